This is an optimization exercise on Yosys and OpenROAD, whose aim is small area, a short achievable clock period and few clock cycles, not a production implementation.
Where RTL was checked, it was by simulation tests only, not by an equivalence proof against the original.
The runs stand in the order in which they began. Some may have run side by side, so a run need not build on the results above it, and the first need not be the original design.
The series may have gaps, and a smaller design here may also do less where the tests do not look.
The RTL of runs 5 to 12, 14 to 17, 21, 29, 30, 32 and 46 to 48 was laid out without a check of its function.
Power is estimated from default activity; no workload was simulated.

**flow/config.mk**
```make
export PLATFORM = sky130hd
export DESIGN_NAME = my_cpu
export DESIGN_NICKNAME = my_cpu
export VERILOG_FILES = /design/flow/design.v
export SDC_FILE = /design/flow/constraint.sdc
export NUM_CORES = 4
export LEC_CHECK = 0
export CAP_MARGIN = 20
export CORE_MARGIN = 2
export CORE_UTILIZATION = 40
export SLEW_MARGIN = 20
```
**flow/constraint.sdc**
```tcl
create_clock -name core_clock -period 5.0 [get_ports {clk}]
set_input_delay 1.0000 -clock core_clock [delete_from_list [all_inputs] [get_ports {clk}]]
set_output_delay 1.0000 -clock core_clock [all_outputs]
set_load 0.01 [all_outputs]
```
**flow/design.v**
```verilog
module flopr # (parameter WIDTH = 8)
(input clk, reset,load,
input [WIDTH-1:0] d,
output [WIDTH-1:0] q);
reg [WIDTH-1:0] data;
assign q = data;
always @ (posedge clk)
begin
if(reset)
	data <= 0;
else if(load)
	data <= d;
end
endmodule 
module mux2 # (parameter WIDTH = 8)
(input [WIDTH-1:0] d0, d1, input s,
output [WIDTH-1:0] y);
assign y = s ? d1 : d0;
endmodule
module acc_mux #(parameter N = 8)
(input [N-1:0]d0,d1,d2,d3,
input [1:0] sel,
output reg [N-1:0] out);
always@(*)
	begin 
		case(sel)
		2'b00: out <= d0;
		2'b01: out <= d1;
		2'b10: out <= d2;
		2'b11: out <= d3;
		default: out <= d0;
		endcase
	end
endmodule
module jump_mux #(parameter N = 6)
(input[N-1:0] d0,d1,d2,d3,
input [1:0] sel,
output reg [N-1:0] out);
always@(*)
 begin
	case(sel)
	2'b00: out <= d0;
	2'b01: out <= d1;
	2'b10: out <= d2;
	2'b11: out <= d3;
	default: out <= d1;
	endcase
 end
endmodule 
module alu (a,b,sel, out);
    input [7:0] a,b;
    input [2:0] sel; 
    output reg [7:0] out;
    always @ (*) 
    begin 
        case(sel) 
            3'b000: out = a; 
		    3'b001: out = a & b; 	
            3'b010: out = a | b;  
			3'b011: out = ~a;    
            3'b100: out = a + b;
			3'b101: out = a - b;
			3'b110: out = a + 8'd1;
			3'b111: out = a - 8'd1;
			default: out = a;  
        endcase
    end
endmodule
module shifter(a,sel,out);
	input [7:0] a;
	input [1:0] sel;
	output reg [7:0] out;
	always@(*)
	begin
		case(sel)
		2'b00:out = a;
		2'b01:out = a << 1;
		2'b10:out = a >> 1;
		2'b11:out = {a[0],a[7:1]};
		default: out = a;
	endcase
	end
endmodule 
module regfile(input[7:0] D,input[2:0] address ,input we,clock,
output [7:0] out);
reg [7:0] register [7:0];
always@(posedge clock)
begin
	if(we)
	begin
		register[address] <= D; 
	end
end
assign out = register[address];
endmodule 
module relplus(input[5:0] a,b,
output[5:0] OUT);
assign OUT =  a + {3'b000,b[2:0]};
endmodule 
module relminus(input[5:0]a,b,
output[5:0] OUT);
assign OUT =  a - {3'b000,b[2:0]};
endmodule 
module pcplus(input[5:0] d,
output [5:0] q);
assign q = d + 6'd1; 
endmodule
module controller(input clk,reset,
			      input [7:0] instr,
			      input [7:0] readdata,
				  output halt,
				  output memWr,
				  output [1:0] Jmpmuxsel,Shiftsel,Asel,
				  output IRload,PCload,MRload,Aload,RFwr,
				  output outen,MemInst,
				  output [2:0] ALUsel,
				  input [7:0] wd
				  );
reg [5:0] present;
reg [5:0] next;
reg [16:0] bits;
localparam FETCH = 6'd0,
		   DECODE = 6'd1,
		   LDA = 6'd2,
		   STA = 6'd3,
		   LDM = 6'd4,
		   STM = 6'd5,
		   LDI = 6'd6,
		   AND = 6'd7,
		   OR = 6'd8,
		   ADD = 6'd9,
		   SUB = 6'd10,
		   NOT = 6'd11,
		   INC = 6'd12,
		   DEC = 6'd13,
		   SHFL = 6'd14,
		   SHFR = 6'd15,
		   ROTR = 6'd16,
		   IN = 6'd17,
		   OUT = 6'd18,
		   HALT = 6'd19,
		   NOP = 6'd20,
		   JMP = 6'd21,
		   JMPR = 6'd22,
		   JZ = 6'd23,
		   JZR = 6'd24,
		   JNZ = 6'd25,
		   JNZR = 6'd26,
		   JP = 6'd27,
		   JPR = 6'd28,
		   LDMC2 = 6'd29,
		   STMC2 = 6'd30;
always@(*)
	present = next;
always@(posedge clk)
begin
		if(reset)
			begin
			next <= FETCH;
			bits <= 17'd0;
		end 
		else 
			begin
			case(present)
				FETCH:
					begin					
						bits <= 17'b10010000000000000;
						next <= DECODE;
					end
				DECODE:
				begin
						bits <= 17'd0;
					if(readdata[7:4] == 4'b0001)
						next <= LDA;
					else if(readdata[7:4] == 4'b0010)
						next <= STA;
					else if(readdata == 8'b0011_0000)
						next <= LDM;
					else if(readdata == 8'b0100_0000)
						next <= STM;
					else if(readdata == 8'b0101_0000)
						next <= LDI;
					else if(readdata[7:4] == 4'b1010)
						next <= AND;
					else if(readdata[7:4] == 4'b1011)
						next <= OR;
					else if(readdata[7:4] == 4'b1100)
						next <= ADD;
					else if(readdata[7:4] == 4'b1101)
						next <= SUB;
					else if(readdata == 8'b1110_0000)
						next <= NOT;
					else if(readdata == 8'b1110_0001)
						next <= INC;
					else if(readdata == 8'b1110_0010)
						next <= DEC;
					else if(readdata == 8'b1110_0011)
						next <= SHFL;
					else if(readdata == 8'b1110_0100)
						next <= SHFR;
					else if(readdata == 8'b1110_0101)
						next <= ROTR;
					else if(readdata == 8'b1111_0000)
						next <= IN;
					else if(readdata == 8'b1111_0001)
						next <= OUT;
					else if(readdata == 8'b1111_0010)
						next <= HALT;
					else if(readdata == 8'b0000_0000)
						next <= NOP;
					else if(readdata == 8'b0110_0000)
						next <= JMP;
					else if(readdata[7:4] == 4'b0110)
						next <= JMPR;
					else if(readdata == 8'b0111_0000)
						next <= JZ;
					else if(readdata[7:4] == 4'b0111)
						next <= JZR;
					else if(readdata[7:4] == 4'b1000)
					begin
						if(readdata[3:0] == 4'd0)
							next <= JNZ;
						else 
							next <= JNZR;
					end
					else if(readdata == 8'b1001_0000)
						next <= JP;
					else if(readdata[7:4] == 4'b1001)
						next <= JPR;
					else 
						next <= FETCH;
				end
				LDA:
					begin
						bits <= 17'b00000000110000000;
						next <= FETCH;
					end
				STA:
					begin
						bits <= 17'b00000000001000000;
						next <= FETCH;
					end
				LDM:
					begin
						bits <= 17'b00010100000000000;
						next <= LDMC2;
					end
				STM:
					begin 
						bits <= 17'b00010100000000000;
						next <= STMC2;
					end
				LDI:
					begin
						bits <= 17'b00010001110000000;
						next <= FETCH;
					end
				AND:
					begin
						bits <= 17'b00000000010001000;
						next <= FETCH;
					end
				OR:
					begin
						bits <= 17'b00000000010010000;
						next <= FETCH;
					end
				ADD:
					begin
						bits <= 17'b00000000010100000;
						next <= FETCH;
					end
				SUB:
					begin
						bits <= 17'b00000000010101000;
						next <= FETCH;
					end
				NOT:
					begin
						bits <= 17'b00000000010011000;
						next <= FETCH;
					end
				INC:
					begin
						bits <= 17'b00000000010110000;
						next <= FETCH;
					end
				DEC:
					begin
						bits <= 17'b00000000010111000;
						next <= FETCH;
					end
				SHFL:
					begin
						bits <= 17'b00000000010000010;
						next <= FETCH;
					end
				SHFR:
					begin
						bits <= 17'b00000000010000100;
						next <= FETCH;
					end
				ROTR:
					begin
						bits <= 17'b00000000010000110;
						next <= FETCH;
					end
				IN:
					begin
						bits <= 17'b00000001010000000;
						next <= FETCH;
					end
				OUT:
					begin
						bits <= 17'b00000000000000001;
						next <= FETCH;
					end
				HALT:
					begin
						bits <= 17'd0;
						next <= HALT;
					end
				NOP:
					begin
						bits <= 17'b00000000000000000;
						next <= FETCH;
					end
				LDMC2:
					begin
						bits <= 17'b00001001110000000;
						next <= FETCH;
					end
				STMC2:
					begin
						bits <= 17'b00001010000000000;
						next <= FETCH;
					end
				JMP:
					begin
						bits <= 17'b00110000000000000;
						next <= FETCH;
					end
				JMPR:
					begin
						if(instr[3:0] == 4'd0)
							bits <= 17'd0;
						else
						begin
							if(instr[3] == 1'd0) 
								bits <= 17'b01110000000000000;
							else 
								bits <= 17'b01010000000000000;
						end
					next <= FETCH;
					end
				JZ:
					begin
						if(wd == 8'b0)
							bits <= 17'b00110000000000000;
						else  
							bits <= 17'b00010000000000000;
						next <= FETCH;
					end
				JZR:
					begin
						if(wd == 8'b0 && instr[3:0]!= 4'd0)
							begin
								if(instr[3] == 1'd0) 
									bits <= 17'b01110000000000000;
								else 
									bits <= 17'b01010000000000000;
							end
						else 
							bits <=17'd0;
						next <= FETCH;
					end
				JNZ:
					begin
						if(wd != 8'b0)
							bits <= 17'b00110000000000000;
						else
							bits <= 17'b00010000000000000;
						next <= FETCH;
					end
				JNZR:
					begin
						if(wd!=8'b0 && instr[3:0] != 4'd0)
							begin
								if(instr[3] == 1'd0) 
									bits <= 17'b01110000000000000;
								else 
									bits <= 17'b01010000000000000;
							end
						else  
							bits <= 17'd0;
						next <= FETCH;
					end
				JP:
					begin
						if(wd[7] == 1'd0 && wd !=8'd0 ) 
							bits <= 17'b00110000000000000;
						else  
							bits <= 17'b00010000000000000;
						next <= FETCH;
					end
				JPR:
					begin
						if(wd[7] == 1'd0 && instr[3:0] != 4'd0)
							begin
								if(instr[3] == 1'd0) 
									bits <= 17'b01110000000000000;
								else 
									bits <= 17'b01010000000000000;
							end
						else  
							bits <= 17'd0;
					next <= FETCH;
					end
			endcase
		end
end
assign IRload = bits[16];
assign Jmpmuxsel = bits[15:14];
assign PCload = bits[13];
assign MemInst = bits[12];
assign MRload = bits[11];
assign memWr = bits[10];
assign Asel = bits[9:8];
assign Aload = bits [7];
assign RFwr = bits [6];
assign ALUsel = bits [5:3];
assign Shiftsel = bits [2:1];
assign outen = bits[0];
assign halt = (present == HALT);	
endmodule 
module datapath(input clk,reset,
				input [7:0] readdata,
				input IRload,
				input [1:0] Jmpmuxsel,
				input PCload,
				input MemInst,
				input MRload,
				input [1:0] Asel,
				input Aload,
				input RFwr,
				input [2:0] ALUsel,
				input [1:0] Shiftsel,
				input outen,
				input [7:0] IN,
				output [7:0] accout,
				output [7:0]OUT,
				output [7:0] INSTR,
				output [5:0] address 
				);				
wire [7:0] result,rfout;
wire [7:0] aluout;
wire [7:0] amux_out; 
wire [5:0] MAout;
wire [5:0] PCout,pos_sign,neg_sign,PCplusone;
wire [5:0] JMPmuxOut; 
wire [7:0] reg_out;
assign OUT = reg_out;
acc_mux #(8) accmux4(result,rfout,IN,readdata,Asel,amux_out);
flopr #(8) accumlator(clk,reset,Aload,amux_out,accout);
regfile RF(accout,INSTR[2:0],RFwr,clk,rfout);
alu ALU(accout,rfout,ALUsel,aluout);
shifter shiftReg(aluout,Shiftsel,result);
flopr #(8) OUTREG(clk,reset,outen,accout,reg_out);
flopr #(8) IR (clk,reset,IRload,readdata,INSTR);
flopr #(6) MA (clk,reset,MRload,readdata[5:0],MAout);
flopr #(6) PC(clk,reset,PCload,JMPmuxOut,PCout);
relplus pos(PCout,INSTR[5:0],pos_sign);
relminus min(PCout,INSTR[5:0],neg_sign);
pcplus pcplusone(PCout,PCplusone);
jump_mux #(6) JMPmux(PCplusone,readdata[5:0],neg_sign,pos_sign,Jmpmuxsel,JMPmuxOut);
mux2 #(6) MemMux(PCout,MAout,MemInst,address);
endmodule
module my_cpu(input clk,reset,
output[5:0] address,
output memWr,
output[7:0] writedata,
input [7:0] readdata,IN,
output [7:0] OUT,
output halt
);
wire IRload,PCload,MRload,RFwr,outen;
wire Aload;
wire MemInst;
wire [1:0] Jmpmuxsel,Shiftsel;
wire [1:0] Asel;
wire [2:0] ALUsel;
wire [7:0] instr;
controller fsm(clk,reset,instr,readdata,halt,memWr,Jmpmuxsel,Shiftsel,Asel,IRload,PCload,MRload,
Aload,RFwr,outen,MemInst,ALUsel,writedata);
datapath DP(clk,reset,readdata,IRload,Jmpmuxsel,PCload,MemInst,MRload,
Asel,Aload,RFwr,ALUsel,Shiftsel,outen,IN,writedata,OUT,instr,address);
endmodule
```
**flow/run.sh**
```bash
#!/bin/bash
# synth_recipe.tcl (not shown) runs the flow's synth.tcl, then flattens the netlist and writes it again
# the make line also repeats each setting of config.mk as NAME=value (left out here)
make -C /OpenROAD-flow-scripts/flow DESIGN_CONFIG=/design/flow/config.mk WORK_HOME=/design/flow/orfs CLKGATE_MAP_FILE= SYNTH_SCRIPT=/design/flow/synth_recipe.tcl finish
```
==> results_dict.tcl, run 1 <==
set metrics [dict create \
    outcome "finished clean" \
    drv_cap 0 \
    setup_violations 0 \
    fin_skew_ps 6.054 \
    clk_latency_ps 420 \
    drt-vias-per-instance 5.883 \
    tritoncts "built" \
    tightest_slew_ps 958.4 \
    yosysSeqAreaShare 0.4415 \
    path_cells "mux4_2, mux2i_2, ha_1, nand3_1, xnor2_1, a22oi_1, ha_1, o2111ai_1, and4_1, or2_2, a2111oi_0, a31oi_1, nor4_1, a221o_1" \
    synth.distinct_cells 69 \
    initial_core_util 0.4053 \
    num_vias 5695 \
    synth_area_um2 6938 \
    setup-tns-final_ps 0 \
    grt_max_degree 40 \
    top_usage_layer "met2" \
    pre_cts_slack_ps 530.9 \
    cts_sinks 121 \
    die_y_um 135.7 \
    num_rows 48 \
    cp_max_fo 8 \
    cp_slowest_cell "mux4_2" \
    crit_arrival_ps 4850 \
    die_area_um2 18410 \
    drc 0 \
    maxSlewViolCount 0 \
    synth-seq-cells 121 \
    peakVddDrop_v 0.0002755 \
    portBuffers 41 \
    antenna_found_initial 0 \
    grt_overflow 0 \
    post_cts_buffers 0 \
    met3_usage 0.03966 \
    numCtsBuffers 17 \
    area_growth_syn_to_layout_pct 17.39 \
    nFillCells 1608 \
    drive_gt1_frac 0.1211 \
    max_slew_margin 0.3587 \
    fmax_mhz 222.7 \
    crit_required_ps 5360 \
    grt_pass1_wl_mm 29.64 \
    grt_util_met1 0.2809 \
    synth-main-ff-cell "edfxtp_1" \
    finalCritPeriodShare 0.8980 \
    r2r_setup_slack_ps 510 \
    diodes 0 \
    cp-end-kind "register" \
    clkSlewWorstSetupHoldPaths_ps 60 \
    track_usage 0.2119 \
    use_met2 0.3437 \
    drtAntennaViolNets 0 \
    power_leakage_nw 2.723 \
    synth.net_count 744 \
    grt_pass1_vias 5484 \
    routed_wl_mm 19.13 \
    synthArstFlopShare 0 \
    cts_buffer_depth 2 \
    place_hpwl_mm 13.01 \
    syn_avg_cell_area_um2 9.785 \
    crit_top_cell "ha_1" \
    synth_edf_count 64 \
    hold_viol_final 0 \
    crit_path_max_incr_delay_ps 580 \
    layout_setup_ws_ps 509.8 \
    rsz0062_at_grt "no" \
    ios 42 \
    die_width_um 135.7 \
    hp-class "register to register" \
    period_needed_ps 4490 \
    cp-start-kind "register" \
    drtPass1Iterations 5 \
    place.gp.congestion 0.8795 \
    core-area_um2 17120 \
    netlist_instances 709 \
    cts-root-buf "clkbuf_16" \
    p_per_area_nw_per_um2 424.6 \
    cts_max_level 4 \
    wl_per_cell_um 19.76 \
    ctsResizeCount 0 \
    yosys_warnings 8 \
    holdBufCountCts 0 \
    worstSetupPathType "register to register" \
    nets 765 \
    initialDrtViolationCount 499 \
]
==> per-stage QoR <==
stage                     hold slack [ps]  std cells  power [mW]  instance area, µm²  utilization
after CTS                           490.7        968       3.468                8144       0.4758
final                               488.6        968       3.458                8144       0.4758
after floorplan                     454.4        709       1.895                6938            -
after global placement              468.3        936       2.103                7496       0.4379
after detailed placement            477.6        936       2.125                7496       0.4379
after global routing                518.1        968       3.622                8144       0.4758
==> power breakdown <==
part | total [mW] | switching (mW) | internal (mW)
logic | 0.864 | 0.469 | 0.395
registers | 1.26 | 0.153 | 1.10
clock network | 1.34 | 0.477 | 0.860
total | 3.46 | 1.10 | 2.36
==> critical path, delay by kind of cell, from the launching register on <==
kind / cells / cell delay, ps
AND/OR/NAND/NOR: 4 / 1080
multiplexers: 2 / 940
XOR/XNOR: 1 / 180
adder cells (fa/ha/maj): 2 / 710
AO/OA/AOI/OAI: 5 / 950
flip-flops: 1 / 550
==> layer usage <==
metal  up-vias  share of wire  wire length (µm)
li1       2682              -                 -
met1      2788           0.44              8421
met2       184           0.48              9102
met3        41          0.058              1107
met4         0          0.026               495
met5         -              0                 0
==> cells by family (layout without fill, tap and decap cells) <==
logic type | after synthesis | count (layout) | share of synthesized area
muxes | 60 | 60 | 0.1246
buffers and inverters | 74 | 108 | 0.04400
xor gates and xnor gates | 17 | 17 | 0.02146
AOI/OAI and AO/OA | 182 | 182 | 0.1730
and+or+nand+nor | 238 | 238 | 0.1627
adders and majority gates | 17 | 17 | 0.03282
DFF | 121 | 121 | 0.4415
==> cell type report <==
type                       count  area [µm²]  share of cell area
tap                          225       281.5             0.03457
sequential                   121        3063              0.3761
multi-input combinational    514        3570              0.4383
inverter                      23       86.33             0.01060
clock buffer                  18       439.2             0.05393
clock inverter                14       209.0             0.02566
timing repair buffer          53       495.5             0.06084
==> worst paths after layout <==
| check | start | to | depth (start not counted) |
|---|---|---|---|
| hold / removal | DP.MA.data[0]$_SDFFE_PP0P_ | DP.MA.data[0]$_SDFFE_PP0P_ | 2 |
| setup reg to reg | register | DP.accumlator.data[7]$_SDFFE_PP0P_ | 14 |
| hold reg to reg | DP.MA.data[0]$_SDFFE_PP0P_ | DP.MA.data[0]$_SDFFE_PP0P_ | 2 |
| setup / recovery | register | DP.accumlator.data[7]$_SDFFE_PP0P_ | 14 |
==> flip-flops by register name, indices dropped and copies added, names as in the netlist, named ones only <==
name,cells
DP.PC.data,6
fsm.bits,17
DP.MA.data,6
fsm.next,5
DP.accumlator.data,8
DP.OUTREG.data,8
DP.IR.data,4
DP.RF.register,64
==> synth_stat cells, drive strengths merged (20+ instances only) <==
cell type | count | area (µm²)
a21oi | 41 | 205.2
clkbuf | 40 | 150.1
dfxtp | 57 | 1141
edfxtp | 64 | 1922
inv | 21 | 78.83
mux2i | 35 | 402.9
nand2 | 61 | 229.0
nor2 | 83 | 311.6
nor3 | 25 | 136.4
o211ai | 20 | 150.1
o21ai | 40 | 200.2
==> layout by cell type, fill, tap and decap left out, types with 6 or more instances in the layout <==
cell type	count
nor2_1	83
edfxtp_1	64
nand2_1	61
dfxtp_1	57
a21oi_1	41
clkdlybuf4s50_1	40
o21ai_0	38
mux2i_1	28
nor3_1	24
inv_1	21
o211ai_1	20
clkbuf_16	17
mux4_2	16
ha_1	15
nand3_1	14
nand2b_1	13
buf_4	12
a31oi_1	11
a211oi_1	11
mux2_2	9
xor2_1	9
xnor2_1	8
nor2b_1	7
or2_2	7
nor4_1	7
a22oi_1	6
a32oi_1	6
a21o_1	6
Testbench counts, summed over its fixed seeds: cycles 59,924.
==> inputs of run 2 (changes only) <==
==> flow/design.v (replaced) <==
module my_cpu(input clk, reset,
output [5:0] address,
output memWr,
output [7:0] writedata,
input [7:0] readdata, IN,
output [7:0] OUT,
output halt
);
reg [5:0] pc;
reg [7:0] a;
reg [7:0] outr;
reg [7:0] ir;       
reg       ev;       
reg [7:0] rf [0:7];
reg       haltr;
reg       s_ldi, s_jmp, s_ldm, s_stm, s_dld, s_dst;
wire fetch = ~(s_ldi | s_jmp | s_ldm | s_stm | s_dld | s_dst | haltr);
assign address   = (s_dld | s_dst) ? ir[5:0] : pc;
assign memWr     = s_dst;
assign writedata = a;
assign OUT       = outr;
assign halt      = haltr;
wire [3:0] eh = ir[7:4];
wire [2:0] er = ir[2:0];
wire [7:0] rv = rf[er];
wire e_lda = ev & (eh == 4'h1);
wire e_sta = ev & (eh == 4'h2);
wire e_and = ev & (eh == 4'hA);
wire e_or  = ev & (eh == 4'hB);
wire e_add = ev & (eh == 4'hC);
wire e_sub = ev & (eh == 4'hD);
wire e_e   = ev & (eh == 4'hE) & (ir[3:0] <= 4'd5);
wire e_not = e_e & (ir[2:0] == 3'd0);
wire e_inc = e_e & (ir[2:0] == 3'd1);
wire e_dec = e_e & (ir[2:0] == 3'd2);
wire e_shl = e_e & (ir[2:0] == 3'd3);
wire e_shr = e_e & (ir[2:0] == 3'd4);
wire e_ror = e_e & (ir[2:0] == 3'd5);
wire e_in  = ev & (ir == 8'hF0);
wire e_out = ev & (ir == 8'hF1);
wire e_aw = e_lda | e_and | e_or | e_add | e_sub | e_e | e_in;
reg [7:0] ares;
always @(*) begin
	ares = a;
	if (e_lda) ares = rv;
	if (e_and) ares = a & rv;
	if (e_or)  ares = a | rv;
	if (e_add) ares = a + rv;
	if (e_sub) ares = a - rv;
	if (e_not) ares = ~a;
	if (e_inc) ares = a + 8'd1;
	if (e_dec) ares = a - 8'd1;
	if (e_shl) ares = {a[6:0], 1'b0};
	if (e_shr) ares = {1'b0, a[7:1]};
	if (e_ror) ares = {a[0], a[7:1]};
	if (e_in)  ares = IN;
end
always @(posedge clk)
	if (e_sta)
		rf[er] <= a;
wire [3:0] fh = readdata[7:4];
wire       flo0 = (readdata[3:0] == 4'd0);
wire       f_br = (fh == 4'h6) | (fh == 4'h7) | (fh == 4'h8) | (fh == 4'h9);
wire       f_cond = (fh != 4'h6);
wire       az = (a == 8'd0);
reg        f_take;
always @(*)
	case (fh)
		4'h7:    f_take = az;
		4'h8:    f_take = ~az;
		4'h9:    f_take = ~a[7] & (~flo0 | ~az);
		default: f_take = 1'b1;
	endcase
wire f_stall = f_br & f_cond & e_aw;
wire f_ldm  = (readdata == 8'h30);
wire f_stm  = (readdata == 8'h40);
wire f_ldi  = (readdata == 8'h50);
wire f_halt = (readdata == 8'hF2);
wire f_e    = ~f_br & ~f_ldm & ~f_stm & ~f_ldi & ~f_halt;
wire [5:0] pc1 = pc + 6'd1;
wire [5:0] pc2 = pc + 6'd2;
wire [5:0] pcrel = readdata[3] ? pc1 - {3'd0, readdata[2:0]} : pc1 + {3'd0, readdata[2:0]};
always @(posedge clk) begin
	if (reset) begin
		pc <= 6'd0;
		a <= 8'd0;
		outr <= 8'd0;
		ev <= 1'b0;
		haltr <= 1'b0;
		s_ldi <= 1'b0; s_jmp <= 1'b0; s_ldm <= 1'b0; s_stm <= 1'b0;
		s_dld <= 1'b0; s_dst <= 1'b0;
	end else begin
		a <= ares;
		if (e_out) outr <= a;
		ev <= 1'b0;
		s_ldi <= 1'b0; s_jmp <= 1'b0; s_ldm <= 1'b0; s_stm <= 1'b0;
		s_dld <= 1'b0; s_dst <= 1'b0;
		if (fetch) begin
			ir <= readdata;
			if (f_stall) begin
				pc <= pc;
			end else if (f_halt) begin
				haltr <= 1'b1;
			end else if (f_br) begin
				if (flo0) begin
					if (f_take) begin
						pc <= pc1;
						s_jmp <= 1'b1;
					end else
						pc <= pc2;
				end else
					pc <= f_take ? pcrel : pc1;
			end else begin
				pc <= pc1;
				ev <= f_e;
				s_ldi <= f_ldi;
				s_ldm <= f_ldm;
				s_stm <= f_stm;
			end
		end
		if (s_ldi) begin
			a <= readdata;
			pc <= pc1;
		end
		if (s_jmp)
			pc <= readdata[5:0];
		if (s_ldm | s_stm) begin
			ir <= readdata;
			pc <= pc1;
			s_dld <= s_ldm;
			s_dst <= s_stm;
		end
		if (s_dld)
			a <= readdata;
	end
end
endmodule
==> results_dict.tcl, run 2 <==
set metrics [dict create \
    rr_worst_depth 12 \
    top_usage_layer "met2" \
    cp_max_fo 6 \
    yosys.area_share.adder 0.07561 \
    yosys.area_share.xor_xnor 0.03212 \
    cts_max_level 3 \
    crit_path_max_incr_delay_ps 620 \
    wl_met3_mm 1.221 \
    synth.distinct_cells 75 \
    die_y_um 134.6 \
    grt_max_degree 31 \
    period_needed_ps 3927 \
    cts_sinks 105 \
    cp-end-kind "register" \
    met3_usage 0.03829 \
    die_width_um 134.6 \
    cts_buffer_depth 2 \
    holdBufCountCts 0 \
    drive_gt1_frac 0.1100 \
    synth-main-ff-cell "edfxtp_1" \
    fin_skew_ps 8.703 \
    yosysSeqAreaShare 0.4140 \
    outcome "finished clean" \
    syn_avg_cell_area_um2 9.838 \
    clkSlewWorstSetupHoldPaths_ps 70 \
    seqCellArea_um2 2823 \
    num_rows 47 \
    p_per_area_nw_per_um2 289.9 \
    synthArstFlopShare 0 \
    antenna_found_initial 0 \
    tightest_slew_ps 919.0 \
    initial_core_util 0.4097 \
    synth_area_um2 6818 \
    synth_edf_count 72 \
    max_slew_margin 0.3851 \
    critPathTopFamily "compound AO/OA/AOI/OAI gates" \
    top_layer "met4" \
    place.gp.congestion 0.9408 \
    final_cell_mix "nor2_1, edfxtp_1, a21oi_1" \
    crit_buf_inv 3 \
    fin_area_um2 7705 \
    use_met2 0.3662 \
    portBuffers 41 \
    synth_top_family_by_area "compound AO/OA/AOI/OAI gates" \
    synth.area.top_cells "edfxtp_1, dfxtp_1, ha_1" \
    dpl_cell_area_um2 7437 \
    numCtsBuffers 9 \
    m1WireLength_mm 8.687 \
    clk_latency_ps 360 \
    multi_input_area_um2 3674 \
    wl_met2_mm 9.542 \
    core-area_um2 16640 \
    largest-register "rf" \
    power_leakage_nw 2.740 \
    peakVddDrop_v 0.0001953 \
    worstSetupPathType "input port to register" \
    largest_reg_flops 64 \
    rsz0062_at_grt "no" \
    yosys_warnings 1 \
    area_growth_syn_to_layout_pct 13.01 \
    grt_pass1_wl_mm 30.87 \
    tritoncts "built" \
    setup_violations 0 \
    layout_commonest_cell "nor2_1" \
    yosysMostFrequentCell "nor2_1" \
    crit_required_ps 5280 \
    hp-class "register to register" \
    post_cts_buffers 0 \
    grt_overflow 0 \
    cts-root-buf "clkbuf_16" \
    track_usage 0.2228 \
    worstHoldPathCells 2 \
    synth_compound_area_frac 0.1760 \
    initialDrtViolationCount 601 \
    grt_util_met1 0.3050 \
    r2r_setup_slack_ps 1240 \
    wl_per_cell_um 20.82 \
    drt-vias-per-instance 5.927 \
    crit_arrival_ps 4210 \
    netlist_instances 693 \
    drv_cap 0 \
    hold_end "outr[1]$_SDFFE_PP0P_" \
    nFillCells 1575 \
    die_area_um2 18110 \
    place_hpwl_mm 14.56 \
    diodes 0 \
    drtPass1Iterations 5 \
    fmax_mhz 254.7 \
    cp-start-kind "input port" \
    synth-simple-area-share 0.1703 \
    finalCritPeriodShare 0.7853 \
    grt_pass1_vias 5330 \
    timing.rr.end "a[7]$_SDFFE_PP0P_" \
    synth.mux.area_fraction 0.08479 \
    num_vias 5613 \
    cp_slowest_cell "clkdlybuf4s50_1" \
    synth-seq-cells 105 \
    synthDominantCellAreaShare 0.3171 \
    setup-tns-final_ps 0 \
    path_cells "clkdlybuf4s50_1, inv_1, ha_1, mux2_2, inv_1, ha_1, nor2b_1, o21a_1, o21ai_0, a21oi_1, o31ai_2, mux2i_1, a211o_1, a211oi_2" \
    routed_wl_mm 19.72 \
    hold_viol_final 0 \
    worstHoldStart "outr[1]$_SDFFE_PP0P_" \
    ios 42 \
    maxSlewViolCount 0 \
    ctsResizeCount 0 \
    drtAntennaViolNets 0 \
    drc 0 \
    nets 780 \
    yosys-top-cells-count "nor2_1, edfxtp_1, a21oi_1" \
    synth.net_count 751 \
    yosysTopAreaCell "edfxtp_1" \
]
run 2: cell types whose count changed in the layout (fill, tap and decap cells not counted), sizes merged, moves of 11 or more:
cell / previous run / this run
inv: 26 / 41
dfxtp: 57 / 33
ha: 15 / 38
mux2i: 35 / 6
o211ai: 20 / 9
nand2: 61 / 44
run 2: logic make-up after synthesis:
logic type	after synthesis
AND/OR/NAND/NOR	227
buffers and inverters	77
adder cells (fa/ha/maj)	40
multiplexers	35
AO/OA/AOI/OAI	184
XOR/XNOR	25
flip-flops	105
run 2: cell type report:
type,count,area share
repair buffers,55,0.06690
inverters,40,0.01949
clock inverters,4,0.004060
flip-flops and latches,105,0.3664
multi-input cells,511,0.4768
well taps,220,0.03573
clock buffers,12,0.03069
run 2: worst max-delay path by stage:
| stage | startpoint | cells after the start | to | slack, ps |
|---|---|---|---|---|
| floorplan | readdata[0] | 13 | pc[5]$_SDFFE_PP0P_ | 1640 |
| detailed placement | readdata[0] | 14 | pc[5]$_SDFFE_PP0P_ | 740 |
| finish | readdata[0] | 14 | pc[5]$_SDFFE_PP0P_ | 1070 |
| global placement | readdata[0] | 14 | pc[5]$_SDFFE_PP0P_ | 850 |
| global route | register | 12 | a[6]$_SDFFE_PP0P_ | 870 |
| CTS | readdata[0] | 14 | pc[5]$_SDFFE_PP0P_ | 1100 |
run 2: stage by stage:
stage | cells | worst slack [ps] | hold WS [ps] | total power, mW | utilization
final | 947 | 1073 | 493.0 | 2.234 | 0.4630
after CTS | 947 | 1103 | 495.5 | 2.243 | 0.4630
after global routing | 947 | 867.7 | 529.5 | 2.341 | 0.4630
after detailed placement | 931 | 743.3 | 479.1 | 1.582 | 0.4469
after global placement | 931 | 854.6 | 464.2 | 1.575 | 0.4469
after floorplan | 693 | 1639 | 467.8 | 1.408 | -
run 2: report_power, final:
group / switching [mW] / internal [mW] / leakage, nW
Sequential: 0.0619 / 0.955 / 0.938
Clock: 0.318 / 0.341 / 0.127
Combinational: 0.312 / 0.246 / 1.68
Total: 0.692 / 1.54 / 2.74
run 2: worst reg2reg max path: stages (launching register included):
cell,delay (ps)
dfxtp_1,700
mux4_2,580
mux2_2,340
inv_1,100
ha_1,290
a211oi_1,250
nor2_1,100
o21a_1,190
o21a_1,180
o41ai_1,400
xor2_1,120
o211ai_1,300
o2bb2ai_1,150
Testbench counts for the RTL of run 2, summed over its fixed seeds: cycles 27,619.
==> inputs of run 3 (changes only) <==
--- a/flow/config.mk
+++ b/flow/config.mk
@@ -7,2 +7,3 @@
 export LEC_CHECK = 0
+export ABC_AREA = 1
 export CAP_MARGIN = 20
==> results_dict.tcl, run 3 <==
set metrics [dict create \
    outcome "finished clean" \
    yosys.area_share.adder 0.07274 \
    largest_reg_flops 64 \
    drtPass1Iterations 5 \
    placedCellCount 1195 \
    wl_per_cell_um 16.29 \
    peakVddDrop_v 0.0001855 \
    drive_gt1_frac 0.08114 \
    worstHoldPathCells 2 \
    drt-vias-per-instance 5.267 \
    maxSlewViolCount 0 \
    yosysMostFrequentCell "nand2_1" \
    nets 1039 \
    worstSetupPathType "input port to register" \
    cp-end-kind "register" \
    portBuffers 41 \
    clkSlewWorstSetupHoldPaths_ps 70 \
    track_usage 0.2197 \
    synth-main-ff-cell "edfxtp_1" \
    synth_compound_area_frac 0.1617 \
    largest-register "rf" \
    synth.mux.area_fraction 0 \
    yosys_warnings 1 \
    holdWs_ps 466.0 \
    yosys.area_share.xor_xnor 0.01854 \
    finish.utilization 0.4670 \
    synth.net_count 994 \
    cts_sinks 105 \
    syn_avg_cell_area_um2 7.571 \
    timing.rr.end "a[6]$_SDFFE_PP0P_" \
    crit_arrival_ps 3870 \
    synth_edf_count 72 \
    yosysSeqAreaShare 0.3983 \
    synth-seq-cells 105 \
    tritoncts "built" \
    area_growth_syn_to_layout_pct 13.98 \
    setup_violations 0 \
    yosysTopAreaCell "edfxtp_1" \
    synth_top_family_by_area "simple AND/OR/NAND/NOR gates" \
    crit_path_max_incr_delay_ps 620 \
    hp-class "register to register" \
    cp_max_fo 6 \
    layout_commonest_cell "nand2_1" \
    synth_area_um2 7087 \
    crit_required_ps 5280 \
    num_vias 6378 \
    layout_setup_ws_ps 1410 \
    drc 0 \
    clk_latency_ps 360 \
    die_y_um 137.1 \
    netlist_instances 936 \
    cts_max_level 3 \
    finalCritPeriodShare 0.7180 \
    crit_top_cell "nand2_1" \
    cts-root-buf "clkbuf_16" \
    core-area_um2 17300 \
    p_per_area_nw_per_um2 292.2 \
    cp_slowest_cell "clkdlybuf4s50_1" \
    yosys-top-cells-count "nand2_1, inv_1, o21ai_0" \
    fmax_mhz 278.6 \
    die_area_um2 18800 \
    place_hpwl_mm 14.44 \
    power_leakage_nw 3.443 \
    grt_max_degree 33 \
    fin_area_um2 8078 \
    drv_cap 0 \
    holdBufCountCts 0 \
    rsz0062_at_grt "no" \
    grt_overflow 0 \
    pre_cts_slack_ps 1037 \
    ctsResizeCount 0 \
    seqCellArea_um2 2823 \
    tightest_slew_ps 978.0 \
    synthArstFlopShare 0 \
    synth-simple-area-share 0.2617 \
    diodes 0 \
    nFillCells 1769 \
    worstHoldStart "s_stm$_SDFF_PP0_" \
    crit-reg2reg-launch "a[0]$_SDFFE_PP0P_" \
    antenna_found_initial 0 \
    routed_wl_mm 19.73 \
    cts_buffer_depth 2 \
    max_slew_margin 0.3430 \
    place.gp.congestion 0.8931 \
    grt_pass1_vias 5924 \
    total_power_mw 2.360 \
    fin_skew_ps 10.60 \
    final_cell_mix "nand2_1, inv_1, o21ai_0" \
    cp-start-kind "input port" \
    hold_end "s_dst$_SDFF_PP0_" \
    multi_input_area_um2 3647 \
    period_needed_ps 3590 \
    dpl_cell_area_um2 7786 \
    setup-tns-final_ps 0 \
    synth.distinct_cells 46 \
    path_cells "clkdlybuf4s50_1, inv_1, ha_1, ha_1, o21ai_0, ha_1, a21oi_1, nand2_1, nand2_1, nand2_1, nand2_1, nand2_1, nand2_1, nand2_1, inv_1, nand2_1, nand2_1, nand3_1, nand3_1, nand2_1, o21ai_1, nand2_1, a21oi_1" \
    initial_core_util 0.4097 \
    rr_worst_depth 19 \
    post_cts_buffers 0 \
    grt_pass1_wl_mm 31.80 \
    synth.area.top_cells "edfxtp_1, nand2_1, dfxtp_1" \
    die_width_um 137.1 \
    num_rows 48 \
    drtAntennaViolNets 0 \
    instances_no_fill 1211 \
    ios 42 \
    numCtsBuffers 9 \
    synthDominantCellAreaShare 0.3051 \
    r2r_setup_slack_ps 1670 \
    hold_viol_final 0 \
    initialDrtViolationCount 592 \
]
run 3: worst max path at each step:
| stage | cells past startpoint | endpoint | start |
|---|---|---|---|
| detailed placement | 23 | pc[5]$_SDFFE_PP0P_ | readdata[1] |
| global placement | 23 | pc[5]$_SDFFE_PP0P_ | readdata[0] |
| CTS | 23 | pc[5]$_SDFFE_PP0P_ | readdata[1] |
| global route | 23 | pc[5]$_SDFFE_PP0P_ | readdata[1] |
| floorplan | 22 | pc[5]$_SDFFE_PP0P_ | readdata[0] |
| finish | 23 | pc[5]$_SDFFE_PP0P_ | readdata[1] |
run 3: area by class of cell:
cell class / instances / share of cell area
tap: 225 / 0.03485
clock inverter: 7 / 0.008209
timing repair buffer: 56 / 0.06475
inverter: 136 / 0.06335
sequential: 105 / 0.3494
multi-input combinational: 673 / 0.4515
clock buffer: 9 / 0.02788
run 3: cell families after synthesis:
logic type	count (synthesis)
AND/OR/NAND/NOR	404
buffers and inverters	158
AO/OA/AOI/OAI	214
XOR/XNOR	15
flip-flops	105
adder cells (fa/ha/maj)	40
run 3: routing by layer:
metal	track usage	wire (µm)	vias to the layer above
met4	0.05155	244	0
met5	0	0	-
met3	0.02704	785	17
li1	-	-	3221
met2	0.3695	9514	155
met1	0.3014	9183	2985
run 3: report_power, final:
part | internal [mW] | total, mW | switching [mW]
registers | 0.955 | 0.995 | 0.0392
clock network | 0.352 | 0.708 | 0.356
logic | 0.241 | 0.657 | 0.416
total | 1.55 | 2.36 | 0.812
run 3: worst max-delay path, delay by kind of cell:
family / cells / cell delay (ps)
AO/OA/AOI/OAI: 4 / 480
adder cells (fa/ha/maj): 3 / 810
buffers and inverters: 3 / 800
AND/OR/NAND/NOR: 13 / 770
==> inputs of run 4 (changes only) <==
--- a/flow/config.mk
+++ b/flow/config.mk
@@ -7,3 +7,2 @@
 export LEC_CHECK = 0
-export ABC_AREA = 1
 export CAP_MARGIN = 20
@@ -11,2 +10,3 @@
 export CORE_UTILIZATION = 40
+export SETUP_SLACK_MARGIN = 2.0
 export SLEW_MARGIN = 20
==> results_dict.tcl, run 4 <==
set metrics [dict create \
    die_area_um2 18110 \
    grt_pass1_vias 5769 \
    clkSlewWorstSetupHoldPaths_ps 70 \
    synthArstFlopShare 0 \
    synth-main-ff-cell "edfxtp_1" \
    period_needed_ps 3119 \
    worstSetupPathType "register to register" \
    largest-register "rf" \
    met3_usage 0.04017 \
    nFillCells 1526 \
    grt_overflow 0 \
    wl_per_cell_um 21.46 \
    finalCritPeriodShare 0.6238 \
    largest_reg_flops 64 \
    worstHoldStart "outr[2]$_SDFFE_PP0P_" \
    yosys_warnings 1 \
    rsz0062_at_grt "yes" \
    pre_cts_slack_ps 879.7 \
    drc 0 \
    grt_util_met1 0.3051 \
    initial_core_util 0.4097 \
    top_layer "met4" \
    drt-vias-per-instance 5.997 \
    drtAntennaViolNets 0 \
    fin_skew_ps 5.722 \
    m1WireLength_mm 8.912 \
    num_rows 47 \
    cp_max_fo 8 \
    drtPass1Iterations 5 \
    outcome "finished clean" \
    cp-start-kind "register" \
    grt_pass1_wl_mm 32.71 \
    fmax_mhz 320.6 \
    top_usage_layer "met2" \
    cts_sinks 105 \
    die_width_um 134.6 \
    synth.area.top_cells "edfxtp_1, dfxtp_1, ha_1" \
    yosys-top-cells-count "nor2_1, edfxtp_1, a21oi_1" \
    area_growth_syn_to_layout_pct 22.28 \
    layout_setup_ws_ps 1881 \
    syn_avg_cell_area_um2 9.838 \
    synthDominantCellAreaShare 0.3171 \
    portBuffers 41 \
    cts_buffer_depth 2 \
    cts_max_level 3 \
    setup-tns-final_ps 0 \
    wl_met2_mm 10.25 \
    hold_viol_final 0 \
    wl_met3_mm 1.203 \
    synth_compound_area_frac 0.1760 \
    finish.utilization 0.5009 \
    tritoncts "built" \
    num_vias 5847 \
    place.gp.congestion 0.9747 \
    synth_top_family_by_area "compound AO/OA/AOI/OAI gates" \
    diodes 0 \
    routed_wl_mm 20.92 \
    holdBufCountCts 0 \
    numCtsBuffers 9 \
    yosys.area_share.xor_xnor 0.03212 \
    yosysMostFrequentCell "nor2_1" \
    power_leakage_nw 2.993 \
    grt_max_degree 31 \
    die_y_um 134.6 \
    cts-root-buf "clkbuf_16" \
    p_per_area_nw_per_um2 286.9 \
    nets 808 \
    clk_latency_ps 360 \
    max_slew_margin 0.2966 \
    synth.mux.area_fraction 0.08479 \
    crit_arrival_ps 3420 \
    initialDrtViolationCount 440 \
    synth.distinct_cells 75 \
    ios 42 \
    hp-class "register to register" \
    cp-end-kind "register" \
    core-area_um2 16640 \
    synth-simple-area-share 0.1703 \
    drive_gt1_frac 0.2185 \
    tightest_slew_ps 1051 \
    netlist_instances 693 \
    layout_commonest_cell "nor2_1" \
    maxSlewViolCount 0 \
    use_met2 0.3988 \
    setup_violations 0 \
    antenna_found_initial 0 \
    peakVddDrop_v 0.0001781 \
    drv_cap 0 \
    yosysTopAreaCell "edfxtp_1" \
    yosysSeqAreaShare 0.4140 \
    worstHoldPathCells 2 \
    crit_required_ps 5300 \
    final_cell_mix "nor2_1, edfxtp_1, nand2_1, a21oi_1" \
    synth-seq-cells 105 \
    track_usage 0.2355 \
    yosys.area_share.adder 0.07561 \
    synth_area_um2 6818 \
    synth.net_count 751 \
    synth_edf_count 72 \
    place_hpwl_mm 14.52 \
    rr_worst_depth 12 \
]
## run 4: cell types whose count changed after synthesis, sizes merged, moves of 9 or more
cell     delta
a21oi      -34
clkbuf     +11
inv        -91
mux2       +12
mux4       +17
nand2     -151
nand3      -43
nor2       -23
nor2b       +9
o2111ai    +10
o21ai      -60
## run 4: stage by stage
stage | std cells | cell area (µm²) | hold slack [ps] | power (mW)
6_report | 975 | 8337 | 487.6 | 2.392
5_1_grt | 975 | 8337 | 522.5 | 2.492
4_1_cts | 967 | 8132 | 492.2 | 2.350
3_5_place_dp | 928 | 7481 | 477.0 | 1.595
3_3_place_gp | 928 | 7481 | 467.9 | 1.584
2_1_floorplan | 693 | 6888 | 467.8 | 1.420
## run 4: logic make-up (layout without fill, tap and decap cells)
kind of cell | Yosys count | count (layout)
flip-flops | 105 | 105
adder cells (fa/ha/maj) | 40 | 40
AND/OR/NAND/NOR | 227 | 227
AO/OA/AOI/OAI | 184 | 184
XOR/XNOR | 25 | 25
buffers and inverters | 77 | 139
multiplexers | 35 | 35
## run 4: worst paths after layout
| kind | end | slack [ps] |
|---|---|---|
| max reg2reg | a[7]$_SDFFE_PP0P_ | 1880 |
| max | a[7]$_SDFFE_PP0P_ | 1880 |
| min | outr[2]$_SDFFE_PP0P_ | 490 |
| min reg2reg | outr[2]$_SDFFE_PP0P_ | 490 |
## run 4: critical path, stage by stage (launching register included)
cell and delay [ps]:
dfxtp_4 420, mux4_2 510, mux2_4 290, inv_2 80, ha_4 220, a211oi_2 230, nor2_1 90, o21a_1 190
o21a_1 200, o41ai_2 270, xor2_1 110, o211ai_1 290, o2bb2ai_1 150
## run 4: timing repair
action / CTS / global route
buffers inserted: 23 / 7
pin swaps: 24 / 23
cloned: 0 / 0
gates resized for setup: 75 / 35
setup endpoints to repair: 20 / 16
## run 4: area by class of cell
cell class | count | area (µm²) | share of cell area
Inverter | 40 | 177.7 | 0.02131
Sequential cell | 105 | 2840 | 0.3407
Clock inverter | 7 | 67.56 | 0.008104
Timing Repair Buffer | 83 | 762.0 | 0.09140
Clock buffer | 9 | 225.2 | 0.02701
Multi-Input combinational cell | 511 | 3989 | 0.4785
Tap cell | 220 | 275.3 | 0.03302
## run 4: power by group
group | internal, mW | total (mW) | switching, mW
combinational | 0.313 | 0.667 | 0.354
sequential | 0.955 | 1.02 | 0.0693
clock | 0.351 | 0.701 | 0.350
total | 1.62 | 2.39 | 0.773
==> inputs of run 5 (changes only) <==
==> flow/design.v (replaced) <==
module my_cpu(input clk, reset,
output [5:0] address,
output memWr,
output [7:0] writedata,
input [7:0] readdata, IN,
output [7:0] OUT,
output halt
);
reg [5:0] pc;
reg [7:0] a;
reg [7:0] outr;
reg [7:0] ir;       
reg       ev;       
reg [7:0] rf [0:7];
reg       haltr;
reg       s_ldi, s_jmp, s_ldm, s_stm, s_dld, s_dst;
wire s_d   = s_dld | s_dst;
wire fetch = ~(s_ldi | s_jmp | s_ldm | s_stm | s_d | haltr);
assign address   = s_d ? ir[5:0] : pc;
assign memWr     = s_dst;
assign writedata = a;
assign OUT       = outr;
assign halt      = haltr;
wire [3:0] eh = ir[7:4];
wire [2:0] er = ir[2:0];
wire [7:0] rv = rf[er];
wire e_lda = ev & (eh == 4'h1);
wire e_sta = ev & (eh == 4'h2);
wire e_and = ev & (eh == 4'hA);
wire e_or  = ev & (eh == 4'hB);
wire e_add = ev & (eh == 4'hC);
wire e_sub = ev & (eh == 4'hD);
wire e_e   = ev & (eh == 4'hE) & ~ir[3] & ~(ir[2] & ir[1]);
wire e_not = e_e & (ir[2:0] == 3'd0);
wire e_inc = e_e & (ir[2:0] == 3'd1);
wire e_dec = e_e & (ir[2:0] == 3'd2);
wire e_shl = e_e & (ir[2:0] == 3'd3);
wire e_shr = e_e & (ir[2:0] == 3'd4);
wire e_ror = e_e & (ir[2:0] == 3'd5);
wire e_in  = ev & (ir == 8'hF0);
wire e_out = ev & (ir == 8'hF1);
wire e_aw = e_lda | e_and | e_or | e_add | e_sub | e_e | e_in;
wire       e_arith = e_add | e_sub | e_inc | e_dec;
wire [7:0] y = ({8{e_add | e_sub}} & rv) ^ {8{e_sub | e_dec}};
wire [7:0] sum = a + y + {7'd0, e_sub | e_inc};
wire       a_mem = s_ldi | s_dld;
wire       a_hold = ~(e_aw | a_mem);
wire [7:0] ares = ({8{e_lda}} & rv)
                | ({8{e_and}} & (a & rv))
                | ({8{e_or}} & (a | rv))
                | ({8{e_arith}} & sum)
                | ({8{e_not}} & ~a)
                | ({8{e_shl}} & {a[6:0], 1'b0})
                | ({8{e_shr}} & {1'b0, a[7:1]})
                | ({8{e_ror}} & {a[0], a[7:1]})
                | ({8{e_in}} & IN)
                | ({8{a_mem}} & readdata)
                | ({8{a_hold}} & a);
always @(posedge clk)
	if (e_sta)
		rf[er] <= a;
wire [3:0] fh = readdata[7:4];
wire       flo0 = (readdata[3:0] == 4'd0);
wire       f_br = (fh[3:2] == 2'b01 & fh[1:0] != 2'b00 & fh[1:0] != 2'b01) | (fh[3:2] == 2'b10 & fh[1] == 1'b0);
wire       az = (a == 8'd0);
reg        f_take;
always @(*)
	case (fh)
		4'h7:    f_take = az;
		4'h8:    f_take = ~az;
		4'h9:    f_take = ~a[7] & (~flo0 | ~az);
		default: f_take = 1'b1;
	endcase
wire f_stall = f_br & (fh != 4'h6) & e_aw;
wire f_ldm  = (readdata == 8'h30);
wire f_stm  = (readdata == 8'h40);
wire f_ldi  = (readdata == 8'h50);
wire f_halt = (readdata == 8'hF2);
wire f_e    = ~f_br & ~f_ldm & ~f_stm & ~f_ldi & ~f_halt;
wire f_go   = fetch & ~f_stall;
wire f_jabs = f_go & f_br & flo0 & f_take;      
wire f_skip = f_go & f_br & flo0 & ~f_take;     
wire f_jrel = f_go & f_br & ~flo0 & f_take;
wire f_next = f_go & ~f_halt & ~f_skip & ~f_jrel;
wire [5:0] pc1 = pc + 6'd1;
wire [5:0] pc2 = pc + 6'd2;
wire [5:0] pcrel = readdata[3] ? pc1 - {3'd0, readdata[2:0]} : pc1 + {3'd0, readdata[2:0]};
wire p_inc  = f_next | s_ldi | s_ldm | s_stm;
wire p_hold = ~(p_inc | f_skip | f_jrel | s_jmp);
wire [5:0] pcn = ({6{p_inc}} & pc1)
               | ({6{f_skip}} & pc2)
               | ({6{f_jrel}} & pcrel)
               | ({6{s_jmp}} & readdata[5:0])
               | ({6{p_hold}} & pc);
always @(posedge clk) begin
	if (~s_d)
		ir <= readdata;
	if (reset) begin
		pc <= 6'd0;
		a <= 8'd0;
		outr <= 8'd0;
		ev <= 1'b0;
		haltr <= 1'b0;
		s_ldi <= 1'b0; s_jmp <= 1'b0; s_ldm <= 1'b0; s_stm <= 1'b0;
		s_dld <= 1'b0; s_dst <= 1'b0;
	end else begin
		a <= ares;
		pc <= pcn;
		if (e_out) outr <= a;
		ev    <= f_go & f_e;
		haltr <= haltr | (f_go & f_halt);
		s_ldi <= f_go & f_ldi;
		s_ldm <= f_go & f_ldm;
		s_stm <= f_go & f_stm;
		s_jmp <= f_jabs;
		s_dld <= s_ldm;
		s_dst <= s_stm;
	end
end
endmodule
--- a/flow/config.mk
+++ b/flow/config.mk
@@ -10,3 +10,3 @@
 export CORE_UTILIZATION = 40
-export SETUP_SLACK_MARGIN = 2.0
+export SETUP_SLACK_MARGIN = 2.5
 export SLEW_MARGIN = 20
==> results_dict.tcl, run 5 <==
set metrics [dict create \
    synth-main-ff-cell "edfxtp_1" \
    power_leakage_nw 2.758 \
    fin_skew_ps 10.79 \
    setup_violations 0 \
    layout_commonest_cell "edfxtp_1" \
    cts-root-buf "clkbuf_16" \
    die_width_um 122.3 \
    area_growth_syn_to_layout_pct 31.09 \
    largest_reg_flops 64 \
    final_cell_mix "edfxtp_1, buf_4, nand2_1" \
    initial_core_util 0.4062 \
    p_sw_mw 0.5536 \
    crit_arrival_ps 3380 \
    largest-register "rf" \
    grt_pass1_wl_mm 23.45 \
    drc 0 \
    hold_viol_final 0 \
    portBuffers 41 \
    rsz0062_at_grt "yes" \
    die_area_um2 14950 \
    finish.utilization 0.5324 \
    track_usage 0.2111 \
    use_met2 0.3191 \
    routed_wl_mm 15.26 \
    setup-tns-final_ps 0 \
    worstSetupPathType "register to register" \
    num_vias 4320 \
    top_usage_layer "met2" \
    drv_cap 0 \
    fmax_mhz 323.7 \
    cts_sinks 105 \
    pwr-share-seq 0.476 \
    drt-vias-per-instance 5.760 \
    grt_overflow 0 \
    drive_gt1_frac 0.3298 \
    synth_edf_count 72 \
    tritoncts "built" \
    place.gp.congestion 0.8275 \
    wl_per_cell_um 20.35 \
    synth.area.top_cells "edfxtp_1, dfxtp_1, mux4_2" \
    grt_pass1_vias 4090 \
    synth.distinct_cells 63 \
    clk_latency_ps 360 \
    yosysMostFrequentCell "edfxtp_1" \
    place_hpwl_mm 10.00 \
    cp-end-kind "register" \
    tightest_slew_ps 773.9 \
    crit_buf_inv 0 \
    yosysSeqAreaShare 0.5046 \
    yosys_warnings 1 \
    critPathTopFamily "multiplexers" \
    period_needed_ps 3089 \
    syn_avg_cell_area_um2 11.53 \
    p_sw_frac 0.2700 \
    max_slew_margin 0.4810 \
    crit_path_max_incr_delay_ps 560 \
    synth.net_count 522 \
    instances_no_fill 750 \
    ios 42 \
    maxSlewViolCount 0 \
    dpl_cell_area_um2 6287 \
    drtPass1Iterations 5 \
    die_y_um 122.3 \
    hp-class "register to register" \
    p_per_area_nw_per_um2 279.6 \
    peakVddDrop_v 0.0001917 \
    core-area_um2 13770 \
    nets 602 \
    cp_slowest_cell "mux4_2" \
    netlist_instances 485 \
    path_cells "mux4_2, mux2i_4, nor2_2, xnor2_2, fa_2, fa_2, a21o_1, a21oi_2, o21bai_1, a21oi_2, xnor2_1, nand2_1, a41oi_2" \
    cts_max_level 3 \
    grt_util_met1 0.3024 \
    synth-seq-cells 105 \
    synthArstFlopShare 0 \
    crit_required_ps 5290 \
    diodes 0 \
    grt_max_degree 20 \
    yosys-top-cells-count "edfxtp_1, nand2_1, nor2_1" \
    p_int_mw 1.497 \
    num_rows 43 \
    outcome "finished clean" \
    fin_area_um2 7333 \
    cp-start-kind "register" \
    cts_buffer_depth 2 \
    antenna_found_initial 0 \
    initialDrtViolationCount 352 \
    power.share.clock 0.364 \
    met3_usage 0.03485 \
    drtAntennaViolNets 0 \
    numCtsBuffers 9 \
    yosysTopAreaCell "edfxtp_1" \
    synthDominantCellAreaShare 0.3865 \
    clkSlewWorstSetupHoldPaths_ps 80 \
    combPwrFrac 0.160 \
    cp_max_fo 7 \
    placedCellCount 687 \
    synth_area_um2 5594 \
    finalCritPeriodShare 0.6179 \
]
[run 5: what timing repair did]
action	CTS	global route
setup endpoints to repair	34	75
pin swaps	19	19
gates resized for setup	110	41
endpoints found under the hold margin	0	0
setup buffers	27	20
hold buffers	0	0
[run 5: per-layer routing]
layer,wire [µm],up-vias,share of wire
li1,-,2016,-
met3,883,31,0.058
met5,0,-,0
met2,7002,154,0.46
met1,6901,2119,0.45
met4,474,0,0.031
[run 5: cell type report]
type                       instances  area [µm²]
clock buffer                      10       229.0
clock inverter                     6       78.83
fill                            1240        6440
inverter                          10       57.56
multi-input combinational        343        2990
sequential                       105        2851
tap                              180       225.2
timing repair buffer              96       900.9
[run 5: worst register-to-register path, delay by kind of cell (launching register included)]
family | cells | cell delay, ps
and+or+nand+nor | 2 | 160
muxes | 2 | 760
adders and majority gates | 2 | 700
xor gates and xnor gates | 2 | 260
DFF | 1 | 420
AOI/OAI and AO/OA | 5 | 730
[run 5: kinds of logic (layout without fill, tap and decap cells)]
group | after synthesis | count (layout) | synth area share
simple gates | 156 | 156 | 0.1443
compound gates | 105 | 105 | 0.1344
flops | 105 | 105 | 0.5046
mux | 39 | 39 | 0.1067
buf+inv | 37 | 122 | 0.02594
xor+xnor | 24 | 24 | 0.03758
fa+ha+maj | 19 | 19 | 0.04652
[run 5: path summary, 6_finish.rpt]
check	start	slack [ps]	depth (start not counted)	end
setup reg to reg	register	1910	13	a[6]$_SDFF_PP0_
hold reg to reg	s_ldm$_SDFF_PP0_	460	1	s_dld$_SDFF_PP0_
hold / removal	s_ldm$_SDFF_PP0_	460	1	s_dld$_SDFF_PP0_
setup / recovery	register	1910	13	a[6]$_SDFF_PP0_
[run 5: through the flow]
stage | power [mW] | hold slack, ps | worst slack (ps)
after global placement | 1.276 | 445.6 | 1224
final | 2.050 | 455.5 | 1911
after CTS | 2.036 | 452.4 | 1859
after detailed placement | 1.279 | 446.9 | 1163
after floorplan | 1.185 | 429.1 | 1890
after global routing | 2.128 | 462.5 | 1730
[run 5: power groups by stage]
| stage | Combinational, mW | Sequential [mW] | Clock [mW] |
|---|---|---|---|
| 6_report | 0.329 | 0.975 | 0.746 |
| 5_1_grt | 0.356 | 0.979 | 0.793 |
| 4_1_cts | 0.307 | 0.975 | 0.754 |
| 3_5_place_dp | 0.278 | 1.00 | 0 |
| 3_3_place_gp | 0.276 | 1.00 | 0 |
| 2_1_floorplan | 0.208 | 0.978 | 0 |
==> inputs of run 6 (changes only) <==
--- a/flow/config.mk
+++ b/flow/config.mk
@@ -10,3 +10,3 @@
 export CORE_UTILIZATION = 40
-export SETUP_SLACK_MARGIN = 2.5
+export SETUP_SLACK_MARGIN = 2.0
 export SLEW_MARGIN = 20
==> results_dict.tcl, run 6 <==
set metrics [dict create \
    outcome "finished clean" \
    num_vias 4219 \
    peakVddDrop_v 0.0001904 \
    synth-main-ff-cell "edfxtp_1" \
    largest-register "rf" \
    initialDrtViolationCount 490 \
    layout_setup_ws_ps 1837 \
    power_leakage_nw 2.575 \
    hold_viol_final 0 \
    rsz0062_at_grt "yes" \
    yosysTopAreaCell "edfxtp_1" \
    wl_per_cell_um 20.66 \
    largest_reg_flops 64 \
    holdBufCountCts 0 \
    crit_arrival_ps 3450 \
    synth-seq-cells 105 \
    max_slew_margin 0.3833 \
    finalCritPeriodShare 0.6325 \
    nFillCells 1283 \
    final_cell_mix "edfxtp_1, nand2_1, nor2_1" \
    grt_pass1_vias 4043 \
    synthDominantCellAreaShare 0.3865 \
    fin_skew_ps 14.13 \
    cts_buffer_depth 2 \
    yosys_warnings 1 \
    synth_edf_count 72 \
    core-area_um2 13770 \
    nets 582 \
    grt_pass1_wl_mm 22.88 \
    worstSetupPathType "register to register" \
    initial_core_util 0.4062 \
    cts_max_level 3 \
    synth.net_count 522 \
    crit_required_ps 5280 \
    synth.distinct_cells 63 \
    drc 0 \
    numCtsBuffers 9 \
    synthArstFlopShare 0 \
    p_per_area_nw_per_um2 293.7 \
    yosysMostFrequentCell "edfxtp_1" \
    diodes 0 \
    cts-root-buf "clkbuf_16" \
    syn_avg_cell_area_um2 11.53 \
    num_rows 43 \
    synth.area.top_cells "edfxtp_1, dfxtp_1, mux4_2" \
    pre_cts_slack_ps 1140 \
    cts_sinks 105 \
    tritoncts "built" \
    layout_commonest_cell "edfxtp_1" \
    tightest_slew_ps 921.6 \
    drv_cap 0 \
    drtPass1Iterations 5 \
    cp_max_fo 4 \
    routed_wl_mm 15.08 \
    cp-end-kind "register" \
    die_area_um2 14950 \
    portBuffers 41 \
    die_width_um 122.3 \
    drt-vias-per-instance 5.779 \
    place_hpwl_mm 10.21 \
    drive_gt1_frac 0.2455 \
    area_growth_syn_to_layout_pct 24.00 \
    yosys-top-cells-count "edfxtp_1, nand2_1, nor2_1" \
    track_usage 0.2063 \
    hp-class "register to register" \
    setup-tns-final_ps 0 \
    antenna_found_initial 0 \
    yosysSeqAreaShare 0.5046 \
    clk_latency_ps 360 \
    dpl_cell_area_um2 6202 \
    place.gp.congestion 0.8460 \
    setup_violations 0 \
    drtAntennaViolNets 0 \
    cp-start-kind "register" \
    ios 42 \
    netlist_instances 485 \
    period_needed_ps 3163 \
    grt_max_degree 23 \
    clkSlewWorstSetupHoldPaths_ps 70 \
    grt_overflow 0 \
    fmax_mhz 316.2 \
    maxSlewViolCount 0 \
    synth_area_um2 5594 \
    fin_area_um2 6937 \
    die_y_um 122.3 \
]
-- run 6: path summary, 6_finish.rpt --
kind               startpoint          endpoint  slack [ps]  cells after the start
max           ir[6]$_DFFE_PP_   a[6]$_SDFF_PP0_        1840                     14
min          s_ldm$_SDFF_PP0_  s_dld$_SDFF_PP0_         460                      1
max reg2reg   ir[6]$_DFFE_PP_   a[6]$_SDFF_PP0_        1840                     14
min reg2reg  s_ldm$_SDFF_PP0_  s_dld$_SDFF_PP0_         460                      1
-- run 6: per-stage QoR --
| stage | power [mW] | cells | util | hold WS, ps |
|---|---|---|---|---|
| floorplan | 1.174 | 485 | - | 429.1 |
| global placement | 1.267 | 686 | 0.4503 | 448.7 |
| detailed placement | 1.269 | 686 | 0.4503 | 451.8 |
| CTS | 2.026 | 715 | 0.4850 | 464.1 |
| global route | 2.110 | 730 | 0.5036 | 476.5 |
| finish | 2.037 | 730 | 0.5036 | 463.9 |
-- run 6: final cells by class --
type,count,area [µm²],area share
clock inverters,6,78.83,0.01136
repair buffers,76,694.4,0.1001
inverters,10,40.04,0.005772
well taps,180,225.2,0.03247
multi-input cells,343,2835,0.4087
flip-flops and latches,105,2834,0.4086
clock buffers,10,229.0,0.03301
-- run 6: per-layer routing --
| layer | GRT usage | part of all wire |
|---|---|---|
| met3 | 0.03857 | 0.059 |
| met4 | 0.04957 | 0.014 |
| met5 | 0 | 0 |
| met2 | 0.3333 | 0.48 |
| met1 | 0.2887 | 0.45 |
-- run 6: power breakdown --
part	internal (mW)	switching (mW)	total [mW]
clock	0.402	0.351	0.753
sequential	0.939	0.0426	0.981
combinational	0.150	0.153	0.303
-- run 6: timing repair --
| action | 4_1_cts | 5_1_grt |
|---|---|---|
| endpoints found under the setup margin | 19 | 11 |
| resized for setup | 38 | 39 |
| endpoints found under the hold margin | 0 | 0 |
| pin swaps | 6 | 17 |
| buffers inserted | 13 | 15 |
| gates cloned | 0 | 0 |
-- run 6: cell families after synthesis --
logic type,share of synthesized area
xor+xnor,0.03758
buf+inv,0.02594
fa+ha+maj,0.04652
mux,0.1067
compound gates,0.1344
simple gates,0.1443
flops,0.5046
-- run 6: critical path, stage by stage (launching register included) --
cell and delay (ps):
edfxtp_1 420, nand4_1 180, nor4_2 350, nand2_1 110
and2_4 170, xnor2_2 150, fa_2 370, fa_2 350
a21o_1 170, a21oi_2 140, o21bai_1 90, a21oi_1 170
xnor2_1 150, nand2_1 90, a41oi_2 170
==> inputs of run 7 (changes only) <==
--- a/flow/design.v
+++ b/flow/design.v
@@ -1 +1,22 @@
+module fastadd #(parameter N = 8)
+(input [N-1:0] x, y,
+input ci,
+output [N-1:0] s);
+reg [N:0] G, P;
+integer i, d;
+always @(*) begin
+	G[0] = ci;
+	P[0] = 1'b0;
+	for (i = 0; i < N; i = i + 1) begin
+		G[i+1] = x[i] & y[i];
+		P[i+1] = x[i] ^ y[i];
+	end
+	for (d = 1; d <= N; d = d * 2)
+		for (i = N; i >= d; i = i - 1) begin
+			G[i] = G[i] | (P[i] & G[i-d]);
+			P[i] = P[i] & P[i-d];
+		end
+end
+assign s = x ^ y ^ G[N-1:0];
+endmodule
 module my_cpu(input clk, reset,
@@ -44,3 +65,4 @@
 wire [7:0] y = ({8{e_add | e_sub}} & rv) ^ {8{e_sub | e_dec}};
-wire [7:0] sum = a + y + {7'd0, e_sub | e_inc};
+wire [7:0] sum;
+fastadd #(8) adder(a, y, e_sub | e_inc, sum);
 wire       a_mem = s_ldi | s_dld;
@@ -86,3 +108,4 @@
 wire [5:0] pc2 = pc + 6'd2;
-wire [5:0] pcrel = readdata[3] ? pc1 - {3'd0, readdata[2:0]} : pc1 + {3'd0, readdata[2:0]};
+wire [5:0] pcrel;
+fastadd #(6) reladd(pc1, {{3{readdata[3]}}, readdata[2:0] ^ {3{readdata[3]}}}, readdata[3], pcrel);
 wire p_inc  = f_next | s_ldi | s_ldm | s_stm;
@@ -95,4 +118,3 @@
 always @(posedge clk) begin
-	if (~s_d)
-		ir <= readdata;
+	ir <= readdata;
 	if (reset) begin
==> results_dict.tcl, run 7 <==
set metrics [dict create \
    wl_met2_mm 6.581 \
    crit_arrival_ps 3250 \
    tightest_slew_ps 1052 \
    clkSlewWorstSetupHoldPaths_ps 70 \
    core-area_um2 13240 \
    crit_path_max_incr_delay_ps 570 \
    placedCellCount 686 \
    drtPass1Iterations 5 \
    die_width_um 120.4 \
    antenna_found_initial 0 \
    outcome "finished clean" \
    drc 0 \
    largest_reg_flops 64 \
    wl_met3_um 772 \
    nets 573 \
    cts_buffer_depth 2 \
    finalCritPeriodShare 0.6042 \
    yosysMostFrequentCell "edfxtp_1" \
    total_power_mw 1.935 \
    setup_violations 0 \
    initialDrtViolationCount 394 \
    routed_wl_mm 14.13 \
    layout_commonest_cell "edfxtp_1" \
    syn_avg_cell_area_um2 11.16 \
    holdWs_ps 486.5 \
    rsz0062_at_grt "yes" \
    grt_overflow 0 \
    peakVddDrop_v 0.0001937 \
    layout_setup_ws_ps 1979 \
    synth.distinct_cells 65 \
    p_per_area_nw_per_um2 294.3 \
    initial_core_util 0.4096 \
    nFillCells 1208 \
    drtAntennaViolNets 0 \
    place.gp.congestion 0.9151 \
    hp-class "register to register" \
    critPathTopFamily "compound AO/OA/AOI/OAI gates" \
    clk_latency_ps 350 \
    cp-start-kind "register" \
    yosys-top-cells-count "edfxtp_1, nor2_1, dfxtp_1" \
    wl_per_cell_um 19.63 \
    drv_cap 0 \
    fin_area_um2 6575 \
    cts_max_level 3 \
    yosysTopAreaCell "edfxtp_1" \
    path_cells "mux4_2, mux2i_4, nor2_2, xnor2_2, fa_2, a21o_1, a21oi_2, o21bai_1, a21oi_2, buf_4, xnor2_1, a211oi_2, nor2_1" \
    worstSetupPathType "register to register" \
    cp_max_fo 5 \
    synth_area_um2 5424 \
    drt-vias-per-instance 5.786 \
    synth-seq-cells 102 \
    power_leakage_nw 2.307 \
    instances_no_fill 720 \
    numCtsBuffers 9 \
    top_layer "met4" \
    drive_gt1_frac 0.1912 \
    fmax_mhz 331.0 \
    synthDominantCellAreaShare 0.3543 \
    synthArstFlopShare 0 \
    diodes 0 \
    yosysSeqAreaShare 0.4946 \
    synth.area.top_cells "edfxtp_1, dfxtp_1, mux4_2" \
    portBuffers 41 \
    yosys_warnings 3 \
    dpl_cell_area_um2 6012 \
    grt_max_degree 31 \
    final_cell_mix "edfxtp_1, nor2_1, nand2_1" \
    track_usage 0.2000 \
    pre_cts_slack_ps 1077 \
    synth.net_count 520 \
    m1WireLength_mm 6.414 \
    setup-tns-final_ps 0 \
    hold_viol_final 0 \
    netlist_instances 486 \
    largest-register "rf" \
    crit_required_ps 5230 \
    cp_slowest_cell "mux4_2" \
    die_y_um 120.4 \
    place_hpwl_mm 9.646 \
    cts_sinks 102 \
    area_growth_syn_to_layout_pct 21.22 \
    max_slew_margin 0.2932 \
    maxSlewViolCount 0 \
    grt_pass1_vias 3989 \
    synth-main-ff-cell "edfxtp_1" \
    cp-end-kind "register" \
    cts-root-buf "clkbuf_16" \
    synth_edf_count 64 \
    num_vias 4166 \
    period_needed_ps 3021 \
    crit_top_cell "a21oi_2" \
    ios 42 \
    die_area_um2 14510 \
    fin_skew_ps 8.961 \
    finish.utilization 0.4965 \
    crit_buf_inv 1 \
    num_rows 42 \
    grt_pass1_wl_mm 22.00 \
    tritoncts "built" \
]
[run 7: cell count changes in the layout (fill, tap and decap cells not counted), moves of 5 or more]
cell	delta
dfxtp_1	+6
edfxtp_1	-8
a21o_1	-5
nor2_1	+15
nand2_1	-9
o21ai_0	+13
xnor2_1	+6
[run 7: cell type report]
cell class                      instances  area, µm²  area share
Clock buffer                           11      242.7     0.03692
Clock inverter                          5      65.06    0.009895
Inverter                               11      41.29    0.006280
Multi-Input combinational cell        346       2690      0.4091
Sequential cell                       102       2698      0.4103
Tap cell                              176      220.2     0.03349
Timing Repair Buffer                   69      618.1     0.09401
[run 7: metal layers]
metal | GRT usage | vias up
li1 | - | 1951
met1 | 0.2749 | 2026
met2 | 0.3097 | 161
met3 | 0.04151 | 28
met4 | 0.08067 | 0
met5 | 0 | -
[run 7: power by group]
| group | total (mW) | switching (mW) | leakage (nW) | internal, mW |
|---|---|---|---|---|
| logic | 0.269 | 0.139 | 1.25 | 0.130 |
| clock network | 0.731 | 0.324 | 0.151 | 0.408 |
| registers | 0.935 | 0.0331 | 0.904 | 0.902 |
| total | 1.94 | 0.496 | 2.31 | 1.44 |
[run 7: logic make-up after synthesis]
| family | after synthesis | share of synthesized area |
|---|---|---|
| simple gates | 152 | 0.1409 |
| compound gates | 111 | 0.1396 |
| flops | 102 | 0.4946 |
| buf+inv | 38 | 0.03137 |
| mux | 38 | 0.1084 |
| xor+xnor | 29 | 0.04683 |
| fa+ha+maj | 16 | 0.03829 |
[run 7: repair_timing]
item	in CTS	in global routing
pin swaps	3	11
buffers inserted	8	10
hold buffers	0	0
resized for setup	32	19
setup endpoints to repair	20	14
[run 7: path summary, 6_finish.rpt]
check,startpoint,end,slack [ps],cells after the start
max,ir[0]$_DFF_P_,a[5]$_SDFF_PP0_,1980,13
max reg2reg,ir[0]$_DFF_P_,a[5]$_SDFF_PP0_,1980,13
min reg2reg,s_stm$_SDFF_PP0_,s_dst$_SDFF_PP0_,490,1
min,s_stm$_SDFF_PP0_,s_dst$_SDFF_PP0_,490,1
[run 7: worst reg2reg max path, stage by stage (launching register included)]
cell	delay, ps
dfxtp_4	410
mux4_2	570
mux2i_4	220
nor2_2	80
xnor2_2	160
fa_2	370
a21o_1	210
a21oi_2	150
o21bai_1	100
a21oi_2	180
buf_4	130
xnor2_1	60
a211oi_2	220
nor2_1	50
==> inputs of run 8 (changes only) <==
--- a/flow/design.v
+++ b/flow/design.v
@@ -46,3 +46,5 @@
 wire [2:0] er = ir[2:0];
-wire [7:0] rv = rf[er];
+reg  [7:0] b;
+reg        fwd;
+wire [7:0] rv = fwd ? a : b;
 wire e_lda = ev & (eh == 4'h1);
@@ -119,2 +121,4 @@
 	ir <= readdata;
+	b <= rf[readdata[2:0]];
+	fwd <= e_sta & (er == readdata[2:0]);
 	if (reset) begin
==> results_dict.tcl, run 8 <==
set metrics [dict create \
    outcome "finished clean" \
    numCtsBuffers 9 \
    combPwrFrac 0.155 \
    synth-main-ff-cell "edfxtp_1" \
    grt_pass1_vias 4544 \
    ios 42 \
    num_rows 44 \
    holdBufCountCts 0 \
    worstSetupPathType "register to primary output" \
    fmax_mhz 343.6 \
    cp-start-kind "register" \
    clkSlewWorstSetupHoldPaths_ps 80 \
    crit-reg2reg-launch "ir[3]$_DFF_P_" \
    yosysMostFrequentCell "edfxtp_1" \
    initial_core_util 0.4090 \
    worstHoldStart "s_ldm$_SDFF_PP0_" \
    nets 630 \
    largest_reg_flops 64 \
    maxSlewViolCount 0 \
    p_per_area_nw_per_um2 298.2 \
    die_y_um 125.9 \
    p_sw_frac 0.2739 \
    rr_worst_depth 12 \
    yosys-top-cells-count "edfxtp_1, nand2_1, dfxtp_1" \
    setup_violations 0 \
    fin_skew_ps 12.28 \
    layout_setup_ws_ps 2090 \
    pwr-share-seq 0.476 \
    layout_commonest_cell "edfxtp_1" \
    max_slew_margin 0.3478 \
    drv_cap 0 \
    hold_viol_final 0 \
    drt-vias-per-instance 6.041 \
    crit_required_ps 4000 \
    timing.rr.end "a[7]$_SDFF_PP0_" \
    portBuffers 41 \
    drc 0 \
    place_hpwl_mm 10.79 \
    largest-register "rf" \
    diodes 0 \
    synth.net_count 584 \
    worstHoldPathCells 1 \
    tightest_slew_ps 970.8 \
    p_int_mw 1.555 \
    yosys_warnings 3 \
    cp-end-kind "primary output" \
    antenna_found_initial 0 \
    drtPass1Iterations 5 \
    finalCritPeriodShare 0.5821 \
    cts_buffer_depth 2 \
    grt_max_degree 26 \
    hold_end "s_dld$_SDFF_PP0_" \
    syn_avg_cell_area_um2 10.81 \
    netlist_instances 550 \
    rsz0062_at_grt "no" \
    area_growth_syn_to_layout_pct 20.80 \
    drtAntennaViolNets 0 \
    power.share.clock 0.369 \
    holdWs_ps 484.3 \
    finish.utilization 0.4941 \
    tritoncts "built" \
    grt_overflow 0 \
    synthArstFlopShare 0 \
    yosysTopAreaCell "edfxtp_1" \
    wl_per_cell_um 20.90 \
    die_area_um2 15850 \
    cts_max_level 3 \
    drive_gt1_frac 0.1963 \
    grt_pass1_wl_mm 25.15 \
    routed_wl_mm 16.40 \
    clk_latency_ps 360 \
    setup-tns-final_ps 0 \
    core-area_um2 14530 \
    cts_sinks 111 \
    num_vias 4742 \
    pre_cts_slack_ps 1121 \
    synth_edf_count 64 \
    cp_max_fo 7 \
    synth.distinct_cells 77 \
    synth.area.top_cells "edfxtp_1, dfxtp_1, mux4_2" \
    startpoint "s_dld$_SDFF_PP0_" \
    track_usage 0.2051 \
    place.gp.congestion 0.8707 \
    initialDrtViolationCount 546 \
    final_cell_mix "edfxtp_1, nand2_1, nor2_1" \
    crit_arrival_ps 1910 \
    cts-root-buf "clkbuf_16" \
    synth-seq-cells 111 \
    p_sw_mw 0.5866 \
    r2r_setup_slack_ps 2120 \
    power_leakage_nw 2.606 \
    period_needed_ps 2910 \
    hp-class "register to register" \
    yosysSeqAreaShare 0.4816 \
    synthDominantCellAreaShare 0.3233 \
    peakVddDrop_v 0.0001508 \
    die_width_um 125.9 \
    synth_area_um2 5944 \
]
==> run 8: changes by cell type after synthesis, sizes merged, moves of 6 or more <==
cell / change
nand2: +21
o21ai: -11
nor2: -10
xor2: +10
dfxtp: +9
nand3: +9
mux2i: -8
nor2b: +8
xnor2: -8
o221ai: +7
buf: +6
clkbuf: +6
==> run 8: what timing repair did <==
action	in CTS	in global routing
buffers inserted	13	6
setup endpoints to repair	17	10
resized for setup	31	30
pin swaps	14	14
gates cloned	0	1
==> run 8: power groups by stage <==
stage	Clock, mW	Combinational (mW)	Sequential (mW)
final	0.791	0.332	1.02
after global routing	0.840	0.358	1.02
after CTS	0.801	0.319	1.02
after detailed placement	0	0.308	1.04
after global placement	0	0.302	1.04
after floorplan	0	0.227	1.02
==> run 8: worst max path at each step <==
stage	to	slack, ps	depth (start not counted)
after CTS	a[7]$_SDFF_PP0_	1890	12
after global routing	pc[0]$_SDFF_PP0_	2000	11
after detailed placement	pc[3]$_SDFF_PP0_	1120	10
final	address[0]	2090	3
after floorplan	pc[2]$_SDFF_PP0_	2020	10
after global placement	pc[4]$_SDFF_PP0_	1240	10
==> run 8: per-layer routing <==
metal  global-route usage  vias up  wire length [µm]  share of wire
li1                     -     2166                 -              -
met1               0.2809     2316              7151           0.44
met2               0.3308      216              7732           0.47
met3              0.03356       44              1126          0.069
met4              0.07369        0               394          0.024
met5                    0        -                 0              0
==> run 8: logic make-up after synthesis <==
logic type / count (synthesis) / share of synthesized area
DFF: 111 / 0.4816
buffers and inverters: 50 / 0.03494
and+or+nand+nor: 197 / 0.1772
xor gates and xnor gates: 31 / 0.04567
adders and majority gates: 16 / 0.03494
muxes: 31 / 0.08735
AOI/OAI and AO/OA: 114 / 0.1383
==> run 8: final cells by class <==
cell class | instances | area (µm²)
multi-input cells | 389 | 2987
clock buffers | 10 | 239.0
well taps | 184 | 230.2
fillers | 1332 | 7353
repair buffers | 74 | 686.9
clock inverters | 6 | 98.84
inverters | 11 | 53.80
flip-flops and latches | 111 | 2885
==> run 8: stage by stage <==
stage	instance area, µm²	total power [mW]	instances
floorplan	5979	1.243	550
global placement	6531	1.342	749
detailed placement	6531	1.347	749
CTS	7051	2.138	778
global route	7181	2.221	785
finish	7181	2.141	785
==> run 8: worst max-delay path: stages (launching register included) <==
cell	delay, ps
dfxtp_1	330
nor2_2	350
mux2_2	390
clkdlybuf4s50_1	480
==> inputs of run 9 (changes only) <==
--- a/flow/design.v
+++ b/flow/design.v
@@ -34,2 +34,3 @@
 reg       ev;       
+reg       ym, yi, yc;   
 reg [7:0] rf [0:7];
@@ -39,3 +40,3 @@
 wire fetch = ~(s_ldi | s_jmp | s_ldm | s_stm | s_d | haltr);
-assign address   = s_d ? ir[5:0] : pc;
+assign address   = pc;
 assign memWr     = s_dst;
@@ -46,5 +47,3 @@
 wire [2:0] er = ir[2:0];
-reg  [7:0] b;
-reg        fwd;
-wire [7:0] rv = fwd ? a : b;
+wire [7:0] rv = rf[er];
 wire e_lda = ev & (eh == 4'h1);
@@ -66,5 +65,5 @@
 wire       e_arith = e_add | e_sub | e_inc | e_dec;
-wire [7:0] y = ({8{e_add | e_sub}} & rv) ^ {8{e_sub | e_dec}};
+wire [7:0] y = ({8{ym}} & rv) ^ {8{yi}};
 wire [7:0] sum;
-fastadd #(8) adder(a, y, e_sub | e_inc, sum);
+fastadd #(8) adder(a, y, yc, sum);
 wire       a_mem = s_ldi | s_dld;
@@ -87,3 +86,3 @@
 wire       flo0 = (readdata[3:0] == 4'd0);
-wire       f_br = (fh[3:2] == 2'b01 & fh[1:0] != 2'b00 & fh[1:0] != 2'b01) | (fh[3:2] == 2'b10 & fh[1] == 1'b0);
+wire       f_br = (fh[3:2] == 2'b01 & fh[1]) | (fh[3:2] == 2'b10 & ~fh[1]);
 wire       az = (a == 8'd0);
@@ -103,2 +102,6 @@
 wire f_e    = ~f_br & ~f_ldm & ~f_stm & ~f_ldi & ~f_halt;
+wire f_add  = (fh == 4'hC);
+wire f_sub  = (fh == 4'hD);
+wire f_inc  = (readdata == 8'hE1);
+wire f_dec  = (readdata == 8'hE2);
 wire f_go   = fetch & ~f_stall;
@@ -112,4 +115,5 @@
 fastadd #(6) reladd(pc1, {{3{readdata[3]}}, readdata[2:0] ^ {3{readdata[3]}}}, readdata[3], pcrel);
-wire p_inc  = f_next | s_ldi | s_ldm | s_stm;
-wire p_hold = ~(p_inc | f_skip | f_jrel | s_jmp);
+wire p_inc  = f_next | s_ldi;
+wire p_rd   = s_jmp | s_ldm | s_stm;
+wire p_hold = ~(p_inc | f_skip | f_jrel | p_rd | s_d);
 wire [5:0] pcn = ({6{p_inc}} & pc1)
@@ -117,8 +121,13 @@
                | ({6{f_jrel}} & pcrel)
-               | ({6{s_jmp}} & readdata[5:0])
+               | ({6{p_rd}} & readdata[5:0])
+               | ({6{s_d}} & ir[5:0])
                | ({6{p_hold}} & pc);
 always @(posedge clk) begin
-	ir <= readdata;
-	b <= rf[readdata[2:0]];
-	fwd <= e_sta & (er == readdata[2:0]);
+	if (s_ldm | s_stm)
+		ir <= {2'b00, pc1};
+	else
+		ir <= readdata;
+	ym <= f_add | f_sub;
+	yi <= f_sub | f_dec;
+	yc <= f_sub | f_inc;
 	if (reset) begin
==> results_dict.tcl, run 9 <==
set metrics [dict create \
    crit-reg2reg-launch "ir[0]$_DFF_P_" \
    clk_latency_ps 350 \
    power.share.clock 0.350 \
    drive_gt1_frac 0.1897 \
    cts_max_level 3 \
    yosys_warnings 3 \
    synth_edf_count 64 \
    finalCritPeriodShare 0.6264 \
    layout_setup_ws_ps 1868 \
    worstSetupPathType "register to register" \
    yosysMostFrequentCell "edfxtp_1" \
    holdBufCountCts 0 \
    path_cells "buf_12, mux4_2, mux2_4, nand2_2, xnor2_2, ha_1, a21o_1, a21oi_2, buf_4, buf_4, buf_4, buf_4, xnor2_2, a22oi_1, a41oi_1" \
    grt_overflow 0 \
    netlist_instances 504 \
    initialDrtViolationCount 589 \
    drt-vias-per-instance 5.820 \
    die_area_um2 14820 \
    num_vias 4330 \
    synth.net_count 538 \
    drv_cap 0 \
    power_leakage_nw 2.464 \
    antenna_found_initial 0 \
    p_sw_mw 0.5517 \
    outcome "finished clean" \
    largest_reg_flops 64 \
    clkSlewWorstSetupHoldPaths_ps 70 \
    wl_per_cell_um 20.42 \
    routed_wl_mm 15.19 \
    final_cell_mix "edfxtp_1, nand2_1, nor2_1" \
    cts-root-buf "clkbuf_16" \
    tightest_slew_ps 912.0 \
    cp_slowest_cell "mux4_2" \
    initial_core_util 0.4041 \
    place.gp.congestion 0.9144 \
    synth_area_um2 5544 \
    fmax_mhz 319.3 \
    drtAntennaViolNets 0 \
    portBuffers 41 \
    die_y_um 121.7 \
    startpoint "ir[0]$_DFF_P_" \
    cp_max_fo 5 \
    synth.area.top_cells "edfxtp_1, dfxtp_1, mux4_2" \
    cp-end-kind "register" \
    yosysTopAreaCell "edfxtp_1" \
    fin_skew_ps 10.77 \
    pwr-share-seq 0.488 \
    p_sw_frac 0.2766 \
    place_hpwl_mm 10.10 \
    p_int_mw 1.443 \
    setup-tns-final_ps 0 \
    num_rows 43 \
    worstHoldStart "s_stm$_SDFF_PP0_" \
    grt_pass1_wl_mm 23.69 \
    drtPass1Iterations 8 \
    synth.distinct_cells 64 \
    crit_path_max_incr_delay_ps 500 \
    yosys-top-cells-count "edfxtp_1, nand2_1, nor2_1" \
    synth-main-ff-cell "edfxtp_1" \
    setup_violations 0 \
    cts_sinks 105 \
    drc 0 \
    crit_arrival_ps 3400 \
    cts_buffer_depth 2 \
    synthDominantCellAreaShare 0.3466 \
    maxSlewViolCount 0 \
    hold_viol_final 0 \
    crit_top_cell "buf_4" \
    core-area_um2 13720 \
    rsz0062_at_grt "yes" \
    layout_commonest_cell "edfxtp_1" \
    ios 42 \
    numCtsBuffers 9 \
    grt_max_degree 28 \
    yosysSeqAreaShare 0.4947 \
    synthArstFlopShare 0 \
    nets 593 \
    period_needed_ps 3132 \
    pre_cts_slack_ps 1265 \
    syn_avg_cell_area_um2 11.00 \
    p_per_area_nw_per_um2 295.1 \
    largest-register "rf" \
    fin_area_um2 6758 \
    combPwrFrac 0.163 \
    max_slew_margin 0.3898 \
    area_growth_syn_to_layout_pct 21.89 \
    crit_required_ps 5260 \
    diodes 0 \
    tritoncts "built" \
    track_usage 0.2128 \
    cp-start-kind "register" \
    peakVddDrop_v 0.0001522 \
    hp-class "register to register" \
    total_power_mw 1.994 \
    grt_pass1_vias 4165 \
    die_width_um 121.7 \
    synth-seq-cells 105 \
    dpl_cell_area_um2 6152 \
]
run 9: worst max-delay path, delay by kind of cell, from the launching register on:
| kind | cells | cell delay (ps) |
|---|---|---|
| mux | 2 | 790 |
| compound gates | 4 | 730 |
| buf+inv | 5 | 550 |
| flops | 1 | 370 |
| fa+ha+maj | 1 | 270 |
| xor+xnor | 2 | 250 |
| simple gates | 1 | 90 |
run 9: kinds of logic (layout without fill, tap and decap cells):
| kind of cell | Yosys count | after routing | share of synthesized area |
|---|---|---|---|
| simple gates | 164 | 164 | 0.1456 |
| flops | 105 | 105 | 0.4947 |
| compound gates | 103 | 103 | 0.1361 |
| buf+inv | 52 | 112 | 0.03927 |
| mux | 35 | 35 | 0.1011 |
| xor+xnor | 29 | 29 | 0.04581 |
| fa+ha+maj | 16 | 16 | 0.03746 |
run 9: final cells by class:
class | count | area [µm²]
Inverter | 22 | 82.58
Sequential cell | 105 | 2751
Timing Repair Buffer | 74 | 700.7
Fill cell | 1209 | 6962
Tap cell | 180 | 225.2
Multi-Input combinational cell | 347 | 2708
Clock inverter | 7 | 65.06
Clock buffer | 9 | 225.2
run 9: repair_timing:
action / in CTS / in global routing
pin swaps: 16 / 15
endpoints found under the hold margin: 0 / 0
gates resized for setup: 27 / 15
setup endpoints to repair: 14 / 12
buffers inserted: 16 / 5
cloned: 0 / 0
run 9: metrics by stage:
step                hold WS (ps)    util  cells
finish                     490.3  0.4926    744
global route               518.2  0.4926    744
CTS                        491.1  0.4857    739
detailed placement         476.4  0.4484    707
global placement           469.6  0.4484    707
floorplan                  454.2       -    504
run 9: final timing paths:
check / slack, ps / to / cells past startpoint
max: 1870 / a[2]$_SDFF_PP0_ / 15
min: 490 / s_dst$_SDFF_PP0_ / 1
max reg2reg: 1870 / a[2]$_SDFF_PP0_ / 15
min reg2reg: 490 / s_dst$_SDFF_PP0_ / 1
run 9: per-layer routing:
metal  GRT usage  wire [µm]  vias up
li1            -          -     1991
met2      0.3399       7217      200
met1      0.3005       6587     2112
met5           0          0        -
met4     0.06897        378        0
met3     0.02996       1010       27
run 9: power groups by stage:
| stage | clock, mW | sequential [mW] | combinational, mW |
|---|---|---|---|
| finish | 0.698 | 0.972 | 0.324 |
| CTS | 0.715 | 0.970 | 0.314 |
| global route | 0.752 | 0.976 | 0.350 |
| floorplan | 0 | 0.976 | 0.209 |
| detailed placement | 0 | 0.993 | 0.291 |
| global placement | 0 | 0.992 | 0.288 |
==> inputs of run 10 (changes only) <==
--- a/flow/config.mk
+++ b/flow/config.mk
@@ -10,3 +10,3 @@
 export CORE_UTILIZATION = 40
-export SETUP_SLACK_MARGIN = 2.0
+export SETUP_SLACK_MARGIN = 2.5
 export SLEW_MARGIN = 20
==> results_dict.tcl, run 10 <==
set metrics [dict create \
    netlist_instances 504 \
    grt_pass1_vias 4394 \
    cp-start-kind "register" \
    final_cell_mix "edfxtp_1, nand2_1, nor2_1" \
    place.gp.congestion 0.8744 \
    hp-class "register to register" \
    num_vias 4336 \
    synthArstFlopShare 0 \
    seqCellArea_um2 2780 \
    num_rows 43 \
    worstSetupPathType "register to register" \
    crit_required_ps 5230 \
    setup_violations 0 \
    place_hpwl_mm 10.03 \
    dpl_cell_area_um2 6201 \
    crit_arrival_ps 3260 \
    yosysSeqAreaShare 0.4947 \
    cts_sinks 105 \
    drc 0 \
    period_needed_ps 3037 \
    synthDominantCellAreaShare 0.3466 \
    largest_reg_flops 64 \
    synth_edf_count 64 \
    yosysMostFrequentCell "edfxtp_1" \
    cts_buffer_depth 2 \
    synth.net_count 538 \
    total_power_mw 2.007 \
    drtPass1Iterations 5 \
    drtAntennaViolNets 0 \
    synth-main-ff-cell "edfxtp_1" \
    finalCritPeriodShare 0.6075 \
    path_cells "mux4_2, mux2_4, nand2_2, xnor2_1, ha_1, nor2b_4, o21ai_2, a21boi_2, o21a_1, or3_1, a32oi_1, a41oi_1" \
    layout_setup_ws_ps 1963 \
    max_slew_margin 0.4215 \
    yosys-top-cells-count "edfxtp_1, nand2_1, nor2_1" \
    largest-register "rf" \
    power_leakage_nw 2.430 \
    grt_pass1_wl_mm 23.90 \
    clkSlewWorstSetupHoldPaths_ps 70 \
    core-area_um2 13720 \
    initial_core_util 0.4041 \
    synth-seq-cells 105 \
    synth.distinct_cells 64 \
    nFillCells 1239 \
    die_width_um 121.7 \
    synth.area.top_cells "edfxtp_1, dfxtp_1, mux4_2" \
    cp-end-kind "register" \
    initialDrtViolationCount 399 \
    synth_area_um2 5544 \
    holdBufCountCts 0 \
    die_area_um2 14820 \
    fmax_mhz 329.2 \
    drt-vias-per-instance 5.836 \
    clk_latency_ps 360 \
    drv_cap 0 \
    fin_skew_ps 10.48 \
    diodes 0 \
    drive_gt1_frac 0.2504 \
    multi_input_area_um2 2825 \
    cp_slowest_cell "mux4_2" \
    die_y_um 121.7 \
    tritoncts "built" \
    p_per_area_nw_per_um2 292.0 \
    area_growth_syn_to_layout_pct 23.94 \
    hold_viol_final 0 \
    portBuffers 41 \
    critPathTopFamily "multiplexers" \
    antenna_found_initial 0 \
    pre_cts_slack_ps 1268 \
    cts-root-buf "clkbuf_16" \
    crit_buf_inv 0 \
    wl_per_cell_um 20.56 \
    peakVddDrop_v 0.0001885 \
    track_usage 0.2154 \
    fin_area_um2 6872 \
    syn_avg_cell_area_um2 11.00 \
    yosys_warnings 3 \
    cp_max_fo 5 \
    tightest_slew_ps 860.6 \
    numCtsBuffers 9 \
    maxSlewViolCount 0 \
    rsz0062_at_grt "yes" \
    grt_max_degree 28 \
    layout_commonest_cell "edfxtp_1" \
    outcome "finished clean" \
    crit_path_max_incr_delay_ps 520 \
    setup-tns-final_ps 0 \
    yosysTopAreaCell "edfxtp_1" \
    routed_wl_mm 15.28 \
    grt_overflow 0 \
    cts_max_level 3 \
    nets 592 \
    ios 42 \
]
[run 10: cell types whose count changed in the layout (fill, tap and decap cells not counted), sizes merged]
| cell | previous run | this run |
|---|---|---|
| buf | 33 | 36 |
| clkbuf | 9 | 10 |
| clkdlybuf4s15 | 1 | 4 |
| clkdlybuf4s50 | 35 | 33 |
| clkinvlp | 0 | 1 |
| dlygate4sd2 | 1 | 0 |
| dlymetal6s2s | 4 | 0 |
| inv | 27 | 25 |
[run 10: final timing paths]
check / from / endpoint / slack, ps / depth (start not counted)
max reg2reg: ir[0]$_DFF_P_ / a[5]$_SDFF_PP0_ / 1960 / 12
min reg2reg: s_ldm$_SDFF_PP0_ / s_dld$_SDFF_PP0_ / 490 / 1
min: s_ldm$_SDFF_PP0_ / s_dld$_SDFF_PP0_ / 490 / 1
max: ir[0]$_DFF_P_ / a[5]$_SDFF_PP0_ / 1960 / 12
[run 10: what timing repair did]
action / CTS / global route
pin swaps: 16 / 13
setup buffers: 19 / 3
hold endpoints to repair: 0 / 0
setup endpoints to repair: 29 / 41
gates resized for setup: 69 / 29
[run 10: kinds of logic after synthesis]
| group | synth area share |
|---|---|
| buffers and inverters | 0.03927 |
| AOI/OAI and AO/OA | 0.1361 |
| and+or+nand+nor | 0.1456 |
| muxes | 0.1011 |
| xor gates and xnor gates | 0.04581 |
| DFF | 0.4947 |
| adders and majority gates | 0.03746 |
[run 10: through the flow]
| step | hold slack [ps] | utilization | instances |
|---|---|---|---|
| finish | 489.5 | 0.5009 | 743 |
| CTS | 493.0 | 0.4928 | 740 |
| floorplan | 454.2 | - | 504 |
| global route | 507.0 | 0.5009 | 743 |
| detailed placement | 477.5 | 0.4520 | 705 |
| global placement | 475.8 | 0.4515 | 705 |
[run 10: layer usage]
layer	vias to the layer above	global-route usage	wire, µm
met4	0	0.08046	395
met3	34	0.04167	831
met5	-	0	0
li1	1992	-	-
met2	149	0.3423	7213
met1	2161	0.2938	6835
[run 10: report_power, final]
part           switching, mW  internal (mW)  total (mW)
sequential            0.0427          0.929       0.972
clock                  0.343          0.345       0.688
combinational          0.175          0.172       0.346
[run 10: layout make-up]
class	instances	share of cell area
multi-input cells	347	0.4111
flip-flops and latches	105	0.4046
inverters	22	0.01275
clock buffers	10	0.03332
repair buffers	73	0.09832
well taps	180	0.03277
clock inverters	6	0.007101
==> inputs of run 11 (changes only) <==
--- a/flow/design.v
+++ b/flow/design.v
@@ -47,3 +47,5 @@
 wire [2:0] er = ir[2:0];
-wire [7:0] rv = rf[er];
+reg  [7:0] b;
+reg        fwd;
+wire [7:0] rv = fwd ? a : b;
 wire e_lda = ev & (eh == 4'h1);
@@ -129,2 +131,4 @@
 		ir <= readdata;
+	b <= rf[readdata[2:0]];
+	fwd <= e_sta & (er == readdata[2:0]);
 	ym <= f_add | f_sub;
--- a/flow/config.mk
+++ b/flow/config.mk
@@ -10,3 +10,3 @@
 export CORE_UTILIZATION = 40
-export SETUP_SLACK_MARGIN = 2.5
+export SETUP_SLACK_MARGIN = 2.0
 export SLEW_MARGIN = 20
==> results_dict.tcl, run 11 <==
set metrics [dict create \
    tightest_slew_ps 1132 \
    place.gp.congestion 0.8304 \
    instances_no_fill 800 \
    holdBufCountCts 0 \
    place_hpwl_mm 10.65 \
    yosys_warnings 3 \
    grt_pass1_wl_mm 25.72 \
    outcome "finished clean" \
    drc 0 \
    max_slew_margin 0.2432 \
    track_usage 0.2090 \
    largest-register "rf" \
    p_sw_mw 0.6689 \
    initial_core_util 0.4123 \
    p_sw_frac 0.2499 \
    yosysMostFrequentCell "edfxtp_1" \
    antenna_found_initial 0 \
    final_cell_mix "edfxtp_1, nand2_1, dfxtp_1" \
    use_met2 0.3242 \
    portBuffers 41 \
    synth-main-ff-cell "edfxtp_1" \
    num_vias 4690 \
    pwr-share-seq 0.390 \
    cts_sinks 114 \
    die_width_um 126.9 \
    grt_pass1_vias 4592 \
    fin_skew_ps 10.40 \
    holdWs_ps 477.2 \
    nets 637 \
    hp-class "register to register" \
    numCtsBuffers 17 \
    cp-start-kind "input port" \
    netlist_instances 566 \
    power.share.clock 0.494 \
    synth_area_um2 6038 \
    drt-vias-per-instance 5.863 \
    num_rows 44 \
    synthDominantCellAreaShare 0.3183 \
    synth_edf_count 64 \
    cp-end-kind "register" \
    pg_comb_mw 0.311 \
    initialDrtViolationCount 483 \
    clkSlewWorstSetupHoldPaths_ps 60 \
    placedCellCount 763 \
    setup-tns-final_ps 0 \
    drtPass1Iterations 6 \
    top_usage_layer "met2" \
    critPathTopFamily "simple AND/OR/NAND/NOR gates" \
    combPwrFrac 0.116 \
    layout_commonest_cell "edfxtp_1" \
    p_seq_mw 1.04 \
    synth.net_count 600 \
    synth.area.top_cells "edfxtp_1, dfxtp_1, mux4_2" \
    crit_required_ps 5300 \
    grt_max_degree 28 \
    cts_max_level 4 \
    p_int_mw 2.008 \
    total_power_mw 2.677 \
    setup_violations 0 \
    die_y_um 126.9 \
    path_cells "clkdlybuf4s50_1, nand2b_1, nor2_1, or4_4, nand3_1, nor2_1, a222oi_1, a21oi_1" \
    met3_usage 0.05441 \
    rsz0062_at_grt "no" \
    drv_cap 0 \
    die_area_um2 16090 \
    fmax_mhz 343.2 \
    synth.distinct_cells 76 \
    cp_max_fo 8 \
    cts_buffer_depth 2 \
    routed_wl_mm 16.30 \
    synth-seq-cells 114 \
    finalCritPeriodShare 0.5827 \
    period_needed_ps 2914 \
    layout_setup_ws_ps 2086 \
    crit_path_max_incr_delay_ps 590 \
    maxSlewViolCount 0 \
    clk_latency_ps 420 \
    grt_util_met1 0.2909 \
    p_per_area_nw_per_um2 362.1 \
    pg_clk_mw 1.32 \
    drive_gt1_frac 0.1753 \
    peakVddDrop_v 0.0002517 \
    yosysTopAreaCell "edfxtp_1" \
    largestPowerGroup "the clock network" \
    ios 42 \
    synthArstFlopShare 0 \
    syn_avg_cell_area_um2 10.67 \
    drtAntennaViolNets 0 \
    yosys-top-cells-count "edfxtp_1, nand2_1, dfxtp_1" \
    wl_per_cell_um 20.38 \
    yosysSeqAreaShare 0.4840 \
    grt_overflow 0 \
    worstSetupPathType "input port to register" \
    diodes 0 \
    hold_viol_final 0 \
    crit_buf_inv 1 \
    crit_top_cell "nor2_1" \
    area_growth_syn_to_layout_pct 22.44 \
    tritoncts "built" \
    pre_cts_slack_ps 1073 \
    power_leakage_nw 2.692 \
    core-area_um2 14640 \
    cp_slowest_cell "clkdlybuf4s50_1" \
    crit_arrival_ps 3210 \
    cts-root-buf "clkbuf_16" \
    largest_reg_flops 64 \
]
[run 11: changes by cell type in the layout (fill, tap and decap cells not counted), moves of 5 or more]
cell and delta:
dlymetal6s2s_1 +5, buf_4 -18, a21oi_1 +12, nand2_1 +8, o221ai_1 +7, a22oi_1 -11
dfxtp_1 +17, o21ai_0 +19, clkbuf_16 +9, nor2b_1 +8, dfxtp_4 -6
[run 11: layer usage]
layer / up-vias / wire length (µm)
met2: 149 / 7614
met4: 0 / 290
met1: 2305 / 7494
li1: 2215 / -
met5: - / 0
met3: 21 / 902
[run 11: per-stage QoR]
stage	utilization	instance area [µm²]
floorplan	-	6057
global placement	0.4499	6589
detailed placement	0.4499	6589
CTS	0.4960	7263
global route	0.5049	7393
finish	0.5049	7393
[run 11: logic make-up (layout without fill, tap and decap cells)]
logic type | count (synthesis) | in the layout | share of synthesized area
adder cells (fa/ha/maj) | 16 | 16 | 0.03440
AND/OR/NAND/NOR | 195 | 195 | 0.1722
buffers and inverters | 54 | 104 | 0.03688
XOR/XNOR | 27 | 27 | 0.03916
AO/OA/AOI/OAI | 129 | 129 | 0.1480
multiplexers | 31 | 31 | 0.08537
flip-flops | 114 | 114 | 0.4840
[run 11: cell type report]
| class | instances | area (µm²) |
|---|---|---|
| well taps | 184 | 230.2 |
| repair buffers | 54 | 545.5 |
| clock buffers | 18 | 439.2 |
| inverters | 18 | 75.07 |
| clock inverters | 14 | 198.9 |
| fillers | 1316 | 7251 |
| flip-flops and latches | 114 | 2935 |
| multi-input cells | 398 | 2969 |
[run 11: what timing repair did]
| action | 4_1_cts | 5_1_grt |
|---|---|---|
| setup endpoints to repair | 14 | 12 |
| pin swaps | 0 | 4 |
| gates resized for setup | 9 | 26 |
| setup buffers | 1 | 2 |
| endpoints found under the hold margin | 0 | 0 |
| cloned | 0 | 1 |
[run 11: final timing paths]
check | start | end | slack [ps] | cells after the start
setup / recovery | readdata[6] | pc[0]$_SDFF_PP0_ | 2090 | 8
hold / removal | s_ldm$_SDFF_PP0_ | s_dld$_SDFF_PP0_ | 480 | 1
setup reg to reg | pc[0]$_SDFF_PP0_ | pc[5]$_SDFF_PP0_ | 2130 | 10
hold reg to reg | s_ldm$_SDFF_PP0_ | s_dld$_SDFF_PP0_ | 480 | 1
==> inputs of run 12 (changes only) <==
--- a/flow/config.mk
+++ b/flow/config.mk
@@ -10,3 +10,3 @@
 export CORE_UTILIZATION = 40
-export SETUP_SLACK_MARGIN = 2.0
+export SETUP_SLACK_MARGIN = 2.5
 export SLEW_MARGIN = 20
==> results_dict.tcl, run 12 <==
set metrics [dict create \
    clk_latency_ps 420 \
    num_vias 5019 \
    wl_met2_mm 8.678 \
    setup_violations 0 \
    die_area_um2 16090 \
    num_rows 44 \
    pre_cts_slack_ps 1147 \
    nets 668 \
    total_power_mw 2.608 \
    netlist_instances 566 \
    cp_max_fo 13 \
    crit_path_max_incr_delay_ps 290 \
    setup-tns-final_ps 0 \
    peakVddDrop_v 0.0002636 \
    synth.net_count 600 \
    fin_skew_ps 8.370 \
    tritoncts "built" \
    clkSlewWorstSetupHoldPaths_ps 60 \
    timing.rr.end "pc[5]$_SDFF_PP0_" \
    worstHoldStart "s_stm$_SDFF_PP0_" \
    cts_buffer_depth 2 \
    drc 0 \
    die_y_um 126.9 \
    synthArstFlopShare 0 \
    cp_slowest_cell "ha_4" \
    wl_per_cell_um 21.85 \
    cts-root-buf "clkbuf_16" \
    core-area_um2 14640 \
    cp-end-kind "register" \
    yosysMostFrequentCell "edfxtp_1" \
    max_slew_margin 0.4292 \
    synth.area.top_cells "edfxtp_1, dfxtp_1, mux4_2" \
    hp-class "register to register" \
    period_needed_ps 2530 \
    p_per_area_nw_per_um2 332.3 \
    r2r_setup_slack_ps 2480 \
    placedCellCount 764 \
    place_hpwl_mm 10.83 \
    yosys_warnings 3 \
    instances_no_fill 831 \
    portBuffers 41 \
    fmax_mhz 395.2 \
    grt_pass1_vias 4983 \
    layout_commonest_cell "edfxtp_1" \
    antenna_found_initial 0 \
    final_cell_mix "edfxtp_1, nand2_1, buf_4" \
    nFillCells 1270 \
    initialDrtViolationCount 533 \
    synthDominantCellAreaShare 0.3183 \
    diodes 0 \
    initial_core_util 0.4123 \
    maxSlewViolCount 0 \
    power_leakage_nw 2.875 \
    crit_end "pc[5]$_SDFF_PP0_" \
    routed_wl_mm 18.16 \
    finalCritPeriodShare 0.5061 \
    syn_avg_cell_area_um2 10.67 \
    dpl_cell_area_um2 6660 \
    largest_reg_flops 64 \
    yosysSeqAreaShare 0.4840 \
    synth-seq-cells 114 \
    synth.distinct_cells 76 \
    path_cells "buf_6, inv_2, ha_4, ha_4, and3_1, nand3_1, a311o_1, o2111ai_2, nor3b_2, mux2i_1, a41oi_2" \
    grt_max_degree 28 \
    top_layer "met4" \
    synth_area_um2 6038 \
    cts_sinks 114 \
    track_usage 0.2267 \
    drv_cap 0 \
    wl_met3_mm 1.159 \
    crit_arrival_ps 2870 \
    hold_viol_final 0 \
    drtPass1Iterations 7 \
    rsz0062_at_grt "yes" \
    cts_max_level 4 \
    crit_required_ps 5340 \
    synth_edf_count 64 \
    yosysTopAreaCell "edfxtp_1" \
    drtAntennaViolNets 0 \
    m1WireLength_mm 7.904 \
    finish.utilization 0.5360 \
    die_width_um 126.9 \
    area_growth_syn_to_layout_pct 29.98 \
    crit_top_cell "ha_4" \
    cp-start-kind "input port" \
    synth-main-ff-cell "edfxtp_1" \
    worstSetupPathType "input port to register" \
    outcome "finished clean" \
    drive_gt1_frac 0.2906 \
    grt_pass1_wl_mm 27.67 \
    startpoint "readdata[3]" \
    tightest_slew_ps 849.6 \
    numCtsBuffers 17 \
    holdWs_ps 473.2 \
    crit-reg2reg-launch "pc[0]$_SDFF_PP0_" \
    fin_area_um2 7849 \
    layout_setup_ws_ps 2470 \
    yosys-top-cells-count "edfxtp_1, nand2_1, dfxtp_1" \
    largest-register "rf" \
    rr_worst_depth 10 \
    ios 42 \
    grt_overflow 0 \
    place.gp.congestion 0.8709 \
    drt-vias-per-instance 6.040 \
]
run 12: cell count changes in the layout (fill, tap and decap cells not counted), moves of 4 or more:
cell            delta
dfxtp_1           -11
dlymetal6s2s_1     -5
dfxtp_2            +6
o21ai_0            -5
nor2_1             -7
dfxtp_4            +5
nor2b_1            -5
buf_8              +4
buf_12             +4
buf_2              +5
nor2b_2            +4
buf_4             +26
nor2_2             +7
run 12: repair_timing:
action                                  4_1_cts  5_1_grt
cloned                                        2        0
gates resized for setup                      75       52
pin swaps                                    10       26
hold buffers                                  0        0
buffers inserted                             24        9
endpoints found under the setup margin       27       64
run 12: cell type report:
type                    count  area, µm²  area share
inverters                  18      80.08     0.01020
clock inverters            15      158.9     0.02025
well taps                 184      230.2     0.02933
clock buffers              17      425.4     0.05420
repair buffers             85      852.1      0.1086
flip-flops and latches    114       2962      0.3773
multi-input cells         398       3141      0.4001
run 12: worst min path at each step:
stage / endpoint / slack [ps] / cells after the start
after CTS: s_dst$_SDFF_PP0_ / 470 / 1
after floorplan: s_dld$_SDFF_PP0_ / 450 / 1
after global placement: s_dst$_SDFF_PP0_ / 460 / 1
after global routing: s_dst$_SDFF_PP0_ / 500 / 1
final: s_dst$_SDFF_PP0_ / 470 / 1
after detailed placement: s_dst$_SDFF_PP0_ / 470 / 1
run 12: critical path: cells and delay by family:
| family | cells | cell delay, ps |
|---|---|---|
| AND/OR/NAND/NOR | 3 | 430 |
| buffers and inverters | 2 | 240 |
| adder cells (fa/ha/maj) | 2 | 520 |
| AO/OA/AOI/OAI | 3 | 570 |
| multiplexers | 1 | 110 |
run 12: cells by family (layout without fill, tap and decap cells):
group	after synthesis	count (layout)	share of synthesized area
buffers and inverters	54	135	0.03688
AO/OA/AOI/OAI	129	129	0.1480
adder cells (fa/ha/maj)	16	16	0.03440
AND/OR/NAND/NOR	195	195	0.1722
flip-flops	114	114	0.4840
XOR/XNOR	27	27	0.03916
multiplexers	31	31	0.08537
run 12: per-layer routing:
metal	track usage	up-vias
met5	0	-
met4	0.07886	0
met3	0.05652	37
met2	0.3703	225
met1	0.2951	2490
li1	-	2267
run 12: report_power, final:
group	internal (mW)	leakage, nW	switching (mW)
sequential	1.00	1.01	0.0358
combinational	0.179	1.58	0.186
clock	0.737	0.282	0.466
total	1.92	2.87	0.687
==> inputs of run 13 (changes only) <==
--- a/flow/design.v
+++ b/flow/design.v
@@ -34,3 +34,3 @@
 reg       ev;       
-reg       ym, yi, yc;   
+reg       yi, yc;   
 reg [7:0] rf [0:7];
@@ -47,5 +47,10 @@
 wire [2:0] er = ir[2:0];
-reg  [7:0] b;
-reg        fwd;
-wire [7:0] rv = fwd ? a : b;
+reg  [7:0] rsel;
+reg  [7:0] rv;
+integer k;
+always @(*) begin
+	rv = 8'd0;
+	for (k = 0; k < 8; k = k + 1)
+		rv = rv | ({8{rsel[k]}} & rf[k]);
+end
 wire e_lda = ev & (eh == 4'h1);
@@ -67,3 +72,3 @@
 wire       e_arith = e_add | e_sub | e_inc | e_dec;
-wire [7:0] y = ({8{ym}} & rv) ^ {8{yi}};
+wire [7:0] y = rv ^ {8{yi}};
 wire [7:0] sum;
@@ -84,4 +89,5 @@
 always @(posedge clk)
-	if (e_sta)
-		rf[er] <= a;
+	for (k = 0; k < 8; k = k + 1)
+		if (e_sta & rsel[k])
+			rf[k] <= a;
 wire [3:0] fh = readdata[7:4];
@@ -131,5 +137,3 @@
 		ir <= readdata;
-	b <= rf[readdata[2:0]];
-	fwd <= e_sta & (er == readdata[2:0]);
-	ym <= f_add | f_sub;
+	rsel <= (f_inc | f_dec) ? 8'd0 : (8'd1 << readdata[2:0]);
 	yi <= f_sub | f_dec;
--- a/flow/config.mk
+++ b/flow/config.mk
@@ -10,3 +10,3 @@
 export CORE_UTILIZATION = 40
-export SETUP_SLACK_MARGIN = 2.5
+export SETUP_SLACK_MARGIN = 2.0
 export SLEW_MARGIN = 20
==> results_dict.tcl, run 13 <==
set metrics [dict create \
    final_cell_mix "edfxtp_1, dfxtp_1, nor2_1" \
    grt_overflow 0 \
    portBuffers 41 \
    drtAntennaViolNets 0 \
    layout_commonest_cell "edfxtp_1" \
    cts_buffer_depth 2 \
    holdWs_ps 473.9 \
    track_usage 0.2032 \
    core-area_um2 13720 \
    period_needed_ps 2917 \
    worstHoldPathCells 1 \
    setup_violations 0 \
    rsz0062_at_grt "yes" \
    crit_path_max_incr_delay_ps 560 \
    synth_edf_count 64 \
    peakVddDrop_v 0.0001677 \
    yosys-top-cells-count "edfxtp_1, dfxtp_1, nor2_1" \
    power_leakage_nw 2.374 \
    total_power_mw 2.031 \
    crit-reg2reg-launch "rsel[5]$_SDFF_PP0_" \
    grt_pass1_wl_mm 22.92 \
    cts_max_level 3 \
    fin_skew_ps 15.41 \
    grt_max_degree 28 \
    combPwrFrac 0.152 \
    tritoncts "built" \
    die_y_um 121.8 \
    rr_worst_depth 11 \
    yosysSeqAreaShare 0.5196 \
    dpl_cell_area_um2 6102 \
    nFillCells 1319 \
    finish.utilization 0.4655 \
    die_width_um 121.8 \
    synth-seq-cells 112 \
    synth.area.top_cells "edfxtp_1, dfxtp_1, a22oi_1" \
    layout_setup_ws_ps 2083 \
    place_hpwl_mm 10.04 \
    cp-end-kind "register" \
    hp-class "register to register" \
    num_vias 4208 \
    cts-root-buf "clkbuf_16" \
    synth-main-ff-cell "edfxtp_1" \
    worstSetupPathType "register to register" \
    drtPass1Iterations 8 \
    synthArstFlopShare 0 \
    synth.distinct_cells 65 \
    worstHoldStart "s_stm$_SDFF_PP0_" \
    power.share.clock 0.337 \
    pwr-share-seq 0.511 \
    p_sw_frac 0.2756 \
    seqCellArea_um2 2887 \
    p_per_area_nw_per_um2 318.0 \
    crit_required_ps 5210 \
    setup-tns-final_ps 0 \
    cts_sinks 112 \
    multi_input_area_um2 2500 \
    nets 585 \
    outcome "finished clean" \
    synth_area_um2 5548 \
    antenna_found_initial 0 \
    initial_core_util 0.4044 \
    yosys_warnings 4 \
    placedCellCount 718 \
    largest_reg_flops 64 \
    wl_met2_mm 7.031 \
    fmax_mhz 342.8 \
    routed_wl_mm 14.41 \
    area_growth_syn_to_layout_pct 15.11 \
    instances_no_fill 734 \
    drt-vias-per-instance 5.733 \
    largest-register "rf" \
    yosysTopAreaCell "edfxtp_1" \
    yosysMostFrequentCell "edfxtp_1" \
    holdBufCountCts 0 \
    num_rows 43 \
    initialDrtViolationCount 362 \
    p_sw_mw 0.5598 \
    die_area_um2 14830 \
    synthDominantCellAreaShare 0.3464 \
    cp-start-kind "register" \
    wl_per_cell_um 19.63 \
    hold_end "s_dst$_SDFF_PP0_" \
    netlist_instances 523 \
    grt_pass1_vias 4225 \
    synth.net_count 558 \
    pre_cts_slack_ps 1267 \
    hold_viol_final 0 \
    r2r_setup_slack_ps 2080 \
    numCtsBuffers 9 \
    syn_avg_cell_area_um2 10.61 \
    diodes 0 \
    cp_max_fo 9 \
    path_cells "a22oi_1, nand4_1, xor2_1, ha_1, nor2b_1, o21ai_0, a21boi_1, o21a_1, or3_1, nand3_1, a41oi_1" \
    cp_slowest_cell "dfxtp_1" \
    finalCritPeriodShare 0.5834 \
    wl_met3_um 744 \
    timing.rr.end "a[5]$_SDFF_PP0_" \
    m1WireLength_mm 6.401 \
    place.gp.congestion 0.8405 \
    fin_area_um2 6386 \
    p_int_mw 1.471 \
    clk_latency_ps 360 \
    maxSlewViolCount 0 \
    drv_cap 0 \
    clkSlewWorstSetupHoldPaths_ps 80 \
    top_layer "met4" \
    drc 0 \
    ios 42 \
    drive_gt1_frac 0.08484 \
    max_slew_margin 0.4571 \
    tightest_slew_ps 807.0 \
    crit_arrival_ps 3130 \
]
## run 13: cell types whose count changed after synthesis, sizes merged, moves of 5 or more
cell	previous run	this run
a22oi	5	39
nor2b	14	6
a41oi	7	1
nand4	2	9
a221oi	0	5
xnor2	21	13
buf	13	4
xor2	6	15
o21ai	29	17
and3	8	0
o221ai	7	0
nand2	58	32
mux4	16	0
## run 13: power groups by stage
stage | sequential [mW] | combinational (mW) | clock, mW
final | 1.04 | 0.309 | 0.685
after CTS | 1.04 | 0.306 | 0.687
after global placement | 1.06 | 0.300 | 0
after global routing | 1.04 | 0.341 | 0.719
after floorplan | 1.04 | 0.211 | 0
after detailed placement | 1.06 | 0.304 | 0
## run 13: critical path, delay by kind of cell, from the launching register on
family,cells,cell delay (ps)
compound gates,5,880
simple gates,4,810
flops,1,560
fa+ha+maj,1,290
xor+xnor,1,240
## run 13: how the worst max path moves through the flow
stage | from | end | cells past startpoint
after global placement | readdata[3] | pc[5]$_SDFF_PP0_ | 11
after global routing | rsel[5]$_SDFF_PP0_ | a[5]$_SDFF_PP0_ | 11
after CTS | readdata[6] | pc[2]$_SDFF_PP0_ | 8
final | rsel[5]$_SDFF_PP0_ | a[5]$_SDFF_PP0_ | 11
after floorplan | readdata[2] | pc[5]$_SDFF_PP0_ | 11
after detailed placement | readdata[3] | pc[5]$_SDFF_PP0_ | 11
## run 13: timing repair
action / 4_1_cts / 5_1_grt
resized for setup: 13 / 10
setup endpoints to repair: 6 / 8
hold endpoints to repair: 0 / 0
buffers inserted: 0 / 1
pin swaps: 0 / 2
## run 13: per-layer routing
metal / GRT usage / up-vias
li1: - / 2028
met1: 0.2690 / 2034
met2: 0.3446 / 127
met3: 0.03043 / 19
met4: 0.06106 / 0
met5: 0 / -
## run 13: kinds of logic after synthesis
kind of cell | count (synthesis) | share of synthesized area
adder cells (fa/ha/maj) | 17 | 0.03969
AO/OA/AOI/OAI | 146 | 0.1861
AND/OR/NAND/NOR | 161 | 0.1567
buffers and inverters | 48 | 0.03293
XOR/XNOR | 28 | 0.04420
flip-flops | 112 | 0.5196
multiplexers | 11 | 0.02075
## run 13: area by class of cell
type	count	share of cell area
Clock buffer	9	0.03527
Clock inverter	6	0.007641
Inverter	17	0.009992
Multi-Input combinational cell	363	0.3915
Sequential cell	112	0.4520
Tap cell	180	0.03527
Timing Repair Buffer	47	0.06838
Testbench counts for the RTL of run 13, summed over its fixed seeds: cycles 27,619.
==> inputs of run 14 (changes only) <==
--- a/flow/design.v
+++ b/flow/design.v
@@ -35,7 +35,8 @@
 reg       yi, yc;   
+reg [7:0] rsel;     
 reg [7:0] rf [0:7];
 reg       haltr;
-reg       s_ldi, s_jmp, s_ldm, s_stm, s_dld, s_dst;
+reg       s_ldi, s_jmp, s_rel, s_ldm, s_stm, s_dld, s_dst;
 wire s_d   = s_dld | s_dst;
-wire fetch = ~(s_ldi | s_jmp | s_ldm | s_stm | s_d | haltr);
+wire fetch = ~(s_ldi | s_jmp | s_rel | s_ldm | s_stm | s_d | haltr);
 assign address   = pc;
@@ -46,4 +47,2 @@
 wire [3:0] eh = ir[7:4];
-wire [2:0] er = ir[2:0];
-reg  [7:0] rsel;
 reg  [7:0] rv;
@@ -92,2 +91,13 @@
 			rf[k] <= a;
+wire az = (a == 8'd0);
+function take;
+	input [7:0] op;
+	input z, n;
+	case (op[7:4])
+		4'h7:    take = z;
+		4'h8:    take = ~z;
+		4'h9:    take = ~n & ((op[3:0] != 4'd0) | ~z);
+		default: take = 1'b1;
+	endcase
+endfunction
 wire [3:0] fh = readdata[7:4];
@@ -95,12 +105,3 @@
 wire       f_br = (fh[3:2] == 2'b01 & fh[1]) | (fh[3:2] == 2'b10 & ~fh[1]);
-wire       az = (a == 8'd0);
-reg        f_take;
-always @(*)
-	case (fh)
-		4'h7:    f_take = az;
-		4'h8:    f_take = ~az;
-		4'h9:    f_take = ~a[7] & (~flo0 | ~az);
-		default: f_take = 1'b1;
-	endcase
-wire f_stall = f_br & (fh != 4'h6) & e_aw;
+wire       f_later = (fh != 4'h6) & e_aw | take(readdata, az, a[7]);
 wire f_ldm  = (readdata == 8'h30);
@@ -114,7 +115,4 @@
 wire f_dec  = (readdata == 8'hE2);
-wire f_go   = fetch & ~f_stall;
-wire f_jabs = f_go & f_br & flo0 & f_take;      
-wire f_skip = f_go & f_br & flo0 & ~f_take;     
-wire f_jrel = f_go & f_br & ~flo0 & f_take;
-wire f_next = f_go & ~f_halt & ~f_skip & ~f_jrel;
+wire f_skip = fetch & f_br & flo0 & ~f_later;     
+wire       j_take = take(ir, az, a[7]);
 wire [5:0] pc1 = pc + 6'd1;
@@ -122,9 +120,10 @@
 wire [5:0] pcrel;
-fastadd #(6) reladd(pc1, {{3{readdata[3]}}, readdata[2:0] ^ {3{readdata[3]}}}, readdata[3], pcrel);
-wire p_inc  = f_next | s_ldi;
-wire p_rd   = s_jmp | s_ldm | s_stm;
-wire p_hold = ~(p_inc | f_skip | f_jrel | p_rd | s_d);
+fastadd #(6) reladd(pc, {{3{ir[3]}}, ir[2:0] ^ {3{ir[3]}}}, ir[3], pcrel);
+wire p_inc  = (fetch & ~f_skip) | s_ldi | (s_jmp & ~j_take);
+wire p_rd   = (s_jmp & j_take) | s_ldm | s_stm;
+wire p_rel  = s_rel & j_take;
+wire p_hold = haltr | (s_rel & ~j_take);
 wire [5:0] pcn = ({6{p_inc}} & pc1)
                | ({6{f_skip}} & pc2)
-               | ({6{f_jrel}} & pcrel)
+               | ({6{p_rel}} & pcrel)
                | ({6{p_rd}} & readdata[5:0])
@@ -146,3 +145,3 @@
 		haltr <= 1'b0;
-		s_ldi <= 1'b0; s_jmp <= 1'b0; s_ldm <= 1'b0; s_stm <= 1'b0;
+		s_ldi <= 1'b0; s_jmp <= 1'b0; s_rel <= 1'b0; s_ldm <= 1'b0; s_stm <= 1'b0;
 		s_dld <= 1'b0; s_dst <= 1'b0;
@@ -152,8 +151,9 @@
 		if (e_out) outr <= a;
-		ev    <= f_go & f_e;
-		haltr <= haltr | (f_go & f_halt);
-		s_ldi <= f_go & f_ldi;
-		s_ldm <= f_go & f_ldm;
-		s_stm <= f_go & f_stm;
-		s_jmp <= f_jabs;
+		ev    <= fetch & f_e;
+		haltr <= haltr | (fetch & f_halt);
+		s_ldi <= fetch & f_ldi;
+		s_ldm <= fetch & f_ldm;
+		s_stm <= fetch & f_stm;
+		s_jmp <= fetch & f_br & flo0 & f_later;
+		s_rel <= fetch & f_br & ~flo0 & f_later;
 		s_dld <= s_ldm;
--- a/flow/config.mk
+++ b/flow/config.mk
@@ -10,3 +10,3 @@
 export CORE_UTILIZATION = 40
-export SETUP_SLACK_MARGIN = 2.0
+export SETUP_SLACK_MARGIN = 3.0
 export SLEW_MARGIN = 20
==> results_dict.tcl, run 14 <==
set metrics [dict create \
    top_usage_layer "met2" \
    cts_sinks 113 \
    drtAntennaViolNets 0 \
    total_power_mw 2.659 \
    synth.net_count 603 \
    yosysMostFrequentCell "edfxtp_1" \
    max_slew_margin 0.5117 \
    worstHoldStart "s_stm$_SDFF_PP0_" \
    die_width_um 125.7 \
    crit_path_max_incr_delay_ps 370 \
    wl_met2_mm 9.709 \
    grt_util_met1 0.2958 \
    setup_violations 0 \
    m1WireLength_mm 7.727 \
    drtPass1Iterations 6 \
    place_hpwl_mm 12.07 \
    p_per_area_nw_per_um2 324.2 \
    period_needed_ps 2564 \
    hold_end "s_dst$_SDFF_PP0_" \
    wl_per_cell_um 22.48 \
    initialDrtViolationCount 442 \
    grt_overflow 0 \
    largest-register "rf" \
    clkSlewWorstSetupHoldPaths_ps 50 \
    clk_latency_ps 420 \
    grt_pass1_vias 5264 \
    grt_pass1_wl_mm 29.93 \
    place.gp.congestion 0.9185 \
    synth_edf_count 64 \
    layout_commonest_cell "buf_4" \
    cts_max_level 4 \
    outcome "finished clean" \
    finalCritPeriodShare 0.5128 \
    nets 717 \
    crit-reg2reg-launch "rf[3][0]$_DFFE_PP_" \
    cp_max_fo 3 \
    synth_area_um2 5919 \
    cp-end-kind "register" \
    syn_avg_cell_area_um2 10.42 \
    crit_buf_inv 1 \
    critPathTopFamily "compound AO/OA/AOI/OAI gates" \
    synthArstFlopShare 0 \
    path_cells "a22oi_2, nand4_1, xor2_1, inv_1, fa_2, nor2b_4, o21ai_2, a21boi_2, o211ai_1, a21o_1, a31oi_1" \
    yosysTopAreaCell "edfxtp_1" \
    hold_viol_final 0 \
    instances_no_fill 879 \
    initial_core_util 0.4088 \
    top_layer "met4" \
    diodes 0 \
    rsz0062_at_grt "yes" \
    setup-tns-final_ps 0 \
    die_y_um 125.7 \
    final_cell_mix "buf_4, edfxtp_1, nor2_1" \
    yosysSeqAreaShare 0.4904 \
    drive_gt1_frac 0.3612 \
    track_usage 0.2511 \
    synth-main-ff-cell "edfxtp_1" \
    maxSlewViolCount 0 \
    wl_met3_mm 1.257 \
    die_area_um2 15790 \
    portBuffers 41 \
    timing.rr.end "a[7]$_SDFF_PP0_" \
    drv_cap 0 \
    synthDominantCellAreaShare 0.3247 \
    largest_reg_flops 64 \
    crit_required_ps 5330 \
    synth.distinct_cells 76 \
    cts-root-buf "clkbuf_16" \
    yosys-top-cells-count "edfxtp_1, dfxtp_1, nor2_1" \
    tritoncts "built" \
    synth-seq-cells 113 \
    cp_slowest_cell "edfxtp_1" \
    hp-class "register to register" \
    drt-vias-per-instance 5.967 \
    cp-start-kind "register" \
    fin_skew_ps 6.354 \
    r2r_setup_slack_ps 2440 \
    num_vias 5245 \
    grt_max_degree 28 \
    routed_wl_mm 19.76 \
    netlist_instances 568 \
    drc 0 \
    core-area_um2 14480 \
    ios 42 \
    area_growth_syn_to_layout_pct 38.55 \
    holdBufCountCts 0 \
    worstHoldPathCells 1 \
    placedCellCount 766 \
    antenna_found_initial 0 \
    worstSetupPathType "register to register" \
    power_leakage_nw 3.040 \
    numCtsBuffers 17 \
    yosys_warnings 4 \
    cts_buffer_depth 2 \
    tightest_slew_ps 732.4 \
    synth.area.top_cells "edfxtp_1, dfxtp_1, a22oi_1" \
    crit_arrival_ps 2890 \
    num_rows 44 \
    met3_usage 0.05650 \
    peakVddDrop_v 0.0002450 \
    use_met2 0.4188 \
    fmax_mhz 390.0 \
    rr_worst_depth 11 \
]
## run 14: cell types whose count changed after synthesis, moves of 6 or more
cell and delta:
o21ai_0 +15, a21oi_1 -6, a221oi_1 +6, a31oi_1 -6, nand3_1 +6
## run 14: area by class of cell
class,instances,area [µm²]
fillers,1211,6277
multi-input cells,402,3181
inverters,19,71.32
well taps,184,230.2
clock buffers,20,436.7
clock inverters,12,141.4
repair buffers,129,1139
flip-flops and latches,113,3003
## run 14: power breakdown
part           switching [mW]  leakage [nW]  internal, mW  total, mW
clock                   0.418         0.272         0.774       1.19
sequential             0.0349          1.01         0.994       1.03
combinational           0.229          1.76         0.208      0.437
## run 14: metrics by stage
step | hold slack [ps] | instance area, µm² | utilization | setup slack [ps]
2_1_floorplan | 468.6 | 6055 | - | 2451
3_3_place_gp | 475.6 | 6530 | 0.4510 | 1772
3_5_place_dp | 483.7 | 6530 | 0.4510 | 1705
4_1_cts | 488.8 | 7971 | 0.5506 | 2458
5_1_grt | 521.5 | 8202 | 0.5665 | 2354
6_report | 493.4 | 8202 | 0.5665 | 2436
## run 14: how the worst max path moves through the flow
stage	startpoint	to	cells after the start
2_1_floorplan	readdata[0]	pc[5]$_SDFF_PP0_	7
3_3_place_gp	readdata[0]	pc[3]$_SDFF_PP0_	7
3_5_place_dp	readdata[0]	pc[3]$_SDFF_PP0_	7
4_1_cts	rf[3][0]$_DFFE_PP_	a[7]$_SDFF_PP0_	11
5_1_grt	rf[3][0]$_DFFE_PP_	a[7]$_SDFF_PP0_	11
6_report	rf[3][0]$_DFFE_PP_	a[7]$_SDFF_PP0_	11
## run 14: logic make-up (layout without fill, tap and decap cells)
kind of cell / Yosys count / count (layout) / synth area share
AO/OA/AOI/OAI: 152 / 152 / 0.1873
buffers and inverters: 54 / 180 / 0.03762
adder cells (fa/ha/maj): 17 / 17 / 0.03720
XOR/XNOR: 26 / 26 / 0.03847
multiplexers: 14 / 15 / 0.02621
flip-flops: 113 / 113 / 0.4904
AND/OR/NAND/NOR: 192 / 192 / 0.1828
## run 14: repair_timing
| action | 4_1_cts | 5_1_grt |
|---|---|---|
| cloned | 1 | 0 |
| setup endpoints to repair | 120 | 69 |
| pin swaps | 18 | 26 |
| gates resized for setup | 247 | 37 |
| buffers inserted | 61 | 19 |
==> inputs of run 15 (changes only) <==
--- a/flow/config.mk
+++ b/flow/config.mk
@@ -10,3 +10,3 @@
 export CORE_UTILIZATION = 40
-export SETUP_SLACK_MARGIN = 3.0
+export SETUP_SLACK_MARGIN = 2.5
 export SLEW_MARGIN = 20
==> results_dict.tcl, run 15 <==
set metrics [dict create \
    hold_viol_final 0 \
    synth.mux.area_fraction 0.02621 \
    yosysMostFrequentCell "edfxtp_1" \
    finalCritPeriodShare 0.5237 \
    crit_arrival_ps 2940 \
    drv_cap 0 \
    critPathTopFamily "compound AO/OA/AOI/OAI gates" \
    synth-simple-area-share 0.1828 \
    routed_wl_mm 18.03 \
    grt_pass1_vias 4767 \
    synth-main-ff-cell "edfxtp_1" \
    fin_skew_ps 9.951 \
    area_growth_syn_to_layout_pct 27.14 \
    worstSetupPathType "register to register" \
    antenna_found_initial 0 \
    yosysSeqAreaShare 0.4904 \
    drive_gt1_frac 0.2333 \
    yosys.area_share.adder 0.03720 \
    cts_sinks 113 \
    die_width_um 125.7 \
    track_usage 0.2257 \
    hold_end "outr[4]$_SDFFE_PP0P_" \
    power_leakage_nw 2.685 \
    timing.rr.end "a[5]$_SDFF_PP0_" \
    drtPass1Iterations 5 \
    num_rows 44 \
    nets 665 \
    synth_compound_area_frac 0.1873 \
    holdWs_ps 495.0 \
    final_cell_mix "edfxtp_1, nor2_1, nand2_1" \
    synth_edf_count 64 \
    met3_usage 0.04503 \
    grt_util_met1 0.2931 \
    yosys-top-cells-count "edfxtp_1, dfxtp_1, nor2_1" \
    netlist_instances 568 \
    peakVddDrop_v 0.0002412 \
    maxSlewViolCount 0 \
    yosysTopAreaCell "edfxtp_1" \
    core-area_um2 14480 \
    grt_max_degree 28 \
    crit_required_ps 5320 \
    synth_top_family_by_area "compound AO/OA/AOI/OAI gates" \
    wl_per_cell_um 21.80 \
    cts_buffer_depth 2 \
    num_vias 4940 \
    synthArstFlopShare 0 \
    use_met2 0.3749 \
    rsz0062_at_grt "yes" \
    seqCellArea_um2 2954 \
    cp-end-kind "register" \
    multi_input_area_um2 3004 \
    cp-start-kind "register" \
    initialDrtViolationCount 406 \
    tightest_slew_ps 840.1 \
    period_needed_ps 2619 \
    holdBufCountCts 0 \
    die_area_um2 15790 \
    tritoncts "built" \
    yosys.area_share.xor_xnor 0.03847 \
    crit_path_max_incr_delay_ps 390 \
    portBuffers 41 \
    synth.net_count 603 \
    synth-seq-cells 113 \
    syn_avg_cell_area_um2 10.42 \
    setup-tns-final_ps 0 \
    clk_latency_ps 410 \
    outcome "finished clean" \
    diodes 0 \
    cp_slowest_cell "dfxtp_4" \
    fmax_mhz 381.9 \
    crit_buf_inv 0 \
    nFillCells 1269 \
    numCtsBuffers 17 \
    rr_worst_depth 10 \
    initial_core_util 0.4088 \
    synthDominantCellAreaShare 0.3247 \
    drtAntennaViolNets 0 \
    cp_max_fo 9 \
    setup_violations 0 \
    grt_pass1_wl_mm 27.34 \
    worstHoldPathCells 2 \
    cts-root-buf "clkbuf_16" \
    clkSlewWorstSetupHoldPaths_ps 50 \
    path_cells "a22oi_1, nand4_1, xor2_2, ha_1, nor2b_4, o21ai_2, a21boi_2, o21a_1, or3_1, a31oi_1" \
    largest_reg_flops 64 \
    crit-reg2reg-launch "rsel[6]$_SDFF_PP0_" \
    synth.distinct_cells 76 \
    grt_overflow 0 \
    layout_commonest_cell "edfxtp_1" \
    synth_area_um2 5919 \
    cts_max_level 4 \
    r2r_setup_slack_ps 2380 \
    total_power_mw 2.550 \
    drt-vias-per-instance 5.973 \
    drc 0 \
    synth.area.top_cells "edfxtp_1, dfxtp_1, a22oi_1" \
    hp-class "register to register" \
    place_hpwl_mm 12.11 \
    yosys_warnings 4 \
    top_usage_layer "met2" \
    place.gp.congestion 0.9061 \
    worstHoldStart "outr[4]$_SDFFE_PP0P_" \
    ios 42 \
    p_per_area_nw_per_um2 338.8 \
    max_slew_margin 0.4399 \
    largest-register "rf" \
    die_y_um 125.7 \
]
-- run 15: worst register-to-register path: stages (launching register included) --
cell      delay, ps
dfxtp_4         390
a22oi_1         210
nand4_1         250
xor2_2          250
ha_1            350
nor2b_4         140
o21ai_2         160
a21boi_2        110
o21a_1          200
or3_1           320
a31oi_1         150
-- run 15: layout make-up --
type / instances / share of cell area
multi-input combinational: 401 / 0.3992
sequential: 113 / 0.3925
timing repair buffer: 78 / 0.09260
clock buffer: 18 / 0.05702
tap: 184 / 0.03059
clock inverter: 14 / 0.01862
inverter: 19 / 0.009476
-- run 15: where the power goes --
part	switching (mW)	internal (mW)
Combinational	0.187	0.159
Clock	0.430	0.731
Sequential	0.0451	0.998
-- run 15: per-layer routing --
metal  wire (µm)  up-vias  part of all wire
met5           0        -                 0
met4         517        0             0.029
met3         976       39             0.054
met2        8645      174              0.48
met1        7891     2445              0.44
li1            -     2282                 -
-- run 15: worst max-delay path by stage --
stage,from,endpoint,slack (ps),cells after the start
final,rsel[6]$_SDFF_PP0_,a[5]$_SDFF_PP0_,2380,10
after global placement,readdata[2],pc[3]$_SDFF_PP0_,1760,7
after detailed placement,readdata[0],pc[2]$_SDFF_PP0_,1670,7
after global routing,rsel[0]$_SDFF_PP0_,a[7]$_SDFF_PP0_,2310,13
after CTS,rf[0][1]$_DFFE_PP_,a[5]$_SDFF_PP0_,2430,10
after floorplan,readdata[0],pc[5]$_SDFF_PP0_,2450,7
-- run 15: logic make-up (layout without fill, tap and decap cells) --
group | Yosys count | after routing
DFF | 113 | 113
buffers and inverters | 54 | 129
xor gates and xnor gates | 26 | 26
and+or+nand+nor | 192 | 192
muxes | 14 | 14
adders and majority gates | 17 | 17
AOI/OAI and AO/OA | 152 | 152
-- run 15: timing repair --
action | in CTS | in global routing
pin swaps | 8 | 20
endpoints found under the setup margin | 27 | 17
setup buffers | 16 | 15
gates resized for setup | 70 | 26
-- run 15: per-stage QoR --
step | util | instance area (µm²) | std cells | worst slack, ps
after global placement | 0.4473 | 6476 | 764 | 1758
after floorplan | - | 5969 | 568 | 2451
final | 0.5198 | 7526 | 827 | 2381
after detailed placement | 0.4473 | 6476 | 764 | 1671
after CTS | 0.5060 | 7327 | 812 | 2431
after global routing | 0.5198 | 7526 | 827 | 2312
==> inputs of run 16 (changes only) <==
--- a/flow/config.mk
+++ b/flow/config.mk
@@ -10,2 +10,5 @@
 export CORE_UTILIZATION = 40
+export CTS_BUF_LIST = sky130_fd_sc_hd__clkbuf_8
+export CTS_CLUSTER_DIAMETER = 150
+export CTS_CLUSTER_SIZE = 40
 export SETUP_SLACK_MARGIN = 2.5
==> results_dict.tcl, run 16 <==
set metrics [dict create \
    rr_worst_depth 10 \
    crit-reg2reg-launch "rsel[6]$_SDFF_PP0_" \
    area_growth_syn_to_layout_pct 23.04 \
    cp-end-kind "register" \
    setup-tns-final_ps 0 \
    timing.rr.end "a[5]$_SDFF_PP0_" \
    critPathTopFamily "compound AO/OA/AOI/OAI gates" \
    synth-seq-cells 113 \
    rsz0062_at_grt "yes" \
    grt_overflow 0 \
    nets 662 \
    num_rows 44 \
    fmax_mhz 389.6 \
    antenna_found_initial 0 \
    place_hpwl_mm 12.11 \
    hp-class "register to register" \
    drt-vias-per-instance 5.961 \
    syn_avg_cell_area_um2 10.42 \
    p_per_area_nw_per_um2 302.9 \
    grt_pass1_wl_mm 27.28 \
    initial_core_util 0.4088 \
    largest_reg_flops 64 \
    initialDrtViolationCount 421 \
    synth.distinct_cells 76 \
    cp_max_fo 9 \
    crit_arrival_ps 2930 \
    finish.utilization 0.5030 \
    outcome "finished clean" \
    r2r_setup_slack_ps 2430 \
    synth.net_count 603 \
    synth_edf_count 64 \
    fin_area_um2 7283 \
    total_power_mw 2.206 \
    synth-main-ff-cell "edfxtp_1" \
    hold_end "outr[4]$_SDFFE_PP0P_" \
    holdBufCountCts 0 \
    routed_wl_mm 17.93 \
    synthDominantCellAreaShare 0.3247 \
    cts_buffer_depth 2 \
    path_cells "a22oi_1, nand4_1, xor2_2, ha_1, nor2b_4, o21ai_2, a21boi_2, o21a_1, or3_1, a31oi_1" \
    layout_commonest_cell "edfxtp_1" \
    numCtsBuffers 17 \
    instances_no_fill 824 \
    cts-root-buf "clkbuf_8" \
    clk_latency_ps 450 \
    cp-start-kind "register" \
    power_leakage_nw 2.573 \
    grt_pass1_vias 4752 \
    netlist_instances 568 \
    die_area_um2 15790 \
    tightest_slew_ps 854.7 \
    yosysMostFrequentCell "edfxtp_1" \
    drtPass1Iterations 5 \
    die_y_um 125.7 \
    cts_max_level 4 \
    synth_area_um2 5919 \
    yosysTopAreaCell "edfxtp_1" \
    largest-register "rf" \
    cts_sinks 113 \
    track_usage 0.2257 \
    max_slew_margin 0.4287 \
    setup_violations 0 \
    synthArstFlopShare 0 \
    place.gp.congestion 0.9061 \
    period_needed_ps 2567 \
    fin_skew_ps 14.99 \
    cp_slowest_cell "dfxtp_4" \
    hold_viol_final 0 \
    yosysSeqAreaShare 0.4904 \
    maxSlewViolCount 0 \
    yosys_warnings 4 \
    yosys-top-cells-count "edfxtp_1, dfxtp_1, nor2_1" \
    portBuffers 41 \
    worstHoldStart "outr[4]$_SDFFE_PP0P_" \
    ios 42 \
    synth.area.top_cells "edfxtp_1, dfxtp_1, a22oi_1" \
    grt_max_degree 28 \
    finalCritPeriodShare 0.5133 \
    worstHoldPathCells 2 \
    core-area_um2 14480 \
    crit_buf_inv 0 \
    worstSetupPathType "register to register" \
    diodes 0 \
    clkSlewWorstSetupHoldPaths_ps 70 \
    drtAntennaViolNets 0 \
    placedCellCount 764 \
    peakVddDrop_v 0.0001722 \
    drc 0 \
    tritoncts "built" \
    dpl_cell_area_um2 6476 \
    final_cell_mix "edfxtp_1, nor2_1, nand2_1" \
    wl_per_cell_um 21.75 \
    crit_required_ps 5360 \
    crit_path_max_incr_delay_ps 390 \
    die_width_um 125.7 \
    drive_gt1_frac 0.2250 \
    drv_cap 0 \
    num_vias 4912 \
]
run 16: timing repair:
action | CTS | global route
buffers inserted | 14 | 14
pin swaps | 9 | 17
resized for setup | 69 | 22
endpoints found under the setup margin | 28 | 18
run 16: stage by stage:
stage | hold slack [ps] | worst slack [ps]
floorplan | 468.6 | 2451
global placement | 490.0 | 1758
detailed placement | 483.4 | 1671
CTS | 493.9 | 2418
global route | 517.5 | 2328
finish | 498.5 | 2433
run 16: how the worst max path moves through the flow:
stage / slack (ps) / to / from / cells after the start
global route: 2330 / a[5]$_SDFF_PP0_ / rsel[0]$_SDFF_PP0_ / 10
global placement: 1760 / pc[3]$_SDFF_PP0_ / readdata[2] / 7
detailed placement: 1670 / pc[2]$_SDFF_PP0_ / readdata[0] / 7
finish: 2430 / a[5]$_SDFF_PP0_ / rsel[6]$_SDFF_PP0_ / 10
CTS: 2420 / writedata[4] / a[4]$_SDFF_PP0_ / 1
floorplan: 2450 / pc[5]$_SDFF_PP0_ / readdata[0] / 7
run 16: layer usage:
metal,global-route usage,routed length (µm)
met4,0.09281,529
met3,0.04291,1000
met5,0,0
met2,0.3727,8592
met1,0.2926,7803
run 16: worst reg2reg max path, cell delays in order, from the launching register on:
cell and delay [ps]:
dfxtp_4 390, a22oi_1 200, nand4_1 230, xor2_2 250, ha_1 350, nor2b_4 140
o21ai_2 150, a21boi_2 100, o21a_1 200, or3_1 310, a31oi_1 160
run 16: power breakdown:
part	internal, mW	switching [mW]
Clock	0.438	0.394
Combinational	0.152	0.181
Sequential	0.995	0.0447
Total	1.59	0.620
run 16: kinds of logic after synthesis:
logic type                 after synthesis  share of synthesized area
and+or+nand+nor                        192                     0.1828
AOI/OAI and AO/OA                      152                     0.1873
DFF                                    113                     0.4904
buffers and inverters                   54                    0.03762
xor gates and xnor gates                26                    0.03847
adders and majority gates               17                    0.03720
muxes                                   14                    0.02621
run 16: layout make-up:
type                            instances  area [µm²]
Clock buffer                           17       234.0
Clock inverter                         15       143.9
Fill cell                            1310        7196
Inverter                               19       71.32
Multi-Input combinational cell        401        2970
Sequential cell                       113        2964
Tap cell                              184       230.2
Timing Repair Buffer                   75       669.4
==> inputs of run 17 (changes only) <==
--- a/flow/config.mk
+++ b/flow/config.mk
@@ -10,5 +10,3 @@
 export CORE_UTILIZATION = 40
-export CTS_BUF_LIST = sky130_fd_sc_hd__clkbuf_8
-export CTS_CLUSTER_DIAMETER = 150
-export CTS_CLUSTER_SIZE = 40
+export CTS_BUF_LIST = sky130_fd_sc_hd__clkbuf_4
 export SETUP_SLACK_MARGIN = 2.5
==> results_dict.tcl, run 17 <==
set metrics [dict create \
    drc 0 \
    fmax_mhz 381.5 \
    hold_viol_final 0 \
    area_growth_syn_to_layout_pct 22.60 \
    pre_cts_slack_ps 1671 \
    place.gp.congestion 0.9061 \
    place_hpwl_mm 12.11 \
    crit_required_ps 5370 \
    clk_latency_ps 510 \
    finalCritPeriodShare 0.5243 \
    nets 666 \
    cts-root-buf "clkbuf_4" \
    drtPass1Iterations 5 \
    dpl_cell_area_um2 6476 \
    hp-class "register to register" \
    antenna_found_initial 1 \
    combPwrFrac 0.168 \
    synth.area.top_cells "edfxtp_1, dfxtp_1, a22oi_1" \
    total_power_mw 2.049 \
    grt_max_degree 28 \
    multi_input_area_um2 2993 \
    fin_area_um2 7257 \
    synth-main-ff-cell "edfxtp_1" \
    pwr-share-seq 0.505 \
    portBuffers 41 \
    cts_buffer_depth 2 \
    synthArstFlopShare 0 \
    wl_per_cell_um 21.96 \
    power.share.clock 0.327 \
    synth_edf_count 64 \
    synth-seq-cells 113 \
    cts_sinks 113 \
    drive_gt1_frac 0.2329 \
    synth.net_count 603 \
    synth.distinct_cells 76 \
    cts_max_level 4 \
    power_leakage_nw 2.627 \
    grt_overflow 0 \
    grt_pass1_wl_mm 27.48 \
    setup-tns-final_ps 0 \
    outcome "finished clean" \
    cp-start-kind "register" \
    diodes 0 \
    rsz0062_at_grt "yes" \
    tightest_slew_ps 847.8 \
    numCtsBuffers 17 \
    drt-vias-per-instance 5.982 \
    yosys_warnings 4 \
    drv_cap 0 \
    yosysMostFrequentCell "edfxtp_1" \
    crit_arrival_ps 2990 \
    worstSetupPathType "register to register" \
    max_slew_margin 0.4348 \
    peakVddDrop_v 0.0001254 \
    die_y_um 125.7 \
    grt_pass1_vias 4771 \
    initialDrtViolationCount 449 \
    maxSlewViolCount 0 \
    layout_commonest_cell "edfxtp_1" \
    routed_wl_mm 18.19 \
    fin_skew_ps 19.16 \
    cp-end-kind "register" \
    track_usage 0.2280 \
    p_int_mw 1.451 \
    instances_no_fill 828 \
    synthDominantCellAreaShare 0.3247 \
    p_per_area_nw_per_um2 282.4 \
    drtAntennaViolNets 0 \
    yosysSeqAreaShare 0.4904 \
    core-area_um2 14480 \
    final_cell_mix "edfxtp_1, nor2_1, nand2_1" \
    num_rows 44 \
    setup_violations 0 \
    syn_avg_cell_area_um2 10.42 \
    seqCellArea_um2 2982 \
    tritoncts "built" \
    layout_setup_ws_ps 2379 \
    synth_area_um2 5919 \
    die_width_um 125.7 \
    yosys-top-cells-count "edfxtp_1, dfxtp_1, nor2_1" \
    netlist_instances 568 \
    cp_max_fo 4 \
    ios 42 \
    clkSlewWorstSetupHoldPaths_ps 100 \
    holdBufCountCts 0 \
    nFillCells 1315 \
    p_sw_mw 0.5982 \
    placedCellCount 764 \
    num_vias 4953 \
    p_sw_frac 0.2919 \
    largest_reg_flops 64 \
    yosysTopAreaCell "edfxtp_1" \
    die_area_um2 15790 \
    period_needed_ps 2621 \
    largest-register "rf" \
    initial_core_util 0.4088 \
]
run 17: cell counts after synthesis:
No cell type changed its count.
run 17: routing by layer:
layer	GRT usage	up-vias	share of wire
met4	0.09346	2	0.027
li1	-	2298	-
met3	0.04673	42	0.062
met5	0	-	0.00071
met2	0.3742	192	0.49
met1	0.2954	2419	0.42
run 17: timing repair:
action / 4_1_cts / 5_1_grt
buffers inserted: 20 / 12
setup endpoints to repair: 29 / 15
gates resized for setup: 88 / 23
pin swaps: 10 / 22
run 17: through the flow:
stage	hold WS [ps]	utilization
final	504.4	0.5012
after global routing	520.4	0.5012
after detailed placement	483.4	0.4473
after global placement	490.0	0.4473
after CTS	499.2	0.4892
after floorplan	468.6	-
run 17: kinds of logic after synthesis:
logic type | Yosys count | synth area share
AND/OR/NAND/NOR | 192 | 0.1828
AO/OA/AOI/OAI | 152 | 0.1873
flip-flops | 113 | 0.4904
buffers and inverters | 54 | 0.03762
XOR/XNOR | 26 | 0.03847
adder cells (fa/ha/maj) | 17 | 0.03720
multiplexers | 14 | 0.02621
run 17: path summary, 6_finish.rpt:
check | slack (ps) | cells after the start | startpoint | endpoint
worst min register to register | 500 | 2 | outr[4]$_SDFFE_PP0P_ | outr[4]$_SDFFE_PP0P_
worst max register to register | 2380 | 11 | rsel[0]$_SDFF_PP0_ | a[4]$_SDFF_PP0_
worst max-delay path | 2380 | 11 | rsel[0]$_SDFF_PP0_ | a[4]$_SDFF_PP0_
worst min-delay path | 500 | 2 | outr[4]$_SDFFE_PP0P_ | outr[4]$_SDFFE_PP0P_
run 17: power groups by stage:
stage          sequential, mW  combinational [mW]  clock (mW)
6_report                 1.03               0.344       0.670
5_1_grt                  1.04               0.373       0.725
4_1_cts                  1.03               0.319       0.680
3_5_place_dp             1.07               0.286           0
3_3_place_gp             1.07               0.280           0
2_1_floorplan            1.04               0.211           0
run 17: layout make-up:
class,count,area share
multi-input combinational,401,0.4124
sequential,113,0.4109
timing repair buffer,79,0.09724
tap,184,0.03172
clock inverter,14,0.01931
clock buffer,18,0.01862
inverter,19,0.009828
run 17: worst max-delay path, stage by stage, from the launching register on:
cell and delay (ps):
dfxtp_4 380, a22oi_2 230, nand4_1 240, xor2_2 250, buf_4 190, ha_4 220
a211oi_2 200, a21oi_2 120, buf_4 150, or3_1 330, nand3_1 110, a21oi_1 70
==> inputs of run 18 (changes only) <==
==> flow/design.v: back to that of run 13 <==
--- a/flow/config.mk
+++ b/flow/config.mk
@@ -10,3 +10,2 @@
 export CORE_UTILIZATION = 40
-export CTS_BUF_LIST = sky130_fd_sc_hd__clkbuf_4
 export SETUP_SLACK_MARGIN = 2.5
==> results_dict.tcl, run 18 <==
set metrics [dict create \
    grt_pass1_vias 4252 \
    cts_sinks 112 \
    final_cell_mix "edfxtp_1, nor2_1, nand2_1" \
    cp_slowest_cell "dfxtp_4" \
    crit-reg2reg-launch "rsel[0]$_SDFF_PP0_" \
    yosys_warnings 4 \
    tritoncts "built" \
    synth_area_um2 5548 \
    cts_max_level 3 \
    yosys-top-cells-count "edfxtp_1, dfxtp_1, nor2_1" \
    initialDrtViolationCount 456 \
    power_leakage_nw 2.531 \
    power.share.clock 0.348 \
    pg_comb_mw 0.371 \
    drive_gt1_frac 0.2112 \
    path_cells "a22oi_2, nand4_1, xor2_2, ha_1, nor2b_4, o21ai_2, a21boi_2, o21a_1, or3_1, nand3_2, a41oi_1" \
    fin_skew_ps 13.19 \
    rsz0062_at_grt "yes" \
    cp_max_fo 6 \
    layout_commonest_cell "edfxtp_1" \
    crit_arrival_ps 2910 \
    finalCritPeriodShare 0.5365 \
    outcome "finished clean" \
    grt_max_degree 21 \
    fin_area_um2 6817 \
    seqCellArea_um2 2932 \
    clk_latency_ps 360 \
    synth.net_count 558 \
    synth.area.top_cells "edfxtp_1, dfxtp_1, a22oi_1" \
    synth-seq-cells 112 \
    netlist_instances 523 \
    wl_per_cell_um 20.20 \
    pre_cts_slack_ps 1503 \
    ctsResizeCount 73 \
    portBuffers 41 \
    dpl_cell_area_um2 6171 \
    die_y_um 121.8 \
    largest-register "rf" \
    crit_end "a[5]$_SDFF_PP0_" \
    rr_worst_depth 11 \
    maxSlewViolCount 0 \
    clkSlewWorstSetupHoldPaths_ps 80 \
    yosysTopAreaCell "edfxtp_1" \
    fmax_mhz 372.8 \
    holdBufCountCts 0 \
    max_slew_margin 0.5359 \
    place.gp.congestion 0.8559 \
    cts_buffer_depth 2 \
    die_width_um 121.8 \
    synth-main-ff-cell "edfxtp_1" \
    total_power_mw 2.166 \
    timing.rr.end "a[5]$_SDFF_PP0_" \
    drtPass1Iterations 6 \
    pwr-share-seq 0.481 \
    synth.distinct_cells 65 \
    place_hpwl_mm 10.14 \
    crit_buf_inv 0 \
    largestPowerGroup "sequential cells" \
    nFillCells 1262 \
    setup_violations 0 \
    yosysSeqAreaShare 0.5196 \
    setup-tns-final_ps 0 \
    p_sw_frac 0.2784 \
    pg_clk_mw 0.754 \
    core-area_um2 13720 \
    yosysMostFrequentCell "edfxtp_1" \
    crit_path_max_incr_delay_ps 390 \
    drtAntennaViolNets 0 \
    cts-root-buf "clkbuf_16" \
    hp-class "register to register" \
    synthArstFlopShare 0 \
    num_vias 4453 \
    numCtsBuffers 9 \
    combPwrFrac 0.171 \
    cp-start-kind "register" \
    cp-end-kind "register" \
    multi_input_area_um2 2698 \
    startpoint "rsel[0]$_SDFF_PP0_" \
    nets 604 \
    drv_cap 0 \
    syn_avg_cell_area_um2 10.61 \
    ios 42 \
    drc 0 \
    p_int_mw 1.563 \
    area_growth_syn_to_layout_pct 22.87 \
    layout_setup_ws_ps 2318 \
    diodes 0 \
    cp.depth 11 \
    routed_wl_mm 15.21 \
    peakVddDrop_v 0.0001501 \
    worstSetupPathType "register to register" \
    crit_required_ps 5230 \
    grt_pass1_wl_mm 23.65 \
    period_needed_ps 2682 \
    largest_reg_flops 64 \
    die_area_um2 14830 \
    grt_overflow 0 \
    post_cts_buffers 10 \
    p_per_area_nw_per_um2 317.8 \
    antenna_found_initial 0 \
    tightest_slew_ps 689.8 \
    num_rows 43 \
    drt-vias-per-instance 5.914 \
    r2r_setup_slack_ps 2320 \
    p_sw_mw 0.6032 \
    track_usage 0.2110 \
    p_seq_mw 1.04 \
    hold_viol_final 0 \
    critPathTopFamily "simple AND/OR/NAND/NOR gates" \
    synth_edf_count 64 \
    initial_core_util 0.4044 \
    synthDominantCellAreaShare 0.3464 \
]
[run 18: cell types whose count changed in the layout (fill, tap and decap cells not counted), moves of 6 or more]
cell,previous run,this run
a221oi_1,10,4
buf_4,34,23
nand3_1,14,8
nor2_1,45,39
clkbuf_4,18,0
dlygate4sd2_1,16,1
dfxtp_4,18,10
o21ai_0,21,7
dfxtp_1,22,29
clkdlybuf4s50_1,19,31
clkbuf_16,0,9
[run 18: final cells by class]
cell class                 instances  share of cell area
clock inverter                     6             0.01230
sequential                       112              0.4301
inverter                          17             0.01083
multi-input combinational        363              0.3957
timing repair buffer              66             0.08499
tap                              180             0.03304
clock buffer                       9             0.03304
[run 18: layer usage]
metal | global-route usage | up-vias | wire length (µm)
li1 | - | 2066 | -
met1 | 0.2888 | 2197 | 6536
met2 | 0.3380 | 163 | 7475
met3 | 0.04026 | 27 | 955
met4 | 0.06897 | 0 | 246
met5 | 0 | - | 0
[run 18: metrics by stage]
step	hold slack [ps]	util	instances
after CTS	481.1	0.4835	742
after detailed placement	467.0	0.4498	717
final	475.6	0.4969	753
after global routing	494.6	0.4969	753
after global placement	464.3	0.4498	717
after floorplan	443.7	-	523
[run 18: how the worst min path moves through the flow]
stage / start / end / slack, ps / cells after the start
2_1_floorplan: s_stm$_SDFF_PP0_ / s_dst$_SDFF_PP0_ / 440 / 1
3_3_place_gp: s_stm$_SDFF_PP0_ / s_dst$_SDFF_PP0_ / 460 / 1
3_5_place_dp: s_stm$_SDFF_PP0_ / s_dst$_SDFF_PP0_ / 470 / 1
4_1_cts: s_stm$_SDFF_PP0_ / s_dst$_SDFF_PP0_ / 480 / 1
5_1_grt: s_stm$_SDFF_PP0_ / s_dst$_SDFF_PP0_ / 490 / 1
6_report: s_stm$_SDFF_PP0_ / s_dst$_SDFF_PP0_ / 480 / 1
[run 18: cell families (layout without fill, tap and decap cells)]
logic type | count (synthesis) | in the layout | synth area share
muxes | 11 | 11 | 0.02075
AOI/OAI and AO/OA | 146 | 146 | 0.1861
buffers and inverters | 48 | 98 | 0.03293
adders and majority gates | 17 | 17 | 0.03969
xor gates and xnor gates | 28 | 28 | 0.04420
DFF | 112 | 112 | 0.5196
and+or+nand+nor | 161 | 161 | 0.1567
[run 18: worst register-to-register path: cells and delay by family, from the launching register on]
kind | cells | cell delay, ps
AND/OR/NAND/NOR | 4 | 810
AO/OA/AOI/OAI | 5 | 750
flip-flops | 1 | 390
adder cells (fa/ha/maj) | 1 | 350
XOR/XNOR | 1 | 240
Testbench counts for the RTL of run 18, summed over its fixed seeds: cycles 27,619.
==> inputs of run 19 (changes only) <==
==> flow/flow/run.sh (new file) <==
#!/bin/bash
# Standard layout, but with plain buffers on the ports instead of the
# delay-cell buffers buffer_ports picks by default.
set -euo pipefail
export BUFFER_PORTS_ARGS="-buffer_cell sky130_fd_sc_hd__buf_1"
bash standard.sh > standard.log 2>&1
==> flow/standard.sh (new file) <==
#!/bin/bash
# synth_recipe.tcl (not shown) runs the flow's synth.tcl, then flattens the netlist and writes it again
# the make line also repeats each setting of config.mk as NAME=value (left out here)
make -C /OpenROAD-flow-scripts/flow DESIGN_CONFIG=/design/flow/config.mk WORK_HOME=/design/flow/orfs CLKGATE_MAP_FILE= SYNTH_SCRIPT=/design/flow/synth_recipe.tcl "${@:-finish}"
removed: flow/run.sh
==> results_dict.tcl, run 19 <==
set metrics [dict create \
    synth-seq-cells 112 \
    yosysSeqAreaShare 0.5196 \
    synth-main-ff-cell "edfxtp_1" \
    drtPass1Iterations 5 \
    clk_latency_ps 360 \
    initial_core_util 0.4044 \
    total_power_mw 2.079 \
    crit-reg2reg-launch "rsel[5]$_SDFF_PP0_" \
    maxSlewViolCount 0 \
    cp_slowest_cell "dfxtp_4" \
    p_sw_mw 0.5900 \
    holdWs_ps 468.7 \
    cp.depth 11 \
    p_sw_frac 0.2838 \
    placedCellCount 719 \
    fin_skew_ps 8.207 \
    die_area_um2 14830 \
    final_cell_mix "edfxtp_1, nor2_1, dfxtp_1" \
    crit_arrival_ps 2850 \
    core-area_um2 13720 \
    drive_gt1_frac 0.1920 \
    cts_sinks 112 \
    peakVddDrop_v 0.0001902 \
    synth.distinct_cells 65 \
    pre_cts_slack_ps 1789 \
    num_vias 4400 \
    netlist_instances 523 \
    rsz0062_at_grt "yes" \
    max_slew_margin 0.5018 \
    cp_max_fo 9 \
    synth.area.top_cells "edfxtp_1, dfxtp_1, a22oi_1" \
    yosysTopAreaCell "edfxtp_1" \
    setup-tns-final_ps 0 \
    largest_reg_flops 64 \
    synth_edf_count 64 \
    startpoint "rsel[5]$_SDFF_PP0_" \
    synthArstFlopShare 0 \
    grt_overflow 0 \
    drv_cap 0 \
    layout_commonest_cell "edfxtp_1" \
    hp-class "register to register" \
    initialDrtViolationCount 424 \
    combPwrFrac 0.162 \
    synthDominantCellAreaShare 0.3464 \
    syn_avg_cell_area_um2 10.61 \
    clkSlewWorstSetupHoldPaths_ps 70 \
    outcome "finished clean" \
    largest-register "rf" \
    drt-vias-per-instance 5.843 \
    finish.utilization 0.4765 \
    layout_setup_ws_ps 2366 \
    synth.net_count 558 \
    antenna_found_initial 0 \
    numCtsBuffers 9 \
    area_growth_syn_to_layout_pct 17.84 \
    cts_max_level 3 \
    power_leakage_nw 2.397 \
    wl_per_cell_um 19.30 \
    yosys_warnings 4 \
    path_cells "a22oi_2, nand4_1, xor2_1, ha_1, nor2b_4, o21ai_2, a21boi_2, o21a_1, or3_1, nand3_2, a41oi_1" \
    finalCritPeriodShare 0.5269 \
    worstHoldStart "s_stm$_SDFF_PP0_" \
    tightest_slew_ps 740.4 \
    worstHoldPathCells 1 \
    place_hpwl_mm 10.03 \
    drtAntennaViolNets 0 \
    cp-start-kind "register" \
    rr_worst_depth 11 \
    p_int_mw 1.489 \
    crit_required_ps 5220 \
    power.share.clock 0.340 \
    cp-end-kind "register" \
    diodes 0 \
    fin_area_um2 6538 \
    tritoncts "built" \
    grt_max_degree 28 \
    nets 603 \
    place.gp.congestion 0.8997 \
    cts_buffer_depth 2 \
    crit_path_max_incr_delay_ps 390 \
    portBuffers 41 \
    fmax_mhz 379.6 \
    period_needed_ps 2634 \
    pwr-share-seq 0.499 \
    drc 0 \
    instances_no_fill 753 \
    grt_pass1_wl_mm 23.27 \
    p_per_area_nw_per_um2 318.0 \
    die_y_um 121.8 \
    grt_pass1_vias 4190 \
    critPathTopFamily "simple AND/OR/NAND/NOR gates" \
    hold_viol_final 0 \
    track_usage 0.2063 \
    die_width_um 121.8 \
    dpl_cell_area_um2 5929 \
    yosysMostFrequentCell "edfxtp_1" \
    crit_buf_inv 0 \
    synth_area_um2 5548 \
    ios 42 \
    cts-root-buf "clkbuf_16" \
    num_rows 43 \
    routed_wl_mm 14.53 \
    yosys-top-cells-count "edfxtp_1, dfxtp_1, nor2_1" \
    setup_violations 0 \
    worstSetupPathType "register to register" \
]
## run 19: cell count changes in the layout (fill, tap and decap cells not counted), moves of 3 or more
cell             delta
dfxtp_1            +10
dfxtp_2             -7
dfxtp_4             -3
buf_1              +34
clkdlybuf4s50_1    -31
## run 19: area by class of cell
| cell class | instances | area, µm² |
|---|---|---|
| repair buffers | 65 | 367.9 |
| multi-input cells | 363 | 2665 |
| well taps | 180 | 225.2 |
| clock buffers | 9 | 225.2 |
| inverters | 17 | 73.82 |
| fillers | 1258 | 7182 |
| clock inverters | 7 | 68.82 |
| flip-flops and latches | 112 | 2912 |
## run 19: repair_timing
item | CTS | global route
hold buffers | 0 | 0
setup buffers | 17 | 1
pin swaps | 27 | 16
gates resized for setup | 41 | 14
endpoints found under the setup margin | 12 | 14
## run 19: routing by layer
| metal | track usage | vias up | share of wire |
|---|---|---|---|
| met5 | 0 | - | 0 |
| met4 | 0.06322 | 0 | 0.016 |
| met3 | 0.03371 | 23 | 0.063 |
| met2 | 0.3230 | 178 | 0.48 |
| met1 | 0.2938 | 2134 | 0.44 |
| li1 | - | 2065 | - |
## run 19: cells by family after synthesis
logic type | share of synthesized area
xor gates and xnor gates | 0.04420
DFF | 0.5196
and+or+nand+nor | 0.1567
adders and majority gates | 0.03969
AOI/OAI and AO/OA | 0.1861
buffers and inverters | 0.03293
muxes | 0.02075
## run 19: worst paths after layout
| check | to | slack (ps) |
|---|---|---|
| worst max-delay path | a[5]$_SDFF_PP0_ | 2370 |
| worst min-delay path | s_dst$_SDFF_PP0_ | 470 |
| worst max register to register | a[5]$_SDFF_PP0_ | 2370 |
| worst min register to register | s_dst$_SDFF_PP0_ | 470 |
## run 19: power by group through the flow
stage               clock network (mW)  logic, mW  registers, mW
global route                     0.761      0.368           1.04
floorplan                            0      0.232           1.04
detailed placement                   0      0.299           1.06
CTS                              0.722      0.325           1.04
global placement                     0      0.295           1.06
finish                           0.706      0.336           1.04
## run 19: worst reg2reg max path, stage by stage, from the launching register on
cell	delay, ps
dfxtp_4	390
a22oi_2	200
nand4_1	210
xor2_1	220
ha_1	350
nor2b_4	140
o21ai_2	170
a21boi_2	80
o21a_1	190
or3_1	330
nand3_2	100
a41oi_1	110
==> inputs of run 20 (changes only) <==
--- a/flow/flow/run.sh
+++ b/flow/flow/run.sh
@@ -4,3 +4,3 @@
 set -euo pipefail
-export BUFFER_PORTS_ARGS="-buffer_cell sky130_fd_sc_hd__buf_1"
+export BUFFER_PORTS_ARGS="-buffer_cell sky130_fd_sc_hd__buf_2"
 bash standard.sh > standard.log 2>&1
==> results_dict.tcl, run 20 <==
set metrics [dict create \
    numCtsBuffers 9 \
    finalCritPeriodShare 0.5374 \
    synth-main-ff-cell "edfxtp_1" \
    total_power_mw 2.119 \
    worstSetupPathType "register to register" \
    wl_per_cell_um 19.76 \
    tritoncts "built" \
    dpl_cell_area_um2 5973 \
    maxSlewViolCount 0 \
    outcome "finished clean" \
    cts_buffer_depth 2 \
    period_needed_ps 2687 \
    synthArstFlopShare 0 \
    p_int_mw 1.511 \
    yosys-top-cells-count "edfxtp_1, dfxtp_1, nor2_1" \
    grt_max_degree 28 \
    power.share.clock 0.338 \
    initialDrtViolationCount 343 \
    hp-class "register to register" \
    finish.utilization 0.4932 \
    nFillCells 1241 \
    nets 610 \
    largest-register "rf" \
    synth_edf_count 64 \
    place.gp.congestion 0.8662 \
    initial_core_util 0.4044 \
    portBuffers 41 \
    grt_pass1_wl_mm 22.66 \
    cts_sinks 112 \
    layout_setup_ws_ps 2313 \
    yosys_warnings 4 \
    cp_max_fo 9 \
    hold_viol_final 0 \
    synth.net_count 558 \
    ios 42 \
    drc 0 \
    instances_no_fill 760 \
    synth_area_um2 5548 \
    netlist_instances 523 \
    holdWs_ps 472.9 \
    rsz0062_at_grt "yes" \
    diodes 0 \
    peakVddDrop_v 0.0001461 \
    synthDominantCellAreaShare 0.3464 \
    antenna_found_initial 0 \
    yosysSeqAreaShare 0.5196 \
    drtAntennaViolNets 0 \
    power_leakage_nw 2.594 \
    setup_violations 0 \
    setup-tns-final_ps 0 \
    startpoint "rsel[6]$_SDFF_PP0_" \
    syn_avg_cell_area_um2 10.61 \
    p_sw_mw 0.6081 \
    final_cell_mix "edfxtp_1, nor2_1, dfxtp_1" \
    grt_overflow 0 \
    clkSlewWorstSetupHoldPaths_ps 80 \
    yosysTopAreaCell "edfxtp_1" \
    yosysMostFrequentCell "edfxtp_1" \
    placedCellCount 718 \
    fin_area_um2 6766 \
    cp-end-kind "register" \
    combPwrFrac 0.173 \
    cts_max_level 3 \
    routed_wl_mm 15.02 \
    layout_commonest_cell "edfxtp_1" \
    p_per_area_nw_per_um2 313.2 \
    p_sw_frac 0.2870 \
    drv_cap 0 \
    die_y_um 121.8 \
    crit_arrival_ps 2910 \
    cp-start-kind "register" \
    die_area_um2 14830 \
    clk_latency_ps 360 \
    drtPass1Iterations 5 \
    worstHoldStart "s_stm$_SDFF_PP0_" \
    core-area_um2 13720 \
    place_hpwl_mm 10.06 \
    synth-seq-cells 112 \
    synth.area.top_cells "edfxtp_1, dfxtp_1, a22oi_1" \
    num_rows 43 \
    tightest_slew_ps 789.3 \
    num_vias 4485 \
    crit-reg2reg-launch "rsel[6]$_SDFF_PP0_" \
    pwr-share-seq 0.489 \
    fmax_mhz 372.2 \
    area_growth_syn_to_layout_pct 21.97 \
    largest_reg_flops 64 \
    max_slew_margin 0.4727 \
    fin_skew_ps 7.484 \
    die_width_um 121.8 \
    drive_gt1_frac 0.2724 \
    cts-root-buf "clkbuf_16" \
    track_usage 0.2028 \
    grt_pass1_vias 4092 \
    pre_cts_slack_ps 2055 \
    synth.distinct_cells 65 \
    crit_required_ps 5220 \
    drt-vias-per-instance 5.901 \
]
[run 20: cell counts after synthesis]
No cell type changed its count.
[run 20: final cells by class]
cell class | instances | area [µm²] | area share
sequential | 112 | 2913 | 0.4305
clock buffer | 9 | 225.2 | 0.03328
tap | 180 | 225.2 | 0.03328
timing repair buffer | 72 | 493.0 | 0.07286
inverter | 17 | 88.84 | 0.01313
clock inverter | 7 | 68.82 | 0.01017
multi-input combinational | 363 | 2753 | 0.4068
[run 20: power by group through the flow]
stage	registers [mW]	clock network (mW)	logic, mW
4_1_cts	1.03	0.726	0.320
3_3_place_gp	1.06	0	0.303
2_1_floorplan	1.04	0	0.232
5_1_grt	1.04	0.764	0.395
3_5_place_dp	1.06	0	0.308
6_report	1.04	0.717	0.366
[run 20: what timing repair did]
item,CTS,global route
hold buffers,0,0
pin swaps,6,34
setup buffers,10,16
gates resized for setup,27,47
setup endpoints to repair,17,12
[run 20: critical path: stages, from the launching register on]
cell and delay (ps):
dfxtp_2 400, a22oi_2 180, nand4_1 220, xor2_2 220, ha_1 360, nor2b_4 140
o21ai_2 170, a21boi_2 90, o21a_1 220, or3_4 350, nand3_2 90, a41oi_2 100
[run 20: worst paths after layout]
kind | endpoint | slack, ps | cells after the start
max | a[5]$_SDFF_PP0_ | 2310 | 11
min | s_dst$_SDFF_PP0_ | 470 | 1
max reg2reg | a[5]$_SDFF_PP0_ | 2310 | 11
min reg2reg | s_dst$_SDFF_PP0_ | 470 | 1
[run 20: logic make-up (layout without fill, tap and decap cells)]
family,count (synthesis),in the layout,share of synthesized area
buf+inv,48,105,0.03293
flops,112,112,0.5196
xor+xnor,28,28,0.04420
fa+ha+maj,17,17,0.03969
mux,11,11,0.02075
simple gates,161,161,0.1567
compound gates,146,146,0.1861
[run 20: per-layer routing]
| metal | vias up | track usage | wire length (µm) |
|---|---|---|---|
| li1 | 2087 | - | - |
| met1 | 2191 | 0.2746 | 6522 |
| met2 | 175 | 0.3240 | 7099 |
| met3 | 32 | 0.03699 | 994 |
| met4 | 0 | 0.07759 | 402 |
| met5 | - | 0 | 0 |
==> inputs of run 21 (changes only) <==
--- a/flow/design.v
+++ b/flow/design.v
@@ -35,7 +35,8 @@
 reg       yi, yc;   
+reg [7:0] rsel;     
 reg [7:0] rf [0:7];
 reg       haltr;
-reg       s_ldi, s_jmp, s_ldm, s_stm, s_dld, s_dst;
+reg       s_ldi, s_jmp, s_rel, s_ldm, s_stm, s_dld, s_dst;
 wire s_d   = s_dld | s_dst;
-wire fetch = ~(s_ldi | s_jmp | s_ldm | s_stm | s_d | haltr);
+wire fetch = ~(s_ldi | s_jmp | s_rel | s_ldm | s_stm | s_d | haltr);
 assign address   = pc;
@@ -46,4 +47,2 @@
 wire [3:0] eh = ir[7:4];
-wire [2:0] er = ir[2:0];
-reg  [7:0] rsel;
 reg  [7:0] rv;
@@ -92,2 +91,13 @@
 			rf[k] <= a;
+wire az = (a == 8'd0);
+function take;
+	input [7:0] op;
+	input z, n;
+	case (op[7:4])
+		4'h7:    take = z;
+		4'h8:    take = ~z;
+		4'h9:    take = ~n & ((op[3:0] != 4'd0) | ~z);
+		default: take = 1'b1;
+	endcase
+endfunction
 wire [3:0] fh = readdata[7:4];
@@ -95,12 +105,2 @@
 wire       f_br = (fh[3:2] == 2'b01 & fh[1]) | (fh[3:2] == 2'b10 & ~fh[1]);
-wire       az = (a == 8'd0);
-reg        f_take;
-always @(*)
-	case (fh)
-		4'h7:    f_take = az;
-		4'h8:    f_take = ~az;
-		4'h9:    f_take = ~a[7] & (~flo0 | ~az);
-		default: f_take = 1'b1;
-	endcase
-wire f_stall = f_br & (fh != 4'h6) & e_aw;
 wire f_ldm  = (readdata == 8'h30);
@@ -114,17 +114,12 @@
 wire f_dec  = (readdata == 8'hE2);
-wire f_go   = fetch & ~f_stall;
-wire f_jabs = f_go & f_br & flo0 & f_take;      
-wire f_skip = f_go & f_br & flo0 & ~f_take;     
-wire f_jrel = f_go & f_br & ~flo0 & f_take;
-wire f_next = f_go & ~f_halt & ~f_skip & ~f_jrel;
+wire       j_take = take(ir, az, a[7]);
 wire [5:0] pc1 = pc + 6'd1;
-wire [5:0] pc2 = pc + 6'd2;
 wire [5:0] pcrel;
-fastadd #(6) reladd(pc1, {{3{readdata[3]}}, readdata[2:0] ^ {3{readdata[3]}}}, readdata[3], pcrel);
-wire p_inc  = f_next | s_ldi;
-wire p_rd   = s_jmp | s_ldm | s_stm;
-wire p_hold = ~(p_inc | f_skip | f_jrel | p_rd | s_d);
+fastadd #(6) reladd(pc, {{3{ir[3]}}, ir[2:0] ^ {3{ir[3]}}}, ir[3], pcrel);
+wire p_inc  = fetch | s_ldi | (s_jmp & ~j_take);
+wire p_rd   = (s_jmp & j_take) | s_ldm | s_stm;
+wire p_rel  = s_rel & j_take;
+wire p_hold = haltr | (s_rel & ~j_take);
 wire [5:0] pcn = ({6{p_inc}} & pc1)
-               | ({6{f_skip}} & pc2)
-               | ({6{f_jrel}} & pcrel)
+               | ({6{p_rel}} & pcrel)
                | ({6{p_rd}} & readdata[5:0])
@@ -146,3 +141,3 @@
 		haltr <= 1'b0;
-		s_ldi <= 1'b0; s_jmp <= 1'b0; s_ldm <= 1'b0; s_stm <= 1'b0;
+		s_ldi <= 1'b0; s_jmp <= 1'b0; s_rel <= 1'b0; s_ldm <= 1'b0; s_stm <= 1'b0;
 		s_dld <= 1'b0; s_dst <= 1'b0;
@@ -152,8 +147,9 @@
 		if (e_out) outr <= a;
-		ev    <= f_go & f_e;
-		haltr <= haltr | (f_go & f_halt);
-		s_ldi <= f_go & f_ldi;
-		s_ldm <= f_go & f_ldm;
-		s_stm <= f_go & f_stm;
-		s_jmp <= f_jabs;
+		ev    <= fetch & f_e;
+		haltr <= haltr | (fetch & f_halt);
+		s_ldi <= fetch & f_ldi;
+		s_ldm <= fetch & f_ldm;
+		s_stm <= fetch & f_stm;
+		s_jmp <= fetch & f_br & flo0;
+		s_rel <= fetch & f_br & ~flo0;
 		s_dld <= s_ldm;
--- a/flow/flow/run.sh
+++ b/flow/flow/run.sh
@@ -4,3 +4,3 @@
 set -euo pipefail
-export BUFFER_PORTS_ARGS="-buffer_cell sky130_fd_sc_hd__buf_2"
+export BUFFER_PORTS_ARGS="-buffer_cell sky130_fd_sc_hd__buf_1"
 bash standard.sh > standard.log 2>&1
==> results_dict.tcl, run 21 <==
set metrics [dict create \
    crit_buf_inv 1 \
    largest_reg_flops 64 \
    rr_worst_depth 11 \
    synth.distinct_cells 70 \
    synth_edf_count 64 \
    setup_violations 0 \
    top_layer "met4" \
    yosys.area_share.xor_xnor 0.03642 \
    wl_per_cell_um 21.27 \
    p_sw_mw 0.6586 \
    tightest_slew_ps 932.7 \
    worstHoldPathCells 1 \
    drt-vias-per-instance 6.004 \
    die_area_um2 15410 \
    peakVddDrop_v 0.0002512 \
    max_slew_margin 0.3774 \
    grt_max_degree 28 \
    crit_required_ps 5350 \
    multi_input_area_um2 2773 \
    yosysMostFrequentCell "edfxtp_1" \
    combPwrFrac 0.125 \
    die_y_um 124.1 \
    worstSetupPathType "register to register" \
    pwr-share-seq 0.411 \
    cp-start-kind "register" \
    initial_core_util 0.4126 \
    drtAntennaViolNets 0 \
    grt_pass1_wl_mm 25.70 \
    netlist_instances 548 \
    tritoncts "built" \
    wl_met3_mm 1.572 \
    p_int_mw 1.900 \
    grt_overflow 0 \
    yosysTopAreaCell "edfxtp_1" \
    grt_pass1_vias 4595 \
    drc 0 \
    layout_commonest_cell "edfxtp_1" \
    yosys-top-cells-count "edfxtp_1, dfxtp_1, nor2_1" \
    timing.rr.end "a[7]$_SDFF_PP0_" \
    crit_arrival_ps 3020 \
    worstHoldStart "s_ldm$_SDFF_PP0_" \
    place_hpwl_mm 11.11 \
    track_usage 0.2269 \
    nets 641 \
    ios 42 \
    wl_met2_mm 7.857 \
    fin_skew_ps 7.157 \
    synth-main-ff-cell "edfxtp_1" \
    setup-tns-final_ps 0 \
    nFillCells 1247 \
    yosysSeqAreaShare 0.5029 \
    p_sw_frac 0.2574 \
    synth_area_um2 5772 \
    drive_gt1_frac 0.1839 \
    synthArstFlopShare 0 \
    drtPass1Iterations 6 \
    syn_avg_cell_area_um2 10.53 \
    seqCellArea_um2 2927 \
    finalCritPeriodShare 0.5346 \
    fmax_mhz 374.1 \
    rsz0062_at_grt "yes" \
    num_vias 4803 \
    period_needed_ps 2673 \
    diodes 0 \
    power_leakage_nw 2.448 \
    holdWs_ps 480.0 \
    numCtsBuffers 17 \
    startpoint "rsel[1]$_SDFF_PP0_" \
    cp.depth 11 \
    cp_slowest_cell "fa_2" \
    final_cell_mix "edfxtp_1, nor2_1, buf_1" \
    r2r_setup_slack_ps 2330 \
    num_rows 43 \
    portBuffers 41 \
    crit-reg2reg-launch "rsel[1]$_SDFF_PP0_" \
    area_growth_syn_to_layout_pct 20.96 \
    total_power_mw 2.559 \
    synth-simple-area-share 0.1728 \
    synth_top_family_by_area "compound AO/OA/AOI/OAI gates" \
    cts_sinks 113 \
    synth.net_count 582 \
    cp-end-kind "register" \
    maxSlewViolCount 0 \
    cts_max_level 4 \
    synth.mux.area_fraction 0.01929 \
    die_width_um 124.1 \
    cts-root-buf "clkbuf_16" \
    place.gp.congestion 0.9324 \
    hp-class "register to register" \
    clkSlewWorstSetupHoldPaths_ps 60 \
    synth.area.top_cells "edfxtp_1, dfxtp_1, a22oi_1" \
    path_cells "a22oi_2, nand4_1, xor2_1, inv_1, fa_2, nand2b_4, a21oi_4, o21a_1, o41a_1, mux2_2, a31oi_1" \
    initialDrtViolationCount 513 \
    outcome "finished clean" \
    routed_wl_mm 17.01 \
    p_per_area_nw_per_um2 366.5 \
    critPathTopFamily "compound AO/OA/AOI/OAI gates" \
    largest-register "rf" \
    hold_viol_final 0 \
    clk_latency_ps 420 \
    crit_path_max_incr_delay_ps 380 \
    holdBufCountCts 0 \
    cp_max_fo 6 \
    yosys_warnings 4 \
    core-area_um2 13990 \
    synth_compound_area_frac 0.1955 \
    synth-seq-cells 113 \
    drv_cap 0 \
    m1WireLength_mm 7.147 \
    cts_buffer_depth 2 \
    yosys.area_share.adder 0.03599 \
    crit_end "a[7]$_SDFF_PP0_" \
    power.share.clock 0.465 \
    synthDominantCellAreaShare 0.3330 \
    antenna_found_initial 0 \
]
==> run 21: area by class of cell <==
class	count	area share
Clock inverter	12	0.01900
Clock buffer	20	0.06541
Timing Repair Buffer	72	0.05896
Sequential cell	113	0.4192
Inverter	15	0.008065
Multi-Input combinational cell	388	0.3971
Tap cell	180	0.03226
==> run 21: worst min path at each step <==
stage,endpoint
3_3_place_gp,s_dld$_SDFF_PP0_
2_1_floorplan,s_dst$_SDFF_PP0_
3_5_place_dp,s_dld$_SDFF_PP0_
4_1_cts,s_dld$_SDFF_PP0_
6_report,s_dld$_SDFF_PP0_
5_1_grt,s_dld$_SDFF_PP0_
==> run 21: what timing repair did <==
item | in CTS | in global routing
setup endpoints to repair | 31 | 8
buffers inserted | 16 | 10
pin swaps | 7 | 18
gates cloned | 0 | 0
gates resized for setup | 19 | 29
==> run 21: power by group through the flow <==
| stage | clock [mW] | sequential, mW | combinational, mW |
|---|---|---|---|
| final | 1.19 | 1.05 | 0.319 |
| after global routing | 1.25 | 1.05 | 0.348 |
| after detailed placement | 0 | 1.07 | 0.267 |
| after CTS | 1.20 | 1.05 | 0.287 |
| after floorplan | 0 | 1.05 | 0.210 |
| after global placement | 0 | 1.07 | 0.259 |
==> run 21: metrics by stage <==
stage,utilization,setup slack (ps),instances,instance area (µm²)
2_1_floorplan,-,2469,548,5782
3_3_place_gp,0.4311,2332,742,6031
3_5_place_dp,0.4311,2250,742,6031
4_1_cts,0.4850,2382,790,6784
5_1_grt,0.4991,2262,800,6982
6_report,0.4991,2327,800,6982
==> run 21: kinds of logic after synthesis <==
kind of cell / after synthesis
AO/OA/AOI/OAI: 154
adder cells (fa/ha/maj): 16
AND/OR/NAND/NOR: 183
flip-flops: 113
buffers and inverters: 47
XOR/XNOR: 24
multiplexers: 11
==> run 21: worst reg2reg max path, delay by kind of cell (launching register included) <==
kind,cells,cell delay (ps)
xor gates and xnor gates,1,280
adders and majority gates,1,380
and+or+nand+nor,2,360
muxes,1,330
DFF,1,370
AOI/OAI and AO/OA,5,790
buffers and inverters,1,100
==> run 21: metal layers <==
layer  vias to the layer above  GRT usage
met1                      2304     0.3092
met5                         -          0
met2                       258     0.3480
met3                        31    0.05907
met4                         0    0.08287
li1                       2210          -
==> inputs of run 22 (changes only) <==
--- a/flow/design.v
+++ b/flow/design.v
@@ -21,2 +21,24 @@
 endmodule
+module alu8
+(input [7:0] x, y,
+input ci, ce, land, lor, finv,
+output [7:0] s);
+reg [8:0] G, P;
+integer i, d;
+always @(*) begin
+	G[0] = ci;
+	P[0] = 1'b0;
+	for (i = 0; i < 8; i = i + 1) begin
+		G[i+1] = ce & x[i] & y[i];
+		P[i+1] = ce & (x[i] | y[i]);
+	end
+	for (d = 1; d <= 8; d = d * 2)
+		for (i = 8; i >= d; i = i - 1) begin
+			G[i] = G[i] | (P[i] & G[i-d]);
+			P[i] = P[i] & P[i-d];
+		end
+end
+wire [7:0] f = land ? (x & y) : lor ? (x | y) : (x ^ y);
+assign s = f ^ G[7:0] ^ {8{finv}};
+endmodule
 module my_cpu(input clk, reset,
@@ -34,3 +56,3 @@
 reg       ev;       
-reg       yi, yc;   
+reg       xz, xinv, cin, ce, land, lor;   
 reg [7:0] rsel;     
@@ -70,13 +92,9 @@
 wire e_aw = e_lda | e_and | e_or | e_add | e_sub | e_e | e_in;
-wire       e_arith = e_add | e_sub | e_inc | e_dec;
-wire [7:0] y = rv ^ {8{yi}};
-wire [7:0] sum;
-fastadd #(8) adder(a, y, yc, sum);
+wire       e_alu = e_lda | e_and | e_or | e_add | e_sub | e_not | e_inc | e_dec;
+wire [7:0] x = (a & {8{~xz}}) ^ {8{xinv}};
+wire [7:0] alu;
+alu8 alu0(x, rv, cin, ce, land, lor, xinv & ce, alu);
 wire       a_mem = s_ldi | s_dld;
 wire       a_hold = ~(e_aw | a_mem);
-wire [7:0] ares = ({8{e_lda}} & rv)
-                | ({8{e_and}} & (a & rv))
-                | ({8{e_or}} & (a | rv))
-                | ({8{e_arith}} & sum)
-                | ({8{e_not}} & ~a)
+wire [7:0] ares = ({8{e_alu}} & alu)
                 | ({8{e_shl}} & {a[6:0], 1'b0})
@@ -114,2 +132,4 @@
 wire f_dec  = (readdata == 8'hE2);
+wire f_not  = (readdata == 8'hE0);
+wire f_reg  = (fh == 4'h1) | (fh == 4'h2) | (fh[3:2] == 2'b10 & fh[1]) | (fh[3:2] == 2'b11 & ~fh[1]);
 wire       j_take = take(ir, az, a[7]);
@@ -132,5 +152,9 @@
 		ir <= readdata;
-	rsel <= (f_inc | f_dec) ? 8'd0 : (8'd1 << readdata[2:0]);
-	yi <= f_sub | f_dec;
-	yc <= f_sub | f_inc;
+	rsel <= f_reg ? (8'd1 << readdata[2:0]) : 8'd0;
+	xz   <= (fh == 4'h1);
+	xinv <= f_sub | f_dec | f_not;
+	cin  <= f_inc | f_dec;
+	ce   <= f_add | f_sub | f_inc | f_dec;
+	land <= (fh == 4'hA);
+	lor  <= (fh == 4'hB);
 	if (reset) begin
==> results_dict.tcl, run 22 <==
set metrics [dict create \
    crit_arrival_ps 2680 \
    initialDrtViolationCount 319 \
    hp-class "register to register" \
    pre_cts_slack_ps 2370 \
    drt-vias-per-instance 5.620 \
    worstSetupPathType "register to register" \
    grt_pass1_wl_mm 23.60 \
    drc 0 \
    diodes 0 \
    routed_wl_mm 14.74 \
    antenna_found_initial 0 \
    r2r_setup_slack_ps 2600 \
    setup-tns-final_ps 0 \
    synth_area_um2 5821 \
    holdWs_ps 479.2 \
    cp-end-kind "register" \
    num_rows 44 \
    m1WireLength_mm 6.257 \
    peakVddDrop_v 0.0003163 \
    cp_max_fo 9 \
    cts-root-buf "clkbuf_16" \
    synth.distinct_cells 58 \
    synth-main-ff-cell "edfxtp_1" \
    cp-start-kind "register" \
    fmax_mhz 417.0 \
    area_growth_syn_to_layout_pct 16.38 \
    top_layer "met4" \
    synth-seq-cells 117 \
    timing.rr.end "a[1]$_SDFF_PP0_" \
    cts_sinks 117 \
    period_needed_ps 2398 \
    wl_met3_um 771 \
    drtAntennaViolNets 0 \
    p_per_area_nw_per_um2 374.5 \
    power.share.clock 0.486 \
    crit_required_ps 5280 \
    grt_pass1_vias 4315 \
    layout_commonest_cell "edfxtp_1" \
    synth.area.top_cells "edfxtp_1, dfxtp_1, ha_1" \
    die_y_um 124.6 \
    drive_gt1_frac 0.1296 \
    synthArstFlopShare 0 \
    crit_path_max_incr_delay_ps 390 \
    largest_reg_flops 64 \
    maxSlewViolCount 0 \
    wl_per_cell_um 18.95 \
    tritoncts "built" \
    worstHoldStart "s_ldm$_SDFF_PP0_" \
    clk_latency_ps 410 \
    rsz0062_at_grt "no" \
    die_width_um 124.6 \
    ios 42 \
    p_sw_frac 0.2458 \
    nFillCells 1289 \
    max_slew_margin 0.4709 \
    p_int_mw 1.913 \
    portBuffers 41 \
    layout_setup_ws_ps 2602 \
    crit_buf_inv 1 \
    initial_core_util 0.4051 \
    hold_viol_final 0 \
    setup_violations 0 \
    outcome "finished clean" \
    netlist_instances 545 \
    top_usage_layer "met2" \
    drv_cap 0 \
    place.gp.congestion 0.8282 \
    p_sw_mw 0.6235 \
    combPwrFrac 0.092 \
    cts_max_level 4 \
    total_power_mw 2.537 \
    nets 622 \
    synth.net_count 586 \
    grt_overflow 0 \
    final_cell_mix "edfxtp_1, buf_1, nor2_1, nand2_1" \
    finalCritPeriodShare 0.4796 \
    grt_util_met1 0.2490 \
    yosysSeqAreaShare 0.5125 \
    track_usage 0.1952 \
    die_area_um2 15530 \
    cp_slowest_cell "dfxtp_2" \
    worstHoldPathCells 1 \
    yosys_warnings 4 \
    synthDominantCellAreaShare 0.3302 \
    path_cells "a22oi_1, nand4_1, buf_4, ha_1, mux2i_1, o21ai_0, xor2_1, xnor2_1, o2111a_1, nor2_1" \
    yosysMostFrequentCell "edfxtp_1" \
    critPathTopFamily "compound AO/OA/AOI/OAI gates" \
    rr_worst_depth 10 \
    place_hpwl_mm 10.17 \
    drtPass1Iterations 5 \
    power_leakage_nw 2.441 \
    hold_end "s_dld$_SDFF_PP0_" \
    numCtsBuffers 17 \
    grt_max_degree 28 \
    crit-reg2reg-launch "rsel[3]$_SDFF_PP0_" \
    tightest_slew_ps 786.5 \
    synth_edf_count 64 \
    pwr-share-seq 0.423 \
    largest-register "rf" \
    yosysTopAreaCell "edfxtp_1" \
    clkSlewWorstSetupHoldPaths_ps 60 \
    fin_skew_ps 6.647 \
    num_vias 4372 \
    met3_usage 0.04424 \
    finish.utilization 0.4714 \
    wl_met2_mm 7.436 \
    use_met2 0.3266 \
    syn_avg_cell_area_um2 10.68 \
    core-area_um2 14370 \
    yosys-top-cells-count "edfxtp_1, dfxtp_1, nand2_1, nor2_1" \
    cts_buffer_depth 2 \
]
-- run 22: cell types whose count changed in the layout (fill, tap and decap cells not counted), moves of 10 or more --
cell,delta
nand3_1,-11
nor3_1,-10
inv_1,+20
a222oi_1,+10
xnor2_1,+18
ha_1,+10
buf_4,-18
-- run 22: worst max-delay path by stage --
stage                                   from         endpoint  slack (ps)  cells after the start
after floorplan              a[1]$_SDFF_PP0_  a[7]$_SDFF_PP0_        2740                      9
after global placement       a[1]$_SDFF_PP0_  a[7]$_SDFF_PP0_        2400                      9
after detailed placement     a[1]$_SDFF_PP0_  a[7]$_SDFF_PP0_        2370                      9
after CTS                 rsel[0]$_SDFF_PP0_  a[7]$_SDFF_PP0_        2500                      9
after global routing      rsel[3]$_SDFF_PP0_  a[1]$_SDFF_PP0_        2470                     10
final                     rsel[3]$_SDFF_PP0_  a[1]$_SDFF_PP0_        2600                     10
-- run 22: through the flow --
step / std cells / area, µm²
global route: 778 / 6774
detailed placement: 744 / 6085
CTS: 776 / 6703
global placement: 744 / 6085
finish: 778 / 6774
floorplan: 545 / 5821
-- run 22: timing repair --
item,4_1_cts,5_1_grt
hold buffers,0,0
hold endpoints to repair,0,0
endpoints found under the setup margin,6,13
resized for setup,9,21
buffers inserted,0,2
pin swaps,0,3
-- run 22: logic make-up (layout without fill, tap and decap cells) --
kind of cell	after synthesis	count (layout)	synth area share
XOR/XNOR	36	36	0.05546
multiplexers	16	16	0.02751
flip-flops	117	117	0.5125
buffers and inverters	63	112	0.04514
AO/OA/AOI/OAI	126	126	0.1574
AND/OR/NAND/NOR	164	164	0.1526
adder cells (fa/ha/maj)	23	23	0.04944
-- run 22: layout make-up --
| type | count | area, µm² | share of cell area |
|---|---|---|---|
| Sequential cell | 117 | 3014 | 0.4450 |
| Multi-Input combinational cell | 365 | 2618 | 0.3864 |
| Clock buffer | 17 | 425.4 | 0.06280 |
| Tap cell | 184 | 230.2 | 0.03399 |
| Timing Repair Buffer | 44 | 176.4 | 0.02604 |
| Clock inverter | 15 | 175.2 | 0.02586 |
| Inverter | 36 | 135.1 | 0.01995 |
-- run 22: power groups by stage --
stage | logic (mW) | registers (mW) | clock network (mW)
detailed placement | 0.226 | 1.09 | 0
global placement | 0.220 | 1.09 | 0
global route | 0.263 | 1.08 | 1.28
floorplan | 0.180 | 1.07 | 0
finish | 0.233 | 1.07 | 1.23
CTS | 0.229 | 1.07 | 1.24
Testbench counts for the RTL of run 22, summed over its fixed seeds: cycles 27,699.
==> inputs of run 23 (changes only) <==
--- a/flow/config.mk
+++ b/flow/config.mk
@@ -10,3 +10,3 @@
 export CORE_UTILIZATION = 40
-export SETUP_SLACK_MARGIN = 2.5
+export SETUP_SLACK_MARGIN = 3.1
 export SLEW_MARGIN = 20
==> results_dict.tcl, run 23 <==
set metrics [dict create \
    holdBufCountCts 0 \
    crit-reg2reg-launch "rf[3][1]$_DFFE_PP_" \
    grt_overflow 0 \
    cp-start-kind "register" \
    worstSetupPathType "register to register" \
    yosysSeqAreaShare 0.5125 \
    routed_wl_mm 16.34 \
    netlist_instances 545 \
    clk_latency_ps 420 \
    crit_required_ps 5290 \
    hold_end "outr[2]$_SDFFE_PP0P_" \
    cts_sinks 117 \
    fin_skew_ps 7.241 \
    p_per_area_nw_per_um2 334.1 \
    ios 42 \
    synth-main-ff-cell "edfxtp_1" \
    synth.distinct_cells 58 \
    place.gp.congestion 0.8361 \
    die_y_um 124.6 \
    yosysTopAreaCell "edfxtp_1" \
    core-area_um2 14370 \
    hold_viol_final 0 \
    final_cell_mix "edfxtp_1, buf_4, nand2_1" \
    diodes 0 \
    antenna_found_initial 0 \
    worstHoldPathCells 2 \
    drtPass1Iterations 6 \
    synth_area_um2 5821 \
    cts_max_level 4 \
    yosys-top-cells-count "edfxtp_1, dfxtp_1, nand2_1, nor2_1" \
    nFillCells 1207 \
    worstHoldStart "outr[2]$_SDFFE_PP0P_" \
    max_slew_margin 0.5109 \
    yosysMostFrequentCell "edfxtp_1" \
    yosys_warnings 4 \
    initial_core_util 0.4051 \
    placedCellCount 744 \
    initialDrtViolationCount 377 \
    peakVddDrop_v 0.0002464 \
    grt_pass1_wl_mm 25.36 \
    num_rows 44 \
    largest_reg_flops 64 \
    cts-root-buf "clkbuf_16" \
    cts_buffer_depth 2 \
    synthArstFlopShare 0 \
    grt_max_degree 28 \
    startpoint "rf[3][1]$_DFFE_PP_" \
    crit_end "a[7]$_SDFF_PP0_" \
    instances_no_fill 833 \
    holdWs_ps 483.1 \
    drt-vias-per-instance 5.611 \
    synth-seq-cells 117 \
    drv_cap 0 \
    syn_avg_cell_area_um2 10.68 \
    fmax_mhz 444.6 \
    hp-class "register to register" \
    drive_gt1_frac 0.3559 \
    wl_per_cell_um 19.62 \
    place_hpwl_mm 10.28 \
    drtAntennaViolNets 0 \
    nets 677 \
    synth.area.top_cells "edfxtp_1, dfxtp_1, ha_1" \
    cp-end-kind "register" \
    die_area_um2 15530 \
    clkSlewWorstSetupHoldPaths_ps 50 \
    finalCritPeriodShare 0.4498 \
    r2r_setup_slack_ps 2750 \
    drc 0 \
    num_vias 4674 \
    largest-register "rf" \
    period_needed_ps 2249 \
    setup_violations 0 \
    tritoncts "built" \
    area_growth_syn_to_layout_pct 32.29 \
    power_leakage_nw 2.929 \
    total_power_mw 2.573 \
    layout_commonest_cell "edfxtp_1" \
    rsz0062_at_grt "yes" \
    rr_worst_depth 12 \
    cp_max_fo 4 \
    tightest_slew_ps 727.5 \
    timing.rr.end "a[7]$_SDFF_PP0_" \
    synth.net_count 586 \
    track_usage 0.2119 \
    grt_pass1_vias 4701 \
    synthDominantCellAreaShare 0.3302 \
    synth_edf_count 64 \
    numCtsBuffers 17 \
    portBuffers 41 \
    crit_arrival_ps 2540 \
    setup-tns-final_ps 0 \
    die_width_um 124.6 \
    maxSlewViolCount 0 \
    outcome "finished clean" \
]
run 23: cell counts after synthesis:
No cell type changed its count.
run 23: cell families (layout without fill, tap and decap cells):
| group | Yosys count | after routing | synth area share |
|---|---|---|---|
| adder cells (fa/ha/maj) | 23 | 23 | 0.04944 |
| AND/OR/NAND/NOR | 164 | 164 | 0.1526 |
| buffers and inverters | 63 | 167 | 0.04514 |
| XOR/XNOR | 36 | 36 | 0.05546 |
| multiplexers | 16 | 16 | 0.02751 |
| AO/OA/AOI/OAI | 126 | 126 | 0.1574 |
| flip-flops | 117 | 117 | 0.5125 |
run 23: area by class of cell:
cell class,instances,area (µm²),share of cell area
repair buffers,99,765.7,0.09945
clock inverters,13,131.4,0.01706
inverters,36,137.6,0.01787
clock buffers,19,442.9,0.05752
flip-flops and latches,117,3080,0.4001
multi-input cells,365,2912,0.3781
well taps,184,230.2,0.02990
run 23: timing repair:
action,4_1_cts,5_1_grt
pin swaps,33,27
gates resized for setup,122,48
endpoints found under the setup margin,123,112
setup buffers,43,14
run 23: report_power, final:
group / internal [mW] / switching, mW
combinational: 0.164 / 0.179
sequential: 1.02 / 0.0320
clock: 0.742 / 0.430
total: 1.93 / 0.641
run 23: through the flow:
step / setup slack [ps] / cell area (µm²) / utilization
2_1_floorplan: 2933 / 5956 / -
3_3_place_gp: 2523 / 6157 / 0.4285
3_5_place_dp: 2519 / 6157 / 0.4285
4_1_cts: 2804 / 7447 / 0.5183
5_1_grt: 2637 / 7700 / 0.5359
6_report: 2751 / 7700 / 0.5359
run 23: per-layer routing:
layer / up-vias / part of all wire / global-route usage
li1: 2196 / - / -
met1: 2278 / 0.40 / 0.2440
met2: 152 / 0.51 / 0.3684
met3: 48 / 0.046 / 0.04854
met4: 0 / 0.040 / 0.1077
met5: - / 0 / 0
run 23: worst max-delay path, stage by stage, from the launching register on:
cell,delay [ps]
edfxtp_1,410
a22oi_2,190
nand4_1,200
inv_2,120
ha_4,150
inv_2,40
nand4_1,130
o41ai_4,120
a211oi_4,250
buf_6,160
o31ai_2,70
xnor2_1,190
o22ai_1,80
==> inputs of run 24 (changes only) <==
--- a/flow/config.mk
+++ b/flow/config.mk
@@ -10,3 +10,3 @@
 export CORE_UTILIZATION = 40
-export SETUP_SLACK_MARGIN = 3.1
+export SETUP_SLACK_MARGIN = 3.4
 export SLEW_MARGIN = 20
==> results_dict.tcl, run 24 <==
set metrics [dict create \
    core-area_um2 14370 \
    area_growth_syn_to_layout_pct 40.74 \
    yosysSeqAreaShare 0.5125 \
    tightest_slew_ps 691.8 \
    grt_overflow 0 \
    layout_commonest_cell "edfxtp_1" \
    clk_latency_ps 420 \
    holdBufCountCts 0 \
    yosys_warnings 4 \
    finish.utilization 0.5701 \
    p_per_area_nw_per_um2 308.9 \
    cp-end-kind "register" \
    setup_violations 0 \
    grt_pass1_wl_mm 27.33 \
    place.gp.congestion 0.8470 \
    max_slew_margin 0.5349 \
    die_area_um2 15530 \
    cts_buffer_depth 2 \
    drive_gt1_frac 0.4374 \
    grt_max_degree 28 \
    crit_arrival_ps 2550 \
    wl_met2_mm 8.963 \
    cp_max_fo 6 \
    cts-root-buf "clkbuf_16" \
    die_width_um 124.6 \
    drc 0 \
    cts_sinks 117 \
    synth.area.top_cells "edfxtp_1, dfxtp_1, ha_1" \
    netlist_instances 545 \
    drtPass1Iterations 6 \
    crit_required_ps 5290 \
    yosys-top-cells-count "edfxtp_1, dfxtp_1, nand2_1, nor2_1" \
    synth-seq-cells 117 \
    tritoncts "built" \
    grt_pass1_vias 4884 \
    nets 691 \
    peakVddDrop_v 0.0001993 \
    pre_cts_slack_ps 2504 \
    placedCellCount 746 \
    antenna_found_initial 0 \
    clkSlewWorstSetupHoldPaths_ps 50 \
    wl_met3_um 938 \
    instances_no_fill 847 \
    holdWs_ps 480.5 \
    largest-register "rf" \
    synth_area_um2 5821 \
    initialDrtViolationCount 456 \
    maxSlewViolCount 0 \
    final_cell_mix "edfxtp_1, buf_4, buf_6" \
    m1WireLength_mm 6.817 \
    nFillCells 1119 \
    crit_path_max_incr_delay_ps 400 \
    period_needed_ps 2264 \
    finalCritPeriodShare 0.4528 \
    initial_core_util 0.4051 \
    place_hpwl_mm 10.73 \
    setup-tns-final_ps 0 \
    synth_edf_count 64 \
    portBuffers 41 \
    track_usage 0.2274 \
    largest_reg_flops 64 \
    die_y_um 124.6 \
    syn_avg_cell_area_um2 10.68 \
    synth.net_count 586 \
    cts_max_level 4 \
    path_cells "buf_6, a22oi_2, nand4_1, inv_1, buf_4, nor4_2, o311ai_1, o31ai_2, xnor2_1, o22ai_1" \
    synth.distinct_cells 58 \
    drt-vias-per-instance 5.625 \
    hp-class "register to register" \
    diodes 0 \
    fin_skew_ps 8.965 \
    drv_cap 0 \
    hold_viol_final 0 \
    rsz0062_at_grt "yes" \
    numCtsBuffers 17 \
    synthDominantCellAreaShare 0.3302 \
    outcome "finished clean" \
    cp_slowest_cell "o311ai_1" \
    synth-main-ff-cell "edfxtp_1" \
    ios 42 \
    top_layer "met4" \
    cp-start-kind "register" \
    num_vias 4764 \
    worstSetupPathType "register to register" \
    fmax_mhz 441.7 \
    wl_per_cell_um 20.36 \
    num_rows 44 \
    routed_wl_mm 17.25 \
    yosysMostFrequentCell "edfxtp_1" \
    power_leakage_nw 3.080 \
    critPathTopFamily "compound AO/OA/AOI/OAI gates" \
    crit_buf_inv 3 \
    layout_setup_ws_ps 2736 \
    drtAntennaViolNets 0 \
    yosysTopAreaCell "edfxtp_1" \
    synthArstFlopShare 0 \
]
==> run 24: cell counts after synthesis <==
Identical to the previous run, type by type.
==> run 24: cells by family after synthesis <==
| family | after synthesis | share of synthesized area |
|---|---|---|
| DFF | 117 | 0.5125 |
| adders and majority gates | 23 | 0.04944 |
| AOI/OAI and AO/OA | 126 | 0.1574 |
| muxes | 16 | 0.02751 |
| and+or+nand+nor | 164 | 0.1526 |
| buffers and inverters | 63 | 0.04514 |
| xor gates and xnor gates | 36 | 0.05546 |
==> run 24: repair_timing <==
item,in CTS,in global routing
pin swaps,61,58
setup buffers,55,14
gates resized for setup,204,55
setup endpoints to repair,128,106
hold endpoints to repair,0,0
cloned,0,0
==> run 24: final timing paths <==
check | from | end | slack [ps] | cells past startpoint
worst max-delay path | rsel[4]$_SDFF_PN0_ | a[7]$_SDFF_PP0_ | 2740 | 10
worst min-delay path | s_stm$_SDFF_PP0_ | s_dst$_SDFF_PP0_ | 480 | 1
worst max register to register | rsel[4]$_SDFF_PN0_ | a[7]$_SDFF_PP0_ | 2740 | 10
worst min register to register | s_stm$_SDFF_PP0_ | s_dst$_SDFF_PP0_ | 480 | 1
==> run 24: area by class of cell <==
cell class              instances  area [µm²]  share of cell area
flip-flops and latches        117        3095              0.3779
clock inverters                11       87.58             0.01069
well taps                     184       230.2             0.02810
multi-input cells             365        3177              0.3878
clock buffers                  21       440.4             0.05377
repair buffers                113        1013              0.1237
inverters                      36       147.6             0.01802
==> run 24: per-stage QoR <==
step	total power, mW	cell area (µm²)
CTS	2.500	7899
global route	2.620	8192
global placement	1.326	6256
finish	2.531	8192
detailed placement	1.334	6256
floorplan	1.276	6136
==> run 24: report_power, final <==
group | internal, mW | total (mW) | leakage, nW | switching (mW)
combinational | 0.187 | 0.386 | 1.78 | 0.199
clock | 0.674 | 1.09 | 0.250 | 0.415
sequential | 1.02 | 1.06 | 1.05 | 0.0310
==> run 24: per-layer routing <==
metal	vias up	GRT usage
met4	0	0.09319
li1	2218	-
met2	168	0.3979
met3	37	0.04467
met1	2341	0.2739
met5	-	0
==> inputs of run 25 (changes only) <==
--- a/flow/config.mk
+++ b/flow/config.mk
@@ -10,3 +10,3 @@
 export CORE_UTILIZATION = 40
-export SETUP_SLACK_MARGIN = 3.4
+export SETUP_SLACK_MARGIN = 2.8
 export SLEW_MARGIN = 20
==> results_dict.tcl, run 25 <==
set metrics [dict create \
    power_leakage_nw 2.555 \
    path_cells "a22oi_1, nand4_1, buf_4, ha_4, mux2i_1, o21ai_1, xor2_1, xnor2_1, o2111a_1, nor2_1" \
    synthDominantCellAreaShare 0.3302 \
    core-area_um2 14370 \
    cts_max_level 4 \
    syn_avg_cell_area_um2 10.68 \
    drtPass1Iterations 6 \
    peakVddDrop_v 0.0002521 \
    pwr-share-seq 0.411 \
    largest-register "rf" \
    crit_required_ps 5290 \
    crit_path_max_incr_delay_ps 380 \
    tritoncts "built" \
    p_sw_mw 0.6195 \
    drc 0 \
    grt_pass1_wl_mm 23.74 \
    nFillCells 1232 \
    diodes 0 \
    cts_sinks 117 \
    holdBufCountCts 0 \
    total_power_mw 2.591 \
    synth-seq-cells 117 \
    yosys_warnings 4 \
    cts_buffer_depth 2 \
    setup_violations 0 \
    cp_max_fo 8 \
    layout_commonest_cell "edfxtp_1" \
    grt_pass1_vias 4410 \
    drtAntennaViolNets 0 \
    ios 42 \
    place.gp.congestion 0.8166 \
    portBuffers 41 \
    setup-tns-final_ps 0 \
    final_cell_mix "edfxtp_1, buf_1, nand2_1" \
    synth_area_um2 5821 \
    synth.net_count 586 \
    synthArstFlopShare 0 \
    fin_skew_ps 4.861 \
    yosysMostFrequentCell "edfxtp_1" \
    combPwrFrac 0.104 \
    initial_core_util 0.4051 \
    maxSlewViolCount 0 \
    max_slew_margin 0.5270 \
    outcome "finished clean" \
    synth.area.top_cells "edfxtp_1, dfxtp_1, ha_1" \
    fmax_mhz 448.9 \
    num_vias 4489 \
    place_hpwl_mm 10.23 \
    drv_cap 0 \
    period_needed_ps 2228 \
    instances_no_fill 795 \
    clk_latency_ps 410 \
    yosysTopAreaCell "edfxtp_1" \
    finalCritPeriodShare 0.4456 \
    p_per_area_nw_per_um2 364.0 \
    yosys-top-cells-count "edfxtp_1, dfxtp_1, nand2_1, nor2_1" \
    p_int_mw 1.971 \
    placedCellCount 744 \
    nets 639 \
    wl_per_cell_um 19.38 \
    num_rows 44 \
    synth-main-ff-cell "edfxtp_1" \
    die_y_um 124.6 \
    die_width_um 124.6 \
    crit_arrival_ps 2520 \
    drt-vias-per-instance 5.647 \
    holdWs_ps 479.6 \
    p_sw_frac 0.2391 \
    worstSetupPathType "register to register" \
    routed_wl_mm 15.41 \
    cp-end-kind "register" \
    rsz0062_at_grt "yes" \
    grt_max_degree 28 \
    hp-class "register to register" \
    grt_overflow 0 \
    netlist_instances 545 \
    cp_slowest_cell "dfxtp_4" \
    cts-root-buf "clkbuf_16" \
    synth.distinct_cells 58 \
    cp-start-kind "register" \
    multi_input_area_um2 2778 \
    crit_buf_inv 1 \
    seqCellArea_um2 3052 \
    initialDrtViolationCount 389 \
    numCtsBuffers 17 \
    track_usage 0.1982 \
    largest_reg_flops 64 \
    area_growth_syn_to_layout_pct 22.29 \
    tightest_slew_ps 703.6 \
    yosysSeqAreaShare 0.5125 \
    antenna_found_initial 0 \
    clkSlewWorstSetupHoldPaths_ps 50 \
    die_area_um2 15530 \
    power.share.clock 0.485 \
    synth_edf_count 64 \
    hold_viol_final 0 \
    critPathTopFamily "compound AO/OA/AOI/OAI gates" \
    drive_gt1_frac 0.2095 \
]
-- run 25: area by class of cell --
| type | instances | area share |
|---|---|---|
| multi-input cells | 365 | 0.3902 |
| clock inverters | 14 | 0.02602 |
| clock buffers | 18 | 0.06029 |
| inverters | 36 | 0.01898 |
| flip-flops and latches | 117 | 0.4287 |
| repair buffers | 61 | 0.04342 |
| well taps | 184 | 0.03234 |
-- run 25: final timing paths --
path	from	end	slack (ps)	cells after the start
setup / recovery	rsel[3]$_SDFF_PP0_	a[1]$_SDFF_PP0_	2770	10
hold / removal	a[3]$_SDFF_PP0_	rf[0][3]$_DFFE_PP_	480	0
setup reg to reg	rsel[3]$_SDFF_PP0_	a[1]$_SDFF_PP0_	2770	10
hold reg to reg	a[3]$_SDFF_PP0_	rf[0][3]$_DFFE_PP_	480	0
-- run 25: power by group through the flow --
stage	Combinational, mW	Sequential [mW]	Clock [mW]
after floorplan	0.181	1.07	0
after global placement	0.219	1.09	0
after detailed placement	0.225	1.09	0
after global routing	0.297	1.07	1.32
final	0.270	1.06	1.26
after CTS	0.244	1.07	1.27
-- run 25: worst reg2reg max path, delay by kind of cell (launching register included) --
kind | cells | cell delay [ps]
simple gates | 2 | 290
flops | 1 | 380
fa+ha+maj | 1 | 240
mux | 1 | 50
compound gates | 3 | 550
buf+inv | 1 | 230
xor+xnor | 2 | 360
-- run 25: cell families after synthesis --
logic type / Yosys count / share of synthesized area
adders and majority gates: 23 / 0.04944
buffers and inverters: 63 / 0.04514
DFF: 117 / 0.5125
xor gates and xnor gates: 36 / 0.05546
and+or+nand+nor: 164 / 0.1526
muxes: 16 / 0.02751
AOI/OAI and AO/OA: 126 / 0.1574
-- run 25: routing by layer --
metal,track usage,share of wire,up-vias,routed length (µm)
li1,-,-,2109,-
met1,0.2472,0.43,2191,6557
met2,0.3211,0.49,152,7559
met3,0.05198,0.054,37,839
met4,0.09319,0.029,0,452
met5,0,0,-,0
-- run 25: through the flow --
step / util / cell area [µm²] / setup slack [ps]
after detailed placement: 0.4240 / 6092 / 2453
after global routing: 0.4954 / 7118 / 2661
after floorplan: - / 5831 / 2806
after global placement: 0.4240 / 6092 / 2464
final: 0.4954 / 7118 / 2772
after CTS: 0.4793 / 6887 / 2781
-- run 25: what timing repair did --
item / 4_1_cts / 5_1_grt
pin swaps: 8 / 26
hold endpoints to repair: 0 / 0
buffers inserted: 7 / 12
gates cloned: 0 / 0
gates resized for setup: 47 / 37
setup endpoints to repair: 21 / 18
==> inputs of run 26 (changes only) <==
--- a/flow/config.mk
+++ b/flow/config.mk
@@ -10,2 +10,3 @@
 export CORE_UTILIZATION = 40
+export CTS_BUF_LIST = sky130_fd_sc_hd__clkbuf_4
 export SETUP_SLACK_MARGIN = 2.8
==> results_dict.tcl, run 26 <==
set metrics [dict create \
    outcome "finished clean" \
    cp-start-kind "register" \
    die_area_um2 15530 \
    grt_pass1_wl_mm 24.38 \
    core-area_um2 14370 \
    rsz0062_at_grt "yes" \
    place.gp.congestion 0.8166 \
    synth-main-ff-cell "edfxtp_1" \
    portBuffers 41 \
    synth-seq-cells 117 \
    yosys-top-cells-count "edfxtp_1, dfxtp_1, nand2_1, nor2_1" \
    cts_max_level 4 \
    holdBufCountCts 0 \
    setup-tns-final_ps 0 \
    cp-end-kind "register" \
    netlist_instances 545 \
    yosysSeqAreaShare 0.5125 \
    numCtsBuffers 17 \
    maxSlewViolCount 0 \
    synth.net_count 586 \
    drtAntennaViolNets 0 \
    synth_edf_count 64 \
    finish.utilization 0.4795 \
    pre_cts_slack_ps 2453 \
    area_growth_syn_to_layout_pct 18.36 \
    die_width_um 124.6 \
    hold_viol_final 0 \
    crit_buf_inv 1 \
    finalCritPeriodShare 0.4596 \
    grt_max_degree 28 \
    clkSlewWorstSetupHoldPaths_ps 110 \
    fmax_mhz 435.2 \
    nFillCells 1249 \
    crit_path_max_incr_delay_ps 400 \
    place_hpwl_mm 10.23 \
    wl_per_cell_um 19.65 \
    die_y_um 124.6 \
    drt-vias-per-instance 5.665 \
    cts_buffer_depth 2 \
    synthArstFlopShare 0 \
    synthDominantCellAreaShare 0.3302 \
    final_cell_mix "edfxtp_1, buf_1, nand2_1" \
    drive_gt1_frac 0.2121 \
    cts-root-buf "clkbuf_4" \
    track_usage 0.2047 \
    path_cells "a22oi_1, nand4_1, buf_4, ha_4, mux2i_1, o21ai_1, xor2_1, xnor2_1, o2111a_1, nor2_1" \
    p_per_area_nw_per_um2 304.7 \
    yosysMostFrequentCell "edfxtp_1" \
    synth_area_um2 5821 \
    crit_required_ps 5410 \
    routed_wl_mm 15.95 \
    crit_arrival_ps 2710 \
    layout_commonest_cell "edfxtp_1" \
    syn_avg_cell_area_um2 10.68 \
    yosysTopAreaCell "edfxtp_1" \
    placedCellCount 744 \
    fin_skew_ps 19.44 \
    worstSetupPathType "register to register" \
    largest-register "rf" \
    hp-class "register to register" \
    peakVddDrop_v 0.0001551 \
    num_vias 4600 \
    yosys_warnings 4 \
    cts_sinks 117 \
    clk_latency_ps 530 \
    antenna_found_initial 1 \
    critPathTopFamily "compound AO/OA/AOI/OAI gates" \
    drv_cap 0 \
    layout_setup_ws_ps 2702 \
    grt_overflow 0 \
    tritoncts "built" \
    period_needed_ps 2298 \
    num_rows 44 \
    synth.area.top_cells "edfxtp_1, dfxtp_1, ha_1" \
    power_leakage_nw 2.519 \
    drtPass1Iterations 6 \
    setup_violations 0 \
    ios 42 \
    synth.distinct_cells 58 \
    drc 0 \
    tightest_slew_ps 728.7 \
    cp_max_fo 4 \
    grt_pass1_vias 4464 \
    initialDrtViolationCount 448 \
    instances_no_fill 812 \
    cp_slowest_cell "edfxtp_1" \
    max_slew_margin 0.5105 \
    nets 655 \
    largest_reg_flops 64 \
    initial_core_util 0.4051 \
]
-- run 26: timing repair --
item                       4_1_cts  5_1_grt
gates resized for setup         51       20
pin swaps                       20        9
setup buffers                   29        6
setup endpoints to repair       26       22
-- run 26: power by group --
part | total [mW] | switching, mW | internal [mW]
combinational | 0.277 | 0.157 | 0.120
sequential | 1.06 | 0.0330 | 1.02
clock | 0.767 | 0.369 | 0.398
-- run 26: kinds of logic (layout without fill, tap and decap cells) --
kind of cell,after synthesis,in the layout,synth area share
and+or+nand+nor,164,164,0.1526
xor gates and xnor gates,36,36,0.05546
buffers and inverters,63,145,0.04514
adders and majority gates,23,23,0.04944
muxes,16,16,0.02751
AOI/OAI and AO/OA,126,126,0.1574
DFF,117,117,0.5125
other,0,1,0
-- run 26: path summary, 6_finish.rpt --
| check | startpoint | endpoint | slack, ps | depth (start not counted) |
|---|---|---|---|---|
| max | rf[5][1]$_DFFE_PP_ | a[1]$_SDFF_PP0_ | 2700 | 10 |
| min | s_ldm$_SDFF_PP0_ | s_dld$_SDFF_PP0_ | 490 | 1 |
| max reg2reg | rf[5][1]$_DFFE_PP_ | a[1]$_SDFF_PP0_ | 2700 | 10 |
| min reg2reg | s_ldm$_SDFF_PP0_ | s_dld$_SDFF_PP0_ | 490 | 1 |
-- run 26: layout make-up --
cell class,instances,area (µm²),area share
multi-input combinational,365,2700,0.3919
antenna,1,2.502,0.0003632
clock inverter,14,185.2,0.02688
clock buffer,18,135.1,0.01962
sequential,117,3057,0.4437
inverter,36,135.1,0.01962
timing repair buffer,77,444.2,0.06448
tap,184,230.2,0.03342
-- run 26: through the flow --
step | hold slack (ps) | cell area, µm² | power [mW]
finish | 485.8 | 6889 | 2.099
global route | 505.7 | 6889 | 2.179
CTS | 486.8 | 6754 | 2.093
detailed placement | 473.0 | 6092 | 1.316
global placement | 469.7 | 6092 | 1.309
floorplan | 453.0 | 5831 | 1.251
-- run 26: routing by layer --
layer / share of wire / up-vias / GRT usage
met5: 0 / - / 0
met4: 0.040 / 0 / 0.1157
met3: 0.062 / 42 / 0.04940
met2: 0.48 / 193 / 0.3259
met1: 0.41 / 2217 / 0.2549
li1: - / 2148 / -
==> inputs of run 27 (changes only) <==
--- a/flow/config.mk
+++ b/flow/config.mk
@@ -9,4 +9,3 @@
 export CORE_MARGIN = 2
-export CORE_UTILIZATION = 40
-export CTS_BUF_LIST = sky130_fd_sc_hd__clkbuf_4
+export CORE_UTILIZATION = 55
 export SETUP_SLACK_MARGIN = 2.8
==> results_dict.tcl, run 27 <==
set metrics [dict create \
    outcome "finished clean" \
    grt_overflow 0 \
    tritoncts "built" \
    nets 654 \
    synth-seq-cells 117 \
    peakVddDrop_v 0.0002403 \
    hold_viol_final 0 \
    worstHoldStart "s_stm$_SDFF_PP0_" \
    final_cell_mix "edfxtp_1, buf_1, nand2_1" \
    timing.rr.end "a[1]$_SDFF_PP0_" \
    critPathTopFamily "compound AO/OA/AOI/OAI gates" \
    ios 42 \
    crit_buf_inv 1 \
    finalCritPeriodShare 0.4467 \
    p_sw_mw 0.6484 \
    setup-tns-final_ps 0 \
    num_vias 4554 \
    die_area_um2 11420 \
    max_slew_margin 0.5077 \
    r2r_setup_slack_ps 2770 \
    setup_violations 0 \
    antenna_found_initial 0 \
    hold_end "s_dst$_SDFF_PP0_" \
    p_sw_frac 0.2579 \
    synth_area_um2 5821 \
    crit-reg2reg-launch "rsel[1]$_SDFF_PP0_" \
    grt_pass1_wl_mm 23.96 \
    drt-vias-per-instance 5.984 \
    track_usage 0.2835 \
    synthArstFlopShare 0 \
    crit_arrival_ps 2640 \
    holdBufCountCts 0 \
    die_width_um 106.9 \
    drc 0 \
    place_hpwl_mm 9.865 \
    cp_max_fo 8 \
    power_leakage_nw 2.626 \
    synth.net_count 586 \
    placedCellCount 697 \
    path_cells "a22oi_2, nand4_1, buf_4, ha_1, mux2i_1, o21ai_1, xor2_1, xnor2_1, o2111a_1, nor2_1" \
    num_rows 37 \
    p_per_area_nw_per_um2 352.4 \
    yosysTopAreaCell "edfxtp_1" \
    yosysSeqAreaShare 0.5125 \
    rr_worst_depth 10 \
    synth-main-ff-cell "edfxtp_1" \
    drtPass1Iterations 5 \
    synth.distinct_cells 58 \
    diodes 0 \
    wl_per_cell_um 20.53 \
    drive_gt1_frac 0.2416 \
    cp-start-kind "register" \
    drtAntennaViolNets 0 \
    pwr-share-seq 0.422 \
    portBuffers 41 \
    total_power_mw 2.515 \
    pre_cts_slack_ps 2419 \
    cts-root-buf "clkbuf_8" \
    maxSlewViolCount 0 \
    area_growth_syn_to_layout_pct 22.61 \
    hp-class "register to register" \
    cts_max_level 4 \
    clk_latency_ps 530 \
    cts_sinks 117 \
    synthDominantCellAreaShare 0.3302 \
    drv_cap 0 \
    numCtsBuffers 17 \
    routed_wl_mm 15.62 \
    initial_core_util 0.5664 \
    finish.utilization 0.6944 \
    netlist_instances 545 \
    clkSlewWorstSetupHoldPaths_ps 60 \
    cp_slowest_cell "dfxtp_4" \
    yosysMostFrequentCell "edfxtp_1" \
    yosys-top-cells-count "edfxtp_1, dfxtp_1, nand2_1, nor2_1" \
    worstHoldPathCells 1 \
    p_int_mw 1.866 \
    period_needed_ps 2233 \
    grt_max_degree 25 \
    grt_pass1_vias 4517 \
    power.share.clock 0.462 \
    fmax_mhz 447.7 \
    place.gp.congestion 0.8483 \
    combPwrFrac 0.116 \
    largest_reg_flops 64 \
    crit_required_ps 5410 \
    layout_commonest_cell "edfxtp_1" \
    die_y_um 106.9 \
    layout_setup_ws_ps 2767 \
    tightest_slew_ps 733.0 \
    yosys_warnings 4 \
    largest-register "rf" \
    instances_no_fill 761 \
    initialDrtViolationCount 402 \
    crit_path_max_incr_delay_ps 380 \
    synth.area.top_cells "edfxtp_1, dfxtp_1, ha_1" \
    cp-end-kind "register" \
    rsz0062_at_grt "yes" \
    cts_buffer_depth 2 \
    fin_skew_ps 10.27 \
    syn_avg_cell_area_um2 10.68 \
    worstSetupPathType "register to register" \
    synth_edf_count 64 \
    core-area_um2 10280 \
]
-- run 27: cell counts after synthesis --
No cell type changed its count.
-- run 27: cells by family (layout without fill, tap and decap cells) --
family          Yosys count  count (layout)  synth area share
mux                      16              16           0.02751
compound gates          126             126            0.1574
xor+xnor                 36              36           0.05546
flops                   117             117            0.5125
buf+inv                  63             143           0.04514
fa+ha+maj                23              23           0.04944
simple gates            164             164            0.1526
-- run 27: power by group through the flow --
stage                     sequential, mW  clock, mW  combinational (mW)
final                               1.06       1.16               0.292
after global routing                1.06       1.21               0.317
after floorplan                     1.07          0               0.181
after CTS                           1.06       1.17               0.266
after detailed placement            1.09          0               0.226
after global placement              1.09          0               0.221
-- run 27: through the flow --
step           hold WS [ps]  cell area [µm²]
6_report              484.8             7137
5_1_grt               512.0             7137
4_1_cts               480.5             6955
3_5_place_dp          472.4             6040
3_3_place_gp          470.2             6040
2_1_floorplan         453.0             5831
-- run 27: cell type report --
class                      instances  area [µm²]
clock buffer                      17       414.1
clock inverter                    14       150.1
fill                             807        3141
inverter                          36       135.1
multi-input combinational        365        2786
sequential                       117        3052
tap                              136       170.2
timing repair buffer              76       429.2
-- run 27: how the worst max path moves through the flow --
stage | endpoint | slack (ps) | startpoint | cells after the start
finish | a[1]$_SDFF_PP0_ | 2770 | rsel[1]$_SDFF_PP0_ | 10
global placement | pc[5]$_SDFF_PP0_ | 2490 | ir[3]$_DFF_P_ | 9
global route | a[4]$_SDFF_PP0_ | 2710 | a[2]$_SDFF_PP0_ | 9
floorplan | a[6]$_SDFF_PP0_ | 2810 | a[2]$_SDFF_PP0_ | 9
CTS | a[5]$_SDFF_PP0_ | 2760 | xz$_DFF_P_ | 9
detailed placement | a[6]$_SDFF_PP0_ | 2420 | a[2]$_SDFF_PP0_ | 9
-- run 27: repair_timing --
item | CTS | global route
endpoints found under the setup margin | 24 | 17
setup buffers | 22 | 11
resized for setup | 60 | 35
pin swaps | 21 | 30
-- run 27: worst reg2reg max path: stages (launching register included) --
cell and delay [ps]:
dfxtp_4 380, a22oi_2 190, nand4_1 220, buf_4 210, ha_1 290, mux2i_1 130, o21ai_1 80, xor2_1 180
xnor2_1 210, o2111a_1 200, nor2_1 40
-- run 27: routing by layer --
layer / wire [µm] / GRT usage
met1: 6479 / 0.3615
met2: 7794 / 0.4718
met3: 906 / 0.06079
met4: 443 / 0.1132
met5: 0 / 0
==> inputs of run 28 (changes only) <==
--- a/flow/config.mk
+++ b/flow/config.mk
@@ -9,3 +9,5 @@
 export CORE_MARGIN = 2
-export CORE_UTILIZATION = 55
+export CORE_UTILIZATION = 40
+export CTS_BUF_LIST = sky130_fd_sc_hd__clkbuf_8
+export CTS_CLUSTER_SIZE = 40
 export SETUP_SLACK_MARGIN = 2.8
==> results_dict.tcl, run 28 <==
set metrics [dict create \
    tritoncts "built" \
    crit-reg2reg-launch "rsel[0]$_SDFF_PP0_" \
    fin_skew_ps 9.185 \
    crit_buf_inv 2 \
    num_rows 44 \
    place_hpwl_mm 10.23 \
    cts_sinks 117 \
    yosysMostFrequentCell "edfxtp_1" \
    critPathTopFamily "compound AO/OA/AOI/OAI gates" \
    synth_edf_count 64 \
    p_per_area_nw_per_um2 326.6 \
    grt_max_degree 28 \
    seqCellArea_um2 3054 \
    cp-start-kind "register" \
    diodes 0 \
    power_leakage_nw 2.464 \
    hp-class "register to register" \
    holdBufCountCts 0 \
    synthDominantCellAreaShare 0.3302 \
    routed_wl_mm 15.33 \
    synth-main-ff-cell "edfxtp_1" \
    wl_per_cell_um 19.34 \
    period_needed_ps 2252 \
    nets 637 \
    grt_pass1_wl_mm 23.73 \
    setup-tns-final_ps 0 \
    num_vias 4511 \
    syn_avg_cell_area_um2 10.68 \
    crit_arrival_ps 2570 \
    dpl_cell_area_um2 6092 \
    cts_buffer_depth 2 \
    crit_required_ps 5310 \
    hold_viol_final 0 \
    maxSlewViolCount 0 \
    nFillCells 1262 \
    fmax_mhz 444.1 \
    multi_input_area_um2 2740 \
    numCtsBuffers 17 \
    place.gp.congestion 0.8166 \
    core-area_um2 14370 \
    synth.area.top_cells "edfxtp_1, dfxtp_1, ha_1" \
    drc 0 \
    ios 42 \
    crit_top_cell "nand4_1" \
    die_area_um2 15530 \
    drive_gt1_frac 0.1905 \
    crit_end "a[3]$_SDFF_PP0_" \
    yosys_warnings 4 \
    finalCritPeriodShare 0.4503 \
    synth.net_count 586 \
    cp-end-kind "register" \
    grt_overflow 0 \
    cts_max_level 4 \
    crit_path_max_incr_delay_ps 390 \
    final_cell_mix "edfxtp_1, buf_1, nand2_1" \
    die_y_um 124.6 \
    largest_reg_flops 64 \
    synth_area_um2 5821 \
    largest-register "rf" \
    antenna_found_initial 0 \
    cts-root-buf "clkbuf_8" \
    outcome "finished clean" \
    cp_max_fo 8 \
    fin_area_um2 6877 \
    synthArstFlopShare 0 \
    finish.utilization 0.4786 \
    grt_pass1_vias 4392 \
    drtPass1Iterations 8 \
    drv_cap 0 \
    area_growth_syn_to_layout_pct 18.14 \
    synth-seq-cells 117 \
    rsz0062_at_grt "yes" \
    peakVddDrop_v 0.0001715 \
    r2r_setup_slack_ps 2750 \
    worstSetupPathType "register to register" \
    die_width_um 124.6 \
    tightest_slew_ps 699.9 \
    yosys-top-cells-count "edfxtp_1, dfxtp_1, nand2_1, nor2_1" \
    initial_core_util 0.4051 \
    rr_worst_depth 11 \
    synth.distinct_cells 58 \
    layout_commonest_cell "edfxtp_1" \
    track_usage 0.1977 \
    yosysTopAreaCell "edfxtp_1" \
    yosysSeqAreaShare 0.5125 \
    netlist_instances 545 \
    total_power_mw 2.246 \
    cp_slowest_cell "dfxtp_4" \
    drtAntennaViolNets 0 \
    portBuffers 41 \
    initialDrtViolationCount 393 \
    drt-vias-per-instance 5.689 \
    setup_violations 0 \
    cp.depth 11 \
    clkSlewWorstSetupHoldPaths_ps 70 \
    path_cells "a22oi_2, nand4_1, inv_1, ha_4, inv_2, nand4_1, o41ai_4, a31oi_2, o32ai_1, xnor2_1, o22ai_1" \
    clk_latency_ps 440 \
    timing.rr.end "a[3]$_SDFF_PP0_" \
    startpoint "rsel[0]$_SDFF_PP0_" \
    max_slew_margin 0.5295 \
]
## run 28: cell counts after synthesis
Identical to the previous run, type by type.
## run 28: power breakdown
part / internal (mW) / total [mW] / leakage (nW) / switching (mW)
logic: 0.115 / 0.259 / 1.22 / 0.144
clock network: 0.536 / 0.923 / 0.204 / 0.387
registers: 1.02 / 1.06 / 1.04 / 0.0415
## run 28: cells by family (layout without fill, tap and decap cells)
| group | after synthesis | count (layout) | synth area share |
|---|---|---|---|
| AND/OR/NAND/NOR | 164 | 164 | 0.1526 |
| AO/OA/AOI/OAI | 126 | 126 | 0.1574 |
| flip-flops | 117 | 117 | 0.5125 |
| buffers and inverters | 63 | 127 | 0.04514 |
| XOR/XNOR | 36 | 36 | 0.05546 |
| adder cells (fa/ha/maj) | 23 | 23 | 0.04944 |
| multiplexers | 16 | 16 | 0.02751 |
## run 28: final cells by class
type                       count  area share
inverter                      36     0.01965
sequential                   117      0.4441
timing repair buffer          59     0.04276
tap                          184     0.03348
multi-input combinational    365      0.3985
clock buffer                  17     0.03402
clock inverter                15     0.02747
## run 28: routing by layer
metal  global-route usage  vias to the layer above  wire (µm)
li1                     -                     2113          -
met1               0.2476                     2198       6377
met2               0.3218                      163       7610
met3              0.04596                       37        879
met4              0.09650                        0        466
met5                    0                        -          0
## run 28: through the flow
step           hold slack (ps)  cells  setup WS [ps]
3_5_place_dp             473.0    744           2453
3_3_place_gp             469.7    744           2464
5_1_grt                  500.4    793           2614
2_1_floorplan            453.0    545           2806
4_1_cts                  482.0    789           2783
6_report                 479.7    793           2748
## run 28: worst min path at each step
stage                          from                   end  slack (ps)  cells after the start
6_report           s_ldm$_SDFF_PP0_      s_dld$_SDFF_PP0_         480                      1
5_1_grt            s_stm$_SDFF_PP0_      s_dst$_SDFF_PP0_         500                      1
4_1_cts            s_ldm$_SDFF_PP0_      s_dld$_SDFF_PP0_         480                      1
3_5_place_dp       s_ldm$_SDFF_PP0_      s_dld$_SDFF_PP0_         470                      1
3_3_place_gp   outr[4]$_SDFFE_PP0P_  outr[4]$_SDFFE_PP0P_         470                      2
2_1_floorplan      s_stm$_SDFF_PP0_      s_dst$_SDFF_PP0_         450                      1
## run 28: what timing repair did
action / CTS / global route
buffers inserted: 13 / 4
endpoints found under the setup margin: 21 / 24
gates resized for setup: 51 / 22
pin swaps: 20 / 7
==> inputs of run 29 (changes only) <==
--- a/flow/design.v
+++ b/flow/design.v
@@ -57,3 +57,4 @@
 reg       xz, xinv, cin, ce, land, lor;   
-reg [7:0] rsel;     
+reg [7:0] b;        
+reg       yen;      
 reg [7:0] rf [0:7];
@@ -69,9 +70,10 @@
 wire [3:0] eh = ir[7:4];
-reg  [7:0] rv;
 integer k;
+reg  [7:0] rvf;
 always @(*) begin
-	rv = 8'd0;
+	rvf = 8'd0;
 	for (k = 0; k < 8; k = k + 1)
-		rv = rv | ({8{rsel[k]}} & rf[k]);
+		rvf = rvf | ({8{readdata[2:0] == k}} & rf[k]);
 end
+wire [7:0] rv = b & {8{yen}};
 wire e_lda = ev & (eh == 4'h1);
@@ -107,3 +109,3 @@
 	for (k = 0; k < 8; k = k + 1)
-		if (e_sta & rsel[k])
+		if (e_sta & (ir[2:0] == k))
 			rf[k] <= a;
@@ -134,2 +136,3 @@
 wire f_reg  = (fh == 4'h1) | (fh == 4'h2) | (fh[3:2] == 2'b10 & fh[1]) | (fh[3:2] == 2'b11 & ~fh[1]);
+wire f_stall = e_sta & (ir[2:0] == readdata[2:0]) & f_reg;
 wire       j_take = take(ir, az, a[7]);
@@ -138,6 +141,6 @@
 fastadd #(6) reladd(pc, {{3{ir[3]}}, ir[2:0] ^ {3{ir[3]}}}, ir[3], pcrel);
-wire p_inc  = fetch | s_ldi | (s_jmp & ~j_take);
+wire p_inc  = (fetch & ~f_stall) | s_ldi | (s_jmp & ~j_take);
 wire p_rd   = (s_jmp & j_take) | s_ldm | s_stm;
 wire p_rel  = s_rel & j_take;
-wire p_hold = haltr | (s_rel & ~j_take);
+wire p_hold = haltr | (s_rel & ~j_take) | (fetch & f_stall);
 wire [5:0] pcn = ({6{p_inc}} & pc1)
@@ -152,3 +155,4 @@
 		ir <= readdata;
-	rsel <= f_reg ? (8'd1 << readdata[2:0]) : 8'd0;
+	b    <= rvf;
+	yen  <= f_reg;
 	xz   <= (fh == 4'h1);
@@ -171,3 +175,3 @@
 		if (e_out) outr <= a;
-		ev    <= fetch & f_e;
+		ev    <= fetch & f_e & ~f_stall;
 		haltr <= haltr | (fetch & f_halt);
--- a/flow/config.mk
+++ b/flow/config.mk
@@ -12,3 +12,3 @@
 export CTS_CLUSTER_SIZE = 40
-export SETUP_SLACK_MARGIN = 2.8
+export SETUP_SLACK_MARGIN = 3.0
 export SLEW_MARGIN = 20
==> results_dict.tcl, run 29 <==
set metrics [dict create \
    outcome "finished clean" \
    max_slew_margin 0.5657 \
    synth-seq-cells 118 \
    track_usage 0.2180 \
    hold_viol_final 0 \
    setup_violations 0 \
    grt_pass1_vias 5026 \
    num_rows 45 \
    hp-class "register to register" \
    cp-end-kind "register" \
    fin_skew_ps 10.81 \
    holdBufCountCts 0 \
    maxSlewViolCount 0 \
    synth_area_um2 6193 \
    synth.net_count 653 \
    cts_max_level 4 \
    clk_latency_ps 440 \
    cp_slowest_cell "a221o_1" \
    initialDrtViolationCount 653 \
    grt_pass1_wl_mm 27.39 \
    fin_area_um2 8295 \
    cp_max_fo 4 \
    die_width_um 128.4 \
    yosys.area_share.xor_xnor 0.05758 \
    netlist_instances 612 \
    grt_max_degree 29 \
    r2r_setup_slack_ps 2670 \
    area_growth_syn_to_layout_pct 33.94 \
    finish.utilization 0.5477 \
    holdWs_ps 479.4 \
    top_usage_layer "met2" \
    synth.mux.area_fraction 0.04747 \
    crit_required_ps 5300 \
    synth-simple-area-share 0.1608 \
    largest_reg_flops 64 \
    portBuffers 41 \
    met3_usage 0.04491 \
    final_cell_mix "edfxtp_1, nand2_1, buf_4" \
    largest-register "rf" \
    rr_worst_depth 10 \
    drc 0 \
    syn_avg_cell_area_um2 10.12 \
    clkSlewWorstSetupHoldPaths_ps 70 \
    synth.distinct_cells 65 \
    use_met2 0.3448 \
    antenna_found_initial 0 \
    dpl_cell_area_um2 6565 \
    crit_buf_inv 0 \
    die_y_um 128.4 \
    drtAntennaViolNets 0 \
    cp-start-kind "register" \
    yosys.area_share.adder 0.04646 \
    path_cells "nor2b_4, xnor2_2, ha_1, nor2b_4, o31ai_4, xnor2_2, and2_4, a221o_1, o21ai_4, a41oi_2" \
    peakVddDrop_v 0.0002318 \
    num_vias 5285 \
    grt_overflow 0 \
    cts_buffer_depth 2 \
    timing.rr.end "a[6]$_SDFF_PP0_" \
    yosys-top-cells-count "edfxtp_1, nand2_1, dfxtp_1" \
    synth_top_family_by_area "simple AND/OR/NAND/NOR gates" \
    cts-root-buf "clkbuf_8" \
    synth_edf_count 64 \
    tightest_slew_ps 649.3 \
    place_hpwl_mm 10.78 \
    place.gp.congestion 0.8961 \
    worstHoldStart "s_stm$_SDFF_PP0_" \
    worstSetupPathType "register to register" \
    die_area_um2 16500 \
    grt_util_met1 0.2869 \
    period_needed_ps 2332 \
    wl_per_cell_um 19.41 \
    yosysSeqAreaShare 0.4848 \
    core-area_um2 15150 \
    rsz0062_at_grt "yes" \
    nFillCells 1240 \
    worstHoldPathCells 1 \
    drt-vias-per-instance 5.770 \
    synthArstFlopShare 0 \
    layout_commonest_cell "edfxtp_1" \
    finalCritPeriodShare 0.4663 \
    critPathTopFamily "compound AO/OA/AOI/OAI gates" \
    tritoncts "built" \
    crit-reg2reg-launch "a[6]$_SDFF_PP0_" \
    p_per_area_nw_per_um2 286.5 \
    crit_arrival_ps 2640 \
    nets 756 \
    ctsResizeCount 140 \
    synth_compound_area_frac 0.1586 \
    yosys_warnings 4 \
    ios 42 \
    numCtsBuffers 17 \
    synth-main-ff-cell "edfxtp_1" \
    setup-tns-final_ps 0 \
    yosysTopAreaCell "edfxtp_1" \
    post_cts_buffers 47 \
    drive_gt1_frac 0.3420 \
    hold_end "s_dst$_SDFF_PP0_" \
    power_leakage_nw 3.235 \
    synthDominantCellAreaShare 0.3103 \
    fmax_mhz 428.9 \
    routed_wl_mm 17.78 \
    initial_core_util 0.4089 \
    synth.area.top_cells "edfxtp_1, dfxtp_1, ha_1" \
    drtPass1Iterations 9 \
    cts_sinks 118 \
    diodes 0 \
    drv_cap 0 \
    crit_path_max_incr_delay_ps 370 \
]
[run 29: cell count changes after synthesis, moves of 8 or more]
cell | before | now
mux2i_1 | 16 | 26
a21oi_1 | 23 | 31
nor2b_1 | 8 | 17
xnor2_1 | 29 | 19
xor2_1 | 6 | 18
a22oi_1 | 34 | 9
nand2_1 | 39 | 64
nor2_1 | 39 | 51
[run 29: per-layer routing]
layer,wire length [µm],up-vias
li1,-,2431
met1,7420,2565
met2,8390,241
met3,1180,48
met4,791,0
met5,0,-
[run 29: cell type report]
type,instances,area [µm²],area share
flip-flops and latches,118,3089,0.3724
multi-input cells,425,3437,0.4143
repair buffers,116,994.7,0.1199
clock buffers,18,247.7,0.02986
clock inverters,14,150.1,0.01810
inverters,37,141.4,0.01704
well taps,188,235.2,0.02836
[run 29: worst reg2reg max path, delay by kind of cell (launching register included)]
kind                       cells  cell delay [ps]
DFF                            1              350
and+or+nand+nor                3              440
xor gates and xnor gates       2              250
adders and majority gates      1              300
AOI/OAI and AO/OA              4              870
[run 29: cells by family after synthesis]
group / count (synthesis)
AOI/OAI and AO/OA: 133
muxes: 29
xor gates and xnor gates: 39
buffers and inverters: 69
and+or+nand+nor: 201
adders and majority gates: 23
DFF: 118
[run 29: how the worst max path moves through the flow]
stage / from / endpoint / cells past startpoint
after floorplan: readdata[4] / pc[1]$_SDFF_PP0_ / 8
after global placement: readdata[5] / pc[1]$_SDFF_PP0_ / 8
after detailed placement: readdata[5] / pc[1]$_SDFF_PP0_ / 8
after CTS: a[6]$_SDFF_PP0_ / a[6]$_SDFF_PP0_ / 10
after global routing: xz$_DFF_P_ / a[6]$_SDFF_PP0_ / 11
final: a[6]$_SDFF_PP0_ / a[6]$_SDFF_PP0_ / 10
[run 29: metrics by stage]
| step | std cells | power, mW | setup slack, ps |
|---|---|---|---|
| final | 916 | 2.377 | 2668 |
| after global routing | 916 | 2.471 | 2575 |
| after CTS | 893 | 2.329 | 2674 |
| after detailed placement | 813 | 1.385 | 1845 |
| after global placement | 813 | 1.377 | 1948 |
| after floorplan | 612 | 1.310 | 2596 |
[run 29: where the power goes]
part / switching [mW] / total, mW / internal, mW
registers: 0.0363 / 1.07 / 1.04
logic: 0.223 / 0.435 / 0.212
clock network: 0.408 / 0.867 / 0.459
total: 0.667 / 2.38 / 1.71
==> inputs of run 30 (changes only) <==
--- a/flow/config.mk
+++ b/flow/config.mk
@@ -12,3 +12,3 @@
 export CTS_CLUSTER_SIZE = 40
-export SETUP_SLACK_MARGIN = 3.0
+export SETUP_SLACK_MARGIN = 2.8
 export SLEW_MARGIN = 20
==> results_dict.tcl, run 30 <==
set metrics [dict create \
    num_rows 45 \
    portBuffers 41 \
    tightest_slew_ps 714.9 \
    nets 713 \
    synthDominantCellAreaShare 0.3103 \
    num_vias 5053 \
    p_per_area_nw_per_um2 305.6 \
    clk_latency_ps 430 \
    clkSlewWorstSetupHoldPaths_ps 70 \
    die_area_um2 16500 \
    crit_buf_inv 0 \
    synth.area.top_cells "edfxtp_1, dfxtp_1, ha_1" \
    crit_arrival_ps 2650 \
    core-area_um2 15150 \
    top_layer "met4" \
    power_leakage_nw 2.815 \
    critPathTopFamily "simple AND/OR/NAND/NOR gates" \
    hold_viol_final 0 \
    pre_cts_slack_ps 1909 \
    syn_avg_cell_area_um2 10.12 \
    place_hpwl_mm 10.81 \
    yosysSeqAreaShare 0.4848 \
    synth.net_count 653 \
    multi_input_area_um2 3277 \
    rsz0062_at_grt "yes" \
    cp-start-kind "register" \
    die_y_um 128.4 \
    synthArstFlopShare 0 \
    largest_reg_flops 64 \
    crit_required_ps 5300 \
    crit_path_max_incr_delay_ps 500 \
    netlist_instances 612 \
    track_usage 0.2042 \
    drt-vias-per-instance 5.788 \
    worstSetupPathType "register to register" \
    yosys-top-cells-count "edfxtp_1, nand2_1, dfxtp_1" \
    initialDrtViolationCount 484 \
    ios 42 \
    instances_no_fill 873 \
    worstHoldPathCells 1 \
    place.gp.congestion 0.8720 \
    cp_max_fo 15 \
    grt_pass1_vias 4874 \
    peakVddDrop_v 0.0001700 \
    wl_met2_mm 8.150 \
    holdBufCountCts 0 \
    max_slew_margin 0.5221 \
    cp_slowest_cell "dfxtp_4" \
    die_width_um 128.4 \
    fin_skew_ps 10.39 \
    m1WireLength_mm 6.900 \
    drv_cap 0 \
    path_cells "nor2b_1, xnor2_1, ha_1, nor2b_2, nand3_1, a21oi_2, mux2_4, o21ai_4, a41oi_2" \
    fmax_mhz 425.2 \
    synth_edf_count 64 \
    drive_gt1_frac 0.2350 \
    drc 0 \
    numCtsBuffers 17 \
    synth_area_um2 6193 \
    cts_buffer_depth 2 \
    layout_commonest_cell "edfxtp_1" \
    total_power_mw 2.315 \
    area_growth_syn_to_layout_pct 22.30 \
    grt_pass1_wl_mm 25.96 \
    crit-reg2reg-launch "a[4]$_SDFF_PP0_" \
    final_cell_mix "edfxtp_1, nand2_1, nor2_1" \
    placedCellCount 817 \
    maxSlewViolCount 0 \
    cts_max_level 4 \
    drtAntennaViolNets 0 \
    timing.rr.end "a[6]$_SDFF_PP0_" \
    diodes 0 \
    yosysTopAreaCell "edfxtp_1" \
    finalCritPeriodShare 0.4704 \
    cts-root-buf "clkbuf_8" \
    initial_core_util 0.4089 \
    nFillCells 1342 \
    routed_wl_mm 16.60 \
    setup-tns-final_ps 0 \
    synth-seq-cells 118 \
    drtPass1Iterations 7 \
    antenna_found_initial 0 \
    rr_worst_depth 9 \
    worstHoldStart "s_stm$_SDFF_PP0_" \
    synth.distinct_cells 65 \
    yosys_warnings 4 \
    tritoncts "built" \
    outcome "finished clean" \
    r2r_setup_slack_ps 2650 \
    grt_max_degree 29 \
    cp-end-kind "register" \
    layout_setup_ws_ps 2648 \
    wl_met3_um 954 \
    hold_end "s_dst$_SDFF_PP0_" \
    holdWs_ps 484.1 \
    setup_violations 0 \
    cts_sinks 118 \
    grt_overflow 0 \
    seqCellArea_um2 3049 \
    largest-register "rf" \
    wl_per_cell_um 19.02 \
    hp-class "register to register" \
    period_needed_ps 2352 \
    synth-main-ff-cell "edfxtp_1" \
]
[run 30: cell counts after synthesis]
No cell type changed its count.
[run 30: final cells by class]
class	instances	area share
flip-flops and latches	118	0.4025
well taps	188	0.03105
multi-input cells	425	0.4326
inverters	37	0.01867
clock buffers	19	0.03452
repair buffers	73	0.06128
clock inverters	13	0.01933
[run 30: report_power, final]
part,switching (mW),internal (mW)
Sequential,0.0437,1.04
Clock,0.406,0.473
Combinational,0.192,0.161
Total,0.642,1.67
[run 30: metrics by stage]
step | area (µm²) | util
5_1_grt | 7575 | 0.5001
3_5_place_dp | 6545 | 0.4321
4_1_cts | 7370 | 0.4866
2_1_floorplan | 6260 | -
3_3_place_gp | 6545 | 0.4321
6_report | 7575 | 0.5001
[run 30: timing repair]
| item | in CTS | in global routing |
|---|---|---|
| setup buffers | 17 | 6 |
| gates resized for setup | 69 | 34 |
| cloned | 1 | 0 |
| setup endpoints to repair | 76 | 69 |
| pin swaps | 20 | 20 |
[run 30: layer usage]
| layer | global-route usage | up-vias |
|---|---|---|
| li1 | - | 2343 |
| met1 | 0.2581 | 2464 |
| met2 | 0.3373 | 203 |
| met3 | 0.03659 | 43 |
| met4 | 0.1028 | 0 |
| met5 | 0 | - |
[run 30: worst max-delay path by stage]
stage                               start          endpoint  slack (ps)  cells after the start
after global placement        readdata[5]  pc[2]$_SDFF_PP0_        1980                      8
after global routing           xz$_DFF_P_   a[5]$_SDFF_PP0_        2530                      9
after floorplan               readdata[4]  pc[1]$_SDFF_PP0_        2600                      8
final                     a[4]$_SDFF_PP0_   a[6]$_SDFF_PP0_        2650                      9
after CTS                 a[6]$_SDFF_PP0_   a[6]$_SDFF_PP0_        2600                     11
after detailed placement      readdata[5]  pc[1]$_SDFF_PP0_        1910                      8
[run 30: cells by family (layout without fill, tap and decap cells)]
family | count (synthesis) | count (layout) | synth area share
buffers and inverters | 69 | 142 | 0.04424
AND/OR/NAND/NOR | 201 | 201 | 0.1608
multiplexers | 29 | 29 | 0.04747
adder cells (fa/ha/maj) | 23 | 23 | 0.04647
AO/OA/AOI/OAI | 133 | 133 | 0.1586
flip-flops | 118 | 118 | 0.4848
XOR/XNOR | 39 | 39 | 0.05758
==> inputs of run 31 (changes only) <==
--- a/flow/design.v
+++ b/flow/design.v
@@ -23,3 +23,4 @@
 (input [7:0] x, y,
-input ci, ce, land, lor, finv,
+input ci, ce,
+input [3:0] t,
 output [7:0] s);
@@ -40,4 +41,7 @@
 end
-wire [7:0] f = land ? (x & y) : lor ? (x | y) : (x ^ y);
-assign s = f ^ G[7:0] ^ {8{finv}};
+reg [7:0] f;
+always @(*)
+	for (i = 0; i < 8; i = i + 1)
+		f[i] = t[{y[i], x[i]}];
+assign s = f ^ G[7:0];
 endmodule
@@ -57,4 +61,3 @@
 reg       xz, xinv, cin, ce, land, lor;   
-reg [7:0] b;        
-reg       yen;      
+reg [7:0] rsel;     
 reg [7:0] rf [0:7];
@@ -70,10 +73,9 @@
 wire [3:0] eh = ir[7:4];
+reg  [7:0] rv;
 integer k;
-reg  [7:0] rvf;
 always @(*) begin
-	rvf = 8'd0;
+	rv = 8'd0;
 	for (k = 0; k < 8; k = k + 1)
-		rvf = rvf | ({8{readdata[2:0] == k}} & rf[k]);
+		rv = rv | ({8{rsel[k]}} & rf[k]);
 end
-wire [7:0] rv = b & {8{yen}};
 wire e_lda = ev & (eh == 4'h1);
@@ -97,3 +99,4 @@
 wire [7:0] alu;
-alu8 alu0(x, rv, cin, ce, land, lor, xinv & ce, alu);
+wire [3:0] tt = land ? 4'b1000 : lor ? 4'b1110 : (xinv & ce) ? 4'b1001 : 4'b0110;
+alu8 alu0(x, rv, cin, ce, tt, alu);
 wire       a_mem = s_ldi | s_dld;
@@ -109,3 +112,3 @@
 	for (k = 0; k < 8; k = k + 1)
-		if (e_sta & (ir[2:0] == k))
+		if (e_sta & rsel[k])
 			rf[k] <= a;
@@ -136,3 +139,2 @@
 wire f_reg  = (fh == 4'h1) | (fh == 4'h2) | (fh[3:2] == 2'b10 & fh[1]) | (fh[3:2] == 2'b11 & ~fh[1]);
-wire f_stall = e_sta & (ir[2:0] == readdata[2:0]) & f_reg;
 wire       j_take = take(ir, az, a[7]);
@@ -141,6 +143,6 @@
 fastadd #(6) reladd(pc, {{3{ir[3]}}, ir[2:0] ^ {3{ir[3]}}}, ir[3], pcrel);
-wire p_inc  = (fetch & ~f_stall) | s_ldi | (s_jmp & ~j_take);
+wire p_inc  = fetch | s_ldi | (s_jmp & ~j_take);
 wire p_rd   = (s_jmp & j_take) | s_ldm | s_stm;
 wire p_rel  = s_rel & j_take;
-wire p_hold = haltr | (s_rel & ~j_take) | (fetch & f_stall);
+wire p_hold = haltr | (s_rel & ~j_take);
 wire [5:0] pcn = ({6{p_inc}} & pc1)
@@ -155,4 +157,3 @@
 		ir <= readdata;
-	b    <= rvf;
-	yen  <= f_reg;
+	rsel <= f_reg ? (8'd1 << readdata[2:0]) : 8'd0;
 	xz   <= (fh == 4'h1);
@@ -175,3 +176,3 @@
 		if (e_out) outr <= a;
-		ev    <= fetch & f_e & ~f_stall;
+		ev    <= fetch & f_e;
 		haltr <= haltr | (fetch & f_halt);
==> results_dict.tcl, run 31 <==
set metrics [dict create \
    yosysTopAreaCell "edfxtp_1" \
    grt_overflow 0 \
    cp-start-kind "register" \
    multi_input_area_um2 2750 \
    grt_pass1_wl_mm 23.03 \
    power_leakage_nw 2.435 \
    crit-reg2reg-launch "a[0]$_SDFF_PP0_" \
    fin_skew_ps 7.909 \
    fmax_mhz 427.3 \
    netlist_instances 526 \
    holdBufCountCts 0 \
    crit_arrival_ps 2710 \
    met3_usage 0.04889 \
    syn_avg_cell_area_um2 10.78 \
    cts-root-buf "clkbuf_8" \
    synth.net_count 551 \
    diodes 0 \
    rr_worst_depth 8 \
    initialDrtViolationCount 406 \
    tightest_slew_ps 775.9 \
    peakVddDrop_v 0.0001694 \
    grt_util_met1 0.2574 \
    top_usage_layer "met2" \
    crit_required_ps 5370 \
    worstSetupPathType "register to register" \
    drtAntennaViolNets 0 \
    p_per_area_nw_per_um2 324.0 \
    synth.distinct_cells 61 \
    yosysSeqAreaShare 0.5260 \
    synth-main-ff-cell "edfxtp_1" \
    setup-tns-final_ps 0 \
    hp-class "register to register" \
    drc 0 \
    yosys-top-cells-count "edfxtp_1, dfxtp_1, nand2_1" \
    r2r_setup_slack_ps 2660 \
    cts_max_level 4 \
    clkSlewWorstSetupHoldPaths_ps 70 \
    die_width_um 123.1 \
    rsz0062_at_grt "yes" \
    worstHoldStart "s_stm$_SDFF_PP0_" \
    wl_met2_mm 7.441 \
    die_y_um 123.1 \
    portBuffers 41 \
    synthArstFlopShare 0 \
    die_area_um2 15150 \
    track_usage 0.2047 \
    num_rows 43 \
    maxSlewViolCount 0 \
    drt-vias-per-instance 5.801 \
    max_slew_margin 0.4780 \
    wl_per_cell_um 19.35 \
    startpoint "a[0]$_SDFF_PP0_" \
    tritoncts "built" \
    wl_met3_um 725 \
    layout_commonest_cell "edfxtp_1" \
    grt_pass1_vias 4275 \
    initial_core_util 0.4085 \
    antenna_found_initial 1 \
    drv_cap 0 \
    finalCritPeriodShare 0.4681 \
    drtPass1Iterations 7 \
    cp-end-kind "register" \
    cts_sinks 117 \
    worstHoldPathCells 1 \
    synth_edf_count 64 \
    m1WireLength_mm 6.506 \
    synth_area_um2 5670 \
    num_vias 4525 \
    cts_buffer_depth 2 \
    synth-seq-cells 117 \
    routed_wl_mm 15.09 \
    drive_gt1_frac 0.2350 \
    synth.area.top_cells "edfxtp_1, dfxtp_1, xnor2_1" \
    largest-register "rf" \
    timing.rr.end "a[6]$_SDFF_PP0_" \
    hold_end "s_dst$_SDFF_PP0_" \
    holdWs_ps 476.9 \
    hold_viol_final 0 \
    nFillCells 1228 \
    largest_reg_flops 64 \
    core-area_um2 13880 \
    cp_max_fo 4 \
    clk_latency_ps 440 \
    place_hpwl_mm 10.04 \
    ios 42 \
    nets 612 \
    outcome "finished clean" \
    use_met2 0.3419 \
    seqCellArea_um2 3049 \
    place.gp.congestion 0.8326 \
    yosysMostFrequentCell "edfxtp_1" \
    period_needed_ps 2341 \
    setup_violations 0 \
    final_cell_mix "edfxtp_1, nand2_1, buf_1" \
    top_layer "met5" \
    grt_max_degree 29 \
    area_growth_syn_to_layout_pct 21.43 \
    yosys_warnings 4 \
    numCtsBuffers 17 \
    synthDominantCellAreaShare 0.3389 \
]
## run 31: changes by cell type in the layout (fill, tap and decap cells not counted), moves of 11 or more
| cell | change |
|---|---|
| a22oi_1 | +20 |
| dfxtp_1 | -11 |
| nand3_1 | -11 |
| nor3_1 | +11 |
| mux2i_1 | -16 |
| nand2_1 | -18 |
| ha_1 | -13 |
| inv_1 | -23 |
## run 31: worst max-delay path, cell delays in order, from the launching register on
cell and delay (ps):
dfxtp_4 370, or2b_1 260, xnor2_2 160, maj3_2 320, maj3_2 350, o2bb2ai_4 150
maj3_2 320, a211o_1 280, o211ai_2 60
## run 31: worst max-delay path by stage
| stage | to | slack, ps | cells after the start |
|---|---|---|---|
| global placement | a[7]$_SDFF_PP0_ | 2460 | 7 |
| CTS | a[6]$_SDFF_PP0_ | 2670 | 8 |
| global route | a[6]$_SDFF_PP0_ | 2570 | 8 |
| detailed placement | a[7]$_SDFF_PP0_ | 2410 | 7 |
| finish | a[6]$_SDFF_PP0_ | 2660 | 8 |
| floorplan | a[6]$_SDFF_PP0_ | 2690 | 8 |
## run 31: what timing repair did
item,4_1_cts,5_1_grt
pin swaps,15,30
cloned,0,1
hold endpoints to repair,0,0
gates resized for setup,49,40
buffers inserted,9,18
endpoints found under the setup margin,21,19
## run 31: cell families (layout without fill, tap and decap cells)
logic type / Yosys count / after routing / synth area share
DFF: 117 / 117 / 0.5260
AOI/OAI and AO/OA: 130 / 130 / 0.1770
and+or+nand+nor: 180 / 180 / 0.1615
buffers and inverters: 40 / 114 / 0.03486
muxes: 13 / 13 / 0.02339
xor gates and xnor gates: 35 / 35 / 0.05406
adders and majority gates: 11 / 11 / 0.02317
## run 31: through the flow
step                        util  std cells  power (mW)  area (µm²)  worst slack (ps)
after floorplan                -        526       1.239        5698              2686
after detailed placement  0.4271        720       1.298        5928              2406
after global routing      0.4960        780       2.315        6885              2565
final                     0.4960        780       2.231        6885              2659
after CTS                 0.4723        761       2.205        6556              2668
after global placement    0.4271        720       1.293        5928              2455
## run 31: area by class of cell
class,instances,area share
inverter,12,0.006542
multi-input combinational,369,0.3994
clock buffer,17,0.03398
sequential,117,0.4428
tap,180,0.03271
timing repair buffer,70,0.05851
clock inverter,15,0.02599
## run 31: report_power, final
| part | switching (mW) | internal, mW | total [mW] |
|---|---|---|---|
| sequential | 0.0393 | 1.02 | 1.06 |
| combinational | 0.146 | 0.125 | 0.271 |
| clock | 0.401 | 0.497 | 0.898 |
| total | 0.587 | 1.64 | 2.23 |
Testbench counts for the RTL of run 31, summed over its fixed seeds: cycles 27,699.
==> inputs of run 32 (changes only) <==
--- a/flow/design.v
+++ b/flow/design.v
@@ -21,9 +21,20 @@
 endmodule
-module alu8
-(input [7:0] x, y,
-input ci, ce,
+module exec_unit
+(input [7:0] a,
+input [63:0] regs,
+input [7:0] rsel,
+input xinv, ci, ce,
 input [3:0] t,
-output [7:0] s);
+input s_alu, s_shl, s_shr, s_ror, s_in, s_mem, s_hold,
+input [7:0] IN, readdata,
+output [7:0] anext);
+integer i, d;
+reg [7:0] y;
+always @(*) begin
+	y = 8'd0;
+	for (i = 0; i < 8; i = i + 1)
+		y = y | ({8{rsel[i]}} & regs[8*i +: 8]);
+end
+wire [7:0] x = a ^ {8{xinv}};
 reg [8:0] G, P;
-integer i, d;
 always @(*) begin
@@ -45,3 +56,10 @@
 		f[i] = t[{y[i], x[i]}];
-assign s = f ^ G[7:0];
+wire [7:0] alu = f ^ G[7:0];
+assign anext = ({8{s_alu}} & alu)
+             | ({8{s_shl}} & {a[6:0], 1'b0})
+             | ({8{s_shr}} & {1'b0, a[7:1]})
+             | ({8{s_ror}} & {a[0], a[7:1]})
+             | ({8{s_in}} & IN)
+             | ({8{s_mem}} & readdata)
+             | ({8{s_hold}} & a);
 endmodule
@@ -60,3 +78,4 @@
 reg       ev;       
-reg       xz, xinv, cin, ce, land, lor;   
+reg       xinv, cin, ce;   
+reg [3:0] tt;
 reg [7:0] rsel;     
@@ -73,9 +92,3 @@
 wire [3:0] eh = ir[7:4];
-reg  [7:0] rv;
 integer k;
-always @(*) begin
-	rv = 8'd0;
-	for (k = 0; k < 8; k = k + 1)
-		rv = rv | ({8{rsel[k]}} & rf[k]);
-end
 wire e_lda = ev & (eh == 4'h1);
@@ -97,15 +110,8 @@
 wire       e_alu = e_lda | e_and | e_or | e_add | e_sub | e_not | e_inc | e_dec;
-wire [7:0] x = (a & {8{~xz}}) ^ {8{xinv}};
-wire [7:0] alu;
-wire [3:0] tt = land ? 4'b1000 : lor ? 4'b1110 : (xinv & ce) ? 4'b1001 : 4'b0110;
-alu8 alu0(x, rv, cin, ce, tt, alu);
 wire       a_mem = s_ldi | s_dld;
 wire       a_hold = ~(e_aw | a_mem);
-wire [7:0] ares = ({8{e_alu}} & alu)
-                | ({8{e_shl}} & {a[6:0], 1'b0})
-                | ({8{e_shr}} & {1'b0, a[7:1]})
-                | ({8{e_ror}} & {a[0], a[7:1]})
-                | ({8{e_in}} & IN)
-                | ({8{a_mem}} & readdata)
-                | ({8{a_hold}} & a);
+wire [7:0] ares;
+exec_unit ex(a, {rf[7], rf[6], rf[5], rf[4], rf[3], rf[2], rf[1], rf[0]}, rsel,
+	xinv, cin, ce, tt, e_alu, e_shl, e_shr, e_ror, e_in, a_mem, a_hold,
+	IN, readdata, ares);
 always @(posedge clk)
@@ -158,8 +164,7 @@
 	rsel <= f_reg ? (8'd1 << readdata[2:0]) : 8'd0;
-	xz   <= (fh == 4'h1);
-	xinv <= f_sub | f_dec | f_not;
+	xinv <= f_sub | f_dec;
 	cin  <= f_inc | f_dec;
 	ce   <= f_add | f_sub | f_inc | f_dec;
-	land <= (fh == 4'hA);
-	lor  <= (fh == 4'hB);
+	tt   <= (fh == 4'h1) ? 4'b1100 : (fh == 4'hA) ? 4'b1000 : (fh == 4'hB) ? 4'b1110 :
+	        f_not ? 4'b0101 : (f_sub | f_dec) ? 4'b1001 : 4'b0110;
 	if (reset) begin
--- a/flow/config.mk
+++ b/flow/config.mk
@@ -14 +14,3 @@
 export SLEW_MARGIN = 20
+export SYNTH_HIERARCHICAL = 1
+export SYNTH_MINIMUM_KEEP_SIZE = 0
==> results_dict.tcl, run 32 <==
set metrics [dict create \
    outcome "finished clean" \
    crit_required_ps 5300 \
    place.gp.congestion 0.8710 \
    cp-end-kind "register" \
    initialDrtViolationCount 434 \
    tightest_slew_ps 781.3 \
    path_cells "a22oi_2, nand4_1, maj3_4, a21bo_4, o211ai_2, a21boi_2, xnor2_2, o2111ai_1, nor2b_1" \
    syn_avg_cell_area_um2 11.01 \
    fin_area_um2 7025 \
    die_width_um 127.0 \
    maxSlewViolCount 0 \
    hold_viol_final 0 \
    top_usage_layer "met2" \
    netlist_instances 549 \
    area_growth_syn_to_layout_pct 16.18 \
    final_cell_mix "edfxtp_1, nand2_1, nor2_1" \
    clkSlewWorstSetupHoldPaths_ps 70 \
    crit_arrival_ps 2560 \
    clk_latency_ps 430 \
    holdWs_ps 493.1 \
    synth_edf_count 64 \
    fmax_mhz 444.1 \
    drv_cap 0 \
    max_slew_margin 0.4752 \
    finalCritPeriodShare 0.4504 \
    layout_commonest_cell "edfxtp_1" \
    hp-class "register to register" \
    grt_util_met1 0.2977 \
    core-area_um2 14640 \
    seqCellArea_um2 3078 \
    drive_gt1_frac 0.2394 \
    cp_slowest_cell "maj3_4" \
    met3_usage 0.04513 \
    cts_max_level 4 \
    rsz0062_at_grt "yes" \
    synthArstFlopShare 0 \
    yosysMostFrequentCell "edfxtp_1" \
    num_rows 44 \
    track_usage 0.2052 \
    yosysSeqAreaShare 0.4966 \
    worstSetupPathType "register to register" \
    cts_buffer_depth 2 \
    power_leakage_nw 2.370 \
    wl_per_cell_um 20.17 \
    p_per_area_nw_per_um2 302.0 \
    nFillCells 1335 \
    period_needed_ps 2252 \
    synthDominantCellAreaShare 0.3178 \
    instances_no_fill 798 \
    grt_max_degree 20 \
    diodes 0 \
    setup-tns-final_ps 0 \
    numCtsBuffers 17 \
    initial_core_util 0.4129 \
    drt-vias-per-instance 6.010 \
    use_met2 0.3046 \
    routed_wl_mm 16.10 \
    placedCellCount 751 \
    synth-seq-cells 118 \
    synth.distinct_cells 78 \
    die_area_um2 16120 \
    num_vias 4796 \
    holdBufCountCts 0 \
    peakVddDrop_v 0.0001559 \
    yosys_warnings 10 \
    tritoncts "built" \
    drtAntennaViolNets 0 \
    antenna_found_initial 0 \
    place_hpwl_mm 10.75 \
    ios 42 \
    synth_area_um2 6047 \
    die_y_um 127.0 \
    yosys-top-cells-count "edfxtp_1, dfxtp_1, nor2_1" \
    nets 627 \
    grt_pass1_wl_mm 25.28 \
    grt_overflow 0 \
    largest-register "rf" \
    synth.net_count 575 \
    cp-start-kind "register" \
    drtPass1Iterations 5 \
    cts_sinks 118 \
    largest_reg_flops 64 \
    grt_pass1_vias 4606 \
    crit_path_max_incr_delay_ps 420 \
    cp_max_fo 9 \
    total_power_mw 2.122 \
    multi_input_area_um2 3010 \
    fin_skew_ps 12.02 \
    synth.area.top_cells "edfxtp_1, dfxtp_1, a22oi_1" \
    cts-root-buf "clkbuf_8" \
    drc 0 \
    setup_violations 0 \
    portBuffers 41 \
    synth-main-ff-cell "edfxtp_1" \
    yosysTopAreaCell "edfxtp_1" \
    dpl_cell_area_um2 6282 \
]
==> run 32: what timing repair did <==
action,in CTS,in global routing
pin swaps,16,17
buffers inserted,12,3
endpoints found under the setup margin,85,54
resized for setup,48,36
==> run 32: power breakdown <==
group | leakage, nW | switching (mW) | total, mW | internal (mW)
Combinational | 1.15 | 0.151 | 0.280 | 0.129
Sequential | 1.05 | 0.0524 | 1.08 | 1.03
Clock | 0.169 | 0.377 | 0.760 | 0.383
Total | 2.37 | 0.580 | 2.12 | 1.54
==> run 32: cells by family (layout without fill, tap and decap cells) <==
group | count (synthesis) | after routing | synth area share
mux | 18 | 18 | 0.03641
xor+xnor | 28 | 28 | 0.05421
simple gates | 188 | 188 | 0.1668
flops | 118 | 118 | 0.4966
fa+ha+maj | 9 | 9 | 0.02007
buf+inv | 43 | 108 | 0.03848
compound gates | 145 | 145 | 0.1875
==> run 32: per-stage QoR <==
stage	util	setup WS, ps
2_1_floorplan	-	2835
3_3_place_gp	0.4290	2344
3_5_place_dp	0.4290	2238
4_1_cts	0.4691	2713
5_1_grt	0.4798	2635
6_report	0.4798	2748
==> run 32: area by class of cell <==
type | count | share of cell area
Multi-Input combinational cell | 388 | 0.4285
Sequential cell | 118 | 0.4381
Clock inverter | 15 | 0.01638
Inverter | 18 | 0.009617
Tap cell | 184 | 0.03277
Clock buffer | 17 | 0.03330
Timing Repair Buffer | 58 | 0.04132
==> run 32: final timing paths <==
| kind | startpoint | to | slack, ps | cells past startpoint |
|---|---|---|---|---|
| min reg2reg | s_ldm$_SDFF_PP0_ | s_dld$_SDFF_PP0_ | 490 | 1 |
| max | rsel[2]$_SDFF_PP0_ | a[5]$_SDFF_PP0_ | 2750 | 9 |
| max reg2reg | rsel[2]$_SDFF_PP0_ | a[5]$_SDFF_PP0_ | 2750 | 9 |
| min | s_ldm$_SDFF_PP0_ | s_dld$_SDFF_PP0_ | 490 | 1 |
==> run 32: Yosys stat by module (local to each module, per instance), excerpt <==
module / flip-flops and latches / cells / copies in the design
my_cpu: 118 / 348 / 1
exec_unit: 0 / 169 / 1
==> run 32: routing by layer <==
layer,share of wire,up-vias
li1,-,2199
met1,0.48,2405
met2,0.45,172
met3,0.060,20
met4,0.014,0
met5,0,-
==> run 32: worst max-delay path: cells and delay by family (launching register included) <==
kind            cells  cell delay (ps)
compound gates      5              730
fa+ha+maj           1              420
flops               1              400
simple gates        2              370
xor+xnor            1              210
==> inputs of run 33 (changes only) <==
==> flow/design.v: back to that of run 31 <==
==> results_dict.tcl, run 33 <==
set metrics [dict create \
    layout_commonest_cell "edfxtp_1" \
    post_cts_buffers 9 \
    drtAntennaViolNets 0 \
    synth_edf_count 64 \
    synthArstFlopShare 0 \
    portBuffers 41 \
    grt_overflow 0 \
    crit_required_ps 5360 \
    placedCellCount 701 \
    p_seq_mw 1.05 \
    power_leakage_nw 2.354 \
    place_hpwl_mm 10.25 \
    drc 0 \
    final_cell_mix "edfxtp_1, buf_1, nor2_1" \
    grt_pass1_wl_mm 23.45 \
    r2r_setup_slack_ps 2800 \
    cts_max_level 4 \
    drtPass1Iterations 5 \
    initial_core_util 0.4093 \
    largestPowerGroup "sequential cells" \
    synth-seq-cells 117 \
    cp_max_fo 5 \
    cts_sinks 117 \
    core-area_um2 13830 \
    die_area_um2 15120 \
    routed_wl_mm 15.73 \
    drive_gt1_frac 0.2530 \
    ctsResizeCount 47 \
    p_sw_frac 0.2686 \
    num_rows 43 \
    cp-end-kind "register" \
    area_growth_syn_to_layout_pct 21.42 \
    instances_no_fill 761 \
    clk_latency_ps 430 \
    p_sw_mw 0.5806 \
    yosys-top-cells-count "edfxtp_1, dfxtp_1, a22oi_1" \
    maxSlewViolCount 0 \
    p_int_mw 1.581 \
    cp-start-kind "register" \
    netlist_instances 504 \
    peakVddDrop_v 0.0001794 \
    cp_slowest_cell "dfxtp_4" \
    hold_viol_final 0 \
    pwr-share-seq 0.488 \
    rsz0062_at_grt "yes" \
    synth.distinct_cells 72 \
    die_width_um 122.9 \
    drv_cap 0 \
    die_y_um 122.9 \
    period_needed_ps 2202 \
    diodes 0 \
    synth.net_count 530 \
    worstSetupPathType "register to register" \
    setup_violations 0 \
    nFillCells 1234 \
    synth-main-ff-cell "edfxtp_1" \
    max_slew_margin 0.4899 \
    clkSlewWorstSetupHoldPaths_ps 70 \
    crit_buf_inv 1 \
    crit_path_max_incr_delay_ps 390 \
    crit_arrival_ps 2560 \
    power.share.clock 0.392 \
    p_per_area_nw_per_um2 314.5 \
    ios 42 \
    setup-tns-final_ps 0 \
    outcome "finished clean" \
    combPwrFrac 0.120 \
    yosysMostFrequentCell "edfxtp_1" \
    nets 594 \
    numCtsBuffers 17 \
    pg_comb_mw 0.260 \
    fin_skew_ps 9.901 \
    syn_avg_cell_area_um2 11.23 \
    yosysSeqAreaShare 0.5271 \
    largest-register "rf" \
    initialDrtViolationCount 323 \
    multi_input_area_um2 2761 \
    cts_buffer_depth 2 \
    holdBufCountCts 0 \
    fmax_mhz 454.1 \
    place.gp.congestion 0.8452 \
    synth_area_um2 5659 \
    track_usage 0.2096 \
    largest_reg_flops 64 \
    tightest_slew_ps 758.9 \
    path_cells "inv_2, ha_1, ha_4, o21a_1, o31a_1, o32ai_2, a311oi_2, a221oi_2, a31oi_1" \
    cts-root-buf "clkbuf_8" \
    yosysTopAreaCell "edfxtp_1" \
    drt-vias-per-instance 5.753 \
    seqCellArea_um2 3058 \
    hp-class "register to register" \
    critPathTopFamily "compound AO/OA/AOI/OAI gates" \
    grt_max_degree 28 \
    yosys_warnings 10 \
    synth.area.top_cells "edfxtp_1, dfxtp_1, a22oi_1" \
    num_vias 4378 \
    pg_clk_mw 0.847 \
    finalCritPeriodShare 0.4405 \
    antenna_found_initial 0 \
    synthDominantCellAreaShare 0.3396 \
    tritoncts "built" \
    grt_pass1_vias 4189 \
    wl_per_cell_um 20.67 \
]
==> run 33: cell types whose count changed in the layout (fill, tap and decap cells not counted), sizes merged, moves of 8 or more <==
cell,previous run,this run
buf,54,70
a221oi,3,11
nand2,45,37
o21ai,18,10
==> run 33: area by class of cell <==
class / instances / area share
multi-input cells: 349 / 0.4019
flip-flops and latches: 117 / 0.4450
well taps: 180 / 0.03277
repair buffers: 70 / 0.05699
clock buffers: 17 / 0.03405
inverters: 13 / 0.007101
clock inverters: 15 / 0.02221
==> run 33: path summary, 6_finish.rpt <==
| check | to | startpoint | cells past startpoint |
|---|---|---|---|
| setup reg to reg | pc[5]$_SDFF_PP0_ | ir[2]$_DFF_P_ | 9 |
| hold / removal | s_dst$_SDFF_PP0_ | s_stm$_SDFF_PP0_ | 1 |
| setup / recovery | pc[5]$_SDFF_PP0_ | ir[2]$_DFF_P_ | 9 |
| hold reg to reg | s_dst$_SDFF_PP0_ | s_stm$_SDFF_PP0_ | 1 |
==> run 33: per-module statistics from Yosys, one instance, submodules excluded, a selection <==
module,flops+latches,cell area (µm²),copies in the design,cells
my_cpu,117,4917,1,421
alu8,0,491.7,1,51
==> run 33: kinds of logic (layout without fill, tap and decap cells) <==
kind of cell,after synthesis,in the layout,share of synthesized area
flops,117,117,0.5271
mux,16,16,0.04709
xor+xnor,28,28,0.04466
simple gates,166,166,0.1627
fa+ha+maj,10,10,0.02299
compound gates,129,129,0.1685
buf+inv,38,115,0.02697
==> run 33: layer usage <==
metal | vias to the layer above | part of all wire | global-route usage
li1 | 2054 | - | -
met1 | 2148 | 0.43 | 0.2729
met2 | 155 | 0.50 | 0.3519
met3 | 21 | 0.050 | 0.03690
met4 | 0 | 0.021 | 0.07399
met5 | - | 0 | 0
==> run 33: worst reg2reg max path, delay by kind of cell, from the launching register on <==
kind / cells / cell delay (ps)
flops: 1 / 390
buf+inv: 1 / 60
compound gates: 6 / 1040
fa+ha+maj: 2 / 650
==> run 33: stage by stage <==
stage | util | worst slack (ps) | power (mW) | cell area (µm²) | hold slack, ps
2_1_floorplan | - | 2843 | 1.230 | 5659 | 452.9
3_3_place_gp | 0.4297 | 2427 | 1.289 | 5942 | 472.8
3_5_place_dp | 0.4297 | 2370 | 1.295 | 5942 | 473.0
4_1_cts | 0.4735 | 2793 | 2.149 | 6548 | 485.9
5_1_grt | 0.4970 | 2712 | 2.242 | 6872 | 503.9
6_report | 0.4970 | 2798 | 2.161 | 6872 | 489.3
Testbench counts for the RTL of run 33, summed over its fixed seeds: cycles 27,699.
==> inputs of run 34 (changes only) <==
--- a/flow/design.v
+++ b/flow/design.v
@@ -46,2 +46,10 @@
 assign s = f ^ G[7:0];
+endmodule
+module reltarget(input [5:0] pc,
+input d,
+input [2:0] o,
+output [5:0] t);
+wire [5:0] fwd = pc + {3'b000, o};
+wire [5:0] back = pc - {3'b000, o};
+assign t = d ? back : fwd;
 endmodule
@@ -142,3 +150,3 @@
 wire [5:0] pcrel;
-fastadd #(6) reladd(pc, {{3{ir[3]}}, ir[2:0] ^ {3{ir[3]}}}, ir[3], pcrel);
+reltarget rel(pc, ir[3], ir[2:0], pcrel);
 wire p_inc  = fetch | s_ldi | (s_jmp & ~j_take);
==> results_dict.tcl, run 34 <==
set metrics [dict create \
    yosysTopAreaCell "edfxtp_1" \
    num_vias 4391 \
    holdWs_ps 481.2 \
    wl_per_cell_um 20.62 \
    dpl_cell_area_um2 5874 \
    crit_arrival_ps 2600 \
    hold_viol_final 0 \
    finish.utilization 0.4763 \
    yosys_warnings 9 \
    setup-tns-final_ps 0 \
    synth_area_um2 5669 \
    synth-seq-cells 117 \
    max_slew_margin 0.5499 \
    num_rows 43 \
    setup_violations 0 \
    synth_edf_count 64 \
    clk_latency_ps 450 \
    yosysMostFrequentCell "edfxtp_1" \
    cp-start-kind "register" \
    area_growth_syn_to_layout_pct 16.62 \
    place.gp.congestion 0.8769 \
    placedCellCount 692 \
    period_needed_ps 2277 \
    portBuffers 41 \
    fin_skew_ps 13.77 \
    grt_pass1_vias 4173 \
    tritoncts "built" \
    grt_overflow 0 \
    fin_area_um2 6611 \
    numCtsBuffers 17 \
    die_y_um 123.1 \
    rsz0062_at_grt "yes" \
    grt_max_degree 28 \
    synth.distinct_cells 71 \
    cts_buffer_depth 2 \
    largest-register "rf" \
    layout_setup_ws_ps 2723 \
    cp-end-kind "register" \
    layout_commonest_cell "edfxtp_1" \
    cp_max_fo 8 \
    cts-root-buf "clkbuf_8" \
    drt-vias-per-instance 5.950 \
    pre_cts_slack_ps 2391 \
    finalCritPeriodShare 0.4554 \
    synthArstFlopShare 0 \
    routed_wl_mm 15.22 \
    nFillCells 1265 \
    worstSetupPathType "register to register" \
    cts_max_level 4 \
    nets 572 \
    die_area_um2 15140 \
    ios 42 \
    yosys-top-cells-count "edfxtp_1, a22oi_1, dfxtp_1" \
    cts_sinks 117 \
    tightest_slew_ps 675.1 \
    drtPass1Iterations 6 \
    initialDrtViolationCount 542 \
    diodes 0 \
    instances_no_fill 738 \
    drive_gt1_frac 0.2348 \
    track_usage 0.2044 \
    die_width_um 123.1 \
    outcome "finished clean" \
    grt_pass1_wl_mm 23.16 \
    largest_reg_flops 64 \
    netlist_instances 496 \
    syn_avg_cell_area_um2 11.43 \
    drv_cap 0 \
    maxSlewViolCount 0 \
    synth-main-ff-cell "edfxtp_1" \
    synthDominantCellAreaShare 0.3390 \
    p_per_area_nw_per_um2 328.8 \
    synth.net_count 523 \
    antenna_found_initial 0 \
    fmax_mhz 439.2 \
    synth.area.top_cells "edfxtp_1, dfxtp_1, a22oi_1" \
    clkSlewWorstSetupHoldPaths_ps 80 \
    total_power_mw 2.174 \
    crit_required_ps 5320 \
    final_cell_mix "edfxtp_1, a22oi_1, buf_1" \
    hp-class "register to register" \
    yosysSeqAreaShare 0.5262 \
    drc 0 \
    initial_core_util 0.4084 \
    power_leakage_nw 2.303 \
    core-area_um2 13880 \
    peakVddDrop_v 0.0001786 \
    place_hpwl_mm 9.972 \
    drtAntennaViolNets 0 \
]
## run 34: Yosys stat by module (local to each module, per instance)
module,flops+latches,cells inside,copies in the design
alu8,0,51,1
my_cpu,117,411,1
reltarget,0,34,1
## run 34: cells by family (layout without fill, tap and decap cells)
group                      after synthesis  in the layout  synth area share
and+or+nand+nor                        159            159            0.1492
AOI/OAI and AO/OA                      129            129            0.1686
DFF                                    117            117            0.5262
buffers and inverters                   36             98           0.03862
xor gates and xnor gates                25             25           0.03995
muxes                                   19             19           0.05231
adders and majority gates               11             11           0.02516
## run 34: area by class of cell
cell class	count	area, µm²	area share
Timing Repair Buffer	56	261.5	0.03955
Clock buffer	17	234.0	0.03539
Clock inverter	15	152.6	0.02309
Sequential cell	117	3044	0.4604
Inverter	10	40.04	0.006056
Multi-Input combinational cell	343	2654	0.4014
Tap cell	180	225.2	0.03407
## run 34: what timing repair did
| item | CTS | global route |
|---|---|---|
| buffers inserted | 1 | 13 |
| hold buffers | 0 | 0 |
| endpoints found under the setup margin | 86 | 23 |
| endpoints found under the hold margin | 0 | 0 |
| pin swaps | 5 | 32 |
| resized for setup | 30 | 43 |
## run 34: report_power, final
part           leakage [nW]  total (mW)  internal, mW  switching [mW]
logic                  1.07       0.247         0.111           0.136
registers              1.04        1.07          1.02          0.0454
clock network         0.192       0.857         0.444           0.413
total                  2.30        2.17          1.58           0.595
## run 34: worst paths after layout
kind,start,to,slack (ps),cells past startpoint
min,s_ldm$_SDFF_PP0_,s_dld$_SDFF_PP0_,480,1
max,rsel[5]$_SDFF_PN0_,a[7]$_SDFF_PP0_,2720,9
min reg2reg,s_ldm$_SDFF_PP0_,s_dld$_SDFF_PP0_,480,1
max reg2reg,rsel[5]$_SDFF_PN0_,a[7]$_SDFF_PP0_,2720,9
## run 34: per-layer routing
layer / part of all wire / GRT usage / vias to the layer above
met2: 0.47 / 0.3149 / 201
met5: 0 / 0 / -
met1: 0.44 / 0.2817 / 2155
met4: 0.020 / 0.07244 / 0
met3: 0.064 / 0.04935 / 30
li1: - / - / 2005
## run 34: worst max-delay path, stage by stage (launching register included)
cell     delay, ps
dfxtp_4        390
a22oi_2        180
nand4_1        270
maj3_2         440
a22oi_2        180
a21oi_2        110
a31oi_2        210
xnor2_1        100
a22oi_1        160
a31oi_1        100
Testbench counts for the RTL of run 34, summed over its fixed seeds: cycles 27,699.
==> inputs of run 35 (changes only) <==
--- a/flow/design.v
+++ b/flow/design.v
@@ -46,10 +46,2 @@
 assign s = f ^ G[7:0];
-endmodule
-module reltarget(input [5:0] pc,
-input d,
-input [2:0] o,
-output [5:0] t);
-wire [5:0] fwd = pc + {3'b000, o};
-wire [5:0] back = pc - {3'b000, o};
-assign t = d ? back : fwd;
 endmodule
@@ -150,3 +142,3 @@
 wire [5:0] pcrel;
-reltarget rel(pc, ir[3], ir[2:0], pcrel);
+fastadd #(6) reladd(pc, {{3{ir[3]}}, ir[2:0] ^ {3{ir[3]}}}, ir[3], pcrel);
 wire p_inc  = fetch | s_ldi | (s_jmp & ~j_take);
--- a/flow/config.mk
+++ b/flow/config.mk
@@ -16 +16,2 @@
 export SYNTH_MINIMUM_KEEP_SIZE = 0
+export TNS_END_PERCENT = 10
==> results_dict.tcl, run 35 <==
set metrics [dict create \
    rr_worst_depth 9 \
    largest-register "rf" \
    drc 0 \
    cts_sinks 117 \
    nFillCells 1256 \
    yosys-top-cells-count "edfxtp_1, dfxtp_1, a22oi_1" \
    wl_per_cell_um 20.53 \
    core-area_um2 13830 \
    grt_pass1_vias 4177 \
    clk_latency_ps 420 \
    place.gp.congestion 0.8452 \
    yosysTopAreaCell "edfxtp_1" \
    grt_pass1_wl_mm 23.40 \
    yosys.area_share.adder 0.02299 \
    maxSlewViolCount 0 \
    layout_commonest_cell "edfxtp_1" \
    yosysMostFrequentCell "edfxtp_1" \
    hold_viol_final 0 \
    synth.distinct_cells 72 \
    cts_buffer_depth 2 \
    rsz0062_at_grt "yes" \
    num_rows 43 \
    path_cells "a22oi_1, nand4_1, maj3_2, o21ai_1, a21oi_2, a31oi_1, xnor2_1, nand2_1, a31oi_1" \
    synth-seq-cells 117 \
    wl_met2_mm 7.606 \
    die_width_um 122.9 \
    top_layer "met4" \
    layout_setup_ws_ps 2763 \
    crit_top_cell "a31oi_1" \
    initial_core_util 0.4093 \
    crit_arrival_ps 2580 \
    synth.net_count 530 \
    synth_compound_area_frac 0.1685 \
    grt_max_degree 28 \
    tritoncts "built" \
    drtAntennaViolNets 0 \
    cp_max_fo 9 \
    worstHoldPathCells 1 \
    clkSlewWorstSetupHoldPaths_ps 70 \
    num_vias 4291 \
    wl_met3_um 686 \
    synthArstFlopShare 0 \
    cp.depth 9 \
    final_cell_mix "edfxtp_1, buf_1, a22oi_1" \
    finish.utilization 0.4793 \
    grt_overflow 0 \
    tightest_slew_ps 902.9 \
    portBuffers 41 \
    synth-main-ff-cell "edfxtp_1" \
    cts-root-buf "clkbuf_8" \
    cts_max_level 4 \
    m1WireLength_mm 6.575 \
    synth_area_um2 5659 \
    setup-tns-final_ps 0 \
    max_slew_margin 0.3931 \
    finalCritPeriodShare 0.4475 \
    drive_gt1_frac 0.2078 \
    synth-simple-area-share 0.1627 \
    place_hpwl_mm 10.25 \
    fin_skew_ps 11.15 \
    drt-vias-per-instance 5.775 \
    drv_cap 0 \
    critPathTopFamily "compound AO/OA/AOI/OAI gates" \
    period_needed_ps 2237 \
    power_leakage_nw 2.223 \
    area_growth_syn_to_layout_pct 17.11 \
    fin_area_um2 6628 \
    ios 42 \
    synth_top_family_by_area "compound AO/OA/AOI/OAI gates" \
    worstSetupPathType "register to register" \
    fmax_mhz 446.9 \
    p_per_area_nw_per_um2 324.1 \
    hp-class "register to register" \
    peakVddDrop_v 0.0001548 \
    initialDrtViolationCount 318 \
    yosysSeqAreaShare 0.5271 \
    syn_avg_cell_area_um2 11.23 \
    numCtsBuffers 17 \
    synth.area.top_cells "edfxtp_1, dfxtp_1, a22oi_1" \
    crit_path_max_incr_delay_ps 400 \
    synthDominantCellAreaShare 0.3396 \
    antenna_found_initial 0 \
    crit_required_ps 5340 \
    drtPass1Iterations 6 \
    cp-start-kind "register" \
    total_power_mw 2.148 \
    largest_reg_flops 64 \
    routed_wl_mm 15.25 \
    synth_edf_count 64 \
    yosys_warnings 10 \
    netlist_instances 504 \
    die_area_um2 15120 \
    die_y_um 122.9 \
    yosys.area_share.xor_xnor 0.04466 \
    pre_cts_slack_ps 2370 \
    cp_slowest_cell "dfxtp_2" \
    outcome "finished clean" \
    diodes 0 \
    dpl_cell_area_um2 5942 \
    nets 576 \
    synth.mux.area_fraction 0.04709 \
    setup_violations 0 \
    track_usage 0.2094 \
    crit_buf_inv 0 \
    cp-end-kind "register" \
]
==> run 35: changes by cell type after synthesis, moves of 4 or more <==
cell,change
or2b_1,+7
nand2b_1,-9
nand3_1,-7
a22o_1,+6
nor2_1,+4
nand2_1,+9
a221oi_1,+10
buf_2,+5
a22oi_1,-20
clkbuf_1,+5
buf_6,-4
a32oi_1,-6
==> run 35: through the flow <==
stage / cells / hold slack [ps]
final: 743 / 488.4
after global routing: 743 / 503.9
after CTS: 742 / 485.9
after detailed placement: 701 / 473.0
after global placement: 701 / 472.8
after floorplan: 504 / 452.9
==> run 35: path summary, 6_finish.rpt <==
path | slack, ps | from | end
min | 490 | s_stm$_SDFF_PP0_ | s_dst$_SDFF_PP0_
min reg2reg | 490 | s_stm$_SDFF_PP0_ | s_dst$_SDFF_PP0_
max | 2760 | rsel[6]$_SDFF_PN0_ | a[7]$_SDFF_PP0_
max reg2reg | 2760 | rsel[6]$_SDFF_PN0_ | a[7]$_SDFF_PP0_
==> run 35: timing repair <==
action                     in CTS  in global routing
setup endpoints to repair      62                 79
buffers inserted                9                  1
pin swaps                       8                 11
resized for setup              41                 19
hold buffers                    0                  0
cloned                          0                  0
==> run 35: layer usage <==
metal	up-vias	GRT usage
met3	26	0.03690
li1	2020	-
met2	138	0.3501
met1	2107	0.2739
met4	0	0.07399
met5	-	0
==> run 35: area by class of cell <==
cell class	count	area [µm²]	area share
tap	180	225.2	0.03398
clock inverter	15	152.6	0.02303
inverter	13	48.80	0.007363
multi-input combinational	349	2688	0.4055
sequential	117	3039	0.4586
clock buffer	17	234.0	0.03530
timing repair buffer	52	240.2	0.03625
==> run 35: power by group <==
part | leakage [nW] | switching (mW) | total (mW) | internal, mW
Sequential | 1.04 | 0.0390 | 1.06 | 1.02
Clock | 0.194 | 0.400 | 0.844 | 0.444
Combinational | 0.993 | 0.134 | 0.244 | 0.110
==> run 35: Yosys stat by module (local to each module, per instance), a selection <==
module  cells  flops+latches  cell area [µm²]  times used
my_cpu    421            117             4917           1
alu8       51              0            491.7           1
==> run 35: kinds of logic (layout without fill, tap and decap cells) <==
family,Yosys count,count (layout)
compound gates,129,129
simple gates,166,166
mux,16,16
xor+xnor,28,28
buf+inv,38,97
fa+ha+maj,10,10
flops,117,117
Testbench counts for the RTL of run 35, summed over its fixed seeds: cycles 27,699.
==> inputs of run 36 (changes only) <==
--- a/flow/config.mk
+++ b/flow/config.mk
@@ -12,3 +12,3 @@
 export CTS_CLUSTER_SIZE = 40
-export SETUP_SLACK_MARGIN = 2.8
+export SETUP_SLACK_MARGIN = 2.7
 export SLEW_MARGIN = 20
==> results_dict.tcl, run 36 <==
set metrics [dict create \
    signal_buffer_area_fraction 0.03609 \
    largest-register "rf" \
    diodes 0 \
    cp_slowest_cell "dfxtp_2" \
    ios 42 \
    drtPass1Iterations 6 \
    cts_sinks 117 \
    instances_no_fill 743 \
    n_clock_buffer 17 \
    setup_violations 0 \
    r2r_setup_slack_ps 2670 \
    die_area_um2 15120 \
    synth.net_count 530 \
    largest_reg_flops 64 \
    grt_overflow 0 \
    cp.depth 9 \
    initial_core_util 0.4093 \
    synth_top_family_by_area "compound AO/OA/AOI/OAI gates" \
    peakVddDrop_v 0.0001555 \
    multi_input_area_um2 2626 \
    nets 576 \
    final_cell_mix "edfxtp_1, buf_1, a22oi_1" \
    yosysMostFrequentCell "edfxtp_1" \
    grt_pass1_vias 4158 \
    dpl_cell_area_um2 5942 \
    die_y_um 122.9 \
    synthDominantCellAreaShare 0.3396 \
    synth-seq-cells 117 \
    crit_path_max_incr_delay_ps 400 \
    crit_arrival_ps 2680 \
    cts_buffer_depth 2 \
    netlist_instances 504 \
    maxSlewViolCount 0 \
    outcome "finished clean" \
    synth.mux.area_fraction 0.04709 \
    rsz0062_at_grt "yes" \
    hp-class "register to register" \
    drive_gt1_frac 0.1936 \
    cp-end-kind "register" \
    rr_worst_depth 9 \
    timing.rr.end "pc[5]$_SDFF_PP0_" \
    drv_cap 0 \
    worstHoldPathCells 1 \
    wl_per_cell_um 20.40 \
    place.gp.congestion 0.8452 \
    crit-reg2reg-launch "ir[2]$_DFF_P_" \
    fin_area_um2 6553 \
    seq_cell_count 117 \
    clk_share 0.05900 \
    grt_max_degree 28 \
    combPwrFrac 0.108 \
    p_sw_mw 0.5672 \
    clk_latency_ps 420 \
    critPathTopFamily "compound AO/OA/AOI/OAI gates" \
    clkSlewWorstSetupHoldPaths_ps 70 \
    numCtsBuffers 17 \
    hold_end "s_dst$_SDFF_PP0_" \
    yosys-top-cells-count "edfxtp_1, dfxtp_1, a22oi_1" \
    p_sw_frac 0.2657 \
    cts_max_level 4 \
    drtAntennaViolNets 0 \
    core-area_um2 13830 \
    p_int_mw 1.568 \
    signal_buffers 52 \
    max_slew_margin 0.3516 \
    seqCellArea_um2 3029 \
    tightest_slew_ps 963.8 \
    antenna_found_initial 0 \
    setup-tns-final_ps 0 \
    place_hpwl_mm 10.25 \
    track_usage 0.2075 \
    num_rows 43 \
    synth_area_um2 5659 \
    num_vias 4299 \
    power.share.clock 0.395 \
    seq-cell-share 0.4623 \
    multi_input_cells 349 \
    crit_top_cell "ha_1" \
    nWellTaps 180 \
    synth-simple-area-share 0.1627 \
    drc 0 \
    cts-root-buf "clkbuf_8" \
    cp_max_fo 5 \
    syn_avg_cell_area_um2 11.23 \
    synth-main-ff-cell "edfxtp_1" \
    finish.utilization 0.4739 \
    routed_wl_mm 15.15 \
    yosys.area_share.xor_xnor 0.04466 \
    holdWs_ps 484.5 \
    yosys.area_share.adder 0.02299 \
    period_needed_ps 2326 \
    die_width_um 122.9 \
    synth_edf_count 64 \
    yosysSeqAreaShare 0.5271 \
    crit_buf_inv 1 \
    initialDrtViolationCount 348 \
    synth_compound_area_frac 0.1685 \
    worstSetupPathType "register to register" \
    grt_pass1_wl_mm 23.20 \
    cp-start-kind "register" \
    drt-vias-per-instance 5.786 \
    tritoncts "built" \
    inv_count 13 \
    crit_required_ps 5350 \
    worstHoldStart "s_stm$_SDFF_PP0_" \
    dominant_cells "registers" \
    fmax_mhz 430.0 \
    yosys_warnings 10 \
    area_growth_syn_to_layout_pct 15.79 \
    layout_commonest_cell "edfxtp_1" \
    portBuffers 41 \
    multi_input_area_share 0.4008 \
    synth.distinct_cells 72 \
    finalCritPeriodShare 0.4652 \
    path_cells "inv_2, ha_1, ha_1, o21a_1, o31a_1, o32ai_1, a311oi_1, a221oi_1, a31oi_1" \
    holdBufCountCts 0 \
    p_per_area_nw_per_um2 325.8 \
    synthArstFlopShare 0 \
    synth.area.top_cells "edfxtp_1, dfxtp_1, a22oi_1" \
    fin_skew_ps 9.955 \
    placedCellCount 701 \
    pwr-share-seq 0.497 \
    hold_viol_final 0 \
    nFillCells 1261 \
    yosysTopAreaCell "edfxtp_1" \
    power_leakage_nw 2.229 \
]
-- run 36: cell count changes in the layout (fill, tap and decap cells not counted), moves of 2 or more --
cell,previous run,this run
inv_2,4,2
ha_1,5,7
o21ai_1,4,2
nor4_2,5,1
dfxtp_4,12,8
dfxtp_2,9,13
inv_1,10,12
nor4_1,4,7
ha_4,2,0
-- run 36: per-module statistics from Yosys (local to each module, per instance), a selection --
| module | cells | area (µm²) | flip-flops and latches | copies in the design |
|---|---|---|---|---|
| alu8 | 51 | 491.7 | 0 | 1 |
| my_cpu | 421 | 4917 | 117 | 1 |
-- run 36: how the worst max path moves through the flow --
stage                          startpoint          endpoint  slack, ps
after detailed placement  a[5]$_SDFF_PP0_   a[6]$_SDFF_PP0_       2370
final                       ir[2]$_DFF_P_  pc[5]$_SDFF_PP0_       2670
after floorplan             ir[3]$_DFF_P_  pc[5]$_SDFF_PP0_       2840
after global placement    a[5]$_SDFF_PP0_   a[6]$_SDFF_PP0_       2430
after CTS                    xinv$_DFF_P_   a[7]$_SDFF_PP0_       2650
after global routing        ir[2]$_DFF_P_  pc[5]$_SDFF_PP0_       2580
-- run 36: what timing repair did --
item                       CTS  global route
resized for setup           21            24
setup buffers                5             5
setup endpoints to repair   22            62
pin swaps                    5             3
-- run 36: kinds of logic (layout without fill, tap and decap cells) --
family | after synthesis | after routing
DFF | 117 | 117
adders and majority gates | 10 | 10
muxes | 16 | 16
AOI/OAI and AO/OA | 129 | 129
xor gates and xnor gates | 28 | 28
and+or+nand+nor | 166 | 166
buffers and inverters | 38 | 97
-- run 36: power by group through the flow --
| stage | registers [mW] | clock network, mW | logic, mW |
|---|---|---|---|
| 2_1_floorplan | 1.07 | 0 | 0.163 |
| 3_3_place_gp | 1.08 | 0 | 0.205 |
| 3_5_place_dp | 1.08 | 0 | 0.211 |
| 4_1_cts | 1.06 | 0.858 | 0.222 |
| 5_1_grt | 1.06 | 0.903 | 0.248 |
| 6_report | 1.06 | 0.844 | 0.230 |
-- run 36: routing by layer --
layer	GRT usage	wire [µm]
met1	0.2737	6437
met2	0.3439	7517
met3	0.03690	872
met4	0.07399	327
met5	0	0
-- run 36: metrics by stage --
step           worst slack (ps)  power [mW]
5_1_grt                    2580       2.213
4_1_cts                    2654       2.141
3_5_place_dp               2370       1.295
3_3_place_gp               2427       1.289
6_report                   2674       2.135
2_1_floorplan              2843       1.230
==> inputs of run 37 (changes only) <==
--- a/flow/config.mk
+++ b/flow/config.mk
@@ -12,3 +12,3 @@
 export CTS_CLUSTER_SIZE = 40
-export SETUP_SLACK_MARGIN = 2.7
+export SETUP_SLACK_MARGIN = 2.9
 export SLEW_MARGIN = 20
==> results_dict.tcl, run 37 <==
set metrics [dict create \
    synth-seq-cells 117 \
    setup-tns-final_ps 0 \
    layout_commonest_cell "edfxtp_1" \
    syn_avg_cell_area_um2 11.23 \
    diodes 0 \
    top_layer "met4" \
    drv_cap 0 \
    grt_max_degree 28 \
    cts_sinks 117 \
    wl_per_cell_um 20.54 \
    place.gp.congestion 0.8276 \
    synth.distinct_cells 72 \
    cp-end-kind "register" \
    crit_path_max_incr_delay_ps 410 \
    m1WireLength_mm 6.594 \
    synth-main-ff-cell "edfxtp_1" \
    maxSlewViolCount 0 \
    netlist_instances 504 \
    clk_latency_ps 430 \
    grt_util_met1 0.2695 \
    synthArstFlopShare 0 \
    pwr-share-seq 0.479 \
    critPathTopFamily "compound AO/OA/AOI/OAI gates" \
    met3_usage 0.03921 \
    wl_met3_um 834 \
    fmax_mhz 450.9 \
    synth.net_count 530 \
    rsz0062_at_grt "yes" \
    path_cells "a22oi_2, nand4_1, maj3_2, a22oi_2, a21oi_2, a31oi_2, xnor2_1, nand2_1, a31oi_1" \
    die_y_um 122.9 \
    top_usage_layer "met2" \
    largest_reg_flops 64 \
    die_width_um 122.9 \
    fin_skew_ps 8.582 \
    worstHoldPathCells 2 \
    peakVddDrop_v 0.0002092 \
    seqCellArea_um2 3059 \
    max_slew_margin 0.4734 \
    grt_overflow 0 \
    die_area_um2 15120 \
    synthDominantCellAreaShare 0.3396 \
    portBuffers 41 \
    hp-class "register to register" \
    routed_wl_mm 15.42 \
    tightest_slew_ps 784.0 \
    crit_buf_inv 0 \
    synth_edf_count 64 \
    yosysSeqAreaShare 0.5271 \
    drt-vias-per-instance 5.834 \
    core-area_um2 13830 \
    timing.rr.end "a[7]$_SDFF_PP0_" \
    worstSetupPathType "register to register" \
    yosysMostFrequentCell "edfxtp_1" \
    place_hpwl_mm 10.13 \
    antenna_found_initial 0 \
    yosys_warnings 10 \
    p_int_mw 1.629 \
    grt_pass1_vias 4158 \
    numCtsBuffers 17 \
    rr_worst_depth 9 \
    tritoncts "built" \
    hold_end "outr[6]$_SDFFE_PP0P_" \
    cts_max_level 4 \
    drive_gt1_frac 0.2347 \
    synth_area_um2 5659 \
    crit-reg2reg-launch "rf[0][0]$_DFFE_PP_" \
    area_growth_syn_to_layout_pct 20.63 \
    p_sw_frac 0.2609 \
    initialDrtViolationCount 473 \
    power_leakage_nw 2.295 \
    cp-start-kind "register" \
    crit_top_cell "a22oi_2" \
    nets 584 \
    synth.area.top_cells "edfxtp_1, dfxtp_1, a22oi_1" \
    initial_core_util 0.4093 \
    period_needed_ps 2218 \
    use_met2 0.3512 \
    cp_max_fo 3 \
    nFillCells 1217 \
    total_power_mw 2.204 \
    worstHoldStart "outr[6]$_SDFFE_PP0P_" \
    r2r_setup_slack_ps 2780 \
    setup_violations 0 \
    crit_arrival_ps 2560 \
    final_cell_mix "edfxtp_1, buf_1, nor2_1" \
    clkSlewWorstSetupHoldPaths_ps 70 \
    multi_input_area_um2 2770 \
    power.share.clock 0.406 \
    finalCritPeriodShare 0.4436 \
    cts-root-buf "clkbuf_8" \
    yosysTopAreaCell "edfxtp_1" \
    largest-register "rf" \
    drc 0 \
    drtAntennaViolNets 0 \
    track_usage 0.2099 \
    combPwrFrac 0.115 \
    crit_required_ps 5340 \
    num_vias 4381 \
    drtPass1Iterations 5 \
    yosys-top-cells-count "edfxtp_1, dfxtp_1, a22oi_1" \
    p_sw_mw 0.5752 \
    cts_buffer_depth 2 \
    num_rows 43 \
    grt_pass1_wl_mm 23.17 \
    holdBufCountCts 0 \
    wl_met2_mm 7.641 \
    ios 42 \
    outcome "finished clean" \
    cp_slowest_cell "maj3_2" \
    p_per_area_nw_per_um2 322.9 \
    hold_viol_final 0 \
]
run 37: how the worst max path moves through the flow:
stage / from / end / slack (ps) / cells past startpoint
after floorplan: a[3]$_SDFF_PP0_ / a[6]$_SDFF_PP0_ / 2850 / 9
after global placement: a[5]$_SDFF_PP0_ / a[6]$_SDFF_PP0_ / 2350 / 9
after detailed placement: a[5]$_SDFF_PP0_ / a[6]$_SDFF_PP0_ / 2340 / 9
after CTS: a[5]$_SDFF_PP0_ / a[6]$_SDFF_PP0_ / 2780 / 9
after global routing: rsel[7]$_SDFF_PN0_ / a[6]$_SDFF_PP0_ / 2680 / 9
final: rf[0][0]$_DFFE_PP_ / a[7]$_SDFF_PP0_ / 2780 / 9
run 37: repair_timing:
action / CTS / global route
pin swaps: 10 / 21
endpoints found under the hold margin: 0 / 0
setup buffers: 9 / 9
endpoints found under the setup margin: 88 / 78
cloned: 0 / 0
gates resized for setup: 57 / 24
run 37: power by group through the flow:
stage               Clock, mW  Combinational, mW  Sequential (mW)
finish                  0.894              0.254             1.06
global route            0.952              0.277             1.06
CTS                     0.904              0.225             1.06
detailed placement          0              0.207             1.08
global placement            0              0.204             1.08
floorplan                   0              0.163             1.07
run 37: cell families after synthesis:
group / synth area share
compound gates: 0.1685
xor+xnor: 0.04466
fa+ha+maj: 0.02299
buf+inv: 0.02697
flops: 0.5271
mux: 0.04709
simple gates: 0.1627
run 37: modules after synthesis (local to each module, per instance), excerpt:
module / flops+latches / area (µm²) / times used / cells inside
my_cpu: 117 / 4917 / 1 / 421
alu8: 0 / 491.7 / 1 / 51
run 37: final cells by class:
class / instances / share of cell area
sequential: 117 / 0.4481
multi-input combinational: 349 / 0.4058
timing repair buffer: 60 / 0.04527
clock buffer: 17 / 0.03427
tap: 180 / 0.03299
clock inverter: 15 / 0.02639
inverter: 13 / 0.007148
run 37: worst min-delay path, cell delays in order, from the launching register on:
cell and delay (ps):
dfxtp_1 330, mux2i_1 70, nor2_1 70
run 37: per-stage QoR:
step	setup slack [ps]	util	area (µm²)	std cells	hold slack [ps]
2_1_floorplan	2849	-	5660	504	452.9
3_3_place_gp	2349	0.4298	5943	701	469.9
3_5_place_dp	2343	0.4298	5943	701	480.6
4_1_cts	2782	0.4797	6633	742	505.0
5_1_grt	2680	0.4937	6827	751	521.5
6_report	2782	0.4937	6827	751	499.7
==> inputs of run 38 (changes only) <==
--- a/flow/design.v
+++ b/flow/design.v
@@ -46,2 +46,10 @@
 assign s = f ^ G[7:0];
+endmodule
+module reltarget(input [5:0] pc,
+input d,
+input [2:0] o,
+output [5:0] t);
+wire [5:0] fwd = pc + {3'b000, o};
+wire [5:0] back = pc - {3'b000, o};
+assign t = d ? back : fwd;
 endmodule
@@ -142,3 +150,3 @@
 wire [5:0] pcrel;
-fastadd #(6) reladd(pc, {{3{ir[3]}}, ir[2:0] ^ {3{ir[3]}}}, ir[3], pcrel);
+reltarget rel(pc, ir[3], ir[2:0], pcrel);
 wire p_inc  = fetch | s_ldi | (s_jmp & ~j_take);
--- a/flow/config.mk
+++ b/flow/config.mk
@@ -12,3 +12,3 @@
 export CTS_CLUSTER_SIZE = 40
-export SETUP_SLACK_MARGIN = 2.9
+export SETUP_SLACK_MARGIN = 2.8
 export SLEW_MARGIN = 20
==> results_dict.tcl, run 38 <==
set metrics [dict create \
    outcome "finished clean" \
    drtPass1Iterations 5 \
    num_vias 4415 \
    place_hpwl_mm 9.972 \
    m1WireLength_mm 6.776 \
    setup_violations 0 \
    wl_met3_um 904 \
    maxSlewViolCount 0 \
    fin_skew_ps 14.26 \
    timing.rr.end "a[6]$_SDFF_PP0_" \
    p_int_mw 1.584 \
    wl_met2_mm 7.187 \
    path_cells "buf_1" \
    p_sw_mw 0.5968 \
    yosys-top-cells-count "edfxtp_1, a22oi_1, dfxtp_1" \
    max_slew_margin 0.5371 \
    synth_area_um2 5669 \
    nFillCells 1251 \
    wl_per_cell_um 20.62 \
    portBuffers 41 \
    combPwrFrac 0.115 \
    grt_overflow 0 \
    cts_max_level 4 \
    die_area_um2 15140 \
    tritoncts "built" \
    top_layer "met4" \
    area_growth_syn_to_layout_pct 17.72 \
    crit_path_max_incr_delay_ps 560 \
    worstHoldPathCells 1 \
    finish.utilization 0.4808 \
    pre_cts_slack_ps 2391 \
    drtAntennaViolNets 0 \
    final_cell_mix "edfxtp_1, a22oi_1, buf_1" \
    cp-start-kind "register" \
    p_sw_frac 0.2736 \
    drc 0 \
    worstSetupPathType "register to primary output" \
    synth.net_count 523 \
    grt_pass1_vias 4178 \
    grt_max_degree 28 \
    power.share.clock 0.393 \
    largest_reg_flops 64 \
    setup-tns-final_ps 0 \
    numCtsBuffers 17 \
    post_cts_buffers 1 \
    synth-seq-cells 117 \
    syn_avg_cell_area_um2 11.43 \
    period_needed_ps 2204 \
    drive_gt1_frac 0.2460 \
    crit_required_ps 4000 \
    cp_slowest_cell "dfxtp_2" \
    cp-end-kind "primary output" \
    largest-register "rf" \
    ios 42 \
    drt-vias-per-instance 5.958 \
    diodes 0 \
    hold_end "s_dld$_SDFF_PP0_" \
    core-area_um2 13880 \
    crit_buf_inv 1 \
    synth.distinct_cells 71 \
    fin_area_um2 6674 \
    tightest_slew_ps 694.4 \
    crit-reg2reg-launch "rsel[5]$_SDFF_PN0_" \
    finalCritPeriodShare 0.4408 \
    cp_max_fo 15 \
    track_usage 0.2038 \
    num_rows 43 \
    crit_arrival_ps 1200 \
    place.gp.congestion 0.8769 \
    p_per_area_nw_per_um2 326.8 \
    peakVddDrop_v 0.0001831 \
    initialDrtViolationCount 493 \
    layout_commonest_cell "edfxtp_1" \
    rsz0062_at_grt "yes" \
    synthDominantCellAreaShare 0.3390 \
    clk_latency_ps 450 \
    hp-class "register to register" \
    power_leakage_nw 2.327 \
    synthArstFlopShare 0 \
    rr_worst_depth 10 \
    synth-main-ff-cell "edfxtp_1" \
    antenna_found_initial 0 \
    multi_input_area_um2 2695 \
    critPathTopFamily "flip-flops" \
    yosysSeqAreaShare 0.5262 \
    netlist_instances 496 \
    seqCellArea_um2 3042 \
    cts_buffer_depth 2 \
    ctsResizeCount 27 \
    synth.area.top_cells "edfxtp_1, dfxtp_1, a22oi_1" \
    cts_sinks 117 \
    die_width_um 123.1 \
    r2r_setup_slack_ps 2820 \
    worstHoldStart "s_ldm$_SDFF_PP0_" \
    die_y_um 123.1 \
    routed_wl_mm 15.28 \
    dpl_cell_area_um2 5874 \
    pwr-share-seq 0.491 \
    drv_cap 0 \
    clkSlewWorstSetupHoldPaths_ps 70 \
    cts-root-buf "clkbuf_8" \
    fmax_mhz 453.7 \
    hold_viol_final 0 \
    layout_setup_ws_ps 2796 \
    grt_pass1_wl_mm 23.10 \
    synth_edf_count 64 \
    holdBufCountCts 0 \
    yosysTopAreaCell "edfxtp_1" \
    initial_core_util 0.4084 \
    nets 575 \
    yosysMostFrequentCell "edfxtp_1" \
    yosys_warnings 9 \
]
-- run 38: cell types whose count changed in the layout (fill, tap and decap cells not counted), sizes merged, moves of 6 or more --
cell,previous run,this run
a32oi,0,6
a22o,6,0
a22oi,42,62
nand3,5,12
nand2b,10,19
a221oi,11,1
nand2,37,29
or2b,7,0
-- run 38: worst max path at each step --
stage	cells after the start	startpoint	end	slack (ps)
global route	9	rf[5][0]$_DFFE_PP_	a[7]$_SDFF_PP0_	2720
global placement	9	a[5]$_SDFF_PP0_	a[6]$_SDFF_PP0_	2490
finish	1	a[2]$_SDFF_PP0_	writedata[2]	2800
CTS	1	a[7]$_SDFF_PP0_	writedata[7]	2630
detailed placement	9	a[5]$_SDFF_PP0_	a[6]$_SDFF_PP0_	2390
floorplan	8	xinv$_DFF_P_	a[6]$_SDFF_PP0_	2850
-- run 38: cells by family after synthesis --
group | Yosys count | share of synthesized area
muxes | 19 | 0.05231
buffers and inverters | 36 | 0.03862
xor gates and xnor gates | 25 | 0.03995
DFF | 117 | 0.5262
and+or+nand+nor | 159 | 0.1492
AOI/OAI and AO/OA | 129 | 0.1686
adders and majority gates | 11 | 0.02516
-- run 38: per-module statistics from Yosys, one instance, submodules excluded --
module / copies in the design / flops+latches / area, µm²
alu8: 1 / 0 / 491.7
reltarget: 1 / 0 / 280.3
my_cpu: 1 / 117 / 4897
-- run 38: power groups by stage --
stage          combinational (mW)  sequential, mW  clock, mW
2_1_floorplan               0.170            1.07          0
5_1_grt                     0.274            1.07      0.904
4_1_cts                     0.216            1.07      0.868
3_3_place_gp                0.209            1.09          0
6_report                    0.251            1.07      0.858
3_5_place_dp                0.210            1.09          0
-- run 38: per-layer routing --
layer / global-route usage / vias up
li1: - / 2009
met1: 0.2805 / 2180
met2: 0.3142 / 188
met3: 0.04935 / 38
met4: 0.07244 / 0
met5: 0 / -
-- run 38: per-stage QoR --
step                hold WS (ps)  std cells  total power [mW]
finish                     487.6        741             2.181
global route               496.6        741             2.252
CTS                        483.2        725             2.156
detailed placement         471.0        692             1.303
global placement           468.2        692             1.299
floorplan                  452.9        496             1.245
-- run 38: cell type report --
class / count / area share
timing repair buffer: 59 / 0.04312
inverter: 10 / 0.005624
clock inverter: 15 / 0.02287
tap: 180 / 0.03375
clock buffer: 17 / 0.03506
sequential: 117 / 0.4558
multi-input combinational: 343 / 0.4038
Testbench counts for the RTL of run 38, summed over its fixed seeds: cycles 27,699.
==> inputs of run 39 (changes only) <==
--- a/flow/design.v
+++ b/flow/design.v
@@ -46,10 +46,2 @@
 assign s = f ^ G[7:0];
-endmodule
-module reltarget(input [5:0] pc,
-input d,
-input [2:0] o,
-output [5:0] t);
-wire [5:0] fwd = pc + {3'b000, o};
-wire [5:0] back = pc - {3'b000, o};
-assign t = d ? back : fwd;
 endmodule
@@ -150,3 +142,3 @@
 wire [5:0] pcrel;
-reltarget rel(pc, ir[3], ir[2:0], pcrel);
+fastadd #(6) reladd(pc, {{3{ir[3]}}, ir[2:0] ^ {3{ir[3]}}}, ir[3], pcrel);
 wire p_inc  = fetch | s_ldi | (s_jmp & ~j_take);
==> flow/flow/run.sh (replaced) <==
#!/bin/bash
# Standard layout, with two changes: plain buffers on the ports instead of the
# delay-cell buffers buffer_ports picks by default, and a clock tree of
# clkbuf_8 cells with larger sink clusters and no dummy loads.
set -euo pipefail
export BUFFER_PORTS_ARGS="-buffer_cell sky130_fd_sc_hd__buf_1"
export CTS_ARGS="-sink_clustering_enable -repair_clock_nets -buf_list sky130_fd_sc_hd__clkbuf_8 -dont_use_dummy_load -sink_clustering_size 30 -sink_clustering_max_diameter 80"
bash standard.sh > standard.log 2>&1
--- a/flow/config.mk
+++ b/flow/config.mk
@@ -10,4 +10,2 @@
 export CORE_UTILIZATION = 40
-export CTS_BUF_LIST = sky130_fd_sc_hd__clkbuf_8
-export CTS_CLUSTER_SIZE = 40
 export SETUP_SLACK_MARGIN = 2.8
==> results_dict.tcl, run 39 <==
set metrics [dict create \
    outcome "finished clean" \
    clk_latency_ps 420 \
    cp_max_fo 15 \
    pre_cts_slack_ps 2370 \
    cp-start-kind "register" \
    crit_arrival_ps 2540 \
    synth-seq-cells 117 \
    pwr-share-seq 0.558 \
    synth_edf_count 64 \
    synth_area_um2 5659 \
    die_area_um2 15120 \
    crit-reg2reg-launch "a[1]$_SDFF_PP0_" \
    drtPass1Iterations 5 \
    cts_buffer_depth 2 \
    largest_reg_flops 64 \
    crit_required_ps 5320 \
    diodes 0 \
    core-area_um2 13830 \
    setup_violations 0 \
    cts-root-buf "clkbuf_8" \
    layout_commonest_cell "edfxtp_1" \
    wl_per_cell_um 20.68 \
    timing.rr.end "a[6]$_SDFF_PP0_" \
    antenna_found_initial 0 \
    hp-class "register to register" \
    combPwrFrac 0.126 \
    worstHoldStart "s_stm$_SDFF_PP0_" \
    numCtsBuffers 17 \
    place_hpwl_mm 10.25 \
    cp_slowest_cell "dfxtp_4" \
    startpoint "a[1]$_SDFF_PP0_" \
    nets 577 \
    routed_wl_mm 15.08 \
    final_cell_mix "edfxtp_1, buf_1, a22oi_1" \
    drv_cap 0 \
    yosysMostFrequentCell "edfxtp_1" \
    fin_skew_ps 29.47 \
    worstHoldPathCells 1 \
    drtAntennaViolNets 0 \
    power_leakage_nw 2.160 \
    place.gp.congestion 0.8452 \
    area_growth_syn_to_layout_pct 13.71 \
    num_rows 43 \
    total_power_mw 1.903 \
    initialDrtViolationCount 302 \
    p_sw_frac 0.2490 \
    die_width_um 122.9 \
    drive_gt1_frac 0.1858 \
    p_int_mw 1.429 \
    hold_end "s_dst$_SDFF_PP0_" \
    path_cells "or2b_1, xnor2_2, a22oi_1, a21oi_1, and3_1, a211oi_2, xnor2_1, nand2_1, a31oi_1" \
    rr_worst_depth 9 \
    num_vias 4217 \
    maxSlewViolCount 0 \
    initial_core_util 0.4093 \
    synth.area.top_cells "edfxtp_1, dfxtp_1, a22oi_1" \
    p_per_area_nw_per_um2 295.8 \
    period_needed_ps 2220 \
    layout_setup_ws_ps 2780 \
    p_sw_mw 0.4739 \
    yosysSeqAreaShare 0.5271 \
    drc 0 \
    top_layer "met4" \
    yosys_warnings 10 \
    m1WireLength_mm 6.448 \
    crit_buf_inv 0 \
    track_usage 0.2087 \
    fmax_mhz 450.4 \
    yosys-top-cells-count "edfxtp_1, dfxtp_1, a22oi_1" \
    worstSetupPathType "register to register" \
    grt_pass1_wl_mm 23.27 \
    synth-main-ff-cell "edfxtp_1" \
    ios 42 \
    cp-end-kind "register" \
    power.share.clock 0.316 \
    clkSlewWorstSetupHoldPaths_ps 50 \
    r2r_setup_slack_ps 2780 \
    tightest_slew_ps 917.9 \
    rsz0062_at_grt "yes" \
    synthArstFlopShare 0 \
    peakVddDrop_v 0.0001599 \
    synth.distinct_cells 72 \
    max_slew_margin 0.3830 \
    finalCritPeriodShare 0.4440 \
    tritoncts "built" \
    cts_sinks 117 \
    yosysTopAreaCell "edfxtp_1" \
    syn_avg_cell_area_um2 11.23 \
    largest-register "rf" \
    netlist_instances 504 \
    wl_met3_um 683 \
    crit_path_max_incr_delay_ps 460 \
    wl_met2_mm 7.585 \
    die_y_um 122.9 \
    grt_max_degree 28 \
    setup-tns-final_ps 0 \
    grt_overflow 0 \
    cts_max_level 4 \
    grt_pass1_vias 4114 \
    drt-vias-per-instance 5.785 \
    synthDominantCellAreaShare 0.3396 \
    synth.net_count 530 \
    portBuffers 41 \
    hold_viol_final 0 \
    critPathTopFamily "compound AO/OA/AOI/OAI gates" \
]
run 39: cell types whose count changed in the layout (fill, tap and decap cells not counted), sizes merged, moves of 7 or more:
cell,change
a22oi,-20
a221oi,+10
nand2b,-9
nand2,+8
nand3,-7
or2b,+7
run 39: per-stage QoR:
step | hold slack [ps] | instances | utilization | area [µm²]
6_report | 489.6 | 729 | 0.4654 | 6435
5_1_grt | 501.9 | 729 | 0.4654 | 6435
4_1_cts | 487.1 | 727 | 0.4625 | 6395
3_5_place_dp | 473.0 | 701 | 0.4297 | 5942
3_3_place_gp | 472.8 | 701 | 0.4297 | 5942
2_1_floorplan | 452.9 | 504 | - | 5659
run 39: how the worst max path moves through the flow:
stage,end,cells past startpoint,slack (ps)
2_1_floorplan,pc[5]$_SDFF_PP0_,9,2840
3_3_place_gp,a[6]$_SDFF_PP0_,9,2430
3_5_place_dp,a[6]$_SDFF_PP0_,9,2370
4_1_cts,rf[0][0]$_DFFE_PP_,3,2750
5_1_grt,pc[5]$_SDFF_PP0_,8,2640
6_report,a[6]$_SDFF_PP0_,9,2780
run 39: timing repair:
item | 4_1_cts | 5_1_grt
setup endpoints to repair | 63 | 79
buffers inserted | 9 | 2
hold buffers | 0 | 0
pin swaps | 8 | 1
resized for setup | 49 | 4
run 39: layout make-up:
cell class | instances | area (µm²)
clock buffers | 17 | 234.0
well taps | 180 | 225.2
repair buffers | 53 | 247.7
fillers | 1280 | 7392
inverters | 13 | 48.80
flip-flops and latches | 117 | 3037
multi-input cells | 349 | 2643
run 39: cells by family after synthesis:
group	share of synthesized area
xor+xnor	0.04466
compound gates	0.1685
mux	0.04709
fa+ha+maj	0.02299
simple gates	0.1627
flops	0.5271
buf+inv	0.02697
run 39: power by group through the flow:
stage,Combinational (mW),Clock [mW],Sequential [mW]
after floorplan,0.163,0,1.07
after global placement,0.205,0,1.08
after detailed placement,0.211,0,1.08
after CTS,0.235,0.613,1.06
after global routing,0.259,0.658,1.06
final,0.241,0.602,1.06
run 39: Yosys stat by module (local to each module, per instance), excerpt:
module | times used | flops+latches | cells | area [µm²]
alu8 | 1 | 0 | 51 | 491.7
my_cpu | 1 | 117 | 421 | 4917
run 39: routing by layer:
layer | global-route usage | vias to the layer above
met5 | 0 | -
met2 | 0.3481 | 127
met3 | 0.03828 | 23
met1 | 0.2735 | 2067
li1 | - | 2000
met4 | 0.07184 | 0
Testbench counts for the RTL of run 39, summed over its fixed seeds: cycles 27,699.
==> inputs of run 40 (changes only) <==
--- a/flow/design.v
+++ b/flow/design.v
@@ -46,2 +46,10 @@
 assign s = f ^ G[7:0];
+endmodule
+module reltarget(input [5:0] pc,
+input d,
+input [2:0] o,
+output [5:0] t);
+wire [5:0] fwd = pc + {3'b000, o};
+wire [5:0] back = pc - {3'b000, o};
+assign t = d ? back : fwd;
 endmodule
@@ -142,3 +150,3 @@
 wire [5:0] pcrel;
-fastadd #(6) reladd(pc, {{3{ir[3]}}, ir[2:0] ^ {3{ir[3]}}}, ir[3], pcrel);
+reltarget rel(pc, ir[3], ir[2:0], pcrel);
 wire p_inc  = fetch | s_ldi | (s_jmp & ~j_take);
==> results_dict.tcl, run 40 <==
set metrics [dict create \
    r2r_setup_slack_ps 2750 \
    ctsResizeCount 27 \
    die_width_um 123.1 \
    track_usage 0.2000 \
    yosysTopAreaCell "edfxtp_1" \
    rr_worst_depth 7 \
    met3_usage 0.04659 \
    timing.rr.end "a[6]$_SDFF_PP0_" \
    pre_cts_slack_ps 2391 \
    syn_avg_cell_area_um2 11.43 \
    post_cts_buffers 1 \
    cp.depth 7 \
    worstSetupPathType "register to register" \
    grt_max_degree 28 \
    core-area_um2 13880 \
    ios 42 \
    startpoint "xinv$_DFF_P_" \
    crit_arrival_ps 2540 \
    max_slew_margin 0.5461 \
    yosys-top-cells-count "edfxtp_1, a22oi_1, dfxtp_1" \
    synth_edf_count 64 \
    top_usage_layer "met2" \
    grt_overflow 0 \
    synth_compound_area_frac 0.1686 \
    fin_skew_ps 28.14 \
    cts_sinks 117 \
    maxSlewViolCount 0 \
    num_vias 4244 \
    yosysMostFrequentCell "edfxtp_1" \
    critPathTopFamily "multiplexers" \
    drtAntennaViolNets 0 \
    netlist_instances 496 \
    use_met2 0.3097 \
    yosys.area_share.adder 0.02516 \
    yosys.area_share.xor_xnor 0.03995 \
    die_area_um2 15140 \
    hp-class "register to register" \
    drt-vias-per-instance 5.919 \
    p_per_area_nw_per_um2 301.9 \
    die_y_um 123.1 \
    initial_core_util 0.4084 \
    layout_commonest_cell "edfxtp_1" \
    yosysSeqAreaShare 0.5262 \
    synth_top_family_by_area "compound AO/OA/AOI/OAI gates" \
    cts-root-buf "clkbuf_8" \
    synth-main-ff-cell "edfxtp_1" \
    tritoncts "built" \
    synth.net_count 523 \
    rsz0062_at_grt "yes" \
    synth.distinct_cells 71 \
    drv_cap 0 \
    antenna_found_initial 0 \
    peakVddDrop_v 0.0001706 \
    power_leakage_nw 2.209 \
    grt_util_met1 0.2775 \
    cp-end-kind "register" \
    crit_end "a[6]$_SDFF_PP0_" \
    outcome "finished clean" \
    synth-seq-cells 117 \
    drc 0 \
    hold_viol_final 0 \
    drive_gt1_frac 0.1899 \
    place.gp.congestion 0.8769 \
    crit_path_max_incr_delay_ps 630 \
    largest-register "rf" \
    crit_buf_inv 0 \
    path_cells "nand2_1, nor2_1, nor2_2, mux4_4, xnor2_1, a22oi_1, a31oi_1" \
    period_needed_ps 2251 \
    finalCritPeriodShare 0.4502 \
    crit_required_ps 5290 \
    initialDrtViolationCount 420 \
    crit-reg2reg-launch "xinv$_DFF_P_" \
    routed_wl_mm 14.72 \
    wl_per_cell_um 20.53 \
    synthDominantCellAreaShare 0.3390 \
    tightest_slew_ps 675.3 \
    synth_area_um2 5669 \
    yosys_warnings 9 \
    clk_latency_ps 430 \
    numCtsBuffers 17 \
    cts_buffer_depth 2 \
    place_hpwl_mm 9.972 \
    num_rows 43 \
    area_growth_syn_to_layout_pct 12.05 \
    drtPass1Iterations 6 \
    setup_violations 0 \
    cp-start-kind "register" \
    nets 566 \
    layout_setup_ws_ps 2749 \
    grt_pass1_wl_mm 22.61 \
    cp_max_fo 16 \
    setup-tns-final_ps 0 \
    grt_pass1_vias 4032 \
    portBuffers 41 \
    clkSlewWorstSetupHoldPaths_ps 50 \
    synthArstFlopShare 0 \
    largest_reg_flops 64 \
    diodes 0 \
    fmax_mhz 444.2 \
    synth-simple-area-share 0.1492 \
    final_cell_mix "edfxtp_1, a22oi_1, buf_1" \
    cp_slowest_cell "mux4_4" \
    cts_max_level 4 \
    holdBufCountCts 0 \
    synth.area.top_cells "edfxtp_1, dfxtp_1, a22oi_1" \
    synth.mux.area_fraction 0.05231 \
]
## run 40: cell types whose count changed in the layout (fill, tap and decap cells not counted), sizes merged, moves of 7 or more
| cell | before | now |
|---|---|---|
| a22oi | 42 | 62 |
| a221oi | 11 | 1 |
| nand2b | 10 | 19 |
| nand2 | 37 | 29 |
| nand3 | 5 | 12 |
| or2b | 7 | 0 |
## run 40: worst min path at each step
| stage | from | end | slack, ps | depth (start not counted) |
|---|---|---|---|---|
| 5_1_grt | s_ldm$_SDFF_PP0_ | s_dld$_SDFF_PP0_ | 490 | 1 |
| 4_1_cts | s_ldm$_SDFF_PP0_ | s_dld$_SDFF_PP0_ | 480 | 1 |
| 6_report | s_ldm$_SDFF_PP0_ | s_dld$_SDFF_PP0_ | 480 | 1 |
| 2_1_floorplan | s_ldm$_SDFF_PP0_ | s_dld$_SDFF_PP0_ | 450 | 1 |
| 3_3_place_gp | s_ldm$_SDFF_PP0_ | s_dld$_SDFF_PP0_ | 470 | 1 |
| 3_5_place_dp | s_ldm$_SDFF_PP0_ | s_dld$_SDFF_PP0_ | 470 | 1 |
## run 40: power breakdown
| group | total (mW) | switching, mW | internal (mW) |
|---|---|---|---|
| clock network | 0.610 | 0.313 | 0.297 |
| registers | 1.07 | 0.0462 | 1.03 |
| logic | 0.233 | 0.128 | 0.104 |
## run 40: per-stage QoR
| stage | hold WS, ps | utilization | power [mW] | std cells | instance area [µm²] |
|---|---|---|---|---|---|
| floorplan | 452.9 | - | 1.245 | 496 | 5669 |
| global placement | 468.2 | 0.4232 | 1.299 | 692 | 5874 |
| CTS | 481.0 | 0.4461 | 1.911 | 710 | 6192 |
| detailed placement | 471.0 | 0.4232 | 1.303 | 692 | 5874 |
| finish | 484.6 | 0.4576 | 1.917 | 717 | 6352 |
| global route | 494.2 | 0.4576 | 1.986 | 717 | 6352 |
## run 40: area by class of cell
class | count | area (µm²)
flip-flops and latches | 117 | 3024
fillers | 1293 | 7528
clock buffers | 17 | 234.0
repair buffers | 50 | 219.0
well taps | 180 | 225.2
inverters | 10 | 37.54
multi-input cells | 343 | 2613
## run 40: metal layers
| layer | wire length [µm] | up-vias |
|---|---|---|
| li1 | - | 1972 |
| met1 | 6673 | 2090 |
| met2 | 6928 | 161 |
| met3 | 856 | 21 |
| met4 | 260 | 0 |
| met5 | 0 | - |
Testbench counts for the RTL of run 40, summed over its fixed seeds: cycles 27,699.
==> inputs of run 41 (changes only) <==
--- a/flow/design.v
+++ b/flow/design.v
@@ -46,10 +46,2 @@
 assign s = f ^ G[7:0];
-endmodule
-module reltarget(input [5:0] pc,
-input d,
-input [2:0] o,
-output [5:0] t);
-wire [5:0] fwd = pc + {3'b000, o};
-wire [5:0] back = pc - {3'b000, o};
-assign t = d ? back : fwd;
 endmodule
@@ -150,3 +142,3 @@
 wire [5:0] pcrel;
-reltarget rel(pc, ir[3], ir[2:0], pcrel);
+fastadd #(6) reladd(pc, {{3{ir[3]}}, ir[2:0] ^ {3{ir[3]}}}, ir[3], pcrel);
 wire p_inc  = fetch | s_ldi | (s_jmp & ~j_take);
==> flow/flow/run.sh (replaced) <==
#!/bin/bash
# Standard layout, with two changes: plain buffers on the ports instead of the
# delay-cell buffers buffer_ports picks by default, and a clock tree of
# clkbuf_4 cells with larger sink clusters and no dummy loads.
set -euo pipefail
export BUFFER_PORTS_ARGS="-buffer_cell sky130_fd_sc_hd__buf_1"
export CTS_ARGS="-sink_clustering_enable -repair_clock_nets -buf_list sky130_fd_sc_hd__clkbuf_4 -dont_use_dummy_load -sink_clustering_size 30 -sink_clustering_max_diameter 80"
bash standard.sh > standard.log 2>&1
==> results_dict.tcl, run 41 <==
set metrics [dict create \
    outcome "finished clean" \
    synth_edf_count 64 \
    synth.net_count 530 \
    initial_core_util 0.4093 \
    initialDrtViolationCount 283 \
    cts_buffer_depth 2 \
    holdBufCountCts 0 \
    largest_reg_flops 64 \
    yosysTopAreaCell "edfxtp_1" \
    synth-seq-cells 117 \
    die_width_um 122.9 \
    wl_per_cell_um 20.68 \
    grt_pass1_wl_mm 23.24 \
    met3_usage 0.04797 \
    finish.utilization 0.4629 \
    antenna_found_initial 1 \
    cp_slowest_cell "nor4_2" \
    largest-register "rf" \
    maxSlewViolCount 0 \
    crit_required_ps 5390 \
    crit_buf_inv 0 \
    cts_max_level 4 \
    drtPass1Iterations 7 \
    rsz0062_at_grt "yes" \
    timing.rr.end "a[2]$_SDFF_PP0_" \
    yosys-top-cells-count "edfxtp_1, dfxtp_1, a22oi_1" \
    startpoint "ir[5]$_DFF_P_" \
    die_area_um2 15120 \
    synth-main-ff-cell "edfxtp_1" \
    placedCellCount 701 \
    setup-tns-final_ps 0 \
    grt_overflow 0 \
    yosysSeqAreaShare 0.5271 \
    rr_worst_depth 5 \
    clk_latency_ps 510 \
    cp-start-kind "register" \
    p_per_area_nw_per_um2 272.8 \
    grt_pass1_vias 4124 \
    worstHoldPathCells 1 \
    numCtsBuffers 17 \
    period_needed_ps 2210 \
    drc 0 \
    synthArstFlopShare 0 \
    num_rows 43 \
    worstHoldStart "s_stm$_SDFF_PP0_" \
    die_y_um 122.9 \
    layout_commonest_cell "edfxtp_1" \
    place.gp.congestion 0.8452 \
    r2r_setup_slack_ps 2790 \
    drive_gt1_frac 0.1967 \
    fmax_mhz 452.6 \
    tightest_slew_ps 890.3 \
    synth.distinct_cells 72 \
    syn_avg_cell_area_um2 11.23 \
    num_vias 4257 \
    cts-root-buf "clkbuf_4" \
    drtAntennaViolNets 0 \
    grt_max_degree 28 \
    synth.area.top_cells "edfxtp_1, dfxtp_1, a22oi_1" \
    clkSlewWorstSetupHoldPaths_ps 80 \
    final_cell_mix "edfxtp_1, buf_1, a22oi_1" \
    yosysMostFrequentCell "edfxtp_1" \
    cp-end-kind "register" \
    drv_cap 0 \
    hp-class "register to register" \
    critPathTopFamily "simple AND/OR/NAND/NOR gates" \
    yosys_warnings 10 \
    ios 42 \
    crit_arrival_ps 2600 \
    top_usage_layer "met2" \
    grt_util_met1 0.2723 \
    place_hpwl_mm 10.25 \
    hold_viol_final 0 \
    tritoncts "built" \
    instances_no_fill 730 \
    portBuffers 41 \
    routed_wl_mm 15.09 \
    crit-reg2reg-launch "ir[5]$_DFF_P_" \
    nets 577 \
    cts_sinks 117 \
    max_slew_margin 0.4016 \
    drt-vias-per-instance 5.832 \
    setup_violations 0 \
    synthDominantCellAreaShare 0.3396 \
    fin_skew_ps 44.90 \
    hold_end "s_dst$_SDFF_PP0_" \
    worstSetupPathType "register to register" \
    power_leakage_nw 2.119 \
    area_growth_syn_to_layout_pct 13.09 \
    crit_path_max_incr_delay_ps 810 \
    use_met2 0.3470 \
    peakVddDrop_v 0.0001441 \
    track_usage 0.2089 \
    core-area_um2 13830 \
    netlist_instances 504 \
    finalCritPeriodShare 0.4419 \
    path_cells "nand4_1, nor4_2, a22o_1, a221oi_1, a31oi_1" \
    cp_max_fo 9 \
    synth_area_um2 5659 \
]
-- run 41: changes by cell type after synthesis, sizes merged, moves of 4 or more --
cell / change
or2b: +7
a221oi: +10
nand2b: -9
nor2: +4
nand2: +8
a22o: +6
a32oi: -6
nor4: +5
a22oi: -20
nand3: -7
-- run 41: what timing repair did --
item,CTS,global route
buffers inserted,7,4
gates resized for setup,48,17
pin swaps,9,12
setup endpoints to repair,48,87
cloned,0,0
-- run 41: kinds of logic (layout without fill, tap and decap cells) --
| logic type | after synthesis | in the layout | share of synthesized area |
|---|---|---|---|
| buffers and inverters | 38 | 83 | 0.02697 |
| AO/OA/AOI/OAI | 129 | 129 | 0.1685 |
| other | 0 | 1 | 0 |
| XOR/XNOR | 28 | 28 | 0.04466 |
| adder cells (fa/ha/maj) | 10 | 10 | 0.02299 |
| flip-flops | 117 | 117 | 0.5271 |
| AND/OR/NAND/NOR | 166 | 166 | 0.1627 |
| multiplexers | 16 | 16 | 0.04709 |
-- run 41: where the power goes --
part	switching, mW	internal, mW	total (mW)	leakage [nW]
clock network	0.286	0.155	0.441	0.0782
logic	0.134	0.112	0.246	1.00
registers	0.0385	1.02	1.06	1.04
-- run 41: per-layer routing --
metal	vias to the layer above	part of all wire
met4	0	0.021
li1	2008	-
met5	-	0
met1	2112	0.44
met2	117	0.50
met3	20	0.039
-- run 41: worst max path at each step --
stage                            end  cells past startpoint  slack (ps)
floorplan           pc[5]$_SDFF_PP0_                      9        2840
global placement     a[6]$_SDFF_PP0_                      9        2430
detailed placement   a[6]$_SDFF_PP0_                      9        2370
CTS                  a[2]$_SDFF_PP0_                      6        2700
global route         a[2]$_SDFF_PP0_                      5        2670
finish               a[2]$_SDFF_PP0_                      5        2790
-- run 41: per-module statistics from Yosys (local to each module, per instance), a selection --
module | area [µm²] | flip-flops and latches | cells
alu8 | 491.7 | 0 | 51
my_cpu | 4917 | 117 | 421
-- run 41: through the flow --
stage                     area (µm²)  power, mW  setup slack (ps)  hold WS (ps)
after global placement          5942      1.289              2427         472.8
after global routing            6400      1.820              2667         505.0
final                           6400      1.746              2790         496.7
after CTS                       6274      1.744              2703         492.6
after floorplan                 5659      1.230              2843         452.9
after detailed placement        5942      1.295              2370         473.0
-- run 41: layout make-up --
class                   instances  area (µm²)
multi-input cells             349        2706
diodes                          1       2.502
fillers                      1291        7427
repair buffers                 53       247.7
inverters                      13       48.80
well taps                     180       225.2
flip-flops and latches        117        3042
clock buffers                  17       127.6
Testbench counts for the RTL of run 41, summed over its fixed seeds: cycles 27,699.
==> inputs of run 42 (changes only) <==
--- a/flow/config.mk
+++ b/flow/config.mk
@@ -14,2 +14,2 @@
 export SYNTH_MINIMUM_KEEP_SIZE = 0
-export TNS_END_PERCENT = 10
+export TNS_END_PERCENT = 0
==> results_dict.tcl, run 42 <==
set metrics [dict create \
    outcome "finished clean" \
    drtPass1Iterations 5 \
    period_needed_ps 2290 \
    initial_core_util 0.4093 \
    grt_overflow 0 \
    drv_cap 0 \
    tritoncts "built" \
    yosys-top-cells-count "edfxtp_1, dfxtp_1, a22oi_1" \
    crit_arrival_ps 2700 \
    largest_reg_flops 64 \
    ios 42 \
    fin_area_um2 6247 \
    dpl_cell_area_um2 5942 \
    yosysMostFrequentCell "edfxtp_1" \
    antenna_found_initial 1 \
    cts-root-buf "clkbuf_4" \
    cts_buffer_depth 2 \
    use_met2 0.3415 \
    p_per_area_nw_per_um2 276.9 \
    track_usage 0.2072 \
    portBuffers 41 \
    worstHoldPathCells 1 \
    cts_max_level 4 \
    setup_violations 0 \
    synth.net_count 530 \
    layout_commonest_cell "edfxtp_1" \
    area_growth_syn_to_layout_pct 10.39 \
    crit_path_max_incr_delay_ps 400 \
    worstSetupPathType "register to register" \
    synth.distinct_cells 72 \
    holdWs_ps 491.9 \
    grt_max_degree 28 \
    setup-tns-final_ps 0 \
    crit_required_ps 5410 \
    nets 572 \
    place.gp.congestion 0.8452 \
    clkSlewWorstSetupHoldPaths_ps 80 \
    synth.area.top_cells "edfxtp_1, dfxtp_1, a22oi_1" \
    final_cell_mix "edfxtp_1, a22oi_1, buf_1" \
    finish.utilization 0.4518 \
    yosys_warnings 10 \
    placedCellCount 701 \
    synth-main-ff-cell "edfxtp_1" \
    num_vias 4196 \
    instances_no_fill 725 \
    tightest_slew_ps 895.2 \
    routed_wl_mm 14.94 \
    largest-register "rf" \
    drc 0 \
    cts_sinks 117 \
    cp.depth 9 \
    rr_worst_depth 9 \
    cp-end-kind "register" \
    place_hpwl_mm 10.25 \
    grt_pass1_vias 4105 \
    wl_per_cell_um 20.61 \
    synth-seq-cells 117 \
    initialDrtViolationCount 321 \
    clk_latency_ps 510 \
    finalCritPeriodShare 0.4579 \
    critPathTopFamily "compound AO/OA/AOI/OAI gates" \
    crit_top_cell "ha_1" \
    path_cells "inv_2, ha_1, ha_1, o21a_1, o31a_1, o32ai_2, a311oi_2, a221oi_1, a31oi_1" \
    drive_gt1_frac 0.1710 \
    grt_util_met1 0.2722 \
    die_width_um 122.9 \
    synth_edf_count 64 \
    die_y_um 122.9 \
    rsz0062_at_grt "yes" \
    yosysSeqAreaShare 0.5271 \
    syn_avg_cell_area_um2 11.23 \
    cp_slowest_cell "dfxtp_2" \
    synth_area_um2 5659 \
    max_slew_margin 0.3982 \
    met3_usage 0.04797 \
    nFillCells 1296 \
    fin_skew_ps 44.74 \
    hold_viol_final 0 \
    crit_buf_inv 1 \
    fmax_mhz 436.7 \
    core-area_um2 13830 \
    die_area_um2 15120 \
    drt-vias-per-instance 5.788 \
    top_usage_layer "met2" \
    num_rows 43 \
    synthArstFlopShare 0 \
    cp_max_fo 5 \
    hp-class "register to register" \
    numCtsBuffers 17 \
    grt_pass1_wl_mm 23.07 \
    netlist_instances 504 \
    yosysTopAreaCell "edfxtp_1" \
    power_leakage_nw 2.083 \
    maxSlewViolCount 0 \
    drtAntennaViolNets 0 \
    synthDominantCellAreaShare 0.3396 \
    cp-start-kind "register" \
    peakVddDrop_v 0.0001469 \
]
-- run 42: cell counts after synthesis --
Identical to the previous run, type by type.
-- run 42: Yosys stat by module, one instance, submodules excluded, a selection --
module / cells / flops+latches / times used
my_cpu: 421 / 117 / 1
alu8: 51 / 0 / 1
-- run 42: logic make-up after synthesis --
family          count (synthesis)  synth area share
compound gates                129            0.1685
xor+xnor                       28           0.04466
fa+ha+maj                      10           0.02299
buf+inv                        38           0.02697
flops                         117            0.5271
mux                            16           0.04709
simple gates                  166            0.1627
-- run 42: layout make-up --
type,instances,area (µm²),area share
Clock buffer,17,127.6,0.02043
Antenna cell,1,2.502,0.0004006
Sequential cell,117,3024,0.4841
Inverter,13,48.80,0.007811
Tap cell,180,225.2,0.03605
Multi-Input combinational cell,349,2613,0.4182
Timing Repair Buffer,48,206.4,0.03305
-- run 42: report_power, final --
part	internal, mW	switching, mW
sequential	1.02	0.0385
combinational	0.0998	0.128
clock	0.155	0.286
total	1.28	0.452
-- run 42: what timing repair did --
action,in CTS,in global routing
endpoints found under the setup margin,48,87
pin swaps,5,4
hold buffers,0,0
gates resized for setup,25,16
cloned,0,0
buffers inserted,4,2
-- run 42: path summary, 6_finish.rpt --
check | to | startpoint | slack (ps)
setup / recovery | pc[5]$_SDFF_PP0_ | ir[2]$_DFF_P_ | 2710
hold / removal | s_dst$_SDFF_PP0_ | s_stm$_SDFF_PP0_ | 490
setup reg to reg | pc[5]$_SDFF_PP0_ | ir[2]$_DFF_P_ | 2710
hold reg to reg | s_dst$_SDFF_PP0_ | s_stm$_SDFF_PP0_ | 490
-- run 42: per-layer routing --
| metal | wire, µm | part of all wire |
|---|---|---|
| met4 | 359 | 0.024 |
| met5 | 0 | 0 |
| met2 | 7376 | 0.49 |
| met3 | 653 | 0.044 |
| met1 | 6551 | 0.44 |
-- run 42: per-stage QoR --
step / setup WS (ps) / total power [mW]
4_1_cts: 2703 / 1.733
3_3_place_gp: 2427 / 1.289
6_report: 2710 / 1.730
5_1_grt: 2583 / 1.802
2_1_floorplan: 2843 / 1.230
3_5_place_dp: 2370 / 1.295
==> inputs of run 43 (changes only) <==
--- a/flow/flow/run.sh
+++ b/flow/flow/run.sh
@@ -3,3 +3,3 @@
 # delay-cell buffers buffer_ports picks by default, and a clock tree of
-# clkbuf_4 cells with larger sink clusters and no dummy loads.
+# clkbuf_4 cells with no dummy loads.
 set -euo pipefail
--- a/flow/config.mk
+++ b/flow/config.mk
@@ -10,3 +10,3 @@
 export CORE_UTILIZATION = 40
-export SETUP_SLACK_MARGIN = 2.8
+export SETUP_SLACK_MARGIN = 3.0
 export SLEW_MARGIN = 20
==> results_dict.tcl, run 43 <==
set metrics [dict create \
    drtPass1Iterations 8 \
    largestPowerGroup "sequential cells" \
    final_cell_mix "edfxtp_1, buf_1, nor2_1" \
    clkSlewWorstSetupHoldPaths_ps 80 \
    finalCritPeriodShare 0.4405 \
    drtAntennaViolNets 0 \
    cp_slowest_cell "dfxtp_4" \
    die_area_um2 15120 \
    fmax_mhz 454.0 \
    wl_per_cell_um 20.63 \
    numCtsBuffers 17 \
    power.share.clock 0.252 \
    drc 0 \
    core-area_um2 13830 \
    worstHoldPathCells 1 \
    num_rows 43 \
    initialDrtViolationCount 364 \
    routed_wl_mm 15.10 \
    max_slew_margin 0.4198 \
    dpl_cell_area_um2 5969 \
    tritoncts "built" \
    grt_pass1_wl_mm 22.81 \
    ios 42 \
    p_seq_mw 1.06 \
    p_sw_frac 0.2620 \
    largest_reg_flops 64 \
    rr_worst_depth 9 \
    cp_max_fo 6 \
    portBuffers 41 \
    worstHoldStart "s_stm$_SDFF_PP0_" \
    setup-tns-final_ps 0 \
    p_per_area_nw_per_um2 271.7 \
    grt_overflow 0 \
    cts_buffer_depth 2 \
    area_growth_syn_to_layout_pct 13.29 \
    antenna_found_initial 1 \
    synth_edf_count 64 \
    num_vias 4293 \
    pg_comb_mw 0.244 \
    power_leakage_nw 2.128 \
    instances_no_fill 732 \
    p_sw_mw 0.4564 \
    synth_area_um2 5659 \
    grt_pass1_vias 4077 \
    cp-start-kind "register" \
    outcome "finished clean" \
    cts-root-buf "clkbuf_4" \
    pwr-share-seq 0.608 \
    yosysTopAreaCell "edfxtp_1" \
    placedCellCount 701 \
    yosysMostFrequentCell "edfxtp_1" \
    p_int_mw 1.286 \
    startpoint "ir[3]$_DFF_P_" \
    synth-main-ff-cell "edfxtp_1" \
    clk_latency_ps 510 \
    fin_skew_ps 52.34 \
    worstSetupPathType "register to register" \
    place.gp.congestion 0.8522 \
    pg_clk_mw 0.438 \
    combPwrFrac 0.140 \
    nets 579 \
    period_needed_ps 2202 \
    die_width_um 122.9 \
    setup_violations 0 \
    yosys-top-cells-count "edfxtp_1, dfxtp_1, a22oi_1" \
    synth.net_count 530 \
    path_cells "buf_6, xor2_2, ha_1, nor2b_2, o31a_1, o32ai_2, a311oi_2, a221oi_2, a31oi_1" \
    finish.utilization 0.4637 \
    tightest_slew_ps 863.2 \
    rsz0062_at_grt "yes" \
    fin_area_um2 6411 \
    synthArstFlopShare 0 \
    synth.area.top_cells "edfxtp_1, dfxtp_1, a22oi_1" \
    cts_sinks 117 \
    crit_arrival_ps 2550 \
    hold_viol_final 0 \
    yosysSeqAreaShare 0.5271 \
    initial_core_util 0.4093 \
    layout_commonest_cell "edfxtp_1" \
    grt_max_degree 28 \
    peakVddDrop_v 0.0001169 \
    crit_required_ps 5350 \
    crit_path_max_incr_delay_ps 380 \
    drv_cap 0 \
    cts_max_level 4 \
    drt-vias-per-instance 5.865 \
    drive_gt1_frac 0.2051 \
    hp-class "register to register" \
    crit-reg2reg-launch "ir[3]$_DFF_P_" \
    netlist_instances 504 \
    maxSlewViolCount 0 \
    die_y_um 122.9 \
    cp-end-kind "register" \
    yosys_warnings 10 \
    place_hpwl_mm 10.14 \
    synth.distinct_cells 72 \
    nFillCells 1270 \
    largest-register "rf" \
    synthDominantCellAreaShare 0.3396 \
    syn_avg_cell_area_um2 11.23 \
    track_usage 0.2048 \
    synth-seq-cells 117 \
]
[run 43: cell types whose count changed in the layout (fill, tap and decap cells not counted), sizes merged]
cell,before,now
buf,48,55
[run 43: what timing repair did]
action                                  in CTS  in global routing
gates resized for setup                     47                 12
hold buffers                                 0                  0
pin swaps                                   12                  8
endpoints found under the setup margin     102                 49
buffers inserted                             9                  4
[run 43: layer usage]
| layer | vias to the layer above | GRT usage | part of all wire |
|---|---|---|---|
| li1 | 2019 | - | - |
| met1 | 2133 | 0.2636 | 0.43 |
| met4 | 0 | 0.08118 | 0.025 |
| met2 | 117 | 0.3453 | 0.51 |
| met3 | 24 | 0.03321 | 0.036 |
| met5 | - | 0 | 0 |
[run 43: critical path: cells and delay by family, from the launching register on]
kind,cells,cell delay (ps)
adders and majority gates,1,330
buffers and inverters,1,140
DFF,1,380
and+or+nand+nor,1,170
xor gates and xnor gates,1,140
AOI/OAI and AO/OA,5,910
[run 43: path summary, 6_finish.rpt]
| path | to | slack (ps) |
|---|---|---|
| setup / recovery | pc[5]$_SDFF_PP0_ | 2800 |
| hold reg to reg | s_dst$_SDFF_PP0_ | 490 |
| setup reg to reg | pc[5]$_SDFF_PP0_ | 2800 |
| hold / removal | s_dst$_SDFF_PP0_ | 490 |
[run 43: cell families after synthesis]
group | after synthesis | share of synthesized area
AO/OA/AOI/OAI | 129 | 0.1685
flip-flops | 117 | 0.5271
multiplexers | 16 | 0.04709
AND/OR/NAND/NOR | 166 | 0.1627
buffers and inverters | 38 | 0.02697
adder cells (fa/ha/maj) | 10 | 0.02299
XOR/XNOR | 28 | 0.04466
[run 43: metrics by stage]
| step | hold WS (ps) | power [mW] | setup WS, ps |
|---|---|---|---|
| after floorplan | 452.9 | 1.231 | 2917 |
| after CTS | 492.9 | 1.735 | 2821 |
| after detailed placement | 477.4 | 1.295 | 2483 |
| after global routing | 513.3 | 1.818 | 2671 |
| after global placement | 474.2 | 1.294 | 2470 |
| final | 492.4 | 1.742 | 2798 |
[run 43: final cells by class]
| cell class | count | area [µm²] | area share |
|---|---|---|---|
| Antenna cell | 1 | 2.502 | 0.0003903 |
| Inverter | 13 | 48.80 | 0.007611 |
| Multi-Input combinational cell | 349 | 2701 | 0.4214 |
| Clock buffer | 17 | 127.6 | 0.01991 |
| Sequential cell | 117 | 3043 | 0.4746 |
| Timing Repair Buffer | 55 | 262.8 | 0.04098 |
| Tap cell | 180 | 225.2 | 0.03513 |
==> inputs of run 44 (changes only) <==
==> flow/flow/run.sh (replaced) <==
#!/bin/bash
# Standard layout, with two changes: plain buffers on the ports instead of the
# delay-cell buffers buffer_ports picks by default, and a clock tree of
# clkbuf_8 cells with no dummy loads.
set -euo pipefail
export BUFFER_PORTS_ARGS="-buffer_cell sky130_fd_sc_hd__buf_1"
export CTS_ARGS="-sink_clustering_enable -repair_clock_nets -buf_list sky130_fd_sc_hd__clkbuf_8 -dont_use_dummy_load -sink_clustering_size 30 -sink_clustering_max_diameter 80"
bash standard.sh > standard.log 2>&1
--- a/flow/config.mk
+++ b/flow/config.mk
@@ -10,3 +10,3 @@
 export CORE_UTILIZATION = 40
-export SETUP_SLACK_MARGIN = 3.0
+export SETUP_SLACK_MARGIN = 2.8
 export SLEW_MARGIN = 20
==> results_dict.tcl, run 44 <==
set metrics [dict create \
    grt_overflow 0 \
    crit_required_ps 5270 \
    clkSlewWorstSetupHoldPaths_ps 50 \
    grt_max_degree 28 \
    finalCritPeriodShare 0.4585 \
    crit-reg2reg-launch "ir[2]$_DFF_P_" \
    cp-end-kind "register" \
    path_cells "inv_2, ha_1, ha_1, o21ai_0, o21bai_1, a21oi_1, xnor2_1, a221oi_1, a31oi_1" \
    syn_avg_cell_area_um2 11.23 \
    clk_latency_ps 420 \
    tritoncts "built" \
    synth_area_um2 5659 \
    cts_sinks 117 \
    period_needed_ps 2293 \
    power_leakage_nw 2.138 \
    routed_wl_mm 14.93 \
    yosysSeqAreaShare 0.5271 \
    num_vias 4186 \
    p_per_area_nw_per_um2 297.5 \
    portBuffers 41 \
    pre_cts_slack_ps 2370 \
    core-area_um2 13830 \
    numCtsBuffers 17 \
    layout_setup_ws_ps 2707 \
    drt-vias-per-instance 5.766 \
    drc 0 \
    initial_core_util 0.4093 \
    antenna_found_initial 0 \
    tightest_slew_ps 888.8 \
    crit_path_max_incr_delay_ps 390 \
    worstHoldStart "s_stm$_SDFF_PP0_" \
    cp_max_fo 5 \
    crit_top_cell "ha_1" \
    cts_buffer_depth 2 \
    cts_max_level 4 \
    rsz0062_at_grt "yes" \
    synth-main-ff-cell "edfxtp_1" \
    fin_area_um2 6367 \
    synth-seq-cells 117 \
    place_hpwl_mm 10.25 \
    synth_edf_count 64 \
    setup-tns-final_ps 0 \
    cp-start-kind "register" \
    total_power_mw 1.894 \
    place.gp.congestion 0.8452 \
    finish.utilization 0.4605 \
    worstSetupPathType "register to register" \
    yosysTopAreaCell "edfxtp_1" \
    maxSlewViolCount 0 \
    track_usage 0.2063 \
    drtAntennaViolNets 0 \
    fmax_mhz 436.2 \
    initialDrtViolationCount 277 \
    crit_arrival_ps 2560 \
    die_width_um 122.9 \
    hold_viol_final 0 \
    largest-register "rf" \
    cp_slowest_cell "dfxtp_2" \
    largest_reg_flops 64 \
    grt_pass1_vias 4101 \
    final_cell_mix "edfxtp_1, a22oi_1, buf_1" \
    layout_commonest_cell "edfxtp_1" \
    r2r_setup_slack_ps 2710 \
    num_rows 43 \
    cts-root-buf "clkbuf_8" \
    max_slew_margin 0.4026 \
    outcome "finished clean" \
    hp-class "register to register" \
    wl_per_cell_um 20.56 \
    drive_gt1_frac 0.1703 \
    synth.area.top_cells "edfxtp_1, dfxtp_1, a22oi_1" \
    fin_skew_ps 30.52 \
    nets 574 \
    synth.net_count 530 \
    yosysMostFrequentCell "edfxtp_1" \
    ios 42 \
    grt_pass1_wl_mm 23.02 \
    synthDominantCellAreaShare 0.3396 \
    synthArstFlopShare 0 \
    dpl_cell_area_um2 5942 \
    peakVddDrop_v 0.0001598 \
    drv_cap 0 \
    startpoint "ir[2]$_DFF_P_" \
    die_y_um 122.9 \
    area_growth_syn_to_layout_pct 12.51 \
    drtPass1Iterations 5 \
    diodes 0 \
    synth.distinct_cells 72 \
    yosys_warnings 10 \
    netlist_instances 504 \
    yosys-top-cells-count "edfxtp_1, dfxtp_1, a22oi_1" \
    die_area_um2 15120 \
    setup_violations 0 \
]
run 44: cell count changes in the layout (fill, tap and decap cells not counted), sizes merged:
cell	before	now
diode	1	0
buf	55	50
run 44: logic make-up (layout without fill, tap and decap cells):
kind of cell             after synthesis  count (layout)  share of synthesized area
buffers and inverters                 38              80                    0.02697
AO/OA/AOI/OAI                        129             129                     0.1685
flip-flops                           117             117                     0.5271
adder cells (fa/ha/maj)               10              10                    0.02299
XOR/XNOR                              28              28                    0.04466
AND/OR/NAND/NOR                      166             166                     0.1627
multiplexers                          16              16                    0.04709
run 44: final timing paths:
path                      end  cells after the start
max          pc[4]$_SDFF_PP0_                      9
max reg2reg  pc[4]$_SDFF_PP0_                      9
min reg2reg  s_dst$_SDFF_PP0_                      1
min          s_dst$_SDFF_PP0_                      1
run 44: cell type report:
cell class / count / area (µm²)
fill: 1281 / 7460
sequential: 117 / 3024
multi-input combinational: 349 / 2614
clock buffer: 17 / 234.0
tap: 180 / 225.2
timing repair buffer: 50 / 221.5
inverter: 13 / 48.80
run 44: power by group:
part	switching [mW]	internal, mW	leakage [nW]
Clock	0.305	0.298	0.122
Sequential	0.0389	1.02	1.03
Combinational	0.127	0.101	0.981
Total	0.471	1.42	2.14
run 44: layer usage:
layer,vias to the layer above,GRT usage,part of all wire
met3,21,0.03967,0.046
met5,-,0,0
met4,0,0.07184,0.022
li1,2000,-,-
met2,121,0.3415,0.49
met1,2044,0.2710,0.44
run 44: stage by stage:
step                      hold slack (ps)  instances
after floorplan                     452.9        504
after global placement              472.8        701
after detailed placement            473.0        701
after CTS                           487.1        723
after global routing                501.9        726
final                               488.9        726
run 44: Yosys stat by module, one instance, submodules excluded, a selection:
| module | copies in the design | area, µm² | flops+latches | cells |
|---|---|---|---|---|
| alu8 | 1 | 491.7 | 0 | 51 |
| my_cpu | 1 | 4917 | 117 | 421 |
run 44: what timing repair did:
| item | 4_1_cts | 5_1_grt |
|---|---|---|
| pin swaps | 3 | 5 |
| gates resized for setup | 24 | 16 |
| setup endpoints to repair | 63 | 81 |
| cloned | 0 | 0 |
| setup buffers | 5 | 3 |
| hold buffers | 0 | 0 |
run 44: critical path, delay by kind of cell (launching register included):
kind,cells,cell delay [ps]
AO/OA/AOI/OAI,5,880
flip-flops,1,390
buffers and inverters,1,70
adder cells (fa/ha/maj),2,670
XOR/XNOR,1,140
==> inputs of run 45 (changes only) <==
==> flow/flow/run.sh (replaced) <==
#!/bin/bash
# Standard layout, with two changes: plain buffers on the ports instead of the
# delay-cell buffers buffer_ports picks by default, and a clock tree of
# {sky130_fd_sc_hd__clkbuf_4 sky130_fd_sc_hd__clkbuf_8} cells with no dummy loads.
set -euo pipefail
export BUFFER_PORTS_ARGS="-buffer_cell sky130_fd_sc_hd__buf_1"
export CTS_ARGS="-sink_clustering_enable -repair_clock_nets -buf_list {sky130_fd_sc_hd__clkbuf_4 sky130_fd_sc_hd__clkbuf_8} -dont_use_dummy_load -sink_clustering_size 30 -sink_clustering_max_diameter 80"
bash standard.sh > standard.log 2>&1
==> results_dict.tcl, run 45 <==
set metrics [dict create \
    hp-class "register to register" \
    cp_max_fo 5 \
    antenna_found_initial 0 \
    yosysMostFrequentCell "edfxtp_1" \
    initialDrtViolationCount 277 \
    crit_arrival_ps 2560 \
    clk_latency_ps 420 \
    dpl_cell_area_um2 5942 \
    cts-root-buf "clkbuf_8" \
    multi_input_area_um2 2614 \
    crit_required_ps 5270 \
    synth-seq-cells 117 \
    track_usage 0.2063 \
    largest-register "rf" \
    place.gp.congestion 0.8452 \
    routed_wl_mm 14.93 \
    drc 0 \
    finalCritPeriodShare 0.4585 \
    maxSlewViolCount 0 \
    grt_pass1_wl_mm 23.02 \
    crit_end "pc[4]$_SDFF_PP0_" \
    yosysSeqAreaShare 0.5271 \
    max_slew_margin 0.4026 \
    synth-main-ff-cell "edfxtp_1" \
    fin_area_um2 6367 \
    cp-start-kind "register" \
    final_cell_mix "edfxtp_1, a22oi_1, buf_1" \
    pre_cts_slack_ps 2370 \
    synth.net_count 530 \
    wl_per_cell_um 20.56 \
    drv_cap 0 \
    yosys-top-cells-count "edfxtp_1, dfxtp_1, a22oi_1" \
    initial_core_util 0.4093 \
    nets 574 \
    placedCellCount 701 \
    grt_overflow 0 \
    drtAntennaViolNets 0 \
    tightest_slew_ps 888.8 \
    diodes 0 \
    seqCellArea_um2 3024 \
    fmax_mhz 436.2 \
    fin_skew_ps 30.52 \
    cts_buffer_depth 2 \
    synth.distinct_cells 72 \
    startpoint "ir[2]$_DFF_P_" \
    cts_max_level 4 \
    syn_avg_cell_area_um2 11.23 \
    numCtsBuffers 17 \
    die_area_um2 15120 \
    die_y_um 122.9 \
    power_leakage_nw 2.138 \
    synth.area.top_cells "edfxtp_1, dfxtp_1, a22oi_1" \
    synthArstFlopShare 0 \
    layout_setup_ws_ps 2707 \
    num_rows 43 \
    period_needed_ps 2293 \
    drive_gt1_frac 0.1703 \
    rsz0062_at_grt "yes" \
    hold_end "s_dst$_SDFF_PP0_" \
    synth_area_um2 5659 \
    grt_pass1_vias 4101 \
    timing.rr.end "pc[4]$_SDFF_PP0_" \
    p_per_area_nw_per_um2 297.5 \
    yosys_warnings 10 \
    cts_sinks 117 \
    hold_viol_final 0 \
    area_growth_syn_to_layout_pct 12.51 \
    rr_worst_depth 9 \
    worstHoldPathCells 1 \
    r2r_setup_slack_ps 2710 \
    die_width_um 122.9 \
    outcome "finished clean" \
    worstSetupPathType "register to register" \
    peakVddDrop_v 0.0001598 \
    num_vias 4186 \
    drtPass1Iterations 5 \
    setup-tns-final_ps 0 \
    core-area_um2 13830 \
    netlist_instances 504 \
    synthDominantCellAreaShare 0.3396 \
    synth_edf_count 64 \
    tritoncts "built" \
    grt_max_degree 28 \
    drt-vias-per-instance 5.766 \
    crit-reg2reg-launch "ir[2]$_DFF_P_" \
    cp-end-kind "register" \
    ios 42 \
    yosysTopAreaCell "edfxtp_1" \
    place_hpwl_mm 10.25 \
    largest_reg_flops 64 \
    clkSlewWorstSetupHoldPaths_ps 50 \
    instances_no_fill 726 \
    portBuffers 41 \
    worstHoldStart "s_stm$_SDFF_PP0_" \
    nFillCells 1281 \
    layout_commonest_cell "edfxtp_1" \
    setup_violations 0 \
]
-- run 45: cell counts in the layout (fill, tap and decap cells not counted) --
No cell type changed its count.
-- run 45: per-module statistics from Yosys, one instance, submodules excluded, excerpt --
module	area (µm²)	cells inside	flip-flops and latches
alu8	491.7	51	0
my_cpu	4917	421	117
-- run 45: cell type report --
class	count	share of cell area
well taps	180	0.03537
repair buffers	50	0.03478
clock buffers	17	0.03675
flip-flops and latches	117	0.4749
multi-input cells	349	0.4105
inverters	13	0.007664
-- run 45: per-stage QoR --
step / util / hold slack [ps] / total power, mW
2_1_floorplan: - / 452.9 / 1.230
3_3_place_gp: 0.4297 / 472.8 / 1.289
3_5_place_dp: 0.4297 / 473.0 / 1.295
4_1_cts: 0.4543 / 487.1 / 1.897
5_1_grt: 0.4605 / 501.9 / 1.968
6_report: 0.4605 / 488.9 / 1.894
-- run 45: timing repair --
| item | 4_1_cts | 5_1_grt |
|---|---|---|
| setup buffers | 5 | 3 |
| pin swaps | 3 | 5 |
| endpoints found under the hold margin | 0 | 0 |
| resized for setup | 24 | 16 |
| hold buffers | 0 | 0 |
| endpoints found under the setup margin | 63 | 81 |
-- run 45: cells by family after synthesis --
group	synth area share
AO/OA/AOI/OAI	0.1685
XOR/XNOR	0.04466
adder cells (fa/ha/maj)	0.02299
buffers and inverters	0.02697
flip-flops	0.5271
multiplexers	0.04709
AND/OR/NAND/NOR	0.1627
-- run 45: per-layer routing --
| layer | vias up | GRT usage | part of all wire |
|---|---|---|---|
| li1 | 2000 | - | - |
| met1 | 2044 | 0.2710 | 0.44 |
| met5 | - | 0 | 0 |
| met2 | 121 | 0.3415 | 0.49 |
| met3 | 21 | 0.03967 | 0.046 |
| met4 | 0 | 0.07184 | 0.022 |
-- run 45: report_power, final --
part	total, mW	switching, mW	internal (mW)
sequential	1.06	0.0389	1.02
combinational	0.228	0.127	0.101
clock	0.602	0.305	0.298
total	1.89	0.471	1.42
-- run 45: critical path, stage by stage, from the launching register on --
cell and delay, ps:
dfxtp_2 390, inv_2 70, ha_1 320, ha_1 350, o21ai_0 100, o21bai_1 250, a21oi_1 130, xnor2_1 140
a221oi_1 280, a31oi_1 120
==> inputs of run 46 (changes only) <==
--- a/flow/design.v
+++ b/flow/design.v
@@ -141,10 +141,11 @@
 wire [5:0] pc1 = pc + 6'd1;
-wire [5:0] pcrel;
-fastadd #(6) reladd(pc, {{3{ir[3]}}, ir[2:0] ^ {3{ir[3]}}}, ir[3], pcrel);
-wire p_inc  = fetch | s_ldi | (s_jmp & ~j_take);
+wire [5:0] pcm1 = pc - 6'd1;
+wire       r_more = (ir[2:1] != 2'b00);    
+wire       r_step = s_rel & j_take & (ir[2:0] != 3'd0);
+wire p_inc  = fetch | s_ldi | (s_jmp & ~j_take) | (r_step & ~ir[3]);
+wire p_dec  = r_step & ir[3];
 wire p_rd   = (s_jmp & j_take) | s_ldm | s_stm;
-wire p_rel  = s_rel & j_take;
-wire p_hold = haltr | (s_rel & ~j_take);
+wire p_hold = haltr | (s_rel & ~r_step);
 wire [5:0] pcn = ({6{p_inc}} & pc1)
-               | ({6{p_rel}} & pcrel)
+               | ({6{p_dec}} & pcm1)
                | ({6{p_rd}} & readdata[5:0])
@@ -155,2 +156,4 @@
 		ir <= {2'b00, pc1};
+	else if (s_rel)
+		ir[2:0] <= ir[2:0] - 3'd1;
 	else
@@ -182,3 +185,3 @@
 		s_jmp <= fetch & f_br & flo0;
-		s_rel <= fetch & f_br & ~flo0;
+		s_rel <= (fetch & f_br & ~flo0) | (r_step & r_more);
 		s_dld <= s_ldm;
==> flow/flow/run.sh (replaced) <==
#!/bin/bash
# Standard layout, with two changes: plain buffers on the ports instead of the
# delay-cell buffers buffer_ports picks by default, and a clock tree of
# clkbuf_8 cells with no dummy loads.
set -euo pipefail
export BUFFER_PORTS_ARGS="-buffer_cell sky130_fd_sc_hd__buf_1"
export CTS_ARGS="-sink_clustering_enable -repair_clock_nets -buf_list sky130_fd_sc_hd__clkbuf_8 -dont_use_dummy_load -sink_clustering_size 30 -sink_clustering_max_diameter 80"
bash standard.sh > standard.log 2>&1
--- a/flow/config.mk
+++ b/flow/config.mk
@@ -10,3 +10,3 @@
 export CORE_UTILIZATION = 40
-export SETUP_SLACK_MARGIN = 2.8
+export SETUP_SLACK_MARGIN = 2.9
 export SLEW_MARGIN = 20
==> results_dict.tcl, run 46 <==
set metrics [dict create \
    cts_buffer_depth 2 \
    cp_slowest_cell "or4_4" \
    synth.net_count 538 \
    cp.depth 7 \
    yosysSeqAreaShare 0.5343 \
    fmax_mhz 420.4 \
    tritoncts "built" \
    cts-root-buf "clkbuf_8" \
    yosysTopAreaCell "edfxtp_1" \
    synth-main-ff-cell "edfxtp_1" \
    synth_edf_count 67 \
    routed_wl_mm 15.43 \
    crit_required_ps 5290 \
    clk_latency_ps 430 \
    die_y_um 122.7 \
    startpoint "a[1]$_SDFF_PP0_" \
    synth-seq-cells 117 \
    numCtsBuffers 17 \
    initial_core_util 0.4078 \
    synth.distinct_cells 68 \
    crit_top_cell "or4_4" \
    drt-vias-per-instance 5.952 \
    rsz0062_at_grt "yes" \
    clkSlewWorstSetupHoldPaths_ps 70 \
    finalCritPeriodShare 0.4757 \
    initialDrtViolationCount 461 \
    crit_path_max_incr_delay_ps 540 \
    drtAntennaViolNets 0 \
    num_rows 43 \
    synth_area_um2 5639 \
    period_needed_ps 2379 \
    timing.rr.end "pc[5]$_SDFF_PP0_" \
    peakVddDrop_v 0.0002063 \
    yosys-top-cells-count "edfxtp_1, dfxtp_1, nor2_1" \
    worstHoldPathCells 1 \
    num_vias 4446 \
    drtPass1Iterations 10 \
    grt_overflow 0 \
    worstSetupPathType "register to register" \
    synthDominantCellAreaShare 0.3568 \
    core-area_um2 13830 \
    path_cells "or4_4, or4_4, a31oi_4, o21ai_4, buf_4, a222oi_1, o221ai_1" \
    yosys_warnings 9 \
    p_per_area_nw_per_um2 300.7 \
    track_usage 0.2130 \
    nets 594 \
    fin_skew_ps 27.21 \
    maxSlewViolCount 0 \
    grt_max_degree 30 \
    drive_gt1_frac 0.1711 \
    layout_commonest_cell "edfxtp_1" \
    place.gp.congestion 0.9011 \
    worstHoldStart "s_ldm$_SDFF_PP0_" \
    tightest_slew_ps 829.1 \
    wl_per_cell_um 20.65 \
    synth.area.top_cells "edfxtp_1, dfxtp_1, a22oi_1" \
    largest_reg_flops 64 \
    die_area_um2 15060 \
    cp_max_fo 3 \
    area_growth_syn_to_layout_pct 14.53 \
    grt_pass1_wl_mm 23.67 \
    cts_sinks 117 \
    ios 42 \
    hold_end "s_dld$_SDFF_PP0_" \
    cts_max_level 4 \
    crit_arrival_ps 2670 \
    drv_cap 0 \
    cp-start-kind "register" \
    nFillCells 1271 \
    antenna_found_initial 0 \
    yosysMostFrequentCell "edfxtp_1" \
    cp-end-kind "register" \
    grt_pass1_vias 4168 \
    die_width_um 122.7 \
    r2r_setup_slack_ps 2620 \
    final_cell_mix "edfxtp_1, nor2_1, nand2_1" \
    rr_worst_depth 7 \
    synthArstFlopShare 0 \
    hp-class "register to register" \
    crit-reg2reg-launch "a[1]$_SDFF_PP0_" \
    setup_violations 0 \
    outcome "finished clean" \
    netlist_instances 513 \
    power_leakage_nw 2.156 \
    critPathTopFamily "simple AND/OR/NAND/NOR gates" \
    crit_buf_inv 1 \
    diodes 0 \
    holdWs_ps 477.5 \
    portBuffers 41 \
    largest-register "rf" \
    syn_avg_cell_area_um2 10.99 \
    drc 0 \
    max_slew_margin 0.4461 \
    setup-tns-final_ps 0 \
    place_hpwl_mm 10.24 \
    hold_viol_final 0 \
]
## run 46: how the worst max path moves through the flow
stage	slack (ps)	to
after floorplan	2850	pc[1]$_SDFF_PP0_
after global placement	2430	pc[1]$_SDFF_PP0_
after detailed placement	2420	a[4]$_SDFF_PP0_
after CTS	2630	pc[1]$_SDFF_PP0_
after global routing	2550	pc[1]$_SDFF_PP0_
final	2620	pc[5]$_SDFF_PP0_
## run 46: modules after synthesis (local to each module, per instance)
| module | times used | cells inside | cell area [µm²] |
|---|---|---|---|
| my_cpu | 1 | 462 | 5147 |
| alu8 | 1 | 51 | 491.7 |
## run 46: what timing repair did
item                                    4_1_cts  5_1_grt
endpoints found under the setup margin       26       85
gates cloned                                  0        0
endpoints found under the hold margin         0        0
hold buffers                                  0        0
buffers inserted                             20        2
resized for setup                            15       17
pin swaps                                     5        5
## run 46: routing by layer
metal  global-route usage  up-vias  wire (µm)
met5                    0        -          0
met4              0.08046        0        424
met3              0.05344       35        887
met2               0.3553      188       7717
met1               0.2657     2170       6399
li1                     -     2053          -
## run 46: cell type report
class                      instances  area (µm²)  share of cell area
tap                              180       225.2             0.03487
timing repair buffer              66       341.6             0.05289
multi-input combinational        354        2559              0.3962
clock buffer                      17       234.0             0.03623
inverter                          13       48.80            0.007555
sequential                       117        3050              0.4723
## run 46: kinds of logic (layout without fill, tap and decap cells)
group,Yosys count,in the layout,share of synthesized area
compound gates,121,121,0.1620
xor+xnor,27,27,0.04194
fa+ha+maj,9,9,0.01952
buf+inv,42,96,0.02862
flops,117,117,0.5343
mux,20,20,0.05458
simple gates,177,177,0.1591
## run 46: through the flow
stage | cell area, µm² | setup slack (ps) | total power [mW] | utilization | cells
2_1_floorplan | 5659 | 2849 | 1.255 | - | 513
3_3_place_gp | 5947 | 2426 | 1.319 | 0.4301 | 708
3_5_place_dp | 5953 | 2423 | 1.325 | 0.4305 | 708
4_1_cts | 6396 | 2634 | 1.942 | 0.4626 | 745
5_1_grt | 6459 | 2552 | 2.020 | 0.4671 | 747
6_report | 6459 | 2621 | 1.942 | 0.4671 | 747
## run 46: where the power goes
part	leakage, nW	switching, mW	internal (mW)	total (mW)
registers	1.04	0.0438	1.03	1.08
clock network	0.122	0.314	0.297	0.611
logic	0.997	0.145	0.108	0.253
==> inputs of run 47 (changes only) <==
--- a/flow/design.v
+++ b/flow/design.v
@@ -1 +1,13 @@
+module jumpcond(input [7:0] op,
+input [7:0] a,
+output reg take);
+wire z = (a == 8'd0);
+always @(*)
+	case (op[7:4])
+		4'h7:    take = z;
+		4'h8:    take = ~z;
+		4'h9:    take = ~a[7] & ((op[3:0] != 4'd0) | ~z);
+		default: take = 1'b1;
+	endcase
+endmodule
 module fastadd #(parameter N = 8)
@@ -46,2 +58,10 @@
 assign s = f ^ G[7:0];
+endmodule
+module reltarget(input [5:0] pc,
+input d,
+input [2:0] o,
+output [5:0] t);
+wire [5:0] fwd = pc + {3'b000, o};
+wire [5:0] back = pc - {3'b000, o};
+assign t = d ? back : fwd;
 endmodule
@@ -114,13 +134,2 @@
 			rf[k] <= a;
-wire az = (a == 8'd0);
-function take;
-	input [7:0] op;
-	input z, n;
-	case (op[7:4])
-		4'h7:    take = z;
-		4'h8:    take = ~z;
-		4'h9:    take = ~n & ((op[3:0] != 4'd0) | ~z);
-		default: take = 1'b1;
-	endcase
-endfunction
 wire [3:0] fh = readdata[7:4];
@@ -139,13 +148,13 @@
 wire f_reg  = (fh == 4'h1) | (fh == 4'h2) | (fh[3:2] == 2'b10 & fh[1]) | (fh[3:2] == 2'b11 & ~fh[1]);
-wire       j_take = take(ir, az, a[7]);
+wire       j_take;
+jumpcond jc(ir, a, j_take);
 wire [5:0] pc1 = pc + 6'd1;
-wire [5:0] pcm1 = pc - 6'd1;
-wire       r_more = (ir[2:1] != 2'b00);    
-wire       r_step = s_rel & j_take & (ir[2:0] != 3'd0);
-wire p_inc  = fetch | s_ldi | (s_jmp & ~j_take) | (r_step & ~ir[3]);
-wire p_dec  = r_step & ir[3];
+wire [5:0] pcrel;
+reltarget rel(pc, ir[3], ir[2:0], pcrel);
+wire p_inc  = fetch | s_ldi | (s_jmp & ~j_take);
 wire p_rd   = (s_jmp & j_take) | s_ldm | s_stm;
-wire p_hold = haltr | (s_rel & ~r_step);
+wire p_rel  = s_rel & j_take;
+wire p_hold = haltr | (s_rel & ~j_take);
 wire [5:0] pcn = ({6{p_inc}} & pc1)
-               | ({6{p_dec}} & pcm1)
+               | ({6{p_rel}} & pcrel)
                | ({6{p_rd}} & readdata[5:0])
@@ -156,4 +165,2 @@
 		ir <= {2'b00, pc1};
-	else if (s_rel)
-		ir[2:0] <= ir[2:0] - 3'd1;
 	else
@@ -185,3 +192,3 @@
 		s_jmp <= fetch & f_br & flo0;
-		s_rel <= (fetch & f_br & ~flo0) | (r_step & r_more);
+		s_rel <= fetch & f_br & ~flo0;
 		s_dld <= s_ldm;
--- a/flow/config.mk
+++ b/flow/config.mk
@@ -10,3 +10,3 @@
 export CORE_UTILIZATION = 40
-export SETUP_SLACK_MARGIN = 2.9
+export SETUP_SLACK_MARGIN = 2.8
 export SLEW_MARGIN = 20
==> results_dict.tcl, run 47 <==
set metrics [dict create \
    core-area_um2 13930 \
    yosysMostFrequentCell "edfxtp_1" \
    cts_max_level 4 \
    holdWs_ps 483.5 \
    clk_latency_ps 440 \
    yosys-top-cells-count "edfxtp_1, dfxtp_1, a22oi_1" \
    syn_avg_cell_area_um2 11.35 \
    yosys_warnings 10 \
    yosys.area_share.adder 0.02498 \
    cp-end-kind "register" \
    antenna_found_initial 0 \
    hold_viol_final 0 \
    synth-simple-area-share 0.1681 \
    hp-class "register to register" \
    synth.area.top_cells "edfxtp_1, dfxtp_1, a22oi_1" \
    track_usage 0.2214 \
    dpl_cell_area_um2 6040 \
    fin_skew_ps 26.22 \
    wl_per_cell_um 22.32 \
    cts_sinks 117 \
    yosysTopAreaCell "edfxtp_1" \
    synth_compound_area_frac 0.1691 \
    largest-register "rf" \
    pre_cts_slack_ps 2377 \
    synth-seq-cells 117 \
    yosysSeqAreaShare 0.5223 \
    yosys.area_share.xor_xnor 0.03966 \
    outcome "finished clean" \
    setup_violations 0 \
    synthDominantCellAreaShare 0.3365 \
    ios 42 \
    place.gp.congestion 0.8912 \
    numCtsBuffers 17 \
    area_growth_syn_to_layout_pct 16.91 \
    worstSetupPathType "register to register" \
    crit_required_ps 5360 \
    tightest_slew_ps 930.8 \
    place_hpwl_mm 10.64 \
    cts-root-buf "clkbuf_8" \
    synth_area_um2 5710 \
    netlist_instances 503 \
    drv_cap 0 \
    total_power_mw 1.924 \
    synthArstFlopShare 0 \
    instances_no_fill 741 \
    fin_area_um2 6676 \
    setup-tns-final_ps 0 \
    cp_max_fo 3 \
    placedCellCount 705 \
    p_per_area_nw_per_um2 288.1 \
    layout_setup_ws_ps 2700 \
    grt_overflow 0 \
    drtPass1Iterations 5 \
    power_leakage_nw 2.170 \
    die_y_um 123.5 \
    grt_pass1_vias 4360 \
    synth_edf_count 64 \
    crit_arrival_ps 2660 \
    drt-vias-per-instance 6.109 \
    grt_max_degree 27 \
    synth-main-ff-cell "edfxtp_1" \
    cp-start-kind "register" \
    drtAntennaViolNets 0 \
    rsz0062_at_grt "yes" \
    die_width_um 123.5 \
    final_cell_mix "edfxtp_1, buf_1, dfxtp_1" \
    drive_gt1_frac 0.2335 \
    fmax_mhz 434.8 \
    drc 0 \
    clkSlewWorstSetupHoldPaths_ps 70 \
    nets 590 \
    routed_wl_mm 16.54 \
    maxSlewViolCount 0 \
    initial_core_util 0.4098 \
    synth_top_family_by_area "compound AO/OA/AOI/OAI gates" \
    grt_pass1_wl_mm 24.71 \
    synth.mux.area_fraction 0.05018 \
    tritoncts "built" \
    num_rows 43 \
    largest_reg_flops 64 \
    synth.distinct_cells 70 \
    cts_buffer_depth 2 \
    holdBufCountCts 0 \
    die_area_um2 15250 \
    max_slew_margin 0.3783 \
    layout_commonest_cell "edfxtp_1" \
    initialDrtViolationCount 444 \
    portBuffers 41 \
    period_needed_ps 2300 \
    peakVddDrop_v 0.0001515 \
    diodes 0 \
    num_vias 4527 \
    finalCritPeriodShare 0.4600 \
    finish.utilization 0.4791 \
    synth.net_count 530 \
]
[run 47: cell count changes after synthesis, moves of 4 or more]
cell	before	now
a21oi_1	19	12
a222oi_1	12	6
a22oi_1	37	42
a31oi_1	4	9
a32oi_1	1	7
and2_1	9	13
nand2_1	43	25
nand4_1	9	17
nor2_1	47	30
nor2b_1	2	6
nor3_1	10	15
nor4_1	8	2
o21ai_0	9	15
or2_2	1	8
[run 47: timing repair]
action / in CTS / in global routing
buffers inserted: 6 / 13
setup endpoints to repair: 77 / 29
gates resized for setup: 32 / 41
pin swaps: 7 / 28
[run 47: final cells by class]
cell class | instances | area [µm²]
multi-input combinational | 347 | 2791
sequential | 117 | 3039
tap | 180 | 225.2
fill | 1254 | 7258
inverter | 15 | 56.30
clock buffer | 17 | 234.0
timing repair buffer | 65 | 330.3
[run 47: per-module statistics from Yosys (local to each module, per instance)]
module	cell area (µm²)	flops+latches
alu8	491.7	0
jumpcond	75.07	0
my_cpu	4863	117
reltarget	280.3	0
[run 47: final timing paths]
| check | end | cells after the start | start | slack (ps) |
|---|---|---|---|---|
| max | a[7]$_SDFF_PP0_ | 9 | rf[0][0]$_DFFE_PP_ | 2700 |
| min | s_dld$_SDFF_PP0_ | 1 | s_ldm$_SDFF_PP0_ | 480 |
| min reg2reg | s_dld$_SDFF_PP0_ | 1 | s_ldm$_SDFF_PP0_ | 480 |
| max reg2reg | a[7]$_SDFF_PP0_ | 9 | rf[0][0]$_DFFE_PP_ | 2700 |
[run 47: routing by layer]
layer / track usage / share of wire / up-vias
met5: 0 / 0 / -
met2: 0.3743 / 0.50 / 170
met3: 0.05351 / 0.052 / 38
met4: 0.07315 / 0.028 / 0
li1: - / - / 2067
met1: 0.2781 / 0.42 / 2252
[run 47: logic make-up (layout without fill, tap and decap cells)]
logic type                 count (synthesis)  after routing
buffers and inverters                     39             97
and+or+nand+nor                          166            166
AOI/OAI and AO/OA                        127            127
muxes                                     18             18
DFF                                      117            117
adders and majority gates                 11             11
xor gates and xnor gates                  25             25
[run 47: report_power, final]
part | internal [mW] | switching (mW) | leakage (nW)
Sequential | 1.02 | 0.0382 | 1.04
Clock | 0.298 | 0.316 | 0.122
Combinational | 0.113 | 0.138 | 1.01
[run 47: critical path: stages (launching register included)]
cell      delay, ps
edfxtp_1        420
a22oi_2         220
nand4_1         220
maj3_2          410
o21ai_2         170
a21oi_2         110
a31oi_2         210
xnor2_1         160
o21ai_1         130
a41oi_2         190
==> inputs of run 48 (changes only) <==
--- a/flow/config.mk
+++ b/flow/config.mk
@@ -10,3 +10,3 @@
 export CORE_UTILIZATION = 40
-export SETUP_SLACK_MARGIN = 2.8
+export SETUP_SLACK_MARGIN = 2.9
 export SLEW_MARGIN = 20
==> results_dict.tcl, run 48 <==
set metrics [dict create \
    outcome "finished clean" \
    drt-vias-per-instance 6.000 \
    synth.distinct_cells 70 \
    netlist_instances 503 \
    power_leakage_nw 2.131 \
    tritoncts "built" \
    initialDrtViolationCount 370 \
    tightest_slew_ps 857.2 \
    fin_skew_ps 32.01 \
    area_growth_syn_to_layout_pct 14.92 \
    yosysTopAreaCell "edfxtp_1" \
    final_cell_mix "edfxtp_1, buf_1, a22oi_1" \
    cts_max_level 4 \
    ios 42 \
    die_y_um 123.5 \
    period_needed_ps 2296 \
    synthArstFlopShare 0 \
    holdBufCountCts 0 \
    grt_max_degree 27 \
    placedCellCount 704 \
    synth-simple-area-share 0.1681 \
    place.gp.congestion 0.8840 \
    yosys.area_share.adder 0.02498 \
    drive_gt1_frac 0.2083 \
    maxSlewViolCount 0 \
    synthDominantCellAreaShare 0.3365 \
    cp-start-kind "register" \
    pre_cts_slack_ps 2399 \
    crit_arrival_ps 2630 \
    die_area_um2 15250 \
    layout_setup_ws_ps 2704 \
    cp-end-kind "register" \
    cts_sinks 117 \
    multi_input_area_um2 2721 \
    synth_top_family_by_area "compound AO/OA/AOI/OAI gates" \
    synth_compound_area_frac 0.1691 \
    drv_cap 0 \
    wl_per_cell_um 21.56 \
    synth.net_count 530 \
    drc 0 \
    synth_area_um2 5710 \
    routed_wl_mm 15.89 \
    yosys-top-cells-count "edfxtp_1, dfxtp_1, a22oi_1" \
    yosysMostFrequentCell "edfxtp_1" \
    track_usage 0.2192 \
    largest_reg_flops 64 \
    synth_edf_count 64 \
    grt_pass1_vias 4300 \
    numCtsBuffers 17 \
    p_per_area_nw_per_um2 291.0 \
    hp-class "register to register" \
    clk_latency_ps 430 \
    instances_no_fill 737 \
    fin_area_um2 6563 \
    portBuffers 41 \
    num_vias 4422 \
    num_rows 43 \
    diodes 0 \
    clkSlewWorstSetupHoldPaths_ps 80 \
    yosysSeqAreaShare 0.5223 \
    synth.area.top_cells "edfxtp_1, dfxtp_1, a22oi_1" \
    cp_max_fo 3 \
    core-area_um2 13930 \
    drtPass1Iterations 5 \
    seqCellArea_um2 3022 \
    setup-tns-final_ps 0 \
    rsz0062_at_grt "yes" \
    grt_overflow 0 \
    cts-root-buf "clkbuf_8" \
    initial_core_util 0.4098 \
    setup_violations 0 \
    nets 586 \
    yosys.area_share.xor_xnor 0.03966 \
    max_slew_margin 0.4275 \
    dpl_cell_area_um2 6068 \
    synth-seq-cells 117 \
    total_power_mw 1.910 \
    hold_viol_final 0 \
    place_hpwl_mm 10.51 \
    syn_avg_cell_area_um2 11.35 \
    yosys_warnings 10 \
    worstSetupPathType "register to register" \
    largest-register "rf" \
    synth.mux.area_fraction 0.05018 \
    fmax_mhz 435.6 \
    peakVddDrop_v 0.0001755 \
    die_width_um 123.5 \
    antenna_found_initial 0 \
    crit_required_ps 5330 \
    nFillCells 1248 \
    layout_commonest_cell "edfxtp_1" \
    synth-main-ff-cell "edfxtp_1" \
    cts_buffer_depth 2 \
    grt_pass1_wl_mm 24.57 \
    finalCritPeriodShare 0.4591 \
    drtAntennaViolNets 0 \
]
## run 48: cells by family (layout without fill, tap and decap cells)
family                   Yosys count  count (layout)
AND/OR/NAND/NOR                  166             166
buffers and inverters             39              93
multiplexers                      18              18
AO/OA/AOI/OAI                    127             127
adder cells (fa/ha/maj)           11              11
flip-flops                       117             117
XOR/XNOR                          25              25
## run 48: report_power, final
part	internal (mW)	switching (mW)	total, mW
combinational	0.105	0.132	0.237
sequential	1.02	0.0385	1.06
clock	0.297	0.312	0.610
## run 48: worst max-delay path, stage by stage (launching register included)
cell and delay [ps]:
edfxtp_1 370, a22oi_1 220, nand4_1 280, inv_1 210, o21ai_2 100, maj3_2 330, a211oi_2 240, xnor2_1 150
o21ai_1 100, a41oi_1 210
## run 48: area by class of cell
class | instances | share of cell area
clock buffers | 17 | 0.03565
flip-flops and latches | 117 | 0.4604
multi-input cells | 347 | 0.4147
repair buffers | 61 | 0.04633
well taps | 180 | 0.03432
inverters | 15 | 0.008580
## run 48: worst paths after layout
| kind | start | cells past startpoint | slack, ps | end |
|---|---|---|---|---|
| setup / recovery | rf[4][4]$_DFFE_PP_ | 9 | 2700 | a[6]$_SDFF_PP0_ |
| hold / removal | s_stm$_SDFF_PP0_ | 1 | 480 | s_dst$_SDFF_PP0_ |
| setup reg to reg | rf[4][4]$_DFFE_PP_ | 9 | 2700 | a[6]$_SDFF_PP0_ |
| hold reg to reg | s_stm$_SDFF_PP0_ | 1 | 480 | s_dst$_SDFF_PP0_ |
## run 48: modules after synthesis (local to each module, per instance)
module,cells inside,copies in the design,area (µm²)
my_cpu,410,1,4863
alu8,51,1,491.7
reltarget,34,1,280.3
jumpcond,8,1,75.07
## run 48: what timing repair did
| action | in CTS | in global routing |
|---|---|---|
| buffers inserted | 13 | 3 |
| cloned | 0 | 0 |
| resized for setup | 44 | 5 |
| endpoints found under the setup margin | 90 | 106 |
| pin swaps | 16 | 8 |
## run 48: routing by layer
metal / track usage / vias up / part of all wire / wire length, µm
met5: 0 / - / 0 / 0
met4: 0.08736 / 0 / 0.027 / 428
met1: 0.2867 / 2149 / 0.41 / 6573
li1: - / 2060 / - / -
met2: 0.3568 / 183 / 0.50 / 7995
met3: 0.04382 / 30 / 0.056 / 895
## run 48: metrics by stage
step / utilization / hold slack [ps]
finish: 0.4710 / 482.3
global route: 0.4710 / 494.2
CTS: 0.4677 / 484.3
detailed placement: 0.4355 / 471.8
global placement: 0.4355 / 473.4
floorplan: - / 452.9
==> inputs of run 49 (changes only) <==
--- a/flow/design.v
+++ b/flow/design.v
@@ -1,13 +1 @@
-module jumpcond(input [7:0] op,
-input [7:0] a,
-output reg take);
-wire z = (a == 8'd0);
-always @(*)
-	case (op[7:4])
-		4'h7:    take = z;
-		4'h8:    take = ~z;
-		4'h9:    take = ~a[7] & ((op[3:0] != 4'd0) | ~z);
-		default: take = 1'b1;
-	endcase
-endmodule
 module fastadd #(parameter N = 8)
@@ -134,2 +122,13 @@
 			rf[k] <= a;
+wire az = (a == 8'd0);
+function take;
+	input [7:0] op;
+	input z, n;
+	case (op[7:4])
+		4'h7:    take = z;
+		4'h8:    take = ~z;
+		4'h9:    take = ~n & ((op[3:0] != 4'd0) | ~z);
+		default: take = 1'b1;
+	endcase
+endfunction
 wire [3:0] fh = readdata[7:4];
@@ -148,4 +147,3 @@
 wire f_reg  = (fh == 4'h1) | (fh == 4'h2) | (fh[3:2] == 2'b10 & fh[1]) | (fh[3:2] == 2'b11 & ~fh[1]);
-wire       j_take;
-jumpcond jc(ir, a, j_take);
+wire       j_take = take(ir, az, a[7]);
 wire [5:0] pc1 = pc + 6'd1;
==> results_dict.tcl, run 49 <==
set metrics [dict create \
    top_usage_layer "met2" \
    die_area_um2 15140 \
    timing.rr.end "a[6]$_SDFF_PP0_" \
    pwr-share-seq 0.559 \
    yosys_warnings 9 \
    clk_latency_ps 430 \
    drv_cap 0 \
    p_sw_mw 0.4787 \
    worstSetupPathType "register to register" \
    grt_pass1_vias 4135 \
    outcome "finished clean" \
    dpl_cell_area_um2 5892 \
    maxSlewViolCount 0 \
    routed_wl_mm 14.54 \
    num_vias 4421 \
    ios 42 \
    crit_arrival_ps 2510 \
    synth.net_count 523 \
    synth_edf_count 64 \
    worstHoldPathCells 1 \
    portBuffers 41 \
    fin_skew_ps 24.39 \
    synth-seq-cells 117 \
    num_rows 43 \
    use_met2 0.3084 \
    peakVddDrop_v 0.0001895 \
    layout_commonest_cell "edfxtp_1" \
    cts_sinks 117 \
    yosysTopAreaCell "edfxtp_1" \
    max_slew_margin 0.5304 \
    instances_no_fill 723 \
    p_int_mw 1.436 \
    core-area_um2 13880 \
    grt_max_degree 28 \
    synth_area_um2 5669 \
    area_growth_syn_to_layout_pct 13.35 \
    ctsResizeCount 6 \
    drtAntennaViolNets 0 \
    numCtsBuffers 17 \
    rr_worst_depth 9 \
    yosysSeqAreaShare 0.5262 \
    initialDrtViolationCount 400 \
    netlist_instances 496 \
    die_width_um 123.1 \
    fmax_mhz 451.3 \
    crit-reg2reg-launch "rf[5][3]$_DFFE_PP_" \
    nets 572 \
    largest_reg_flops 64 \
    layout_setup_ws_ps 2784 \
    grt_util_met1 0.2722 \
    finalCritPeriodShare 0.4431 \
    grt_overflow 0 \
    yosysMostFrequentCell "edfxtp_1" \
    synthDominantCellAreaShare 0.3390 \
    synthArstFlopShare 0 \
    drtPass1Iterations 5 \
    hp-class "register to register" \
    grt_pass1_wl_mm 22.62 \
    holdBufCountCts 0 \
    rsz0062_at_grt "yes" \
    drt-vias-per-instance 6.115 \
    diodes 0 \
    cp_max_fo 5 \
    antenna_found_initial 0 \
    nFillCells 1288 \
    tightest_slew_ps 698.6 \
    holdWs_ps 476.8 \
    setup-tns-final_ps 0 \
    cts_max_level 4 \
    cts_buffer_depth 2 \
    wl_per_cell_um 20.11 \
    tritoncts "built" \
    synth-main-ff-cell "edfxtp_1" \
    power.share.clock 0.314 \
    hold_viol_final 0 \
    cp-end-kind "register" \
    p_per_area_nw_per_um2 298.0 \
    setup_violations 0 \
    total_power_mw 1.915 \
    initial_core_util 0.4084 \
    syn_avg_cell_area_um2 11.43 \
    drc 0 \
    met3_usage 0.05304 \
    die_y_um 123.1 \
    combPwrFrac 0.127 \
    worstHoldStart "s_ldm$_SDFF_PP0_" \
    crit_required_ps 5300 \
    hold_end "s_dld$_SDFF_PP0_" \
    post_cts_buffers 0 \
    placedCellCount 694 \
    yosys-top-cells-count "edfxtp_1, a22oi_1, dfxtp_1" \
    synth.distinct_cells 71 \
    clkSlewWorstSetupHoldPaths_ps 70 \
    fin_area_um2 6426 \
    period_needed_ps 2216 \
    r2r_setup_slack_ps 2780 \
    finish.utilization 0.4630 \
    drive_gt1_frac 0.2007 \
    final_cell_mix "edfxtp_1, a22oi_1, buf_1" \
    cts-root-buf "clkbuf_8" \
    track_usage 0.1989 \
    place_hpwl_mm 9.851 \
    cp-start-kind "register" \
    synth.area.top_cells "edfxtp_1, dfxtp_1, a22oi_1" \
    largest-register "rf" \
    power_leakage_nw 2.226 \
    p_sw_frac 0.2500 \
    place.gp.congestion 0.8787 \
    pre_cts_slack_ps 2411 \
]
-- run 49: changes by cell type after synthesis, sizes merged, moves of 5 or more --
cell,delta
o21ai,-10
a222oi,-5
nand4,-9
a22oi,+19
inv,-5
a41oi,-6
a21oi,+5
nand3,+5
a31oi,+5
nor2,+6
-- run 49: cell families (layout without fill, tap and decap cells) --
logic type	Yosys count	after routing	share of synthesized area
buf+inv	36	83	0.03862
simple gates	159	159	0.1492
fa+ha+maj	11	11	0.02516
compound gates	129	129	0.1686
flops	117	117	0.5262
mux	19	19	0.05231
xor+xnor	25	25	0.03995
-- run 49: how the worst max path moves through the flow --
stage                        from         endpoint  slack (ps)
5_1_grt        rf[5][3]$_DFFE_PP_  a[6]$_SDFF_PP0_        2630
3_5_place_dp      a[1]$_SDFF_PP0_  a[6]$_SDFF_PP0_        2410
3_3_place_gp      a[1]$_SDFF_PP0_  a[6]$_SDFF_PP0_        2440
4_1_cts           a[6]$_SDFF_PP0_  a[6]$_SDFF_PP0_        2570
6_report       rf[5][3]$_DFFE_PP_  a[6]$_SDFF_PP0_        2780
2_1_floorplan     a[5]$_SDFF_PP0_  a[6]$_SDFF_PP0_        2890
-- run 49: power by group through the flow --
| stage | Clock, mW | Sequential (mW) | Combinational, mW |
|---|---|---|---|
| 6_report | 0.601 | 1.07 | 0.243 |
| 3_5_place_dp | 0 | 1.09 | 0.213 |
| 3_3_place_gp | 0 | 1.09 | 0.211 |
| 5_1_grt | 0.656 | 1.07 | 0.267 |
| 2_1_floorplan | 0 | 1.08 | 0.170 |
| 4_1_cts | 0.615 | 1.07 | 0.216 |
-- run 49: worst max-delay path: stages, from the launching register on --
cell and delay, ps:
edfxtp_1 390, a22oi_2 200, nand4_1 280, a21oi_2 270, o21ai_2 100, maj3_2 320
a211oi_2 200, xnor2_1 90, a22oi_1 140, a31oi_1 90
-- run 49: layout make-up --
class	count	area (µm²)	area share
Sequential cell	117	3015	0.4692
Inverter	10	37.54	0.005841
Multi-Input combinational cell	343	2648	0.4120
Timing Repair Buffer	56	266.5	0.04147
Clock buffer	17	234.0	0.03641
Tap cell	180	225.2	0.03505
-- run 49: routing by layer --
| layer | part of all wire | vias to the layer above | wire length [µm] |
|---|---|---|---|
| met4 | 0.024 | 0 | 346 |
| met1 | 0.42 | 2183 | 6148 |
| met3 | 0.081 | 29 | 1176 |
| met5 | 0 | - | 0 |
| li1 | - | 1992 | - |
| met2 | 0.47 | 217 | 6871 |
Testbench counts for the RTL of run 49, summed over its fixed seeds: cycles 27,699.
==> inputs of run 50 (changes only) <==
==> flow/flow/run.sh (replaced) <==
#!/bin/bash
# Standard layout, with two changes: plain buffers on the ports instead of the
# delay-cell buffers buffer_ports picks by default, and a clock tree of
# clkbuf_4 -root_buf sky130_fd_sc_hd__clkbuf_16 cells with no dummy loads.
set -euo pipefail
export BUFFER_PORTS_ARGS="-buffer_cell sky130_fd_sc_hd__buf_1"
export CTS_ARGS="-sink_clustering_enable -repair_clock_nets -buf_list sky130_fd_sc_hd__clkbuf_4 -root_buf sky130_fd_sc_hd__clkbuf_16 -dont_use_dummy_load -sink_clustering_size 30 -sink_clustering_max_diameter 80"
bash standard.sh > standard.log 2>&1
==> results_dict.tcl, run 50 <==
set metrics [dict create \
    place_hpwl_mm 9.851 \
    finish.utilization 0.4568 \
    finalCritPeriodShare 0.4488 \
    cp-end-kind "register" \
    nets 572 \
    drv_cap 0 \
    placedCellCount 694 \
    fmax_mhz 445.6 \
    num_rows 43 \
    clk_latency_ps 370 \
    grt_pass1_wl_mm 22.59 \
    r2r_setup_slack_ps 2760 \
    rsz0062_at_grt "yes" \
    tritoncts "built" \
    fin_skew_ps 33.33 \
    drt-vias-per-instance 6.064 \
    cts_max_level 4 \
    crit_arrival_ps 2480 \
    grt_max_degree 28 \
    clkSlewWorstSetupHoldPaths_ps 100 \
    yosysSeqAreaShare 0.5262 \
    cts_sinks 117 \
    crit_buf_inv 0 \
    maxSlewViolCount 0 \
    setup_violations 0 \
    ios 42 \
    synth.distinct_cells 71 \
    initial_core_util 0.4084 \
    synth_edf_count 64 \
    worstSetupPathType "register to register" \
    hold_end "s_dld$_SDFF_PP0_" \
    largest-register "rf" \
    diodes 0 \
    yosys_warnings 9 \
    layout_commonest_cell "edfxtp_1" \
    drtPass1Iterations 6 \
    grt_pass1_vias 4090 \
    worstHoldStart "s_ldm$_SDFF_PP0_" \
    outcome "finished clean" \
    instances_no_fill 723 \
    drive_gt1_frac 0.1989 \
    die_area_um2 15140 \
    portBuffers 41 \
    die_width_um 123.1 \
    hold_viol_final 0 \
    tightest_slew_ps 722.8 \
    antenna_found_initial 0 \
    area_growth_syn_to_layout_pct 11.85 \
    power_leakage_nw 2.192 \
    cts_buffer_depth 2 \
    yosysTopAreaCell "edfxtp_1" \
    synthArstFlopShare 0 \
    p_per_area_nw_per_um2 281.6 \
    initialDrtViolationCount 463 \
    die_y_um 123.1 \
    cp_slowest_cell "edfxtp_1" \
    syn_avg_cell_area_um2 11.43 \
    track_usage 0.1986 \
    synth_area_um2 5669 \
    max_slew_margin 0.5141 \
    synth.net_count 523 \
    wl_per_cell_um 20.24 \
    grt_overflow 0 \
    numCtsBuffers 17 \
    total_power_mw 1.786 \
    drtAntennaViolNets 0 \
    rr_worst_depth 9 \
    synth-seq-cells 117 \
    cp_max_fo 5 \
    largest_reg_flops 64 \
    holdWs_ps 480.9 \
    setup-tns-final_ps 0 \
    period_needed_ps 2244 \
    core-area_um2 13880 \
    synthDominantCellAreaShare 0.3390 \
    drc 0 \
    worstHoldPathCells 1 \
    cts-root-buf "clkbuf_16" \
    hp-class "register to register" \
    synth.area.top_cells "edfxtp_1, dfxtp_1, a22oi_1" \
    synth-main-ff-cell "edfxtp_1" \
    final_cell_mix "edfxtp_1, a22oi_1, buf_1" \
    timing.rr.end "a[6]$_SDFF_PP0_" \
    critPathTopFamily "compound AO/OA/AOI/OAI gates" \
    routed_wl_mm 14.63 \
    num_vias 4384 \
    peakVddDrop_v 0.0001729 \
    crit-reg2reg-launch "rf[5][3]$_DFFE_PP_" \
    crit_path_max_incr_delay_ps 410 \
    yosys-top-cells-count "edfxtp_1, a22oi_1, dfxtp_1" \
    path_cells "a22oi_2, nand4_1, a21oi_2, o21ai_2, maj3_2, a211oi_2, xnor2_1, a22oi_1, a31oi_1" \
    place.gp.congestion 0.8787 \
    netlist_instances 496 \
    cp-start-kind "register" \
    yosysMostFrequentCell "edfxtp_1" \
    crit_required_ps 5230 \
]
[run 50: cell counts after synthesis]
No cell type changed its count.
[run 50: modules after synthesis, one instance, submodules excluded]
| module | cells inside | flops+latches |
|---|---|---|
| alu8 | 51 | 0 |
| reltarget | 34 | 0 |
| my_cpu | 411 | 117 |
[run 50: timing repair]
item / CTS / global route
hold buffers: 0 / 0
setup buffers: 0 / 12
pin swaps: 0 / 23
setup endpoints to repair: 86 / 92
gates resized for setup: 5 / 46
[run 50: per-layer routing]
metal,share of wire,wire length [µm],track usage
met5,0,0,0
met4,0.013,183,0.05540
met3,0.064,940,0.04889
met2,0.48,7026,0.3128
met1,0.44,6483,0.2735
[run 50: final cells by class]
type,count,area [µm²]
tap,180,225.2
sequential,117,3020
inverter,10,37.54
timing repair buffer,56,266.5
clock buffer,17,145.1
multi-input combinational,343,2646
fill,1301,7540
[run 50: cell families after synthesis]
kind of cell / synth area share
buffers and inverters: 0.03862
xor gates and xnor gates: 0.03995
AOI/OAI and AO/OA: 0.1686
adders and majority gates: 0.02516
muxes: 0.05231
DFF: 0.5262
and+or+nand+nor: 0.1492
[run 50: how the worst max path moves through the flow]
stage | start | to | slack [ps] | cells after the start
6_report | rf[5][3]$_DFFE_PP_ | a[6]$_SDFF_PP0_ | 2760 | 9
5_1_grt | rf[5][3]$_DFFE_PP_ | a[6]$_SDFF_PP0_ | 2630 | 9
4_1_cts | xinv$_DFF_P_ | a[6]$_SDFF_PP0_ | 2560 | 6
3_5_place_dp | a[1]$_SDFF_PP0_ | a[6]$_SDFF_PP0_ | 2410 | 9
3_3_place_gp | a[1]$_SDFF_PP0_ | a[6]$_SDFF_PP0_ | 2440 | 9
2_1_floorplan | a[5]$_SDFF_PP0_ | a[6]$_SDFF_PP0_ | 2890 | 9
[run 50: power by group]
| group | switching, mW | leakage (nW) | internal [mW] |
|---|---|---|---|
| combinational | 0.133 | 1.07 | 0.109 |
| clock | 0.290 | 0.0859 | 0.185 |
| sequential | 0.0419 | 1.03 | 1.03 |
[run 50: metrics by stage]
step	setup WS [ps]	instance area, µm²
final	2756	6341
after global routing	2625	6341
after CTS	2563	6048
after detailed placement	2411	5892
after global placement	2443	5892
after floorplan	2886	5673
==> inputs of run 51 (changes only) <==
==> flow/flow/run.sh (replaced) <==
#!/bin/bash
# Standard layout, with two changes: plain buffers on the ports instead of the
# delay-cell buffers buffer_ports picks by default, and a clock tree of
# clkbuf_8 cells with no dummy loads.
set -euo pipefail
export BUFFER_PORTS_ARGS="-buffer_cell sky130_fd_sc_hd__buf_1"
export CTS_ARGS="-sink_clustering_enable -repair_clock_nets -buf_list sky130_fd_sc_hd__clkbuf_8 -dont_use_dummy_load -sink_clustering_size 30 -sink_clustering_max_diameter 80"
bash standard.sh > standard.log 2>&1
--- a/flow/config.mk
+++ b/flow/config.mk
@@ -9,3 +9,3 @@
 export CORE_MARGIN = 2
-export CORE_UTILIZATION = 40
+export CORE_UTILIZATION = 55
 export SETUP_SLACK_MARGIN = 2.9
==> results_dict.tcl, run 51 <==
set metrics [dict create \
    largestPowerGroup "sequential cells" \
    core-area_um2 10180 \
    drv_cap 0 \
    finalCritPeriodShare 0.4590 \
    cp_max_fo 7 \
    power.share.clock 0.315 \
    syn_avg_cell_area_um2 11.43 \
    setup-tns-final_ps 0 \
    numCtsBuffers 17 \
    diodes 0 \
    p_int_mw 1.427 \
    tritoncts "built" \
    grt_pass1_wl_mm 22.75 \
    cts-root-buf "clkbuf_8" \
    cts_max_level 4 \
    fin_skew_ps 23.30 \
    nets 568 \
    hp-class "register to register" \
    drtPass1Iterations 6 \
    nFillCells 873 \
    drt-vias-per-instance 6.293 \
    layout_setup_ws_ps 2705 \
    pg_comb_mw 0.236 \
    num_rows 37 \
    period_needed_ps 2295 \
    initialDrtViolationCount 332 \
    portBuffers 41 \
    p_seq_mw 1.07 \
    drc 0 \
    pre_cts_slack_ps 2452 \
    routed_wl_mm 14.44 \
    die_area_um2 11140 \
    cts_sinks 117 \
    synth.area.top_cells "edfxtp_1, dfxtp_1, a22oi_1" \
    max_slew_margin 0.5528 \
    yosys_warnings 9 \
    area_growth_syn_to_layout_pct 10.97 \
    die_width_um 105.5 \
    netlist_instances 496 \
    setup_violations 0 \
    drtAntennaViolNets 0 \
    clkSlewWorstSetupHoldPaths_ps 60 \
    total_power_mw 1.908 \
    p_sw_frac 0.2520 \
    synthDominantCellAreaShare 0.3390 \
    yosysTopAreaCell "edfxtp_1" \
    worstSetupPathType "register to register" \
    yosysSeqAreaShare 0.5262 \
    clk_latency_ps 430 \
    crit_required_ps 5330 \
    grt_max_degree 28 \
    synth_edf_count 64 \
    drive_gt1_frac 0.1837 \
    crit_arrival_ps 2620 \
    cp-start-kind "register" \
    yosys-top-cells-count "edfxtp_1, a22oi_1, dfxtp_1" \
    peakVddDrop_v 0.0001385 \
    synth-main-ff-cell "edfxtp_1" \
    largest_reg_flops 64 \
    cp-end-kind "register" \
    synth-seq-cells 117 \
    yosysMostFrequentCell "edfxtp_1" \
    finish.utilization 0.6177 \
    cts_buffer_depth 2 \
    p_per_area_nw_per_um2 303.3 \
    grt_pass1_vias 4096 \
    hold_viol_final 0 \
    rsz0062_at_grt "yes" \
    fmax_mhz 435.7 \
    power_leakage_nw 2.192 \
    ios 42 \
    num_vias 4248 \
    initial_core_util 0.5566 \
    wl_per_cell_um 21.39 \
    layout_commonest_cell "edfxtp_1" \
    place.gp.congestion 0.8448 \
    synthArstFlopShare 0 \
    pwr-share-seq 0.561 \
    antenna_found_initial 0 \
    tightest_slew_ps 670.9 \
    holdBufCountCts 0 \
    p_sw_mw 0.4809 \
    pg_clk_mw 0.602 \
    largest-register "rf" \
    grt_overflow 0 \
    synth_area_um2 5669 \
    combPwrFrac 0.123 \
    maxSlewViolCount 0 \
    synth.distinct_cells 71 \
    track_usage 0.2716 \
    die_y_um 105.5 \
    place_hpwl_mm 9.740 \
    synth.net_count 523 \
    final_cell_mix "edfxtp_1, a22oi_1, buf_1" \
    outcome "finished clean" \
]
[run 51: cells by family after synthesis]
logic type / share of synthesized area
DFF: 0.5262
adders and majority gates: 0.02516
buffers and inverters: 0.03862
xor gates and xnor gates: 0.03995
AOI/OAI and AO/OA: 0.1686
and+or+nand+nor: 0.1492
muxes: 0.05231
[run 51: repair_timing]
action                                 CTS  global route
pin swaps                                2            17
resized for setup                       26            20
setup endpoints to repair               86            96
endpoints found under the hold margin    0             0
cloned                                   0             0
setup buffers                            3             6
[run 51: final cells by class]
| class | instances | area, µm² | share of cell area |
|---|---|---|---|
| sequential | 117 | 3028 | 0.4813 |
| timing repair buffer | 52 | 231.5 | 0.03679 |
| clock buffer | 17 | 234.0 | 0.03719 |
| multi-input combinational | 343 | 2590 | 0.4117 |
| inverter | 10 | 37.54 | 0.005967 |
| tap | 136 | 170.2 | 0.02705 |
[run 51: through the flow]
| stage | cell area [µm²] | cells | hold slack (ps) |
|---|---|---|---|
| after detailed placement | 5829 | 649 | 477.7 |
| after global placement | 5829 | 649 | 465.9 |
| after floorplan | 5673 | 496 | 452.9 |
| after CTS | 6168 | 669 | 485.9 |
| final | 6291 | 675 | 484.6 |
| after global routing | 6291 | 675 | 506.2 |
[run 51: per-module statistics from Yosys (local to each module, per instance)]
module	copies in the design	cell area, µm²	flops+latches
my_cpu	1	4897	117
reltarget	1	280.3	0
alu8	1	491.7	0
[run 51: critical path, cell delays in order, from the launching register on]
cell,delay (ps)
dfxtp_4,380
inv_1,70
ha_1,200
ha_1,270
mux2i_1,170
ha_1,300
nand2_1,100
nand2_1,80
a21oi_2,180
xnor2_1,170
a32oi_1,130
a31oi_1,160
[run 51: final timing paths]
path / start / end / slack (ps) / depth (start not counted)
worst min register to register: s_ldm$_SDFF_PP0_ / s_dld$_SDFF_PP0_ / 480 / 1
worst min-delay path: s_ldm$_SDFF_PP0_ / s_dld$_SDFF_PP0_ / 480 / 1
worst max register to register: ir[0]$_DFF_P_ / pc[4]$_SDFF_PP0_ / 2710 / 11
worst max-delay path: ir[0]$_DFF_P_ / pc[4]$_SDFF_PP0_ / 2710 / 11
[run 51: layer usage]
layer / track usage / share of wire
met3: 0.05875 / 0.064
met1: 0.3983 / 0.46
met4: 0.07519 / 0.011
met5: 0 / 0
met2: 0.4097 / 0.46
==> inputs of run 52 (changes only) <==
--- a/flow/config.mk
+++ b/flow/config.mk
@@ -9,3 +9,3 @@
 export CORE_MARGIN = 2
-export CORE_UTILIZATION = 55
+export CORE_UTILIZATION = 30
 export SETUP_SLACK_MARGIN = 2.9
==> results_dict.tcl, run 52 <==
set metrics [dict create \
    outcome "finished clean" \
    nFillCells 1873 \
    synth-seq-cells 117 \
    max_slew_margin 0.4876 \
    rr_worst_depth 10 \
    fmax_mhz 443.0 \
    p_int_mw 1.436 \
    startpoint "ir[1]$_DFF_P_" \
    drive_gt1_frac 0.2147 \
    routed_wl_mm 15.07 \
    core-area_um2 18640 \
    largestPowerGroup "sequential cells" \
    p_sw_frac 0.2537 \
    area_growth_syn_to_layout_pct 15.43 \
    drtAntennaViolNets 0 \
    timing.rr.end "pc[5]$_SDFF_PP0_" \
    grt_pass1_wl_mm 23.15 \
    synth-simple-area-share 0.1492 \
    total_power_mw 1.924 \
    largest_reg_flops 64 \
    worstSetupPathType "register to register" \
    hp-class "register to register" \
    place.gp.congestion 0.8566 \
    track_usage 0.1525 \
    synth-main-ff-cell "edfxtp_1" \
    synth_area_um2 5669 \
    pwr-share-seq 0.556 \
    pg_clk_mw 0.606 \
    cp-end-kind "register" \
    layout_commonest_cell "edfxtp_1" \
    holdBufCountCts 0 \
    synth.net_count 523 \
    rsz0062_at_grt "yes" \
    yosysMostFrequentCell "edfxtp_1" \
    synth_edf_count 64 \
    netlist_instances 496 \
    die_y_um 141.5 \
    maxSlewViolCount 0 \
    p_seq_mw 1.07 \
    crit_end "pc[5]$_SDFF_PP0_" \
    clk_latency_ps 440 \
    num_vias 4325 \
    drv_cap 0 \
    yosysTopAreaCell "edfxtp_1" \
    numCtsBuffers 17 \
    yosys_warnings 9 \
    power.share.clock 0.315 \
    crit_arrival_ps 2560 \
    synth.area.top_cells "edfxtp_1, dfxtp_1, a22oi_1" \
    power_leakage_nw 2.241 \
    ios 42 \
    grt_max_degree 28 \
    grt_pass1_vias 4126 \
    yosys.area_share.xor_xnor 0.03995 \
    synthArstFlopShare 0 \
    yosys.area_share.adder 0.02516 \
    crit-reg2reg-launch "ir[1]$_DFF_P_" \
    cp-start-kind "register" \
    drtPass1Iterations 6 \
    num_rows 50 \
    fin_skew_ps 26.16 \
    largest-register "rf" \
    setup_violations 0 \
    initialDrtViolationCount 476 \
    cp_max_fo 5 \
    portBuffers 41 \
    p_per_area_nw_per_um2 294.0 \
    setup-tns-final_ps 0 \
    place_hpwl_mm 10.17 \
    finalCritPeriodShare 0.4515 \
    wl_per_cell_um 19.35 \
    die_width_um 141.5 \
    yosysSeqAreaShare 0.5262 \
    clkSlewWorstSetupHoldPaths_ps 60 \
    pg_comb_mw 0.248 \
    drt-vias-per-instance 5.552 \
    tritoncts "built" \
    drc 0 \
    synthDominantCellAreaShare 0.3390 \
    nets 574 \
    final_cell_mix "edfxtp_1, a22oi_1, buf_1" \
    synth_top_family_by_area "compound AO/OA/AOI/OAI gates" \
    combPwrFrac 0.129 \
    synth.distinct_cells 71 \
    cts-root-buf "clkbuf_8" \
    diodes 0 \
    grt_overflow 0 \
    syn_avg_cell_area_um2 11.43 \
    r2r_setup_slack_ps 2740 \
    peakVddDrop_v 0.0001768 \
    die_area_um2 20010 \
    p_sw_mw 0.4880 \
    yosys-top-cells-count "edfxtp_1, a22oi_1, dfxtp_1" \
    cts_max_level 4 \
    crit_required_ps 5300 \
    period_needed_ps 2257 \
    cts_sinks 117 \
    antenna_found_initial 0 \
    synth.mux.area_fraction 0.05231 \
    tightest_slew_ps 768.7 \
    hold_viol_final 0 \
    synth_compound_area_frac 0.1686 \
    initial_core_util 0.3041 \
    cts_buffer_depth 2 \
]
## run 52: cell counts after synthesis
No cell type changed its count.
## run 52: through the flow
stage               hold WS [ps]  utilization  std cells  setup WS [ps]  area, µm²
floorplan                  452.9            -        496           2886       5673
global placement           468.4       0.3197        748           2507       5959
detailed placement         471.4       0.3197        748           2458       5959
CTS                        481.6       0.3354        768           2689       6252
global route               500.6       0.3510        779           2657       6544
finish                     480.7       0.3510        779           2743       6544
## run 52: cells by family (layout without fill, tap and decap cells)
group	after synthesis	in the layout
buffers and inverters	36	85
flip-flops	117	117
AND/OR/NAND/NOR	159	159
XOR/XNOR	25	25
AO/OA/AOI/OAI	129	129
adder cells (fa/ha/maj)	11	11
multiplexers	19	19
## run 52: worst max-delay path, stage by stage, from the launching register on
cell	delay (ps)
dfxtp_4	380
inv_2	60
ha_4	230
mux2i_2	200
ha_1	260
nor2b_1	150
o2111ai_1	190
nand3_1	150
xnor2_2	170
a32oi_1	240
a31oi_1	110
## run 52: repair_timing
action	CTS	global route
setup endpoints to repair	88	41
hold endpoints to repair	0	0
pin swaps	4	31
setup buffers	3	11
gates resized for setup	11	54
## run 52: routing by layer
metal	global-route usage	part of all wire
met1	0.2029	0.44
met2	0.2366	0.47
met3	0.04792	0.069
met4	0.05053	0.021
met5	0	0
## run 52: area by class of cell
| class | count | area (µm²) | share of cell area |
|---|---|---|---|
| flip-flops and latches | 117 | 3029 | 0.4629 |
| multi-input cells | 343 | 2666 | 0.4075 |
| well taps | 234 | 292.8 | 0.04474 |
| repair buffers | 58 | 284.0 | 0.04340 |
| clock buffers | 17 | 234.0 | 0.03576 |
| inverters | 10 | 37.54 | 0.005736 |
## run 52: worst min-delay path by stage
stage	endpoint	depth (start not counted)	slack [ps]	start
2_1_floorplan	s_dld$_SDFF_PP0_	1	450	s_ldm$_SDFF_PP0_
3_3_place_gp	s_dld$_SDFF_PP0_	1	470	s_ldm$_SDFF_PP0_
3_5_place_dp	s_dld$_SDFF_PP0_	1	470	s_ldm$_SDFF_PP0_
5_1_grt	s_dst$_SDFF_PP0_	1	500	s_stm$_SDFF_PP0_
4_1_cts	s_dld$_SDFF_PP0_	1	480	s_ldm$_SDFF_PP0_
6_report	s_dld$_SDFF_PP0_	1	480	s_ldm$_SDFF_PP0_
## run 52: per-module statistics from Yosys (local to each module, per instance)
module / area, µm² / times used
alu8: 491.7 / 1
my_cpu: 4897 / 1
reltarget: 280.3 / 1

==> separate check: timing with driven ports <==
In the flow no input, the clock included, has a driving cell. The finished layouts below were timed again as built, in two steps. Step 1 assumes that a clkbuf_16 drives the clock port and a buf_2 every other input. Step 2 adds t to the input delays and takes it off the output delays; t is the mean of the earliest and latest rising clock arrival at the registers after step 1. Input paths then give back, and output paths get back, about the clock's delay inside the block. a / b / c = ideal / step 1 / step 2; a / b = the first two.
run | shift t [ns] | slack for setup (ns) | hold WS [ns] | worst register clock-pin slew, ns | pins driven straight from the clock port
run 1 | 0.457 | 0.510 / 0.510 / 0.510 | 0.489 / 0.489 / 0.489 | 0.06 / 0.06 | 1
run 2 | 0.400 | 1.073 / 1.098 / 0.698 | 0.493 / 0.493 / 0.493 | 0.07 / 0.07 | 1
run 3 | 0.393 | 1.410 / 1.429 / 1.036 | 0.466 / 0.466 / 0.466 | 0.08 / 0.08 | 1
run 4 | 0.404 | 1.881 / 1.881 / 1.606 | 0.488 / 0.488 / 0.488 | 0.07 / 0.07 | 1
run 5 | 0.397 | 1.911 / 1.911 / 1.827 | 0.456 / 0.456 / 0.456 | 0.08 / 0.08 | 1
run 6 | 0.391 | 1.837 / 1.837 / 1.683 | 0.464 / 0.464 / 0.464 | 0.08 / 0.08 | 1
run 7 | 0.388 | 1.979 / 1.979 / 1.717 | 0.487 / 0.487 / 0.487 | 0.07 / 0.07 | 1
run 8 | 0.398 | 2.090 / 2.048 / 1.732 | 0.484 / 0.484 / 0.484 | 0.08 / 0.08 | 1
run 9 | 0.388 | 1.868 / 1.868 / 1.715 | 0.490 / 0.490 / 0.490 | 0.08 / 0.08 | 1
run 10 | 0.396 | 1.963 / 1.963 / 1.963 | 0.489 / 0.489 / 0.489 | 0.08 / 0.08 | 1
run 11 | 0.459 | 2.086 / 2.078 / 1.644 | 0.477 / 0.477 / 0.477 | 0.06 / 0.06 | 1
run 12 | 0.460 | 2.470 / 2.471 / 2.011 | 0.473 / 0.473 / 0.473 | 0.06 / 0.06 | 1
run 13 | 0.386 | 2.083 / 2.083 / 1.798 | 0.474 / 0.474 / 0.474 | 0.08 / 0.08 | 1
run 14 | 0.459 | 2.436 / 2.436 / 2.342 | 0.493 / 0.493 / 0.493 | 0.05 / 0.05 | 1
run 15 | 0.445 | 2.381 / 2.381 / 2.110 | 0.495 / 0.495 / 0.495 | 0.06 / 0.06 | 1
run 16 | 0.473 | 2.433 / 2.433 / 2.070 | 0.498 / 0.498 / 0.498 | 0.08 / 0.08 | 1
run 17 | 0.540 | 2.379 / 2.379 / 2.036 | 0.504 / 0.504 / 0.504 | 0.12 / 0.12 | 1
run 18 | 0.393 | 2.318 / 2.318 / 2.218 | 0.476 / 0.476 / 0.476 | 0.08 / 0.08 | 1
run 19 | 0.390 | 2.366 / 2.366 / 2.094 | 0.469 / 0.469 / 0.469 | 0.08 / 0.08 | 1
run 20 | 0.397 | 2.313 / 2.313 / 2.127 | 0.473 / 0.473 / 0.473 | 0.08 / 0.08 | 1
run 21 | 0.462 | 2.327 / 2.327 / 2.180 | 0.480 / 0.480 / 0.480 | 0.06 / 0.06 | 1
run 22 | 0.446 | 2.602 / 2.602 / 2.391 | 0.479 / 0.479 / 0.479 | 0.06 / 0.06 | 1
run 23 | 0.457 | 2.751 / 2.751 / 2.751 | 0.483 / 0.483 / 0.483 | 0.06 / 0.06 | 1
run 24 | 0.454 | 2.736 / 2.736 / 2.736 | 0.480 / 0.480 / 0.480 | 0.06 / 0.06 | 1
run 25 | 0.451 | 2.772 / 2.772 / 2.448 | 0.480 / 0.480 / 0.480 | 0.06 / 0.06 | 1
run 26 | 0.556 | 2.702 / 2.702 / 2.459 | 0.486 / 0.486 / 0.486 | 0.11 / 0.11 | 1
run 27 | 0.555 | 2.767 / 2.767 / 2.542 | 0.485 / 0.485 / 0.485 | 0.06 / 0.06 | 1
run 28 | 0.466 | 2.748 / 2.748 / 2.441 | 0.480 / 0.480 / 0.480 | 0.07 / 0.07 | 1
run 29 | 0.469 | 2.668 / 2.668 / 2.293 | 0.479 / 0.479 / 0.479 | 0.08 / 0.08 | 1
run 30 | 0.465 | 2.648 / 2.648 / 2.305 | 0.484 / 0.484 / 0.484 | 0.08 / 0.08 | 1
run 31 | 0.474 | 2.659 / 2.659 / 2.432 | 0.477 / 0.477 / 0.477 | 0.07 / 0.07 | 1
run 32 | 0.463 | 2.748 / 2.748 / 2.401 | 0.493 / 0.493 / 0.493 | 0.07 / 0.07 | 1
run 33 | 0.460 | 2.798 / 2.798 / 2.478 | 0.489 / 0.489 / 0.489 | 0.08 / 0.08 | 1
run 34 | 0.479 | 2.723 / 2.723 / 2.611 | 0.481 / 0.481 / 0.481 | 0.08 / 0.08 | 1
run 35 | 0.455 | 2.763 / 2.763 / 2.476 | 0.488 / 0.488 / 0.488 | 0.08 / 0.08 | 1
run 36 | 0.453 | 2.674 / 2.674 / 2.513 | 0.485 / 0.485 / 0.485 | 0.08 / 0.08 | 1
run 37 | 0.465 | 2.782 / 2.782 / 2.437 | 0.500 / 0.500 / 0.500 | 0.07 / 0.07 | 1
run 38 | 0.480 | 2.796 / 2.759 / 2.485 | 0.488 / 0.488 / 0.488 | 0.08 / 0.08 | 1
run 39 | 0.442 | 2.780 / 2.780 / 2.497 | 0.490 / 0.490 / 0.490 | 0.08 / 0.08 | 1
run 40 | 0.456 | 2.749 / 2.749 / 2.449 | 0.485 / 0.485 / 0.485 | 0.07 / 0.07 | 1
run 41 | 0.524 | 2.790 / 2.790 / 2.482 | 0.497 / 0.497 / 0.497 | 0.12 / 0.12 | 1
run 42 | 0.524 | 2.710 / 2.710 / 2.492 | 0.492 / 0.492 / 0.492 | 0.12 / 0.12 | 1
run 43 | 0.512 | 2.798 / 2.798 / 2.443 | 0.492 / 0.492 / 0.492 | 0.12 / 0.12 | 1
run 44 | 0.442 | 2.707 / 2.707 / 2.506 | 0.489 / 0.489 / 0.489 | 0.08 / 0.08 | 1
run 45 | 0.442 | 2.707 / 2.707 / 2.506 | 0.489 / 0.489 / 0.489 | 0.08 / 0.08 | 1
run 46 | 0.455 | 2.621 / 2.621 / 2.429 | 0.477 / 0.477 / 0.477 | 0.07 / 0.07 | 1
run 47 | 0.460 | 2.700 / 2.700 / 2.349 | 0.484 / 0.484 / 0.484 | 0.07 / 0.07 | 1
run 48 | 0.449 | 2.704 / 2.704 / 2.337 | 0.482 / 0.482 / 0.482 | 0.08 / 0.08 | 1
run 49 | 0.456 | 2.784 / 2.784 / 2.478 | 0.477 / 0.477 / 0.477 | 0.07 / 0.07 | 1
run 50 | 0.390 | 2.756 / 2.756 / 2.488 | 0.481 / 0.481 / 0.481 | 0.11 / 0.11 | 1
run 51 | 0.452 | 2.705 / 2.705 / 2.451 | 0.485 / 0.485 / 0.485 | 0.07 / 0.07 | 1
run 52 | 0.467 | 2.743 / 2.743 / 2.560 | 0.481 / 0.481 / 0.481 | 0.07 / 0.07 | 1
After both steps every run listed still meets setup and hold. For run 12, which loses most, drivers alone change the setup slack by +0.001 ns; drivers and shift together by -0.459 ns.
